Background: an optimization exercise with open tools, aiming at small area and a short achievable clock period. Do not read the settings as production practice. Where RTL was checked, it was by simulation tests only, not by an equivalence proof against the original. Order is by start time. A run may have started before the one above it ended, and the first run may already hold edits. Not every run is shown, and edits may drop behaviour that the tests do not exercise. Function not checked in runs 2 to 8, 11 to 17, 19 and 26: the RTL went through the layout flow alone. The clock port is modelled as an ideal driver; clocking choices that lean on that would not hold on a real chip.

File: flow/run.sh
#!/bin/bash
# synth_recipe.tcl (not shown) runs the flow's synth.tcl, then flattens the netlist and writes it again
# the make line also repeats each setting of config.mk as NAME=value (left out here)
make -C /OpenROAD-flow-scripts/flow DESIGN_CONFIG=/design/flow/config.mk WORK_HOME=/design/flow/orfs CLKGATE_MAP_FILE= SYNTH_SCRIPT=/design/flow/synth_recipe.tcl finish
File: flow/config.mk
export PLATFORM = sky130hd
export DESIGN_NAME = fir_filter_top
export DESIGN_NICKNAME = fir_filter_top
export VERILOG_FILES = /design/flow/design.v
export SDC_FILE = /design/flow/constraint.sdc
export NUM_CORES = 4
export LEC_CHECK = 0
export CAP_MARGIN = 20
export CORE_MARGIN = 2
export CORE_UTILIZATION = 40
export SLEW_MARGIN = 20
File: flow/constraint.sdc
create_clock -name core_clock -period 10.0 [get_ports {clk}]
set_input_delay 2.0000 -clock core_clock [delete_from_list [all_inputs] [get_ports {clk}]]
set_output_delay 2.0000 -clock core_clock [all_outputs]
set_load 0.01 [all_outputs]
File: flow/design.v
module shift_register_8 #(parameter WIDTH = 16) (
    input wire clk,
    input wire rst,
    input wire [WIDTH-1:0] data_in,
    output wire [WIDTH*8-1:0] taps_flat  
);
    reg [WIDTH-1:0] taps [7:0];   
    integer i;
    always @(posedge clk or posedge rst) begin
        if (rst) begin
            for (i = 0; i < 8; i = i + 1)
                taps[i] <= 0;
        end else begin
            for (i = 7; i > 0; i = i - 1)
                taps[i] <= taps[i-1];
            taps[0] <= data_in;
        end
    end
    genvar j;
    generate
        for (j = 0; j < 8; j = j + 1) begin : flatten_loop
            assign taps_flat[WIDTH*(j+1)-1 -: WIDTH] = taps[j];
        end
    endgenerate
endmodule
module fir_multiply_array #(parameter WIDTH = 16, parameter TAPS = 8) (
    input wire signed [TAPS*WIDTH-1:0] taps_flat,
    input wire signed [TAPS*WIDTH-1:0] coeffs_flat,
    output wire signed [TAPS*2*WIDTH-1:0] products_flat
);
    wire signed [WIDTH-1:0] taps     [TAPS-1:0];
    wire signed [WIDTH-1:0] coeffs   [TAPS-1:0];
    wire signed [2*WIDTH-1:0] products [TAPS-1:0];
    genvar i;
    generate
        for (i = 0; i < TAPS; i = i + 1) begin : slice_inputs
            assign taps[i]   = taps_flat[WIDTH*(i+1)-1 -: WIDTH];
            assign coeffs[i] = coeffs_flat[WIDTH*(i+1)-1 -: WIDTH];
        end
    endgenerate
    generate
        for (i = 0; i < TAPS; i = i + 1) begin : multiply_loop
            assign products[i] = taps[i] * coeffs[i];
        end
    endgenerate
    generate
        for (i = 0; i < TAPS; i = i + 1) begin : flatten_output
            assign products_flat[2*WIDTH*(i+1)-1 -: 2*WIDTH] = products[i];
        end
    endgenerate
endmodule
module pipeline_register_array #(parameter WIDTH = 32, parameter STAGES = 8) (
    input wire clk,
    input wire rst,
    input wire signed [WIDTH*STAGES-1:0] data_in_flat,
    output reg signed [WIDTH*STAGES-1:0] data_out_flat
);
    reg signed [WIDTH-1:0] stage_regs [STAGES-1:0];
    integer i;
    wire signed [WIDTH-1:0] input_array [STAGES-1:0];
    genvar j;
    generate
        for (j = 0; j < STAGES; j = j + 1) begin : unpack_input
            assign input_array[j] = data_in_flat[WIDTH*(j+1)-1 -: WIDTH];
        end
    endgenerate
    always @(posedge clk or posedge rst) begin
        if (rst) begin
            for (i = 0; i < STAGES; i = i + 1)
                stage_regs[i] <= 0;
        end else begin
            for (i = 0; i < STAGES; i = i + 1)
                stage_regs[i] <= input_array[i];
        end
    end
    generate
        for (j = 0; j < STAGES; j = j + 1) begin : flatten_output
            always @(*) begin
                data_out_flat[WIDTH*(j+1)-1 -: WIDTH] = stage_regs[j];
            end
        end
    endgenerate
endmodule
module fir_sum_tree_pipelined #(parameter WIDTH = 32) (
    input wire clk,
    input wire rst,
    input wire signed [WIDTH*8-1:0] data_in_flat,
    output reg signed [WIDTH+3:0] sum_out
);
    wire signed [WIDTH-1:0] data_in [7:0];
    genvar i;
    generate
        for (i = 0; i < 8; i = i + 1) begin : unpack
            assign data_in[i] = data_in_flat[WIDTH*(i+1)-1 -: WIDTH];
        end
    endgenerate
    reg signed [WIDTH:0] stage1 [3:0];   
    always @(posedge clk or posedge rst) begin
        if (rst) begin
            stage1[0] <= 0; stage1[1] <= 0;
            stage1[2] <= 0; stage1[3] <= 0;
        end else begin
            stage1[0] <= data_in[0] + data_in[1];
            stage1[1] <= data_in[2] + data_in[3];
            stage1[2] <= data_in[4] + data_in[5];
            stage1[3] <= data_in[6] + data_in[7];
        end
    end
    reg signed [WIDTH+1:0] stage2 [1:0];
    always @(posedge clk or posedge rst) begin
        if (rst) begin
            stage2[0] <= 0; stage2[1] <= 0;
        end else begin
            stage2[0] <= stage1[0] + stage1[1];
            stage2[1] <= stage1[2] + stage1[3];
        end
    end
    always @(posedge clk or posedge rst) begin
        if (rst)
            sum_out <= 0;
        else
            sum_out <= stage2[0] + stage2[1];
    end
endmodule
module fir_filter_top #(
    parameter WIDTH = 16,
    parameter TAPS = 8, 
    parameter COEFF_SUM = 20
) (
    input wire clk,
    input wire rst,
    input wire signed [WIDTH-1:0] x_in,
    output wire signed [WIDTH+3:0] y_out_raw,
    output wire signed [WIDTH+3:0] y_out   
);
    wire signed [WIDTH*8-1:0] taps_flat;
    wire signed [WIDTH*8-1:0] coeffs_flat;
    wire signed [2*WIDTH*8-1:0] products_flat;
    wire signed [2*WIDTH*8-1:0] products_pipeline_out;
    shift_register_8 #(.WIDTH(WIDTH)) shift_reg_inst (
        .clk(clk),
        .rst(rst),
        .data_in(x_in),
        .taps_flat(taps_flat)
    );
    assign coeffs_flat = {
        16'd1, 16'd2, 16'd3, 16'd4, 16'd4, 16'd3, 16'd2, 16'd1
    };  
    fir_multiply_array #(.WIDTH(WIDTH), .TAPS(TAPS)) mults_inst (
        .taps_flat(taps_flat),
        .coeffs_flat(coeffs_flat),
        .products_flat(products_flat)
    );
    pipeline_register_array #(.WIDTH(2*WIDTH), .STAGES(8)) pipe_regs_inst (
        .clk(clk),
        .rst(rst),
        .data_in_flat(products_flat),
        .data_out_flat(products_pipeline_out)
    );
    fir_sum_tree_pipelined #(.WIDTH(2*WIDTH)) sum_tree_inst (
        .clk(clk),
        .rst(rst),
        .data_in_flat(products_pipeline_out),
        .sum_out(y_out_raw)
    );
    assign y_out = y_out_raw / COEFF_SUM;
endmodule
==> impl_metrics.sql, run 1 <==
INSERT INTO impl_metrics (metric_group, metric, value, unit) VALUES
('status', 'outcome', 'no timing/DRC/antenna violations', ''),
('drt', 'antenna_violating_nets_post_route', '0', ''),
('logic_synthesis', 'syn-instance-count', '1526', ''),
('drt', 'post_drt_wl_per_cell', '14.3', 'um'),
('drt', 'drt_first_iter_violations', '480', ''),
('clock_network', 'cts_made_buffers', '31', ''),
('drt', 'drc_violations_left', '0', ''),
('floorplanning', 'die_area', '43200', 'um2'),
('global_routing', 'track_usage', '0.145', ''),
('drt', 'drt_wl_total', '31.0', 'mm'),
('setup_path', 'worst_setup_path_end_kind', 'output pin', ''),
('clock_network', 'cts.reportedPaths.clkPinSlew', '0.06', 'ns'),
('finish', 'drive_above_1_share', '0.0970', ''),
('finish', 'num-fill-cells', '3753', ''),
('finish', 'syn_to_final_growth', '16.2', '%'),
('logic_synthesis', 'post_synth_instance_area', '16600', 'um2'),
('sta', 'fin_crit_sh', '0.968', ''),
('setup_path', 'crit_fanout', '13', ''),
('clock_network', 'cell_chosen_for_the_clock_root', 'sky130_fd_sc_hd__clkbuf_16', ''),
('flow_run', 'drv_cap', '0', ''),
('place', 'hpwlAfterDp', '22.6', 'mm'),
('finish', 'most_frequent_cells_in_the_layout', 'sky130_fd_sc_hd__dfrtp_1 (309), sky130_fd_sc_hd__ha_1 (182), sky130_fd_sc_hd__inv_1 (130)', ''),
('logic_synthesis', 'synth_nets', '1736', ''),
('logic_synthesis', 'ys_warn_count', '9', ''),
('setup_path', 'crit_required', '8.00', 'ns'),
('floorplanning', 'floorplan.core_area', '40900', 'um2'),
('logic_synthesis', 'syn_avg_cell_area', '10.9', 'um2'),
('global_routing', 'number_of_antenna_violations_at_the_first_check_in_global_routing', '0', ''),
('sta', 'setup_repair_after_global_routing_missed_its_margin', 'no', ''),
('sta', 'hold_viol_final', '0', ''),
('drt', 'drt-vias-per-instance', '5.15', ''),
('floorplanning', 'chipHeight', '208', 'um'),
('finish', 'layoutNonFillerInstCount', '2172', ''),
('place', 'post-place-cells', '2098', ''),
('logic_synthesis', 'synth_edf_count', '0', ''),
('logic_synthesis', 'synth_flop_cell', 'sky130_fd_sc_hd__dfrtp_1', ''),
('sta', 'slew_viol_final', '0', ''),
('logic_synthesis', 'asyncSetResetFlopFracSynth', '1.00', ''),
('place', 'placed_area', '17800', 'um2'),
('place', 'place.port_buffers', '57', ''),
('sta', 'hold-worst-slack', '0.345', 'ns'),
('sta', 'finalSetupTns', '0', 'ns'),
('clock_network', 'htree_num_levels', '1', ''),
('drt', 'drt_pass1_iterations', '5', ''),
('logic_synthesis', 'seq_area_frac_synth', '0.471', ''),
('clock_network', 'clock-sinks', '313', ''),
('sta', 'min_period', '9.68', 'ns'),
('floorplanning', 'chipWidth', '208', 'um'),
('finish', 'layout.cells.most_common', 'sky130_fd_sc_hd__dfrtp_1', ''),
('global_routing', 'first_global_vias', '11520', ''),
('sta', 'setup_viol_count_final', '0', ''),
('sta', 'finalClockSkew', '0.0167', 'ns'),
('sta', 'max_slew_margin', '0.252', ''),
('clock_network', 'cts_hold_buf', '0', ''),
('clock_network', 'cts_tree', 'yes', ''),
('sta', 'achievable-frequency', '103', 'MHz'),
('logic_synthesis', 'netlist-cell-type-count', '92', ''),
('clock_network', 'ctsLongestPathBuffers', '3', ''),
('drt', 'vias', '11176', ''),
('global_routing', 'grt_first_pass_wirelength', '53.0', 'mm'),
('finish', 'fin_nets', '1827', ''),
('floorplanning', 'initial_standard_cell_utilization_of_the_core', '0.406', ''),
('setup_path', 'start_kind', 'flop', ''),
('setup_path', 'arrival', '7.68', 'ns'),
('floorplanning', 'count_of_standard_cell_rows', '74', ''),
('setup_path', 'path_class', 'reg -> out', ''),
('global_routing', 'globalRoute.totalOverflow', '0', ''),
('sta', 'worstMarginPinSlew', '1.11', 'ns'),
('clock_network', 'clock_latency', '0.56', 'ns'),
('place', 'gp_congestion', '0.845', ''),
('floorplanning', 'floorplan.io_pins', '58', ''),
('finish', 'antenna_cells_inserted', '0', ''),
('global_routing', 'grt_max_degree', '164', ''),
('logic_synthesis', 'synth_seq_cells', '313', ''),
('worst_hold_path', 'type_of_the_tightest_min_delay_check', 'reg -> reg', ''),
('finish', 'stdcell_area', '19300', 'um2');
-- registers in the layout (all words and copies together), names as in the netlist --
register / cells
sum_tree_inst.stage2: 40
sum_tree_inst.sum_out: 20
pipe_regs_inst.stage_regs: 74
sum_tree_inst.stage1: 76
shift_reg_inst.taps: 103
-- worst max-delay path: stages, from the launching register on --
cell and delay [ns]:
sky130_fd_sc_hd__dfrtp_2 0.46, sky130_fd_sc_hd__nor4_4 0.39, sky130_fd_sc_hd__buf_4 0.22, sky130_fd_sc_hd__and4b_2 0.28, sky130_fd_sc_hd__o32ai_4 0.12, sky130_fd_sc_hd__or2_4 0.32
sky130_fd_sc_hd__and4_4 0.18, sky130_fd_sc_hd__a311o_4 0.41, sky130_fd_sc_hd__o31a_1 0.34, sky130_fd_sc_hd__o221a_1 0.27, sky130_fd_sc_hd__a21oi_4 0.17, sky130_fd_sc_hd__a21oi_2 0.08
sky130_fd_sc_hd__buf_4 0.20, sky130_fd_sc_hd__a211o_1 0.34, sky130_fd_sc_hd__a211oi_4 0.26, sky130_fd_sc_hd__a2bb2oi_4 0.14, sky130_fd_sc_hd__or4_1 0.56, sky130_fd_sc_hd__o211ai_1 0.16
sky130_fd_sc_hd__mux2i_2 0.15, sky130_fd_sc_hd__maj3_1 0.41, sky130_fd_sc_hd__o22ai_2 0.20, sky130_fd_sc_hd__a311o_1 0.14, sky130_fd_sc_hd__ha_1 0.20, sky130_fd_sc_hd__o211ai_4 0.16
sky130_fd_sc_hd__o31ai_2 0.24, sky130_fd_sc_hd__xor2_1 0.16, sky130_fd_sc_hd__clkdlybuf4s50_1 0.55
-- what timing repair did --
item                                    CTS  global route
buffers inserted                          8             9
pin swaps                                 4             9
endpoints found under the setup margin    9            10
gates cloned                              0             1
gates resized for setup                   5            52
-- kinds of logic (layout without fill, tap and decap cells) --
family | count (synthesis) | after routing | share of synthesized area
adders and majority gates | 193 | 193 | 0.149
muxes | 4 | 4 | 0.00279
AOI/OAI and AO/OA | 408 | 408 | 0.164
buffers and inverters | 159 | 273 | 0.0390
xor gates and xnor gates | 163 | 163 | 0.0859
and+or+nand+nor | 286 | 286 | 0.0876
DFF | 313 | 313 | 0.471
-- cell type report --
cell class / count / area [um2] / area share
Multi-Input combinational cell: 1054 / 8430 / 0.437
Sequential cell: 313 / 7840 / 0.406
Clock buffer: 40 / 860 / 0.0445
Timing Repair Buffer: 86 / 827 / 0.0428
Clock inverter: 16 / 188 / 0.00972
Tap cell: 532 / 666 / 0.0345
Inverter: 131 / 495 / 0.0257
-- stage by stage --
step	util	setup slack [ns]
final	0.472	0.322
after detailed placement	0.435	0.320
after floorplan	-	1.74
after global routing	0.472	0.0318
after global placement	0.435	0.433
after CTS	0.463	0.0118
-- routing by layer --
layer,track usage,part of all wire
met5,0,0
met4,0.0337,0.024
met3,0.0171,0.036
met2,0.261,0.50
met1,0.185,0.44
-- cells in the mapped netlist, drive strengths merged, types with 5 or more instances --
| library cell | count | share of area |
|---|---|---|
| dfrtp | 313 | 0.47 |
| ha | 183 | 0.14 |
| inv | 131 | 0.030 |
| xnor2 | 121 | 0.064 |
| a21oi | 114 | 0.035 |
| o21ai | 109 | 0.033 |
| nor2 | 90 | 0.022 |
| nand2 | 68 | 0.015 |
| xor2 | 42 | 0.022 |
| o21bai | 34 | 0.015 |
| a21o | 31 | 0.014 |
| nor3 | 21 | 0.0069 |
| nand2b | 20 | 0.0075 |
| o211ai | 19 | 0.0095 |
| a21boi | 16 | 0.0072 |
| buf | 15 | 0.0065 |
| nand3 | 15 | 0.0048 |
| nor2b | 14 | 0.0053 |
| clkbuf | 13 | 0.0029 |
| nor4 | 11 | 0.0054 |
| and2 | 10 | 0.0038 |
| o31ai | 10 | 0.0054 |
| fa | 9 | 0.011 |
| nand4 | 9 | 0.0043 |
| a31oi | 8 | 0.0030 |
| or2 | 8 | 0.0030 |
| o31a | 7 | 0.0037 |
| a2111oi | 6 | 0.0063 |
| or3 | 6 | 0.0026 |
| a211oi | 5 | 0.0026 |
| o22ai | 5 | 0.0026 |
| o41ai | 5 | 0.0026 |
-- final timing paths --
| path | to | from | slack, ns | cells past startpoint |
|---|---|---|---|---|
| setup / recovery | y_out[8] | sum_tree_inst.sum_out[2] | 0.32 | 26 |
| hold / removal | shift_reg_inst.taps[4][7] | shift_reg_inst.taps[3][7] | 0.34 | 0 |
| setup reg to reg | sum_tree_inst.stage2[0][18] | sum_tree_inst.stage1[0][0] | 5.65 | 22 |
| hold reg to reg | shift_reg_inst.taps[4][7] | shift_reg_inst.taps[3][7] | 0.34 | 0 |
| max in group asynchronous | shift_reg_inst.taps[6][13] | rst | 6.68 | 4 |
| min in group asynchronous | shift_reg_inst.taps[0][4] | rst | 2.05 | 3 |
Power of run 1 is not shown: default switching activity piles up to over one toggle a cycle in this logic, so the estimate is an artifact.
==> run 2, diff against run 1 <==
==> flow/design.v (replaced) <==
module fir_filter_top #(
    parameter WIDTH = 16,
    parameter TAPS = 8,
    parameter COEFF_SUM = 20
) (
    input wire clk,
    input wire rst,
    input wire signed [WIDTH-1:0] x_in,
    output wire signed [WIDTH+3:0] y_out_raw,
    output wire signed [WIDTH+3:0] y_out
);
    reg signed [15:0] h [0:9];
    integer i;
    always @(posedge clk or posedge rst) begin
        if (rst) begin
            for (i = 0; i < 10; i = i + 1) h[i] <= 16'sd0;
        end else begin
            h[0] <= x_in;
            for (i = 1; i < 10; i = i + 1) h[i] <= h[i-1];
        end
    end
    wire signed [16:0] p0 = h[2] + h[9];
    wire signed [16:0] p1 = h[3] + h[8];
    wire signed [16:0] p2 = h[4] + h[7];
    wire signed [16:0] p3 = h[5] + h[6];
    wire signed [19:0] s = p0 + (p1 <<< 1) + p2 + (p2 <<< 1) + (p3 <<< 2);
    reg signed [19:0] sreg;
    always @(posedge clk or posedge rst) begin
        if (rst) sreg <= 20'sd0;
        else     sreg <= s;
    end
    wire signed [39:0] prod = sreg * 40'sd419431;
    wire signed [15:0] q = prod[38:23] + {15'd0, sreg[19]};
    reg signed [19:0] yraw;
    reg signed [15:0] ydiv;
    always @(posedge clk or posedge rst) begin
        if (rst) begin
            yraw <= 20'sd0;
            ydiv <= 16'sd0;
        end else begin
            yraw <= sreg;
            ydiv <= q;
        end
    end
    assign y_out_raw = yraw;
    assign y_out = {{4{ydiv[15]}}, ydiv};
endmodule
==> run 2 against run 1 <==
  * Utilization decreased by 2.1 points
  * Via count rose by 2.0%
  * Setup slack better by 2.2 ns
  * Critical endpoint is now ydiv[15]
  * Largest cell class unchanged
  * Critical path depth shrank 4
  * Clock skew is 0.00066 ns higher
  * Final cell count grew 9.6%
==> impl_metrics.sql, run 2 <==
INSERT INTO impl_metrics (metric_group, metric, value, unit) VALUES
('place', 'place.port_buffers', '57', ''),
('sta', 'max_slew_margin', '0.390', ''),
('sta', 'achievable-frequency', '134', 'MHz'),
('worst_hold_path', 'worstHoldEndpoint', 'h[2][4]', ''),
('drt', 'drt-vias-per-instance', '4.79', ''),
('sta', 'setup_viol_count_final', '0', ''),
('flow_run', 'drv_cap', '0', ''),
('status', 'outcome', 'no timing/DRC/antenna violations', ''),
('sta', 'fin_crit_sh', '0.746', ''),
('clock_network', 'cts_hold_buf', '0', ''),
('logic_synthesis', 'synth_flop_cell', 'sky130_fd_sc_hd__dfrtp_1', ''),
('global_routing', 'number_of_antenna_violations_at_the_first_check_in_global_routing', '0', ''),
('finish', 'layout.cells.most_common', 'sky130_fd_sc_hd__inv_1', ''),
('floorplanning', 'die_area', '47500', 'um2'),
('finish', 'most_frequent_cells_in_the_layout', 'sky130_fd_sc_hd__inv_1 (382), sky130_fd_sc_hd__fa_1 (226), sky130_fd_sc_hd__ha_1 (220)', ''),
('logic_synthesis', 'netlist-cell-type-count', '73', ''),
('logic_synthesis', 'synth_top_cells_by_area', 'sky130_fd_sc_hd__dfrtp_1 (30%), sky130_fd_sc_hd__fa_1 (25%), sky130_fd_sc_hd__ha_1 (15%), sky130_fd_sc_hd__inv_1 (7.9%), sky130_fd_sc_hd__xnor2_1 (4.2%)', ''),
('setup_path', 'worst_r2r_path_depth', '22', ''),
('floorplanning', 'chipHeight', '218', 'um'),
('floorplanning', 'initial_standard_cell_utilization_of_the_core', '0.404', ''),
('place', 'post-place-cells', '2333', ''),
('global_routing', 'track_usage', '0.167', ''),
('logic_synthesis', 'syn_avg_cell_area', '10.8', 'um2'),
('logic_synthesis', 'syn-instance-count', '1693', ''),
('finish', 'antenna_cells_inserted', '0', ''),
('floorplanning', 'floorplan.io_pins', '58', ''),
('clock_network', 'clock_latency', '0.57', 'ns'),
('finish', 'utilization', '0.451', ''),
('sta', 'setup_repair_after_global_routing_missed_its_margin', 'no', ''),
('clock_network', 'cts_made_buffers', '26', ''),
('place', 'gp_congestion', '0.895', ''),
('finish', 'drive_above_1_share', '0.0365', ''),
('sta', 'worstMarginPinSlew', '0.915', 'ns'),
('logic_synthesis', 'ys_warn_count', '2', ''),
('logic_synthesis', 'post_synth_instance_area', '18300', 'um2'),
('setup_path', 'path_class', 'reg -> reg', ''),
('setup_path', 'reg2reg_to', 'ydiv[15]', ''),
('setup_path', 'arrival', '7.90', 'ns'),
('sta', 'finalSetupTns', '0', 'ns'),
('place', 'hpwlAfterDp', '31.0', 'mm'),
('logic_synthesis', 'yosys.area.top_type', 'sky130_fd_sc_hd__dfrtp_1', ''),
('logic_synthesis', 'seq_area_frac_synth', '0.295', ''),
('clock_network', 'clock-sinks', '216', ''),
('worst_hold_path', 'worstHoldPathCells', '0', ''),
('clock_network', 'cts_post_setup_buffers_inserted', '0', ''),
('clock_network', 'cts_tree', 'yes', ''),
('clock_network', 'ctsLongestPathBuffers', '3', ''),
('floorplanning', 'count_of_standard_cell_rows', '78', ''),
('finish', 'reg_top3', 'h (160), sreg (20), yraw (20)', ''),
('finish', 'area_taken_by_multi_input_logic_gates', '11300', 'um2'),
('setup_path', 'start_kind', 'flop', ''),
('worst_hold_path', 'hold_path_origin', 'h[1][4]', ''),
('drt', 'vias', '11400', ''),
('setup_path', 'crit_fanout', '6', ''),
('global_routing', 'first_global_vias', '12531', ''),
('place', 'placed_area', '19500', 'um2'),
('setup_path', 'rr_startpoint', 'sreg[2]', ''),
('global_routing', 'grt_first_pass_wirelength', '63.3', 'mm'),
('drt', 'drc_violations_left', '0', ''),
('finish', 'largest_register_ff_count', '160', ''),
('logic_synthesis', 'asyncSetResetFlopFracSynth', '1.00', ''),
('drt', 'post_drt_wl_per_cell', '15.9', 'um'),
('logic_synthesis', 'synth_seq_cells', '216', ''),
('drt', 'drt_first_iter_violations', '476', ''),
('logic_synthesis', 'synth.most_common_cell', 'sky130_fd_sc_hd__inv_1', ''),
('setup_path', 'reg2reg_setup_slack', '2.54', 'ns'),
('finish', 'layoutNonFillerInstCount', '2381', ''),
('clock_network', 'cts.reportedPaths.clkPinSlew', '0.06', 'ns'),
('finish', 'syn_to_final_growth', '11.6', '%'),
('finish', 'largest-register', 'h', ''),
('drt', 'drt_wl_total', '37.8', 'mm'),
('worst_hold_path', 'type_of_the_tightest_min_delay_check', 'reg -> reg', ''),
('finish', 'fin_nets', '2225', ''),
('clock_network', 'cts_resized', '0', ''),
('logic_synthesis', 'synth_top_cell_area_share', '0.295', ''),
('drt', 'antenna_violating_nets_post_route', '0', ''),
('logic_synthesis', 'synth.cells.most_frequent', 'sky130_fd_sc_hd__inv_1 (384), sky130_fd_sc_hd__fa_1 (226), sky130_fd_sc_hd__ha_1 (220), sky130_fd_sc_hd__dfrtp_1 (216), sky130_fd_sc_hd__xnor2_1 (88)', ''),
('setup_path', 'worst_setup_path_end_kind', 'flop', ''),
('clock_network', 'htree_num_levels', '1', ''),
('sta', 'hold_viol_final', '0', ''),
('sta', 'slew_viol_final', '0', ''),
('floorplanning', 'chipWidth', '218', 'um'),
('global_routing', 'globalRoute.totalOverflow', '0', ''),
('logic_synthesis', 'synth_nets', '2157', ''),
('logic_synthesis', 'synth_edf_count', '0', ''),
('global_routing', 'grt_max_degree', '83', ''),
('sta', 'finalClockSkew', '0.0174', 'ns'),
('floorplanning', 'floorplan.core_area', '45300', 'um2'),
('clock_network', 'cell_chosen_for_the_clock_root', 'sky130_fd_sc_hd__clkbuf_16', ''),
('finish', 'num-fill-cells', '4271', ''),
('setup_path', 'crit_required', '10.44', 'ns'),
('sta', 'min_period', '7.46', 'ns'),
('finish', 'area.sequential', '5410', 'um2'),
('finish', 'stdcell_area', '20400', 'um2'),
('drt', 'drt_pass1_iterations', '5', '');
-- run 2: per-stage QoR --
| step | hold slack [ns] | setup slack [ns] |
|---|---|---|
| 2_1_floorplan | 0.331 | 2.09 |
| 3_5_place_dp | 0.335 | 2.58 |
| 4_1_cts | 0.344 | 2.57 |
| 6_report | 0.339 | 2.54 |
| 5_1_grt | 0.343 | 2.12 |
| 3_3_place_gp | 0.333 | 2.66 |
-- run 2: cell type report --
class                      count  area share
clock inverter                13     0.00809
inverter                     384      0.0709
clock buffer                  35      0.0360
multi-input combinational   1072       0.554
sequential                   216       0.265
tap                          600      0.0368
timing repair buffer          61      0.0294
-- run 2: worst max path at each step --
stage	from	to	slack [ns]	depth (start not counted)
finish	sreg[2]	ydiv[15]	2.54	22
global route	sreg[1]	ydiv[15]	2.12	22
CTS	sreg[2]	ydiv[15]	2.57	22
detailed placement	sreg[6]	ydiv[15]	2.58	22
global placement	sreg[7]	ydiv[15]	2.66	22
floorplan	rst	h[0][0]	2.09	1
-- run 2: cells by family after synthesis --
| family | share of synthesized area |
|---|---|
| compound gates | 0.0840 |
| xor+xnor | 0.0622 |
| fa+ha+maj | 0.398 |
| buf+inv | 0.0861 |
| flops | 0.295 |
| mux | 0.00444 |
| simple gates | 0.0697 |
-- run 2: worst max-delay path, cell delays in order (launching register included) --
cell and delay [ns]:
sky130_fd_sc_hd__dfrtp_1 0.45, sky130_fd_sc_hd__ha_1 0.39, sky130_fd_sc_hd__xor2_1 0.46, sky130_fd_sc_hd__ha_1 0.35, sky130_fd_sc_hd__fa_1 0.54, sky130_fd_sc_hd__fa_1 0.53
sky130_fd_sc_hd__fa_1 0.52, sky130_fd_sc_hd__fa_1 0.56, sky130_fd_sc_hd__inv_1 0.06, sky130_fd_sc_hd__fa_1 0.49, sky130_fd_sc_hd__inv_1 0.04, sky130_fd_sc_hd__ha_1 0.36
sky130_fd_sc_hd__nand4_1 0.21, sky130_fd_sc_hd__nor4b_2 0.33, sky130_fd_sc_hd__o21ai_0 0.26, sky130_fd_sc_hd__o21ai_1 0.22, sky130_fd_sc_hd__nor2_1 0.08, sky130_fd_sc_hd__xnor2_1 0.29
sky130_fd_sc_hd__nand4_1 0.29, sky130_fd_sc_hd__nor4_4 0.45, sky130_fd_sc_hd__a31oi_1 0.14, sky130_fd_sc_hd__nand3b_1 0.19, sky130_fd_sc_hd__xnor2_1 0.13
-- run 2: routing by layer --
metal  global-route usage  share of wire  routed length (um)
met4               0.0392          0.024                 889
met1                0.223           0.46               17500
met3               0.0190          0.029                1080
met5                    0              0                   0
met2                0.292           0.48               18300
Power of run 2 is left out for the same reason.
==> run 3, diff against run 2 <==
==> flow/design.v (replaced) <==
module fir_filter_top #(
    parameter WIDTH = 16,
    parameter TAPS = 8,
    parameter COEFF_SUM = 20
) (
    input wire clk,
    input wire rst,
    input wire signed [WIDTH-1:0] x_in,
    output wire signed [WIDTH+3:0] y_out_raw,
    output wire signed [WIDTH+3:0] y_out
);
    function [5:0] dstep(input [4:0] r, input b);
        begin
            dstep[5] = r[3] | r[4] | (r[2] & b);
            dstep[0] = b ? r[2] : r[0];
            dstep[1] = b ? r[0] : r[3];
            dstep[2] = b ? r[3] : r[1];
            dstep[3] = b ? r[1] : r[4];
            dstep[4] = b ? r[4] : r[2];
        end
    endfunction
    reg signed [15:0] xh [0:3];
    reg signed [17:0] bh [0:5];
    wire [15:0] u0 = {~xh[0][15], xh[0][14:0]};
    wire [15:0] u1 = {~xh[1][15], xh[1][14:0]};
    wire [15:0] u2 = {~xh[2][15], xh[2][14:0]};
    wire [15:0] u3 = {~xh[3][15], xh[3][14:0]};
    wire [15:0] ba_s = u0 ^ u1 ^ u2;
    wire [15:0] ba_c = (u0 & u1) | (u0 & u2) | (u1 & u2);
    wire [16:0] bb_x = {1'b0, ba_s};
    wire [16:0] bb_y = {ba_c, 1'b0};
    wire [16:0] bb_z = {1'b0, u3};
    wire [16:0] bb_s = bb_x ^ bb_y ^ bb_z;
    wire [16:0] bb_c = (bb_x & bb_y) | (bb_x & bb_z) | (bb_y & bb_z);
    wire [17:0] bu = {1'b0, bb_s} + {bb_c, 1'b0};
    wire [17:0] bsum = {~bu[17], bu[16:0]};
    integer i;
    always @(posedge clk or posedge rst) begin
        if (rst) begin
            for (i = 0; i < 4; i = i + 1) xh[i] <= 16'sd0;
            for (i = 0; i < 6; i = i + 1) bh[i] <= 18'sd0;
        end else begin
            xh[0] <= x_in;
            for (i = 1; i < 4; i = i + 1) xh[i] <= xh[i-1];
            bh[0] <= bsum;
            for (i = 1; i < 6; i = i + 1) bh[i] <= bh[i-1];
        end
    end
    reg signed [19:0] s2, s1, yraw;
    wire [19:0] sa_x = s2;
    wire [19:0] sa_y = {{2{bh[0][17]}}, bh[0]};
    wire [19:0] sa_z = ~{{2{bh[5][17]}}, bh[5]};
    wire [19:0] sa_s = sa_x ^ sa_y ^ sa_z;
    wire [19:0] sa_c = (sa_x & sa_y) | (sa_x & sa_z) | (sa_y & sa_z);
    wire [19:0] snext = sa_s + {sa_c[18:0], 1'b1};
    always @(posedge clk or posedge rst) begin
        if (rst) begin
            s2 <= 20'sd0;
            s1 <= 20'sd0;
            yraw <= 20'sd0;
        end else begin
            s2 <= snext;
            s1 <= s2;
            yraw <= s1;
        end
    end
    localparam SPLIT = 8;
    reg [4:0] ra [0:SPLIT];
    reg [SPLIT-1:0] qa;
    reg [5:0] ta;
    integer ka;
    always @(*) begin
        case (s2[19:18])
            2'b00:   ra[0] = 5'b00001;   
            2'b01:   ra[0] = 5'b00010;   
            2'b10:   ra[0] = 5'b01000;   
            default: ra[0] = 5'b10000;   
        endcase
        for (ka = 0; ka < SPLIT; ka = ka + 1) begin
            ta = dstep(ra[ka], s2[17-ka]);
            qa[SPLIT-1-ka] = ta[5];
            ra[ka+1] = ta[4:0];
        end
    end
    reg [SPLIT-1:0] qh;
    reg [4:0] rh;
    always @(posedge clk or posedge rst) begin
        if (rst) begin
            qh <= {SPLIT{1'b0}};
            rh <= 5'b00001;
        end else begin
            qh <= qa;
            rh <= ra[SPLIT];
        end
    end
    reg [4:0] rb [SPLIT:16];
    reg [15-SPLIT:0] qb;
    reg [5:0] tb;
    integer kb;
    always @(*) begin
        rb[SPLIT] = rh;
        for (kb = SPLIT; kb < 16; kb = kb + 1) begin
            tb = dstep(rb[kb], s1[17-kb]);
            qb[15-kb] = tb[5];
            rb[kb+1] = tb[4:0];
        end
    end
    wire inc = s1[19] & ((|s1[1:0]) | ~rb[16][0]);
    wire [15:0] q = {qh, qb} + {15'd0, inc};
    reg [15:0] ydiv;
    always @(posedge clk or posedge rst) begin
        if (rst) ydiv <= 16'd0;
        else     ydiv <= q;
    end
    assign y_out_raw = yraw;
    assign y_out = {{4{ydiv[15]}}, ydiv};
endmodule
--- a/flow/config.mk
+++ b/flow/config.mk
@@ -7,2 +7,3 @@
 export LEC_CHECK = 0
+export ABC_AREA = 1
 export CAP_MARGIN = 20
==> run 3 against run 2 <==
  * Worst hold slack better by 0.0073 ns
  * Register-to-register slack better by 3.9 ns
  * Setup slack better by 3.9 ns
  * Maximum frequency is 110% higher
  * Final cell count is 43% lower
==> impl_metrics.sql, run 3 <==
INSERT INTO impl_metrics (metric_group, metric, value, unit) VALUES
('global_routing', 'track_usage', '0.126', ''),
('logic_synthesis', 'asyncSetResetFlopFracSynth', '1.00', ''),
('drt', 'drt-vias-per-instance', '4.64', ''),
('setup_path', 'reg2reg_setup_slack', '6.48', 'ns'),
('setup_path', 'max_stage_delay', '0.54', 'ns'),
('setup_path', 'worst_setup_path_end_kind', 'flop', ''),
('floorplanning', 'initial_standard_cell_utilization_of_the_core', '0.405', ''),
('setup_path', 'path_class', 'reg -> reg', ''),
('clock_network', 'cts_made_buffers', '26', ''),
('sta', 'worstMarginPinSlew', '0.717', 'ns'),
('logic_synthesis', 'yosys.area.top_type', 'sky130_fd_sc_hd__dfrtp_1', ''),
('clock_network', 'clock_latency', '0.54', 'ns'),
('place', 'gp_congestion', '0.848', ''),
('setup_path', 'worst_path_buffer_plus_inverter_count', '3', ''),
('global_routing', 'number_of_antenna_violations_at_the_first_check_in_global_routing', '0', ''),
('drt', 'post_drt_wl_per_cell', '12.3', 'um'),
('flow_run', 'drv_cap', '0', ''),
('finish', 'syn_to_final_growth', '17.2', '%'),
('setup_path', 'critPathTopFamily', 'adder cells', ''),
('status', 'outcome', 'no timing/DRC/antenna violations', ''),
('logic_synthesis', 'synth_top_cells_by_area', 'sky130_fd_sc_hd__dfrtp_1 (60%), sky130_fd_sc_hd__fa_1 (9.6%), sky130_fd_sc_hd__nand2_1 (5.2%), sky130_fd_sc_hd__nand3_1 (4.4%), sky130_fd_sc_hd__ha_1 (4.3%)', ''),
('setup_path', 'crit_path_start', 'xh[0][1]', ''),
('clock_network', 'cts_post_setup_buffers_inserted', '0', ''),
('logic_synthesis', 'syn-instance-count', '920', ''),
('clock_network', 'cts_tree', 'yes', ''),
('sta', 'setup_repair_after_global_routing_missed_its_margin', 'no', ''),
('setup_path', 'crit_path_end', 'bh[0][13]', ''),
('finish', 'area_taken_by_multi_input_logic_gates', '3790', 'um2'),
('finish', 'most_frequent_cells_in_the_layout', 'sky130_fd_sc_hd__dfrtp_1 (260), sky130_fd_sc_hd__nand2_1 (150), sky130_fd_sc_hd__inv_1 (122)', ''),
('setup_path', 'crit_fanout', '2', ''),
('logic_synthesis', 'synth_nets', '1027', ''),
('setup_path', 'timing.critical_path.cells', 'fa_1 > inv_1 > fa_1 > inv_1 > ha_1 > fa_1 > nand3_1 > nand2_1 > a21oi_1 > inv_1 > nand2_1 > nand2_1 > a21oi_1 > o21ai_0 > a21oi_1 > xnor2_1', ''),
('logic_synthesis', 'synth_flop_cell', 'sky130_fd_sc_hd__dfrtp_1', ''),
('global_routing', 'grt_first_pass_wirelength', '29.7', 'mm'),
('drt', 'drc_violations_left', '0', ''),
('setup_path', 'arrival', '3.98', 'ns'),
('sta', 'fin_crit_sh', '0.352', ''),
('sta', 'hold_viol_final', '0', ''),
('global_routing', 'first_global_vias', '6620', ''),
('drt', 'drt_pass1_iterations', '5', ''),
('setup_path', 'crit_required', '10.46', 'ns'),
('logic_synthesis', 'ys_warn_count', '5', ''),
('floorplanning', 'floorplan.io_pins', '58', ''),
('floorplanning', 'chipHeight', '169', 'um'),
('global_routing', 'globalRoute.totalOverflow', '0', ''),
('finish', 'drive_above_1_share', '0.0676', ''),
('finish', 'reg_top3', 'bh (108), xh (64)', ''),
('sta', 'achievable-frequency', '284', 'MHz'),
('logic_synthesis', 'post_synth_instance_area', '10800', 'um2'),
('sta', 'finalSetupTns', '0', 'ns'),
('worst_hold_path', 'hold_path_origin', 'bh[4][10]', ''),
('setup_path', 'reg2reg_to', 'bh[0][13]', ''),
('sta', 'min_period', '3.52', 'ns'),
('sta', 'slew_viol_final', '0', ''),
('finish', 'largest-register', 'bh', ''),
('finish', 'num-fill-cells', '2417', ''),
('floorplanning', 'chipWidth', '169', 'um'),
('logic_synthesis', 'synth_top_cell_area_share', '0.600', ''),
('global_routing', 'grt_max_degree', '94', ''),
('clock_network', 'htree_num_levels', '1', ''),
('finish', 'antenna_cells_inserted', '0', ''),
('place', 'place.port_buffers', '57', ''),
('setup_path', 'rr_startpoint', 'xh[0][1]', ''),
('logic_synthesis', 'syn_avg_cell_area', '11.8', 'um2'),
('clock_network', 'cell_chosen_for_the_clock_root', 'sky130_fd_sc_hd__clkbuf_16', ''),
('drt', 'vias', '6318', ''),
('logic_synthesis', 'synth_seq_cells', '261', ''),
('floorplanning', 'floorplan.core_area', '26800', 'um2'),
('setup_path', 'start_kind', 'flop', ''),
('clock_network', 'cts_resized', '0', ''),
('clock_network', 'cts.reportedPaths.clkPinSlew', '0.07', 'ns'),
('clock_network', 'cts_hold_buf', '0', ''),
('logic_synthesis', 'synth.most_common_cell', 'sky130_fd_sc_hd__dfrtp_1', ''),
('sta', 'setup_viol_count_final', '0', ''),
('sta', 'max_slew_margin', '0.522', ''),
('drt', 'drt_first_iter_violations', '379', ''),
('logic_synthesis', 'synth_edf_count', '0', ''),
('finish', 'fin_nets', '1108', ''),
('clock_network', 'clock-sinks', '261', ''),
('worst_hold_path', 'type_of_the_tightest_min_delay_check', 'reg -> reg', ''),
('clock_network', 'ctsLongestPathBuffers', '3', ''),
('setup_path', 'worst_r2r_path_depth', '16', ''),
('logic_synthesis', 'netlist-cell-type-count', '41', ''),
('drt', 'antenna_violating_nets_post_route', '0', ''),
('logic_synthesis', 'synth.cells.most_frequent', 'sky130_fd_sc_hd__dfrtp_1 (260), sky130_fd_sc_hd__nand2_1 (150), sky130_fd_sc_hd__inv_1 (123), sky130_fd_sc_hd__nand3_1 (96), sky130_fd_sc_hd__fa_1 (52)', ''),
('logic_synthesis', 'seq_area_frac_synth', '0.603', ''),
('finish', 'area.sequential', '6530', 'um2'),
('place', 'hpwlAfterDp', '12.2', 'mm'),
('floorplanning', 'die_area', '28400', 'um2'),
('finish', 'largest_register_ff_count', '108', ''),
('floorplanning', 'count_of_standard_cell_rows', '60', ''),
('sta', 'finalClockSkew', '0.0252', 'ns'),
('setup_path', 'critical-path-slowest-cell', 'sky130_fd_sc_hd__fa_1', ''),
('drt', 'drt_wl_total', '16.7', 'mm'),
('sta', 'hold-worst-slack', '0.346', 'ns'),
('finish', 'layout.cells.most_common', 'sky130_fd_sc_hd__dfrtp_1', ''),
('setup_path', 'cp.depth', '16', '');
-- run 3: cell types whose count changed after synthesis, sizes merged, moves of 71 or more --
| cell | delta |
|---|---|
| inv | -258 |
| ha | -183 |
| fa | -174 |
| nand2 | +97 |
| xnor2 | -73 |
| nand3 | +71 |
-- run 3: worst min path at each step --
stage / endpoint / slack (ns) / cells past startpoint
final: bh[5][10] / 0.35 / 0
after global routing: bh[2][17] / 0.35 / 0
after CTS: bh[5][6] / 0.35 / 0
after detailed placement: bh[2][17] / 0.33 / 0
after global placement: bh[2][6] / 0.33 / 0
after floorplan: bh[2][0] / 0.33 / 0
-- run 3: logic make-up after synthesis --
| logic type | Yosys count | synth area share |
|---|---|---|
| AOI/OAI and AO/OA | 88 | 0.0480 |
| and+or+nand+nor | 304 | 0.127 |
| buffers and inverters | 134 | 0.0479 |
| DFF | 261 | 0.603 |
| adders and majority gates | 89 | 0.139 |
| xor gates and xnor gates | 44 | 0.0355 |
-- run 3: cell type report --
cell class                      count  share of cell area
Sequential cell                   261               0.514
Multi-Input combinational cell    525               0.298
Clock buffer                       37              0.0584
Timing Repair Buffer               59              0.0467
Inverter                          128              0.0384
Tap cell                          341              0.0336
Clock inverter                     11              0.0106
-- run 3: stage by stage --
| stage | worst slack, ns | std cells | instance area, um2 | util |
|---|---|---|---|---|
| 4_1_cts | 6.45 | 1362 | 12700 | 0.474 |
| 6_report | 6.48 | 1362 | 12700 | 0.474 |
| 2_1_floorplan | 0.818 | 920 | 10800 | - |
| 5_1_grt | 6.25 | 1362 | 12700 | 0.474 |
| 3_5_place_dp | 5.91 | 1314 | 11800 | 0.441 |
| 3_3_place_gp | 5.95 | 1314 | 11800 | 0.441 |
-- run 3: metal layers --
layer	wire length, um	up-vias	global-route usage
met3	515	40	0.0199
met2	7750	129	0.207
li1	-	3121	-
met1	7820	3028	0.171
met5	0	-	0
met4	632	0	0.0457
Power of run 3 is left out for the same reason.
==> run 4, diff against run 3 <==
==> flow/flow/run.sh (new file) <==
#!/bin/bash
# Standard flow, unchanged; each tool's output goes to a log of its own.
set -e
cp standard.sh flow/standard.sh.seen 2>/dev/null || true
bash standard.sh > standard.log 2>&1
==> flow/flow/standard.sh.seen (new file) <==
#!/bin/bash
# The standard flow's own layout of this design, on the ORFS make targets given (by default finish). After
# finish it leaves the final layout's DEF at /design/flow/out/final.def.
set -euo pipefail
make -C /OpenROAD-flow-scripts/flow DESIGN_CONFIG=/design/flow/config.mk WORK_HOME=/design/flow/orfs CLKGATE_MAP_FILE= SYNTH_SCRIPT=/design/flow/synth_recipe.tcl ABC_AREA=1 CAP_MARGIN=20 CORE_MARGIN=2 CORE_UTILIZATION=40 SLEW_MARGIN=20 "${@:-finish}"
if [[ -f /design/flow/orfs/results/sky130hd/fir_filter_top/base/6_final.odb ]]; then
  : # left out here: write the final layout as DEF
fi
==> flow/standard.sh (new file) <==
#!/bin/bash
# synth_recipe.tcl (not shown) runs the flow's synth.tcl, then flattens the netlist and writes it again
# the make line also repeats each setting of config.mk as NAME=value (left out here)
make -C /OpenROAD-flow-scripts/flow DESIGN_CONFIG=/design/flow/config.mk WORK_HOME=/design/flow/orfs CLKGATE_MAP_FILE= SYNTH_SCRIPT=/design/flow/synth_recipe.tcl "${@:-finish}"
removed: flow/run.sh
==> run 4 against run 3 <==
  * Design area is the same
  * Flip-flop and latch count is the same
  * Routed wire length is the same
  * Final cell count is the same
  * Die area is the same
  * Largest cell class unchanged
  * Highest routed layer unchanged
==> impl_metrics.sql, run 4 <==
INSERT INTO impl_metrics (metric_group, metric, value, unit) VALUES
('setup_path', 'critical-path-slowest-cell', 'sky130_fd_sc_hd__fa_1', ''),
('global_routing', 'globalRouteMet3Util', '0.0199', ''),
('floorplanning', 'count_of_standard_cell_rows', '60', ''),
('drt', 'drt-vias-per-instance', '4.64', ''),
('floorplanning', 'chipWidth', '169', 'um'),
('status', 'outcome', 'no timing/DRC/antenna violations', ''),
('finish', 'layout.cells.most_common', 'sky130_fd_sc_hd__dfrtp_1', ''),
('global_routing', 'global_route.usage.met2', '0.207', ''),
('logic_synthesis', 'synth.most_common_cell', 'sky130_fd_sc_hd__dfrtp_1', ''),
('logic_synthesis', 'synth_top_cells_by_area', 'sky130_fd_sc_hd__dfrtp_1 (60%), sky130_fd_sc_hd__fa_1 (9.6%), sky130_fd_sc_hd__nand2_1 (5.2%), sky130_fd_sc_hd__nand3_1 (4.4%), sky130_fd_sc_hd__ha_1 (4.3%)', ''),
('global_routing', 'track_usage', '0.126', ''),
('clock_network', 'cts_tree', 'yes', ''),
('sta', 'fin_crit_sh', '0.352', ''),
('setup_path', 'reg2reg_setup_slack', '6.48', 'ns'),
('logic_synthesis', 'netlist-cell-type-count', '41', ''),
('setup_path', 'start_kind', 'flop', ''),
('clock_network', 'htree_num_levels', '1', ''),
('place', 'gp_congestion', '0.848', ''),
('flow_run', 'drv_cap', '0', ''),
('global_routing', 'grt_first_pass_wirelength', '29.7', 'mm'),
('setup_path', 'worst_path_buffer_plus_inverter_count', '3', ''),
('global_routing', 'globalRoute.totalOverflow', '0', ''),
('finish', 'syn_to_final_growth', '17.2', '%'),
('logic_synthesis', 'synth_top_cell_area_share', '0.600', ''),
('setup_path', 'arrival', '3.98', 'ns'),
('logic_synthesis', 'synth_edf_count', '0', ''),
('finish', 'utilization', '0.474', ''),
('sta', 'achievable-frequency', '284', 'MHz'),
('global_routing', 'gr-max-usage-layer', 'met2', ''),
('floorplanning', 'die_area', '28400', 'um2'),
('floorplanning', 'initial_standard_cell_utilization_of_the_core', '0.405', ''),
('logic_synthesis', 'synth_seq_cells', '261', ''),
('setup_path', 'max_stage_delay', '0.54', 'ns'),
('finish', 'reg_top3', 'bh (108), xh (64)', ''),
('floorplanning', 'floorplan.io_pins', '58', ''),
('logic_synthesis', 'yosys.area.top_type', 'sky130_fd_sc_hd__dfrtp_1', ''),
('finish', 'largest-register', 'bh', ''),
('logic_synthesis', 'syn_avg_cell_area', '11.8', 'um2'),
('drt', 'drt_pass1_iterations', '5', ''),
('global_routing', 'first_global_vias', '6620', ''),
('worst_hold_path', 'type_of_the_tightest_min_delay_check', 'reg -> reg', ''),
('logic_synthesis', 'synth.cells.most_frequent', 'sky130_fd_sc_hd__dfrtp_1 (260), sky130_fd_sc_hd__nand2_1 (150), sky130_fd_sc_hd__inv_1 (123), sky130_fd_sc_hd__nand3_1 (96), sky130_fd_sc_hd__fa_1 (52)', ''),
('clock_network', 'cts_hold_buf', '0', ''),
('sta', 'min_period', '3.52', 'ns'),
('global_routing', 'number_of_antenna_violations_at_the_first_check_in_global_routing', '0', ''),
('place', 'post-place-cells', '1314', ''),
('sta', 'max_slew_margin', '0.522', ''),
('drt', 'vias', '6318', ''),
('setup_path', 'crit_required', '10.46', 'ns'),
('setup_path', 'timing.critical_path.cells', 'fa_1 > inv_1 > fa_1 > inv_1 > ha_1 > fa_1 > nand3_1 > nand2_1 > a21oi_1 > inv_1 > nand2_1 > nand2_1 > a21oi_1 > o21ai_0 > a21oi_1 > xnor2_1', ''),
('clock_network', 'ctsLongestPathBuffers', '3', ''),
('clock_network', 'cts_post_setup_buffers_inserted', '0', ''),
('sta', 'finalClockSkew', '0.0252', 'ns'),
('clock_network', 'cell_chosen_for_the_clock_root', 'sky130_fd_sc_hd__clkbuf_16', ''),
('finish', 'antenna_cells_inserted', '0', ''),
('sta', 'hold_viol_final', '0', ''),
('setup_path', 'crit_fanout', '2', ''),
('global_routing', 'met1_usage', '0.171', ''),
('finish', 'largest_register_ff_count', '108', ''),
('setup_path', 'critPathTopFamily', 'adder cells', ''),
('logic_synthesis', 'synth_nets', '1027', ''),
('sta', 'worstMarginPinSlew', '0.717', 'ns'),
('sta', 'setup_repair_after_global_routing_missed_its_margin', 'no', ''),
('clock_network', 'cts.reportedPaths.clkPinSlew', '0.07', 'ns'),
('finish', 'layoutNonFillerInstCount', '1362', ''),
('floorplanning', 'chipHeight', '169', 'um'),
('drt', 'post_drt_wl_per_cell', '12.3', 'um'),
('sta', 'finalSetupTns', '0', 'ns'),
('logic_synthesis', 'ys_warn_count', '5', ''),
('clock_network', 'cts_resized', '0', ''),
('drt', 'antenna_violating_nets_post_route', '0', ''),
('global_routing', 'grt_max_degree', '94', ''),
('logic_synthesis', 'syn-instance-count', '920', ''),
('sta', 'setup_viol_count_final', '0', ''),
('place', 'place.port_buffers', '57', ''),
('finish', 'num-fill-cells', '2417', ''),
('drt', 'drt_wl_total', '16.7', 'mm'),
('logic_synthesis', 'seq_area_frac_synth', '0.603', ''),
('logic_synthesis', 'asyncSetResetFlopFracSynth', '1.00', ''),
('drt', 'drt_first_iter_violations', '379', ''),
('floorplanning', 'floorplan.core_area', '26800', 'um2'),
('clock_network', 'clock_latency', '0.54', 'ns'),
('clock_network', 'clock-sinks', '261', ''),
('sta', 'slew_viol_final', '0', ''),
('finish', 'most_frequent_cells_in_the_layout', 'sky130_fd_sc_hd__dfrtp_1 (260), sky130_fd_sc_hd__nand2_1 (150), sky130_fd_sc_hd__inv_1 (122)', ''),
('drt', 'drc_violations_left', '0', ''),
('finish', 'drive_above_1_share', '0.0676', ''),
('logic_synthesis', 'synth_flop_cell', 'sky130_fd_sc_hd__dfrtp_1', ''),
('place', 'hpwlAfterDp', '12.2', 'mm'),
('logic_synthesis', 'post_synth_instance_area', '10800', 'um2'),
('finish', 'fin_nets', '1108', ''),
('setup_path', 'path_class', 'reg -> reg', ''),
('clock_network', 'cts_made_buffers', '26', ''),
('setup_path', 'worst_setup_path_end_kind', 'flop', '');
run 4: cell counts after synthesis:
Identical to the previous run, type by type.
run 4: worst paths after layout:
| path | start | endpoint | cells past startpoint |
|---|---|---|---|
| worst max-delay path | xh[0][1] | bh[0][13] | 16 |
| worst max register to register | xh[0][1] | bh[0][13] | 16 |
| min in group asynchronous | rst | xh[0][3] | 2 |
| max in group asynchronous | rst | bh[5][6] | 3 |
| worst min register to register | bh[4][10] | bh[5][10] | 0 |
| worst min-delay path | bh[4][10] | bh[5][10] | 0 |
run 4: logic make-up (layout without fill, tap and decap cells):
kind of cell / Yosys count / in the layout / synth area share
flops: 261 / 261 / 0.603
buf+inv: 134 / 235 / 0.0479
fa+ha+maj: 89 / 89 / 0.139
simple gates: 304 / 304 / 0.127
xor+xnor: 44 / 44 / 0.0355
compound gates: 88 / 88 / 0.0480
run 4: worst reg2reg max path, cell delays in order (launching register included):
cell                      delay [ns]
sky130_fd_sc_hd__dfrtp_1        0.40
sky130_fd_sc_hd__fa_1           0.54
sky130_fd_sc_hd__inv_1          0.05
sky130_fd_sc_hd__fa_1           0.49
sky130_fd_sc_hd__inv_1          0.04
sky130_fd_sc_hd__ha_1           0.22
sky130_fd_sc_hd__fa_1           0.40
sky130_fd_sc_hd__nand3_1        0.10
sky130_fd_sc_hd__nand2_1        0.08
sky130_fd_sc_hd__a21oi_1        0.22
sky130_fd_sc_hd__inv_1          0.09
sky130_fd_sc_hd__nand2_1        0.07
sky130_fd_sc_hd__nand2_1        0.05
sky130_fd_sc_hd__a21oi_1        0.18
sky130_fd_sc_hd__o21ai_0        0.17
sky130_fd_sc_hd__a21oi_1        0.19
sky130_fd_sc_hd__xnor2_1        0.14
run 4: metrics by stage:
stage               setup WS (ns)  hold WS [ns]  cell area [um2]
finish                       6.48         0.346            12700
global route                 6.25         0.351            12700
CTS                          6.45         0.348            12700
detailed placement           5.91         0.335            11800
global placement             5.95         0.333            11800
floorplan                   0.818         0.331            10800
run 4: final cells by class:
type                            count  area, um2  share of cell area
Clock buffer                       37        742              0.0584
Clock inverter                     11        135              0.0106
Inverter                          128        488              0.0384
Multi-Input combinational cell    525       3790               0.298
Sequential cell                   261       6530               0.514
Tap cell                          341        427              0.0336
Timing Repair Buffer               59        593              0.0467
run 4: per-layer routing:
layer,routed length (um),vias up
met1,7820,3028
met5,0,-
met3,515,40
met2,7750,129
met4,632,0
li1,-,3121
Power of run 4 is left out for the same reason.
==> run 5, diff against run 4 <==
--- a/flow/design.v
+++ b/flow/design.v
@@ -22,3 +22,2 @@
     reg signed [15:0] xh [0:3];
-    reg signed [17:0] bh [0:5];
     wire [15:0] u0 = {~xh[0][15], xh[0][14:0]};
@@ -34,4 +33,6 @@
     wire [16:0] bb_c = (bb_x & bb_y) | (bb_x & bb_z) | (bb_y & bb_z);
-    wire [17:0] bu = {1'b0, bb_s} + {bb_c, 1'b0};
-    wire [17:0] bsum = {~bu[17], bu[16:0]};
+    wire [9:0] b_lo = {1'b0, bb_s[8:0]} + {1'b0, bb_c[7:0], 1'b0};
+    wire [8:0] b_hi = {1'b0, bb_s[16:9]} + bb_c[16:8];
+    reg [17:0] bh [0:5];
+    reg bc;
     integer i;
@@ -40,3 +41,4 @@
             for (i = 0; i < 4; i = i + 1) xh[i] <= 16'sd0;
-            for (i = 0; i < 6; i = i + 1) bh[i] <= 18'sd0;
+            for (i = 0; i < 6; i = i + 1) bh[i] <= 18'd0;
+            bc <= 1'b0;
         end else begin
@@ -44,4 +46,6 @@
             for (i = 1; i < 4; i = i + 1) xh[i] <= xh[i-1];
-            bh[0] <= bsum;
-            for (i = 1; i < 6; i = i + 1) bh[i] <= bh[i-1];
+            bh[0] <= {b_hi[8] ^ 1'b1, b_hi[7:0], b_lo[8:0]};
+            bc <= b_lo[9];
+            bh[1] <= {bh[0][17:9] + {8'd0, bc}, bh[0][8:0]};
+            for (i = 2; i < 6; i = i + 1) bh[i] <= bh[i-1];
         end
@@ -50,7 +54,7 @@
     wire [19:0] sa_x = s2;
-    wire [19:0] sa_y = {{2{bh[0][17]}}, bh[0]};
-    wire [19:0] sa_z = ~{{2{bh[5][17]}}, bh[5]};
+    wire [19:0] sa_y = {2'b00, ~bh[0][17], bh[0][16:0]};
+    wire [19:0] sa_z = ~{2'b00, ~bh[5][17], bh[5][16:0]};
     wire [19:0] sa_s = sa_x ^ sa_y ^ sa_z;
     wire [19:0] sa_c = (sa_x & sa_y) | (sa_x & sa_z) | (sa_y & sa_z);
-    wire [19:0] snext = sa_s + {sa_c[18:0], 1'b1};
+    wire [19:0] snext = sa_s + {sa_c[18:0], 1'b1} + {10'd0, bc, 9'd0};
     always @(posedge clk or posedge rst) begin
@@ -66,3 +70,3 @@
     end
-    localparam SPLIT = 8;
+    localparam SPLIT = 9;
     reg [4:0] ra [0:SPLIT];
==> flow/flow/run.sh (replaced) <==
#!/bin/bash
# The standard layout flow, with the port buffers made of a small buffer cell.
set -euo pipefail
bash standard.sh "BUFFER_PORTS_ARGS=-buffer_cell sky130_fd_sc_hd__buf_2" finish > standard.log 2>&1
--- a/flow/config.mk
+++ b/flow/config.mk
@@ -11,2 +11,3 @@
 export CORE_UTILIZATION = 40
+export CTS_BUF_LIST = sky130_fd_sc_hd__clkbuf_8
 export SLEW_MARGIN = 20
removed: flow/flow/standard.sh.seen
==> run 5 against run 4 <==
  * Utilization fell by 0.89 points
  * First-iteration DRC count is 30% lower
  * Clock skew fell by 0.010 ns
  * Design area grew 1.4%
  * Worst hold slack got worse by 0.0029 ns
  * Flip-flop and latch count rose by 2
  * Register-to-register slack improved by 0.17 ns
  * Critical path depth is 2 lower
  * Setup slack improved by 0.17 ns
  * Non-clock buffer count is the same
  * Die area rose by 3.3%
  * Highest routed layer unchanged
==> impl_metrics.sql, run 5 <==
INSERT INTO impl_metrics (metric_group, metric, value, unit) VALUES
('status', 'outcome', 'no timing/DRC/antenna violations', ''),
('clock_network', 'htree_num_levels', '2', ''),
('logic_synthesis', 'netlist-cell-type-count', '38', ''),
('place', 'hpwlAfterDp', '12.5', 'mm'),
('logic_synthesis', 'synth_flop_cell', 'sky130_fd_sc_hd__dfrtp_1', ''),
('setup_path', 'crit_fanout', '7', ''),
('global_routing', 'grt_first_pass_wirelength', '29.9', 'mm'),
('clock_network', 'cts.reportedPaths.clkPinSlew', '0.07', 'ns'),
('finish', 'drive_above_1_share', '0.146', ''),
('global_routing', 'first_global_vias', '6579', ''),
('clock_network', 'cts_hold_buf', '0', ''),
('sta', 'setup_viol_count_final', '0', ''),
('finish', 'utilization', '0.465', ''),
('sta', 'finalClockSkew', '0.0152', 'ns'),
('clock_network', 'cts_resized', '0', ''),
('finish', 'largest_register_ff_count', '108', ''),
('logic_synthesis', 'yosys.area.top_type', 'sky130_fd_sc_hd__dfrtp_1', ''),
('drt', 'drt_wl_total', '17.1', 'mm'),
('sta', 'worstMarginPinSlew', '0.956', 'ns'),
('finish', 'syn_to_final_growth', '15.0', '%'),
('floorplanning', 'count_of_standard_cell_rows', '61', ''),
('logic_synthesis', 'asyncSetResetFlopFracSynth', '1.00', ''),
('sta', 'max_slew_margin', '0.363', ''),
('place', 'dp_worst_setup_slack', '6.30', 'ns'),
('drt', 'post_drt_wl_per_cell', '11.7', 'um'),
('drt', 'drt-vias-per-instance', '4.42', ''),
('logic_synthesis', 'synth_top_cells_by_area', 'sky130_fd_sc_hd__dfrtp_1 (59%), sky130_fd_sc_hd__fa_1 (9.5%), sky130_fd_sc_hd__ha_1 (6.7%), sky130_fd_sc_hd__nand2_1 (5.6%), sky130_fd_sc_hd__nand3_1 (4.4%)', ''),
('finish', 'num-fill-cells', '2534', ''),
('drt', 'drc_violations_left', '0', ''),
('setup_path', 'critical-path-top-cell-by-count', 'sky130_fd_sc_hd__nand2_1', ''),
('flow_run', 'drv_cap', '0', ''),
('clock_network', 'cts_post_setup_buffers_inserted', '0', ''),
('clock_network', 'clock_latency', '0.54', 'ns'),
('floorplanning', 'die_area', '29400', 'um2'),
('finish', 'reg_top3', 'bh (108), xh (64)', ''),
('logic_synthesis', 'synth_nets', '1084', ''),
('finish', 'fin_nets', '1183', ''),
('setup_path', 'timing.critical_path.cells', 'inv_1 > fa_1 > inv_1 > fa_1 > ha_1 > nand2_1 > nor2_1 > o21ai_0 > o211ai_1 > a31oi_1 > o21ai_0 > nand2_1 > nand3_1 > nand2_1', ''),
('global_routing', 'track_usage', '0.127', ''),
('worst_hold_path', 'hold_path_origin', 'bh[1][12]', ''),
('logic_synthesis', 'syn_avg_cell_area', '11.8', 'um2'),
('place', 'gp_congestion', '0.865', ''),
('logic_synthesis', 'ys_warn_count', '5', ''),
('logic_synthesis', 'post_synth_instance_area', '11200', 'um2'),
('drt', 'drt_first_iter_violations', '266', ''),
('drt', 'antenna_violating_nets_post_route', '0', ''),
('clock_network', 'cts_made_buffers', '42', ''),
('sta', 'fin_crit_sh', '0.335', ''),
('setup_path', 'worst_r2r_path_depth', '14', ''),
('logic_synthesis', 'synth_top_cell_area_share', '0.585', ''),
('setup_path', 'path_class', 'reg -> reg', ''),
('sta', 'finalSetupTns', '0', 'ns'),
('finish', 'area.sequential', '6580', 'um2'),
('sta', 'achievable-frequency', '298', 'MHz'),
('global_routing', 'grt_max_degree', '105', ''),
('logic_synthesis', 'seq_area_frac_synth', '0.587', ''),
('drt', 'vias', '6461', ''),
('finish', 'most_frequent_cells_in_the_layout', 'sky130_fd_sc_hd__dfrtp_1 (262), sky130_fd_sc_hd__nand2_1 (167), sky130_fd_sc_hd__inv_1 (138)', ''),
('setup_path', 'crit_required', '10.43', 'ns'),
('logic_synthesis', 'syn-instance-count', '953', ''),
('sta', 'min_period', '3.35', 'ns'),
('setup_path', 'reg2reg_setup_slack', '6.65', 'ns'),
('setup_path', 'max_stage_delay', '0.56', 'ns'),
('clock_network', 'clock-sinks', '263', ''),
('setup_path', 'reg2reg_to', 's2[14]', ''),
('sta', 'hold-worst-slack', '0.343', 'ns'),
('floorplanning', 'chipWidth', '171', 'um'),
('floorplanning', 'floorplan.core_area', '27700', 'um2'),
('place', 'place.port_buffers', '57', ''),
('logic_synthesis', 'synth.most_common_cell', 'sky130_fd_sc_hd__dfrtp_1', ''),
('global_routing', 'globalRoute.totalOverflow', '0', ''),
('sta', 'slew_viol_final', '0', ''),
('logic_synthesis', 'synth_edf_count', '0', ''),
('logic_synthesis', 'synth_seq_cells', '263', ''),
('worst_hold_path', 'worstHoldPathCells', '0', ''),
('setup_path', 'worst_setup_path_end_kind', 'flop', ''),
('global_routing', 'number_of_antenna_violations_at_the_first_check_in_global_routing', '0', ''),
('setup_path', 'start_kind', 'flop', ''),
('setup_path', 'critical-path-slowest-cell', 'sky130_fd_sc_hd__fa_1', ''),
('setup_path', 'worst_path_buffer_plus_inverter_count', '2', ''),
('clock_network', 'cell_chosen_for_the_clock_root', 'sky130_fd_sc_hd__clkbuf_8', ''),
('worst_hold_path', 'type_of_the_tightest_min_delay_check', 'reg -> reg', ''),
('floorplanning', 'chipHeight', '171', 'um'),
('sta', 'setup_repair_after_global_routing_missed_its_margin', 'no', ''),
('sta', 'hold_viol_final', '0', ''),
('logic_synthesis', 'synth.cells.most_frequent', 'sky130_fd_sc_hd__dfrtp_1 (262), sky130_fd_sc_hd__nand2_1 (167), sky130_fd_sc_hd__inv_1 (129), sky130_fd_sc_hd__nand3_1 (98), sky130_fd_sc_hd__ha_1 (60)', ''),
('finish', 'largest-register', 'bh', ''),
('setup_path', 'rr_startpoint', 's2[9]', ''),
('clock_network', 'cts_tree', 'yes', ''),
('setup_path', 'arrival', '3.78', 'ns'),
('sta', 'fin_ws', '6.65', 'ns'),
('floorplanning', 'floorplan.io_pins', '58', ''),
('drt', 'drt_pass1_iterations', '4', ''),
('finish', 'antenna_cells_inserted', '0', ''),
('clock_network', 'ctsLongestPathBuffers', '3', ''),
('floorplanning', 'initial_standard_cell_utilization_of_the_core', '0.404', ''),
('finish', 'layout.cells.most_common', 'sky130_fd_sc_hd__dfrtp_1', ''),
('setup_path', 'critPathTopFamily', 'adder cells', ''),
('setup_path', 'crit_path_start', 's2[9]', ''),
('worst_hold_path', 'worstHoldEndpoint', 'bh[2][12]', ''),
('finish', 'area_taken_by_multi_input_logic_gates', '4090', 'um2');
run 5: kinds of logic after synthesis:
family,count (synthesis),share of synthesized area
buf+inv,138,0.0478
flops,263,0.587
simple gates,338,0.140
fa+ha+maj,113,0.162
compound gates,59,0.0303
xor+xnor,42,0.0328
run 5: stage by stage:
step	instances	cell area (um2)
floorplan	953	11200
global placement	1386	12000
detailed placement	1386	12000
CTS	1462	12900
global route	1462	12900
finish	1462	12900
run 5: worst max-delay path by stage:
| stage | depth (start not counted) | slack [ns] | end |
|---|---|---|---|
| after CTS | 14 | 6.63 | s2[14] |
| after global placement | 3 | 6.35 | bh[5][8] |
| after detailed placement | 3 | 6.30 | bh[4][8] |
| after global routing | 13 | 6.36 | s2[17] |
| final | 14 | 6.65 | s2[14] |
| after floorplan | 1 | 0.76 | bc |
run 5: worst reg2reg max path, delay by kind of cell, from the launching register on:
kind                       cells  cell delay, ns
adders and majority gates      3            1.37
AOI/OAI and AO/OA              4            0.62
and+or+nand+nor                5            0.55
DFF                            1            0.46
buffers and inverters          2            0.24
run 5: layout make-up:
type,instances,share of cell area
Sequential cell,263,0.511
Timing Repair Buffer,59,0.0233
Tap cell,378,0.0367
Clock inverter,24,0.0169
Multi-Input combinational cell,552,0.317
Inverter,134,0.0398
Clock buffer,52,0.0555
run 5: layer usage:
metal | wire [um] | share of wire | vias up | GRT usage
met1 | 8130 | 0.48 | 3057 | 0.170
met5 | 0 | 0 | - | 0
met2 | 7700 | 0.45 | 116 | 0.199
met3 | 799 | 0.047 | 35 | 0.0295
li1 | - | - | 3253 | -
met4 | 468 | 0.027 | 0 | 0.0523
Power of run 5 is left out for the same reason.
==> run 6, diff against run 5 <==
==> flow/flow/run.sh (replaced) <==
#!/bin/bash
# The standard layout flow, with the port buffers made of a small buffer cell.
set -euo pipefail
bash standard.sh "BUFFER_PORTS_ARGS=-buffer_cell sky130_fd_sc_hd__buf_1" finish > standard.log 2>&1
--- a/flow/config.mk
+++ b/flow/config.mk
@@ -11,3 +11,3 @@
 export CORE_UTILIZATION = 40
-export CTS_BUF_LIST = sky130_fd_sc_hd__clkbuf_8
+export CTS_BUF_LIST = sky130_fd_sc_hd__clkbuf_4
 export SLEW_MARGIN = 20
==> run 6 against run 5 <==
  * Via count is 3.7% higher
  * Final cell count is 2.7% higher
  * Design area is 1.3% lower
  * Count of clock-buffer cells in the layout is 47 higher
  * Register-to-register slack better by 0.05 ns
  * Flip-flop and latch count stayed put
  * Maximum frequency is 1.6% higher
  * Clock skew is 0.039 ns higher
  * Utilization is 0.59 points lower
  * Critical path type unchanged
  * Critical endpoint is now s2[17]
  * Largest cell class unchanged
  * Highest routed layer unchanged
==> impl_metrics.sql, run 6 <==
INSERT INTO impl_metrics (metric_group, metric, value, unit) VALUES
('floorplanning', 'chipWidth', '171', 'um'),
('global_routing', 'gr-max-usage-layer', 'met2', ''),
('global_routing', 'first_global_vias', '7017', ''),
('clock_network', 'cts.reportedPaths.clkPinSlew', '0.06', 'ns'),
('setup_path', 'timing.critical_path.cells', 'inv_1 > fa_1 > inv_1 > fa_1 > ha_1 > nand2_1 > nor2_1 > inv_1 > o21bai_1 > a21oi_1 > o21ai_0 > a21oi_1 > xor2_1', ''),
('sta', 'setup_viol_count_final', '0', ''),
('floorplanning', 'chipHeight', '171', 'um'),
('setup_path', 'crit_fanout', '7', ''),
('global_routing', 'globalRoute.totalOverflow', '0', ''),
('place', 'gp_congestion', '0.869', ''),
('clock_network', 'cts_tree', 'yes', ''),
('sta', 'slew_viol_final', '0', ''),
('setup_path', 'critical-path-slowest-cell', 'sky130_fd_sc_hd__fa_1', ''),
('clock_network', 'cell_chosen_for_the_clock_root', 'sky130_fd_sc_hd__clkbuf_4', ''),
('clock_network', 'cts_post_setup_buffers_inserted', '0', ''),
('logic_synthesis', 'synth_flop_cell', 'sky130_fd_sc_hd__dfrtp_1', ''),
('logic_synthesis', 'syn_avg_cell_area', '11.8', 'um2'),
('logic_synthesis', 'synth_top_cells_by_area', 'sky130_fd_sc_hd__dfrtp_1 (59%), sky130_fd_sc_hd__fa_1 (9.5%), sky130_fd_sc_hd__ha_1 (6.7%), sky130_fd_sc_hd__nand2_1 (5.6%), sky130_fd_sc_hd__nand3_1 (4.4%)', ''),
('sta', 'fin_crit_sh', '0.330', ''),
('setup_path', 'crit_required', '10.51', 'ns'),
('finish', 'largest_register_ff_count', '108', ''),
('clock_network', 'cts_resized', '0', ''),
('global_routing', 'track_usage', '0.130', ''),
('finish', 'syn_to_final_growth', '13.6', '%'),
('clock_network', 'clock_latency', '0.67', 'ns'),
('drt', 'drt_first_iter_violations', '285', ''),
('finish', 'stdcell_area', '12700', 'um2'),
('worst_hold_path', 'worstHoldEndpoint', 'bh[4][0]', ''),
('sta', 'setup_repair_after_global_routing_missed_its_margin', 'no', ''),
('drt', 'drc_violations_left', '0', ''),
('logic_synthesis', 'post_synth_instance_area', '11200', 'um2'),
('setup_path', 'worst_r2r_path_depth', '13', ''),
('floorplanning', 'floorplan.core_area', '27700', 'um2'),
('drt', 'vias', '6697', ''),
('setup_path', 'rr_startpoint', 's2[9]', ''),
('global_routing', 'globalRouteMet3Util', '0.0345', ''),
('setup_path', 'arrival', '3.81', 'ns'),
('sta', 'max_slew_margin', '0.436', ''),
('drt', 'post_drt_wl_per_cell', '11.6', 'um'),
('sta', 'finalSetupTns', '0', 'ns'),
('setup_path', 'worst_setup_path_end_kind', 'flop', ''),
('floorplanning', 'die_area', '29400', 'um2'),
('flow_run', 'drv_cap', '0', ''),
('floorplanning', 'floorplan.io_pins', '58', ''),
('logic_synthesis', 'ys_warn_count', '5', ''),
('place', 'post-place-cells', '1386', ''),
('place', 'place.port_buffers', '57', ''),
('drt', 'drt_wl_total', '17.4', 'mm'),
('setup_path', 'reg2reg_setup_slack', '6.70', 'ns'),
('sta', 'hold_viol_final', '0', ''),
('finish', 'drive_above_1_share', '0.125', ''),
('logic_synthesis', 'syn-instance-count', '953', ''),
('sta', 'worstMarginPinSlew', '0.846', 'ns'),
('finish', 'fin_nets', '1209', ''),
('clock_network', 'clock-sinks', '263', ''),
('setup_path', 'path_class', 'reg -> reg', ''),
('status', 'outcome', 'no timing/DRC/antenna violations', ''),
('sta', 'achievable-frequency', '303', 'MHz'),
('logic_synthesis', 'yosys.area.top_type', 'sky130_fd_sc_hd__dfrtp_1', ''),
('setup_path', 'crit_path_start', 's2[9]', ''),
('setup_path', 'start_kind', 'flop', ''),
('global_routing', 'grt_max_degree', '123', ''),
('setup_path', 'max_stage_delay', '0.55', 'ns'),
('clock_network', 'cts_made_buffers', '68', ''),
('global_routing', 'met1_usage', '0.164', ''),
('sta', 'finalClockSkew', '0.0539', 'ns'),
('floorplanning', 'initial_standard_cell_utilization_of_the_core', '0.404', ''),
('worst_hold_path', 'hold_path_origin', 'bh[3][0]', ''),
('worst_hold_path', 'type_of_the_tightest_min_delay_check', 'reg -> reg', ''),
('finish', 'layout.cells.most_common', 'sky130_fd_sc_hd__dfrtp_1', ''),
('place', 'placed_area', '11900', 'um2'),
('finish', 'most_frequent_cells_in_the_layout', 'sky130_fd_sc_hd__dfrtp_1 (262), sky130_fd_sc_hd__nand2_1 (167), sky130_fd_sc_hd__inv_1 (128)', ''),
('logic_synthesis', 'synth.most_common_cell', 'sky130_fd_sc_hd__dfrtp_1', ''),
('drt', 'drt_pass1_iterations', '5', ''),
('logic_synthesis', 'synth_top_cell_area_share', '0.585', ''),
('logic_synthesis', 'seq_area_frac_synth', '0.587', ''),
('drt', 'drt-vias-per-instance', '4.46', ''),
('clock_network', 'htree_num_levels', '3', ''),
('logic_synthesis', 'netlist-cell-type-count', '38', ''),
('drt', 'antenna_violating_nets_post_route', '0', ''),
('floorplanning', 'count_of_standard_cell_rows', '61', ''),
('worst_hold_path', 'worstHoldPathCells', '0', ''),
('clock_network', 'cts_hold_buf', '0', ''),
('finish', 'largest-register', 'bh', ''),
('logic_synthesis', 'asyncSetResetFlopFracSynth', '1.00', ''),
('finish', 'layoutNonFillerInstCount', '1501', ''),
('global_routing', 'global_route.usage.met2', '0.206', ''),
('logic_synthesis', 'synth_seq_cells', '263', ''),
('clock_network', 'ctsLongestPathBuffers', '3', ''),
('place', 'hpwlAfterDp', '12.5', 'mm'),
('global_routing', 'grt_first_pass_wirelength', '30.4', 'mm'),
('setup_path', 'critical-path-top-cell-by-count', 'sky130_fd_sc_hd__inv_1', ''),
('logic_synthesis', 'synth_edf_count', '0', ''),
('global_routing', 'number_of_antenna_violations_at_the_first_check_in_global_routing', '1', ''),
('sta', 'min_period', '3.30', 'ns'),
('setup_path', 'reg2reg_to', 's2[17]', ''),
('logic_synthesis', 'synth.cells.most_frequent', 'sky130_fd_sc_hd__dfrtp_1 (262), sky130_fd_sc_hd__nand2_1 (167), sky130_fd_sc_hd__inv_1 (129), sky130_fd_sc_hd__nand3_1 (98), sky130_fd_sc_hd__ha_1 (60)', ''),
('finish', 'reg_top3', 'bh (108), xh (64)', ''),
('logic_synthesis', 'synth_nets', '1084', '');
==> run 6: cell families after synthesis <==
family | count (synthesis) | share of synthesized area
xor+xnor | 42 | 0.0328
compound gates | 59 | 0.0303
flops | 263 | 0.587
simple gates | 338 | 0.140
fa+ha+maj | 113 | 0.162
buf+inv | 138 | 0.0478
==> run 6: how the worst max path moves through the flow <==
stage / endpoint / slack [ns] / depth (start not counted)
2_1_floorplan: bc / 0.76 / 1
3_3_place_gp: ydiv[1] / 6.30 / 3
3_5_place_dp: yraw[4] / 6.26 / 3
4_1_cts: s2[17] / 6.71 / 12
5_1_grt: s2[14] / 6.43 / 14
6_report: s2[17] / 6.70 / 13
==> run 6: metrics by stage <==
| stage | hold slack (ns) | util | worst slack [ns] |
|---|---|---|---|
| 6_report | 0.316 | 0.459 | 6.70 |
| 5_1_grt | 0.339 | 0.459 | 6.43 |
| 4_1_cts | 0.323 | 0.459 | 6.71 |
| 3_5_place_dp | 0.335 | 0.429 | 6.26 |
| 3_3_place_gp | 0.331 | 0.429 | 6.30 |
| 2_1_floorplan | 0.331 | - | 0.761 |
==> run 6: final cells by class <==
type | instances | area (um2)
inverter | 134 | 513
sequential | 263 | 6580
clock buffer | 99 | 743
timing repair buffer | 59 | 229
antenna | 1 | 2.50
clock inverter | 15 | 96.3
multi-input combinational | 552 | 4090
tap | 378 | 473
fill | 2646 | 15000
==> run 6: worst max-delay path, delay by kind of cell (launching register included) <==
| kind | cells | cell delay, ns |
|---|---|---|
| AND/OR/NAND/NOR | 2 | 0.21 |
| AO/OA/AOI/OAI | 4 | 0.72 |
| buffers and inverters | 3 | 0.29 |
| XOR/XNOR | 1 | 0.15 |
| flip-flops | 1 | 0.45 |
| adder cells (fa/ha/maj) | 3 | 1.36 |
==> run 6: routing by layer <==
metal / vias up / routed length [um]
met3: 48 / 791
met4: 0 / 539
met2: 140 / 8030
met5: - / 0
li1: 3334 / -
met1: 3175 / 8050
Power of run 6 is left out for the same reason.
==> run 7, diff against run 6 <==
--- a/flow/design.v
+++ b/flow/design.v
@@ -21,18 +21,12 @@
     endfunction
-    reg signed [15:0] xh [0:3];
-    wire [15:0] u0 = {~xh[0][15], xh[0][14:0]};
-    wire [15:0] u1 = {~xh[1][15], xh[1][14:0]};
-    wire [15:0] u2 = {~xh[2][15], xh[2][14:0]};
-    wire [15:0] u3 = {~xh[3][15], xh[3][14:0]};
-    wire [15:0] ba_s = u0 ^ u1 ^ u2;
-    wire [15:0] ba_c = (u0 & u1) | (u0 & u2) | (u1 & u2);
-    wire [16:0] bb_x = {1'b0, ba_s};
-    wire [16:0] bb_y = {ba_c, 1'b0};
-    wire [16:0] bb_z = {1'b0, u3};
-    wire [16:0] bb_s = bb_x ^ bb_y ^ bb_z;
-    wire [16:0] bb_c = (bb_x & bb_y) | (bb_x & bb_z) | (bb_y & bb_z);
-    wire [9:0] b_lo = {1'b0, bb_s[8:0]} + {1'b0, bb_c[7:0], 1'b0};
-    wire [8:0] b_hi = {1'b0, bb_s[16:9]} + bb_c[16:8];
-    reg [17:0] bh [0:5];
-    reg bc;
+    reg signed [15:0] xh [0:2];    
+    reg signed [17:0] t;           
+    reg signed [17:0] bh [0:5];    
+    wire [17:0] tx0 = {{2{xh[0][15]}}, xh[0]};
+    wire [17:0] tx1 = {{2{xh[1][15]}}, xh[1]};
+    wire [17:0] tx2 = {{2{xh[2][15]}}, xh[2]};
+    wire [17:0] ta_s = tx0 ^ tx1 ^ tx2;
+    wire [17:0] ta_c = (tx0 & tx1) | (tx0 & tx2) | (tx1 & tx2);
+    wire [17:0] tsum = ta_s + {ta_c[16:0], 1'b0};
+    wire [17:0] bsum = tx0 + t;
     integer i;
@@ -40,12 +34,11 @@
         if (rst) begin
-            for (i = 0; i < 4; i = i + 1) xh[i] <= 16'sd0;
+            for (i = 0; i < 3; i = i + 1) xh[i] <= 16'sd0;
+            t <= 18'd0;
             for (i = 0; i < 6; i = i + 1) bh[i] <= 18'd0;
-            bc <= 1'b0;
         end else begin
             xh[0] <= x_in;
-            for (i = 1; i < 4; i = i + 1) xh[i] <= xh[i-1];
-            bh[0] <= {b_hi[8] ^ 1'b1, b_hi[7:0], b_lo[8:0]};
-            bc <= b_lo[9];
-            bh[1] <= {bh[0][17:9] + {8'd0, bc}, bh[0][8:0]};
-            for (i = 2; i < 6; i = i + 1) bh[i] <= bh[i-1];
+            for (i = 1; i < 3; i = i + 1) xh[i] <= xh[i-1];
+            t <= tsum;
+            bh[0] <= bsum;
+            for (i = 1; i < 6; i = i + 1) bh[i] <= bh[i-1];
         end
@@ -54,7 +47,7 @@
     wire [19:0] sa_x = s2;
-    wire [19:0] sa_y = {2'b00, ~bh[0][17], bh[0][16:0]};
-    wire [19:0] sa_z = ~{2'b00, ~bh[5][17], bh[5][16:0]};
+    wire [19:0] sa_y = {{2{bh[0][17]}}, bh[0]};
+    wire [19:0] sa_z = ~{{2{bh[5][17]}}, bh[5]};
     wire [19:0] sa_s = sa_x ^ sa_y ^ sa_z;
     wire [19:0] sa_c = (sa_x & sa_y) | (sa_x & sa_z) | (sa_y & sa_z);
-    wire [19:0] snext = sa_s + {sa_c[18:0], 1'b1} + {10'd0, bc, 9'd0};
+    wire [19:0] snext = sa_s + {sa_c[18:0], 1'b1};
     always @(posedge clk or posedge rst) begin
@@ -70,3 +63,3 @@
     end
-    localparam SPLIT = 9;
+    localparam SPLIT = 8;
     reg [4:0] ra [0:SPLIT];
==> flow/flow/run.sh (replaced) <==
#!/bin/bash
# The standard layout flow, with small port buffers and a clock tree
# built from one buffer type, without dummy loads.
set -euo pipefail
bash standard.sh \
  "BUFFER_PORTS_ARGS=-buffer_cell sky130_fd_sc_hd__buf_1" \
  "CTS_ARGS=-sink_clustering_enable -repair_clock_nets -buf_list sky130_fd_sc_hd__clkbuf_16 -dont_use_dummy_load" \
  finish > standard.log 2>&1
--- a/flow/config.mk
+++ b/flow/config.mk
@@ -11,3 +11,2 @@
 export CORE_UTILIZATION = 40
-export CTS_BUF_LIST = sky130_fd_sc_hd__clkbuf_4
 export SLEW_MARGIN = 20
==> run 7 against run 6 <==
  * Utilization fell by 0.35 points
  * Via count rose by 1.4%
  * First-iteration DRC count rose by 27%
  * Register-to-register slack better by 0.29 ns
  * Die area is 1.3% higher
  * Global-route usage down 0.071 points
==> impl_metrics.sql, run 7 <==
INSERT INTO impl_metrics (metric_group, metric, value, unit) VALUES
('status', 'outcome', 'no timing/DRC/antenna violations', ''),
('logic_synthesis', 'seq_area_frac_synth', '0.580', ''),
('global_routing', 'track_usage', '0.129', ''),
('setup_path', 'crit_required', '10.50', 'ns'),
('logic_synthesis', 'post_synth_instance_area', '11400', 'um2'),
('clock_network', 'clock-sinks', '263', ''),
('place', 'gp_congestion', '0.846', ''),
('logic_synthesis', 'yosys.area.top_type', 'sky130_fd_sc_hd__dfrtp_1', ''),
('global_routing', 'first_global_vias', '6902', ''),
('logic_synthesis', 'synth_top_cells_by_area', 'sky130_fd_sc_hd__dfrtp_1 (58%), sky130_fd_sc_hd__fa_1 (6.7%), sky130_fd_sc_hd__ha_1 (5.8%), sky130_fd_sc_hd__nand2_1 (5.6%), sky130_fd_sc_hd__inv_1 (4.3%)', ''),
('worst_hold_path', 'worstHoldEndpoint', 'bh[5][3]', ''),
('logic_synthesis', 'ys_warn_count', '5', ''),
('drt', 'drt-vias-per-instance', '4.62', ''),
('place', 'place.port_buffers', '57', ''),
('clock_network', 'htree_num_levels', '1', ''),
('finish', 'fin_nets', '1202', ''),
('finish', 'layout.cells.most_common', 'sky130_fd_sc_hd__dfrtp_1', ''),
('setup_path', 'worst_path_buffer_plus_inverter_count', '3', ''),
('setup_path', 'path_class', 'in -> async', ''),
('logic_synthesis', 'synth_top_cell_area_share', '0.577', ''),
('global_routing', 'grt_max_degree', '116', ''),
('clock_network', 'cts_resized', '0', ''),
('sta', 'finalClockSkew', '0.0227', 'ns'),
('logic_synthesis', 'asyncSetResetFlopFracSynth', '1.00', ''),
('clock_network', 'cts_post_setup_buffers_inserted', '0', ''),
('setup_path', 'arrival', '3.63', 'ns'),
('setup_path', 'crit_fanout', '115', ''),
('clock_network', 'cts_made_buffers', '27', ''),
('finish', 'reg_top3', 'bh (108), xh (48)', ''),
('setup_path', 'timing.critical_path.cells', 'buf_1 > inv_8 > buf_4', ''),
('sta', 'min_period', '3.13', 'ns'),
('clock_network', 'cts_tree', 'yes', ''),
('finish', 'largest-register', 'bh', ''),
('logic_synthesis', 'synth_nets', '1120', ''),
('logic_synthesis', 'syn_avg_cell_area', '11.2', 'um2'),
('drt', 'route.met3.wl', '670', 'um'),
('logic_synthesis', 'netlist-cell-type-count', '45', ''),
('floorplanning', 'floorplan.io_pins', '58', ''),
('setup_path', 'worst_setup_path_end_kind', 'async pin', ''),
('clock_network', 'ctsLongestPathBuffers', '3', ''),
('sta', 'achievable-frequency', '319', 'MHz'),
('sta', 'finalSetupTns', '0', 'ns'),
('worst_hold_path', 'type_of_the_tightest_min_delay_check', 'reg -> reg', ''),
('drt', 'detail_route_met2_wl', '8.27', 'mm'),
('worst_hold_path', 'worstHoldPathCells', '0', ''),
('finish', 'stdcell_area', '12700', 'um2'),
('place', 'hpwlAfterDp', '13.2', 'mm'),
('drt', 'vias', '6791', ''),
('floorplanning', 'floorplan.core_area', '27900', 'um2'),
('clock_network', 'cts.reportedPaths.clkPinSlew', '0.06', 'ns'),
('clock_network', 'clock_latency', '0.52', 'ns'),
('drt', 'maxUsedRoutingLayer', 'met4', ''),
('sta', 'fin_crit_sh', '0.313', ''),
('logic_synthesis', 'synth.most_common_cell', 'sky130_fd_sc_hd__dfrtp_1', ''),
('finish', 'drive_above_1_share', '0.0577', ''),
('floorplanning', 'count_of_standard_cell_rows', '61', ''),
('clock_network', 'cts_hold_buf', '0', ''),
('drt', 'drt_first_iter_violations', '363', ''),
('sta', 'slew_viol_final', '0', ''),
('global_routing', 'number_of_antenna_violations_at_the_first_check_in_global_routing', '0', ''),
('place', 'placed_area', '12000', 'um2'),
('logic_synthesis', 'synth_flop_cell', 'sky130_fd_sc_hd__dfrtp_1', ''),
('clock_network', 'cell_chosen_for_the_clock_root', 'sky130_fd_sc_hd__clkbuf_16', ''),
('drt', 'post_drt_wl_per_cell', '12.1', 'um'),
('logic_synthesis', 'synth.cells.most_frequent', 'sky130_fd_sc_hd__dfrtp_1 (262), sky130_fd_sc_hd__nand2_1 (169), sky130_fd_sc_hd__inv_1 (130), sky130_fd_sc_hd__nand3_1 (92)', ''),
('sta', 'setup_repair_after_global_routing_missed_its_margin', 'no', ''),
('floorplanning', 'initial_standard_cell_utilization_of_the_core', '0.408', ''),
('global_routing', 'grt_first_pass_wirelength', '31.1', 'mm'),
('global_routing', 'globalRoute.totalOverflow', '0', ''),
('drt', 'wl_met1', '8.19', 'mm'),
('setup_path', 'critPathTopFamily', 'buffers and inverters', ''),
('worst_hold_path', 'hold_path_origin', 'bh[4][3]', ''),
('sta', 'setup_viol_count_final', '0', ''),
('floorplanning', 'die_area', '29700', 'um2'),
('sta', 'hold-worst-slack', '0.338', 'ns'),
('drt', 'antenna_violating_nets_post_route', '0', ''),
('sta', 'hold_viol_final', '0', ''),
('finish', 'most_frequent_cells_in_the_layout', 'sky130_fd_sc_hd__dfrtp_1 (262), sky130_fd_sc_hd__nand2_1 (169), sky130_fd_sc_hd__inv_1 (129)', ''),
('logic_synthesis', 'synth_seq_cells', '263', ''),
('logic_synthesis', 'syn-instance-count', '1011', ''),
('finish', 'syn_to_final_growth', '11.9', '%'),
('drt', 'drt_wl_total', '17.7', 'mm'),
('finish', 'utilization', '0.456', ''),
('setup_path', 'start_kind', 'input port', ''),
('setup_path', 'rr_startpoint', 's1[9]', ''),
('setup_path', 'reg2reg_to', 'ydiv[14]', ''),
('sta', 'worstMarginPinSlew', '0.961', 'ns'),
('drt', 'drc_violations_left', '0', ''),
('setup_path', 'max_stage_delay', '0.84', 'ns'),
('sta', 'max_slew_margin', '0.359', ''),
('setup_path', 'critical-path-slowest-cell', 'sky130_fd_sc_hd__buf_4', ''),
('finish', 'largest_register_ff_count', '108', ''),
('finish', 'antenna_cells_inserted', '0', ''),
('drt', 'drt_pass1_iterations', '4', ''),
('floorplanning', 'chipHeight', '172', 'um'),
('floorplanning', 'chipWidth', '172', 'um'),
('logic_synthesis', 'synth_edf_count', '0', ''),
('setup_path', 'worst_r2r_path_depth', '18', ''),
('flow_run', 'drv_cap', '0', ''),
('setup_path', 'reg2reg_setup_slack', '6.99', 'ns');
run 7: cell families after synthesis:
| logic type | after synthesis | share of synthesized area |
|---|---|---|
| buf+inv | 140 | 0.0477 |
| compound gates | 123 | 0.0631 |
| flops | 263 | 0.580 |
| simple gates | 332 | 0.136 |
| fa+ha+maj | 91 | 0.125 |
| xor+xnor | 62 | 0.0478 |
run 7: layout make-up:
| cell class | instances | area [um2] |
|---|---|---|
| Sequential cell | 263 | 6580 |
| Fill cell | 2571 | 15200 |
| Clock buffer | 27 | 676 |
| Tap cell | 378 | 473 |
| Inverter | 134 | 510 |
| Timing Repair Buffer | 59 | 229 |
| Multi-Input combinational cell | 608 | 4230 |
run 7: worst max-delay path by stage:
| stage | endpoint | cells after the start | slack, ns | start |
|---|---|---|---|---|
| floorplan | bh[0][0] | 1 | 0.76 | rst |
| finish | yraw[19] | 3 | 6.87 | rst |
| detailed placement | yraw[17] | 3 | 6.22 | rst |
| global route | ydiv[1] | 3 | 6.54 | rst |
| CTS | qh[2] | 3 | 6.77 | rst |
| global placement | ydiv[15] | 3 | 6.24 | rst |
run 7: metrics by stage:
| step | instances | worst slack (ns) |
|---|---|---|
| global placement | 1442 | 6.24 |
| finish | 1469 | 6.87 |
| global route | 1469 | 6.54 |
| detailed placement | 1442 | 6.22 |
| floorplan | 1011 | 0.761 |
| CTS | 1469 | 6.77 |
run 7: metal layers:
| layer | global-route usage | vias to the layer above |
|---|---|---|
| met4 | 0.0460 | 0 |
| li1 | - | 3432 |
| met5 | 0 | - |
| met2 | 0.217 | 119 |
| met1 | 0.168 | 3197 |
| met3 | 0.0224 | 43 |
Power of run 7 is left out for the same reason.
==> run 8, diff against run 7 <==
==> flow/flow/run.sh (replaced) <==
#!/bin/bash
# The standard layout flow, with small port buffers and a clock tree
# built from one buffer type, without dummy loads.
set -euo pipefail
bash standard.sh \
  "BUFFER_PORTS_ARGS=-buffer_cell sky130_fd_sc_hd__buf_1" \
  "CTS_ARGS=-sink_clustering_enable -repair_clock_nets -buf_list sky130_fd_sc_hd__clkbuf_8 -sink_clustering_size 20 -sink_clustering_max_diameter 80 -dont_use_dummy_load" \
  finish > standard.log 2>&1
==> run 8 against run 7 <==
  * Still clean on timing, DRC and antenna
  * Utilization shrank 1.6 points
  * Register-to-register slack lost 0.03 ns
  * Synthesized cell count is the same
  * Flip-flop and latch count is the same
  * Non-clock buffer count is the same
  * Worst hold slack gained 0.012 ns
  * Global-route usage shrank 0.14 points
  * Routed wire length shrank 0.37%
==> impl_metrics.sql, run 8 <==
INSERT INTO impl_metrics (metric_group, metric, value, unit) VALUES
('finish', 'reg_top3', 'bh (108), xh (48)', ''),
('drt', 'drt_first_iter_violations', '365', ''),
('logic_synthesis', 'post_synth_instance_area', '11400', 'um2'),
('sta', 'achievable-frequency', '322', 'MHz'),
('place', 'hpwlAfterDp', '13.2', 'mm'),
('global_routing', 'global_route.usage.met2', '0.215', ''),
('finish', 'antenna_cells_inserted', '0', ''),
('finish', 'syn_to_final_growth', '7.97', '%'),
('setup_path', 'crit_required', '10.51', 'ns'),
('sta', 'setup_viol_count_final', '0', ''),
('drt', 'drt-vias-per-instance', '4.61', ''),
('finish', 'layout.cells.most_common', 'sky130_fd_sc_hd__dfrtp_1', ''),
('logic_synthesis', 'synth_top_cell_area_share', '0.577', ''),
('global_routing', 'met1_usage', '0.170', ''),
('setup_path', 'crit_fanout', '115', ''),
('floorplanning', 'floorplan.core_area', '27900', 'um2'),
('place', 'placed_area', '12000', 'um2'),
('drt', 'drt_wl_total', '17.7', 'mm'),
('logic_synthesis', 'synth.most_common_cell', 'sky130_fd_sc_hd__dfrtp_1', ''),
('logic_synthesis', 'syn-instance-count', '1011', ''),
('logic_synthesis', 'ys_warn_count', '5', ''),
('global_routing', 'number_of_antenna_violations_at_the_first_check_in_global_routing', '0', ''),
('logic_synthesis', 'netlist-cell-type-count', '45', ''),
('finish', 'stdcell_area', '12300', 'um2'),
('floorplanning', 'floorplan.io_pins', '58', ''),
('logic_synthesis', 'synth.cells.most_frequent', 'sky130_fd_sc_hd__dfrtp_1 (262), sky130_fd_sc_hd__nand2_1 (169), sky130_fd_sc_hd__inv_1 (130), sky130_fd_sc_hd__nand3_1 (92)', ''),
('floorplanning', 'chipHeight', '172', 'um'),
('place', 'gp_congestion', '0.846', ''),
('sta', 'hold_viol_final', '0', ''),
('logic_synthesis', 'synth_flop_cell', 'sky130_fd_sc_hd__dfrtp_1', ''),
('setup_path', 'path_class', 'in -> async', ''),
('floorplanning', 'initial_standard_cell_utilization_of_the_core', '0.408', ''),
('sta', 'finalSetupTns', '0', 'ns'),
('place', 'place.port_buffers', '57', ''),
('finish', 'drive_above_1_share', '0.0490', ''),
('clock_network', 'cts_tree', 'yes', ''),
('setup_path', 'arrival', '3.62', 'ns'),
('setup_path', 'critical-path-slowest-cell', 'sky130_fd_sc_hd__buf_4', ''),
('drt', 'antenna_violating_nets_post_route', '0', ''),
('global_routing', 'track_usage', '0.128', ''),
('sta', 'fin_crit_sh', '0.311', ''),
('finish', 'largest_register_ff_count', '108', ''),
('finish', 'most_frequent_cells_in_the_layout', 'sky130_fd_sc_hd__dfrtp_1 (262), sky130_fd_sc_hd__nand2_1 (169), sky130_fd_sc_hd__inv_1 (129)', ''),
('clock_network', 'cts_hold_buf', '0', ''),
('setup_path', 'max_stage_delay', '0.84', 'ns'),
('setup_path', 'critPathTopFamily', 'buffers and inverters', ''),
('logic_synthesis', 'yosys.area.top_type', 'sky130_fd_sc_hd__dfrtp_1', ''),
('logic_synthesis', 'seq_area_frac_synth', '0.580', ''),
('sta', 'min_period', '3.11', 'ns'),
('floorplanning', 'count_of_standard_cell_rows', '61', ''),
('global_routing', 'globalRouteMet3Util', '0.0183', ''),
('clock_network', 'cts_resized', '0', ''),
('floorplanning', 'chipWidth', '172', 'um'),
('setup_path', 'start_kind', 'input port', ''),
('logic_synthesis', 'synth_seq_cells', '263', ''),
('sta', 'setup_repair_after_global_routing_missed_its_margin', 'no', ''),
('logic_synthesis', 'syn_avg_cell_area', '11.2', 'um2'),
('global_routing', 'grt_first_pass_wirelength', '30.8', 'mm'),
('logic_synthesis', 'asyncSetResetFlopFracSynth', '1.00', ''),
('worst_hold_path', 'type_of_the_tightest_min_delay_check', 'reg -> reg', ''),
('sta', 'worstMarginPinSlew', '0.948', 'ns'),
('clock_network', 'cts.reportedPaths.clkPinSlew', '0.12', 'ns'),
('clock_network', 'cell_chosen_for_the_clock_root', 'sky130_fd_sc_hd__clkbuf_8', ''),
('clock_network', 'cts_made_buffers', '17', ''),
('flow_run', 'drv_cap', '0', ''),
('global_routing', 'globalRoute.totalOverflow', '0', ''),
('clock_network', 'clock-sinks', '263', ''),
('status', 'outcome', 'no timing/DRC/antenna violations', ''),
('setup_path', 'worst_path_buffer_plus_inverter_count', '3', ''),
('place', 'post-place-cells', '1442', ''),
('drt', 'post_drt_wl_per_cell', '12.1', 'um'),
('logic_synthesis', 'synth_edf_count', '0', ''),
('clock_network', 'htree_num_levels', '1', ''),
('drt', 'vias', '6732', ''),
('global_routing', 'grt_max_degree', '116', ''),
('drt', 'drc_violations_left', '0', ''),
('drt', 'drt_pass1_iterations', '5', ''),
('clock_network', 'cts_post_setup_buffers_inserted', '0', ''),
('logic_synthesis', 'synth_nets', '1120', ''),
('sta', 'slew_viol_final', '0', ''),
('finish', 'fin_nets', '1192', ''),
('finish', 'layoutNonFillerInstCount', '1459', ''),
('floorplanning', 'die_area', '29700', 'um2'),
('setup_path', 'worst_setup_path_end_kind', 'async pin', ''),
('logic_synthesis', 'synth_top_cells_by_area', 'sky130_fd_sc_hd__dfrtp_1 (58%), sky130_fd_sc_hd__fa_1 (6.7%), sky130_fd_sc_hd__ha_1 (5.8%), sky130_fd_sc_hd__nand2_1 (5.6%), sky130_fd_sc_hd__inv_1 (4.3%)', ''),
('finish', 'largest-register', 'bh', ''),
('global_routing', 'first_global_vias', '6812', ''),
('setup_path', 'timing.critical_path.cells', 'buf_1 > inv_8 > buf_4', ''),
('clock_network', 'ctsLongestPathBuffers', '3', ''),
('sta', 'max_slew_margin', '0.368', ''),
('sta', 'finalClockSkew', '0.0361', 'ns'),
('clock_network', 'clock_latency', '0.54', 'ns'),
('global_routing', 'gr-max-usage-layer', 'met2', '');
-- run 8: cell counts after synthesis --
No cell type changed its count.
-- run 8: logic make-up (layout without fill, tap and decap cells) --
family	Yosys count	count (layout)	share of synthesized area
compound gates	123	123	0.0631
simple gates	332	332	0.136
flops	263	263	0.580
xor+xnor	62	62	0.0478
buf+inv	140	210	0.0477
fa+ha+maj	91	91	0.125
-- run 8: cell type report --
class | count | area (um2)
fill | 2616 | 15600
inverter | 134 | 510
timing repair buffer | 59 | 229
multi-input combinational | 608 | 4230
sequential | 263 | 6580
clock buffer | 17 | 234
tap | 378 | 473
-- run 8: metrics by stage --
stage,hold slack [ns],worst slack [ns],utilization
3_5_place_dp,0.335,6.22,0.432
2_1_floorplan,0.331,0.761,-
3_3_place_gp,0.331,6.24,0.432
4_1_cts,0.359,6.79,0.440
5_1_grt,0.366,6.55,0.440
6_report,0.350,6.89,0.440
-- run 8: final timing paths --
kind,to,start,slack (ns),cells after the start
max reg2reg,ydiv[14],s1[9],6.96,18
min in group asynchronous,xh[1][2],rst,1.63,2
min reg2reg,bh[2][8],bh[1][8],0.35,0
min,bh[2][8],bh[1][8],0.35,0
max,ydiv[0],rst,6.89,3
max in group core_clock,y_out[17],ydiv[15],6.93,1
-- run 8: layer usage --
layer,vias to the layer above,wire [um]
met5,-,0
met4,0,592
met3,37,609
met2,123,8060
met1,3170,8380
li1,3402,-
Power of run 8 is left out for the same reason.
==> run 9, diff against run 8 <==
--- a/flow/design.v
+++ b/flow/design.v
@@ -23,3 +23,4 @@
     reg signed [17:0] t;           
-    reg signed [17:0] bh [0:5];    
+    reg signed [17:0] bh [0:4];    
+    reg [17:0] bn5;                
     wire [17:0] tx0 = {{2{xh[0][15]}}, xh[0]};
@@ -36,3 +37,4 @@
             t <= 18'd0;
-            for (i = 0; i < 6; i = i + 1) bh[i] <= 18'd0;
+            for (i = 0; i < 5; i = i + 1) bh[i] <= 18'd0;
+            bn5 <= {18{1'b1}};
         end else begin
@@ -42,3 +44,4 @@
             bh[0] <= bsum;
-            for (i = 1; i < 6; i = i + 1) bh[i] <= bh[i-1];
+            for (i = 1; i < 5; i = i + 1) bh[i] <= bh[i-1];
+            bn5 <= ~bh[4];
         end
@@ -48,3 +51,3 @@
     wire [19:0] sa_y = {{2{bh[0][17]}}, bh[0]};
-    wire [19:0] sa_z = ~{{2{bh[5][17]}}, bh[5]};
+    wire [19:0] sa_z = {{2{bn5[17]}}, bn5};
     wire [19:0] sa_s = sa_x ^ sa_y ^ sa_z;
==> flow/flow/run.sh (replaced) <==
#!/bin/bash
# The standard layout flow, with small port buffers, a clock tree built
# from one buffer type without dummy loads, and after CTS a setup repair that
# aims for a 3.05 ns period (the SDC keeps the design's 10 ns clock).
set -euo pipefail
bash standard.sh \
  "BUFFER_PORTS_ARGS=-buffer_cell sky130_fd_sc_hd__buf_1" \
  "CTS_ARGS=-sink_clustering_enable -repair_clock_nets -buf_list sky130_fd_sc_hd__clkbuf_8 -sink_clustering_size 16 -sink_clustering_max_diameter 80 -dont_use_dummy_load" \
  "POST_CTS_TCL=$PWD/flow/post_cts.tcl" \
  finish > standard.log 2>&1
==> flow/flow/post_cts.tcl (new file) <==
estimate_parasitics -placement
repair_timing -setup -setup_margin 6.95 -repair_tns 100
detailed_placement
==> run 9 against run 8 <==
  * Sequential share of layout area up 0.55 points
  * Synthesized cell count down 4.4%
  * Design area down 0.68%
  * Synthesized area down 1.2%
  * Critical endpoint is now y_out[15]
==> impl_metrics.sql, run 9 <==
INSERT INTO impl_metrics (metric_group, metric, value, unit) VALUES
('logic_synthesis', 'synth_flop_cell', 'sky130_fd_sc_hd__dfrtp_1', ''),
('drt', 'antenna_violating_nets_post_route', '0', ''),
('logic_synthesis', 'yosys.area.top_type', 'sky130_fd_sc_hd__dfrtp_1', ''),
('setup_path', 'timing.critical_path.cells', 'buf_1', ''),
('logic_synthesis', 'asyncSetResetFlopFracSynth', '1.00', ''),
('finish', 'syn_to_final_growth', '8.53', '%'),
('logic_synthesis', 'synth.cells.most_frequent', 'sky130_fd_sc_hd__dfrtp_1 (244), sky130_fd_sc_hd__nand2_1 (175), sky130_fd_sc_hd__nand3_1 (94), sky130_fd_sc_hd__inv_1 (85), sky130_fd_sc_hd__ha_1 (53)', ''),
('drt', 'drt_wl_total', '17.3', 'mm'),
('global_routing', 'track_usage', '0.125', ''),
('finish', 'antenna_cells_inserted', '0', ''),
('setup_path', 'max_stage_delay', '0.40', 'ns'),
('floorplanning', 'count_of_standard_cell_rows', '61', ''),
('sta', 'achievable-frequency', '327', 'MHz'),
('finish', 'layout.cells.most_common', 'sky130_fd_sc_hd__dfrtp_1', ''),
('finish', 'layoutNonFillerInstCount', '1418', ''),
('logic_synthesis', 'post_synth_instance_area', '11200', 'um2'),
('place', 'place.port_buffers', '57', ''),
('logic_synthesis', 'synth_top_cells_by_area', 'sky130_fd_sc_hd__dfrtp_1 (54%), sky130_fd_sc_hd__fa_1 (6.8%), sky130_fd_sc_hd__ha_1 (5.9%), sky130_fd_sc_hd__nand2_1 (5.9%), sky130_fd_sc_hd__dfstp_2 (4.5%)', ''),
('drt', 'maxUsedRoutingLayer', 'met4', ''),
('sta', 'hold-worst-slack', '0.345', 'ns'),
('drt', 'drt_pass1_iterations', '5', ''),
('drt', 'post_drt_wl_per_cell', '12.2', 'um'),
('logic_synthesis', 'arithmetic_cell_share_of_the_synthesized_area_counting_full_adders_half_adders_and_majority_gates', '0.127', ''),
('global_routing', 'first_global_vias', '6593', ''),
('setup_path', 'critical-path-slowest-cell', 'sky130_fd_sc_hd__dfrtp_1', ''),
('logic_synthesis', 'post_synth_simple_gate_area', '0.143', ''),
('sta', 'slew_viol_final', '0', ''),
('logic_synthesis', 'post_synth_xor_area_fraction', '0.0484', ''),
('setup_path', 'crit_fanout', '5', ''),
('clock_network', 'cts.reportedPaths.clkPinSlew', '0.09', 'ns'),
('sta', 'min_period', '3.06', 'ns'),
('floorplanning', 'chipWidth', '171', 'um'),
('clock_network', 'clock-sinks', '263', ''),
('global_routing', 'grt_first_pass_wirelength', '30.0', 'mm'),
('setup_path', 'worst_path_buffer_plus_inverter_count', '1', ''),
('global_routing', 'globalRoute.totalOverflow', '0', ''),
('global_routing', 'grt_max_degree', '125', ''),
('floorplanning', 'floorplan.io_pins', '58', ''),
('logic_synthesis', 'netlist-cell-type-count', '43', ''),
('drt', 'wl_met1', '7.97', 'mm'),
('finish', 'fin_nets', '1151', ''),
('place', 'dp_worst_setup_slack', '6.11', 'ns'),
('sta', 'fin_ws', '6.94', 'ns'),
('drt', 'detail_route_met2_wl', '8.02', 'mm'),
('drt', 'drt_first_iter_violations', '293', ''),
('clock_network', 'cts_tree', 'yes', ''),
('sta', 'finalSetupTns', '0', 'ns'),
('drt', 'route.met3.wl', '620', 'um'),
('sta', 'finalClockSkew', '0.0229', 'ns'),
('drt', 'drc_violations_left', '0', ''),
('place', 'hpwlAfterDp', '12.8', 'mm'),
('floorplanning', 'initial_standard_cell_utilization_of_the_core', '0.405', ''),
('logic_synthesis', 'synth_edf_count', '0', ''),
('floorplanning', 'chipHeight', '171', 'um'),
('logic_synthesis', 'synth.most_common_cell', 'sky130_fd_sc_hd__dfrtp_1', ''),
('flow_run', 'drv_cap', '0', ''),
('drt', 'drt-vias-per-instance', '4.71', ''),
('finish', 'reg_top3', 'bh (90), xh (48)', ''),
('finish', 'largest_register_ff_count', '90', ''),
('setup_path', 'path_class', 'reg -> out', ''),
('logic_synthesis', 'synth_nets', '1076', ''),
('status', 'outcome', 'no timing/DRC/antenna violations', ''),
('place', 'post-place-cells', '1398', ''),
('logic_synthesis', 'synth_top_family_by_area', 'simple AND/OR/NAND/NOR gates', ''),
('setup_path', 'crit_required', '8.00', 'ns'),
('finish', 'drive_above_1_share', '0.0740', ''),
('drt', 'vias', '6676', ''),
('logic_synthesis', 'synth-compound-area-share', '0.0607', ''),
('sta', 'worstMarginPinSlew', '0.784', 'ns'),
('logic_synthesis', 'syn-instance-count', '967', ''),
('logic_synthesis', 'seq_area_frac_synth', '0.589', ''),
('logic_synthesis', 'ys_warn_count', '5', ''),
('setup_path', 'critPathTopFamily', 'flip-flops', ''),
('logic_synthesis', 'synth_seq_cells', '263', ''),
('floorplanning', 'die_area', '29400', 'um2'),
('logic_synthesis', 'syn_avg_cell_area', '11.6', 'um2'),
('finish', 'most_frequent_cells_in_the_layout', 'sky130_fd_sc_hd__dfrtp_1 (244), sky130_fd_sc_hd__nand2_1 (175), sky130_fd_sc_hd__nand3_1 (94)', ''),
('sta', 'setup_repair_after_global_routing_missed_its_margin', 'no', ''),
('sta', 'fin_crit_sh', '0.306', ''),
('sta', 'setup_viol_count_final', '0', ''),
('setup_path', 'start_kind', 'flop', ''),
('setup_path', 'arrival', '1.06', 'ns'),
('sta', 'hold_viol_final', '0', ''),
('global_routing', 'number_of_antenna_violations_at_the_first_check_in_global_routing', '0', ''),
('setup_path', 'worst_setup_path_end_kind', 'output pin', ''),
('worst_hold_path', 'type_of_the_tightest_min_delay_check', 'reg -> reg', ''),
('finish', 'largest-register', 'bh', ''),
('floorplanning', 'floorplan.core_area', '27700', 'um2'),
('clock_network', 'clock_latency', '0.53', 'ns'),
('logic_synthesis', 'synth_top_cell_area_share', '0.544', ''),
('sta', 'max_slew_margin', '0.477', ''),
('place', 'gp_congestion', '0.865', ''),
('logic_synthesis', 'post_synth_mux_area_share', '0', '');
[run 9: per-layer routing]
metal / track usage / vias up
met2: 0.211 / 148
li1: - / 3326
met3: 0.0184 / 41
met4: 0.0486 / 0
met5: 0 / -
met1: 0.165 / 3161
[run 9: layout make-up]
cell class / count / area (um2)
Timing Repair Buffer: 59 / 239
Inverter: 86 / 330
Tap cell: 378 / 473
Sequential cell: 263 / 6610
Multi-Input combinational cell: 612 / 4250
Fill cell: 2557 / 15500
Clock buffer: 20 / 275
[run 9: path summary, 6_finish.rpt]
kind,slack [ns],cells after the start,from,end
max in group asynchronous,7.09,3,rst,yraw[10]
hold reg to reg,0.34,0,bh[2][0],bh[3][0]
setup / recovery,6.94,1,ydiv[15],y_out[15]
setup reg to reg,7.04,20,s1[9],ydiv[14]
hold / removal,0.34,0,bh[2][0],bh[3][0]
min in group asynchronous,1.66,2,rst,xh[2][4]
[run 9: cells by family (layout without fill, tap and decap cells)]
family                   after synthesis  after routing
adder cells (fa/ha/maj)               91             91
AO/OA/AOI/OAI                        115            115
AND/OR/NAND/NOR                      344            344
XOR/XNOR                              62             62
flip-flops                           263            263
buffers and inverters                 92            165
[run 9: per-stage QoR]
step	utilization	cell area (um2)
3_3_place_gp	0.429	11900
6_report	0.439	12200
5_1_grt	0.439	12200
3_5_place_dp	0.429	11900
2_1_floorplan	-	11200
Power of run 9 is not shown: the default activity estimate is doubtful for this run.
==> run 10, diff against run 9 <==
==> flow/flow/run.sh (replaced) <==
#!/bin/bash
# The standard layout flow, with small port buffers and a clock tree
# built from one buffer type, without dummy loads.
set -euo pipefail
bash standard.sh \
  "BUFFER_PORTS_ARGS=-buffer_cell sky130_fd_sc_hd__buf_1" \
  "CTS_ARGS=-sink_clustering_enable -repair_clock_nets -buf_list sky130_fd_sc_hd__clkbuf_8 -sink_clustering_size 16 -sink_clustering_max_diameter 80 -dont_use_dummy_load" \
  finish > standard.log 2>&1
removed: flow/flow/post_cts.tcl
==> run 10 against run 9 <==
  * Worst hold slack about the same
  * First-iteration DRC count decreased by 4.8%
  * Design area about the same
  * Via count decreased by 0.28%
  * Die area unchanged
  * Sequential share of layout area about the same
  * Routed wire length decreased by 0.10%
  * Global-route usage about the same
  * Synthesized area unchanged
  * Still clean on timing, DRC and antenna
  * Non-clock buffer count unchanged
  * Maximum frequency about the same
==> impl_metrics.sql, run 10 <==
INSERT INTO impl_metrics (metric_group, metric, value, unit) VALUES
('setup_path', 'crit_path_start', 'ydiv[15]', ''),
('clock_network', 'cell_chosen_for_the_clock_root', 'sky130_fd_sc_hd__clkbuf_8', ''),
('place', 'hpwlAfterDp', '12.8', 'mm'),
('floorplanning', 'floorplan.core_area', '27700', 'um2'),
('logic_synthesis', 'seq_area_frac_synth', '0.589', ''),
('status', 'outcome', 'no timing/DRC/antenna violations', ''),
('drt', 'drt_pass1_iterations', '5', ''),
('finish', 'drive_above_1_share', '0.0692', ''),
('worst_hold_path', 'type_of_the_tightest_min_delay_check', 'reg -> reg', ''),
('global_routing', 'gr-max-usage-layer', 'met2', ''),
('drt', 'drt-vias-per-instance', '4.69', ''),
('clock_network', 'htree_num_levels', '1', ''),
('sta', 'finalSetupTns', '0', 'ns'),
('setup_path', 'arrival', '1.05', 'ns'),
('flow_run', 'drv_cap', '0', ''),
('clock_network', 'cts_tree', 'yes', ''),
('global_routing', 'track_usage', '0.125', ''),
('finish', 'fin_nets', '1151', ''),
('logic_synthesis', 'synth.most_common_cell', 'sky130_fd_sc_hd__dfrtp_1', ''),
('logic_synthesis', 'synth_top_cell_area_share', '0.544', ''),
('drt', 'drc_violations_left', '0', ''),
('logic_synthesis', 'syn-instance-count', '967', ''),
('clock_network', 'clock_latency', '0.53', 'ns'),
('global_routing', 'first_global_vias', '6601', ''),
('finish', 'utilization', '0.439', ''),
('setup_path', 'path_class', 'reg -> out', ''),
('setup_path', 'crit_required', '8.00', 'ns'),
('clock_network', 'cts_resized', '0', ''),
('finish', 'area.sequential', '6610', 'um2'),
('floorplanning', 'die_area', '29400', 'um2'),
('logic_synthesis', 'synth_flop_cell', 'sky130_fd_sc_hd__dfrtp_1', ''),
('sta', 'min_period', '3.05', 'ns'),
('finish', 'num-fill-cells', '2561', ''),
('global_routing', 'grt_first_pass_wirelength', '30.0', 'mm'),
('sta', 'finalClockSkew', '0.0224', 'ns'),
('clock_network', 'clock-sinks', '263', ''),
('clock_network', 'cts.reportedPaths.clkPinSlew', '0.09', 'ns'),
('global_routing', 'globalRoute.totalOverflow', '0', ''),
('logic_synthesis', 'synth_seq_cells', '263', ''),
('clock_network', 'cts_made_buffers', '20', ''),
('global_routing', 'number_of_antenna_violations_at_the_first_check_in_global_routing', '0', ''),
('logic_synthesis', 'ys_warn_count', '5', ''),
('drt', 'drt_first_iter_violations', '279', ''),
('setup_path', 'reg2reg_setup_slack', '7.04', 'ns'),
('global_routing', 'global_route.usage.met2', '0.211', ''),
('sta', 'worstMarginPinSlew', '0.784', 'ns'),
('setup_path', 'critical-path-slowest-cell', 'sky130_fd_sc_hd__dfrtp_1', ''),
('setup_path', 'rr_startpoint', 's1[9]', ''),
('setup_path', 'reg2reg_to', 'ydiv[14]', ''),
('finish', 'largest_register_ff_count', '90', ''),
('logic_synthesis', 'yosys.area.top_type', 'sky130_fd_sc_hd__dfrtp_1', ''),
('logic_synthesis', 'netlist-cell-type-count', '43', ''),
('logic_synthesis', 'syn_avg_cell_area', '11.6', 'um2'),
('sta', 'max_slew_margin', '0.477', ''),
('setup_path', 'worst_setup_path_end_kind', 'output pin', ''),
('finish', 'largest-register', 'bh', ''),
('global_routing', 'grt_max_degree', '125', ''),
('drt', 'post_drt_wl_per_cell', '12.2', 'um'),
('setup_path', 'cp.depth', '1', ''),
('logic_synthesis', 'synth.cells.most_frequent', 'sky130_fd_sc_hd__dfrtp_1 (244), sky130_fd_sc_hd__nand2_1 (175), sky130_fd_sc_hd__nand3_1 (94), sky130_fd_sc_hd__inv_1 (85), sky130_fd_sc_hd__ha_1 (53)', ''),
('sta', 'hold_viol_final', '0', ''),
('sta', 'setup_repair_after_global_routing_missed_its_margin', 'no', ''),
('floorplanning', 'initial_standard_cell_utilization_of_the_core', '0.405', ''),
('logic_synthesis', 'synth_top_cells_by_area', 'sky130_fd_sc_hd__dfrtp_1 (54%), sky130_fd_sc_hd__fa_1 (6.8%), sky130_fd_sc_hd__ha_1 (5.9%), sky130_fd_sc_hd__nand2_1 (5.9%), sky130_fd_sc_hd__dfstp_2 (4.5%)', ''),
('sta', 'hold-worst-slack', '0.345', 'ns'),
('global_routing', 'globalRouteMet3Util', '0.0184', ''),
('setup_path', 'max_stage_delay', '0.39', 'ns'),
('floorplanning', 'chipWidth', '171', 'um'),
('global_routing', 'met1_usage', '0.164', ''),
('floorplanning', 'floorplan.io_pins', '58', ''),
('drt', 'vias', '6657', ''),
('logic_synthesis', 'post_synth_instance_area', '11200', 'um2'),
('finish', 'layout.cells.most_common', 'sky130_fd_sc_hd__dfrtp_1', ''),
('setup_path', 'critPathTopFamily', 'flip-flops', ''),
('clock_network', 'cts_hold_buf', '0', ''),
('logic_synthesis', 'asyncSetResetFlopFracSynth', '1.00', ''),
('setup_path', 'crit_path_end', 'y_out[18]', ''),
('worst_hold_path', 'hold_path_origin', 'bh[2][0]', ''),
('clock_network', 'cts_post_setup_buffers_inserted', '0', ''),
('clock_network', 'ctsLongestPathBuffers', '3', ''),
('logic_synthesis', 'synth_edf_count', '0', ''),
('sta', 'achievable-frequency', '327', 'MHz'),
('finish', 'reg_top3', 'bh (90), xh (48)', ''),
('logic_synthesis', 'synth_nets', '1076', ''),
('setup_path', 'crit_fanout', '5', ''),
('place', 'place.port_buffers', '57', ''),
('floorplanning', 'chipHeight', '171', 'um'),
('setup_path', 'worst_path_buffer_plus_inverter_count', '1', ''),
('sta', 'slew_viol_final', '0', ''),
('drt', 'antenna_violating_nets_post_route', '0', ''),
('drt', 'drt_wl_total', '17.3', 'mm'),
('finish', 'area_taken_by_multi_input_logic_gates', '4250', 'um2'),
('finish', 'syn_to_final_growth', '8.48', '%'),
('finish', 'most_frequent_cells_in_the_layout', 'sky130_fd_sc_hd__dfrtp_1 (244), sky130_fd_sc_hd__nand2_1 (175), sky130_fd_sc_hd__nand3_1 (94)', ''),
('sta', 'fin_crit_sh', '0.305', ''),
('place', 'gp_congestion', '0.865', ''),
('setup_path', 'timing.critical_path.cells', 'buf_1', ''),
('floorplanning', 'count_of_standard_cell_rows', '61', ''),
('finish', 'antenna_cells_inserted', '0', ''),
('setup_path', 'worst_r2r_path_depth', '20', ''),
('sta', 'setup_viol_count_final', '0', ''),
('setup_path', 'start_kind', 'flop', '');
[run 10: cell counts after synthesis]
Identical to the previous run, type by type.
[run 10: worst min-delay path by stage]
stage / to / depth (start not counted) / slack [ns]
6_report: bh[3][0] / 0 / 0.34
5_1_grt: yraw[13] / 0 / 0.35
4_1_cts: bh[3][0] / 0 / 0.35
3_5_place_dp: bh[2][6] / 0 / 0.33
3_3_place_gp: bh[3][1] / 0 / 0.33
2_1_floorplan: bh[2][0] / 0 / 0.33
[run 10: final cells by class]
cell class / count / area share
timing repair buffer: 59 / 0.0191
tap: 378 / 0.0389
multi-input combinational: 612 / 0.349
sequential: 263 / 0.543
clock buffer: 20 / 0.0226
inverter: 86 / 0.0271
[run 10: logic make-up after synthesis]
family	count (synthesis)	share of synthesized area
adder cells (fa/ha/maj)	91	0.127
buffers and inverters	92	0.0321
XOR/XNOR	62	0.0484
AND/OR/NAND/NOR	344	0.143
AO/OA/AOI/OAI	115	0.0607
flip-flops	263	0.589
[run 10: through the flow]
| step | worst slack, ns | cells | instance area (um2) |
|---|---|---|---|
| 4_1_cts | 6.68 | 1418 | 12200 |
| 6_report | 6.95 | 1418 | 12200 |
| 3_3_place_gp | 6.15 | 1398 | 11900 |
| 2_1_floorplan | 0.791 | 967 | 11200 |
| 3_5_place_dp | 6.11 | 1398 | 11900 |
| 5_1_grt | 6.60 | 1418 | 12200 |
[run 10: layer usage]
metal,part of all wire,wire length (um)
met5,0,0
met4,0.040,688
met1,0.46,8010
met3,0.033,563
met2,0.46,8030
Power of run 10 is not shown: the default activity estimate is doubtful for this run.
==> run 11, diff against run 10 <==
--- a/flow/design.v
+++ b/flow/design.v
@@ -1 +1,43 @@
+module fir_cpa #(parameter N = 18) (
+    input wire [N-1:0] a,
+    input wire [N-1:0] b,
+    output wire [N-1:0] s
+);
+    localparam integer M = (N + 1) / 2;                  
+    localparam integer TOP = (M > 1) ? (1 << ($clog2(M) - 1)) : 1;
+    reg [N-1:0] g, p;
+    reg [M-1:0] pg, pp;   
+    reg [N:0] c;          
+    integer d, i, k;
+    always @(*) begin
+        g = a & b;
+        p = a ^ b;
+        for (k = 0; k < M; k = k + 1)
+            if (2 * k + 1 < N) begin
+                pg[k] = g[2*k+1] | (p[2*k+1] & g[2*k]);
+                pp[k] = p[2*k+1] & p[2*k];
+            end else begin
+                pg[k] = g[2*k];
+                pp[k] = p[2*k];
+            end
+        for (d = 1; d < M; d = d * 2)
+            for (k = 2 * d - 1; k < M; k = k + 2 * d) begin
+                pg[k] = pg[k] | (pp[k] & pg[k-d]);
+                pp[k] = pp[k] & pp[k-d];
+            end
+        for (d = TOP; d >= 1; d = d / 2)
+            for (k = 3 * d - 1; k < M; k = k + 2 * d) begin
+                pg[k] = pg[k] | (pp[k] & pg[k-d]);
+                pp[k] = pp[k] & pp[k-d];
+            end
+        c = {(N+1){1'b0}};
+        c[1] = g[0];
+        for (k = 0; 2 * k + 2 <= N; k = k + 1)
+            c[2*k+2] = pg[k];
+        for (i = 2; i < N; i = i + 2)
+            c[i+1] = g[i] | (p[i] & (g[i-1] | (p[i-1] & g[i-2])))
+                   | (p[i] & p[i-1] & p[i-2] & c[i-2]);
+    end
+    assign s = p ^ c[N-1:0];
+endmodule
 module fir_filter_top #(
@@ -30,4 +72,5 @@
     wire [17:0] ta_c = (tx0 & tx1) | (tx0 & tx2) | (tx1 & tx2);
-    wire [17:0] tsum = ta_s + {ta_c[16:0], 1'b0};
-    wire [17:0] bsum = tx0 + t;
+    wire [17:0] tsum, bsum;
+    fir_cpa #(.N(18)) t_add (.a(ta_s), .b({ta_c[16:0], 1'b0}), .s(tsum));
+    fir_cpa #(.N(18)) b_add (.a(tx0), .b(t), .s(bsum));
     integer i;
@@ -54,3 +97,4 @@
     wire [19:0] sa_c = (sa_x & sa_y) | (sa_x & sa_z) | (sa_y & sa_z);
-    wire [19:0] snext = sa_s + {sa_c[18:0], 1'b1};
+    wire [19:0] snext;
+    fir_cpa #(.N(20)) s_add (.a(sa_s), .b({sa_c[18:0], 1'b1}), .s(snext));
     always @(posedge clk or posedge rst) begin
==> run 11 against run 10 <==
  * Worst hold slack worse by 0.00070 ns
  * Setup slack worse by 0.033 ns
  * Register-to-register slack lost 0.05 ns
  * Synthesized cell count down 5.5%
  * First-iteration DRC count fell by 21%
  * Via count is 7.3% lower
  * Count of clock-buffer cells in the layout is the same
  * Global-route usage shrank 0.81 points
  * Utilization decreased by 0.068 points
  * Critical path type is now in -> async
  * Highest routed layer unchanged
==> impl_metrics.sql, run 11 <==
INSERT INTO impl_metrics (metric_group, metric, value, unit) VALUES
('logic_synthesis', 'syn-instance-count', '914', ''),
('finish', 'layout.cells.most_common', 'sky130_fd_sc_hd__dfrtp_1', ''),
('worst_hold_path', 'type_of_the_tightest_min_delay_check', 'reg -> reg', ''),
('floorplanning', 'floorplan.io_pins', '58', ''),
('drt', 'drt_first_iter_violations', '221', ''),
('setup_path', 'arrival', '3.58', 'ns'),
('global_routing', 'grt_max_degree', '111', ''),
('logic_synthesis', 'synth.most_common_cell', 'sky130_fd_sc_hd__dfrtp_1', ''),
('clock_network', 'clock-sinks', '263', ''),
('global_routing', 'number_of_antenna_violations_at_the_first_check_in_global_routing', '0', ''),
('finish', 'num-fill-cells', '2456', ''),
('clock_network', 'clock_latency', '0.54', 'ns'),
('drt', 'drt_wl_total', '15.6', 'mm'),
('clock_network', 'ctsLongestPathBuffers', '3', ''),
('sta', 'worstMarginPinSlew', '0.921', 'ns'),
('global_routing', 'globalRoute.totalOverflow', '0', ''),
('drt', 'drc_violations_left', '0', ''),
('sta', 'fin_crit_sh', '0.309', ''),
('floorplanning', 'chipHeight', '169', 'um'),
('clock_network', 'htree_num_levels', '1', ''),
('logic_synthesis', 'ys_warn_count', '7', ''),
('global_routing', 'first_global_vias', '6166', ''),
('sta', 'setup_viol_count_final', '0', ''),
('logic_synthesis', 'post_synth_instance_area', '10900', 'um2'),
('logic_synthesis', 'synth.cells.most_frequent', 'sky130_fd_sc_hd__dfrtp_1 (244), sky130_fd_sc_hd__nand2_1 (167), sky130_fd_sc_hd__inv_1 (99), sky130_fd_sc_hd__nand3_1 (97), sky130_fd_sc_hd__ha_1 (51)', ''),
('sta', 'hold_viol_final', '0', ''),
('setup_path', 'start_kind', 'input port', ''),
('logic_synthesis', 'netlist-cell-type-count', '39', ''),
('drt', 'vias', '6173', ''),
('logic_synthesis', 'synth_top_cells_by_area', 'sky130_fd_sc_hd__dfrtp_1 (56%), sky130_fd_sc_hd__fa_1 (7.4%), sky130_fd_sc_hd__ha_1 (5.9%), sky130_fd_sc_hd__nand2_1 (5.8%), sky130_fd_sc_hd__dfstp_2 (4.6%)', ''),
('sta', 'finalSetupTns', '0', 'ns'),
('place', 'place.port_buffers', '57', ''),
('logic_synthesis', 'synth_flop_cell', 'sky130_fd_sc_hd__dfrtp_1', ''),
('logic_synthesis', 'synth_edf_count', '0', ''),
('logic_synthesis', 'seq_area_frac_synth', '0.608', ''),
('finish', 'fin_nets', '1097', ''),
('sta', 'hold-worst-slack', '0.344', 'ns'),
('drt', 'antenna_violating_nets_post_route', '0', ''),
('logic_synthesis', 'synth_top_cell_area_share', '0.562', ''),
('clock_network', 'cts_post_setup_buffers_inserted', '0', ''),
('finish', 'area_taken_by_multi_input_logic_gates', '3830', 'um2'),
('clock_network', 'cell_chosen_for_the_clock_root', 'sky130_fd_sc_hd__clkbuf_8', ''),
('logic_synthesis', 'syn_avg_cell_area', '11.9', 'um2'),
('finish', 'syn_to_final_growth', '8.24', '%'),
('clock_network', 'cts_hold_buf', '0', ''),
('setup_path', 'path_class', 'in -> async', ''),
('global_routing', 'track_usage', '0.117', ''),
('logic_synthesis', 'synth_nets', '1023', ''),
('floorplanning', 'initial_standard_cell_utilization_of_the_core', '0.405', ''),
('flow_run', 'drv_cap', '0', ''),
('clock_network', 'cts_made_buffers', '20', ''),
('place', 'hpwlAfterDp', '11.3', 'mm'),
('finish', 'antenna_cells_inserted', '0', ''),
('drt', 'post_drt_wl_per_cell', '11.8', 'um'),
('floorplanning', 'floorplan.core_area', '26800', 'um2'),
('logic_synthesis', 'synth_seq_cells', '263', ''),
('floorplanning', 'count_of_standard_cell_rows', '60', ''),
('setup_path', 'crit_required', '10.49', 'ns'),
('sta', 'finalClockSkew', '0.0664', 'ns'),
('finish', 'most_frequent_cells_in_the_layout', 'sky130_fd_sc_hd__dfrtp_1 (244), sky130_fd_sc_hd__nand2_1 (167), sky130_fd_sc_hd__inv_1 (98)', ''),
('logic_synthesis', 'asyncSetResetFlopFracSynth', '1.00', ''),
('clock_network', 'cts_tree', 'yes', ''),
('drt', 'drt-vias-per-instance', '4.65', ''),
('finish', 'area.sequential', '6610', 'um2'),
('setup_path', 'crit_fanout', '110', ''),
('drt', 'drt_pass1_iterations', '4', ''),
('sta', 'min_period', '3.09', 'ns'),
('finish', 'largest-register', 'bh', ''),
('place', 'gp_congestion', '0.811', ''),
('sta', 'max_slew_margin', '0.386', ''),
('finish', 'reg_top3', 'bh (90), xh (48)', ''),
('floorplanning', 'chipWidth', '169', 'um'),
('floorplanning', 'die_area', '28500', 'um2'),
('status', 'outcome', 'no timing/DRC/antenna violations', ''),
('setup_path', 'worst_setup_path_end_kind', 'async pin', ''),
('finish', 'largest_register_ff_count', '90', ''),
('logic_synthesis', 'yosys.area.top_type', 'sky130_fd_sc_hd__dfrtp_1', ''),
('sta', 'setup_repair_after_global_routing_missed_its_margin', 'no', ''),
('clock_network', 'cts_resized', '0', ''),
('global_routing', 'grt_first_pass_wirelength', '27.8', 'mm'),
('finish', 'drive_above_1_share', '0.0710', ''),
('clock_network', 'cts.reportedPaths.clkPinSlew', '0.09', 'ns'),
('sta', 'achievable-frequency', '324', 'MHz'),
('sta', 'slew_viol_final', '0', '');
run 11: cell count changes in the layout (fill, tap and decap cells not counted), moves of 3 or more:
cell and delta:
sky130_fd_sc_hd__a31oi_1 -3, sky130_fd_sc_hd__nand2_1 -8, sky130_fd_sc_hd__nor2_1 -7, sky130_fd_sc_hd__o21ai_0 -14
sky130_fd_sc_hd__nand3_1 +3, sky130_fd_sc_hd__a21oi_1 -13, sky130_fd_sc_hd__xor2_1 -12, sky130_fd_sc_hd__nand3b_1 +3
sky130_fd_sc_hd__o31ai_1 -3, sky130_fd_sc_hd__inv_1 +14, sky130_fd_sc_hd__o211ai_1 -5
run 11: final cells by class:
cell class,instances,share of cell area
timing repair buffer,59,0.0195
multi-input combinational,542,0.326
tap,341,0.0363
sequential,263,0.562
clock buffer,20,0.0234
inverter,102,0.0332
run 11: logic make-up after synthesis:
group / count (synthesis) / synth area share
AO/OA/AOI/OAI: 66 / 0.0347
XOR/XNOR: 52 / 0.0419
adder cells (fa/ha/maj): 91 / 0.133
buffers and inverters: 109 / 0.0393
flip-flops: 263 / 0.608
AND/OR/NAND/NOR: 333 / 0.143
run 11: stage by stage:
step | setup WS, ns | cells | utilization | area, um2
final | 6.91 | 1327 | 0.439 | 11800
after global routing | 6.62 | 1327 | 0.439 | 11800
after CTS | 6.81 | 1327 | 0.439 | 11800
after detailed placement | 6.25 | 1307 | 0.428 | 11500
after global placement | 6.28 | 1307 | 0.428 | 11500
after floorplan | 0.791 | 914 | - | 10900
run 11: final timing paths:
check,end,cells after the start,startpoint,slack [ns]
setup reg to reg,ydiv[10],19,s1[9],6.99
hold / removal,bh[2][16],0,bh[1][16],0.34
min in group asynchronous,xh[0][4],2,rst,1.62
setup / recovery,s2[15],3,rst,6.91
max in group core_clock,y_out[16],1,ydiv[15],6.97
hold reg to reg,bh[2][16],0,bh[1][16],0.34
run 11: layer usage:
layer / global-route usage / up-vias / part of all wire
met5: 0 / - / 0
met4: 0.0427 / 0 / 0.029
met3: 0.0206 / 30 / 0.040
met2: 0.188 / 112 / 0.45
met1: 0.162 / 2959 / 0.48
li1: - / 3072 / -
run 11: worst max-delay path, cell delays in order:
cell and delay [ns]:
sky130_fd_sc_hd__buf_1 0.13, sky130_fd_sc_hd__inv_8 0.53, sky130_fd_sc_hd__buf_4 0.85
Power of run 11 is not shown: the default activity estimate is doubtful for this run.
==> run 12, diff against run 11 <==
--- a/flow/design.v
+++ b/flow/design.v
@@ -63,4 +63,3 @@
     endfunction
-    reg signed [15:0] xh [0:2];    
-    reg signed [17:0] t;           
+    reg signed [15:0] xh [0:3];    
     reg signed [17:0] bh [0:4];    
@@ -70,7 +69,10 @@
     wire [17:0] tx2 = {{2{xh[2][15]}}, xh[2]};
+    wire [17:0] tx3 = {{2{xh[3][15]}}, xh[3]};
     wire [17:0] ta_s = tx0 ^ tx1 ^ tx2;
     wire [17:0] ta_c = (tx0 & tx1) | (tx0 & tx2) | (tx1 & tx2);
-    wire [17:0] tsum, bsum;
-    fir_cpa #(.N(18)) t_add (.a(ta_s), .b({ta_c[16:0], 1'b0}), .s(tsum));
-    fir_cpa #(.N(18)) b_add (.a(tx0), .b(t), .s(bsum));
+    wire [17:0] tb_y = {ta_c[16:0], 1'b0};
+    wire [17:0] tb_s = ta_s ^ tb_y ^ tx3;
+    wire [17:0] tb_c = (ta_s & tb_y) | (ta_s & tx3) | (tb_y & tx3);
+    wire [17:0] bsum;
+    fir_cpa #(.N(18)) b_add (.a(tb_s), .b({tb_c[16:0], 1'b0}), .s(bsum));
     integer i;
@@ -78,4 +80,3 @@
         if (rst) begin
-            for (i = 0; i < 3; i = i + 1) xh[i] <= 16'sd0;
-            t <= 18'd0;
+            for (i = 0; i < 4; i = i + 1) xh[i] <= 16'sd0;
             for (i = 0; i < 5; i = i + 1) bh[i] <= 18'd0;
@@ -84,4 +85,3 @@
             xh[0] <= x_in;
-            for (i = 1; i < 3; i = i + 1) xh[i] <= xh[i-1];
-            t <= tsum;
+            for (i = 1; i < 4; i = i + 1) xh[i] <= xh[i-1];
             bh[0] <= bsum;
==> run 12 against run 11 <==
  * Non-clock buffer count stayed put
  * Critical path depth up 10
  * Synthesized area down 3.4%
  * Routed wire length is 5.6% lower
  * Critical path type is now reg -> reg
==> impl_metrics.sql, run 12 <==
INSERT INTO impl_metrics (metric_group, metric, value, unit) VALUES
('status', 'outcome', 'no timing/DRC/antenna violations', ''),
('global_routing', 'globalRoute.totalOverflow', '0', ''),
('finish', 'antenna_cells_inserted', '0', ''),
('clock_network', 'cell_chosen_for_the_clock_root', 'sky130_fd_sc_hd__clkbuf_8', ''),
('finish', 'area_taken_by_multi_input_logic_gates', '3550', 'um2'),
('place', 'placed_area', '11100', 'um2'),
('clock_network', 'clock-sinks', '261', ''),
('drt', 'vias', '5662', ''),
('sta', 'fin_crit_sh', '0.326', ''),
('sta', 'setup_viol_count_final', '0', ''),
('drt', 'drt-vias-per-instance', '4.55', ''),
('setup_path', 'critical-path-slowest-cell', 'sky130_fd_sc_hd__fa_1', ''),
('logic_synthesis', 'netlist-cell-type-count', '33', ''),
('finish', 'largest-register', 'bh', ''),
('logic_synthesis', 'synth_top_cell_area_share', '0.577', ''),
('drt', 'drt_first_iter_violations', '235', ''),
('global_routing', 'number_of_antenna_violations_at_the_first_check_in_global_routing', '0', ''),
('sta', 'setup_repair_after_global_routing_missed_its_margin', 'no', ''),
('finish', 'largest_register_ff_count', '90', ''),
('logic_synthesis', 'yosys.area.top_type', 'sky130_fd_sc_hd__dfrtp_1', ''),
('global_routing', 'first_global_vias', '5693', ''),
('sta', 'min_period', '3.26', 'ns'),
('drt', 'drt_wl_total', '14.7', 'mm'),
('clock_network', 'cts_made_buffers', '20', ''),
('finish', 'reg_top3', 'bh (90), xh (64)', ''),
('global_routing', 'grt_first_pass_wirelength', '26.0', 'mm'),
('setup_path', 'start_kind', 'flop', ''),
('floorplanning', 'chipHeight', '166', 'um'),
('worst_hold_path', 'type_of_the_tightest_min_delay_check', 'reg -> reg', ''),
('drt', 'maxUsedRoutingLayer', 'met4', ''),
('clock_network', 'htree_num_levels', '1', ''),
('finish', 'area.sequential', '6560', 'um2'),
('place', 'post-place-cells', '1225', ''),
('setup_path', 'timing.critical_path.cells', 'fa_1 > fa_1 > ha_1 > nand3_1 > nand2_1 > nand4_1 > nand2_1 > inv_1 > o21ai_0 > nand3_1 > nand2_1 > a21oi_1 > xnor2_1', ''),
('logic_synthesis', 'synth_nets', '946', ''),
('sta', 'slew_viol_final', '0', ''),
('finish', 'stdcell_area', '11400', 'um2'),
('floorplanning', 'floorplan.io_pins', '58', ''),
('drt', 'route.met3.wl', '681', 'um'),
('sta', 'fin_ws', '6.74', 'ns'),
('drt', 'wl_met1', '7.06', 'mm'),
('clock_network', 'cts_hold_buf', '0', ''),
('drt', 'antenna_violating_nets_post_route', '0', ''),
('setup_path', 'crit_required', '10.39', 'ns'),
('logic_synthesis', 'synth.most_common_cell', 'sky130_fd_sc_hd__dfrtp_1', ''),
('floorplanning', 'die_area', '27500', 'um2'),
('finish', 'layout.cells.most_common', 'sky130_fd_sc_hd__dfrtp_1', ''),
('global_routing', 'track_usage', '0.113', ''),
('logic_synthesis', 'seq_area_frac_synth', '0.625', ''),
('finish', 'num-fill-cells', '2394', ''),
('setup_path', 'worst_setup_path_end_kind', 'flop', ''),
('setup_path', 'arrival', '3.65', 'ns'),
('logic_synthesis', 'ys_warn_count', '7', ''),
('finish', 'layoutNonFillerInstCount', '1245', ''),
('setup_path', 'path_class', 'reg -> reg', ''),
('setup_path', 'crit_fanout', '4', ''),
('drt', 'post_drt_wl_per_cell', '11.8', 'um'),
('setup_path', 'max_stage_delay', '0.51', 'ns'),
('drt', 'drc_violations_left', '0', ''),
('logic_synthesis', 'synth_seq_cells', '261', ''),
('place', 'hpwlAfterDp', '10.7', 'mm'),
('clock_network', 'cts_resized', '0', ''),
('logic_synthesis', 'syn_avg_cell_area', '12.5', 'um2'),
('clock_network', 'cts_post_setup_buffers_inserted', '0', ''),
('sta', 'max_slew_margin', '0.371', ''),
('logic_synthesis', 'syn-instance-count', '838', ''),
('finish', 'most_frequent_cells_in_the_layout', 'sky130_fd_sc_hd__dfrtp_1 (242), sky130_fd_sc_hd__nand2_1 (150), sky130_fd_sc_hd__nand3_1 (98)', ''),
('finish', 'drive_above_1_share', '0.0670', ''),
('logic_synthesis', 'synth_edf_count', '0', ''),
('floorplanning', 'chipWidth', '166', 'um'),
('place', 'place.port_buffers', '57', ''),
('clock_network', 'clock_latency', '0.52', 'ns'),
('sta', 'finalClockSkew', '0.0229', 'ns'),
('floorplanning', 'floorplan.core_area', '25900', 'um2'),
('clock_network', 'cts_tree', 'yes', ''),
('drt', 'detail_route_met2_wl', '6.67', 'mm'),
('finish', 'syn_to_final_growth', '8.43', '%'),
('clock_network', 'cts.reportedPaths.clkPinSlew', '0.10', 'ns'),
('flow_run', 'drv_cap', '0', ''),
('logic_synthesis', 'asyncSetResetFlopFracSynth', '1.00', ''),
('floorplanning', 'initial_standard_cell_utilization_of_the_core', '0.405', ''),
('logic_synthesis', 'synth.cells.most_frequent', 'sky130_fd_sc_hd__dfrtp_1 (242), sky130_fd_sc_hd__nand2_1 (150), sky130_fd_sc_hd__nand3_1 (98), sky130_fd_sc_hd__inv_1 (88), sky130_fd_sc_hd__fa_1 (54)', ''),
('setup_path', 'critical-path-top-cell-by-count', 'sky130_fd_sc_hd__nand2_1', ''),
('logic_synthesis', 'post_synth_instance_area', '10500', 'um2'),
('floorplanning', 'count_of_standard_cell_rows', '59', ''),
('global_routing', 'grt_max_degree', '128', ''),
('sta', 'worstMarginPinSlew', '0.944', 'ns'),
('sta', 'achievable-frequency', '306', 'MHz'),
('logic_synthesis', 'synth_top_cells_by_area', 'sky130_fd_sc_hd__dfrtp_1 (58%), sky130_fd_sc_hd__fa_1 (10%), sky130_fd_sc_hd__nand2_1 (5.4%), sky130_fd_sc_hd__dfstp_2 (4.8%), sky130_fd_sc_hd__nand3_1 (4.7%)', ''),
('drt', 'drt_pass1_iterations', '4', ''),
('sta', 'hold_viol_final', '0', ''),
('finish', 'fin_nets', '1020', ''),
('place', 'dp_worst_setup_slack', '6.20', 'ns'),
('sta', 'finalSetupTns', '0', 'ns'),
('logic_synthesis', 'synth_flop_cell', 'sky130_fd_sc_hd__dfrtp_1', ''),
('place', 'gp_congestion', '0.815', ''),
('clock_network', 'ctsLongestPathBuffers', '3', '');
[run 12: cell count changes after synthesis, moves of 3 or more]
cell / change
sky130_fd_sc_hd__nand2_1: -17
sky130_fd_sc_hd__ha_1: -15
sky130_fd_sc_hd__fa_1: +14
sky130_fd_sc_hd__a21oi_1: -11
sky130_fd_sc_hd__inv_1: -11
sky130_fd_sc_hd__xnor2_1: -6
sky130_fd_sc_hd__nand3_2: -5
sky130_fd_sc_hd__xor2_1: -5
sky130_fd_sc_hd__o21ai_1: -4
sky130_fd_sc_hd__nand4_1: -3
sky130_fd_sc_hd__nor2_1: -3
[run 12: stage by stage]
step | hold slack (ns) | utilization
after global placement | 0.332 | 0.428
final | 0.346 | 0.439
after global routing | 0.354 | 0.439
after floorplan | 0.331 | -
after CTS | 0.340 | 0.439
after detailed placement | 0.335 | 0.428
[run 12: worst max-delay path: cells and delay by family, from the launching register on]
family,cells,cell delay [ns]
AO/OA/AOI/OAI,2,0.43
XOR/XNOR,1,0.13
adder cells (fa/ha/maj),3,1.34
buffers and inverters,1,0.06
flip-flops,1,0.41
AND/OR/NAND/NOR,6,0.76
[run 12: worst paths after layout]
check                       endpoint  slack (ns)  depth (start not counted)  startpoint
max                        bh[0][16]        6.74                         13    xh[0][3]
min                        bh[3][14]        0.35                          0   bh[2][14]
max reg2reg                bh[0][16]        6.74                         13    xh[0][3]
min reg2reg                bh[3][14]        0.35                          0   bh[2][14]
max in group asynchronous  bh[0][16]        6.86                          3         rst
min in group asynchronous   xh[1][1]        1.65                          2         rst
[run 12: layout make-up]
cell class                      count  area share
Inverter                           90      0.0304
Sequential cell                   261       0.576
Clock buffer                       20      0.0242
Timing Repair Buffer               59      0.0201
Tap cell                          335      0.0369
Multi-Input combinational cell    480       0.312
[run 12: per-layer routing]
metal / track usage / vias to the layer above
li1: - / 2821
met1: 0.159 / 2732
met2: 0.177 / 91
met3: 0.0219 / 18
met4: 0.0367 / 0
met5: 0 / -
[run 12: cells by family (layout without fill, tap and decap cells)]
kind of cell | Yosys count | after routing | synth area share
AOI/OAI and AO/OA | 50 | 50 | 0.0280
DFF | 261 | 261 | 0.625
adders and majority gates | 90 | 90 | 0.146
buffers and inverters | 97 | 169 | 0.0366
and+or+nand+nor | 299 | 299 | 0.130
xor gates and xnor gates | 41 | 41 | 0.0342
Power of run 12 is not shown: the default activity estimate is doubtful for this run.
==> run 13, diff against run 12 <==
--- a/flow/design.v
+++ b/flow/design.v
@@ -63,3 +63,4 @@
     endfunction
-    reg signed [15:0] xh [0:3];    
+    reg signed [15:0] xh [0:2];    
+    reg signed [17:0] t;           
     reg signed [17:0] bh [0:4];    
@@ -69,10 +70,7 @@
     wire [17:0] tx2 = {{2{xh[2][15]}}, xh[2]};
-    wire [17:0] tx3 = {{2{xh[3][15]}}, xh[3]};
     wire [17:0] ta_s = tx0 ^ tx1 ^ tx2;
     wire [17:0] ta_c = (tx0 & tx1) | (tx0 & tx2) | (tx1 & tx2);
-    wire [17:0] tb_y = {ta_c[16:0], 1'b0};
-    wire [17:0] tb_s = ta_s ^ tb_y ^ tx3;
-    wire [17:0] tb_c = (ta_s & tb_y) | (ta_s & tx3) | (tb_y & tx3);
-    wire [17:0] bsum;
-    fir_cpa #(.N(18)) b_add (.a(tb_s), .b({tb_c[16:0], 1'b0}), .s(bsum));
+    wire [17:0] tsum, bsum;
+    fir_cpa #(.N(18)) t_add (.a(ta_s), .b({ta_c[16:0], 1'b0}), .s(tsum));
+    fir_cpa #(.N(18)) b_add (.a(tx0), .b(t), .s(bsum));
     integer i;
@@ -80,3 +78,4 @@
         if (rst) begin
-            for (i = 0; i < 4; i = i + 1) xh[i] <= 16'sd0;
+            for (i = 0; i < 3; i = i + 1) xh[i] <= 16'sd0;
+            t <= 18'd0;
             for (i = 0; i < 5; i = i + 1) bh[i] <= 18'd0;
@@ -85,3 +84,4 @@
             xh[0] <= x_in;
-            for (i = 1; i < 4; i = i + 1) xh[i] <= xh[i-1];
+            for (i = 1; i < 3; i = i + 1) xh[i] <= xh[i-1];
+            t <= tsum;
             bh[0] <= bsum;
==> flow/flow/run.sh (replaced) <==
#!/bin/bash
# The standard layout flow, with small port buffers, a clock tree built
# from one buffer type without dummy loads, and after CTS a setup repair that
# aims for a 3.05 ns period (the SDC keeps the design's 10 ns clock).
set -euo pipefail
bash standard.sh \
  "BUFFER_PORTS_ARGS=-buffer_cell sky130_fd_sc_hd__buf_1" \
  "CTS_ARGS=-sink_clustering_enable -repair_clock_nets -buf_list sky130_fd_sc_hd__clkbuf_8 -sink_clustering_size 16 -sink_clustering_max_diameter 80 -dont_use_dummy_load" \
  "POST_CTS_TCL=$PWD/flow/post_cts.tcl" \
  finish > standard.log 2>&1
==> flow/flow/post_cts.tcl (new file) <==
estimate_parasitics -placement
repair_timing -setup -setup_margin 7.0 -repair_tns 100
detailed_placement
==> run 13 against run 12 <==
  * Die area grew 3.4%
  * Critical path depth shrank 12
  * Maximum frequency grew 7.5%
  * Design area grew 3.6%
  * Critical endpoint is now y_out[15]
==> impl_metrics.sql, run 13 <==
INSERT INTO impl_metrics (metric_group, metric, value, unit) VALUES
('setup_path', 'critical-path-slowest-cell', 'sky130_fd_sc_hd__dfrtp_1', ''),
('floorplanning', 'die_area', '28500', 'um2'),
('logic_synthesis', 'syn_avg_cell_area', '11.9', 'um2'),
('global_routing', 'first_global_vias', '6166', ''),
('setup_path', 'critPathTopFamily', 'flip-flops', ''),
('finish', 'fin_nets', '1097', ''),
('finish', 'antenna_cells_inserted', '0', ''),
('drt', 'antenna_violating_nets_post_route', '0', ''),
('global_routing', 'number_of_antenna_violations_at_the_first_check_in_global_routing', '0', ''),
('sta', 'slew_viol_final', '0', ''),
('finish', 'largest-register', 'bh', ''),
('drt', 'drc_violations_left', '0', ''),
('logic_synthesis', 'netlist-cell-type-count', '39', ''),
('sta', 'setup_repair_after_global_routing_missed_its_margin', 'no', ''),
('finish', 'most_frequent_cells_in_the_layout', 'sky130_fd_sc_hd__dfrtp_1 (243), sky130_fd_sc_hd__nand2_1 (167), sky130_fd_sc_hd__inv_1 (98)', ''),
('drt', 'drt_pass1_iterations', '4', ''),
('sta', 'setup_viol_count_final', '0', ''),
('setup_path', 'worst_path_buffer_plus_inverter_count', '1', ''),
('clock_network', 'cts.reportedPaths.clkPinSlew', '0.09', 'ns'),
('sta', 'finalSetupTns', '0', 'ns'),
('logic_synthesis', 'synth_top_cells_by_area', 'sky130_fd_sc_hd__dfrtp_1 (56%), sky130_fd_sc_hd__fa_1 (7.4%), sky130_fd_sc_hd__ha_1 (5.9%), sky130_fd_sc_hd__nand2_1 (5.8%), sky130_fd_sc_hd__dfstp_2 (4.6%)', ''),
('logic_synthesis', 'synth_edf_count', '0', ''),
('sta', 'achievable-frequency', '329', 'MHz'),
('sta', 'hold_viol_final', '0', ''),
('drt', 'vias', '6188', ''),
('floorplanning', 'initial_standard_cell_utilization_of_the_core', '0.405', ''),
('setup_path', 'worst_setup_path_end_kind', 'output pin', ''),
('setup_path', 'worst_r2r_path_depth', '19', ''),
('logic_synthesis', 'asyncSetResetFlopFracSynth', '1.00', ''),
('floorplanning', 'floorplan.io_pins', '58', ''),
('setup_path', 'crit_fanout', '5', ''),
('floorplanning', 'chipHeight', '169', 'um'),
('place', 'hpwlAfterDp', '11.3', 'mm'),
('finish', 'layout.cells.most_common', 'sky130_fd_sc_hd__dfrtp_1', ''),
('logic_synthesis', 'synth_flop_cell', 'sky130_fd_sc_hd__dfrtp_1', ''),
('setup_path', 'rr_startpoint', 's1[9]', ''),
('finish', 'largest_register_ff_count', '90', ''),
('drt', 'post_drt_wl_per_cell', '11.8', 'um'),
('logic_synthesis', 'synth_seq_cells', '263', ''),
('setup_path', 'arrival', '1.04', 'ns'),
('floorplanning', 'count_of_standard_cell_rows', '60', ''),
('logic_synthesis', 'synth.most_common_cell', 'sky130_fd_sc_hd__dfrtp_1', ''),
('global_routing', 'grt_first_pass_wirelength', '27.8', 'mm'),
('clock_network', 'clock-sinks', '263', ''),
('clock_network', 'cts_tree', 'yes', ''),
('setup_path', 'path_class', 'reg -> out', ''),
('status', 'outcome', 'no timing/DRC/antenna violations', ''),
('logic_synthesis', 'ys_warn_count', '7', ''),
('finish', 'reg_top3', 'bh (90), xh (48)', ''),
('global_routing', 'globalRoute.totalOverflow', '0', ''),
('logic_synthesis', 'synth_top_cell_area_share', '0.562', ''),
('sta', 'finalClockSkew', '0.0664', 'ns'),
('drt', 'drt_wl_total', '15.6', 'mm'),
('setup_path', 'reg2reg_to', 'ydiv[10]', ''),
('drt', 'drt-vias-per-instance', '4.66', ''),
('logic_synthesis', 'seq_area_frac_synth', '0.608', ''),
('sta', 'fin_crit_sh', '0.304', ''),
('setup_path', 'reg2reg_setup_slack', '7.08', 'ns'),
('setup_path', 'max_stage_delay', '0.40', 'ns'),
('place', 'gp_congestion', '0.811', ''),
('clock_network', 'clock_latency', '0.54', 'ns'),
('logic_synthesis', 'yosys.area.top_type', 'sky130_fd_sc_hd__dfrtp_1', ''),
('sta', 'min_period', '3.04', 'ns'),
('floorplanning', 'floorplan.core_area', '26800', 'um2'),
('logic_synthesis', 'syn-instance-count', '914', ''),
('setup_path', 'start_kind', 'flop', ''),
('global_routing', 'grt_max_degree', '111', ''),
('setup_path', 'crit_required', '8.00', 'ns'),
('sta', 'worstMarginPinSlew', '0.746', 'ns'),
('floorplanning', 'chipWidth', '169', 'um'),
('flow_run', 'drv_cap', '0', ''),
('worst_hold_path', 'type_of_the_tightest_min_delay_check', 'reg -> reg', ''),
('finish', 'drive_above_1_share', '0.0882', ''),
('logic_synthesis', 'synth_nets', '1023', ''),
('logic_synthesis', 'synth.cells.most_frequent', 'sky130_fd_sc_hd__dfrtp_1 (244), sky130_fd_sc_hd__nand2_1 (167), sky130_fd_sc_hd__inv_1 (99), sky130_fd_sc_hd__nand3_1 (97), sky130_fd_sc_hd__ha_1 (51)', ''),
('global_routing', 'track_usage', '0.117', ''),
('worst_hold_path', 'worstHoldPathCells', '0', ''),
('drt', 'drt_first_iter_violations', '247', ''),
('worst_hold_path', 'hold_path_origin', 'bh[1][16]', ''),
('sta', 'max_slew_margin', '0.503', ''),
('finish', 'syn_to_final_growth', '8.50', '%'),
('logic_synthesis', 'post_synth_instance_area', '10900', 'um2'),
('place', 'place.port_buffers', '57', ''),
('worst_hold_path', 'worstHoldEndpoint', 'bh[2][16]', ''),
('setup_path', 'timing.critical_path.cells', 'buf_1', '');
## run 13: metrics by stage
step                hold slack, ns  std cells  area (um2)  utilization  setup slack [ns]
finish                       0.344       1327       11800        0.440              6.96
global route                 0.353       1327       11800        0.440              6.72
detailed placement           0.335       1307       11500        0.428              6.25
global placement             0.332       1307       11500        0.428              6.28
floorplan                    0.331        914       10900            -             0.791
## run 13: layout make-up
type                            instances  area, um2
Timing Repair Buffer                   59        256
Inverter                              102        390
Sequential cell                       263       6610
Fill cell                            2450      15000
Tap cell                              341        427
Multi-Input combinational cell        542       3830
Clock buffer                           20        275
## run 13: worst max path at each step
stage	depth (start not counted)	endpoint	startpoint	slack, ns
floorplan	1	bh[0][0]	rst	0.79
global placement	3	bh[1][5]	rst	6.28
detailed placement	3	bh[0][4]	rst	6.25
global route	19	ydiv[10]	s1[9]	6.72
finish	1	y_out[15]	ydiv[15]	6.96
## run 13: routing by layer
metal | global-route usage | part of all wire
met3 | 0.0206 | 0.040
met1 | 0.162 | 0.48
met5 | 0 | 0
met2 | 0.188 | 0.45
met4 | 0.0427 | 0.028
## run 13: logic make-up after synthesis
kind of cell / count (synthesis) / share of synthesized area
simple gates: 333 / 0.143
xor+xnor: 52 / 0.0419
compound gates: 66 / 0.0347
fa+ha+maj: 91 / 0.133
buf+inv: 109 / 0.0393
flops: 263 / 0.608
Power of run 13 is not shown: the default activity estimate is doubtful for this run.
==> run 14, diff against run 13 <==
--- a/flow/design.v
+++ b/flow/design.v
@@ -152,3 +152,24 @@
     wire inc = s1[19] & ((|s1[1:0]) | ~rb[16][0]);
-    wire [15:0] q = {qh, qb} + {15'd0, inc};
+    wire [15:0] fq = {qh, qb};
+    wire [3:0] nib_ones = {&fq[15:12], &fq[11:8], &fq[7:4], &fq[3:0]};
+    wire [3:0] nib_c = {inc & nib_ones[0] & nib_ones[1] & nib_ones[2],
+                        inc & nib_ones[0] & nib_ones[1], inc & nib_ones[0], inc};
+    wire [15:0] cy;
+    assign cy[0] = nib_c[0];
+    assign cy[1] = nib_c[0] & fq[0];
+    assign cy[2] = nib_c[0] & fq[0] & fq[1];
+    assign cy[3] = nib_c[0] & fq[0] & fq[1] & fq[2];
+    assign cy[4] = nib_c[1];
+    assign cy[5] = nib_c[1] & fq[4];
+    assign cy[6] = nib_c[1] & fq[4] & fq[5];
+    assign cy[7] = nib_c[1] & fq[4] & fq[5] & fq[6];
+    assign cy[8] = nib_c[2];
+    assign cy[9] = nib_c[2] & fq[8];
+    assign cy[10] = nib_c[2] & fq[8] & fq[9];
+    assign cy[11] = nib_c[2] & fq[8] & fq[9] & fq[10];
+    assign cy[12] = nib_c[3];
+    assign cy[13] = nib_c[3] & fq[12];
+    assign cy[14] = nib_c[3] & fq[12] & fq[13];
+    assign cy[15] = nib_c[3] & fq[12] & fq[13] & fq[14];
+    wire [15:0] q = fq ^ cy;
     reg [15:0] ydiv;
==> run 14 against run 13 <==
  * Register-to-register slack better by 0.09 ns
  * Highest routed layer unchanged
  * Clock skew is 0.035 ns lower
  * Flip-flop and latch count stayed put
  * Still clean on timing, DRC and antenna
  * Design area is 1.8% lower
==> impl_metrics.sql, run 14 <==
INSERT INTO impl_metrics (metric_group, metric, value, unit) VALUES
('status', 'outcome', 'no timing/DRC/antenna violations', ''),
('setup_path', 'critical-path-slowest-cell', 'sky130_fd_sc_hd__dfrtp_1', ''),
('finish', 'fin_nets', '1041', ''),
('sta', 'fin_crit_sh', '0.307', ''),
('drt', 'drt-vias-per-instance', '4.59', ''),
('finish', 'most_frequent_cells_in_the_layout', 'sky130_fd_sc_hd__dfrtp_1 (244), sky130_fd_sc_hd__nand2_1 (141), sky130_fd_sc_hd__inv_1 (79)', ''),
('global_routing', 'track_usage', '0.112', ''),
('drt', 'drc_violations_left', '0', ''),
('sta', 'setup_viol_count_final', '0', ''),
('logic_synthesis', 'synth_seq_cells', '263', ''),
('logic_synthesis', 'synth_flop_cell', 'sky130_fd_sc_hd__dfrtp_1', ''),
('global_routing', 'grt_max_degree', '106', ''),
('sta', 'hold_viol_final', '0', ''),
('logic_synthesis', 'syn-instance-count', '847', ''),
('floorplanning', 'chipWidth', '167', 'um'),
('floorplanning', 'floorplan.core_area', '26100', 'um2'),
('finish', 'layout.cells.most_common', 'sky130_fd_sc_hd__dfrtp_1', ''),
('clock_network', 'clock_latency', '0.53', 'ns'),
('finish', 'drive_above_1_share', '0.105', ''),
('sta', 'slew_viol_final', '0', ''),
('drt', 'drt_wl_total', '14.5', 'mm'),
('logic_synthesis', 'yosys.area.top_type', 'sky130_fd_sc_hd__dfrtp_1', ''),
('floorplanning', 'chipHeight', '167', 'um'),
('global_routing', 'number_of_antenna_violations_at_the_first_check_in_global_routing', '0', ''),
('sta', 'finalClockSkew', '0.0309', 'ns'),
('sta', 'finalSetupTns', '0', 'ns'),
('setup_path', 'worst_path_buffer_plus_inverter_count', '1', ''),
('drt', 'post_drt_wl_per_cell', '11.6', 'um'),
('logic_synthesis', 'netlist-cell-type-count', '35', ''),
('floorplanning', 'die_area', '28000', 'um2'),
('place', 'hpwlAfterDp', '10.5', 'mm'),
('logic_synthesis', 'seq_area_frac_synth', '0.619', ''),
('logic_synthesis', 'syn_avg_cell_area', '12.6', 'um2'),
('floorplanning', 'initial_standard_cell_utilization_of_the_core', '0.408', ''),
('logic_synthesis', 'synth_nets', '966', ''),
('logic_synthesis', 'ys_warn_count', '7', ''),
('logic_synthesis', 'synth.most_common_cell', 'sky130_fd_sc_hd__dfrtp_1', ''),
('place', 'gp_congestion', '0.813', ''),
('drt', 'vias', '5761', ''),
('drt', 'drt_first_iter_violations', '239', ''),
('setup_path', 'critPathTopFamily', 'flip-flops', ''),
('clock_network', 'cts.reportedPaths.clkPinSlew', '0.09', 'ns'),
('setup_path', 'start_kind', 'flop', ''),
('setup_path', 'max_stage_delay', '0.40', 'ns'),
('finish', 'antenna_cells_inserted', '0', ''),
('sta', 'max_slew_margin', '0.481', ''),
('global_routing', 'grt_first_pass_wirelength', '26.1', 'mm'),
('sta', 'setup_repair_after_global_routing_missed_its_margin', 'no', ''),
('setup_path', 'arrival', '1.07', 'ns'),
('sta', 'min_period', '3.07', 'ns'),
('place', 'place.port_buffers', '57', ''),
('logic_synthesis', 'synth_top_cell_area_share', '0.573', ''),
('logic_synthesis', 'synth.cells.most_frequent', 'sky130_fd_sc_hd__dfrtp_1 (244), sky130_fd_sc_hd__nand2_1 (141), sky130_fd_sc_hd__inv_1 (80), sky130_fd_sc_hd__nand3_1 (68), sky130_fd_sc_hd__ha_1 (61)', ''),
('clock_network', 'clock-sinks', '263', ''),
('logic_synthesis', 'post_synth_instance_area', '10700', 'um2'),
('setup_path', 'worst_setup_path_end_kind', 'output pin', ''),
('clock_network', 'cts_tree', 'yes', ''),
('sta', 'achievable-frequency', '326', 'MHz'),
('finish', 'largest_register_ff_count', '90', ''),
('setup_path', 'crit_required', '8.00', 'ns'),
('setup_path', 'crit_fanout', '5', ''),
('sta', 'worstMarginPinSlew', '0.778', 'ns'),
('global_routing', 'first_global_vias', '5590', ''),
('drt', 'drt_pass1_iterations', '15', ''),
('logic_synthesis', 'asyncSetResetFlopFracSynth', '1.00', ''),
('floorplanning', 'floorplan.io_pins', '58', ''),
('finish', 'reg_top3', 'bh (90), xh (48)', ''),
('logic_synthesis', 'synth_top_cells_by_area', 'sky130_fd_sc_hd__dfrtp_1 (57%), sky130_fd_sc_hd__fa_1 (7.5%), sky130_fd_sc_hd__ha_1 (7.2%), sky130_fd_sc_hd__nand2_1 (5.0%), sky130_fd_sc_hd__dfstp_2 (4.7%)', ''),
('logic_synthesis', 'synth_edf_count', '0', ''),
('drt', 'antenna_violating_nets_post_route', '0', ''),
('floorplanning', 'count_of_standard_cell_rows', '59', ''),
('flow_run', 'drv_cap', '0', ''),
('finish', 'syn_to_final_growth', '8.50', '%'),
('worst_hold_path', 'type_of_the_tightest_min_delay_check', 'reg -> reg', ''),
('finish', 'largest-register', 'bh', ''),
('setup_path', 'timing.critical_path.cells', 'buf_1', ''),
('global_routing', 'globalRoute.totalOverflow', '0', ''),
('setup_path', 'path_class', 'reg -> out', '');
run 14: changes by cell type in the layout (fill, tap and decap cells not counted), moves of 4 or more:
cell	change
sky130_fd_sc_hd__nand4_1	-10
sky130_fd_sc_hd__ha_1	+10
sky130_fd_sc_hd__nand2_1	-26
sky130_fd_sc_hd__o21ai_0	-4
sky130_fd_sc_hd__nand3_1	-29
sky130_fd_sc_hd__o21ai_2	+9
sky130_fd_sc_hd__inv_1	-19
run 14: cell type report:
type | instances | area, um2
Clock buffer | 20 | 275
Multi-Input combinational cell | 493 | 3690
Timing Repair Buffer | 59 | 249
Sequential cell | 263 | 6610
Inverter | 85 | 327
Fill cell | 2441 | 14600
Tap cell | 335 | 419
run 14: per-stage QoR:
stage	hold slack [ns]	cells	worst slack [ns]	cell area, um2	utilization
3_3_place_gp	0.332	1235	6.18	11300	0.431
3_5_place_dp	0.335	1235	6.13	11300	0.431
6_report	0.323	1255	6.93	11600	0.443
5_1_grt	0.331	1255	6.81	11600	0.443
2_1_floorplan	0.331	847	0.791	10700	-
run 14: cell families after synthesis:
group / after synthesis / synth area share
adders and majority gates: 101 / 0.147
and+or+nand+nor: 264 / 0.113
muxes: 1 / 0.000939
AOI/OAI and AO/OA: 77 / 0.0444
DFF: 263 / 0.619
buffers and inverters: 91 / 0.0341
xor gates and xnor gates: 50 / 0.0411
run 14: routing by layer:
metal | track usage | vias to the layer above | part of all wire
li1 | - | 2882 | -
met1 | 0.166 | 2759 | 0.50
met2 | 0.171 | 96 | 0.44
met3 | 0.0189 | 24 | 0.032
met4 | 0.0363 | 0 | 0.026
met5 | 0 | - | 0
run 14: worst paths after layout:
path	from	end	slack, ns	depth (start not counted)
max	ydiv[15]	y_out[18]	6.93	1
min	bh[3][17]	bh[4][17]	0.32	0
max reg2reg	bn5[1]	s2[18]	7.17	17
min reg2reg	bh[3][17]	bh[4][17]	0.32	0
max in group asynchronous	rst	bh[1][17]	7.11	3
min in group asynchronous	rst	xh[1][8]	1.61	2
Power of run 14 is not shown: the default activity estimate is doubtful for this run.
==> run 15, diff against run 14 <==
--- a/flow/flow/run.sh
+++ b/flow/flow/run.sh
@@ -6,3 +6,3 @@
 bash standard.sh \
-  "BUFFER_PORTS_ARGS=-buffer_cell sky130_fd_sc_hd__buf_1" \
+  "BUFFER_PORTS_ARGS=-buffer_cell sky130_fd_sc_hd__buf_2" \
   "CTS_ARGS=-sink_clustering_enable -repair_clock_nets -buf_list sky130_fd_sc_hd__clkbuf_8 -sink_clustering_size 16 -sink_clustering_max_diameter 80 -dont_use_dummy_load" \
==> run 15 against run 14 <==
  * Synthesized area unchanged
  * Synthesized cell count unchanged
  * Critical path depth unchanged
  * Sequential share of layout area decreased by 0.42 points
  * First-iteration DRC count decreased by 21%
  * Count of clock-buffer cells in the layout unchanged
  * Non-clock buffer count unchanged
  * Utilization increased by 0.33 points
  * Flip-flop and latch count unchanged
  * Register-to-register slack about the same
  * Critical path type unchanged
  * Highest routed layer unchanged
==> impl_metrics.sql, run 15 <==
INSERT INTO impl_metrics (metric_group, metric, value, unit) VALUES
('setup_path', 'timing.critical_path.cells', 'buf_2', ''),
('finish', 'syn_to_final_growth', '9.29', '%'),
('flow_run', 'drv_cap', '0', ''),
('logic_synthesis', 'synth_top_cells_by_area', 'sky130_fd_sc_hd__dfrtp_1 (57%), sky130_fd_sc_hd__fa_1 (7.5%), sky130_fd_sc_hd__ha_1 (7.2%), sky130_fd_sc_hd__nand2_1 (5.0%), sky130_fd_sc_hd__dfstp_2 (4.7%)', ''),
('setup_path', 'crit_required', '8.00', 'ns'),
('drt', 'vias', '5782', ''),
('drt', 'post_drt_wl_per_cell', '11.6', 'um'),
('finish', 'fin_nets', '1041', ''),
('place', 'hpwlAfterDp', '10.4', 'mm'),
('logic_synthesis', 'ys_warn_count', '7', ''),
('sta', 'finalSetupTns', '0', 'ns'),
('global_routing', 'globalRoute.totalOverflow', '0', ''),
('setup_path', 'worst_path_buffer_plus_inverter_count', '1', ''),
('sta', 'finalClockSkew', '0.0534', 'ns'),
('sta', 'setup_viol_count_final', '0', ''),
('sta', 'hold_viol_final', '0', ''),
('setup_path', 'max_stage_delay', '0.41', 'ns'),
('setup_path', 'cp.depth', '1', ''),
('finish', 'antenna_cells_inserted', '0', ''),
('finish', 'num-fill-cells', '2444', ''),
('setup_path', 'worst_setup_path_end_kind', 'output pin', ''),
('global_routing', 'first_global_vias', '5570', ''),
('place', 'gp_congestion', '0.819', ''),
('logic_synthesis', 'syn_avg_cell_area', '12.6', 'um2'),
('status', 'outcome', 'no timing/DRC/antenna violations', ''),
('worst_hold_path', 'type_of_the_tightest_min_delay_check', 'reg -> reg', ''),
('drt', 'drt_wl_total', '14.5', 'mm'),
('floorplanning', 'count_of_standard_cell_rows', '59', ''),
('sta', 'setup_repair_after_global_routing_missed_its_margin', 'no', ''),
('sta', 'worstMarginPinSlew', '0.738', 'ns'),
('drt', 'drt_first_iter_violations', '190', ''),
('setup_path', 'arrival', '1.05', 'ns'),
('global_routing', 'grt_first_pass_wirelength', '25.8', 'mm'),
('logic_synthesis', 'yosys.area.top_type', 'sky130_fd_sc_hd__dfrtp_1', ''),
('logic_synthesis', 'synth_flop_cell', 'sky130_fd_sc_hd__dfrtp_1', ''),
('global_routing', 'number_of_antenna_violations_at_the_first_check_in_global_routing', '0', ''),
('sta', 'slew_viol_final', '0', ''),
('floorplanning', 'floorplan.io_pins', '58', ''),
('sta', 'min_period', '3.05', 'ns'),
('sta', 'achievable-frequency', '328', 'MHz'),
('finish', 'reg_top3', 'bh (90), xh (48)', ''),
('logic_synthesis', 'synth.most_common_cell', 'sky130_fd_sc_hd__dfrtp_1', ''),
('logic_synthesis', 'synth_edf_count', '0', ''),
('clock_network', 'cts.reportedPaths.clkPinSlew', '0.10', 'ns'),
('drt', 'antenna_violating_nets_post_route', '0', ''),
('finish', 'layout.cells.most_common', 'sky130_fd_sc_hd__dfrtp_1', ''),
('sta', 'max_slew_margin', '0.508', ''),
('global_routing', 'track_usage', '0.110', ''),
('logic_synthesis', 'synth_nets', '966', ''),
('floorplanning', 'floorplan.core_area', '26100', 'um2'),
('setup_path', 'worst_r2r_path_depth', '17', ''),
('sta', 'fin_crit_sh', '0.305', ''),
('finish', 'largest-register', 'bh', ''),
('clock_network', 'clock_latency', '0.54', 'ns'),
('finish', 'drive_above_1_share', '0.153', ''),
('logic_synthesis', 'netlist-cell-type-count', '35', ''),
('global_routing', 'grt_max_degree', '141', ''),
('drt', 'drt_pass1_iterations', '18', ''),
('finish', 'utilization', '0.446', ''),
('drt', 'drt-vias-per-instance', '4.61', ''),
('setup_path', 'critPathTopFamily', 'flip-flops', ''),
('drt', 'drc_violations_left', '0', ''),
('finish', 'largest_register_ff_count', '90', ''),
('logic_synthesis', 'seq_area_frac_synth', '0.619', ''),
('finish', 'most_frequent_cells_in_the_layout', 'sky130_fd_sc_hd__dfrtp_1 (244), sky130_fd_sc_hd__nand2_1 (141), sky130_fd_sc_hd__inv_1 (79)', ''),
('setup_path', 'path_class', 'reg -> out', ''),
('setup_path', 'crit_fanout', '5', ''),
('floorplanning', 'chipWidth', '167', 'um'),
('setup_path', 'critical-path-slowest-cell', 'sky130_fd_sc_hd__dfrtp_1', ''),
('floorplanning', 'initial_standard_cell_utilization_of_the_core', '0.408', ''),
('logic_synthesis', 'synth.cells.most_frequent', 'sky130_fd_sc_hd__dfrtp_1 (244), sky130_fd_sc_hd__nand2_1 (141), sky130_fd_sc_hd__inv_1 (80), sky130_fd_sc_hd__nand3_1 (68), sky130_fd_sc_hd__ha_1 (61)', ''),
('logic_synthesis', 'post_synth_instance_area', '10700', 'um2'),
('logic_synthesis', 'syn-instance-count', '847', ''),
('place', 'place.port_buffers', '57', ''),
('setup_path', 'start_kind', 'flop', ''),
('logic_synthesis', 'synth_seq_cells', '263', ''),
('floorplanning', 'die_area', '28000', 'um2'),
('logic_synthesis', 'synth_top_cell_area_share', '0.573', ''),
('clock_network', 'clock-sinks', '263', ''),
('logic_synthesis', 'asyncSetResetFlopFracSynth', '1.00', ''),
('floorplanning', 'chipHeight', '167', 'um'),
('worst_hold_path', 'worstHoldPathCells', '0', ''),
('clock_network', 'cts_tree', 'yes', '');
-- run 15: changes by cell type in the layout (fill, tap and decap cells not counted), sizes merged --
cell / before / now
inv: 85 / 84
clkbuf: 33 / 20
clkinv: 0 / 1
buf: 46 / 59
-- run 15: stage by stage --
stage / instance area (um2) / hold slack [ns] / instances / worst slack, ns
finish: 11700 / 0.329 / 1255 / 6.95
floorplan: 10700 / 0.331 / 847 / 0.791
global route: 11700 / 0.344 / 1255 / 6.88
detailed placement: 11300 / 0.335 / 1235 / 6.06
global placement: 11300 / 0.332 / 1235 / 6.13
-- run 15: final timing paths --
kind	from	endpoint	slack (ns)
setup / recovery	ydiv[15]	y_out[17]	6.95
hold / removal	bh[1][1]	bh[2][1]	0.33
setup reg to reg	bn5[1]	s2[18]	7.17
hold reg to reg	bh[1][1]	bh[2][1]	0.33
max in group asynchronous	rst	yraw[14]	7.22
min in group asynchronous	rst	xh[0][7]	1.53
-- run 15: final cells by class --
type | count | area [um2] | share of cell area
timing repair buffer | 59 | 329 | 0.0282
tap | 335 | 419 | 0.0360
sequential | 263 | 6610 | 0.567
multi-input combinational | 493 | 3690 | 0.317
inverter | 85 | 332 | 0.0285
clock buffer | 20 | 275 | 0.0236
-- run 15: layer usage --
metal / part of all wire / vias to the layer above / track usage / routed length [um]
li1: - / 2872 / - / -
met1: 0.50 / 2784 / 0.163 / 7190
met2: 0.44 / 109 / 0.168 / 6440
met3: 0.037 / 17 / 0.0201 / 531
met4: 0.023 / 0 / 0.0344 / 339
met5: 0 / - / 0 / 0
-- run 15: kinds of logic (layout without fill, tap and decap cells) --
logic type | after synthesis | in the layout | share of synthesized area
AOI/OAI and AO/OA | 77 | 77 | 0.0444
xor gates and xnor gates | 50 | 50 | 0.0411
adders and majority gates | 101 | 101 | 0.147
buffers and inverters | 91 | 164 | 0.0341
DFF | 263 | 263 | 0.619
muxes | 1 | 1 | 0.000939
and+or+nand+nor | 264 | 264 | 0.113
Power of run 15 is not shown: the default activity estimate is doubtful for this run.
==> run 16, diff against run 15 <==
--- a/flow/flow/run.sh
+++ b/flow/flow/run.sh
@@ -6,3 +6,3 @@
 bash standard.sh \
-  "BUFFER_PORTS_ARGS=-buffer_cell sky130_fd_sc_hd__buf_2" \
+  "BUFFER_PORTS_ARGS=-buffer_cell sky130_fd_sc_hd__buf_1" \
   "CTS_ARGS=-sink_clustering_enable -repair_clock_nets -buf_list sky130_fd_sc_hd__clkbuf_8 -sink_clustering_size 16 -sink_clustering_max_diameter 80 -dont_use_dummy_load" \
--- a/flow/config.mk
+++ b/flow/config.mk
@@ -10,3 +10,3 @@
 export CORE_MARGIN = 2
-export CORE_UTILIZATION = 40
+export CORE_UTILIZATION = 65
 export SLEW_MARGIN = 20
==> run 16 against run 15 <==
  * Critical endpoint is now y_out[19]
  * Sequential share of layout area increased by 1.2 points
  * Utilization is 27 points higher
  * Clock skew down 0.022 ns
  * Die area down 38%
  * Final cell count shrank 9.5%
  * Register-to-register slack worse by 0.05 ns
==> impl_metrics.sql, run 16 <==
INSERT INTO impl_metrics (metric_group, metric, value, unit) VALUES
('logic_synthesis', 'synth_top_cells_by_area', 'sky130_fd_sc_hd__dfrtp_1 (57%), sky130_fd_sc_hd__fa_1 (7.5%), sky130_fd_sc_hd__ha_1 (7.2%), sky130_fd_sc_hd__nand2_1 (5.0%), sky130_fd_sc_hd__dfstp_2 (4.7%)', ''),
('setup_path', 'crit_fanout', '5', ''),
('logic_synthesis', 'netlist-cell-type-count', '35', ''),
('logic_synthesis', 'ys_warn_count', '7', ''),
('setup_path', 'path_class', 'reg -> out', ''),
('status', 'outcome', 'no timing/DRC/antenna violations', ''),
('clock_network', 'cts_tree', 'yes', ''),
('finish', 'most_frequent_cells_in_the_layout', 'sky130_fd_sc_hd__dfrtp_1 (244), sky130_fd_sc_hd__nand2_1 (141), sky130_fd_sc_hd__inv_1 (79)', ''),
('logic_synthesis', 'yosys.area.top_type', 'sky130_fd_sc_hd__dfrtp_1', ''),
('place', 'place.port_buffers', '57', ''),
('clock_network', 'clock_latency', '0.53', 'ns'),
('logic_synthesis', 'synth_flop_cell', 'sky130_fd_sc_hd__dfrtp_1', ''),
('sta', 'fin_crit_sh', '0.308', ''),
('clock_network', 'cts.reportedPaths.clkPinSlew', '0.10', 'ns'),
('setup_path', 'critical-path-slowest-cell', 'sky130_fd_sc_hd__dfrtp_1', ''),
('setup_path', 'crit_path_start', 'ydiv[15]', ''),
('place', 'dp_worst_setup_slack', '6.29', 'ns'),
('sta', 'min_period', '3.08', 'ns'),
('finish', 'largest-register', 'bh', ''),
('logic_synthesis', 'synth.most_common_cell', 'sky130_fd_sc_hd__dfrtp_1', ''),
('worst_hold_path', 'hold_path_origin', 'bh[4][8]', ''),
('floorplanning', 'count_of_standard_cell_rows', '46', ''),
('clock_network', 'clock-sinks', '263', ''),
('logic_synthesis', 'synth_nets', '966', ''),
('logic_synthesis', 'synth.cells.most_frequent', 'sky130_fd_sc_hd__dfrtp_1 (244), sky130_fd_sc_hd__nand2_1 (141), sky130_fd_sc_hd__inv_1 (80), sky130_fd_sc_hd__nand3_1 (68), sky130_fd_sc_hd__ha_1 (61)', ''),
('setup_path', 'arrival', '1.08', 'ns'),
('place', 'gp_congestion', '0.833', ''),
('logic_synthesis', 'syn_avg_cell_area', '12.6', 'um2'),
('drt', 'drc_violations_left', '0', ''),
('drt', 'drt-vias-per-instance', '5.31', ''),
('setup_path', 'reg2reg_to', 's2[15]', ''),
('logic_synthesis', 'synth_seq_cells', '263', ''),
('finish', 'fin_nets', '1041', ''),
('finish', 'stdcell_area', '11400', 'um2'),
('worst_hold_path', 'type_of_the_tightest_min_delay_check', 'reg -> reg', ''),
('setup_path', 'worst_r2r_path_depth', '18', ''),
('logic_synthesis', 'synth_top_cell_area_share', '0.573', ''),
('sta', 'setup_repair_after_global_routing_missed_its_margin', 'no', ''),
('logic_synthesis', 'asyncSetResetFlopFracSynth', '1.00', ''),
('global_routing', 'globalRoute.totalOverflow', '0', ''),
('drt', 'drt_pass1_iterations', '8', ''),
('finish', 'largest_register_ff_count', '90', ''),
('finish', 'drive_above_1_share', '0.102', ''),
('sta', 'setup_viol_count_final', '0', ''),
('place', 'hpwlAfterDp', '11.4', 'mm'),
('sta', 'fin_ws', '6.92', 'ns'),
('global_routing', 'grt_first_pass_wirelength', '27.6', 'mm'),
('global_routing', 'number_of_antenna_violations_at_the_first_check_in_global_routing', '0', ''),
('floorplanning', 'floorplan.core_area', '15900', 'um2'),
('drt', 'post_drt_wl_per_cell', '13.8', 'um'),
('place', 'placed_area', '11100', 'um2'),
('sta', 'worstMarginPinSlew', '0.722', 'ns'),
('flow_run', 'drv_cap', '0', ''),
('sta', 'max_slew_margin', '0.519', ''),
('setup_path', 'start_kind', 'flop', ''),
('finish', 'layout.cells.most_common', 'sky130_fd_sc_hd__dfrtp_1', ''),
('sta', 'achievable-frequency', '325', 'MHz'),
('setup_path', 'critPathTopFamily', 'flip-flops', ''),
('floorplanning', 'floorplan.io_pins', '58', ''),
('floorplanning', 'initial_standard_cell_utilization_of_the_core', '0.669', ''),
('global_routing', 'track_usage', '0.193', ''),
('finish', 'syn_to_final_growth', '7.10', '%'),
('sta', 'slew_viol_final', '0', ''),
('sta', 'hold_viol_final', '0', ''),
('floorplanning', 'die_area', '17400', 'um2'),
('logic_synthesis', 'seq_area_frac_synth', '0.619', ''),
('setup_path', 'worst_path_buffer_plus_inverter_count', '1', ''),
('finish', 'antenna_cells_inserted', '0', ''),
('finish', 'reg_top3', 'bh (90), xh (48)', ''),
('sta', 'finalClockSkew', '0.0314', 'ns'),
('setup_path', 'max_stage_delay', '0.39', 'ns'),
('global_routing', 'grt_max_degree', '114', ''),
('setup_path', 'crit_path_end', 'y_out[19]', ''),
('drt', 'drt_wl_total', '15.6', 'mm'),
('floorplanning', 'chipWidth', '132', 'um'),
('sta', 'finalSetupTns', '0', 'ns'),
('setup_path', 'cp.depth', '1', ''),
('setup_path', 'worst_setup_path_end_kind', 'output pin', ''),
('drt', 'vias', '6032', ''),
('setup_path', 'rr_startpoint', 'bn5[3]', ''),
('logic_synthesis', 'syn-instance-count', '847', ''),
('drt', 'antenna_violating_nets_post_route', '0', ''),
('drt', 'drt_first_iter_violations', '377', ''),
('setup_path', 'timing.critical_path.cells', 'buf_1', ''),
('floorplanning', 'chipHeight', '132', 'um'),
('setup_path', 'crit_required', '8.00', 'ns'),
('logic_synthesis', 'synth_edf_count', '0', ''),
('global_routing', 'first_global_vias', '6244', ''),
('logic_synthesis', 'post_synth_instance_area', '10700', 'um2'),
('setup_path', 'reg2reg_setup_slack', '7.12', 'ns');
run 16: stage by stage:
stage          utilization  cells  hold slack, ns
2_1_floorplan            -    847           0.331
3_3_place_gp         0.698   1116           0.332
3_5_place_dp         0.698   1116           0.335
5_1_grt              0.716   1136           0.352
6_report             0.716   1136           0.328
run 16: final cells by class:
| class | count | area, um2 |
|---|---|---|
| fill | 1079 | 4520 |
| clock buffer | 20 | 275 |
| tap | 216 | 270 |
| inverter | 85 | 327 |
| sequential | 263 | 6610 |
| timing repair buffer | 59 | 249 |
| multi-input combinational | 493 | 3690 |
run 16: cell families after synthesis:
| family | synth area share |
|---|---|
| xor gates and xnor gates | 0.0411 |
| buffers and inverters | 0.0341 |
| and+or+nand+nor | 0.113 |
| AOI/OAI and AO/OA | 0.0444 |
| muxes | 0.000939 |
| adders and majority gates | 0.147 |
| DFF | 0.619 |
run 16: how the worst min path moves through the flow:
| stage | endpoint | cells after the start | slack, ns |
|---|---|---|---|
| final | bn5[8] | 1 | 0.33 |
| after global placement | yraw[17] | 0 | 0.33 |
| after detailed placement | bh[2][6] | 0 | 0.33 |
| after global routing | bh[4][11] | 0 | 0.35 |
| after floorplan | bh[2][0] | 0 | 0.33 |
run 16: routing by layer:
layer / part of all wire / track usage / vias up
met4: 0.019 / 0.0622 / 0
met1: 0.43 / 0.259 / 2973
met5: 0 / 0 / -
li1: - / - / 2864
met2: 0.50 / 0.329 / 167
met3: 0.046 / 0.0292 / 28
Power of run 16 is not shown: the default activity estimate is doubtful for this run.
==> run 17, diff against run 16 <==
--- a/flow/flow/run.sh
+++ b/flow/flow/run.sh
@@ -7,3 +7,3 @@
   "BUFFER_PORTS_ARGS=-buffer_cell sky130_fd_sc_hd__buf_1" \
-  "CTS_ARGS=-sink_clustering_enable -repair_clock_nets -buf_list sky130_fd_sc_hd__clkbuf_8 -sink_clustering_size 16 -sink_clustering_max_diameter 80 -dont_use_dummy_load" \
+  "CTS_ARGS=-sink_clustering_enable -repair_clock_nets -buf_list sky130_fd_sc_hd__clkbuf_8 -root_buf sky130_fd_sc_hd__clkbuf_16 -sink_clustering_size 19 -sink_clustering_max_diameter 60 -dont_use_dummy_load" \
   "POST_CTS_TCL=$PWD/flow/post_cts.tcl" \
--- a/flow/config.mk
+++ b/flow/config.mk
@@ -10,3 +10,3 @@
 export CORE_MARGIN = 2
-export CORE_UTILIZATION = 65
+export CORE_UTILIZATION = 40
 export SLEW_MARGIN = 20
==> run 17 against run 16 <==
  * Utilization down 27 points
  * Maximum frequency grew 2.4%
  * Global-route usage decreased by 8.1 points
  * Via count is 4.3% lower
  * Design area increased by 1.8%
  * Flip-flop and latch count is the same
  * Count of clock-buffer cells in the layout increased by 2
  * Register-to-register slack better by 0.08 ns
  * Critical path depth is the same
  * Routed wire length down 6.9%
==> impl_metrics.sql, run 17 <==
INSERT INTO impl_metrics (metric_group, metric, value, unit) VALUES
('status', 'outcome', 'no timing/DRC/antenna violations', ''),
('finish', 'antenna_cells_inserted', '0', ''),
('sta', 'slew_viol_final', '0', ''),
('sta', 'setup_viol_count_final', '0', ''),
('finish', 'largest-register', 'bh', ''),
('sta', 'finalClockSkew', '0.0459', 'ns'),
('finish', 'largest_register_ff_count', '90', ''),
('finish', 'drive_above_1_share', '0.101', ''),
('global_routing', 'met1_usage', '0.164', ''),
('sta', 'max_slew_margin', '0.473', ''),
('setup_path', 'reg2reg_setup_slack', '7.20', 'ns'),
('finish', 'reg_top3', 'bh (90), xh (48)', ''),
('logic_synthesis', 'post_synth_instance_area', '10700', 'um2'),
('finish', 'area.sequential', '6610', 'um2'),
('drt', 'post_drt_wl_per_cell', '11.6', 'um'),
('global_routing', 'first_global_vias', '5594', ''),
('setup_path', 'worst_setup_path_end_kind', 'output pin', ''),
('place', 'hpwlAfterDp', '10.5', 'mm'),
('sta', 'fin_ws', '6.99', 'ns'),
('global_routing', 'globalRouteMet3Util', '0.0184', ''),
('clock_network', 'clock-sinks', '263', ''),
('logic_synthesis', 'ys_warn_count', '7', ''),
('logic_synthesis', 'yosys.area.top_type', 'sky130_fd_sc_hd__dfrtp_1', ''),
('logic_synthesis', 'synth_seq_cells', '263', ''),
('logic_synthesis', 'synth_top_cell_area_share', '0.573', ''),
('setup_path', 'reg2reg_to', 's2[18]', ''),
('sta', 'achievable-frequency', '332', 'MHz'),
('floorplanning', 'die_area', '28000', 'um2'),
('drt', 'drt_pass1_iterations', '15', ''),
('sta', 'finalSetupTns', '0', 'ns'),
('drt', 'drt_wl_total', '14.6', 'mm'),
('floorplanning', 'count_of_standard_cell_rows', '59', ''),
('sta', 'worstMarginPinSlew', '0.790', 'ns'),
('floorplanning', 'floorplan.io_pins', '58', ''),
('setup_path', 'rr_startpoint', 'bn5[1]', ''),
('setup_path', 'max_stage_delay', '0.39', 'ns'),
('logic_synthesis', 'synth_edf_count', '0', ''),
('drt', 'drc_violations_left', '0', ''),
('setup_path', 'path_class', 'reg -> out', ''),
('sta', 'fin_crit_sh', '0.301', ''),
('logic_synthesis', 'synth_flop_cell', 'sky130_fd_sc_hd__dfrtp_1', ''),
('logic_synthesis', 'synth.cells.most_frequent', 'sky130_fd_sc_hd__dfrtp_1 (244), sky130_fd_sc_hd__nand2_1 (141), sky130_fd_sc_hd__inv_1 (80), sky130_fd_sc_hd__nand3_1 (68), sky130_fd_sc_hd__ha_1 (61)', ''),
('finish', 'most_frequent_cells_in_the_layout', 'sky130_fd_sc_hd__dfrtp_1 (244), sky130_fd_sc_hd__nand2_1 (141), sky130_fd_sc_hd__inv_1 (79)', ''),
('logic_synthesis', 'netlist-cell-type-count', '35', ''),
('setup_path', 'critical-path-slowest-cell', 'sky130_fd_sc_hd__dfrtp_1', ''),
('setup_path', 'worst_path_buffer_plus_inverter_count', '1', ''),
('worst_hold_path', 'worstHoldPathCells', '0', ''),
('global_routing', 'track_usage', '0.112', ''),
('drt', 'antenna_violating_nets_post_route', '0', ''),
('sta', 'hold_viol_final', '0', ''),
('drt', 'drt_first_iter_violations', '254', ''),
('setup_path', 'critPathTopFamily', 'flip-flops', ''),
('global_routing', 'grt_first_pass_wirelength', '26.0', 'mm'),
('floorplanning', 'floorplan.core_area', '26100', 'um2'),
('flow_run', 'drv_cap', '0', ''),
('worst_hold_path', 'worstHoldEndpoint', 'bh[4][1]', ''),
('floorplanning', 'initial_standard_cell_utilization_of_the_core', '0.408', ''),
('place', 'post-place-cells', '1235', ''),
('logic_synthesis', 'synth_top_cells_by_area', 'sky130_fd_sc_hd__dfrtp_1 (57%), sky130_fd_sc_hd__fa_1 (7.5%), sky130_fd_sc_hd__ha_1 (7.2%), sky130_fd_sc_hd__nand2_1 (5.0%), sky130_fd_sc_hd__dfstp_2 (4.7%)', ''),
('global_routing', 'globalRoute.totalOverflow', '0', ''),
('global_routing', 'global_route.usage.met2', '0.170', ''),
('global_routing', 'grt_max_degree', '106', ''),
('clock_network', 'cts.reportedPaths.clkPinSlew', '0.11', 'ns'),
('place', 'dp_worst_setup_slack', '6.13', 'ns'),
('logic_synthesis', 'synth_nets', '966', ''),
('worst_hold_path', 'type_of_the_tightest_min_delay_check', 'reg -> reg', ''),
('setup_path', 'crit_fanout', '5', ''),
('finish', 'fin_nets', '1043', ''),
('worst_hold_path', 'hold_path_origin', 'bh[3][1]', ''),
('place', 'gp_congestion', '0.813', ''),
('sta', 'setup_repair_after_global_routing_missed_its_margin', 'no', ''),
('logic_synthesis', 'syn-instance-count', '847', ''),
('logic_synthesis', 'asyncSetResetFlopFracSynth', '1.00', ''),
('drt', 'vias', '5772', ''),
('floorplanning', 'chipHeight', '167', 'um'),
('setup_path', 'start_kind', 'flop', ''),
('setup_path', 'crit_required', '8.00', 'ns'),
('finish', 'layout.cells.most_common', 'sky130_fd_sc_hd__dfrtp_1', ''),
('logic_synthesis', 'synth.most_common_cell', 'sky130_fd_sc_hd__dfrtp_1', ''),
('finish', 'syn_to_final_growth', '9.04', '%'),
('sta', 'hold-worst-slack', '0.311', 'ns'),
('finish', 'area_taken_by_multi_input_logic_gates', '3690', 'um2'),
('global_routing', 'gr-max-usage-layer', 'met2', ''),
('floorplanning', 'chipWidth', '167', 'um'),
('logic_synthesis', 'syn_avg_cell_area', '12.6', 'um2'),
('finish', 'num-fill-cells', '2437', ''),
('clock_network', 'cts_tree', 'yes', ''),
('sta', 'min_period', '3.01', 'ns'),
('clock_network', 'clock_latency', '0.49', 'ns'),
('finish', 'layoutNonFillerInstCount', '1257', ''),
('setup_path', 'timing.critical_path.cells', 'buf_1', ''),
('logic_synthesis', 'seq_area_frac_synth', '0.619', ''),
('setup_path', 'arrival', '1.01', 'ns'),
('place', 'place.port_buffers', '57', ''),
('global_routing', 'number_of_antenna_violations_at_the_first_check_in_global_routing', '0', ''),
('drt', 'drt-vias-per-instance', '4.59', ''),
('setup_path', 'worst_r2r_path_depth', '17', '');
==> run 17: changes by cell type in the layout (fill, tap and decap cells not counted) <==
cell,delta
sky130_fd_sc_hd__buf_1,+3
sky130_fd_sc_hd__clkbuf_16,+3
sky130_fd_sc_hd__clkbuf_2,-3
sky130_fd_sc_hd__clkbuf_8,-1
==> run 17: logic make-up after synthesis <==
family | share of synthesized area
adder cells (fa/ha/maj) | 0.147
multiplexers | 0.000939
buffers and inverters | 0.0341
flip-flops | 0.619
AND/OR/NAND/NOR | 0.113
XOR/XNOR | 0.0411
AO/OA/AOI/OAI | 0.0444
==> run 17: final cells by class <==
class	instances	share of cell area
clock buffers	22	0.0289
inverters	85	0.0281
multi-input cells	493	0.318
flip-flops and latches	263	0.568
well taps	335	0.0361
repair buffers	59	0.0211
==> run 17: worst max path at each step <==
stage	start	end	cells after the start
after detailed placement	rst	yraw[4]	3
after global placement	rst	ydiv[14]	3
final	ydiv[15]	y_out[18]	1
after global routing	rst	ydiv[13]	3
after floorplan	rst	bh[0][0]	1
==> run 17: layer usage <==
metal | up-vias | share of wire | wire length (um)
met3 | 27 | 0.032 | 459
met5 | - | 0 | 0
met2 | 97 | 0.44 | 6390
li1 | 2882 | - | -
met4 | 0 | 0.028 | 413
met1 | 2766 | 0.50 | 7300
==> run 17: through the flow <==
stage          utilization  area (um2)
2_1_floorplan            -       10700
3_3_place_gp         0.431       11300
3_5_place_dp         0.431       11300
5_1_grt              0.445       11600
6_report             0.445       11600
Power of run 17 is not shown: the default activity estimate is doubtful for this run.
==> run 18, diff against run 17 <==
--- a/flow/design.v
+++ b/flow/design.v
@@ -6,3 +6,3 @@
     localparam integer M = (N + 1) / 2;                  
-    localparam integer TOP = (M > 1) ? (1 << ($clog2(M) - 1)) : 1;
+    localparam integer TOP = (M > 16) ? 16 : (M > 8) ? 8 : (M > 4) ? 4 : (M > 2) ? 2 : 1;   
     reg [N-1:0] g, p;
--- a/flow/flow/run.sh
+++ b/flow/flow/run.sh
@@ -7,3 +7,3 @@
   "BUFFER_PORTS_ARGS=-buffer_cell sky130_fd_sc_hd__buf_1" \
-  "CTS_ARGS=-sink_clustering_enable -repair_clock_nets -buf_list sky130_fd_sc_hd__clkbuf_8 -root_buf sky130_fd_sc_hd__clkbuf_16 -sink_clustering_size 19 -sink_clustering_max_diameter 60 -dont_use_dummy_load" \
+  "CTS_ARGS=-sink_clustering_enable -repair_clock_nets -buf_list sky130_fd_sc_hd__clkbuf_8 -sink_clustering_size 16 -sink_clustering_max_diameter 80 -dont_use_dummy_load" \
   "POST_CTS_TCL=$PWD/flow/post_cts.tcl" \
==> run 18 against run 17 <==
  * Worst hold slack better by 0.013 ns
  * Critical path depth did not move
  * Die area is the same
  * Utilization down 0.22 points
  * Synthesized area unchanged
  * Count of clock-buffer cells in the layout down 2
  * Highest routed layer unchanged
==> impl_metrics.sql, run 18 <==
INSERT INTO impl_metrics (metric_group, metric, value, unit) VALUES
('finish', 'num-fill-cells', '2441', ''),
('finish', 'most_frequent_cells_in_the_layout', 'sky130_fd_sc_hd__dfrtp_1 (244), sky130_fd_sc_hd__nand2_1 (141), sky130_fd_sc_hd__inv_1 (79)', ''),
('sta', 'min_period', '3.07', 'ns'),
('setup_path', 'worst_setup_path_end_kind', 'output pin', ''),
('finish', 'largest-register', 'bh', ''),
('global_routing', 'globalRoute.totalOverflow', '0', ''),
('clock_network', 'clock-sinks', '263', ''),
('clock_network', 'clock_latency', '0.53', 'ns'),
('logic_synthesis', 'post_synth_mux_area_share', '0.000939', ''),
('logic_synthesis', 'synth.cells.most_frequent', 'sky130_fd_sc_hd__dfrtp_1 (244), sky130_fd_sc_hd__nand2_1 (141), sky130_fd_sc_hd__inv_1 (80), sky130_fd_sc_hd__nand3_1 (68), sky130_fd_sc_hd__ha_1 (61)', ''),
('setup_path', 'rr_startpoint', 'bn5[1]', ''),
('global_routing', 'first_global_vias', '5590', ''),
('logic_synthesis', 'synth_edf_count', '0', ''),
('setup_path', 'crit_required', '8.00', 'ns'),
('global_routing', 'grt_first_pass_wirelength', '26.1', 'mm'),
('logic_synthesis', 'synth-compound-area-share', '0.0444', ''),
('logic_synthesis', 'synth_flop_cell', 'sky130_fd_sc_hd__dfrtp_1', ''),
('drt', 'drt-vias-per-instance', '4.59', ''),
('setup_path', 'arrival', '1.07', 'ns'),
('setup_path', 'crit_path_end', 'y_out[18]', ''),
('logic_synthesis', 'synth_nets', '966', ''),
('logic_synthesis', 'post_synth_xor_area_fraction', '0.0411', ''),
('sta', 'setup_viol_count_final', '0', ''),
('sta', 'hold_viol_final', '0', ''),
('sta', 'finalClockSkew', '0.0309', 'ns'),
('finish', 'layout.cells.most_common', 'sky130_fd_sc_hd__dfrtp_1', ''),
('setup_path', 'worst_path_buffer_plus_inverter_count', '1', ''),
('flow_run', 'drv_cap', '0', ''),
('finish', 'largest_register_ff_count', '90', ''),
('drt', 'antenna_violating_nets_post_route', '0', ''),
('logic_synthesis', 'synth_top_family_by_area', 'adder cells', ''),
('worst_hold_path', 'type_of_the_tightest_min_delay_check', 'reg -> reg', ''),
('place', 'place.port_buffers', '57', ''),
('logic_synthesis', 'synth_top_cells_by_area', 'sky130_fd_sc_hd__dfrtp_1 (57%), sky130_fd_sc_hd__fa_1 (7.5%), sky130_fd_sc_hd__ha_1 (7.2%), sky130_fd_sc_hd__nand2_1 (5.0%), sky130_fd_sc_hd__dfstp_2 (4.7%)', ''),
('place', 'hpwlAfterDp', '10.5', 'mm'),
('setup_path', 'reg2reg_setup_slack', '7.17', 'ns'),
('logic_synthesis', 'synth.most_common_cell', 'sky130_fd_sc_hd__dfrtp_1', ''),
('finish', 'syn_to_final_growth', '8.50', '%'),
('sta', 'max_slew_margin', '0.481', ''),
('global_routing', 'track_usage', '0.112', ''),
('setup_path', 'critPathTopFamily', 'flip-flops', ''),
('drt', 'vias', '5761', ''),
('logic_synthesis', 'syn_avg_cell_area', '12.6', 'um2'),
('logic_synthesis', 'synth_top_cell_area_share', '0.573', ''),
('floorplanning', 'chipHeight', '167', 'um'),
('logic_synthesis', 'ys_warn_count', '7', ''),
('floorplanning', 'floorplan.io_pins', '58', ''),
('logic_synthesis', 'post_synth_instance_area', '10700', 'um2'),
('status', 'outcome', 'no timing/DRC/antenna violations', ''),
('logic_synthesis', 'synth_seq_cells', '263', ''),
('clock_network', 'cts.reportedPaths.clkPinSlew', '0.09', 'ns'),
('floorplanning', 'floorplan.core_area', '26100', 'um2'),
('logic_synthesis', 'netlist-cell-type-count', '35', ''),
('floorplanning', 'chipWidth', '167', 'um'),
('logic_synthesis', 'syn-instance-count', '847', ''),
('finish', 'reg_top3', 'bh (90), xh (48)', ''),
('logic_synthesis', 'arithmetic_cell_share_of_the_synthesized_area_counting_full_adders_half_adders_and_majority_gates', '0.147', ''),
('setup_path', 'reg2reg_to', 's2[18]', ''),
('setup_path', 'worst_r2r_path_depth', '17', ''),
('setup_path', 'critical-path-slowest-cell', 'sky130_fd_sc_hd__dfrtp_1', ''),
('global_routing', 'number_of_antenna_violations_at_the_first_check_in_global_routing', '0', ''),
('floorplanning', 'initial_standard_cell_utilization_of_the_core', '0.408', ''),
('setup_path', 'start_kind', 'flop', ''),
('setup_path', 'cp.depth', '1', ''),
('clock_network', 'cts_tree', 'yes', ''),
('worst_hold_path', 'hold_path_origin', 'bh[3][17]', ''),
('logic_synthesis', 'asyncSetResetFlopFracSynth', '1.00', ''),
('finish', 'antenna_cells_inserted', '0', ''),
('setup_path', 'max_stage_delay', '0.40', 'ns'),
('setup_path', 'path_class', 'reg -> out', ''),
('sta', 'achievable-frequency', '326', 'MHz'),
('drt', 'drt_first_iter_violations', '239', ''),
('drt', 'drt_wl_total', '14.5', 'mm'),
('setup_path', 'crit_fanout', '5', ''),
('sta', 'worstMarginPinSlew', '0.778', 'ns'),
('sta', 'slew_viol_final', '0', ''),
('setup_path', 'timing.critical_path.cells', 'buf_1', ''),
('sta', 'finalSetupTns', '0', 'ns'),
('drt', 'drc_violations_left', '0', ''),
('finish', 'fin_nets', '1041', ''),
('place', 'gp_congestion', '0.813', ''),
('logic_synthesis', 'post_synth_simple_gate_area', '0.113', ''),
('sta', 'fin_crit_sh', '0.307', ''),
('drt', 'post_drt_wl_per_cell', '11.6', 'um'),
('sta', 'setup_repair_after_global_routing_missed_its_margin', 'no', ''),
('finish', 'drive_above_1_share', '0.105', ''),
('global_routing', 'grt_max_degree', '106', ''),
('drt', 'drt_pass1_iterations', '15', ''),
('setup_path', 'crit_path_start', 'ydiv[15]', ''),
('floorplanning', 'die_area', '28000', 'um2'),
('logic_synthesis', 'yosys.area.top_type', 'sky130_fd_sc_hd__dfrtp_1', ''),
('floorplanning', 'count_of_standard_cell_rows', '59', ''),
('logic_synthesis', 'seq_area_frac_synth', '0.619', '');
-- run 18: logic make-up (layout without fill, tap and decap cells) --
| kind of cell | count (synthesis) | count (layout) |
|---|---|---|
| xor+xnor | 50 | 50 |
| mux | 1 | 1 |
| buf+inv | 91 | 164 |
| simple gates | 264 | 264 |
| flops | 263 | 263 |
| compound gates | 77 | 77 |
| fa+ha+maj | 101 | 101 |
-- run 18: worst min-delay path by stage --
| stage | endpoint | slack (ns) | cells after the start |
|---|---|---|---|
| after global routing | bh[4][17] | 0.33 | 0 |
| final | bh[4][17] | 0.32 | 0 |
| after detailed placement | bh[3][10] | 0.33 | 0 |
| after floorplan | bh[2][0] | 0.33 | 0 |
| after global placement | bh[2][7] | 0.33 | 0 |
-- run 18: metrics by stage --
| stage | hold slack, ns | setup slack (ns) | utilization | std cells | instance area, um2 |
|---|---|---|---|---|---|
| finish | 0.323 | 6.93 | 0.443 | 1255 | 11600 |
| detailed placement | 0.335 | 6.13 | 0.431 | 1235 | 11300 |
| floorplan | 0.331 | 0.791 | - | 847 | 10700 |
| global route | 0.331 | 6.81 | 0.443 | 1255 | 11600 |
| global placement | 0.332 | 6.18 | 0.431 | 1235 | 11300 |
-- run 18: cell type report --
class                      instances  area, um2  area share
timing repair buffer              59        249      0.0215
inverter                          85        327      0.0282
multi-input combinational        493       3690       0.319
clock buffer                      20        275      0.0238
tap                              335        419      0.0362
sequential                       263       6610       0.571
-- run 18: metal layers --
| layer | vias to the layer above | part of all wire | track usage |
|---|---|---|---|
| met3 | 24 | 0.032 | 0.0189 |
| met4 | 0 | 0.026 | 0.0363 |
| met1 | 2759 | 0.50 | 0.166 |
| li1 | 2882 | - | - |
| met2 | 96 | 0.44 | 0.171 |
| met5 | - | 0 | 0 |
Power of run 18 is not shown: the default activity estimate is doubtful for this run.
==> run 19, diff against run 18 <==
--- a/flow/design.v
+++ b/flow/design.v
@@ -63,14 +63,13 @@
     endfunction
-    reg signed [15:0] xh [0:2];    
-    reg signed [17:0] t;           
+    reg signed [15:0] xh [0:3];    
+    reg [15:0] xn4;                
     reg signed [17:0] bh [0:4];    
     reg [17:0] bn5;                
-    wire [17:0] tx0 = {{2{xh[0][15]}}, xh[0]};
-    wire [17:0] tx1 = {{2{xh[1][15]}}, xh[1]};
-    wire [17:0] tx2 = {{2{xh[2][15]}}, xh[2]};
-    wire [17:0] ta_s = tx0 ^ tx1 ^ tx2;
-    wire [17:0] ta_c = (tx0 & tx1) | (tx0 & tx2) | (tx1 & tx2);
-    wire [17:0] tsum, bsum;
-    fir_cpa #(.N(18)) t_add (.a(ta_s), .b({ta_c[16:0], 1'b0}), .s(tsum));
-    fir_cpa #(.N(18)) b_add (.a(tx0), .b(t), .s(bsum));
+    wire [17:0] ba_x = bh[0];
+    wire [17:0] ba_y = {{2{xh[0][15]}}, xh[0]};
+    wire [17:0] ba_z = {{2{xn4[15]}}, xn4};
+    wire [17:0] ba_s = ba_x ^ ba_y ^ ba_z;
+    wire [17:0] ba_c = (ba_x & ba_y) | (ba_x & ba_z) | (ba_y & ba_z);
+    wire [17:0] bsum;
+    fir_cpa #(.N(18)) b_add (.a(ba_s), .b({ba_c[16:0], 1'b1}), .s(bsum));
     integer i;
@@ -78,4 +77,4 @@
         if (rst) begin
-            for (i = 0; i < 3; i = i + 1) xh[i] <= 16'sd0;
-            t <= 18'd0;
+            for (i = 0; i < 4; i = i + 1) xh[i] <= 16'sd0;
+            xn4 <= {16{1'b1}};
             for (i = 0; i < 5; i = i + 1) bh[i] <= 18'd0;
@@ -84,4 +83,4 @@
             xh[0] <= x_in;
-            for (i = 1; i < 3; i = i + 1) xh[i] <= xh[i-1];
-            t <= tsum;
+            for (i = 1; i < 4; i = i + 1) xh[i] <= xh[i-1];
+            xn4 <= ~xh[3];
             bh[0] <= bsum;
--- a/flow/flow/run.sh
+++ b/flow/flow/run.sh
@@ -7,3 +7,3 @@
   "BUFFER_PORTS_ARGS=-buffer_cell sky130_fd_sc_hd__buf_1" \
-  "CTS_ARGS=-sink_clustering_enable -repair_clock_nets -buf_list sky130_fd_sc_hd__clkbuf_8 -sink_clustering_size 16 -sink_clustering_max_diameter 80 -dont_use_dummy_load" \
+  "CTS_ARGS=-sink_clustering_enable -repair_clock_nets -buf_list sky130_fd_sc_hd__clkbuf_8 -root_buf sky130_fd_sc_hd__clkbuf_16 -sink_clustering_size 19 -sink_clustering_max_diameter 60 -dont_use_dummy_load" \
   "POST_CTS_TCL=$PWD/flow/post_cts.tcl" \
==> run 19 against run 18 <==
  * Still clean on timing, DRC and antenna
  * Design area fell by 0.34%
  * Sequential share of layout area grew 3.4 points
  * Via count fell by 5.0%
  * Register-to-register slack lost 0.06 ns
  * Utilization grew 0.10 points
  * Die area is 0.78% lower
  * Global-route usage is 0.65 points lower
  * Clock skew rose by 0.012 ns
  * Synthesized cell count down 4.8%
  * Non-clock buffer count unchanged
  * Setup slack improved by 0.032 ns
  * Synthesized area shrank 0.80%
  * Critical path type unchanged
  * Largest cell class unchanged
==> impl_metrics.sql, run 19 <==
INSERT INTO impl_metrics (metric_group, metric, value, unit) VALUES
('finish', 'area.sequential', '6980', 'um2'),
('floorplanning', 'chipWidth', '167', 'um'),
('flow_run', 'drv_cap', '0', ''),
('drt', 'drt_first_iter_violations', '296', ''),
('sta', 'min_period', '3.03', 'ns'),
('place', 'hpwlAfterDp', '9.95', 'mm'),
('setup_path', 'start_kind', 'flop', ''),
('logic_synthesis', 'synth_flop_cell', 'sky130_fd_sc_hd__dfrtp_1', ''),
('logic_synthesis', 'netlist-cell-type-count', '35', ''),
('logic_synthesis', 'synth_seq_cells', '277', ''),
('drt', 'drc_violations_left', '0', ''),
('setup_path', 'critPathTopFamily', 'flip-flops', ''),
('setup_path', 'worst_path_buffer_plus_inverter_count', '1', ''),
('finish', 'antenna_cells_inserted', '0', ''),
('drt', 'antenna_violating_nets_post_route', '0', ''),
('drt', 'post_drt_wl_per_cell', '11.4', 'um'),
('logic_synthesis', 'synth.most_common_cell', 'sky130_fd_sc_hd__dfrtp_1', ''),
('place', 'place.port_buffers', '57', ''),
('sta', 'slew_viol_final', '0', ''),
('global_routing', 'met1_usage', '0.155', ''),
('floorplanning', 'initial_standard_cell_utilization_of_the_core', '0.407', ''),
('global_routing', 'globalRouteMet3Util', '0.0223', ''),
('finish', 'fin_nets', '984', ''),
('worst_hold_path', 'type_of_the_tightest_min_delay_check', 'reg -> reg', ''),
('sta', 'achievable-frequency', '330', 'MHz'),
('logic_synthesis', 'syn-instance-count', '806', ''),
('place', 'gp_congestion', '0.788', ''),
('clock_network', 'cts.reportedPaths.clkPinSlew', '0.11', 'ns'),
('global_routing', 'global_route.usage.met2', '0.160', ''),
('clock_network', 'cts_tree', 'yes', ''),
('finish', 'area_taken_by_multi_input_logic_gates', '3210', 'um2'),
('drt', 'drt_pass1_iterations', '5', ''),
('finish', 'syn_to_final_growth', '9.00', '%'),
('logic_synthesis', 'synth_top_cells_by_area', 'sky130_fd_sc_hd__dfrtp_1 (57%), sky130_fd_sc_hd__dfstp_2 (8.7%), sky130_fd_sc_hd__fa_1 (7.6%), sky130_fd_sc_hd__ha_1 (5.2%), sky130_fd_sc_hd__nand2_1 (4.7%)', ''),
('setup_path', 'crit_required', '8.00', 'ns'),
('logic_synthesis', 'asyncSetResetFlopFracSynth', '1.00', ''),
('sta', 'setup_repair_after_global_routing_missed_its_margin', 'no', ''),
('global_routing', 'first_global_vias', '5343', ''),
('global_routing', 'grt_max_degree', '132', ''),
('logic_synthesis', 'syn_avg_cell_area', '13.1', 'um2'),
('setup_path', 'cp.depth', '1', ''),
('sta', 'fin_crit_sh', '0.303', ''),
('global_routing', 'gr-max-usage-layer', 'met2', ''),
('floorplanning', 'die_area', '27800', 'um2'),
('finish', 'layout.cells.most_common', 'sky130_fd_sc_hd__dfrtp_1', ''),
('status', 'outcome', 'no timing/DRC/antenna violations', ''),
('drt', 'vias', '5475', ''),
('finish', 'most_frequent_cells_in_the_layout', 'sky130_fd_sc_hd__dfrtp_1 (242), sky130_fd_sc_hd__nand2_1 (132), sky130_fd_sc_hd__inv_1 (88)', ''),
('setup_path', 'crit_fanout', '5', ''),
('setup_path', 'path_class', 'reg -> out', ''),
('floorplanning', 'floorplan.io_pins', '58', ''),
('setup_path', 'worst_setup_path_end_kind', 'output pin', ''),
('clock_network', 'clock-sinks', '277', ''),
('setup_path', 'critical-path-slowest-cell', 'sky130_fd_sc_hd__dfrtp_1', ''),
('global_routing', 'grt_first_pass_wirelength', '24.7', 'mm'),
('logic_synthesis', 'synth.cells.most_frequent', 'sky130_fd_sc_hd__dfrtp_1 (242), sky130_fd_sc_hd__nand2_1 (132), sky130_fd_sc_hd__inv_1 (89), sky130_fd_sc_hd__nand3_1 (65), sky130_fd_sc_hd__ha_1 (44)', ''),
('logic_synthesis', 'synth_nets', '908', ''),
('drt', 'drt-vias-per-instance', '4.51', ''),
('logic_synthesis', 'synth_top_cell_area_share', '0.573', ''),
('sta', 'setup_viol_count_final', '0', ''),
('floorplanning', 'floorplan.core_area', '26000', 'um2'),
('floorplanning', 'chipHeight', '167', 'um'),
('setup_path', 'max_stage_delay', '0.41', 'ns'),
('global_routing', 'track_usage', '0.106', ''),
('logic_synthesis', 'post_synth_instance_area', '10600', 'um2'),
('finish', 'num-fill-cells', '2357', ''),
('finish', 'largest-register', 'bh', ''),
('sta', 'max_slew_margin', '0.427', ''),
('logic_synthesis', 'seq_area_frac_synth', '0.659', ''),
('setup_path', 'timing.critical_path.cells', 'buf_2', ''),
('logic_synthesis', 'ys_warn_count', '7', ''),
('finish', 'largest_register_ff_count', '90', ''),
('sta', 'finalSetupTns', '0', 'ns'),
('finish', 'drive_above_1_share', '0.119', ''),
('global_routing', 'globalRoute.totalOverflow', '0', ''),
('drt', 'drt_wl_total', '13.9', 'mm'),
('setup_path', 'worst_r2r_path_depth', '15', ''),
('global_routing', 'number_of_antenna_violations_at_the_first_check_in_global_routing', '0', ''),
('worst_hold_path', 'worstHoldPathCells', '1', ''),
('sta', 'finalClockSkew', '0.0428', 'ns'),
('logic_synthesis', 'synth_edf_count', '0', ''),
('setup_path', 'arrival', '1.03', 'ns'),
('sta', 'worstMarginPinSlew', '0.859', 'ns'),
('sta', 'hold_viol_final', '0', ''),
('logic_synthesis', 'yosys.area.top_type', 'sky130_fd_sc_hd__dfrtp_1', ''),
('finish', 'reg_top3', 'bh (90), xh (64)', ''),
('clock_network', 'clock_latency', '0.49', 'ns'),
('floorplanning', 'count_of_standard_cell_rows', '59', '');
-- run 19: stage by stage --
step	cells	cell area (um2)	worst slack, ns	hold slack [ns]	utilization
2_1_floorplan	806	10600	0.421	0.331	-
3_3_place_gp	1194	11200	6.22	0.331	0.431
3_5_place_dp	1194	11200	6.17	0.335	0.431
5_1_grt	1215	11500	6.83	0.315	0.444
6_report	1215	11500	6.97	0.306	0.444
-- run 19: final timing paths --
check	startpoint	end	slack, ns
worst max-delay path	ydiv[15]	y_out[18]	6.97
worst min-delay path	xh[3][12]	xn4[12]	0.31
worst max register to register	bh[0][1]	bh[0][16]	7.11
worst min register to register	xh[3][12]	xn4[12]	0.31
max in group asynchronous	rst	xh[2][5]	7.12
min in group asynchronous	rst	yraw[9]	1.70
-- run 19: final cells by class --
| cell class | instances | share of cell area |
|---|---|---|
| flip-flops and latches | 277 | 0.605 |
| well taps | 335 | 0.0364 |
| repair buffers | 59 | 0.0215 |
| clock buffers | 21 | 0.0280 |
| inverters | 93 | 0.0309 |
| multi-input cells | 430 | 0.278 |
-- run 19: logic make-up (layout without fill, tap and decap cells) --
group	Yosys count	after routing	synth area share
mux	1	1	0.00130
fa+ha+maj	84	84	0.128
compound gates	61	61	0.0357
buf+inv	99	173	0.0373
flops	277	277	0.659
xor+xnor	36	36	0.0298
simple gates	248	248	0.109
-- run 19: metal layers --
metal	share of wire	vias to the layer above
li1	-	2717
met1	0.49	2640
met2	0.43	96
met3	0.051	22
met4	0.021	0
met5	0	-
Power of run 19 is not shown: the default activity estimate is doubtful for this run.
==> run 20, diff against run 19 <==
--- a/flow/design.v
+++ b/flow/design.v
@@ -63,13 +63,14 @@
     endfunction
-    reg signed [15:0] xh [0:3];    
-    reg [15:0] xn4;                
+    reg signed [15:0] xh [0:2];    
+    reg signed [17:0] t;           
     reg signed [17:0] bh [0:4];    
     reg [17:0] bn5;                
-    wire [17:0] ba_x = bh[0];
-    wire [17:0] ba_y = {{2{xh[0][15]}}, xh[0]};
-    wire [17:0] ba_z = {{2{xn4[15]}}, xn4};
-    wire [17:0] ba_s = ba_x ^ ba_y ^ ba_z;
-    wire [17:0] ba_c = (ba_x & ba_y) | (ba_x & ba_z) | (ba_y & ba_z);
-    wire [17:0] bsum;
-    fir_cpa #(.N(18)) b_add (.a(ba_s), .b({ba_c[16:0], 1'b1}), .s(bsum));
+    wire [17:0] tx0 = {{2{xh[0][15]}}, xh[0]};
+    wire [17:0] tx1 = {{2{xh[1][15]}}, xh[1]};
+    wire [17:0] tx2 = {{2{xh[2][15]}}, xh[2]};
+    wire [17:0] ta_s = tx0 ^ tx1 ^ tx2;
+    wire [17:0] ta_c = (tx0 & tx1) | (tx0 & tx2) | (tx1 & tx2);
+    wire [17:0] tsum, bsum;
+    fir_cpa #(.N(18)) t_add (.a(ta_s), .b({ta_c[16:0], 1'b0}), .s(tsum));
+    fir_cpa #(.N(18)) b_add (.a(tx0), .b(t), .s(bsum));
     integer i;
@@ -77,4 +78,4 @@
         if (rst) begin
-            for (i = 0; i < 4; i = i + 1) xh[i] <= 16'sd0;
-            xn4 <= {16{1'b1}};
+            for (i = 0; i < 3; i = i + 1) xh[i] <= 16'sd0;
+            t <= 18'd0;
             for (i = 0; i < 5; i = i + 1) bh[i] <= 18'd0;
@@ -83,4 +84,4 @@
             xh[0] <= x_in;
-            for (i = 1; i < 4; i = i + 1) xh[i] <= xh[i-1];
-            xn4 <= ~xh[3];
+            for (i = 1; i < 3; i = i + 1) xh[i] <= xh[i-1];
+            t <= tsum;
             bh[0] <= bsum;
==> run 20 against run 19 <==
  * Register-to-register slack gained 0.09 ns
  * Routed wire length grew 5.0%
  * Worst hold slack gained 0.0049 ns
  * Synthesized cell count grew 5.1%
  * Synthesized area grew 0.80%
  * Via count grew 5.4%
  * Still clean on timing, DRC and antenna
  * Critical endpoint unchanged
  * Utilization grew 0.12 points
  * Design area grew 0.84%
==> impl_metrics.sql, run 20 <==
INSERT INTO impl_metrics (metric_group, metric, value, unit) VALUES
('global_routing', 'global_route.usage.met2', '0.170', ''),
('global_routing', 'gr-max-usage-layer', 'met2', ''),
('sta', 'slew_viol_final', '0', ''),
('setup_path', 'max_stage_delay', '0.39', 'ns'),
('finish', 'antenna_cells_inserted', '0', ''),
('setup_path', 'worst_path_buffer_plus_inverter_count', '1', ''),
('place', 'hpwlAfterDp', '10.5', 'mm'),
('clock_network', 'clock-sinks', '263', ''),
('sta', 'setup_repair_after_global_routing_missed_its_margin', 'no', ''),
('setup_path', 'path_class', 'reg -> out', ''),
('worst_hold_path', 'worstHoldPathCells', '0', ''),
('finish', 'syn_to_final_growth', '9.04', '%'),
('drt', 'post_drt_wl_per_cell', '11.6', 'um'),
('global_routing', 'grt_first_pass_wirelength', '26.0', 'mm'),
('floorplanning', 'chipHeight', '167', 'um'),
('finish', 'largest_register_ff_count', '90', ''),
('clock_network', 'clock_latency', '0.49', 'ns'),
('logic_synthesis', 'ys_warn_count', '7', ''),
('drt', 'vias', '5772', ''),
('floorplanning', 'floorplan.core_area', '26100', 'um2'),
('clock_network', 'cts.reportedPaths.clkPinSlew', '0.11', 'ns'),
('sta', 'worstMarginPinSlew', '0.790', 'ns'),
('logic_synthesis', 'synth_edf_count', '0', ''),
('logic_synthesis', 'synth_top_cells_by_area', 'sky130_fd_sc_hd__dfrtp_1 (57%), sky130_fd_sc_hd__fa_1 (7.5%), sky130_fd_sc_hd__ha_1 (7.2%), sky130_fd_sc_hd__nand2_1 (5.0%), sky130_fd_sc_hd__dfstp_2 (4.7%)', ''),
('logic_synthesis', 'synth.cells.most_frequent', 'sky130_fd_sc_hd__dfrtp_1 (244), sky130_fd_sc_hd__nand2_1 (141), sky130_fd_sc_hd__inv_1 (80), sky130_fd_sc_hd__nand3_1 (68), sky130_fd_sc_hd__ha_1 (61)', ''),
('logic_synthesis', 'synth_top_cell_area_share', '0.573', ''),
('setup_path', 'start_kind', 'flop', ''),
('drt', 'drt_wl_total', '14.6', 'mm'),
('place', 'gp_congestion', '0.813', ''),
('finish', 'reg_top3', 'bh (90), xh (48)', ''),
('setup_path', 'arrival', '1.01', 'ns'),
('global_routing', 'globalRoute.totalOverflow', '0', ''),
('drt', 'drt_first_iter_violations', '254', ''),
('clock_network', 'cts_tree', 'yes', ''),
('sta', 'achievable-frequency', '332', 'MHz'),
('global_routing', 'first_global_vias', '5594', ''),
('drt', 'drt_pass1_iterations', '15', ''),
('flow_run', 'drv_cap', '0', ''),
('logic_synthesis', 'synth_nets', '966', ''),
('status', 'outcome', 'no timing/DRC/antenna violations', ''),
('sta', 'fin_ws', '6.99', 'ns'),
('drt', 'antenna_violating_nets_post_route', '0', ''),
('place', 'post-place-cells', '1235', ''),
('floorplanning', 'die_area', '28000', 'um2'),
('setup_path', 'crit_required', '8.00', 'ns'),
('setup_path', 'crit_fanout', '5', ''),
('logic_synthesis', 'syn-instance-count', '847', ''),
('logic_synthesis', 'yosys.area.top_type', 'sky130_fd_sc_hd__dfrtp_1', ''),
('sta', 'setup_viol_count_final', '0', ''),
('finish', 'largest-register', 'bh', ''),
('setup_path', 'critPathTopFamily', 'flip-flops', ''),
('global_routing', 'grt_max_degree', '106', ''),
('place', 'dp_worst_setup_slack', '6.13', 'ns'),
('finish', 'fin_nets', '1043', ''),
('place', 'place.port_buffers', '57', ''),
('global_routing', 'met1_usage', '0.164', ''),
('finish', 'layoutNonFillerInstCount', '1257', ''),
('global_routing', 'number_of_antenna_violations_at_the_first_check_in_global_routing', '0', ''),
('logic_synthesis', 'syn_avg_cell_area', '12.6', 'um2'),
('logic_synthesis', 'seq_area_frac_synth', '0.619', ''),
('sta', 'fin_crit_sh', '0.301', ''),
('finish', 'drive_above_1_share', '0.101', ''),
('setup_path', 'cp.depth', '1', ''),
('sta', 'hold_viol_final', '0', ''),
('logic_synthesis', 'synth_seq_cells', '263', ''),
('floorplanning', 'initial_standard_cell_utilization_of_the_core', '0.408', ''),
('logic_synthesis', 'synth.most_common_cell', 'sky130_fd_sc_hd__dfrtp_1', ''),
('sta', 'max_slew_margin', '0.473', ''),
('drt', 'drc_violations_left', '0', ''),
('floorplanning', 'count_of_standard_cell_rows', '59', ''),
('setup_path', 'reg2reg_setup_slack', '7.20', 'ns'),
('floorplanning', 'floorplan.io_pins', '58', ''),
('drt', 'drt-vias-per-instance', '4.59', ''),
('finish', 'most_frequent_cells_in_the_layout', 'sky130_fd_sc_hd__dfrtp_1 (244), sky130_fd_sc_hd__nand2_1 (141), sky130_fd_sc_hd__inv_1 (79)', ''),
('finish', 'layout.cells.most_common', 'sky130_fd_sc_hd__dfrtp_1', ''),
('worst_hold_path', 'type_of_the_tightest_min_delay_check', 'reg -> reg', ''),
('logic_synthesis', 'asyncSetResetFlopFracSynth', '1.00', ''),
('setup_path', 'worst_r2r_path_depth', '17', ''),
('logic_synthesis', 'synth_flop_cell', 'sky130_fd_sc_hd__dfrtp_1', ''),
('global_routing', 'track_usage', '0.112', ''),
('setup_path', 'critical-path-slowest-cell', 'sky130_fd_sc_hd__dfrtp_1', ''),
('logic_synthesis', 'netlist-cell-type-count', '35', ''),
('global_routing', 'globalRouteMet3Util', '0.0184', ''),
('setup_path', 'worst_setup_path_end_kind', 'output pin', ''),
('setup_path', 'timing.critical_path.cells', 'buf_1', ''),
('sta', 'finalClockSkew', '0.0459', 'ns'),
('sta', 'finalSetupTns', '0', 'ns'),
('logic_synthesis', 'post_synth_instance_area', '10700', 'um2'),
('floorplanning', 'chipWidth', '167', 'um'),
('sta', 'min_period', '3.01', 'ns');
## run 20: layout make-up
class	instances	area, um2
inverter	85	327
tap	335	419
sequential	263	6610
multi-input combinational	493	3690
clock buffer	22	337
fill	2437	14500
timing repair buffer	59	245
## run 20: worst paths after layout
| check | start | to |
|---|---|---|
| min in group asynchronous | rst | xh[0][8] |
| max in group asynchronous | rst | ydiv[14] |
| worst max register to register | bn5[1] | s2[18] |
| worst min register to register | bh[3][1] | bh[4][1] |
| worst max-delay path | ydiv[15] | y_out[18] |
| worst min-delay path | bh[3][1] | bh[4][1] |
## run 20: kinds of logic (layout without fill, tap and decap cells)
kind of cell | count (synthesis) | after routing | share of synthesized area
muxes | 1 | 1 | 0.000939
and+or+nand+nor | 264 | 264 | 0.113
xor gates and xnor gates | 50 | 50 | 0.0411
DFF | 263 | 263 | 0.619
buffers and inverters | 91 | 166 | 0.0341
AOI/OAI and AO/OA | 77 | 77 | 0.0444
adders and majority gates | 101 | 101 | 0.147
## run 20: per-layer routing
metal	vias to the layer above	wire, um
met5	-	0
met4	0	413
met3	27	459
met2	97	6390
met1	2766	7300
li1	2882	-
## run 20: through the flow
stage	hold slack (ns)	util	cell area, um2
3_3_place_gp	0.332	0.431	11300
6_report	0.311	0.445	11600
3_5_place_dp	0.335	0.431	11300
2_1_floorplan	0.331	-	10700
5_1_grt	0.309	0.445	11600
Power of run 20 is not shown: the default activity estimate is doubtful for this run.
==> run 21, diff against run 20 <==
--- a/flow/design.v
+++ b/flow/design.v
@@ -63,29 +63,37 @@
     endfunction
-    reg signed [15:0] xh [0:2];    
-    reg signed [17:0] t;           
-    reg signed [17:0] bh [0:4];    
+    reg signed [15:0] xh0;         
+    reg signed [15:0] xd [1:3];    
+    reg [15:0] xn4;                
+    reg signed [17:0] bh0;         
+    reg signed [17:0] bd [1:4];    
     reg [17:0] bn5;                
-    wire [17:0] tx0 = {{2{xh[0][15]}}, xh[0]};
-    wire [17:0] tx1 = {{2{xh[1][15]}}, xh[1]};
-    wire [17:0] tx2 = {{2{xh[2][15]}}, xh[2]};
-    wire [17:0] ta_s = tx0 ^ tx1 ^ tx2;
-    wire [17:0] ta_c = (tx0 & tx1) | (tx0 & tx2) | (tx1 & tx2);
-    wire [17:0] tsum, bsum;
-    fir_cpa #(.N(18)) t_add (.a(ta_s), .b({ta_c[16:0], 1'b0}), .s(tsum));
-    fir_cpa #(.N(18)) b_add (.a(tx0), .b(t), .s(bsum));
-    integer i;
+    reg [4:1] vld;                 
+    wire [17:0] ba_x = bh0;
+    wire [17:0] ba_y = {{2{xh0[15]}}, xh0};
+    wire [17:0] ba_z = {{2{xn4[15]}}, xn4};
+    wire [17:0] ba_s = ba_x ^ ba_y ^ ba_z;
+    wire [17:0] ba_c = (ba_x & ba_y) | (ba_x & ba_z) | (ba_y & ba_z);
+    wire [17:0] bsum;
+    fir_cpa #(.N(18)) b_add (.a(ba_s), .b({ba_c[16:0], 1'b1}), .s(bsum));
     always @(posedge clk or posedge rst) begin
         if (rst) begin
-            for (i = 0; i < 3; i = i + 1) xh[i] <= 16'sd0;
-            t <= 18'd0;
-            for (i = 0; i < 5; i = i + 1) bh[i] <= 18'd0;
+            xh0 <= 16'sd0;
+            xn4 <= {16{1'b1}};
+            bh0 <= 18'sd0;
             bn5 <= {18{1'b1}};
+            vld <= 4'd0;
         end else begin
-            xh[0] <= x_in;
-            for (i = 1; i < 3; i = i + 1) xh[i] <= xh[i-1];
-            t <= tsum;
-            bh[0] <= bsum;
-            for (i = 1; i < 5; i = i + 1) bh[i] <= bh[i-1];
-            bn5 <= ~bh[4];
+            xh0 <= x_in;
+            xn4 <= ~(xd[3] & {16{vld[3]}});
+            bh0 <= bsum;
+            bn5 <= ~(bd[4] & {18{vld[4]}});
+            vld <= {vld[3:1], 1'b1};
         end
+    end
+    integer i;
+    always @(posedge clk) begin
+        xd[1] <= xh0;
+        for (i = 2; i < 4; i = i + 1) xd[i] <= xd[i-1];
+        bd[1] <= bh0;
+        for (i = 2; i < 5; i = i + 1) bd[i] <= bd[i-1];
     end
@@ -93,3 +101,3 @@
     wire [19:0] sa_x = s2;
-    wire [19:0] sa_y = {{2{bh[0][17]}}, bh[0]};
+    wire [19:0] sa_y = {{2{bh0[17]}}, bh0};
     wire [19:0] sa_z = {{2{bn5[17]}}, bn5};
==> run 21 against run 20 <==
  * Flip-flop and latch count is 18 higher
  * Highest routed layer unchanged
  * Global-route usage down 0.10 points
  * Synthesized cell count fell by 3.2%
  * Count of clock-buffer cells in the layout down 1
  * Critical path depth unchanged
  * Worst hold slack lost 0.032 ns
  * Register-to-register slack got worse by 0.12 ns
  * Synthesized area fell by 5.6%
  * Sequential share of layout area increased by 2.2 points
  * Utilization shrank 0.53 points
  * First-iteration DRC count down 11%
==> impl_metrics.sql, run 21 <==
INSERT INTO impl_metrics (metric_group, metric, value, unit) VALUES
('floorplanning', 'count_of_standard_cell_rows', '58', ''),
('global_routing', 'grt_max_degree', '88', ''),
('setup_path', 'critPathTopFamily', 'flip-flops', ''),
('floorplanning', 'initial_standard_cell_utilization_of_the_core', '0.403', ''),
('setup_path', 'critical-path-slowest-cell', 'sky130_fd_sc_hd__dfrtp_1', ''),
('sta', 'finalSetupTns', '0', 'ns'),
('sta', 'setup_repair_after_global_routing_missed_its_margin', 'no', ''),
('drt', 'vias', '5413', ''),
('finish', 'area.sequential', '6470', 'um2'),
('setup_path', 'crit_required', '8.00', 'ns'),
('global_routing', 'number_of_antenna_violations_at_the_first_check_in_global_routing', '0', ''),
('floorplanning', 'die_area', '26400', 'um2'),
('drt', 'drt_first_iter_violations', '225', ''),
('logic_synthesis', 'synth_flop_cell', 'sky130_fd_sc_hd__dfrtp_1', ''),
('drt', 'drt_pass1_iterations', '4', ''),
('sta', 'fin_ws', '6.96', 'ns'),
('global_routing', 'first_global_vias', '5311', ''),
('sta', 'worstMarginPinSlew', '0.728', 'ns'),
('global_routing', 'track_usage', '0.111', ''),
('floorplanning', 'floorplan.io_pins', '58', ''),
('floorplanning', 'chipWidth', '163', 'um'),
('place', 'dp_worst_setup_slack', '6.26', 'ns'),
('setup_path', 'crit_path_start', 'ydiv[15]', ''),
('setup_path', 'max_stage_delay', '0.42', 'ns'),
('setup_path', 'path_class', 'reg -> out', ''),
('drt', 'drc_violations_left', '0', ''),
('setup_path', 'worst_setup_path_end_kind', 'output pin', ''),
('finish', 'reg_top3', 'bd (72), xd (48)', ''),
('place', 'gp_congestion', '0.843', ''),
('logic_synthesis', 'synth.most_common_cell', 'sky130_fd_sc_hd__nand2_1', ''),
('worst_hold_path', 'hold_path_origin', 'bd[3][17]', ''),
('finish', 'antenna_cells_inserted', '0', ''),
('logic_synthesis', 'synth_nets', '922', ''),
('logic_synthesis', 'netlist-cell-type-count', '35', ''),
('setup_path', 'rr_startpoint', 'bn5[3]', ''),
('sta', 'fin_crit_sh', '0.304', ''),
('logic_synthesis', 'synth.cells.most_frequent', 'sky130_fd_sc_hd__nand2_1 (172), sky130_fd_sc_hd__dfrtp_1 (126), sky130_fd_sc_hd__dfxtp_1 (120), sky130_fd_sc_hd__nand3_1 (72), sky130_fd_sc_hd__inv_1 (55)', ''),
('drt', 'drt_wl_total', '13.8', 'mm'),
('finish', 'most_frequent_cells_in_the_layout', 'sky130_fd_sc_hd__nand2_1 (172), sky130_fd_sc_hd__dfrtp_1 (126), sky130_fd_sc_hd__dfxtp_1 (120)', ''),
('setup_path', 'crit_fanout', '5', ''),
('global_routing', 'globalRoute.totalOverflow', '0', ''),
('finish', 'fin_nets', '992', ''),
('sta', 'max_slew_margin', '0.515', ''),
('logic_synthesis', 'synth_top_cells_by_area', 'sky130_fd_sc_hd__dfrtp_1 (31%), sky130_fd_sc_hd__dfxtp_1 (24%), sky130_fd_sc_hd__dfstp_2 (9.1%), sky130_fd_sc_hd__fa_1 (8.0%), sky130_fd_sc_hd__nand2_1 (6.4%)', ''),
('sta', 'min_period', '3.04', 'ns'),
('place', 'hpwlAfterDp', '10.1', 'mm'),
('clock_network', 'clock-sinks', '281', ''),
('sta', 'slew_viol_final', '0', ''),
('clock_network', 'clock_latency', '0.48', 'ns'),
('drt', 'post_drt_wl_per_cell', '11.4', 'um'),
('logic_synthesis', 'synth_seq_cells', '281', ''),
('finish', 'num-fill-cells', '2355', ''),
('drt', 'antenna_violating_nets_post_route', '0', ''),
('drt', 'drt-vias-per-instance', '4.44', ''),
('finish', 'area_taken_by_multi_input_logic_gates', '3310', 'um2'),
('logic_synthesis', 'post_synth_instance_area', '10100', 'um2'),
('global_routing', 'grt_first_pass_wirelength', '24.0', 'mm'),
('setup_path', 'timing.critical_path.cells', 'buf_2', ''),
('floorplanning', 'floorplan.core_area', '25000', 'um2'),
('finish', 'largest-register', 'bd', ''),
('sta', 'hold_viol_final', '0', ''),
('sta', 'achievable-frequency', '329', 'MHz'),
('sta', 'finalClockSkew', '0.0455', 'ns'),
('sta', 'setup_viol_count_final', '0', ''),
('logic_synthesis', 'syn-instance-count', '820', ''),
('finish', 'layout.cells.most_common', 'sky130_fd_sc_hd__nand2_1', ''),
('worst_hold_path', 'type_of_the_tightest_min_delay_check', 'reg -> reg', ''),
('setup_path', 'worst_path_buffer_plus_inverter_count', '1', ''),
('floorplanning', 'chipHeight', '163', 'um'),
('setup_path', 'arrival', '1.04', 'ns'),
('logic_synthesis', 'asyncSetResetFlopFracSynth', '0.573', ''),
('finish', 'drive_above_1_share', '0.0991', ''),
('logic_synthesis', 'syn_avg_cell_area', '12.3', 'um2'),
('logic_synthesis', 'yosys.area.top_type', 'sky130_fd_sc_hd__dfrtp_1', ''),
('clock_network', 'cts_tree', 'yes', ''),
('flow_run', 'drv_cap', '0', ''),
('status', 'outcome', 'no timing/DRC/antenna violations', ''),
('logic_synthesis', 'synth_edf_count', '0', ''),
('logic_synthesis', 'seq_area_frac_synth', '0.643', ''),
('logic_synthesis', 'ys_warn_count', '7', ''),
('finish', 'utilization', '0.440', ''),
('logic_synthesis', 'synth_top_cell_area_share', '0.313', ''),
('finish', 'largest_register_ff_count', '72', ''),
('clock_network', 'cts.reportedPaths.clkPinSlew', '0.10', 'ns'),
('place', 'place.port_buffers', '57', ''),
('setup_path', 'start_kind', 'flop', ''),
('finish', 'syn_to_final_growth', '9.05', '%');
## run 21: changes by cell type after synthesis, moves of 6 or more
cell,delta
sky130_fd_sc_hd__inv_1,-25
sky130_fd_sc_hd__ha_1,-17
sky130_fd_sc_hd__dfstp_2,+16
sky130_fd_sc_hd__a21oi_1,-14
sky130_fd_sc_hd__dfxtp_1,+120
sky130_fd_sc_hd__dfrtp_1,-118
sky130_fd_sc_hd__nand2_1,+31
sky130_fd_sc_hd__xnor2_1,-6
sky130_fd_sc_hd__o21ai_1,+6
sky130_fd_sc_hd__xor2_1,-8
## run 21: layout make-up
cell class,instances,area share
Clock buffer,21,0.0294
Inverter,58,0.0203
Multi-Input combinational cell,470,0.301
Sequential cell,281,0.590
Tap cell,330,0.0376
Timing Repair Buffer,58,0.0213
## run 21: per-stage QoR
step	instances	instance area, um2	hold WS, ns
2_1_floorplan	820	10100	0.310
3_3_place_gp	1197	10600	0.309
3_5_place_dp	1197	10600	0.312
5_1_grt	1218	11000	0.284
6_report	1218	11000	0.278
## run 21: final timing paths
path,to,slack [ns],cells past startpoint
worst max register to register,s2[18],7.08,14
min in group asynchronous,yraw[3],1.63,2
worst min-delay path,bd[4][17],0.28,0
worst min register to register,bd[4][17],0.28,0
worst max-delay path,y_out[16],6.96,1
max in group asynchronous,xh0[15],7.19,3
## run 21: cells by family after synthesis
| kind of cell | after synthesis | share of synthesized area |
|---|---|---|
| AOI/OAI and AO/OA | 60 | 0.0351 |
| xor gates and xnor gates | 36 | 0.0313 |
| adders and majority gates | 84 | 0.134 |
| buffers and inverters | 69 | 0.0280 |
| DFF | 281 | 0.643 |
| muxes | 1 | 0.000995 |
| other | 1 | 0.000373 |
| and+or+nand+nor | 288 | 0.126 |
## run 21: routing by layer
metal | routed length [um] | global-route usage
met5 | 0 | 0
met4 | 387 | 0.0354
met3 | 516 | 0.0204
met2 | 6130 | 0.180
met1 | 6810 | 0.151
Power of run 21 is not shown: the default activity estimate is doubtful for this run.
==> run 22, diff against run 21 <==
--- a/flow/flow/run.sh
+++ b/flow/flow/run.sh
@@ -7,3 +7,3 @@
   "BUFFER_PORTS_ARGS=-buffer_cell sky130_fd_sc_hd__buf_1" \
-  "CTS_ARGS=-sink_clustering_enable -repair_clock_nets -buf_list sky130_fd_sc_hd__clkbuf_8 -root_buf sky130_fd_sc_hd__clkbuf_16 -sink_clustering_size 19 -sink_clustering_max_diameter 60 -dont_use_dummy_load" \
+  "CTS_ARGS=-sink_clustering_enable -repair_clock_nets -buf_list sky130_fd_sc_hd__clkbuf_16 -root_buf sky130_fd_sc_hd__clkbuf_16 -sink_clustering_size 24 -sink_clustering_max_diameter 100 -dont_use_dummy_load" \
   "POST_CTS_TCL=$PWD/flow/post_cts.tcl" \
==> run 22 against run 21 <==
  * Still clean
  * Critical path depth unchanged
  * Worst hold slack improved by 0.030 ns
  * Die area unchanged
  * Non-clock buffer count unchanged
  * Register-to-register slack about the same
  * Global-route usage about the same
  * Critical path type unchanged
  * Highest routed layer unchanged
==> impl_metrics.sql, run 22 <==
INSERT INTO impl_metrics (metric_group, metric, value, unit) VALUES
('drt', 'drt_first_iter_violations', '241', ''),
('logic_synthesis', 'synth.cells.most_frequent', 'sky130_fd_sc_hd__nand2_1 (172), sky130_fd_sc_hd__dfrtp_1 (126), sky130_fd_sc_hd__dfxtp_1 (120), sky130_fd_sc_hd__nand3_1 (72), sky130_fd_sc_hd__inv_1 (55)', ''),
('logic_synthesis', 'synth_top_cell_area_share', '0.313', ''),
('logic_synthesis', 'synth_nets', '922', ''),
('clock_network', 'cts_tree', 'yes', ''),
('logic_synthesis', 'synth-compound-area-share', '0.0351', ''),
('global_routing', 'grt_first_pass_wirelength', '23.9', 'mm'),
('drt', 'drc_violations_left', '0', ''),
('logic_synthesis', 'netlist-cell-type-count', '35', ''),
('setup_path', 'max_stage_delay', '0.41', 'ns'),
('clock_network', 'clock_latency', '0.49', 'ns'),
('setup_path', 'arrival', '1.03', 'ns'),
('logic_synthesis', 'seq_area_frac_synth', '0.643', ''),
('finish', 'layout.cells.most_common', 'sky130_fd_sc_hd__nand2_1', ''),
('logic_synthesis', 'post_synth_xor_area_fraction', '0.0313', ''),
('setup_path', 'worst_path_buffer_plus_inverter_count', '1', ''),
('drt', 'drt_wl_total', '13.9', 'mm'),
('sta', 'min_period', '3.03', 'ns'),
('setup_path', 'start_kind', 'flop', ''),
('clock_network', 'cts.reportedPaths.clkPinSlew', '0.09', 'ns'),
('setup_path', 'rr_startpoint', 'bn5[3]', ''),
('setup_path', 'reg2reg_setup_slack', '7.09', 'ns'),
('sta', 'setup_viol_count_final', '0', ''),
('finish', 'syn_to_final_growth', '9.57', '%'),
('logic_synthesis', 'synth_seq_cells', '281', ''),
('place', 'hpwlAfterDp', '10.1', 'mm'),
('clock_network', 'clock-sinks', '281', ''),
('finish', 'drive_above_1_share', '0.0930', ''),
('setup_path', 'cp.depth', '1', ''),
('logic_synthesis', 'syn_avg_cell_area', '12.3', 'um2'),
('finish', 'most_frequent_cells_in_the_layout', 'sky130_fd_sc_hd__nand2_1 (172), sky130_fd_sc_hd__dfrtp_1 (126), sky130_fd_sc_hd__dfxtp_1 (120)', ''),
('place', 'gp_congestion', '0.843', ''),
('floorplanning', 'floorplan.io_pins', '58', ''),
('worst_hold_path', 'worstHoldEndpoint', 'xd[3][12]', ''),
('floorplanning', 'chipHeight', '163', 'um'),
('drt', 'post_drt_wl_per_cell', '11.4', 'um'),
('finish', 'fin_nets', '986', ''),
('floorplanning', 'initial_standard_cell_utilization_of_the_core', '0.403', ''),
('setup_path', 'crit_required', '8.00', 'ns'),
('drt', 'drt_pass1_iterations', '4', ''),
('logic_synthesis', 'synth_top_cells_by_area', 'sky130_fd_sc_hd__dfrtp_1 (31%), sky130_fd_sc_hd__dfxtp_1 (24%), sky130_fd_sc_hd__dfstp_2 (9.1%), sky130_fd_sc_hd__fa_1 (8.0%), sky130_fd_sc_hd__nand2_1 (6.4%)', ''),
('finish', 'antenna_cells_inserted', '0', ''),
('sta', 'finalSetupTns', '0', 'ns'),
('global_routing', 'track_usage', '0.110', ''),
('setup_path', 'timing.critical_path.cells', 'buf_2', ''),
('status', 'outcome', 'no timing/DRC/antenna violations', ''),
('logic_synthesis', 'post_synth_instance_area', '10100', 'um2'),
('setup_path', 'critPathTopFamily', 'flip-flops', ''),
('worst_hold_path', 'hold_path_origin', 'xd[2][12]', ''),
('logic_synthesis', 'synth_top_family_by_area', 'adder cells', ''),
('place', 'dp_worst_setup_slack', '6.26', 'ns'),
('finish', 'stdcell_area', '11000', 'um2'),
('logic_synthesis', 'arithmetic_cell_share_of_the_synthesized_area_counting_full_adders_half_adders_and_majority_gates', '0.134', ''),
('sta', 'setup_repair_after_global_routing_missed_its_margin', 'no', ''),
('drt', 'vias', '5422', ''),
('place', 'place.port_buffers', '57', ''),
('logic_synthesis', 'ys_warn_count', '7', ''),
('setup_path', 'crit_fanout', '5', ''),
('finish', 'largest_register_ff_count', '72', ''),
('floorplanning', 'chipWidth', '163', 'um'),
('global_routing', 'number_of_antenna_violations_at_the_first_check_in_global_routing', '0', ''),
('worst_hold_path', 'type_of_the_tightest_min_delay_check', 'reg -> reg', ''),
('global_routing', 'grt_max_degree', '88', ''),
('finish', 'num-fill-cells', '2330', ''),
('logic_synthesis', 'synth.most_common_cell', 'sky130_fd_sc_hd__nand2_1', ''),
('sta', 'hold_viol_final', '0', ''),
('floorplanning', 'die_area', '26400', 'um2'),
('global_routing', 'globalRoute.totalOverflow', '0', ''),
('sta', 'slew_viol_final', '0', ''),
('worst_hold_path', 'worstHoldPathCells', '0', ''),
('setup_path', 'reg2reg_to', 's2[18]', ''),
('global_routing', 'first_global_vias', '5254', ''),
('sta', 'finalClockSkew', '0.0300', 'ns'),
('logic_synthesis', 'syn-instance-count', '820', ''),
('sta', 'fin_ws', '6.97', 'ns'),
('drt', 'antenna_violating_nets_post_route', '0', ''),
('setup_path', 'worst_r2r_path_depth', '14', ''),
('setup_path', 'worst_setup_path_end_kind', 'output pin', ''),
('place', 'placed_area', '10600', 'um2'),
('logic_synthesis', 'asyncSetResetFlopFracSynth', '0.573', ''),
('finish', 'reg_top3', 'bd (72), xd (48)', ''),
('logic_synthesis', 'synth_edf_count', '0', ''),
('setup_path', 'path_class', 'reg -> out', ''),
('flow_run', 'drv_cap', '0', ''),
('sta', 'worstMarginPinSlew', '0.729', 'ns'),
('drt', 'drt-vias-per-instance', '4.47', ''),
('logic_synthesis', 'synth_flop_cell', 'sky130_fd_sc_hd__dfrtp_1', ''),
('logic_synthesis', 'yosys.area.top_type', 'sky130_fd_sc_hd__dfrtp_1', ''),
('sta', 'fin_crit_sh', '0.303', ''),
('floorplanning', 'count_of_standard_cell_rows', '58', ''),
('floorplanning', 'floorplan.core_area', '25000', 'um2'),
('logic_synthesis', 'post_synth_simple_gate_area', '0.126', ''),
('setup_path', 'critical-path-slowest-cell', 'sky130_fd_sc_hd__dfrtp_1', ''),
('sta', 'max_slew_margin', '0.514', ''),
('sta', 'achievable-frequency', '330', 'MHz'),
('logic_synthesis', 'post_synth_mux_area_share', '0.000995', ''),
('finish', 'largest-register', 'bd', '');
run 22: cell counts after synthesis:
Identical to the previous run, type by type.
run 22: worst register-to-register path, stage by stage, from the launching register on:
cell and delay (ns):
sky130_fd_sc_hd__dfstp_2 0.54, sky130_fd_sc_hd__fa_1 0.39, sky130_fd_sc_hd__ha_1 0.35, sky130_fd_sc_hd__a21o_1 0.19, sky130_fd_sc_hd__a31oi_1 0.28, sky130_fd_sc_hd__o21ai_1 0.16, sky130_fd_sc_hd__nand3_1 0.09, sky130_fd_sc_hd__nand2_1 0.11
sky130_fd_sc_hd__nand4_1 0.10, sky130_fd_sc_hd__nand2_1 0.12, sky130_fd_sc_hd__a21o_1 0.22, sky130_fd_sc_hd__nand2_1 0.09, sky130_fd_sc_hd__nand2_1 0.05, sky130_fd_sc_hd__nand2_1 0.06, sky130_fd_sc_hd__nand2_1 0.05
run 22: area by class of cell:
type	instances	area (um2)	area share
clock buffer	15	375	0.0340
sequential	281	6470	0.587
inverter	58	223	0.0202
timing repair buffer	58	234	0.0212
tap	330	413	0.0374
multi-input combinational	470	3310	0.300
run 22: worst max-delay path by stage:
stage                   from         to  slack (ns)
floorplan                rst     bh0[0]        3.71
global placement         rst    xh0[15]        6.30
detailed placement       rst    xh0[14]        6.26
global route          bh0[3]     s2[18]        6.87
finish              ydiv[15]  y_out[16]        6.97
run 22: cells by family after synthesis:
kind of cell	after synthesis
AND/OR/NAND/NOR	288
flip-flops	281
XOR/XNOR	36
buffers and inverters	69
other	1
AO/OA/AOI/OAI	60
adder cells (fa/ha/maj)	84
multiplexers	1
run 22: through the flow:
step,hold slack [ns],utilization,std cells
after global routing,0.325,0.442,1212
after global placement,0.309,0.426,1197
after floorplan,0.310,-,820
final,0.308,0.442,1212
after detailed placement,0.312,0.426,1197
run 22: routing by layer:
layer | GRT usage | vias to the layer above | share of wire | wire [um]
li1 | - | 2762 | - | -
met1 | 0.153 | 2544 | 0.49 | 6840
met2 | 0.180 | 95 | 0.44 | 6170
met3 | 0.0188 | 21 | 0.037 | 518
met4 | 0.0326 | 0 | 0.025 | 351
met5 | 0 | - | 0 | 0
Power of run 22 is not shown: the default activity estimate is doubtful for this run.
==> run 23, diff against run 22 <==
--- a/flow/flow/run.sh
+++ b/flow/flow/run.sh
@@ -7,3 +7,3 @@
   "BUFFER_PORTS_ARGS=-buffer_cell sky130_fd_sc_hd__buf_1" \
-  "CTS_ARGS=-sink_clustering_enable -repair_clock_nets -buf_list sky130_fd_sc_hd__clkbuf_16 -root_buf sky130_fd_sc_hd__clkbuf_16 -sink_clustering_size 24 -sink_clustering_max_diameter 100 -dont_use_dummy_load" \
+  "CTS_ARGS=-sink_clustering_enable -repair_clock_nets -buf_list sky130_fd_sc_hd__clkbuf_4 -root_buf sky130_fd_sc_hd__clkbuf_16 -sink_clustering_size 10 -sink_clustering_max_diameter 50 -dont_use_dummy_load" \
   "POST_CTS_TCL=$PWD/flow/post_cts.tcl" \
==> run 23 against run 22 <==
  * Worst hold slack lost 0.025 ns
  * Highest routed layer unchanged
  * Largest cell class unchanged
  * Synthesized cell count stayed put
  * Count of clock-buffer cells in the layout grew 21
  * Routed wire length up 1.2%
==> impl_metrics.sql, run 23 <==
INSERT INTO impl_metrics (metric_group, metric, value, unit) VALUES
('sta', 'slew_viol_final', '0', ''),
('drt', 'drt-vias-per-instance', '4.50', ''),
('logic_synthesis', 'ys_warn_count', '7', ''),
('floorplanning', 'count_of_standard_cell_rows', '58', ''),
('setup_path', 'critical-path-slowest-cell', 'sky130_fd_sc_hd__dfrtp_1', ''),
('global_routing', 'number_of_antenna_violations_at_the_first_check_in_global_routing', '0', ''),
('sta', 'min_period', '3.05', 'ns'),
('global_routing', 'globalRoute.totalOverflow', '0', ''),
('floorplanning', 'initial_standard_cell_utilization_of_the_core', '0.403', ''),
('finish', 'drive_above_1_share', '0.118', ''),
('finish', 'largest-register', 'bd', ''),
('place', 'place.port_buffers', '57', ''),
('drt', 'vias', '5544', ''),
('sta', 'hold_viol_final', '0', ''),
('global_routing', 'grt_first_pass_wirelength', '24.4', 'mm'),
('logic_synthesis', 'synth_top_cell_area_share', '0.313', ''),
('sta', 'setup_repair_after_global_routing_missed_its_margin', 'no', ''),
('clock_network', 'clock-sinks', '281', ''),
('global_routing', 'grt_max_degree', '88', ''),
('setup_path', 'max_stage_delay', '0.42', 'ns'),
('floorplanning', 'die_area', '26400', 'um2'),
('finish', 'syn_to_final_growth', '9.45', '%'),
('setup_path', 'worst_r2r_path_depth', '14', ''),
('sta', 'finalSetupTns', '0', 'ns'),
('drt', 'drt_wl_total', '14.0', 'mm'),
('place', 'gp_congestion', '0.843', ''),
('drt', 'drt_pass1_iterations', '6', ''),
('logic_synthesis', 'synth_top_cells_by_area', 'sky130_fd_sc_hd__dfrtp_1 (31%), sky130_fd_sc_hd__dfxtp_1 (24%), sky130_fd_sc_hd__dfstp_2 (9.1%), sky130_fd_sc_hd__fa_1 (8.0%), sky130_fd_sc_hd__nand2_1 (6.4%)', ''),
('status', 'outcome', 'no timing/DRC/antenna violations', ''),
('finish', 'antenna_cells_inserted', '0', ''),
('clock_network', 'cts.reportedPaths.clkPinSlew', '0.10', 'ns'),
('floorplanning', 'chipHeight', '163', 'um'),
('sta', 'finalClockSkew', '0.0380', 'ns'),
('setup_path', 'crit_required', '8.00', 'ns'),
('setup_path', 'path_class', 'reg -> out', ''),
('worst_hold_path', 'type_of_the_tightest_min_delay_check', 'reg -> reg', ''),
('finish', 'layout.cells.most_common', 'sky130_fd_sc_hd__nand2_1', ''),
('floorplanning', 'floorplan.io_pins', '58', ''),
('logic_synthesis', 'synth_nets', '922', ''),
('sta', 'fin_crit_sh', '0.305', ''),
('floorplanning', 'chipWidth', '163', 'um'),
('setup_path', 'arrival', '1.05', 'ns'),
('floorplanning', 'floorplan.core_area', '25000', 'um2'),
('global_routing', 'first_global_vias', '5474', ''),
('worst_hold_path', 'worstHoldPathCells', '0', ''),
('logic_synthesis', 'synth_seq_cells', '281', ''),
('sta', 'worstMarginPinSlew', '0.730', 'ns'),
('logic_synthesis', 'synth.most_common_cell', 'sky130_fd_sc_hd__nand2_1', ''),
('drt', 'drc_violations_left', '0', ''),
('finish', 'largest_register_ff_count', '72', ''),
('finish', 'fin_nets', '1007', ''),
('place', 'hpwlAfterDp', '10.1', 'mm'),
('drt', 'drt_first_iter_violations', '211', ''),
('finish', 'most_frequent_cells_in_the_layout', 'sky130_fd_sc_hd__nand2_1 (172), sky130_fd_sc_hd__dfrtp_1 (126), sky130_fd_sc_hd__dfxtp_1 (120)', ''),
('logic_synthesis', 'syn-instance-count', '820', ''),
('clock_network', 'clock_latency', '0.48', 'ns'),
('setup_path', 'critPathTopFamily', 'flip-flops', ''),
('logic_synthesis', 'synth_edf_count', '0', ''),
('clock_network', 'cts_tree', 'yes', ''),
('logic_synthesis', 'syn_avg_cell_area', '12.3', 'um2'),
('finish', 'utilization', '0.441', ''),
('setup_path', 'start_kind', 'flop', ''),
('global_routing', 'track_usage', '0.114', ''),
('setup_path', 'cp.depth', '1', ''),
('finish', 'num-fill-cells', '2347', ''),
('sta', 'achievable-frequency', '328', 'MHz'),
('finish', 'reg_top3', 'bd (72), xd (48)', ''),
('drt', 'post_drt_wl_per_cell', '11.4', 'um'),
('setup_path', 'worst_path_buffer_plus_inverter_count', '1', ''),
('logic_synthesis', 'asyncSetResetFlopFracSynth', '0.573', ''),
('setup_path', 'crit_fanout', '5', ''),
('logic_synthesis', 'synth_flop_cell', 'sky130_fd_sc_hd__dfrtp_1', ''),
('setup_path', 'worst_setup_path_end_kind', 'output pin', ''),
('drt', 'antenna_violating_nets_post_route', '0', ''),
('sta', 'setup_viol_count_final', '0', ''),
('logic_synthesis', 'yosys.area.top_type', 'sky130_fd_sc_hd__dfrtp_1', ''),
('flow_run', 'drv_cap', '0', ''),
('setup_path', 'timing.critical_path.cells', 'buf_2', ''),
('logic_synthesis', 'netlist-cell-type-count', '35', ''),
('logic_synthesis', 'post_synth_instance_area', '10100', 'um2'),
('logic_synthesis', 'seq_area_frac_synth', '0.643', ''),
('logic_synthesis', 'synth.cells.most_frequent', 'sky130_fd_sc_hd__nand2_1 (172), sky130_fd_sc_hd__dfrtp_1 (126), sky130_fd_sc_hd__dfxtp_1 (120), sky130_fd_sc_hd__nand3_1 (72), sky130_fd_sc_hd__inv_1 (55)', ''),
('sta', 'max_slew_margin', '0.513', '');
run 23: cell types whose count changed in the layout (fill, tap and decap cells not counted):
cell and delta:
sky130_fd_sc_hd__clkbuf_4 +31, sky130_fd_sc_hd__clkbuf_16 -10, sky130_fd_sc_hd__buf_1 -4, sky130_fd_sc_hd__clkbuf_2 +4
run 23: layout make-up:
class,instances,area (um2),area share
sequential,281,6470,0.588
multi-input combinational,470,3310,0.300
tap,330,413,0.0375
clock buffer,36,358,0.0325
timing repair buffer,58,239,0.0217
inverter,58,223,0.0202
run 23: kinds of logic after synthesis:
| logic type | after synthesis | share of synthesized area |
|---|---|---|
| AND/OR/NAND/NOR | 288 | 0.126 |
| adder cells (fa/ha/maj) | 84 | 0.134 |
| XOR/XNOR | 36 | 0.0313 |
| AO/OA/AOI/OAI | 60 | 0.0351 |
| flip-flops | 281 | 0.643 |
| buffers and inverters | 69 | 0.0280 |
| multiplexers | 1 | 0.000995 |
| other | 1 | 0.000373 |
run 23: worst paths after layout:
kind                            from         to  slack [ns]
setup / recovery            ydiv[15]  y_out[16]        6.95
hold / removal             bd[3][17]  bd[4][17]        0.28
setup reg to reg              bn5[3]     s2[18]        7.10
hold reg to reg            bd[3][17]  bd[4][17]        0.28
max in group asynchronous        rst     xh0[2]        7.22
min in group asynchronous        rst    yraw[3]        1.64
run 23: stage by stage:
step | hold slack [ns] | cells | setup slack, ns | area [um2]
finish | 0.283 | 1233 | 6.95 | 11000
floorplan | 0.310 | 820 | 3.71 | 10100
detailed placement | 0.312 | 1197 | 6.26 | 10600
global placement | 0.309 | 1197 | 6.30 | 10600
global route | 0.295 | 1233 | 6.88 | 11000
run 23: metal layers:
| metal | global-route usage | vias up | share of wire |
|---|---|---|---|
| li1 | - | 2817 | - |
| met1 | 0.151 | 2573 | 0.48 |
| met2 | 0.181 | 117 | 0.44 |
| met3 | 0.0252 | 37 | 0.049 |
| met4 | 0.0499 | 0 | 0.029 |
| met5 | 0 | - | 0 |
Power of run 23 is not shown: the default activity estimate is doubtful for this run.
==> run 24, diff against run 23 <==
--- a/flow/design.v
+++ b/flow/design.v
@@ -182,9 +182,16 @@
     wire [15:0] q = fq ^ cy;
+    wire sneg = s1[19] & ~((&s1[18:5]) & (s1[4:0] >= 5'd13));
     reg [15:0] ydiv;
+    reg ysgn;
     always @(posedge clk or posedge rst) begin
-        if (rst) ydiv <= 16'd0;
-        else     ydiv <= q;
+        if (rst) begin
+            ydiv <= 16'd0;
+            ysgn <= 1'b0;
+        end else begin
+            ydiv <= q;
+            ysgn <= sneg;
+        end
     end
     assign y_out_raw = yraw;
-    assign y_out = {{4{ydiv[15]}}, ydiv};
+    assign y_out = {{3{ysgn}}, ydiv[15], ydiv};
 endmodule
--- a/flow/flow/run.sh
+++ b/flow/flow/run.sh
@@ -7,3 +7,3 @@
   "BUFFER_PORTS_ARGS=-buffer_cell sky130_fd_sc_hd__buf_1" \
-  "CTS_ARGS=-sink_clustering_enable -repair_clock_nets -buf_list sky130_fd_sc_hd__clkbuf_4 -root_buf sky130_fd_sc_hd__clkbuf_16 -sink_clustering_size 10 -sink_clustering_max_diameter 50 -dont_use_dummy_load" \
+  "CTS_ARGS=-sink_clustering_enable -repair_clock_nets -buf_list sky130_fd_sc_hd__clkbuf_8 -root_buf sky130_fd_sc_hd__clkbuf_16 -sink_clustering_size 19 -sink_clustering_max_diameter 60 -dont_use_dummy_load" \
   "POST_CTS_TCL=$PWD/flow/post_cts.tcl" \
==> run 24 against run 23 <==
  * Clock skew is 0.021 ns higher
  * Utilization is 0.063 points lower
  * Worst hold slack better by 0.028 ns
  * Sequential share of layout area is 0.14 points higher
  * Global-route usage is 0.20 points lower
==> impl_metrics.sql, run 24 <==
INSERT INTO impl_metrics (metric_group, metric, value, unit) VALUES
('drt', 'drt_pass1_iterations', '4', ''),
('setup_path', 'worst_path_buffer_plus_inverter_count', '1', ''),
('logic_synthesis', 'yosys.area.top_type', 'sky130_fd_sc_hd__dfrtp_1', ''),
('sta', 'achievable-frequency', '333', 'MHz'),
('setup_path', 'crit_required', '8.00', 'ns'),
('sta', 'fin_crit_sh', '0.300', ''),
('setup_path', 'timing.critical_path.cells', 'clkbuf_2', ''),
('place', 'post-place-cells', '1201', ''),
('sta', 'setup_viol_count_final', '0', ''),
('floorplanning', 'chipWidth', '163', 'um'),
('global_routing', 'met1_usage', '0.153', ''),
('finish', 'area_taken_by_multi_input_logic_gates', '3310', 'um2'),
('setup_path', 'path_class', 'reg -> out', ''),
('logic_synthesis', 'synth_edf_count', '0', ''),
('logic_synthesis', 'synth_nets', '926', ''),
('finish', 'antenna_cells_inserted', '0', ''),
('global_routing', 'grt_first_pass_wirelength', '24.2', 'mm'),
('sta', 'finalClockSkew', '0.0592', 'ns'),
('finish', 'layoutNonFillerInstCount', '1223', ''),
('logic_synthesis', 'asyncSetResetFlopFracSynth', '0.574', ''),
('sta', 'slew_viol_final', '0', ''),
('logic_synthesis', 'synth_top_cells_by_area', 'sky130_fd_sc_hd__dfrtp_1 (31%), sky130_fd_sc_hd__dfxtp_1 (24%), sky130_fd_sc_hd__dfstp_2 (9.1%), sky130_fd_sc_hd__fa_1 (7.9%), sky130_fd_sc_hd__nand2_1 (6.3%)', ''),
('worst_hold_path', 'type_of_the_tightest_min_delay_check', 'reg -> reg', ''),
('global_routing', 'global_route.usage.met2', '0.177', ''),
('finish', 'layout.cells.most_common', 'sky130_fd_sc_hd__nand2_1', ''),
('place', 'place.port_buffers', '57', ''),
('global_routing', 'grt_max_degree', '85', ''),
('drt', 'antenna_violating_nets_post_route', '0', ''),
('floorplanning', 'chipHeight', '163', 'um'),
('floorplanning', 'initial_standard_cell_utilization_of_the_core', '0.404', ''),
('sta', 'max_slew_margin', '0.516', ''),
('place', 'gp_congestion', '0.851', ''),
('logic_synthesis', 'seq_area_frac_synth', '0.643', ''),
('global_routing', 'track_usage', '0.112', ''),
('sta', 'finalSetupTns', '0', 'ns'),
('global_routing', 'globalRouteMet3Util', '0.0186', ''),
('place', 'hpwlAfterDp', '10.2', 'mm'),
('worst_hold_path', 'worstHoldEndpoint', 'bd[2][7]', ''),
('logic_synthesis', 'synth.cells.most_frequent', 'sky130_fd_sc_hd__nand2_1 (169), sky130_fd_sc_hd__dfrtp_1 (127), sky130_fd_sc_hd__dfxtp_1 (120), sky130_fd_sc_hd__nand3_1 (70), sky130_fd_sc_hd__inv_1 (56)', ''),
('logic_synthesis', 'synth.most_common_cell', 'sky130_fd_sc_hd__nand2_1', ''),
('setup_path', 'max_stage_delay', '0.38', 'ns'),
('sta', 'hold_viol_final', '0', ''),
('finish', 'largest-register', 'bd', ''),
('setup_path', 'start_kind', 'flop', ''),
('setup_path', 'critPathTopFamily', 'flip-flops', ''),
('floorplanning', 'floorplan.io_pins', '58', ''),
('sta', 'hold-worst-slack', '0.311', 'ns'),
('logic_synthesis', 'synth_flop_cell', 'sky130_fd_sc_hd__dfrtp_1', ''),
('flow_run', 'drv_cap', '0', ''),
('finish', 'area.sequential', '6500', 'um2'),
('setup_path', 'reg2reg_setup_slack', '7.12', 'ns'),
('clock_network', 'clock_latency', '0.49', 'ns'),
('finish', 'num-fill-cells', '2348', ''),
('finish', 'drive_above_1_share', '0.102', ''),
('finish', 'most_frequent_cells_in_the_layout', 'sky130_fd_sc_hd__nand2_1 (169), sky130_fd_sc_hd__dfrtp_1 (127), sky130_fd_sc_hd__dfxtp_1 (120)', ''),
('finish', 'fin_nets', '997', ''),
('setup_path', 'crit_fanout', '1', ''),
('logic_synthesis', 'syn-instance-count', '824', ''),
('logic_synthesis', 'netlist-cell-type-count', '35', ''),
('finish', 'reg_top3', 'bd (72), xd (48)', ''),
('drt', 'drc_violations_left', '0', ''),
('drt', 'post_drt_wl_per_cell', '11.4', 'um'),
('logic_synthesis', 'synth_top_cell_area_share', '0.314', ''),
('setup_path', 'rr_startpoint', 'bn5[1]', ''),
('logic_synthesis', 'synth_seq_cells', '282', ''),
('sta', 'worstMarginPinSlew', '0.726', 'ns'),
('worst_hold_path', 'worstHoldPathCells', '0', ''),
('clock_network', 'clock-sinks', '282', ''),
('global_routing', 'gr-max-usage-layer', 'met2', ''),
('floorplanning', 'count_of_standard_cell_rows', '58', ''),
('drt', 'drt_first_iter_violations', '206', ''),
('global_routing', 'first_global_vias', '5313', ''),
('floorplanning', 'die_area', '26600', 'um2'),
('drt', 'drt_wl_total', '13.9', 'mm'),
('drt', 'vias', '5491', ''),
('finish', 'syn_to_final_growth', '9.07', '%'),
('setup_path', 'worst_r2r_path_depth', '14', ''),
('setup_path', 'critical-path-slowest-cell', 'sky130_fd_sc_hd__dfrtp_1', ''),
('status', 'outcome', 'no timing/DRC/antenna violations', ''),
('setup_path', 'worst_setup_path_end_kind', 'output pin', ''),
('finish', 'largest_register_ff_count', '72', ''),
('logic_synthesis', 'ys_warn_count', '7', ''),
('global_routing', 'number_of_antenna_violations_at_the_first_check_in_global_routing', '0', ''),
('setup_path', 'reg2reg_to', 's2[15]', ''),
('floorplanning', 'floorplan.core_area', '25000', 'um2'),
('worst_hold_path', 'hold_path_origin', 'bd[1][7]', ''),
('clock_network', 'cts.reportedPaths.clkPinSlew', '0.10', 'ns'),
('sta', 'setup_repair_after_global_routing_missed_its_margin', 'no', ''),
('sta', 'min_period', '3.00', 'ns'),
('setup_path', 'arrival', '1.00', 'ns'),
('global_routing', 'globalRoute.totalOverflow', '0', ''),
('drt', 'drt-vias-per-instance', '4.49', ''),
('logic_synthesis', 'post_synth_instance_area', '10100', 'um2'),
('logic_synthesis', 'syn_avg_cell_area', '12.3', 'um2'),
('clock_network', 'cts_tree', 'yes', '');
[run 24: cell types whose count changed after synthesis, sizes merged, moves of 2 or more]
cell and delta:
nand2 -3, nand4 +3, inv +2, nand3 -2
[run 24: how the worst max path moves through the flow]
stage / start / endpoint / slack, ns / cells after the start
global placement: rst / xh0[15] / 6.26 / 3
detailed placement: rst / xh0[15] / 6.24 / 3
floorplan: rst / bh0[0] / 3.68 / 1
finish: yraw[3] / y_out_raw[3] / 7.00 / 1
global route: s1[9] / ydiv[7] / 6.84 / 22
[run 24: final cells by class]
cell class,instances,area share
multi-input cells,471,0.300
inverters,60,0.0209
clock buffers,22,0.0305
flip-flops and latches,282,0.589
repair buffers,58,0.0216
well taps,330,0.0374
[run 24: stage by stage]
| step | area (um2) | setup WS (ns) | util |
|---|---|---|---|
| final | 11000 | 7.00 | 0.441 |
| after global routing | 11000 | 6.84 | 0.441 |
| after detailed placement | 10700 | 6.24 | 0.426 |
| after global placement | 10700 | 6.26 | 0.426 |
| after floorplan | 10100 | 3.68 | - |
[run 24: logic make-up after synthesis]
logic type | synth area share
other cells | 0.000371
compound gates | 0.0349
xor+xnor | 0.0312
mux | 0.000990
simple gates | 0.126
buf+inv | 0.0297
fa+ha+maj | 0.134
flops | 0.643
[run 24: layer usage]
metal / wire [um] / share of wire
met5: 0 / 0
met4: 425 / 0.031
met3: 624 / 0.045
met2: 6160 / 0.44
met1: 6720 / 0.48
Power of run 24 is not shown: the default activity estimate is doubtful for this run.
==> run 25, diff against run 24 <==
--- a/flow/flow/run.sh
+++ b/flow/flow/run.sh
@@ -7,3 +7,3 @@
   "BUFFER_PORTS_ARGS=-buffer_cell sky130_fd_sc_hd__buf_1" \
-  "CTS_ARGS=-sink_clustering_enable -repair_clock_nets -buf_list sky130_fd_sc_hd__clkbuf_8 -root_buf sky130_fd_sc_hd__clkbuf_16 -sink_clustering_size 19 -sink_clustering_max_diameter 60 -dont_use_dummy_load" \
+  "CTS_ARGS=-sink_clustering_enable -repair_clock_nets -buf_list sky130_fd_sc_hd__clkbuf_16 -root_buf sky130_fd_sc_hd__clkbuf_16 -sink_clustering_size 24 -sink_clustering_max_diameter 100 -dont_use_dummy_load" \
   "POST_CTS_TCL=$PWD/flow/post_cts.tcl" \
==> run 25 against run 24 <==
  * Synthesized cell count unchanged
  * Critical endpoint is now y_out_raw[5]
  * Largest cell class unchanged
  * Sequential share of layout area decreased by 0.15 points
  * Final cell count is 0.57% lower
  * Maximum frequency grew 0.51%
  * First-iteration DRC count fell by 3.9%
==> impl_metrics.sql, run 25 <==
INSERT INTO impl_metrics (metric_group, metric, value, unit) VALUES
('place', 'hpwlAfterDp', '10.2', 'mm'),
('setup_path', 'start_kind', 'flop', ''),
('logic_synthesis', 'syn-instance-count', '824', ''),
('drt', 'vias', '5450', ''),
('logic_synthesis', 'synth_edf_count', '0', ''),
('sta', 'setup_repair_after_global_routing_missed_its_margin', 'no', ''),
('logic_synthesis', 'syn_avg_cell_area', '12.3', 'um2'),
('sta', 'achievable-frequency', '335', 'MHz'),
('drt', 'drc_violations_left', '0', ''),
('drt', 'post_drt_wl_per_cell', '11.4', 'um'),
('worst_hold_path', 'hold_path_origin', 'bd[2][14]', ''),
('setup_path', 'critical-path-slowest-cell', 'sky130_fd_sc_hd__dfrtp_1', ''),
('logic_synthesis', 'synth_top_cells_by_area', 'sky130_fd_sc_hd__dfrtp_1 (31%), sky130_fd_sc_hd__dfxtp_1 (24%), sky130_fd_sc_hd__dfstp_2 (9.1%), sky130_fd_sc_hd__fa_1 (7.9%), sky130_fd_sc_hd__nand2_1 (6.3%)', ''),
('logic_synthesis', 'synth_top_cell_area_share', '0.314', ''),
('finish', 'antenna_cells_inserted', '0', ''),
('clock_network', 'clock-sinks', '282', ''),
('setup_path', 'worst_setup_path_end_kind', 'output pin', ''),
('sta', 'max_slew_margin', '0.517', ''),
('sta', 'fin_crit_sh', '0.299', ''),
('clock_network', 'clock_latency', '0.48', 'ns'),
('flow_run', 'drv_cap', '0', ''),
('logic_synthesis', 'yosys.area.top_type', 'sky130_fd_sc_hd__dfrtp_1', ''),
('setup_path', 'reg2reg_to', 'ydiv[15]', ''),
('setup_path', 'max_stage_delay', '0.39', 'ns'),
('setup_path', 'worst_path_buffer_plus_inverter_count', '1', ''),
('global_routing', 'grt_max_degree', '85', ''),
('status', 'outcome', 'no timing/DRC/antenna violations', ''),
('global_routing', 'first_global_vias', '5214', ''),
('sta', 'setup_viol_count_final', '0', ''),
('setup_path', 'worst_r2r_path_depth', '17', ''),
('finish', 'reg_top3', 'bd (72), xd (48)', ''),
('drt', 'drt_pass1_iterations', '5', ''),
('finish', 'stdcell_area', '11100', 'um2'),
('logic_synthesis', 'asyncSetResetFlopFracSynth', '0.574', ''),
('floorplanning', 'chipWidth', '163', 'um'),
('finish', 'most_frequent_cells_in_the_layout', 'sky130_fd_sc_hd__nand2_1 (169), sky130_fd_sc_hd__dfrtp_1 (127), sky130_fd_sc_hd__dfxtp_1 (120)', ''),
('worst_hold_path', 'type_of_the_tightest_min_delay_check', 'reg -> reg', ''),
('finish', 'largest-register', 'bd', ''),
('finish', 'fin_nets', '990', ''),
('clock_network', 'cts_tree', 'yes', ''),
('global_routing', 'number_of_antenna_violations_at_the_first_check_in_global_routing', '0', ''),
('global_routing', 'track_usage', '0.111', ''),
('logic_synthesis', 'ys_warn_count', '7', ''),
('drt', 'drt-vias-per-instance', '4.48', ''),
('place', 'place.port_buffers', '57', ''),
('drt', 'drt_first_iter_violations', '198', ''),
('drt', 'drt_wl_total', '13.9', 'mm'),
('floorplanning', 'initial_standard_cell_utilization_of_the_core', '0.404', ''),
('drt', 'antenna_violating_nets_post_route', '0', ''),
('clock_network', 'cts.reportedPaths.clkPinSlew', '0.09', 'ns'),
('logic_synthesis', 'seq_area_frac_synth', '0.643', ''),
('logic_synthesis', 'synth_seq_cells', '282', ''),
('sta', 'finalClockSkew', '0.0229', 'ns'),
('setup_path', 'cp.depth', '1', ''),
('logic_synthesis', 'synth_nets', '926', ''),
('sta', 'hold_viol_final', '0', ''),
('setup_path', 'rr_startpoint', 's1[9]', ''),
('place', 'placed_area', '10700', 'um2'),
('finish', 'drive_above_1_share', '0.0858', ''),
('global_routing', 'grt_first_pass_wirelength', '23.9', 'mm'),
('setup_path', 'path_class', 'reg -> out', ''),
('sta', 'fin_ws', '7.01', 'ns'),
('finish', 'layout.cells.most_common', 'sky130_fd_sc_hd__nand2_1', ''),
('setup_path', 'arrival', '0.99', 'ns'),
('logic_synthesis', 'netlist-cell-type-count', '35', ''),
('logic_synthesis', 'post_synth_instance_area', '10100', 'um2'),
('setup_path', 'crit_path_end', 'y_out_raw[5]', ''),
('floorplanning', 'floorplan.io_pins', '58', ''),
('setup_path', 'critPathTopFamily', 'flip-flops', ''),
('setup_path', 'reg2reg_setup_slack', '7.10', 'ns'),
('logic_synthesis', 'synth_flop_cell', 'sky130_fd_sc_hd__dfrtp_1', ''),
('sta', 'worstMarginPinSlew', '0.725', 'ns'),
('sta', 'hold-worst-slack', '0.328', 'ns'),
('floorplanning', 'chipHeight', '163', 'um'),
('finish', 'syn_to_final_growth', '9.35', '%'),
('floorplanning', 'count_of_standard_cell_rows', '58', ''),
('logic_synthesis', 'synth.cells.most_frequent', 'sky130_fd_sc_hd__nand2_1 (169), sky130_fd_sc_hd__dfrtp_1 (127), sky130_fd_sc_hd__dfxtp_1 (120), sky130_fd_sc_hd__nand3_1 (70), sky130_fd_sc_hd__inv_1 (56)', ''),
('setup_path', 'crit_required', '8.00', 'ns'),
('floorplanning', 'floorplan.core_area', '25000', 'um2'),
('place', 'dp_worst_setup_slack', '6.24', 'ns'),
('setup_path', 'timing.critical_path.cells', 'clkbuf_2', ''),
('floorplanning', 'die_area', '26600', 'um2'),
('setup_path', 'crit_path_start', 'yraw[5]', ''),
('finish', 'largest_register_ff_count', '72', ''),
('sta', 'finalSetupTns', '0', 'ns'),
('global_routing', 'globalRoute.totalOverflow', '0', ''),
('setup_path', 'crit_fanout', '1', ''),
('logic_synthesis', 'synth.most_common_cell', 'sky130_fd_sc_hd__nand2_1', ''),
('sta', 'min_period', '2.99', 'ns'),
('sta', 'slew_viol_final', '0', ''),
('place', 'gp_congestion', '0.851', '');
-- run 25: how the worst min path moves through the flow --
stage | to | slack [ns] | cells after the start
2_1_floorplan | bd[2][0] | 0.31 | 0
5_1_grt | bd[2][5] | 0.33 | 0
6_report | bd[3][14] | 0.33 | 0
3_5_place_dp | bd[2][17] | 0.31 | 0
3_3_place_gp | bd[4][10] | 0.31 | 0
-- run 25: logic make-up (layout without fill, tap and decap cells) --
| kind of cell | count (synthesis) | count (layout) | share of synthesized area |
|---|---|---|---|
| mux | 1 | 1 | 0.000990 |
| other cells | 1 | 1 | 0.000371 |
| flops | 282 | 282 | 0.643 |
| compound gates | 60 | 60 | 0.0349 |
| buf+inv | 71 | 133 | 0.0297 |
| simple gates | 289 | 289 | 0.126 |
| xor+xnor | 36 | 36 | 0.0312 |
| fa+ha+maj | 84 | 84 | 0.134 |
-- run 25: layout make-up --
cell class / instances / area (um2)
Fill cell: 2338 / 14000
Tap cell: 330 / 413
Timing Repair Buffer: 58 / 228
Sequential cell: 282 / 6500
Multi-Input combinational cell: 471 / 3310
Inverter: 60 / 230
Clock buffer: 15 / 375
-- run 25: through the flow --
step | cells | utilization
after global routing | 1216 | 0.442
after floorplan | 824 | -
after detailed placement | 1201 | 0.426
after global placement | 1201 | 0.426
final | 1216 | 0.442
-- run 25: metal layers --
layer | vias to the layer above | GRT usage | part of all wire
met5 | - | 0 | 0
met4 | 0 | 0.0378 | 0.032
met3 | 24 | 0.0176 | 0.037
met2 | 94 | 0.178 | 0.45
met1 | 2565 | 0.154 | 0.48
li1 | 2767 | - | -
Power of run 25 is not shown: the default activity estimate is doubtful for this run.
==> run 26, diff against run 25 <==
--- a/flow/design.v
+++ b/flow/design.v
@@ -118,3 +118,3 @@
     end
-    localparam SPLIT = 8;
+    localparam SPLIT = 6;
     reg [4:0] ra [0:SPLIT];
--- a/flow/flow/run.sh
+++ b/flow/flow/run.sh
@@ -7,3 +7,3 @@
   "BUFFER_PORTS_ARGS=-buffer_cell sky130_fd_sc_hd__buf_1" \
-  "CTS_ARGS=-sink_clustering_enable -repair_clock_nets -buf_list sky130_fd_sc_hd__clkbuf_16 -root_buf sky130_fd_sc_hd__clkbuf_16 -sink_clustering_size 24 -sink_clustering_max_diameter 100 -dont_use_dummy_load" \
+  "CTS_ARGS=-sink_clustering_enable -repair_clock_nets -buf_list sky130_fd_sc_hd__clkbuf_8 -root_buf sky130_fd_sc_hd__clkbuf_16 -sink_clustering_size 19 -sink_clustering_max_diameter 60 -dont_use_dummy_load" \
   "POST_CTS_TCL=$PWD/flow/post_cts.tcl" \
==> run 26 against run 25 <==
  * Still clean on timing, DRC and antenna
  * Setup slack worse by 0.027 ns
  * Clock skew is 0.026 ns higher
  * Synthesized area is 0.85% lower
  * Sequential share of layout area is 1.2 points lower
  * Critical path depth is 18 higher
  * Final cell count is 0.49% higher
  * Register-to-register slack worse by 0.11 ns
  * Via count is 1.1% higher
  * Highest routed layer unchanged
==> impl_metrics.sql, run 26 <==
INSERT INTO impl_metrics (metric_group, metric, value, unit) VALUES
('logic_synthesis', 'post_synth_simple_gate_area', '0.127', ''),
('global_routing', 'grt_max_degree', '91', ''),
('drt', 'antenna_violating_nets_post_route', '0', ''),
('logic_synthesis', 'synth.cells.most_frequent', 'sky130_fd_sc_hd__nand2_1 (168), sky130_fd_sc_hd__dfrtp_1 (125), sky130_fd_sc_hd__dfxtp_1 (120), sky130_fd_sc_hd__nand3_1 (72), sky130_fd_sc_hd__inv_1 (57)', ''),
('clock_network', 'clock_latency', '0.49', 'ns'),
('logic_synthesis', 'synth_edf_count', '0', ''),
('sta', 'finalSetupTns', '0', 'ns'),
('sta', 'finalClockSkew', '0.0486', 'ns'),
('clock_network', 'clock-sinks', '280', ''),
('drt', 'drt_wl_total', '14.4', 'mm'),
('drt', 'drt_first_iter_violations', '215', ''),
('sta', 'max_slew_margin', '0.490', ''),
('global_routing', 'met1_usage', '0.155', ''),
('logic_synthesis', 'yosys.area.top_type', 'sky130_fd_sc_hd__dfrtp_1', ''),
('finish', 'stdcell_area', '11200', 'um2'),
('global_routing', 'track_usage', '0.115', ''),
('global_routing', 'number_of_antenna_violations_at_the_first_check_in_global_routing', '0', ''),
('sta', 'achievable-frequency', '332', 'MHz'),
('finish', 'most_frequent_cells_in_the_layout', 'sky130_fd_sc_hd__nand2_1 (156), sky130_fd_sc_hd__dfrtp_1 (121), sky130_fd_sc_hd__dfxtp_1 (120)', ''),
('finish', 'largest-register', 'bd', ''),
('logic_synthesis', 'synth_top_cells_by_area', 'sky130_fd_sc_hd__dfrtp_1 (31%), sky130_fd_sc_hd__dfxtp_1 (24%), sky130_fd_sc_hd__dfstp_2 (9.2%), sky130_fd_sc_hd__fa_1 (8.0%), sky130_fd_sc_hd__nand2_1 (6.3%)', ''),
('finish', 'antenna_cells_inserted', '0', ''),
('logic_synthesis', 'syn_avg_cell_area', '12.2', 'um2'),
('setup_path', 'crit_fanout', '9', ''),
('logic_synthesis', 'synth_top_cell_area_share', '0.312', ''),
('logic_synthesis', 'asyncSetResetFlopFracSynth', '0.571', ''),
('floorplanning', 'chipWidth', '162', 'um'),
('global_routing', 'globalRouteMet3Util', '0.0189', ''),
('floorplanning', 'floorplan.io_pins', '58', ''),
('place', 'dp_worst_setup_slack', '6.31', 'ns'),
('floorplanning', 'floorplan.core_area', '24500', 'um2'),
('finish', 'reg_top3', 'bd (72), xd (48)', ''),
('place', 'placed_area', '10600', 'um2'),
('logic_synthesis', 'ys_warn_count', '7', ''),
('global_routing', 'grt_first_pass_wirelength', '24.8', 'mm'),
('drt', 'vias', '5512', ''),
('sta', 'setup_viol_count_final', '0', ''),
('place', 'hpwlAfterDp', '10.2', 'mm'),
('finish', 'drive_above_1_share', '0.155', ''),
('place', 'gp_congestion', '0.836', ''),
('setup_path', 'crit_required', '10.35', 'ns'),
('logic_synthesis', 'post_synth_xor_area_fraction', '0.0306', ''),
('global_routing', 'global_route.usage.met2', '0.188', ''),
('drt', 'drc_violations_left', '0', ''),
('setup_path', 'worst_setup_path_end_kind', 'flop', ''),
('logic_synthesis', 'synth_seq_cells', '280', ''),
('drt', 'post_drt_wl_per_cell', '11.8', 'um'),
('global_routing', 'first_global_vias', '5393', ''),
('flow_run', 'drv_cap', '0', ''),
('logic_synthesis', 'netlist-cell-type-count', '41', ''),
('floorplanning', 'chipHeight', '162', 'um'),
('finish', 'layout.cells.most_common', 'sky130_fd_sc_hd__nand2_1', ''),
('clock_network', 'cts_tree', 'yes', ''),
('global_routing', 'gr-max-usage-layer', 'met2', ''),
('setup_path', 'start_kind', 'flop', ''),
('sta', 'hold-worst-slack', '0.296', 'ns'),
('sta', 'fin_crit_sh', '0.301', ''),
('setup_path', 'arrival', '3.37', 'ns'),
('sta', 'worstMarginPinSlew', '0.765', 'ns'),
('logic_synthesis', 'synth_nets', '923', ''),
('clock_network', 'cts.reportedPaths.clkPinSlew', '0.10', 'ns'),
('logic_synthesis', 'seq_area_frac_synth', '0.643', ''),
('logic_synthesis', 'synth-compound-area-share', '0.0322', ''),
('setup_path', 'path_class', 'reg -> reg', ''),
('sta', 'min_period', '3.01', 'ns'),
('logic_synthesis', 'post_synth_instance_area', '10000', 'um2'),
('status', 'outcome', 'no timing/DRC/antenna violations', ''),
('logic_synthesis', 'synth_flop_cell', 'sky130_fd_sc_hd__dfrtp_1', ''),
('drt', 'drt_pass1_iterations', '5', ''),
('logic_synthesis', 'arithmetic_cell_share_of_the_synthesized_area_counting_full_adders_half_adders_and_majority_gates', '0.135', ''),
('floorplanning', 'initial_standard_cell_utilization_of_the_core', '0.410', ''),
('finish', 'syn_to_final_growth', '11.8', '%'),
('worst_hold_path', 'type_of_the_tightest_min_delay_check', 'reg -> reg', ''),
('logic_synthesis', 'synth_top_family_by_area', 'adder cells', ''),
('place', 'place.port_buffers', '57', ''),
('finish', 'fin_nets', '1002', ''),
('drt', 'drt-vias-per-instance', '4.51', ''),
('sta', 'setup_repair_after_global_routing_missed_its_margin', 'no', ''),
('sta', 'hold_viol_final', '0', ''),
('logic_synthesis', 'synth.most_common_cell', 'sky130_fd_sc_hd__nand2_1', ''),
('sta', 'slew_viol_final', '0', ''),
('global_routing', 'globalRoute.totalOverflow', '0', ''),
('logic_synthesis', 'post_synth_mux_area_share', '0.00200', ''),
('logic_synthesis', 'syn-instance-count', '821', ''),
('floorplanning', 'count_of_standard_cell_rows', '57', ''),
('finish', 'largest_register_ff_count', '72', ''),
('floorplanning', 'die_area', '26300', 'um2'),
('sta', 'fin_ws', '6.99', 'ns');
-- run 26: cell type report --
cell class,instances,area (um2)
fillers,2212,13300
flip-flops and latches,280,6450
multi-input cells,469,3480
well taps,324,405
clock buffers,22,337
repair buffers,67,293
inverters,60,233
-- run 26: path summary, 6_finish.rpt --
check | startpoint | endpoint | slack, ns | cells past startpoint
hold reg to reg | bd[3][3] | bd[4][3] | 0.30 | 0
hold / removal | bd[3][3] | bd[4][3] | 0.30 | 0
max in group asynchronous | rst | bh0[1] | 7.18 | 3
setup reg to reg | s1[9] | ydiv[14] | 6.99 | 19
setup / recovery | s1[9] | ydiv[14] | 6.99 | 19
min in group asynchronous | rst | ydiv[7] | 1.68 | 2
-- run 26: critical path, stage by stage, from the launching register on --
cell	delay, ns
sky130_fd_sc_hd__dfrtp_1	0.58
sky130_fd_sc_hd__inv_1	0.20
sky130_fd_sc_hd__nand3_1	0.15
sky130_fd_sc_hd__nand3_1	0.14
sky130_fd_sc_hd__nand3_1	0.15
sky130_fd_sc_hd__nand3_2	0.12
sky130_fd_sc_hd__nand3_1	0.11
sky130_fd_sc_hd__nand2_1	0.09
sky130_fd_sc_hd__nand2_1	0.07
sky130_fd_sc_hd__nand2_1	0.07
sky130_fd_sc_hd__nand2_1	0.07
sky130_fd_sc_hd__nand2_2	0.06
sky130_fd_sc_hd__inv_1	0.05
sky130_fd_sc_hd__nand2_1	0.05
sky130_fd_sc_hd__nand2_2	0.07
sky130_fd_sc_hd__nand4_1	0.16
sky130_fd_sc_hd__nor2_1	0.17
sky130_fd_sc_hd__ha_2	0.19
sky130_fd_sc_hd__ha_2	0.16
sky130_fd_sc_hd__ha_2	0.26
-- run 26: cell families after synthesis --
kind of cell             Yosys count
AO/OA/AOI/OAI                     57
XOR/XNOR                          35
adder cells (fa/ha/maj)           84
buffers and inverters             72
flip-flops                       280
multiplexers                       2
other                              1
AND/OR/NAND/NOR                  290
-- run 26: metal layers --
layer	share of wire	up-vias
met3	0.037	29
met2	0.45	95
met5	0	-
met4	0.030	0
li1	-	2777
met1	0.48	2611
-- run 26: through the flow --
step / util / std cells
floorplan: - / 821
global placement: 0.433 / 1191
detailed placement: 0.433 / 1191
global route: 0.458 / 1222
finish: 0.458 / 1222
Power of run 26 is left out: the tool's default activity adds up to more than one toggle a clock period on the data nets, which glitch-free logic cannot reach.
==> run 27, diff against run 26 <==
--- a/flow/design.v
+++ b/flow/design.v
@@ -118,3 +118,3 @@
     end
-    localparam SPLIT = 6;
+    localparam SPLIT = 8;
     reg [4:0] ra [0:SPLIT];
==> flow/flow/run.sh (replaced) <==
#!/bin/bash
# The standard layout flow (standard.sh, its own synthesis unchanged) with:
# - port buffers of the small cell buf_1;
# - a clock tree of clkbuf_16 buffers, sinks clustered by up to 24, and no
#   dummy loads;
# - after CTS, a setup repair that aims for a 3 ns period (flow/post_cts.tcl);
#   the SDC keeps the design's 10 ns clock.
# ORFS writes each step's log under orfs/logs; make's output goes to standard.log.
set -euo pipefail
bash standard.sh \
  "BUFFER_PORTS_ARGS=-buffer_cell sky130_fd_sc_hd__buf_1" \
  "CTS_ARGS=-sink_clustering_enable -repair_clock_nets -buf_list sky130_fd_sc_hd__clkbuf_16 -root_buf sky130_fd_sc_hd__clkbuf_16 -sink_clustering_size 24 -sink_clustering_max_diameter 100 -dont_use_dummy_load" \
  "POST_CTS_TCL=$PWD/flow/post_cts.tcl" \
  finish > standard.log 2>&1
==> flow/flow/post_cts.tcl (replaced) <==
# After CTS: repair setup toward a 3 ns period (slack margin 7 ns on the 10 ns
# clock), then legalize the placement again.
estimate_parasitics -placement
repair_timing -setup -setup_margin 7.0 -repair_tns 100
detailed_placement
==> run 27 against run 26 <==
  * Routed wire length decreased by 3.6%
  * Synthesized area rose by 0.86%
  * Largest cell class unchanged
  * Still clean on timing, DRC and antenna
  * Clock skew shrank 0.026 ns
  * Highest routed layer unchanged
  * Critical path depth fell by 18
==> impl_metrics.sql, run 27 <==
INSERT INTO impl_metrics (metric_group, metric, value, unit) VALUES
('worst_hold_path', 'worstHoldPathCells', '0', ''),
('worst_hold_path', 'worstHoldEndpoint', 'bd[3][14]', ''),
('finish', 'layout.cells.most_common', 'sky130_fd_sc_hd__nand2_1', ''),
('logic_synthesis', 'synth.cells.most_frequent', 'sky130_fd_sc_hd__nand2_1 (169), sky130_fd_sc_hd__dfrtp_1 (127), sky130_fd_sc_hd__dfxtp_1 (120), sky130_fd_sc_hd__nand3_1 (70), sky130_fd_sc_hd__inv_1 (56)', ''),
('setup_path', 'timing.critical_path.cells', 'clkbuf_2', ''),
('sta', 'achievable-frequency', '335', 'MHz'),
('drt', 'drt_first_iter_violations', '198', ''),
('place', 'hpwlAfterDp', '10.2', 'mm'),
('finish', 'largest_register_ff_count', '72', ''),
('setup_path', 'critical-path-slowest-cell', 'sky130_fd_sc_hd__dfrtp_1', ''),
('setup_path', 'worst_path_buffer_plus_inverter_count', '1', ''),
('drt', 'antenna_violating_nets_post_route', '0', ''),
('drt', 'drc_violations_left', '0', ''),
('drt', 'detail_route_met2_wl', '6.21', 'mm'),
('drt', 'vias', '5450', ''),
('setup_path', 'crit_required', '8.00', 'ns'),
('logic_synthesis', 'syn_avg_cell_area', '12.3', 'um2'),
('setup_path', 'max_stage_delay', '0.39', 'ns'),
('finish', 'antenna_cells_inserted', '0', ''),
('setup_path', 'arrival', '0.99', 'ns'),
('drt', 'drt-vias-per-instance', '4.48', ''),
('logic_synthesis', 'post_synth_instance_area', '10100', 'um2'),
('setup_path', 'start_kind', 'flop', ''),
('place', 'place.port_buffers', '57', ''),
('setup_path', 'crit_path_start', 'yraw[5]', ''),
('logic_synthesis', 'synth.most_common_cell', 'sky130_fd_sc_hd__nand2_1', ''),
('sta', 'hold_viol_final', '0', ''),
('setup_path', 'path_class', 'reg -> out', ''),
('floorplanning', 'die_area', '26600', 'um2'),
('drt', 'drt_pass1_iterations', '5', ''),
('setup_path', 'critPathTopFamily', 'flip-flops', ''),
('drt', 'post_drt_wl_per_cell', '11.4', 'um'),
('logic_synthesis', 'synth_flop_cell', 'sky130_fd_sc_hd__dfrtp_1', ''),
('logic_synthesis', 'ys_warn_count', '7', ''),
('global_routing', 'first_global_vias', '5214', ''),
('sta', 'finalSetupTns', '0', 'ns'),
('logic_synthesis', 'yosys.area.top_type', 'sky130_fd_sc_hd__dfrtp_1', ''),
('logic_synthesis', 'syn-instance-count', '824', ''),
('setup_path', 'worst_setup_path_end_kind', 'output pin', ''),
('logic_synthesis', 'seq_area_frac_synth', '0.643', ''),
('finish', 'most_frequent_cells_in_the_layout', 'sky130_fd_sc_hd__nand2_1 (169), sky130_fd_sc_hd__dfrtp_1 (127), sky130_fd_sc_hd__dfxtp_1 (120)', ''),
('logic_synthesis', 'synth_edf_count', '0', ''),
('floorplanning', 'floorplan.io_pins', '58', ''),
('worst_hold_path', 'type_of_the_tightest_min_delay_check', 'reg -> reg', ''),
('setup_path', 'cp.depth', '1', ''),
('clock_network', 'cts_tree', 'yes', ''),
('setup_path', 'reg2reg_setup_slack', '7.10', 'ns'),
('sta', 'setup_viol_count_final', '0', ''),
('flow_run', 'drv_cap', '0', ''),
('drt', 'route.met3.wl', '513', 'um'),
('sta', 'setup_repair_after_global_routing_missed_its_margin', 'no', ''),
('logic_synthesis', 'asyncSetResetFlopFracSynth', '0.574', ''),
('finish', 'largest-register', 'bd', ''),
('finish', 'syn_to_final_growth', '9.35', '%'),
('setup_path', 'worst_r2r_path_depth', '17', ''),
('logic_synthesis', 'netlist-cell-type-count', '35', ''),
('floorplanning', 'initial_standard_cell_utilization_of_the_core', '0.404', ''),
('sta', 'finalClockSkew', '0.0229', 'ns'),
('clock_network', 'clock-sinks', '282', ''),
('status', 'outcome', 'no timing/DRC/antenna violations', ''),
('global_routing', 'grt_max_degree', '85', ''),
('logic_synthesis', 'synth_top_cells_by_area', 'sky130_fd_sc_hd__dfrtp_1 (31%), sky130_fd_sc_hd__dfxtp_1 (24%), sky130_fd_sc_hd__dfstp_2 (9.1%), sky130_fd_sc_hd__fa_1 (7.9%), sky130_fd_sc_hd__nand2_1 (6.3%)', ''),
('global_routing', 'track_usage', '0.111', ''),
('drt', 'drt_wl_total', '13.9', 'mm'),
('clock_network', 'cts.reportedPaths.clkPinSlew', '0.09', 'ns'),
('finish', 'drive_above_1_share', '0.0858', ''),
('drt', 'maxUsedRoutingLayer', 'met4', ''),
('global_routing', 'globalRoute.totalOverflow', '0', ''),
('floorplanning', 'chipWidth', '163', 'um'),
('finish', 'reg_top3', 'bd (72), xd (48)', ''),
('sta', 'fin_crit_sh', '0.299', ''),
('setup_path', 'rr_startpoint', 's1[9]', ''),
('logic_synthesis', 'synth_top_cell_area_share', '0.314', ''),
('sta', 'slew_viol_final', '0', ''),
('sta', 'min_period', '2.99', 'ns'),
('logic_synthesis', 'synth_nets', '926', ''),
('global_routing', 'grt_first_pass_wirelength', '23.9', 'mm'),
('finish', 'fin_nets', '990', ''),
('floorplanning', 'floorplan.core_area', '25000', 'um2'),
('clock_network', 'clock_latency', '0.48', 'ns'),
('finish', 'num-fill-cells', '2338', ''),
('sta', 'worstMarginPinSlew', '0.725', 'ns'),
('place', 'gp_congestion', '0.851', ''),
('setup_path', 'crit_fanout', '1', ''),
('global_routing', 'number_of_antenna_violations_at_the_first_check_in_global_routing', '0', ''),
('logic_synthesis', 'synth_seq_cells', '282', ''),
('floorplanning', 'chipHeight', '163', 'um'),
('drt', 'wl_met1', '6.70', 'mm'),
('floorplanning', 'count_of_standard_cell_rows', '58', ''),
('setup_path', 'reg2reg_to', 'ydiv[15]', ''),
('sta', 'max_slew_margin', '0.517', ''),
('worst_hold_path', 'hold_path_origin', 'bd[2][14]', '');
-- run 27: cell count changes in the layout (fill, tap and decap cells not counted), moves of 5 or more --
cell,delta
sky130_fd_sc_hd__nand2_1,+13
sky130_fd_sc_hd__nand3_2,-24
sky130_fd_sc_hd__o21ai_0,-22
sky130_fd_sc_hd__nand2_2,-13
sky130_fd_sc_hd__dfrtp_1,+6
sky130_fd_sc_hd__o21ai_1,+12
sky130_fd_sc_hd__nand3_1,+24
sky130_fd_sc_hd__clkbuf_16,+12
sky130_fd_sc_hd__clkbuf_8,-19
sky130_fd_sc_hd__a21oi_1,+14
sky130_fd_sc_hd__buf_4,-9
sky130_fd_sc_hd__o21ai_2,+5
sky130_fd_sc_hd__xnor2_1,+5
-- run 27: per-layer routing --
metal	vias up	global-route usage
li1	2767	-
met1	2565	0.154
met2	94	0.178
met3	24	0.0176
met4	0	0.0378
met5	-	0
-- run 27: through the flow --
step	area [um2]	setup slack, ns	hold slack, ns	utilization	std cells
floorplan	10100	3.68	0.310	-	824
global placement	10700	6.26	0.310	0.426	1201
detailed placement	10700	6.24	0.312	0.426	1201
global route	11100	6.86	0.335	0.442	1216
finish	11100	7.01	0.328	0.442	1216
-- run 27: how the worst max path moves through the flow --
stage / to
detailed placement: xh0[15]
floorplan: bh0[0]
global placement: xh0[15]
global route: ydiv[11]
finish: y_out_raw[5]
-- run 27: cell families (layout without fill, tap and decap cells) --
kind of cell             Yosys count  in the layout  synth area share
other                              1              1          0.000371
flip-flops                       282            282             0.643
AND/OR/NAND/NOR                  289            289             0.126
buffers and inverters             71            133            0.0297
adder cells (fa/ha/maj)           84             84             0.134
AO/OA/AOI/OAI                     60             60            0.0349
multiplexers                       1              1          0.000990
XOR/XNOR                          36             36            0.0312
-- run 27: final cells by class --
cell class              count  area, um2  share of cell area
clock buffers              15        375              0.0339
inverters                  60        230              0.0208
multi-input cells         471       3310               0.300
flip-flops and latches    282       6500               0.588
well taps                 330        413              0.0373
repair buffers             58        228              0.0206
Power of run 27 is not shown: the default activity estimate is doubtful for this run.
==> run 28, diff against run 27 <==
--- a/flow/flow/run.sh
+++ b/flow/flow/run.sh
@@ -11,3 +11,3 @@
   "BUFFER_PORTS_ARGS=-buffer_cell sky130_fd_sc_hd__buf_1" \
-  "CTS_ARGS=-sink_clustering_enable -repair_clock_nets -buf_list sky130_fd_sc_hd__clkbuf_16 -root_buf sky130_fd_sc_hd__clkbuf_16 -sink_clustering_size 24 -sink_clustering_max_diameter 100 -dont_use_dummy_load" \
+  "CTS_ARGS=-sink_clustering_enable -repair_clock_nets -buf_list sky130_fd_sc_hd__clkbuf_16 -root_buf sky130_fd_sc_hd__clkbuf_16 -sink_clustering_size 24 -sink_clustering_max_diameter 100 -sink_clustering_levels 1 -dont_use_dummy_load" \
   "POST_CTS_TCL=$PWD/flow/post_cts.tcl" \
==> run 28 against run 27 <==
  * Via count did not move
  * Count of clock-buffer cells in the layout did not move
  * Synthesized area did not move
  * Final cell count did not move
  * Routed wire length did not move
  * Critical path type unchanged
  * Maximum frequency did not move
  * Largest cell class unchanged
  * Setup slack did not move
  * Sequential share of layout area did not move
  * Critical endpoint unchanged
==> impl_metrics.sql, run 28 <==
INSERT INTO impl_metrics (metric_group, metric, value, unit) VALUES
('finish', 'reg_top3', 'bd (72), xd (48)', ''),
('sta', 'hold_viol_final', '0', ''),
('setup_path', 'start_kind', 'flop', ''),
('logic_synthesis', 'synth_edf_count', '0', ''),
('floorplanning', 'count_of_standard_cell_rows', '58', ''),
('logic_synthesis', 'synth_seq_cells', '282', ''),
('sta', 'achievable-frequency', '335', 'MHz'),
('sta', 'fin_crit_sh', '0.299', ''),
('finish', 'layout.cells.most_common', 'sky130_fd_sc_hd__nand2_1', ''),
('logic_synthesis', 'post_synth_instance_area', '10100', 'um2'),
('sta', 'worstMarginPinSlew', '0.725', 'ns'),
('setup_path', 'crit_fanout', '1', ''),
('clock_network', 'clock_latency', '0.48', 'ns'),
('finish', 'syn_to_final_growth', '9.35', '%'),
('floorplanning', 'initial_standard_cell_utilization_of_the_core', '0.404', ''),
('place', 'post-place-cells', '1201', ''),
('sta', 'min_period', '2.99', 'ns'),
('logic_synthesis', 'synth_top_cells_by_area', 'sky130_fd_sc_hd__dfrtp_1 (31%), sky130_fd_sc_hd__dfxtp_1 (24%), sky130_fd_sc_hd__dfstp_2 (9.1%), sky130_fd_sc_hd__fa_1 (7.9%), sky130_fd_sc_hd__nand2_1 (6.3%)', ''),
('global_routing', 'number_of_antenna_violations_at_the_first_check_in_global_routing', '0', ''),
('setup_path', 'timing.critical_path.cells', 'clkbuf_2', ''),
('drt', 'drt_pass1_iterations', '5', ''),
('setup_path', 'worst_path_buffer_plus_inverter_count', '1', ''),
('worst_hold_path', 'type_of_the_tightest_min_delay_check', 'reg -> reg', ''),
('logic_synthesis', 'synth.most_common_cell', 'sky130_fd_sc_hd__nand2_1', ''),
('drt', 'drt_wl_total', '13.9', 'mm'),
('finish', 'antenna_cells_inserted', '0', ''),
('drt', 'drt-vias-per-instance', '4.48', ''),
('clock_network', 'cts_tree', 'yes', ''),
('sta', 'finalClockSkew', '0.0229', 'ns'),
('sta', 'slew_viol_final', '0', ''),
('floorplanning', 'floorplan.core_area', '25000', 'um2'),
('setup_path', 'worst_setup_path_end_kind', 'output pin', ''),
('place', 'place.port_buffers', '57', ''),
('logic_synthesis', 'asyncSetResetFlopFracSynth', '0.574', ''),
('logic_synthesis', 'seq_area_frac_synth', '0.643', ''),
('finish', 'drive_above_1_share', '0.0858', ''),
('setup_path', 'critical-path-slowest-cell', 'sky130_fd_sc_hd__dfrtp_1', ''),
('sta', 'setup_viol_count_final', '0', ''),
('finish', 'fin_nets', '990', ''),
('global_routing', 'grt_first_pass_wirelength', '23.9', 'mm'),
('finish', 'most_frequent_cells_in_the_layout', 'sky130_fd_sc_hd__nand2_1 (169), sky130_fd_sc_hd__dfrtp_1 (127), sky130_fd_sc_hd__dfxtp_1 (120)', ''),
('sta', 'max_slew_margin', '0.517', ''),
('sta', 'finalSetupTns', '0', 'ns'),
('setup_path', 'arrival', '0.99', 'ns'),
('setup_path', 'crit_required', '8.00', 'ns'),
('drt', 'post_drt_wl_per_cell', '11.4', 'um'),
('setup_path', 'max_stage_delay', '0.39', 'ns'),
('logic_synthesis', 'netlist-cell-type-count', '35', ''),
('global_routing', 'first_global_vias', '5214', ''),
('floorplanning', 'chipHeight', '163', 'um'),
('logic_synthesis', 'yosys.area.top_type', 'sky130_fd_sc_hd__dfrtp_1', ''),
('clock_network', 'clock-sinks', '282', ''),
('logic_synthesis', 'synth_flop_cell', 'sky130_fd_sc_hd__dfrtp_1', ''),
('drt', 'drt_first_iter_violations', '198', ''),
('place', 'placed_area', '10700', 'um2'),
('logic_synthesis', 'synth.cells.most_frequent', 'sky130_fd_sc_hd__nand2_1 (169), sky130_fd_sc_hd__dfrtp_1 (127), sky130_fd_sc_hd__dfxtp_1 (120), sky130_fd_sc_hd__nand3_1 (70), sky130_fd_sc_hd__inv_1 (56)', ''),
('drt', 'drc_violations_left', '0', ''),
('place', 'gp_congestion', '0.851', ''),
('place', 'hpwlAfterDp', '10.2', 'mm'),
('global_routing', 'track_usage', '0.111', ''),
('logic_synthesis', 'synth_nets', '926', ''),
('clock_network', 'cts.reportedPaths.clkPinSlew', '0.09', 'ns'),
('setup_path', 'critPathTopFamily', 'flip-flops', ''),
('drt', 'vias', '5450', ''),
('sta', 'setup_repair_after_global_routing_missed_its_margin', 'no', ''),
('logic_synthesis', 'syn_avg_cell_area', '12.3', 'um2'),
('logic_synthesis', 'ys_warn_count', '7', ''),
('global_routing', 'globalRoute.totalOverflow', '0', ''),
('finish', 'largest-register', 'bd', ''),
('floorplanning', 'floorplan.io_pins', '58', ''),
('drt', 'antenna_violating_nets_post_route', '0', ''),
('floorplanning', 'chipWidth', '163', 'um'),
('finish', 'largest_register_ff_count', '72', ''),
('finish', 'layoutNonFillerInstCount', '1216', ''),
('logic_synthesis', 'synth_top_cell_area_share', '0.314', ''),
('flow_run', 'drv_cap', '0', ''),
('global_routing', 'grt_max_degree', '85', ''),
('logic_synthesis', 'syn-instance-count', '824', ''),
('setup_path', 'path_class', 'reg -> out', ''),
('finish', 'stdcell_area', '11100', 'um2'),
('status', 'outcome', 'no timing/DRC/antenna violations', ''),
('floorplanning', 'die_area', '26600', 'um2');
[run 28: cell counts after synthesis]
No cell type changed its count.
[run 28: per-stage QoR]
step / utilization / hold WS (ns) / worst slack (ns)
after global placement: 0.426 / 0.310 / 6.26
after floorplan: - / 0.310 / 3.68
after detailed placement: 0.426 / 0.312 / 6.24
final: 0.442 / 0.328 / 7.01
after global routing: 0.442 / 0.335 / 6.86
[run 28: final timing paths]
check                               end  slack (ns)  cells past startpoint       from
max in group asynchronous       xh0[15]        7.19                      3        rst
hold / removal                bd[3][14]        0.33                      0  bd[2][14]
setup reg to reg               ydiv[15]        7.10                     17      s1[9]
min in group asynchronous       yraw[0]        1.64                      2        rst
hold reg to reg               bd[3][14]        0.33                      0  bd[2][14]
setup / recovery           y_out_raw[5]        7.01                      1    yraw[5]
[run 28: final cells by class]
cell class	instances	area (um2)
clock buffer	15	375
tap	330	413
timing repair buffer	58	228
multi-input combinational	471	3310
fill	2338	14000
inverter	60	230
sequential	282	6500
[run 28: kinds of logic after synthesis]
| kind of cell | after synthesis | synth area share |
|---|---|---|
| muxes | 1 | 0.000990 |
| AOI/OAI and AO/OA | 60 | 0.0349 |
| DFF | 282 | 0.643 |
| adders and majority gates | 84 | 0.134 |
| and+or+nand+nor | 289 | 0.126 |
| other | 1 | 0.000371 |
| xor gates and xnor gates | 36 | 0.0312 |
| buffers and inverters | 71 | 0.0297 |
[run 28: metal layers]
layer	wire length, um	vias to the layer above	track usage
met5	0	-	0
met4	438	0	0.0378
met3	513	24	0.0176
met2	6210	94	0.178
met1	6700	2565	0.154
li1	-	2767	-
Power of run 28 is not shown: the default activity estimate is doubtful for this run.
==> run 29, diff against run 28 <==
--- a/flow/flow/run.sh
+++ b/flow/flow/run.sh
@@ -11,3 +11,3 @@
   "BUFFER_PORTS_ARGS=-buffer_cell sky130_fd_sc_hd__buf_1" \
-  "CTS_ARGS=-sink_clustering_enable -repair_clock_nets -buf_list sky130_fd_sc_hd__clkbuf_16 -root_buf sky130_fd_sc_hd__clkbuf_16 -sink_clustering_size 24 -sink_clustering_max_diameter 100 -sink_clustering_levels 1 -dont_use_dummy_load" \
+  "CTS_ARGS=-sink_clustering_enable -repair_clock_nets -buf_list sky130_fd_sc_hd__clkbuf_16 -root_buf sky130_fd_sc_hd__clkbuf_16 -sink_clustering_size 24 -sink_clustering_max_diameter 100 -num_static_layers 1 -dont_use_dummy_load" \
   "POST_CTS_TCL=$PWD/flow/post_cts.tcl" \
==> run 29 against run 28 <==
  * First-iteration DRC count rose by 16%
  * Synthesized area did not move
  * Clock skew barely moved
  * Synthesized cell count did not move
==> impl_metrics.sql, run 29 <==
INSERT INTO impl_metrics (metric_group, metric, value, unit) VALUES
('logic_synthesis', 'syn-instance-count', '824', ''),
('floorplanning', 'initial_standard_cell_utilization_of_the_core', '0.404', ''),
('logic_synthesis', 'synth_flop_cell', 'sky130_fd_sc_hd__dfrtp_1', ''),
('sta', 'min_period', '2.98', 'ns'),
('logic_synthesis', 'synth_nets', '926', ''),
('place', 'place.port_buffers', '57', ''),
('floorplanning', 'chipHeight', '163', 'um'),
('logic_synthesis', 'synth_edf_count', '0', ''),
('setup_path', 'max_stage_delay', '0.39', 'ns'),
('setup_path', 'worst_path_buffer_plus_inverter_count', '1', ''),
('status', 'outcome', 'no timing/DRC/antenna violations', ''),
('logic_synthesis', 'yosys.area.top_type', 'sky130_fd_sc_hd__dfrtp_1', ''),
('floorplanning', 'count_of_standard_cell_rows', '58', ''),
('setup_path', 'critical-path-slowest-cell', 'sky130_fd_sc_hd__dfrtp_1', ''),
('logic_synthesis', 'netlist-cell-type-count', '35', ''),
('finish', 'fin_nets', '990', ''),
('flow_run', 'drv_cap', '0', ''),
('setup_path', 'arrival', '0.98', 'ns'),
('logic_synthesis', 'synth_top_cells_by_area', 'sky130_fd_sc_hd__dfrtp_1 (31%), sky130_fd_sc_hd__dfxtp_1 (24%), sky130_fd_sc_hd__dfstp_2 (9.1%), sky130_fd_sc_hd__fa_1 (7.9%), sky130_fd_sc_hd__nand2_1 (6.3%)', ''),
('place', 'hpwlAfterDp', '10.2', 'mm'),
('finish', 'drive_above_1_share', '0.0858', ''),
('drt', 'drc_violations_left', '0', ''),
('clock_network', 'cts.reportedPaths.clkPinSlew', '0.09', 'ns'),
('logic_synthesis', 'ys_warn_count', '7', ''),
('worst_hold_path', 'type_of_the_tightest_min_delay_check', 'reg -> reg', ''),
('global_routing', 'number_of_antenna_violations_at_the_first_check_in_global_routing', '0', ''),
('sta', 'worstMarginPinSlew', '0.715', 'ns'),
('clock_network', 'clock-sinks', '282', ''),
('floorplanning', 'floorplan.core_area', '25000', 'um2'),
('sta', 'finalSetupTns', '0', 'ns'),
('floorplanning', 'die_area', '26600', 'um2'),
('logic_synthesis', 'seq_area_frac_synth', '0.643', ''),
('drt', 'drt_first_iter_violations', '230', ''),
('finish', 'reg_top3', 'bd (72), xd (48)', ''),
('sta', 'setup_viol_count_final', '0', ''),
('global_routing', 'track_usage', '0.111', ''),
('place', 'gp_congestion', '0.851', ''),
('finish', 'layout.cells.most_common', 'sky130_fd_sc_hd__nand2_1', ''),
('logic_synthesis', 'asyncSetResetFlopFracSynth', '0.574', ''),
('floorplanning', 'floorplan.io_pins', '58', ''),
('drt', 'drt_wl_total', '13.8', 'mm'),
('global_routing', 'grt_max_degree', '85', ''),
('sta', 'max_slew_margin', '0.523', ''),
('finish', 'most_frequent_cells_in_the_layout', 'sky130_fd_sc_hd__nand2_1 (169), sky130_fd_sc_hd__dfrtp_1 (127), sky130_fd_sc_hd__dfxtp_1 (120)', ''),
('sta', 'finalClockSkew', '0.0232', 'ns'),
('drt', 'post_drt_wl_per_cell', '11.4', 'um'),
('sta', 'fin_crit_sh', '0.298', ''),
('finish', 'antenna_cells_inserted', '0', ''),
('setup_path', 'start_kind', 'flop', ''),
('floorplanning', 'chipWidth', '163', 'um'),
('sta', 'slew_viol_final', '0', ''),
('logic_synthesis', 'post_synth_instance_area', '10100', 'um2'),
('drt', 'drt_pass1_iterations', '4', ''),
('drt', 'antenna_violating_nets_post_route', '0', ''),
('logic_synthesis', 'syn_avg_cell_area', '12.3', 'um2'),
('setup_path', 'crit_fanout', '1', ''),
('logic_synthesis', 'synth.cells.most_frequent', 'sky130_fd_sc_hd__nand2_1 (169), sky130_fd_sc_hd__dfrtp_1 (127), sky130_fd_sc_hd__dfxtp_1 (120), sky130_fd_sc_hd__nand3_1 (70), sky130_fd_sc_hd__inv_1 (56)', ''),
('finish', 'largest-register', 'bd', ''),
('global_routing', 'globalRoute.totalOverflow', '0', ''),
('sta', 'setup_repair_after_global_routing_missed_its_margin', 'no', ''),
('clock_network', 'cts_tree', 'yes', ''),
('setup_path', 'crit_required', '8.00', 'ns'),
('setup_path', 'worst_setup_path_end_kind', 'output pin', ''),
('logic_synthesis', 'synth_top_cell_area_share', '0.314', ''),
('sta', 'hold_viol_final', '0', ''),
('setup_path', 'path_class', 'reg -> out', ''),
('setup_path', 'critPathTopFamily', 'flip-flops', ''),
('sta', 'achievable-frequency', '335', 'MHz'),
('setup_path', 'timing.critical_path.cells', 'clkbuf_2', ''),
('finish', 'syn_to_final_growth', '9.35', '%'),
('clock_network', 'clock_latency', '0.48', 'ns'),
('global_routing', 'grt_first_pass_wirelength', '24.0', 'mm'),
('global_routing', 'first_global_vias', '5225', ''),
('logic_synthesis', 'synth.most_common_cell', 'sky130_fd_sc_hd__nand2_1', ''),
('drt', 'drt-vias-per-instance', '4.49', ''),
('drt', 'vias', '5462', ''),
('finish', 'largest_register_ff_count', '72', ''),
('logic_synthesis', 'synth_seq_cells', '282', '');
[run 29: cells by family (layout without fill, tap and decap cells)]
group           Yosys count  in the layout  synth area share
simple gates            289            289             0.126
flops                   282            282             0.643
fa+ha+maj                84             84             0.134
buf+inv                  71            133            0.0297
compound gates           60             60            0.0349
xor+xnor                 36             36            0.0312
other cells               1              1          0.000371
mux                       1              1          0.000990
[run 29: metal layers]
layer | global-route usage | share of wire
met1 | 0.154 | 0.49
met2 | 0.178 | 0.45
met3 | 0.0183 | 0.036
met4 | 0.0366 | 0.031
met5 | 0 | 0
[run 29: worst paths after layout]
path                       depth (start not counted)      endpoint       from  slack (ns)
setup / recovery                                   1  y_out_raw[5]    yraw[5]        7.02
hold / removal                                     0     bd[3][14]  bd[2][14]        0.33
setup reg to reg                                  17      ydiv[15]      s1[9]        7.12
hold reg to reg                                    0     bd[3][14]  bd[2][14]        0.33
max in group asynchronous                          3       xh0[15]        rst        7.20
min in group asynchronous                          2       yraw[0]        rst        1.64
[run 29: through the flow]
stage          setup WS (ns)  hold WS, ns  utilization  cells  instance area (um2)
2_1_floorplan           3.68        0.310            -    824                10100
3_3_place_gp            6.26        0.310        0.426   1201                10700
3_5_place_dp            6.24        0.312        0.426   1201                10700
5_1_grt                 6.87        0.334        0.442   1216                11100
6_report                7.02        0.327        0.442   1216                11100
[run 29: area by class of cell]
type	instances	area, um2
Sequential cell	282	6500
Multi-Input combinational cell	471	3310
Inverter	60	230
Clock buffer	15	375
Fill cell	2338	14000
Timing Repair Buffer	58	228
Tap cell	330	413
Power of run 29 is not shown: the default activity estimate is doubtful for this run.
==> run 30, diff against run 29 <==
--- a/flow/flow/run.sh
+++ b/flow/flow/run.sh
@@ -11,3 +11,3 @@
   "BUFFER_PORTS_ARGS=-buffer_cell sky130_fd_sc_hd__buf_1" \
-  "CTS_ARGS=-sink_clustering_enable -repair_clock_nets -buf_list sky130_fd_sc_hd__clkbuf_16 -root_buf sky130_fd_sc_hd__clkbuf_16 -sink_clustering_size 24 -sink_clustering_max_diameter 100 -num_static_layers 1 -dont_use_dummy_load" \
+  "CTS_ARGS=-sink_clustering_enable -repair_clock_nets -buf_list sky130_fd_sc_hd__clkbuf_16 -root_buf sky130_fd_sc_hd__clkbuf_16 -sink_clustering_size 24 -sink_clustering_max_diameter 100 -dont_use_dummy_load" \
   "POST_CTS_TCL=$PWD/flow/post_cts.tcl" \
==> flow/flow/post_cts.tcl (replaced) <==
# After CTS: repair setup toward a 3 ns period (slack margin 7 ns on the 10 ns
# clock), then legalize the placement again.
estimate_parasitics -placement
repair_timing -setup -setup_margin 7.1 -repair_tns 100
detailed_placement
==> run 30 against run 29 <==
  * Maximum frequency fell by 0.12%
  * Routed wire length is 0.14% higher
  * Final cell count did not move
  * Critical endpoint unchanged
  * Largest cell class unchanged
  * Highest routed layer unchanged
==> impl_metrics.sql, run 30 <==
INSERT INTO impl_metrics (metric_group, metric, value, unit) VALUES
('status', 'outcome', 'no timing/DRC/antenna violations', ''),
('place', 'placed_area', '10700', 'um2'),
('setup_path', 'start_kind', 'flop', ''),
('global_routing', 'grt_max_degree', '85', ''),
('setup_path', 'arrival', '0.99', 'ns'),
('global_routing', 'track_usage', '0.111', ''),
('logic_synthesis', 'synth_flop_cell', 'sky130_fd_sc_hd__dfrtp_1', ''),
('clock_network', 'cts_tree', 'yes', ''),
('finish', 'fin_nets', '990', ''),
('logic_synthesis', 'syn-instance-count', '824', ''),
('sta', 'finalSetupTns', '0', 'ns'),
('sta', 'worstMarginPinSlew', '0.716', 'ns'),
('logic_synthesis', 'synth_top_cells_by_area', 'sky130_fd_sc_hd__dfrtp_1 (31%), sky130_fd_sc_hd__dfxtp_1 (24%), sky130_fd_sc_hd__dfstp_2 (9.1%), sky130_fd_sc_hd__fa_1 (7.9%), sky130_fd_sc_hd__nand2_1 (6.3%)', ''),
('global_routing', 'grt_first_pass_wirelength', '24.0', 'mm'),
('setup_path', 'crit_fanout', '1', ''),
('setup_path', 'reg2reg_setup_slack', '7.13', 'ns'),
('clock_network', 'clock-sinks', '282', ''),
('finish', 'num-fill-cells', '2337', ''),
('floorplanning', 'chipWidth', '163', 'um'),
('sta', 'setup_viol_count_final', '0', ''),
('place', 'hpwlAfterDp', '10.2', 'mm'),
('drt', 'post_drt_wl_per_cell', '11.4', 'um'),
('logic_synthesis', 'synth_edf_count', '0', ''),
('setup_path', 'critPathTopFamily', 'flip-flops', ''),
('finish', 'reg_top3', 'bd (72), xd (48)', ''),
('global_routing', 'first_global_vias', '5218', ''),
('logic_synthesis', 'post_synth_simple_gate_area', '0.126', ''),
('drt', 'drc_violations_left', '0', ''),
('drt', 'antenna_violating_nets_post_route', '0', ''),
('floorplanning', 'initial_standard_cell_utilization_of_the_core', '0.404', ''),
('drt', 'drt-vias-per-instance', '4.48', ''),
('setup_path', 'timing.critical_path.cells', 'clkbuf_2', ''),
('finish', 'area_taken_by_multi_input_logic_gates', '3310', 'um2'),
('global_routing', 'number_of_antenna_violations_at_the_first_check_in_global_routing', '0', ''),
('logic_synthesis', 'synth_top_cell_area_share', '0.314', ''),
('floorplanning', 'floorplan.io_pins', '58', ''),
('finish', 'syn_to_final_growth', '9.53', '%'),
('finish', 'largest_register_ff_count', '72', ''),
('logic_synthesis', 'synth.most_common_cell', 'sky130_fd_sc_hd__nand2_1', ''),
('logic_synthesis', 'post_synth_instance_area', '10100', 'um2'),
('drt', 'drt_first_iter_violations', '210', ''),
('finish', 'largest-register', 'bd', ''),
('logic_synthesis', 'synth_nets', '926', ''),
('logic_synthesis', 'netlist-cell-type-count', '35', ''),
('drt', 'drt_pass1_iterations', '4', ''),
('logic_synthesis', 'asyncSetResetFlopFracSynth', '0.574', ''),
('sta', 'fin_ws', '7.01', 'ns'),
('floorplanning', 'floorplan.core_area', '25000', 'um2'),
('logic_synthesis', 'synth_top_family_by_area', 'adder cells', ''),
('sta', 'fin_crit_sh', '0.299', ''),
('logic_synthesis', 'syn_avg_cell_area', '12.3', 'um2'),
('clock_network', 'clock_latency', '0.48', 'ns'),
('finish', 'layout.cells.most_common', 'sky130_fd_sc_hd__nand2_1', ''),
('logic_synthesis', 'seq_area_frac_synth', '0.643', ''),
('worst_hold_path', 'type_of_the_tightest_min_delay_check', 'reg -> reg', ''),
('logic_synthesis', 'synth-compound-area-share', '0.0349', ''),
('floorplanning', 'count_of_standard_cell_rows', '58', ''),
('logic_synthesis', 'yosys.area.top_type', 'sky130_fd_sc_hd__dfrtp_1', ''),
('floorplanning', 'die_area', '26600', 'um2'),
('finish', 'antenna_cells_inserted', '0', ''),
('flow_run', 'drv_cap', '0', ''),
('clock_network', 'cts.reportedPaths.clkPinSlew', '0.09', 'ns'),
('setup_path', 'max_stage_delay', '0.39', 'ns'),
('sta', 'setup_repair_after_global_routing_missed_its_margin', 'no', ''),
('finish', 'stdcell_area', '11100', 'um2'),
('setup_path', 'critical-path-slowest-cell', 'sky130_fd_sc_hd__dfrtp_1', ''),
('sta', 'achievable-frequency', '335', 'MHz'),
('place', 'dp_worst_setup_slack', '6.24', 'ns'),
('setup_path', 'crit_required', '8.00', 'ns'),
('drt', 'vias', '5448', ''),
('sta', 'finalClockSkew', '0.0224', 'ns'),
('finish', 'drive_above_1_share', '0.0993', ''),
('finish', 'most_frequent_cells_in_the_layout', 'sky130_fd_sc_hd__nand2_1 (169), sky130_fd_sc_hd__dfrtp_1 (125), sky130_fd_sc_hd__dfxtp_1 (120)', ''),
('place', 'place.port_buffers', '57', ''),
('setup_path', 'worst_setup_path_end_kind', 'output pin', ''),
('logic_synthesis', 'synth.cells.most_frequent', 'sky130_fd_sc_hd__nand2_1 (169), sky130_fd_sc_hd__dfrtp_1 (127), sky130_fd_sc_hd__dfxtp_1 (120), sky130_fd_sc_hd__nand3_1 (70), sky130_fd_sc_hd__inv_1 (56)', ''),
('place', 'gp_congestion', '0.851', ''),
('sta', 'slew_viol_final', '0', ''),
('logic_synthesis', 'synth_seq_cells', '282', ''),
('global_routing', 'globalRoute.totalOverflow', '0', ''),
('setup_path', 'path_class', 'reg -> out', ''),
('sta', 'hold_viol_final', '0', ''),
('logic_synthesis', 'ys_warn_count', '7', ''),
('finish', 'area.sequential', '6500', 'um2'),
('floorplanning', 'chipHeight', '163', 'um'),
('logic_synthesis', 'post_synth_xor_area_fraction', '0.0312', ''),
('logic_synthesis', 'post_synth_mux_area_share', '0.000990', ''),
('sta', 'min_period', '2.99', 'ns'),
('sta', 'max_slew_margin', '0.522', ''),
('logic_synthesis', 'arithmetic_cell_share_of_the_synthesized_area_counting_full_adders_half_adders_and_majority_gates', '0.134', ''),
('setup_path', 'worst_path_buffer_plus_inverter_count', '1', ''),
('drt', 'drt_wl_total', '13.9', 'mm');
[run 30: worst register-to-register path, delay by kind of cell (launching register included)]
| family | cells | cell delay (ns) |
|---|---|---|
| adder cells (fa/ha/maj) | 2 | 0.82 |
| AO/OA/AOI/OAI | 3 | 0.64 |
| flip-flops | 1 | 0.45 |
| AND/OR/NAND/NOR | 10 | 0.83 |
[run 30: routing by layer]
metal  share of wire  GRT usage  routed length [um]
met1            0.49      0.154                6740
met2            0.45      0.177                6170
met3           0.036     0.0176                 503
met5               0          0                   0
met4           0.032     0.0378                 438
[run 30: worst paths after layout]
| path | from | end | cells after the start |
|---|---|---|---|
| max | yraw[5] | y_out_raw[5] | 1 |
| min | xd[1][10] | xd[2][10] | 0 |
| max reg2reg | bh0[3] | s2[15] | 15 |
| min reg2reg | xd[1][10] | xd[2][10] | 0 |
| max in group asynchronous | rst | xh0[15] | 3 |
| min in group asynchronous | rst | yraw[0] | 2 |
[run 30: stage by stage]
step	instances	hold WS, ns	util
2_1_floorplan	824	0.310	-
3_3_place_gp	1201	0.310	0.426
3_5_place_dp	1201	0.312	0.426
5_1_grt	1216	0.335	0.442
6_report	1216	0.328	0.442
[run 30: layout make-up]
| class | instances | share of cell area |
|---|---|---|
| sequential | 282 | 0.587 |
| multi-input combinational | 471 | 0.299 |
| tap | 330 | 0.0373 |
| clock buffer | 15 | 0.0339 |
| timing repair buffer | 58 | 0.0219 |
| inverter | 60 | 0.0208 |
[run 30: cells by family (layout without fill, tap and decap cells)]
kind of cell	Yosys count	count (layout)
and+or+nand+nor	289	289
DFF	282	282
adders and majority gates	84	84
buffers and inverters	71	133
AOI/OAI and AO/OA	60	60
xor gates and xnor gates	36	36
other	1	1
muxes	1	1
Power of run 30 is not shown: the default activity estimate is doubtful for this run.

-- re-timing with driven ports --
The flow's constraints put no driver on any port. The routed layouts listed below were extracted and timed again, unchanged, in two steps. Step 1 sets driving cells, clkbuf_16 on the clock port and buf_2 on the other inputs (assumed; they add their load-dependent delay and slew). Step 2 adds t to the input delays and takes it off the output delays; t is the mean of the earliest and latest rising clock arrival at the registers after step 1. Input paths then give back, and output paths get back, about the clock's delay inside the block. a / b / c = ideal ports / drivers / drivers and shift; a / b = the first two.
| run | t, ns | setup slack, ns | worst register clock-pin slew, ns |
|---|---|---|---|
| run 1 | 0.603 | 0.322 / 0.268 / 0.872 | 0.06 / 0.06 |
| run 2 | 0.610 | 2.540 / 2.540 / 2.540 | 0.06 / 0.06 |
| run 3 | 0.569 | 6.481 / 6.481 / 6.342 | 0.07 / 0.07 |
| run 4 | 0.569 | 6.481 / 6.481 / 6.342 | 0.07 / 0.07 |
| run 5 | 0.571 | 6.648 / 6.648 / 6.433 | 0.07 / 0.07 |
| run 6 | 0.677 | 6.700 / 6.700 / 6.390 | 0.07 / 0.07 |
| run 7 | 0.556 | 6.869 / 6.893 / 6.337 | 0.06 / 0.06 |
| run 8 | 0.557 | 6.890 / 6.893 / 6.351 | 0.12 / 0.12 |
| run 9 | 0.548 | 6.945 / 6.907 / 6.561 | 0.10 / 0.10 |
| run 10 | 0.548 | 6.946 / 6.908 / 6.567 | 0.10 / 0.10 |
| run 11 | 0.550 | 6.913 / 6.924 / 6.384 | 0.10 / 0.10 |
| run 12 | 0.546 | 6.736 / 6.736 / 6.333 | 0.10 / 0.10 |
| run 13 | 0.550 | 6.964 / 6.922 / 6.671 | 0.10 / 0.10 |
| run 14 | 0.557 | 6.934 / 6.893 / 6.578 | 0.10 / 0.10 |
| run 15 | 0.549 | 6.947 / 6.910 / 6.688 | 0.10 / 0.10 |
| run 16 | 0.556 | 6.918 / 6.879 / 6.699 | 0.10 / 0.10 |
| run 17 | 0.514 | 6.989 / 6.947 / 6.584 | 0.11 / 0.11 |
| run 18 | 0.557 | 6.934 / 6.893 / 6.578 | 0.10 / 0.10 |
| run 19 | 0.512 | 6.966 / 6.925 / 6.631 | 0.11 / 0.11 |
| run 20 | 0.514 | 6.989 / 6.947 / 6.584 | 0.11 / 0.11 |
| run 21 | 0.503 | 6.962 / 6.919 / 6.708 | 0.11 / 0.11 |
| run 22 | 0.518 | 6.974 / 6.932 / 6.735 | 0.09 / 0.09 |
| run 23 | 0.499 | 6.955 / 6.915 / 6.746 | 0.10 / 0.10 |
| run 24 | 0.509 | 6.997 / 6.955 / 6.716 | 0.11 / 0.11 |
| run 25 | 0.510 | 7.013 / 6.971 / 6.701 | 0.09 / 0.09 |
| run 26 | 0.499 | 6.985 / 6.978 / 6.699 | 0.10 / 0.10 |
| run 27 | 0.510 | 7.013 / 6.971 / 6.701 | 0.09 / 0.09 |
| run 28 | 0.510 | 7.013 / 6.971 / 6.701 | 0.09 / 0.09 |
| run 29 | 0.510 | 7.016 / 6.975 / 6.711 | 0.09 / 0.09 |
| run 30 | 0.510 | 7.012 / 6.971 / 6.702 | 0.09 / 0.09 |
After both steps setup and hold are still met in every run listed. For run 8, which loses most, drivers alone change the setup slack by +0.003 ns; drivers and shift together by -0.539 ns. The worst setup slack also covers recovery checks on asynchronous resets.
